Context: an optimization exercise on an open-source flow, tuned for small area and a short achievable clock period. The choices shown serve that exercise and are no tape-out recipe. At most, simulation tests tie the RTL to the original design; equivalence was not proved. The runs stand in the order in which they began. Some may have run side by side, so a run need not build on the results above it, and the first need not be the original design. The series may have gaps, and a smaller design here may also do less where the tests do not look. For runs 2 to 9, 12, 13, 15, 17, 21 and 27, only the layout was checked, not whether the RTL still works. No activity file was given, so power comes from the tool's default toggle rates.

**flow/design.v**
```verilog
module multiplier #(parameter width_p="inv")
  ( input      [width_p-1:0] a_i
  , input      [width_p-1:0] b_i
  , output [(2*width_p)-1:0] c_o
  );
  assign c_o = a_i * b_i;
endmodule
module chip_top
  ( input          clk_i
  , input          reset_i
  , input          v_i
  , input  [31:0]  a_i
  , input  [31:0]  b_i
  , output         v_o
  , output [63:0]  c_o
  );
  reg        v_r, v_o_r;
  reg [31:0] a_r, b_r;
  reg [63:0] c_r;
  wire [63:0] c_n;
  multiplier #(.width_p(32)) MULT
    (.a_i(a_r)
    ,.b_i(b_r)
    ,.c_o(c_n)
    );
  always @(posedge clk_i) begin
    if (reset_i) begin
      v_r   <= 1'b0;
      v_o_r <= 1'b0;
    end else begin
      v_r   <= v_i;
      v_o_r <= v_r;
    end
    a_r <= a_i;
    b_r <= b_i;
    c_r <= c_n;
  end
  assign v_o = v_o_r;
  assign c_o = c_r;
endmodule
```
**flow/run.sh**
```bash
#!/bin/bash
# synth_recipe.tcl (not shown) runs the flow's synth.tcl, then flattens the netlist and writes it again
# the make line also repeats each setting of config.mk as NAME=value (left out here)
make -C /OpenROAD-flow-scripts/flow DESIGN_CONFIG=/design/flow/config.mk WORK_HOME=/design/flow/orfs CLKGATE_MAP_FILE= SYNTH_SCRIPT=/design/flow/synth_recipe.tcl finish
```
**flow/config.mk**
```make
export PLATFORM = sky130hd
export DESIGN_NAME = chip_top
export DESIGN_NICKNAME = chip_top
export VERILOG_FILES = /design/flow/design.v
export SDC_FILE = /design/flow/constraint.sdc
export NUM_CORES = 4
export LEC_CHECK = 0
export CAP_MARGIN = 20
export CORE_MARGIN = 2
export CORE_UTILIZATION = 40
export SLEW_MARGIN = 20
```
**flow/constraint.sdc**
```tcl
create_clock -name core_clock -period 7.5 [get_ports {clk_i}]
set_input_delay 1.5000 -clock core_clock [delete_from_list [all_inputs] [get_ports {clk_i}]]
set_output_delay 1.5000 -clock core_clock [all_outputs]
set_load 0.01 [all_outputs]
```
==> run notes, run 1 <==
HP Class reg -> reg; Starting Density 40.5%; vias in the first global route 28257; Post-synth EDFFs 0; syn_area_per_cell 9.38 um^2; antenna diode count 0; dpl cells 5238; cell area after synthesis 35900 um^2; slowest cell delay on critical path 620 ps; clock latency (worst-skew pair) 530 ps; ys async rst share 0%; Mapped Cells 3824; pre-CTS setup slack -302 ps; number of nets in the layout 5325; final worst slack 195 ps; CTS clock-pin slew for the worst setup and hold paths 80 ps; CP delay by family, top adder cells; Yosys reg bits 130; fmax 137 MHz; clk sinks 130; Total Routing Usage GR 22.7%; area grow syn2layout 17.4%; mean routed wirelength per cell 18.6 um; final hold slack 453 ps; Final Max Tran Viols 0; Hold Vio Cnt, Final 0; Detailed Route Iter0 Violations 1294; Core Rows 109; Post-route DRC 0; Post-Route Setup TNS 0 ps; core area 88600 um^2; Main synth FF type dfxtp_1; skew final 37.2 ps; Setup crit end kind register; DRT antenna net count 0; DP HPWL 85100 um; Synth Warn # 1; DRT Wirelength 97900 um; total iterations of the first detailed-routing run 5; I/O Buffers 131; startpoint types register; Die W 303 um; CP Buf/Inv Count 6; RSZ-0062 raised after global routing yes; share of layout cells above drive strength 1 11.1%; total grt overflow 0; maximum fanout along the worst path 13; final setup vio count 0; die area 92100 um^2; Top Ports 132; Slew HR 45.0%; minimum clock period 7300 ps; CP dominant cell by count fa_1; slowest CP cell fa_1; root buffer cell clkbuf_16; Non-Filler Instances 5277; Worst Tran Pin Value 825 ps; CTS Buf Count 17; period utilization 97.4%; Synth cell types 50; outcome timing/DRC/antenna clean; initial antenna violation count 1; syn nets 5050; RePlAce Congestion 0.877; Seq/Total Area, Yosys 7.26%; Hold-fix buffers, CTS 0; Worst Path Required 7970 ps; worst-path cell chain buf_12 -> buf_6 -> and2_1 -> fa_1 -> fa_1 -> inv_1 -> fa_1 -> fa_1 -> inv_1 -> fa_1 -> fa_1 -> fa_1 -> fa_1 -> ha_4 -> buf_4 -> buf_4 -> nand2_1 -> or4_1 -> o41ai_4 -> nand2_4 -> o41ai_4 -> xor2_1; CTS tree done; worst setup path class reg -> reg; die height 303 um; htree depth 4; first-pass GRT wire length 160000 um; clk buf depth 2; DR vias 25740; Max-cap violations 0; FF-to-FF setup slack 200 ps; routed vias/inst 4.88; largest net degree at the start of global routing 33; CP Data Arrival Time 7770 ps
## routing by layer
metal | GRT usage (%) | routed length, um
met1 | 32.2 | 44800
met2 | 36.4 | 45700
met3 | 3.52 | 4990
met4 | 6.38 | 2450
met5 | 0 | 0
## final timing paths
path,startpoint,end,depth (start not counted)
worst max-delay path,b_r[8]$_DFF_P_,c_r[52]$_DFF_P_,22
worst min-delay path,v_r$_SDFF_PP0_,v_o_r$_SDFF_PP0_,1
worst max register to register,b_r[8]$_DFF_P_,c_r[52]$_DFF_P_,22
worst min register to register,v_r$_SDFF_PP0_,v_o_r$_SDFF_PP0_,1
## placed cells by master, fill, tap and decap left out, types with 9 or more instances in the layout
master and n:
buf_4 289, and2_1 598, inv_1 873, clkdlybuf4s50_1 131, buf_12 49, xnor2_1 41
clkbuf_16 17, xor2_1 21, nand4_1 22, nand2_1 469, nor2_1 31, fa_1 890
nand3_1 11, o21ai_0 30, a21o_1 29, o21bai_1 13, ha_4 13, a21oi_1 59
dfxtp_2 16, dfxtp_1 111, ha_1 247, o21a_1 9
## final cells by class
| class | count | area, um^2 |
|---|---|---|
| Fill cell | 8504 | 46500 |
| Timing Repair Buffer | 474 | 4520 |
| Clock buffer | 17 | 425 |
| Clock inverter | 15 | 158 |
| Tap cell | 1165 | 1460 |
| Inverter | 873 | 3280 |
| Sequential cell | 130 | 2630 |
| Multi-Input combinational cell | 2603 | 29600 |
## synth_stat cells, types with 2 or more instances
library cell	count	area, um^2
a211oi_1	4	30.0
a21boi_0	3	22.5
a21o_1	29	218
a21oi_1	67	335
a221oi_1	2	17.5
a22oi_1	2	15.0
a31o_2	2	17.5
a31oi_1	10	62.6
and2_1	599	3750
and3_1	6	37.5
and4_1	2	17.5
clkbuf_1	218	818
dfxtp_1	130	2600
fa_1	896	17900
ha_1	263	3290
inv_1	873	3280
nand2_1	471	1770
nand3_1	12	60.1
nand4_1	22	138
nor2_1	32	120
nor2b_1	4	25.0
nor3_1	10	50.1
nor3b_1	2	15.0
nor4_1	2	12.5
o2111ai_1	2	17.5
o211a_1	3	30.0
o211ai_1	5	37.5
o21a_1	10	75.1
o21ai_0	37	185
o21ai_1	3	15.0
o21bai_1	13	97.6
o221a_2	2	22.5
o221ai_1	2	17.5
o31ai_1	3	22.5
o41ai_1	4	35.0
or3_1	4	25.0
or4_1	2	15.0
xnor2_1	41	359
xor2_1	21	184
## kinds of logic after synthesis
kind of cell	share of synthesized area, %
adders and majority gates	59.2
and+or+nand+nor	16.8
DFF	7.26
xor gates and xnor gates	1.51
buffers and inverters	11.4
AOI/OAI and AO/OA	3.79
## registers in the layout (all words and copies together) (netlist names)
signal and flops:
c_r 64, a_r 32, b_r 32, v_o_r 1, v_r 1
## metrics by stage
step / util (%) / area (um^2)
floorplan: - / 35900
global placement: 46.2 / 40900
detailed placement: 46.2 / 40900
CTS: 46.9 / 41600
global route: 47.5 / 42100
finish: 47.5 / 42100
## worst register-to-register path, stage by stage (launching register included)
cell and delay, ps:
dfxtp_1 330, buf_12 150, buf_6 150, and2_1 150, fa_1 510, fa_1 540
inv_1 50, fa_1 490, fa_1 520, inv_1 60, fa_1 620, fa_1 460
fa_1 530, fa_1 450, ha_4 310, buf_4 110, buf_4 120, nand2_1 100
or4_1 570, o41ai_4 350, nand2_4 150, o41ai_4 370, xor2_1 170
## what timing repair did
action,in CTS,in global routing
resized for setup,22,89
setup buffers,1,7
pin swaps,4,23
setup endpoints to repair,20,28
Power of run 1 is not shown: default switching activity piles up to over one toggle a cycle in this logic, so the estimate is an artifact.
## Run 2: large edit since run 1, in outline
flow/design.v: 40 -> 5796 lines; modules unchanged: 0
  chip_top: edited, 33 -> 5796 lines, shown in part
  removed: multiplier
==> module chip_top, changes in run 2, first 120 of 5806 lines <==
@@ -8,26 +8,5789 @@
   , output [63:0]  c_o
   );
-  reg        v_r, v_o_r;
   reg [31:0] a_r, b_r;
+  reg [2:0] v_r;
   reg [63:0] c_r;
-  wire [63:0] c_n;
-  multiplier #(.width_p(32)) MULT
-    (.a_i(a_r)
-    ,.b_i(b_r)
-    ,.c_o(c_n)
-    );
+  reg [63:0] fx_r, fy_r;
+  wire p1;
+  wire p2;
+  wire p3;
+  wire p4;
+  wire p5;
+  wire p6;
+  wire p7;
+  wire p8;
+  wire p9;
+  wire p10;
+  wire p11;
+  wire p12;
+  wire p13;
+  wire p14;
+  wire p15;
+  wire p16;
+  wire p17;
+  wire p18;
+  wire p19;
+  wire p20;
+  wire p21;
+  wire p22;
+  wire p23;
+  wire p24;
+  wire p25;
+  wire p26;
+  wire p27;
+  wire p28;
+  wire p29;
+  wire p30;
+  wire p31;
+  wire p32;
+  wire p33;
+  wire p34;
+  wire p35;
+  wire p36;
+  wire p37;
+  wire p38;
+  wire p39;
+  wire p40;
+  wire p41;
+  wire p42;
+  wire p43;
+  wire p44;
+  wire p45;
+  wire p46;
+  wire p47;
+  wire p48;
+  wire p49;
+  wire p50;
+  wire p51;
+  wire p52;
+  wire p53;
+  wire p54;
+  wire p55;
+  wire p56;
+  wire p57;
+  wire p58;
+  wire p59;
+  wire p60;
+  wire p61;
+  wire p62;
+  wire p63;
+  wire p64;
+  wire p65;
+  wire p66;
+  wire p67;
+  wire p68;
+  wire p69;
+  wire p70;
+  wire p71;
+  wire p72;
+  wire p73;
+  wire p74;
+  wire p75;
+  wire p76;
+  wire p77;
+  wire p78;
+  wire p79;
+  wire p80;
+  wire p81;
+  wire p82;
+  wire p83;
+  wire p84;
+  wire p85;
+  wire p86;
+  wire p87;
+  wire p88;
+  wire p89;
+  wire p90;
+  wire p91;
+  wire p92;
+  wire p93;
+  wire p94;
+  wire p95;
+  wire p96;
+  wire p97;
+  wire p98;
+  wire p99;
+  wire p100;
+  wire p101;
+  wire p102;
+  wire p103;
+  wire p104;
+  wire p105;
+  wire p106;
==> run notes, run 2 <==
worst setup path class reg -> reg; Worst Tran Pin Value 1250 ps; htree depth 2; CP Data Arrival Time 6070 ps; Reg2Reg Capture Point fy_r[32]$_DFF_P_; Slew HR 16.6%; DRT Wirelength 110000 um; CTS clock-pin slew for the worst setup and hold paths 60 ps; period utilization 75.0%; area grow syn2layout 9.92%; CP dominant cell by count fa_1; first-pass GRT wire length 168000 um; Setup crit end kind register; DR vias 23587; Total Routing Usage GR 25.2%; initial antenna violation count 10; Post-synth EDFFs 0; skew final 26.2 ps; CP Depth 11; ys async rst share 0%; Largest register FFs 64; total grt overflow 0; Die W 302 um; fmax 178 MHz; share of layout cells above drive strength 1 4.88%; slowest cell delay on critical path 1140 ps; total iterations of the first detailed-routing run 5; Finished Cell Area 39000 um^2; Synth cell types 53; outcome timing/DRC/antenna clean; gr busiest metal met2; Top Ports 132; syn nets 4382; Starting Density 40.3%; Max-cap violations 0; Mapped Cells 3322; Synth Warn # 1; Final Max Tran Viols 0; Hold Vio Cnt, Final 0; maximum fanout along the worst path 19; dpl cell area 37800 um^2; commonest non-fill, non-tap cell in the layout and2_1; core area 88100 um^2; I/O Buffers 131; Synth top cells by count and2_1 (937), fa_1 (900), inv_1 (428), dfxtp_1 (256), clkbuf_1 (209); Post-Route Setup TNS 0 ps; DRT antenna net count 0; syn_area_per_cell 10.7 um^2; FF-to-FF path depth 11; die area 91100 um^2; cells taking the most area after synthesis fa_1 (51%), and2_1 (17%), dfxtp_1 (14%), inv_1 (4.5%), ha_1 (3.3%); cell area after synthesis 35500 um^2; routed vias/inst 5.23; Main synth FF type dfxtp_1; Hold-fix buffers, CTS 0; crit path launch a_r[14]$_DFF_P_; clk buf depth 3; most frequent cells in the layout and2_1 (937), fa_1 (900), inv_1 (428); Worst R2R Start a_r[14]$_DFF_P_; startpoint types register; end of the critical path fy_r[32]$_DFF_P_; largest net degree at the start of global routing 33; CP Buf/Inv Count 2; CTS tree done; number of nets in the layout 4374; HP Class reg -> reg; CP delay by family, top adder cells; final setup vio count 0; DP HPWL 76700 um; die height 302 um; root buffer cell clkbuf_16; slowest CP cell dfxtp_1; RSZ-0062 raised after global routing no; RePlAce Congestion 0.909; Yosys top cell area share 50.8%; clock latency (worst-skew pair) 590 ps; post_cts resized 0; mean routed wirelength per cell 24.4 um; minimum clock period 5620 ps; routing usage on met3 7.29%; cell accounting for the most synthesized area fa_1; Core Rows 109; Largest Register c_r; most numerous cell in the Yosys netlist and2_1; Worst Path Required 7950 ps; Top Registers c_r (64), fx_r (63), fy_r (62); Seq/Total Area, Yosys 14.4%; FF-to-FF setup slack 1880 ps; worst-path cell chain and2_1 -> fa_1 -> fa_1 -> fa_1 -> fa_1 -> fa_1 -> fa_1 -> inv_1 -> fa_1 -> inv_1 -> fa_1; clk sinks 256; CTS Buf Count 34; Post-route DRC 0; Detailed Route Iter0 Violations 1929; post-CTS setup buffers 0; met1 GRT Util 35.1%; grt met2 use 38.6%; Yosys reg bits 256; vias in the first global route 26401
==> run 2: cell types whose count changed after synthesis, moves of 6 or more <==
cell / change
nor3_1: -6
o21ai_0: -15
dfxtp_1: +126
inv_1: -445
ha_1: -170
nand2_1: -339
nand4_1: -7
xnor2_1: -7
and2_1: +338
clkbuf_1: -9
a21o_1: +24
nand3_1: +6
==> run 2: worst min-delay path by stage <==
stage | startpoint | to | slack [ps] | depth (start not counted)
floorplan | fx_r[0]$_DFF_P_ | c_r[0]$_DFF_P_ | 310 | 0
global placement | fx_r[0]$_DFF_P_ | c_r[0]$_DFF_P_ | 310 | 0
detailed placement | fx_r[0]$_DFF_P_ | c_r[0]$_DFF_P_ | 320 | 0
CTS | fx_r[0]$_DFF_P_ | c_r[0]$_DFF_P_ | 330 | 0
global route | fx_r[0]$_DFF_P_ | c_r[0]$_DFF_P_ | 340 | 0
finish | fx_r[0]$_DFF_P_ | c_r[0]$_DFF_P_ | 330 | 0
==> run 2: logic make-up (layout without fill, tap and decap cells) <==
logic type / count (synthesis) / in the layout / share of synthesized area (%)
compound gates: 203 / 203 / 3.80
simple gates: 1168 / 1168 / 19.4
other cells: 0 / 1 / 0
xor+xnor: 60 / 60 / 1.48
fa+ha+maj: 993 / 993 / 54.1
flops: 256 / 256 / 14.4
buf+inv: 642 / 660 / 6.81
==> run 2: layout make-up <==
| type | instances | area, um^2 |
|---|---|---|
| diodes | 1 | 2.50 |
| clock buffers | 45 | 983 |
| clock inverters | 17 | 213 |
| fillers | 8411 | 49100 |
| inverters | 428 | 1610 |
| multi-input cells | 2424 | 27900 |
| flip-flops and latches | 256 | 5190 |
| well taps | 1165 | 1460 |
| repair buffers | 170 | 1600 |
==> run 2: routing by layer <==
layer / routed length, um / share of wire, %
met1: 46100 / 42
met2: 48700 / 44
met3: 12400 / 11
met4: 2980 / 2.7
met5: 51 / 0.046
==> run 2: stage by stage <==
| stage | worst slack (ps) | util [%] | hold slack, ps | cells |
|---|---|---|---|---|
| 2_1_floorplan | 2750 | - | 310 | 3322 |
| 3_3_place_gp | 1870 | 42.9 | 312 | 4443 |
| 3_5_place_dp | 1970 | 42.9 | 318 | 4443 |
| 4_1_cts | 1950 | 44.2 | 332 | 4505 |
| 5_1_grt | 1790 | 44.2 | 342 | 4505 |
| 6_report | 1880 | 44.3 | 330 | 4506 |
Power of run 2 is not shown: the default activity estimate is doubtful for this run.
==> run 3: too many edits to list; what changed since run 2 <==
flow/design.v: 5796 -> 6388 lines; modules unchanged: 0
  chip_top: edited, 5796 -> 6388 lines, shown in part
==> module chip_top, changes in run 3, first 108 of 1924 lines <==
@@ -9,5 +9,5 @@
   );
   reg [31:0] a_r, b_r;
-  reg [2:0] v_r;
+  reg [3:0] v_r;
   reg [63:0] c_r;
   reg [63:0] fx_r, fy_r;
@@ -2548,302 +2548,302 @@
   wire s2535;
   wire c2536;
-  wire h2537;
-  wire k2538;
-  wire s2539;
-  wire c2540;
-  wire s2541;
-  wire c2542;
-  wire s2543;
-  wire c2544;
-  wire s2545;
-  wire c2546;
-  wire s2547;
-  wire c2548;
-  wire s2549;
-  wire c2550;
-  wire s2551;
-  wire c2552;
-  wire s2553;
-  wire c2554;
-  wire s2555;
-  wire c2556;
-  wire s2557;
-  wire c2558;
-  wire s2559;
-  wire c2560;
-  wire s2561;
-  wire c2562;
-  wire s2563;
-  wire c2564;
-  wire s2565;
-  wire c2566;
-  wire s2567;
-  wire c2568;
-  wire s2569;
-  wire c2570;
-  wire s2571;
-  wire c2572;
-  wire s2573;
-  wire c2574;
-  wire s2575;
-  wire c2576;
-  wire s2577;
-  wire c2578;
-  wire s2579;
-  wire c2580;
-  wire s2581;
-  wire c2582;
-  wire s2583;
-  wire c2584;
-  wire s2585;
-  wire c2586;
-  wire s2587;
-  wire c2588;
-  wire s2589;
-  wire c2590;
-  wire s2591;
-  wire c2592;
-  wire s2593;
-  wire c2594;
-  wire s2595;
-  wire c2596;
-  wire s2597;
-  wire c2598;
-  wire s2599;
-  wire c2600;
-  wire s2601;
-  wire c2602;
-  wire s2603;
-  wire c2604;
-  wire s2605;
-  wire c2606;
-  wire s2607;
-  wire c2608;
-  wire s2609;
-  wire c2610;
-  wire s2611;
-  wire c2612;
-  wire s2613;
-  wire c2614;
-  wire s2615;
-  wire c2616;
-  wire s2617;
-  wire c2618;
-  wire s2619;
-  wire c2620;
-  wire s2621;
-  wire c2622;
-  wire s2623;
-  wire c2624;
-  wire s2625;
-  wire c2626;
-  wire s2627;
-  wire c2628;
-  wire s2629;
-  wire c2630;
-  wire s2631;
-  wire c2632;
-  wire s2633;
-  wire c2634;
==> run notes, run 3 <==
largest net degree at the start of global routing 33; clk sinks 553; Synth cell types 69; RSZ-0062 raised after global routing no; post-synthesis simple-gate area fraction 15.6%; mean routed wirelength per cell 21.7 um; Pwr Density 402 nW/um^2; Total Routing Usage GR 22.8%; Starting Density 40.5%; RePlAce Congestion 0.838; Top Ports 132; pre-CTS setup slack 3330 ps; fmax 238 MHz; Max-cap violations 0; largest family of logic cells by synthesized area adder cells; cell accounting for the most synthesized area fa_1; CTS Buf Count 67; Final Max Tran Viols 0; Synth Warn # 1; post-CTS setup buffers 0; maximum vdd ir drop 0.000226 V; Largest register FFs 64; Die W 331 um; Hold Vio Cnt, Final 0; Synth top cells by count fa_1 (900), and2_1 (812), inv_1 (752), dfxtp_1 (553), nand2_1 (265); minimum clock period 4210 ps; Post-route DRC 0; most numerous cell in the Yosys netlist fa_1; Adder-Cell Fraction of Synth Area 44.9%; root buffer cell clkbuf_16; filler cell count 9931; vias in the first global route 30021; routed vias/inst 4.95; CP Data Arrival Time 4740 ps; die area 109000 um^2; Top Registers c_r (64), fx_r (63), fy_r (62); Hold-fix buffers, CTS 0; number of nets in the layout 5073; complex-gate fraction of the synthesized area 3.77%; clock latency (worst-skew pair) 660 ps; Slew HR 25.4%; Core Rows 119; Yosys reg bits 553; Worst Path Required 8030 ps; Main synth FF type dfxtp_1; DR vias 27034; Largest Register c_r; Pleak 21.3 nW; CTS tree done; Yosys top cell area share 42.2%; commonest non-fill, non-tap cell in the layout fa_1; worst setup path class reg -> reg; outcome timing/DRC/antenna clean; syn nets 5044; Post-synth EDFFs 0; syn_area_per_cell 10.7 um^2; final setup vio count 0; maximum fanout along the worst path 19; startpoint types register; DRT Wirelength 119000 um; Worst Tran Pin Value 1120 ps; Post-Synth XOR/XNOR Area 1.17%; initial antenna violation count 7; DP HPWL 82700 um; total iterations of the first detailed-routing run 8; final worst slack 3290 ps; Detailed Route Iter0 Violations 1933; Setup crit end kind register; total grt overflow 0; mux share of post-synthesis cell area 0%; period utilization 56.1%; most frequent cells in the layout fa_1 (900), and2_1 (812), inv_1 (752); area grow syn2layout 11.2%; clk buf depth 3; cell area after synthesis 42700 um^2; first-pass GRT wire length 184000 um; HP Class reg -> reg; ys async rst share 0%; die height 331 um; core area 106000 um^2; Seq/Total Area, Yosys 25.9%; I/O Buffers 131; share of layout cells above drive strength 1 5.32%; CTS clock-pin slew for the worst setup and hold paths 60 ps; Post-Route Setup TNS 0 ps; post_cts resized 0; cells taking the most area after synthesis fa_1 (42%), dfxtp_1 (26%), and2_1 (12%), inv_1 (6.6%), ha_1 (2.7%); Mapped Cells 3984; DRT antenna net count 0; skew final 34.6 ps; htree depth 3
==> run 3: cell count changes after synthesis, moves of 5 or more <==
cell and delta:
a31oi_1 -6, a21o_1 -17, inv_1 +324, o21ai_0 +7, o21a_1 -7, a21oi_1 +12
nand3_1 -6, nand4_1 +5, and2_1 -125, nand2_1 +133, dfxtp_1 +297, buf_2 +7
==> run 3: per-layer routing <==
metal / share of wire [%] / global-route usage (%)
met2: 46 / 36.2
met4: 2.7 / 6.49
met5: 0.011 / 0
met1: 43 / 31.2
met3: 8.6 / 5.27
==> run 3: cell type report <==
| class | count | area [um^2] | area share [%] |
|---|---|---|---|
| timing repair buffer | 180 | 1680 | 3.54 |
| sequential | 553 | 11100 | 23.4 |
| inverter | 752 | 2820 | 5.94 |
| multi-input combinational | 2459 | 28000 | 58.9 |
| clock buffer | 89 | 1890 | 3.98 |
| antenna | 3 | 7.51 | 0.0158 |
| clock inverter | 29 | 294 | 0.619 |
| tap | 1391 | 1740 | 3.67 |
==> run 3: final timing paths <==
kind	startpoint	endpoint	slack, ps	depth (start not counted)
hold reg to reg	fx_r[0]$_DFF_P_	c_r[0]$_DFF_P_	330	0
hold / removal	fx_r[0]$_DFF_P_	c_r[0]$_DFF_P_	330	0
setup / recovery	b_r[18]$_DFF_P_	r1_2720$_DFF_P_	3290	10
setup reg to reg	b_r[18]$_DFF_P_	r1_2720$_DFF_P_	3290	10
==> run 3: power by group <==
part	switching (mW)	leakage [nW]	internal, mW
clock	1.36	1.09	1.87
sequential	0.551	4.65	4.20
combinational	6.53	15.6	4.56
total	8.44	21.3	10.6
==> run 3: logic make-up after synthesis <==
group                      after synthesis
xor gates and xnor gates                57
buffers and inverters                  972
and+or+nand+nor                       1187
adders and majority gates              993
DFF                                    553
AOI/OAI and AO/OA                      222
==> run 3: critical path, cell delays in order, from the launching register on <==
cell,delay (ps)
dfxtp_1,940
buf_4,380
and2_1,180
fa_1,440
fa_1,450
fa_1,540
inv_1,60
fa_1,520
inv_1,50
fa_1,480
inv_1,40
==> run 3: stage by stage <==
stage | hold WS, ps | utilization (%) | cell area (um^2) | std cells | total power [mW]
6_report | 328 | 45.0 | 47500 | 5456 | 19.1
5_1_grt | 334 | 45.0 | 47500 | 5453 | 20.8
4_1_cts | 326 | 45.0 | 47500 | 5453 | 19.2
3_5_place_dp | 313 | 42.9 | 45300 | 5335 | 15.9
3_3_place_gp | 313 | 42.9 | 45300 | 5335 | 15.7
2_1_floorplan | 310 | - | 42700 | 3984 | 11.6
==> run 4, diff against run 3 <==
--- a/flow/config.mk
+++ b/flow/config.mk
@@ -9,3 +9,4 @@
 export CORE_MARGIN = 2
 export CORE_UTILIZATION = 40
+export SETUP_SLACK_MARGIN = 4.0
 export SLEW_MARGIN = 20
==> run notes, run 4 <==
Synth top cells by count fa_1 (900), and2_1 (812), inv_1 (752), dfxtp_1 (553), nand2_1 (265); commonest non-fill, non-tap cell in the layout fa_1; Top Ports 132; Starting Density 40.5%; slowest cell delay on critical path 590 ps; clock share of power 16.7%; total grt overflow 0; Seq/Total Area, Yosys 25.9%; Worst Min Path Start fx_r[0]$_DFF_P_; htree depth 3; die height 331 um; I/O Buffers 131; Post-Route Setup TNS 0 ps; worst hold path depth 0; worst-path cell chain buf_12 -> and2_4 -> fa_1 -> fa_1 -> fa_1 -> inv_1 -> fa_1 -> inv_1 -> fa_1 -> inv_1; mean routed wirelength per cell 24.0 um; skew final 42.9 ps; ys async rst share 0%; dpl cells 5335; maximum fanout along the worst path 16; Yosys reg bits 553; CTS Buf Count 67; outcome timing/DRC/antenna clean; CTS clock-pin slew for the worst setup and hold paths 60 ps; Detailed Route Iter0 Violations 2214; CP Buf/Inv Count 4; die area 109000 um^2; DRT antenna net count 0; area grow syn2layout 18.0%; first-pass GRT wire length 199000 um; Yosys top cell area share 42.2%; DP HPWL 82700 um; Post-route DRC 0; Flop pwr share 24.3%; DR vias 28046; Pleak 22.7 nW; Hold-fix buffers, CTS 0; fmax 284 MHz; Reg2Reg Capture Point r1_2735$_DFF_P_; clock latency (worst-skew pair) 670 ps; most numerous cell in the Yosys netlist fa_1; Pwr Density 385 nW/um^2; syn_area_per_cell 10.7 um^2; slowest CP cell fa_1; Top Registers c_r (64), fx_r (63), fy_r (62); cells taking the most area after synthesis fa_1 (42%), dfxtp_1 (26%), and2_1 (12%), inv_1 (6.6%), ha_1 (2.7%); number of nets in the layout 5195; cell area after synthesis 42700 um^2; Logic pwr share 59.0%; CP dominant cell by count fa_1; routed vias/inst 5.02; Largest register FFs 64; Power Internal 10.8 mW; maximum vdd ir drop 0.000269 V; Core Rows 119; switching share of power 44.4%; period utilization 47.0%; root buffer cell clkbuf_16; Total Routing Usage GR 25.2%; Mapped Cells 3984; core area 106000 um^2; Non-Filler Instances 5586; Synth Warn # 1; final setup vio count 0; CP Data Arrival Time 4050 ps; initial antenna violation count 15; Max-cap violations 0; Main synth FF type dfxtp_1; Worst Tran Pin Value 979 ps; Die W 331 um; Worst R2R Start b_r[31]$_DFF_P_; RePlAce Congestion 0.838; DRT Wirelength 134000 um; Hold Vio Cnt, Final 0; worst setup path class reg -> reg; FF-to-FF setup slack 3970 ps; clk sinks 553; share of layout cells above drive strength 1 10.8%; clk buf depth 3; Synth cell types 69; syn nets 5044; HP Class reg -> reg; CTS tree done; Final Max Tran Viols 0; minimum clock period 3530 ps; startpoint types register; largest net degree at the start of global routing 33; RSZ-0062 raised after global routing yes; total iterations of the first detailed-routing run 6; FF-to-FF path depth 10; Hold Path End c_r[0]$_DFF_P_; most frequent cells in the layout fa_1 (862), and2_1 (778), inv_1 (746); Worst Path Required 8020 ps; Net Sw Power 8.62 mW; Setup crit end kind register; Post-synth EDFFs 0; vias in the first global route 30753; Slew HR 34.7%; Largest Register c_r; cell accounting for the most synthesized area fa_1; CP delay by family, top adder cells
[run 4: cell counts after synthesis]
Identical to the previous run, type by type.
[run 4: final cells by class]
cell class,instances,area [um^2]
fill,9578,55100
multi-input combinational,2459,28100
sequential,553,11300
timing repair buffer,302,4250
inverter,752,2820
clock buffer,89,1890
tap,1391,1740
clock inverter,29,294
antenna,11,27.5
[run 4: kinds of logic (layout without fill, tap and decap cells)]
| family | Yosys count | in the layout | share of synthesized area [%] |
|---|---|---|---|
| AND/OR/NAND/NOR | 1187 | 1187 | 15.6 |
| adder cells (fa/ha/maj) | 993 | 993 | 44.9 |
| buffers and inverters | 972 | 1172 | 8.63 |
| flip-flops | 553 | 553 | 25.9 |
| AO/OA/AOI/OAI | 222 | 222 | 3.77 |
| XOR/XNOR | 57 | 57 | 1.17 |
| other | 0 | 11 | 0 |
[run 4: how the worst max path moves through the flow]
stage / startpoint / end / depth (start not counted)
4_1_cts: b_r[29]$_DFF_P_ / r1_2720$_DFF_P_ / 10
6_report: b_r[31]$_DFF_P_ / r1_2735$_DFF_P_ / 10
5_1_grt: a_r[5]$_DFF_P_ / r1_2710$_DFF_P_ / 10
3_3_place_gp: a_r[15]$_DFF_P_ / r1_2725$_DFF_P_ / 10
3_5_place_dp: b_r[17]$_DFF_P_ / r1_2660$_DFF_P_ / 10
2_1_floorplan: b_r[17]$_DFF_P_ / r1_2660$_DFF_P_ / 10
[run 4: power groups by stage]
stage	clock, mW	sequential, mW	combinational, mW
CTS	3.31	4.74	11.3
global route	3.42	4.83	12.8
finish	3.24	4.73	11.5
global placement	0	4.81	10.9
floorplan	0	4.72	6.89
detailed placement	0	4.83	11.0
[run 4: per-layer routing]
metal	vias to the layer above	wire length [um]	track usage [%]
met2	1222	60200	39.3
met4	10	5030	9.05
li1	11912	-	-
met1	14619	55500	33.8
met5	-	63	0
met3	283	13000	6.56
[run 4: what timing repair did]
action,4_1_cts,5_1_grt
buffers inserted,69,15
setup endpoints to repair,81,24
gates cloned,32,6
gates resized for setup,230,56
pin swaps,60,65
[run 4: through the flow]
| stage | setup WS (ps) | instance area, um^2 | hold slack [ps] | power (mW) | util, % |
|---|---|---|---|---|---|
| after global placement | 3420 | 45300 | 313 | 15.7 | 42.9 |
| after floorplan | 4030 | 42700 | 310 | 11.6 | - |
| after CTS | 3930 | 50000 | 326 | 19.4 | 47.4 |
| after detailed placement | 3330 | 45300 | 313 | 15.9 | 42.9 |
| after global routing | 3880 | 50400 | 334 | 21.1 | 47.7 |
| final | 3970 | 50400 | 327 | 19.4 | 47.8 |
[run 4: worst reg2reg max path, delay by kind of cell, from the launching register on]
kind                     cells  cell delay [ps]
flip-flops                   1              350
adder cells (fa/ha/maj)      5             2550
AND/OR/NAND/NOR              1              200
buffers and inverters        4              300
--- run 5: outline of the changes from run 4 ---
flow/design.v: 6388 -> 4085 lines; modules unchanged: 0
  chip_top: edited, 6388 -> 4085 lines, shown in part
==> module chip_top, changes in run 5, first 103 of 9449 lines <==
@@ -8,1044 +8,1093 @@
   , output [63:0]  c_o
   );
-  reg [31:0] a_r, b_r;
+  reg [31:0] a_r;
+  reg one0;
+  reg two0;
+  reg neg0;
+  reg one1;
+  reg two1;
+  reg neg1;
+  reg one2;
+  reg two2;
+  reg neg2;
+  reg one3;
+  reg two3;
+  reg neg3;
+  reg one4;
+  reg two4;
+  reg neg4;
+  reg one5;
+  reg two5;
+  reg neg5;
+  reg one6;
+  reg two6;
+  reg neg6;
+  reg one7;
+  reg two7;
+  reg neg7;
+  reg one8;
+  reg two8;
+  reg neg8;
+  reg one9;
+  reg two9;
+  reg neg9;
+  reg one10;
+  reg two10;
+  reg neg10;
+  reg one11;
+  reg two11;
+  reg neg11;
+  reg one12;
+  reg two12;
+  reg neg12;
+  reg one13;
+  reg two13;
+  reg neg13;
+  reg one14;
+  reg two14;
+  reg neg14;
+  reg one15;
+  reg two15;
+  reg neg15;
+  reg b31;
   reg [3:0] v_r;
   reg [63:0] c_r;
   reg [63:0] fx_r, fy_r;
-  wire p1;
-  wire p2;
-  wire p3;
-  wire p4;
-  wire p5;
-  wire p6;
-  wire p7;
-  wire p8;
-  wire p9;
-  wire p10;
-  wire p11;
-  wire p12;
-  wire p13;
-  wire p14;
-  wire p15;
-  wire p16;
-  wire p17;
-  wire p18;
-  wire p19;
-  wire p20;
-  wire p21;
-  wire p22;
-  wire p23;
-  wire p24;
-  wire p25;
-  wire p26;
-  wire p27;
-  wire p28;
-  wire p29;
-  wire p30;
-  wire p31;
-  wire p32;
-  wire p33;
-  wire p34;
-  wire p35;
-  wire p36;
-  wire p37;
-  wire p38;
-  wire p39;
-  wire p40;
-  wire p41;
-  wire p42;
-  wire p43;
-  wire p44;
-  wire p45;
-  wire p46;
--- a/flow/config.mk
+++ b/flow/config.mk
@@ -6,7 +6,7 @@
 export NUM_CORES = 4
 export LEC_CHECK = 0
+export ABC_AREA = 1
 export CAP_MARGIN = 20
 export CORE_MARGIN = 2
 export CORE_UTILIZATION = 40
-export SETUP_SLACK_MARGIN = 4.0
 export SLEW_MARGIN = 20
==> run notes, run 5 <==
first-pass GRT wire length 196000 um; CTS clock-pin slew for the worst setup and hold paths 60 ps; syn_area_per_cell 9.20 um^2; mean routed wirelength per cell 23.7 um; Worst Min Path Start r1_1166$_DFF_P_; Detail Route met3 WL 16300 um; Worst R2R Start neg6$_DFF_P_; Yosys top cell area share 31.7%; Main synth FF type dfxtp_1; DRT Wirelength 133000 um; maximum fanout along the worst path 23; filler cell count 9187; minimum clock period 3790 ps; clk sinks 619; DRT antenna net count 0; Core Rows 114; most frequent cells in the layout inv_1 (727), nand2_1 (675), dfxtp_1 (618); DP HPWL 93200 um; DR vias 29802; Top Registers c_r (64), fx_r (64), fy_r (63); largest net degree at the start of global routing 33; syn nets 4886; I/O Buffers 131; Top Metal Used met5; antenna diode count 0; die area 100000 um^2; final setup vio count 0; worst hold path depth 0; total grt overflow 0; pre-CTS setup slack 3800 ps; clk buf depth 3; root buffer cell clkbuf_16; HP Class reg -> reg; Max-cap violations 0; Post-synth EDFFs 0; CTS tree done; Starting Density 40.4%; CP Data Arrival Time 4310 ps; Top Ports 132; FF-to-FF setup slack 3710 ps; number of nets in the layout 4924; post-layout util 45.5%; Finished Cell Area 44100 um^2; Seq/Total Area, Yosys 31.7%; Final Max Tran Viols 0; fmax 264 MHz; period utilization 50.5%; FF-to-FF path depth 9; outcome timing/DRC/antenna clean; area grow syn2layout 12.6%; dpl cell area 41700 um^2; RSZ-0062 raised after global routing no; htree depth 3; final worst slack 3710 ps; Worst Tran Pin Value 1070 ps; dpl cells 5492; initial antenna violation count 3; Worst Path Required 8020 ps; skew final 34.2 ps; commonest non-fill, non-tap cell in the layout inv_1; Synth top cells by count inv_1 (742), nand2_1 (675), dfxtp_1 (619), xor2_1 (560), o22ai_1 (496); Synth Warn # 1; post_cts resized 0; Hold Path End fy_r[0]$_DFF_P_; cells taking the most area after synthesis dfxtp_1 (32%), fa_1 (24%), xor2_1 (13%), o22ai_1 (7.9%), inv_1 (7.1%); Detailed Route Iter0 Violations 3196; crit path launch neg6$_DFF_P_; met2 WL 56200 um; Slew HR 28.8%; clock latency (worst-skew pair) 640 ps; CTS Buf Count 72; cell accounting for the most synthesized area dfxtp_1; vias in the first global route 30136; Yosys reg bits 619; final hold slack 329 ps; Mapped Cells 4252; Setup crit end kind register; RePlAce Congestion 0.975; die height 317 um; Post-route DRC 0; Die W 317 um; Hold Vio Cnt, Final 0; met1 wire length 53300 um; most numerous cell in the Yosys netlist inv_1; total iterations of the first detailed-routing run 7; Power Total 20.9 mW; core area 96900 um^2; post-CTS setup buffers 0; share of layout cells above drive strength 1 6.19%; Post-Route Setup TNS 0 ps; Pleak 20.9 nW; Non-Filler Instances 5621; maximum vdd ir drop 0.000230 V; ys async rst share 0%; Synth cell types 32; Total Routing Usage GR 26.6%; Hold-fix buffers, CTS 0; Reg2Reg Capture Point r1_1311$_DFF_P_; cell area after synthesis 39100 um^2; startpoint types register; worst setup path class reg -> reg; Pwr Density 473 nW/um^2; routed vias/inst 5.30
run 5: cell types whose count changed in the layout (fill, tap and decap cells not counted), sizes merged, moves of 55 or more:
| cell | before | now |
|---|---|---|
| and2 | 812 | 1 |
| buf | 137 | 82 |
| dfxtp | 553 | 619 |
| fa | 900 | 474 |
| nand2 | 265 | 691 |
| nor2 | 38 | 150 |
| o22ai | 0 | 496 |
| xor2 | 26 | 560 |
run 5: how the worst max path moves through the flow:
stage	endpoint	slack (ps)	cells after the start
after CTS	r1_1311$_DFF_P_	3770	9
after detailed placement	r1_1311$_DFF_P_	3800	9
after floorplan	r1_1311$_DFF_P_	4620	10
final	r1_1311$_DFF_P_	3710	9
after global placement	r1_1311$_DFF_P_	3830	9
after global routing	r1_1311$_DFF_P_	3720	9
run 5: kinds of logic (layout without fill, tap and decap cells):
kind of cell,after synthesis,after routing,synth area share [%]
mux,13,13,0.374
compound gates,549,549,8.63
simple gates,936,936,9.71
fa+ha+maj,567,567,27.2
buf+inv,1005,1098,9.80
flops,619,619,31.7
xor+xnor,563,563,12.6
run 5: worst max-delay path, stage by stage (launching register included):
cell and delay [ps]:
dfxtp_1 300, buf_4 380, clkinv_1 820, xor2_1 410, fa_1 500, inv_1 50, fa_1 530, inv_1 60
fa_1 540, inv_1 50
run 5: area by class of cell:
class                           instances  area (um^2)  area share, %
Sequential cell                       619        12400           28.1
Clock buffer                           99         2090           4.74
Inverter                              756         2840           6.44
Timing Repair Buffer                  213         1930           4.37
Clock inverter                         30          319          0.724
Multi-Input combinational cell       2628        22900           52.0
Tap cell                             1276         1600           3.62
run 5: where the power goes:
| part | internal (mW) | switching (mW) |
|---|---|---|
| combinational | 4.51 | 7.43 |
| sequential | 4.73 | 0.600 |
| clock | 2.13 | 1.47 |
run 5: metal layers:
metal | global-route usage, % | up-vias
met5 | 0.616 | -
met4 | 13.5 | 4
met3 | 9.11 | 396
met2 | 39.3 | 1775
met1 | 34.6 | 14401
li1 | - | 13226
--- run 6: outline of the changes from run 5 ---
flow/design.v: 4085 -> 6388 lines; modules unchanged: 0
  chip_top: edited, 4085 -> 6388 lines, shown in part
==> module chip_top as of run 6, first 42 of 6388 lines <==
module chip_top
  ( input          clk_i
  , input          reset_i
  , input          v_i
  , input  [31:0]  a_i
  , input  [31:0]  b_i
  , output         v_o
  , output [63:0]  c_o
  );
  reg [31:0] a_r, b_r;
  reg [3:0] v_r;
  reg [63:0] c_r;
  reg [63:0] fx_r, fy_r;
  wire p1;
  wire p2;
  wire p3;
  wire p4;
  wire p5;
  wire p6;
  wire p7;
  wire p8;
  wire p9;
  wire p10;
  wire p11;
  wire p12;
  wire p13;
  wire p14;
  wire p15;
  wire p16;
  wire p17;
  wire p18;
  wire p19;
  wire p20;
  wire p21;
  wire p22;
  wire p23;
  wire p24;
  wire p25;
  wire p26;
  wire p27;
  wire p28;
  wire p29;
new, not shown: flow/flow/polfix.py
removed: flow/run.sh
==> flow/flow/run.sh (new file) <==
#!/bin/bash
# Standard ORFS flow with one extra step after synthesis: flow/polfix.py
# removes inverters between full adders (and other self-dual cells) by
# choosing each cell's polarity; registers are not touched.
set -e
cp standard.sh standard.sh.txt 2>/dev/null || true
bash standard.sh synth > 1_synth_std.log 2>&1
R=orfs/results/${FLOW_PLATFORM}/chip_top/base
cp $R/1_2_yosys.v $R/1_2_yosys_std.v
python3 flow/polfix.py $R/1_2_yosys_std.v $R/1_2_yosys.v > polfix.log 2>&1
rm -f $R/1_synth.odb $R/1_synth.sdc
bash standard.sh finish > 2_finish_std.log 2>&1
==> flow/standard.sh (new file) <==
#!/bin/bash
# synth_recipe.tcl (not shown) runs the flow's synth.tcl, then flattens the netlist and writes it again
# the make line also repeats each setting of config.mk as NAME=value (left out here)
make -C /OpenROAD-flow-scripts/flow DESIGN_CONFIG=/design/flow/config.mk WORK_HOME=/design/flow/orfs CLKGATE_MAP_FILE= SYNTH_SCRIPT=/design/flow/synth_recipe.tcl "${@:-finish}"
--- a/flow/config.mk
+++ b/flow/config.mk
@@ -6,7 +6,7 @@
 export NUM_CORES = 4
 export LEC_CHECK = 0
-export ABC_AREA = 1
 export CAP_MARGIN = 20
 export CORE_MARGIN = 2
 export CORE_UTILIZATION = 40
+export SETUP_SLACK_MARGIN = 4.0
 export SLEW_MARGIN = 20
==> run notes, run 6 <==
DRT antenna net count 0; Slew HR 40.8%; mean routed wirelength per cell 25.6 um; antenna diode count 0; Max-cap violations 0; Total Routing Usage GR 24.4%; Detailed Route Iter0 Violations 2580; Setup crit end kind register; largest net degree at the start of global routing 33; CP dominant cell by count fa_1; routed vias/inst 5.35; share of layout cells above drive strength 1 11.1%; most frequent cells in the layout fa_1 (895), nand2_1 (662), dfxtp_1 (492); area grow syn2layout 19.9%; period utilization 46.2%; final worst slack 4040 ps; RePlAce Congestion 0.845; clk sinks 553; CP Buf/Inv Count 2; slowest cell delay on critical path 600 ps; clock latency (worst-skew pair) 680 ps; total iterations of the first detailed-routing run 7; end of the critical path r1_2665$_DFF_P_; Core Rows 115; Pleak 19.7 nW; CTS tree done; clk buf depth 3; core area 98100 um^2; Reg2Reg Capture Point r1_2665$_DFF_P_; cell area after synthesis 39500 um^2; Die W 318 um; Post-route DRC 0; number of nets in the layout 4697; DRT Wirelength 127000 um; fmax 289 MHz; Post-Route Setup TNS 0 ps; total grt overflow 0; FF-to-FF path depth 8; Largest register FFs 64; filler cell count 8762; Top Ports 132; root buffer cell clkbuf_16; Worst Tran Pin Value 888 ps; skew final 42.5 ps; Worst Path Required 8060 ps; DR vias 26616; crit path launch a_r[8]$_DFF_P_; Hold Vio Cnt, Final 0; initial antenna violation count 5; syn nets 4502; slowest CP cell fa_1; commonest non-fill, non-tap cell in the layout fa_1; Synth Warn # 1; CTS clock-pin slew for the worst setup and hold paths 60 ps; pre-CTS setup slack 3490 ps; worst setup path class reg -> reg; minimum clock period 3460 ps; vias in the first global route 29046; Worst R2R Start a_r[8]$_DFF_P_; maximum fanout along the worst path 16; Largest Register c_r; outcome timing/DRC/antenna clean; CP delay by family, top adder cells; startpoint types register; CP Depth 8; Final Max Tran Viols 0; htree depth 2; DP HPWL 78500 um; HP Class reg -> reg; worst-path cell chain buf_12 -> nand2_1 -> fa_1 -> fa_1 -> fa_1 -> fa_1 -> fa_1 -> inv_1; syn_area_per_cell 11.5 um^2; I/O Buffers 131; maximum vdd ir drop 0.000212 V; FF-to-FF setup slack 4040 ps; RSZ-0062 raised after global routing yes; Hold-fix buffers, CTS 0; Mapped Cells 3442; die height 318 um; Top Registers c_r (64), fx_r (63), fy_r (62); Starting Density 40.2%; CTS Buf Count 61; Pwr Density 374 nW/um^2; die area 101000 um^2; first-pass GRT wire length 183000 um; final setup vio count 0; CP Data Arrival Time 4020 ps
## run 6: cell types whose count changed in the layout (fill, tap and decap cells not counted), moves of 19 or more
cell / previous run / this run
fa_1: 474 / 895
o22ai_1: 496 / 3
buf_12: 0 / 56
dfxtp_1: 618 / 492
a21o_1: 0 / 32
inv_1: 727 / 257
nand3_1: 55 / 7
and2_1: 0 / 413
xor2_1: 560 / 20
o21ai_0: 6 / 25
dfxtp_4: 0 / 52
nor2_1: 136 / 25
xnor2_1: 3 / 35
## run 6: worst min path at each step
stage	start	end	slack [ps]	cells past startpoint
after detailed placement	fx_r[0]$_DFF_P_	c_r[0]$_DFF_P_	310	0
after global routing	r1_2538$_DFF_P_	fx_r[1]$_DFF_P_	320	0
after CTS	r1_2538$_DFF_P_	fx_r[1]$_DFF_P_	310	0
final	r1_2538$_DFF_P_	fx_r[1]$_DFF_P_	310	0
after global placement	fx_r[0]$_DFF_P_	c_r[0]$_DFF_P_	310	0
after floorplan	fx_r[0]$_DFF_P_	c_r[0]$_DFF_P_	310	0
## run 6: routing by layer
layer / global-route usage, % / share of wire, %
met5: 0 / 0.013
met4: 10.5 / 5.5
met3: 6.50 / 12
met2: 39.0 / 45
met1: 31.5 / 38
## run 6: area by class of cell
class / count / area (um^2) / area share [%]
clock buffers: 80 / 1660 / 3.51
clock inverters: 33 / 437 / 0.923
inverters: 260 / 978 / 2.07
multi-input cells: 2415 / 26700 / 56.5
flip-flops and latches: 553 / 11300 / 23.8
well taps: 1287 / 1610 / 3.41
repair buffers: 346 / 4610 / 9.75
## run 6: metrics by stage
step           instances  instance area [um^2]  hold slack (ps)  util (%)  power [mW]
2_1_floorplan       3442                 39500              310         -        10.7
3_3_place_gp        4702                 42000              310      42.8        14.1
3_5_place_dp        4702                 42000              315      42.8        14.3
4_1_cts             4872                 45700              313      46.6        17.6
5_1_grt             4974                 47300              322      48.2        19.2
6_report            4974                 47300              312      48.2        17.7
## run 6: report_power, final
part | internal [mW] | switching, mW | total (mW)
sequential | 4.20 | 0.539 | 4.73
clock | 1.79 | 1.32 | 3.10
combinational | 4.33 | 5.51 | 9.84
## run 6: what timing repair did
item / 4_1_cts / 5_1_grt
endpoints found under the setup margin: 133 / 59
hold endpoints to repair: 0 / 0
cloned: 17 / 24
gates resized for setup: 165 / 75
pin swaps: 2 / 53
setup buffers: 40 / 78
==> run 7, diff against run 6 <==
==> flow/design.v: back to that of run 5 <==
--- a/flow/config.mk
+++ b/flow/config.mk
@@ -6,7 +6,8 @@
 export NUM_CORES = 4
 export LEC_CHECK = 0
+export ABC_AREA = 1
 export CAP_MARGIN = 20
 export CORE_MARGIN = 2
 export CORE_UTILIZATION = 40
-export SETUP_SLACK_MARGIN = 4.0
+export SETUP_SLACK_MARGIN = 4.5
 export SLEW_MARGIN = 20
==> run notes, run 7 <==
DRT Wirelength 130000 um; largest net degree at the start of global routing 55; DP HPWL 89200 um; vias in the first global route 30181; final worst slack 4520 ps; final setup vio count 0; syn_area_per_cell 9.54 um^2; clk sinks 619; fmax 335 MHz; DRT antenna net count 0; Post-Route Setup TNS 0 ps; Die W 314 um; clock latency (worst-skew pair) 650 ps; FF-to-FF setup slack 4520 ps; mean routed wirelength per cell 23.9 um; Reg2Reg Capture Point r1_1371$_DFF_P_; clk buf depth 3; CP Data Arrival Time 3530 ps; DR vias 29139; most frequent cells in the layout nand2_1 (642), dfxtp_1 (614), xor2_1 (541); Pwr Density 480 nW/um^2; Setup crit end kind register; Max-cap violations 0; root buffer cell clkbuf_16; total grt overflow 0; startpoint types register; Top Ports 132; first-pass GRT wire length 191000 um; Starting Density 40.4%; period utilization 39.8%; commonest non-fill, non-tap cell in the layout nand2_1; initial antenna violation count 5; Pleak 20.0 nW; final hold slack 326 ps; pre-CTS setup slack 3860 ps; RSZ-0062 raised after global routing yes; Total Routing Usage GR 26.3%; Multi-input gate area 23000 um^2; I/O Buffers 131; Hold-fix buffers, CTS 0; core area 95000 um^2; filler cell count 8992; minimum clock period 2980 ps; Worst Path Required 8050 ps; die area 98300 um^2; end of the critical path r1_1371$_DFF_P_; Detailed Route Iter0 Violations 3000; Worst Tran Pin Value 821 ps; Power Total 21.1 mW; routed vias/inst 5.37; Final Max Tran Viols 0; cell area after synthesis 38300 um^2; CTS clock-pin slew for the worst setup and hold paths 60 ps; maximum fanout along the worst path 32; skew final 43.1 ps; die height 314 um; RePlAce Congestion 0.963; Mapped Cells 4019; Top Registers c_r (64), fx_r (64), fy_r (63); Post-route DRC 0; FF-to-FF path depth 9; Hold Vio Cnt, Final 0; HP Class reg -> reg; syn nets 4653; area grow syn2layout 14.6%; share of layout cells above drive strength 1 8.32%; total iterations of the first detailed-routing run 6; crit path launch a_r[28]$_DFF_P_; sequential cell area 12400 um^2; Slew HR 45.3%; htree depth 3; Worst R2R Start a_r[28]$_DFF_P_; maximum vdd ir drop 0.000408 V; number of nets in the layout 4736; CTS Buf Count 72; outcome timing/DRC/antenna clean; post-layout util 46.2%; worst setup path class reg -> reg; Core Rows 113; Synth Warn # 1; CTS tree done
==> run 7: cell types whose count changed in the layout (fill, tap and decap cells not counted), sizes merged, moves of 42 or more <==
cell / previous run / this run
xor2: 20 / 543
fa: 900 / 474
inv: 265 / 503
and2: 415 / 34
buf: 174 / 125
dfxtp: 553 / 619
nor2: 26 / 145
nand3: 7 / 59
clkdlybuf4s50: 131 / 89
o22ai: 3 / 496
==> run 7: how the worst min path moves through the flow <==
stage                     from               to  slack (ps)  cells past startpoint
2_1_floorplan  r1_1165$_DFF_P_  fx_r[0]$_DFF_P_         310                      0
3_3_place_gp   r1_1166$_DFF_P_  fy_r[0]$_DFF_P_         310                      0
3_5_place_dp   r1_1165$_DFF_P_  fx_r[0]$_DFF_P_         310                      0
4_1_cts        r1_1165$_DFF_P_  fx_r[0]$_DFF_P_         330                      0
5_1_grt        r1_1165$_DFF_P_  fx_r[0]$_DFF_P_         330                      0
6_report       r1_1166$_DFF_P_  fy_r[0]$_DFF_P_         330                      0
==> run 7: cell type report <==
cell class / count / share of cell area [%]
antenna: 3 / 0.0171
clock buffer: 99 / 4.75
clock inverter: 30 / 0.757
inverter: 523 / 4.67
multi-input combinational: 2628 / 52.4
sequential: 619 / 28.2
tap: 1265 / 3.60
timing repair buffer: 258 / 5.57
==> run 7: per-stage QoR <==
step | std cells | instance area (um^2)
detailed placement | 5246 | 40800
floorplan | 4019 | 38300
global placement | 5246 | 40800
finish | 5425 | 43900
global route | 5422 | 43900
CTS | 5407 | 43600
==> run 7: routing by layer <==
metal | GRT usage, % | vias up | wire [um]
met5 | 0 | - | 42
met4 | 15.1 | 4 | 8410
met3 | 8.83 | 468 | 15300
met2 | 39.8 | 1776 | 55900
met1 | 32.7 | 13997 | 50100
li1 | - | 12894 | -
==> run 7: timing repair <==
action                     4_1_cts  5_1_grt
gates resized for setup         76       60
pin swaps                        1        4
buffers inserted                32       14
cloned                           0        1
setup endpoints to repair      122       45
==> run 7: critical path, stage by stage (launching register included) <==
cell and delay [ps]:
dfxtp_1 310, inv_1 50, buf_4 420, o22ai_1 160
xor2_1 190, fa_1 560, inv_1 100, fa_1 490
fa_1 540, inv_1 40
==> run 7: where the power goes <==
part	internal [mW]	switching (mW)	total (mW)	leakage, nW
clock network	2.13	1.44	3.57	1.18
registers	4.73	0.563	5.30	5.22
logic	4.63	7.59	12.2	13.6
total	11.5	9.60	21.1	20.0
==> run 8: too many edits to list; what changed since run 7 <==
flow/design.v: 4085 -> 3849 lines; modules unchanged: 0
  chip_top: edited, 4085 -> 3849 lines, shown in part
==> module chip_top, changes in run 8, first 115 of 3593 lines <==
@@ -653,28 +653,28 @@
   wire f591;
   wire f592;
-  wire h593;
-  wire k594;
-  wire h595;
-  wire k596;
+  wire s593;
+  wire c594;
+  wire s595;
+  wire c596;
   wire s597;
   wire c598;
-  wire h599;
-  wire k600;
+  wire s599;
+  wire c600;
   wire s601;
   wire c602;
-  wire h603;
-  wire k604;
+  wire s603;
+  wire c604;
   wire s605;
   wire c606;
   wire s607;
   wire c608;
-  wire h609;
-  wire k610;
+  wire s609;
+  wire c610;
   wire s611;
   wire c612;
   wire s613;
   wire c614;
-  wire h615;
-  wire k616;
+  wire s615;
+  wire c616;
   wire s617;
   wire c618;
@@ -683,6 +683,6 @@
   wire s621;
   wire c622;
-  wire h623;
-  wire k624;
+  wire s623;
+  wire c624;
   wire s625;
   wire c626;
@@ -691,6 +691,6 @@
   wire s629;
   wire c630;
-  wire h631;
-  wire k632;
+  wire s631;
+  wire c632;
   wire s633;
   wire c634;
@@ -701,6 +701,6 @@
   wire s639;
   wire c640;
-  wire h641;
-  wire k642;
+  wire s641;
+  wire c642;
   wire s643;
   wire c644;
@@ -711,6 +711,6 @@
   wire s649;
   wire c650;
-  wire h651;
-  wire k652;
+  wire s651;
+  wire c652;
   wire s653;
   wire c654;
@@ -793,28 +793,28 @@
   wire s731;
   wire c732;
-  wire h733;
-  wire k734;
-  wire h735;
-  wire k736;
+  wire s733;
+  wire c734;
+  wire s735;
+  wire c736;
   wire s737;
   wire c738;
-  wire h739;
-  wire k740;
+  wire s739;
+  wire c740;
   wire s741;
   wire c742;
-  wire h743;
-  wire k744;
+  wire s743;
+  wire c744;
   wire s745;
   wire c746;
   wire s747;
   wire c748;
-  wire h749;
-  wire k750;
+  wire s749;
+  wire c750;
   wire s751;
   wire c752;
   wire s753;
   wire c754;
-  wire h755;
-  wire k756;
+  wire s755;
changed, not shown: flow/flow/polfix.py
==> run notes, run 8 <==
total grt overflow 0; Synth Warn # 1; die height 303 um; Finished Cell Area 40800 um^2; final setup vio count 0; Core Rows 109; htree depth 2; fmax 334 MHz; largest net degree at the start of global routing 46; Logic pwr share 59.8%; I/O Buffers 131; DRT Wirelength 120000 um; Worst Tran Pin Value 607 ps; worst hold path depth 0; minimum clock period 3000 ps; maximum fanout along the worst path 32; Post-Route Setup TNS 0 ps; DP HPWL 86000 um; startpoint types register; Hold Vio Cnt, Final 0; routed vias/inst 5.45; commonest non-fill, non-tap cell in the layout nand2_1; Slew HR 59.3%; clock latency (worst-skew pair) 650 ps; filler cell count 8421; Net Sw Power 8.56 mW; share of layout cells above drive strength 1 8.55%; number of nets in the layout 4521; Pwr Density 454 nW/um^2; RePlAce Congestion 0.958; CP Data Arrival Time 3500 ps; die area 91700 um^2; DR vias 27806; HP Class reg -> reg; cell area after synthesis 35700 um^2; maximum vdd ir drop 0.000258 V; root buffer cell clkbuf_16; Mapped Cells 3822; RSZ-0062 raised after global routing yes; total iterations of the first detailed-routing run 6; Top Registers c_r (64), fx_r (64), fy_r (60); final hold slack 323 ps; Top Ports 132; dpl cell area 38100 um^2; Setup crit end kind register; worst setup path class reg -> reg; core area 88400 um^2; period utilization 39.9%; clk buf depth 3; DRT antenna net count 0; area grow syn2layout 14.3%; most frequent cells in the layout nand2_1 (600), o22ai_1 (494), dfxtp_1 (482); Non-Filler Instances 5106; Pleak 17.3 nW; Worst Path Required 8010 ps; CTS Buf Count 57; first-pass GRT wire length 180000 um; syn_area_per_cell 9.34 um^2; CTS clock-pin slew for the worst setup and hold paths 60 ps; FF-to-FF path depth 8; dpl cells 4949; Power Internal 9.99 mW; Post-route DRC 0; Flop pwr share 24.5%; outcome timing/DRC/antenna clean; Total Routing Usage GR 26.4%; clock share of power 15.7%; Final Max Tran Viols 0; Starting Density 40.4%; initial antenna violation count 8; clk sinks 498; mean routed wirelength per cell 23.6 um; vias in the first global route 28184; Max-cap violations 0; Detailed Route Iter0 Violations 2759; CTS tree done; syn nets 4450; switching share of power 46.1%; Die W 303 um; skew final 31.1 ps
==> run 8: cell types whose count changed in the layout (fill, tap and decap cells not counted), moves of 7 or more <==
cell,change
nand2_1,-42
dlygate4sd2_1,+20
inv_1,-37
nor2_1,-10
and2_1,+19
clkbuf_16,-18
nand3_1,-7
buf_6,+16
xor2_1,-447
buf_4,-20
dfxtp_1,-132
clkdlybuf4s50_1,-17
xnor2_1,+448
==> run 8: timing repair <==
item	in CTS	in global routing
pin swaps	0	1
gates resized for setup	101	65
buffers inserted	33	14
hold endpoints to repair	0	0
setup endpoints to repair	212	94
cloned	3	0
hold buffers	0	0
==> run 8: final timing paths <==
path,start,to,slack [ps]
max,a_r[27]$_DFF_P_,r1_1471$_DFF_P_,4500
min,r1_1357$_DFF_P_,fx_r[1]$_DFF_P_,320
max reg2reg,a_r[27]$_DFF_P_,r1_1471$_DFF_P_,4500
min reg2reg,r1_1357$_DFF_P_,fx_r[1]$_DFF_P_,320
==> run 8: area by class of cell <==
| cell class | instances | area [um^2] | share of cell area, % |
|---|---|---|---|
| clock buffers | 74 | 1590 | 3.90 |
| flip-flops and latches | 498 | 10000 | 24.5 |
| diodes | 1 | 2.50 | 0.00613 |
| multi-input cells | 2596 | 23000 | 56.3 |
| repair inverters | 3 | 22.5 | 0.0552 |
| well taps | 1165 | 1460 | 3.57 |
| repair buffers | 257 | 2510 | 6.14 |
| inverters | 480 | 1880 | 4.61 |
| clock inverters | 32 | 379 | 0.929 |
==> run 8: critical path: stages (launching register included) <==
cell and delay (ps):
dfxtp_1 320, inv_1 50, buf_4 420, o22ai_1 150, xnor2_1 230, fa_1 540
fa_1 560, inv_1 60, fa_1 500
==> run 8: metal layers <==
metal / vias up / track usage [%] / share of wire, %
met4: 4 / 12.4 / 5.5
li1: 12288 / - / -
met5: - / 0 / 0.018
met1: 13426 / 34.3 / 39
met2: 1701 / 40.0 / 43
met3: 387 / 8.10 / 12
==> run 8: power groups by stage <==
stage	registers, mW	logic (mW)	clock network (mW)
floorplan	4.50	6.67	0
global placement	4.60	10.7	0
detailed placement	4.61	11.0	0
CTS	4.55	11.0	2.96
global route	4.64	12.4	3.07
finish	4.54	11.1	2.90
==> run 8: stage by stage <==
step / total power [mW] / utilization [%] / setup slack, ps
4_1_cts: 18.5 / 45.8 / 4500
3_5_place_dp: 15.6 / 43.1 / 3920
2_1_floorplan: 11.2 / - / 4740
3_3_place_gp: 15.3 / 43.1 / 3950
6_report: 18.5 / 46.2 / 4500
5_1_grt: 20.1 / 46.2 / 4470
==> run 9, diff against run 8 <==
==> flow/flow/run.sh (replaced) <==
#!/bin/bash
# Layout flow: the standard ORFS flow, with a cleaner synthesis netlist.
#  2. the same synthesis again with one change: Yosys's pre-mapping 'abc -fast'
#     (in synth's fine step) is skipped (-noabc), so extract_fa maps the
#     RTL's full adders without the inverters abc's restructuring leaves
#     between them.  Everything else (ORFS synth.tcl, synth_recipe.tcl,
#     -nofsm -noshare, flatten, renames, final abc mapping) is unchanged.
#  3. flow/polfix.py removes inverters left between self-dual cells.
#  4. the netlist is used only if its registers (names and cell types) are
#     exactly the standard synthesis's; otherwise the standard one is used.
#  5. bash standard.sh finish for the rest of the layout.
# Each tool's output goes to a log file of its own in this folder.
set -u
R=orfs/results/${FLOW_PLATFORM}/chip_top/base
bash standard.sh synth > 1_synth_standard.log 2>&1 || exit 1
cp $R/1_2_yosys.v $R/1_2_yosys_standard.v

# step 2: same make command as standard.sh, own WORK_HOME and synthesis script
sed '1s/yosys synth -nofsm -noshare /yosys synth -nofsm -noshare -noabc /' synth_recipe.tcl > synth_recipe_noabc.tcl
MK=$(grep -m1 '^make ' standard.sh | sed -e "s#SYNTH_SCRIPT=[^ ]*#SYNTH_SCRIPT=$PWD/synth_recipe_noabc.tcl#" -e "s#WORK_HOME=[^ ]*#WORK_HOME=$PWD/orfs_noabc#" -e 's#"${@:-finish}"#synth#')
echo "$MK" > 1_synth_noabc.cmd
ok=0
if bash -c "$MK" > 1_synth_noabc.log 2>&1; then
  N=orfs_noabc/results/${FLOW_PLATFORM}/chip_top/base/1_2_yosys.v
  if python3 flow/polfix.py $N $R/1_2_yosys_fixed.v > polfix.log 2>&1; then
    python3 - $R/1_2_yosys_standard.v $R/1_2_yosys_fixed.v > regcheck.log 2>&1 <<'PY' && ok=1
import re, sys
def regs(f):
    t = open(f).read()
    return sorted(re.findall(r'\n  (sky130_fd_sc_hd__(?:dfxtp|dfrtp|dfstp|dfbbp|dfrbp|dfxbp|edfxtp|sdf\w*|dl\w*)_\d+)\s+(\S+)', t))
a, b = regs(sys.argv[1]), regs(sys.argv[2])
print('registers: standard %d, new %d' % (len(a), len(b)))
sys.exit(0 if a == b and a else 1)
PY
  fi
fi
if [ $ok = 1 ]; then
  echo "using the -noabc netlist" >> regcheck.log
  cp $R/1_2_yosys_fixed.v $R/1_2_yosys.v
  rm -f $R/1_synth.odb $R/1_synth.sdc
else
  echo "using the standard netlist" >> regcheck.log
fi
bash standard.sh finish > 2_finish.log 2>&1
--- a/flow/flow/polfix.py
+++ b/flow/flow/polfix.py
@@ -33,5 +33,6 @@
 AREA, OUTS = lib_info()
 P = 'sky130_fd_sc_hd__'
-SELFDUAL = re.compile(P + r'(fa|maj3|xor3|xnor3|buf|clkbuf)_\d+$')
+SELFDUAL = re.compile(P + r'(fa|maj3|buf|clkbuf)_\d+$')
+XORC = re.compile(P + r'(xor2|xnor2|xor3|xnor3)_\d+$')
 INV = re.compile(P + r'(inv|clkinv)_\d+$')
 COMP = [('and2', 'nand2'), ('or2', 'nor2'), ('and3', 'nand3'), ('or3', 'nor3'), ('and4', 'nand4'),
@@ -39,5 +40,5 @@
         ('o22a', 'o22ai'), ('a211o', 'a211oi'), ('o211a', 'o211ai'), ('a31o', 'a31oi'), ('o31a', 'o31ai'),
         ('a32o', 'a32oi'), ('o32a', 'o32ai'), ('a221o', 'a221oi'), ('o221a', 'o221ai'), ('a2111o', 'a2111oi'),
-        ('o2111a', 'o2111ai'), ('a311o', 'a311oi'), ('o311a', 'o311ai'), ('a41o', 'a41oi'), ('o41a', 'o41ai'),
+        ('o2111a', 'o2111ai'), ('xor3', 'xnor3'), ('a311o', 'a311oi'), ('o311a', 'o311ai'), ('a41o', 'a41oi'), ('o41a', 'o41ai'),
         ('a21bo', 'a21boi'), ('o21ba', 'o21bai'), ('mux2', 'mux2i'), ('nor2b', 'or2b'), ('and2b', 'nand2b')]
 def comp_of(typ):
@@ -109,5 +110,7 @@
     if any(key(n) in ports for p, n in pins if p in OUTS[typ]):
         continue   # drives a port: frozen
-    if SELFDUAL.match(typ):
+    if XORC.match(typ):
+        kind[idx] = 'xor'
+    elif SELFDUAL.match(typ):
         kind[idx] = 'sd'
     elif comp_of(typ):
@@ -141,4 +144,6 @@
 def mism(k, ld):
     idx, pi, par = ld
+    if kind.get(idx) == 'xor':
+        return 0
     r = x.get(idx, 0) if kind.get(idx) == 'sd' else 0
     return par ^ r ^ xd(k)
@@ -146,4 +151,6 @@
 def comp_delta(idx):
     typ = insts[idx][0]
+    if kind.get(idx) == 'xor':
+        return 0.0
     return AREA[comp_of(typ)] - AREA[typ]
 
@@ -151,5 +158,5 @@
     changes = {}
     for k in cell_out.get(idx, []):
-        changes[k] = len(loads[k]) - mm[k]
+        changes[k] = sum(1 for ld in loads[k] if kind.get(ld[0]) != 'xor') - mm[k]
     if kind[idx] == 'sd':
         for k, li in cell_in.get(idx, []):
@@ -271,4 +278,22 @@
     for pi, (p, n) in enumerate(pins):
         pl.append((p, newpins.get((idx, pi), n)))
+    if kind.get(idx) == 'xor':
+        flip = x[idx]
+        for k, li in cell_in.get(idx, []):
+            flip ^= loads[k][li][2] ^ xd(k)
+        pl = []
+        for pi, (p, n) in enumerate(pins):
+            if (idx, pi) in newpins:
+                ks = key(resolve(n)[0])
+                n = srcname[ks]
+            pl.append((p, n))
+        if flip:
+            nt = comp_of(typ)
+            o_old = list(OUTS[typ])[0]; o_new = list(OUTS[nt])[0]
+            pl = [((o_new if p == o_old else p), n) for p, n in pl]
+            typ = nt
+            ncomp += 1
+        out_insts.append((typ, name, pl))
+        continue
     if kind.get(idx) == 'comp' and x[idx]:
         nt = comp_of(typ)
--- a/flow/config.mk
+++ b/flow/config.mk
@@ -6,5 +6,4 @@
 export NUM_CORES = 4
 export LEC_CHECK = 0
-export ABC_AREA = 1
 export CAP_MARGIN = 20
 export CORE_MARGIN = 2
==> run notes, run 9 <==
DP HPWL 65700 um; FF-to-FF path depth 5; root buffer cell clkbuf_16; Max-cap violations 0; die area 87500 um^2; CTS tree done; total grt overflow 0; worst hold path depth 0; period utilization 39.7%; Hold Vio Cnt, Final 0; die height 296 um; syn nets 3708; Post-route DRC 0; initial antenna violation count 4; Core Rows 107; Synth Warn # 1; post-layout util 44.9%; RSZ-0062 raised after global routing yes; Slew HR 41.6%; Total Routing Usage GR 24.9%; number of nets in the layout 3611; Worst Path Required 7950 ps; Post-Route Setup TNS 0 ps; syn_area_per_cell 11.1 um^2; outcome timing/DRC/antenna clean; Worst Tran Pin Value 876 ps; DR vias 24331; DRT antenna net count 0; share of layout cells above drive strength 1 8.38%; RePlAce Congestion 0.870; DRT Wirelength 110000 um; fmax 336 MHz; Detailed Route Iter0 Violations 2847; Starting Density 40.2%; routed vias/inst 5.84; area grow syn2layout 11.7%; first-pass GRT wire length 163000 um; Die W 296 um; Top Registers c_r (64), fx_r (64), fy_r (60); Pleak 14.3 nW; final setup vio count 0; maximum fanout along the worst path 35; clk sinks 498; Non-Filler Instances 4166; mean routed wirelength per cell 26.3 um; commonest non-fill, non-tap cell in the layout xnor2_1; htree depth 2; minimum clock period 2980 ps; clk buf depth 3; dpl cells 4061; startpoint types register; CTS Buf Count 53; Top Ports 132; largest net degree at the start of global routing 67; CP Data Arrival Time 3430 ps; Final Max Tran Viols 0; skew final 30.8 ps; I/O Buffers 131; Setup crit end kind register; most frequent cells in the layout xnor2_1 (532), a22oi_1 (496), fa_1 (482); maximum vdd ir drop 0.000237 V; clock latency (worst-skew pair) 630 ps; Pwr Density 464 nW/um^2; Mapped Cells 3072; total iterations of the first detailed-routing run 6; vias in the first global route 25790; cell area after synthesis 34100 um^2; core area 84700 um^2; worst setup path class reg -> reg; HP Class reg -> reg; CTS clock-pin slew for the worst setup and hold paths 70 ps
run 9: area by class of cell:
class / count / area [um^2]
flip-flops and latches: 498 / 10200
well taps: 1144 / 1430
clock buffers: 68 / 1490
clock inverters: 32 / 372
repair buffers: 166 / 1560
fillers: 7813 / 46700
multi-input cells: 2197 / 22800
diodes: 2 / 5.00
inverters: 59 / 226
run 9: through the flow:
step | hold WS, ps | total power, mW | instance area (um^2) | worst slack (ps)
finish | 326 | 17.7 | 38100 | 4520
global route | 321 | 19.1 | 38100 | 4440
CTS | 321 | 17.5 | 37900 | 4500
detailed placement | 312 | 14.7 | 35900 | 4130
global placement | 311 | 14.6 | 35900 | 4180
floorplan | 310 | 11.0 | 34100 | 4500
run 9: power breakdown:
group	leakage [nW]	switching, mW	internal, mW
Combinational	9.16	5.68	4.42
Clock	0.899	1.16	1.60
Sequential	4.22	0.788	4.03
run 9: layer usage:
metal | track usage, % | share of wire, %
met1 | 33.7 | 41
met2 | 36.9 | 43
met3 | 8.22 | 12
met4 | 9.79 | 3.9
met5 | 0.554 | 0.068
run 9: path summary, 6_finish.rpt:
check,startpoint,to,slack [ps]
setup / recovery,neg12$_DFF_P_,r1_1456$_DFF_P_,4520
hold reg to reg,r1_1573$_DFF_P_,fx_r[60]$_DFF_P_,330
setup reg to reg,neg12$_DFF_P_,r1_1456$_DFF_P_,4520
hold / removal,r1_1573$_DFF_P_,fx_r[60]$_DFF_P_,330
run 9: worst max-delay path: stages, from the launching register on:
cell and delay, ps:
dfxtp_2 310, buf_4 640, xnor2_1 240, fa_1 580, fa_1 460, fa_1 530
run 9: repair_timing:
item                       in CTS  in global routing
buffers inserted                1                  2
hold buffers                    0                  0
cloned                          0                  0
pin swaps                       5                  3
setup endpoints to repair     177                 70
resized for setup             101                 36
## Run 10: large edit since run 9, in outline
flow/design.v: 3849 -> 4007 lines; modules unchanged: 0
  chip_top: edited, 3849 -> 4007 lines, shown in part
==> module chip_top, changes in run 10, first 56 of 2456 lines <==
@@ -1257,162 +1257,162 @@
   wire s1195;
   wire c1196;
-  wire s1197;
-  wire c1198;
-  wire s1199;
-  wire c1200;
-  wire s1201;
-  wire c1202;
-  wire s1203;
-  wire c1204;
-  wire s1205;
-  wire c1206;
-  wire s1207;
-  wire c1208;
-  wire s1209;
-  wire c1210;
-  wire s1211;
-  wire c1212;
-  wire s1213;
-  wire c1214;
-  wire s1215;
-  wire c1216;
-  wire s1217;
-  wire c1218;
-  wire s1219;
-  wire c1220;
-  wire s1221;
-  wire c1222;
-  wire s1223;
-  wire c1224;
-  wire s1225;
-  wire c1226;
-  wire s1227;
-  wire c1228;
-  wire s1229;
-  wire c1230;
-  wire s1231;
-  wire c1232;
-  wire s1233;
-  wire c1234;
-  wire s1235;
-  wire c1236;
-  wire s1237;
-  wire c1238;
-  wire s1239;
-  wire c1240;
-  wire s1241;
-  wire c1242;
-  wire s1243;
-  wire c1244;
-  wire s1245;
-  wire c1246;
-  wire s1247;
-  wire c1248;
-  wire s1249;
==> flow/flow/run.sh (replaced) <==
#!/bin/bash
# Standard ORFS flow with one extra step after synthesis: flow/polfix.py
# removes inverters between full adders (and other self-dual cells) by
# choosing each cell's polarity; registers are not touched.
set -e
cp standard.sh standard.sh.txt 2>/dev/null || true
bash standard.sh synth > 1_synth_std.log 2>&1
R=orfs/results/${FLOW_PLATFORM}/chip_top/base
cp $R/1_2_yosys.v $R/1_2_yosys_std.v
python3 flow/polfix.py $R/1_2_yosys_std.v $R/1_2_yosys.v > polfix.log 2>&1
rm -f $R/1_synth.odb $R/1_synth.sdc
bash standard.sh finish > 2_finish_std.log 2>&1
==> flow/flow/polfix.py: back to that of run 8 <==
--- a/flow/config.mk
+++ b/flow/config.mk
@@ -6,7 +6,8 @@
 export NUM_CORES = 4
 export LEC_CHECK = 0
+export ABC_AREA = 1
 export CAP_MARGIN = 20
 export CORE_MARGIN = 2
 export CORE_UTILIZATION = 40
-export SETUP_SLACK_MARGIN = 4.5
+export SETUP_SLACK_MARGIN = 4.8
 export SLEW_MARGIN = 20
==> run notes, run 10 <==
FF-to-FF setup slack 4850 ps; first-pass GRT wire length 189000 um; DRT Wirelength 127000 um; Worst Path Required 6000 ps; share of layout cells above drive strength 1 9.42%; Synth Warn # 1; cell area after synthesis 37500 um^2; CP Buf/Inv Count 1; maximum fanout along the worst path 1; number of nets in the layout 4635; initial antenna violation count 4; Starting Density 40.3%; die area 96200 um^2; Top Registers c_r (64), fx_r (64), fy_r (61); met1 wire length 50100 um; die height 310 um; Core Rows 112; DP HPWL 88400 um; Hold-fix buffers, CTS 0; pre-CTS setup slack 4510 ps; Post-Route Setup TNS 0 ps; Worst Tran Pin Value 995 ps; Total Routing Usage GR 26.7%; Max-cap violations 0; antenna diode count 0; Setup crit end kind output pin; Non-Filler Instances 5308; total iterations of the first detailed-routing run 6; Detail Route met3 WL 14700 um; CP Data Arrival Time 1160 ps; dpl cells 5157; met2 WL 55800 um; slowest cell delay on critical path 310 ps; clock latency (worst-skew pair) 630 ps; sequential cell area 11600 um^2; Detailed Route Iter0 Violations 3029; area grow syn2layout 13.6%; Multi-input gate area 22900 um^2; largest net degree at the start of global routing 51; final setup vio count 0; syn_area_per_cell 9.49 um^2; syn nets 4581; CTS tree done; root buffer cell clkbuf_16; worst-path cell chain clkdlybuf4s15_1; mean routed wirelength per cell 24.0 um; core area 93000 um^2; filler cell count 8872; commonest non-fill, non-tap cell in the layout nand2_1; slowest CP cell dfxtp_1; DR vias 28326; fmax 376 MHz; RSZ-0062 raised after global routing no; minimum clock period 2660 ps; vias in the first global route 29452; Mapped Cells 3951; skew final 26.5 ps; post-layout util 45.8%; routed vias/inst 5.34; htree depth 3; Post-route DRC 0; Top Metal Used met5; Slew HR 33.6%; Hold Vio Cnt, Final 0; period utilization 35.4%; CTS clock-pin slew for the worst setup and hold paths 60 ps; clk buf depth 3; RePlAce Congestion 0.948; CTS Buf Count 68; clk sinks 578; Top Ports 132; HP Class reg -> reg; Final Max Tran Viols 0; Die W 310 um; most frequent cells in the layout nand2_1 (606), dfxtp_1 (577), xor2_1 (537); final worst slack 4840 ps; DRT antenna net count 0; startpoint types register; CP delay by family, top flip-flops; total grt overflow 0; I/O Buffers 131; outcome timing/DRC/antenna clean; worst setup path class reg -> out
-- run 10: path summary, 6_finish.rpt --
| kind | start | end | cells past startpoint |
|---|---|---|---|
| setup / recovery | c_r[6]$_DFF_P_ | c_o[6] | 1 |
| setup reg to reg | neg2$_DFF_P_ | r1_1237$_DFF_P_ | 6 |
| hold reg to reg | r1_1198$_DFF_P_ | fy_r[0]$_DFF_P_ | 0 |
| hold / removal | r1_1198$_DFF_P_ | fy_r[0]$_DFF_P_ | 0 |
-- run 10: timing repair --
action	4_1_cts	5_1_grt
endpoints found under the setup margin	213	77
hold endpoints to repair	0	0
resized for setup	193	52
buffers inserted	26	6
-- run 10: routing by layer --
layer  vias to the layer above  global-route usage, %
met5                         -                      0
met4                         4                   13.6
met3                       396                   8.00
met2                      1703                   41.0
met1                     13628                   34.2
li1                      12595                      -
-- run 10: area by class of cell --
type | instances | share of cell area [%]
Timing Repair Buffer | 231 | 4.80
Multi-Input combinational cell | 2591 | 53.8
Clock buffer | 88 | 4.58
Tap cell | 1254 | 3.69
Sequential cell | 578 | 27.2
Inverter | 535 | 4.93
Clock inverter | 31 | 1.00
-- run 10: per-stage QoR --
step | hold WS, ps | area [um^2]
CTS | 326 | 42600
finish | 325 | 42600
global placement | 310 | 39900
floorplan | 310 | 37500
global route | 331 | 42600
detailed placement | 312 | 39900
Power of run 10 is not shown: the default activity estimate is doubtful for this run.
==> run 11, diff against run 10 <==
==> flow/flow/run.sh (replaced) <==
#!/bin/bash
# Layout flow: the standard ORFS flow, with a cleaner synthesis netlist.
#  2. the same synthesis again with one change: Yosys's pre-mapping 'abc -fast'
#     (in synth's fine step) is skipped (-noabc), so extract_fa maps the
#     RTL's full adders without the inverters abc's restructuring leaves
#     between them.  Everything else (ORFS synth.tcl, synth_recipe.tcl,
#     -nofsm -noshare, flatten, renames, final abc mapping) is unchanged.
#  3. flow/polfix.py removes inverters left between self-dual cells.
#  4. the netlist is used only if its registers (names and cell types) are
#     exactly the standard synthesis's; otherwise the standard one is used.
#  5. bash standard.sh finish for the rest of the layout.
# Each tool's output goes to a log file of its own in this folder.
set -u
R=orfs/results/${FLOW_PLATFORM}/chip_top/base
bash standard.sh synth > 1_synth_standard.log 2>&1 || exit 1
cp $R/1_2_yosys.v $R/1_2_yosys_standard.v

# step 2: same make command as standard.sh, own WORK_HOME and synthesis script
sed '1s/yosys synth -nofsm -noshare /yosys synth -nofsm -noshare -noabc /' synth_recipe.tcl > synth_recipe_noabc.tcl
MK=$(grep -m1 '^make ' standard.sh | sed -e "s#SYNTH_SCRIPT=[^ ]*#SYNTH_SCRIPT=$PWD/synth_recipe_noabc.tcl#" -e "s#WORK_HOME=[^ ]*#WORK_HOME=$PWD/orfs_noabc#" -e 's#"${@:-finish}"#synth#')
echo "$MK" > 1_synth_noabc.cmd
ok=0
if bash -c "$MK" > 1_synth_noabc.log 2>&1; then
  N=orfs_noabc/results/${FLOW_PLATFORM}/chip_top/base/1_2_yosys.v
  if python3 flow/polfix.py $N $R/1_2_yosys_fixed.v > polfix.log 2>&1; then
    python3 - $R/1_2_yosys_standard.v $R/1_2_yosys_fixed.v > regcheck.log 2>&1 <<'PY' && ok=1
import re, sys
def regs(f):
    t = open(f).read()
    return sorted(re.findall(r'\n  (sky130_fd_sc_hd__(?:dfxtp|dfrtp|dfstp|dfbbp|dfrbp|dfxbp|edfxtp|sdf\w*|dl\w*)_\d+)\s+(\S+)', t))
a, b = regs(sys.argv[1]), regs(sys.argv[2])
print('registers: standard %d, new %d' % (len(a), len(b)))
sys.exit(0 if a == b and a else 1)
PY
  fi
fi
if [ $ok = 1 ]; then
  echo "using the -noabc netlist" >> regcheck.log
  cp $R/1_2_yosys_fixed.v $R/1_2_yosys.v
  rm -f $R/1_synth.odb $R/1_synth.sdc
else
  echo "using the standard netlist" >> regcheck.log
fi
bash standard.sh finish > 2_finish.log 2>&1
==> flow/flow/polfix.py: back to that of run 9 <==
--- a/flow/config.mk
+++ b/flow/config.mk
@@ -6,5 +6,4 @@
 export NUM_CORES = 4
 export LEC_CHECK = 0
-export ABC_AREA = 1
 export CAP_MARGIN = 20
 export CORE_MARGIN = 2
==> run notes, run 11 <==
CTS tree done; HP Class reg -> reg; Setup crit end kind register; antenna diode count 0; grt met2 use 35.9%; filler cell count 8063; cell area after synthesis 35600 um^2; vias in the first global route 26004; Total Routing Usage GR 25.8%; clk buf depth 3; syn nets 3777; Die W 302 um; largest net degree at the start of global routing 67; mean routed wirelength per cell 27.4 um; Post-Route Setup TNS 0 ps; CTS Buf Count 72; met1 GRT Util 37.0%; Hold Vio Cnt, Final 0; Worst Tran Pin Value 1050 ps; CP Data Arrival Time 3400 ps; CTS clock-pin slew for the worst setup and hold paths 60 ps; I/O Buffers 131; routing usage on met3 7.99%; end of the critical path c_r[60]$_DFF_P_; dpl cells 4145; RePlAce Congestion 0.869; clk sinks 578; Max-cap violations 0; syn_area_per_cell 11.3 um^2; DRT Wirelength 118000 um; Hold-fix buffers, CTS 0; clock latency (worst-skew pair) 640 ps; final worst slack 4610 ps; final setup vio count 0; Non-Filler Instances 4289; pre-CTS setup slack 4360 ps; gr busiest metal met1; FF-to-FF setup slack 4610 ps; dpl cell area 37400 um^2; htree depth 3; routed vias/inst 5.82; total iterations of the first detailed-routing run 6; Reg2Reg Capture Point c_r[60]$_DFF_P_; DR vias 24973; core area 88200 um^2; Pwr Density 532 nW/um^2; initial antenna violation count 7; FF-to-FF path depth 11; Slew HR 29.7%; Mapped Cells 3140; skew final 20.0 ps; Worst Path Required 8010 ps; DP HPWL 71200 um; Pleak 15.1 nW; total grt overflow 0; startpoint types register; RSZ-0062 raised after global routing yes; period utilization 38.5%; Final Max Tran Viols 0; final hold slack 327 ps; most frequent cells in the layout xnor2_1 (536), a22oi_1 (498), dfxtp_1 (484); Finished Cell Area 40200 um^2; crit path launch fy_r[5]$_DFF_P_; die height 302 um; maximum vdd ir drop 0.000346 V; outcome timing/DRC/antenna clean; minimum clock period 2890 ps; root buffer cell clkbuf_16; first-pass GRT wire length 173000 um; Post-route DRC 0; commonest non-fill, non-tap cell in the layout xnor2_1; Starting Density 40.3%; maximum fanout along the worst path 3; Core Rows 109; number of nets in the layout 3702; share of layout cells above drive strength 1 12.1%; DRT antenna net count 0; fmax 347 MHz; Top Ports 132; Top Registers c_r (64), fx_r (64), fy_r (61); Worst R2R Start fy_r[5]$_DFF_P_; worst setup path class reg -> reg; die area 91300 um^2; area grow syn2layout 13.1%; Detailed Route Iter0 Violations 2961; Synth Warn # 1
==> run 11: power breakdown <==
group / switching (mW) / internal [mW] / total, mW / leakage [nW]
clock network: 1.45 / 2.25 / 3.70 / 1.24
registers: 0.983 / 4.65 / 5.63 / 4.89
logic: 6.86 / 5.19 / 12.1 / 9.01
==> run 11: routing by layer <==
metal	vias up	share of wire, %	wire, um
li1	10489	-	-
met1	12482	43	51000
met2	1672	41	48200
met3	328	12	14400
met4	2	3.4	4050
met5	-	0.011	13
==> run 11: critical path, stage by stage (launching register included) <==
cell and delay [ps]:
dfxtp_2 340, ha_4 240, a211o_1 280, a311o_2 330, inv_2 80, o21a_4 150, o21ai_4 90, a2111o_4 570
clkinv_4 80, o31ai_4 60, a311o_2 410, xor2_1 140
==> run 11: per-stage QoR <==
step                      total power [mW]  util (%)
after floorplan                       12.3         -
after global placement                17.2      42.4
after detailed placement              17.2      42.4
after CTS                             21.1      45.3
after global routing                  22.9      45.6
final                                 21.4      45.6
==> run 11: how the worst min path moves through the flow <==
stage,cells after the start,slack (ps),startpoint,endpoint
floorplan,0,310,r1_1197$_DFF_P_,fx_r[0]$_DFF_P_
global placement,0,310,r1_1501$_DFF_P_,fy_r[63]$_DFF_P_
detailed placement,0,310,r1_1500$_DFF_P_,fx_r[63]$_DFF_P_
finish,0,330,r1_1500$_DFF_P_,fx_r[63]$_DFF_P_
CTS,0,330,r1_1500$_DFF_P_,fx_r[63]$_DFF_P_
global route,0,330,r1_1198$_DFF_P_,fy_r[0]$_DFF_P_
==> run 11: cell type report <==
type / count / area [um^2] / area share, %
Multi-Input combinational cell: 2189 / 22900 / 57.0
Clock inverter: 39 / 514 / 1.28
Sequential cell: 578 / 11800 / 29.4
Timing Repair Buffer: 162 / 1260 / 3.14
Clock buffer: 94 / 2000 / 4.98
Inverter: 62 / 238 / 0.591
Tap cell: 1165 / 1460 / 3.62
==> run 11: repair_timing <==
action	CTS	global route
setup endpoints to repair	115	93
cloned	0	0
pin swaps	14	15
gates resized for setup	326	71
endpoints found under the hold margin	0	0
buffers inserted	7	4
==> run 12, diff against run 11 <==
--- a/flow/design.v
+++ b/flow/design.v
@@ -3640,5 +3640,581 @@
   wire [63:0] fa_x = {r1_1500, r1_1498, c1917, c1915, c1913, c1911, c1909, c1907, c1905, c1903, c1901, c1899, c1897, c1895, c1893, c1891, c1889, c1887, c1885, c1883, c1881, c1879, c1877, c1875, c1873, c1871, c1869, c1867, c1865, c1863, c1861, c1859, c1857, c1855, c1853, c1851, c1849, c1847, c1845, c1843, c1841, c1839, c1837, c1835, c1833, c1831, c1829, c1827, c1825, c1823, c1821, c1819, c1817, c1815, k1813, k1811, k1809, k1807, k1805, h1804, r1_1201, r1_1200, r1_1199, r1_1197};
   wire [63:0] fa_y = {r1_1501, r1_1499, r1_1497, s1916, s1914, s1912, s1910, s1908, s1906, s1904, s1902, s1900, s1898, s1896, s1894, s1892, s1890, s1888, s1886, s1884, s1882, s1880, s1878, s1876, s1874, s1872, s1870, s1868, s1866, s1864, s1862, s1860, s1858, s1856, s1854, s1852, s1850, s1848, s1846, s1844, s1842, s1840, s1838, s1836, s1834, s1832, s1830, s1828, s1826, s1824, s1822, s1820, s1818, s1816, s1814, h1812, h1810, h1808, h1806, r1_1204, 1'b0, 1'b0, 1'b0, r1_1198};
-  wire [63:0] prod_n = fx_r + fy_r;
+  wire ad_g0_0 = fx_r[0] & fy_r[0];
+  wire ad_p0_0 = fx_r[0] ^ fy_r[0];
+  wire ad_g0_1 = fx_r[1] & fy_r[1];
+  wire ad_p0_1 = fx_r[1] ^ fy_r[1];
+  wire ad_g0_2 = fx_r[2] & fy_r[2];
+  wire ad_p0_2 = fx_r[2] ^ fy_r[2];
+  wire ad_g0_3 = fx_r[3] & fy_r[3];
+  wire ad_p0_3 = fx_r[3] ^ fy_r[3];
+  wire ad_g0_4 = fx_r[4] & fy_r[4];
+  wire ad_p0_4 = fx_r[4] ^ fy_r[4];
+  wire ad_g0_5 = fx_r[5] & fy_r[5];
+  wire ad_p0_5 = fx_r[5] ^ fy_r[5];
+  wire ad_g0_6 = fx_r[6] & fy_r[6];
+  wire ad_p0_6 = fx_r[6] ^ fy_r[6];
+  wire ad_g0_7 = fx_r[7] & fy_r[7];
+  wire ad_p0_7 = fx_r[7] ^ fy_r[7];
+  wire ad_g0_8 = fx_r[8] & fy_r[8];
+  wire ad_p0_8 = fx_r[8] ^ fy_r[8];
+  wire ad_g0_9 = fx_r[9] & fy_r[9];
+  wire ad_p0_9 = fx_r[9] ^ fy_r[9];
+  wire ad_g0_10 = fx_r[10] & fy_r[10];
+  wire ad_p0_10 = fx_r[10] ^ fy_r[10];
+  wire ad_g0_11 = fx_r[11] & fy_r[11];
+  wire ad_p0_11 = fx_r[11] ^ fy_r[11];
+  wire ad_g0_12 = fx_r[12] & fy_r[12];
+  wire ad_p0_12 = fx_r[12] ^ fy_r[12];
+  wire ad_g0_13 = fx_r[13] & fy_r[13];
+  wire ad_p0_13 = fx_r[13] ^ fy_r[13];
+  wire ad_g0_14 = fx_r[14] & fy_r[14];
+  wire ad_p0_14 = fx_r[14] ^ fy_r[14];
+  wire ad_g0_15 = fx_r[15] & fy_r[15];
+  wire ad_p0_15 = fx_r[15] ^ fy_r[15];
+  wire ad_g0_16 = fx_r[16] & fy_r[16];
+  wire ad_p0_16 = fx_r[16] ^ fy_r[16];
+  wire ad_g0_17 = fx_r[17] & fy_r[17];
+  wire ad_p0_17 = fx_r[17] ^ fy_r[17];
+  wire ad_g0_18 = fx_r[18] & fy_r[18];
+  wire ad_p0_18 = fx_r[18] ^ fy_r[18];
+  wire ad_g0_19 = fx_r[19] & fy_r[19];
+  wire ad_p0_19 = fx_r[19] ^ fy_r[19];
+  wire ad_g0_20 = fx_r[20] & fy_r[20];
+  wire ad_p0_20 = fx_r[20] ^ fy_r[20];
+  wire ad_g0_21 = fx_r[21] & fy_r[21];
+  wire ad_p0_21 = fx_r[21] ^ fy_r[21];
+  wire ad_g0_22 = fx_r[22] & fy_r[22];
+  wire ad_p0_22 = fx_r[22] ^ fy_r[22];
+  wire ad_g0_23 = fx_r[23] & fy_r[23];
+  wire ad_p0_23 = fx_r[23] ^ fy_r[23];
+  wire ad_g0_24 = fx_r[24] & fy_r[24];
+  wire ad_p0_24 = fx_r[24] ^ fy_r[24];
+  wire ad_g0_25 = fx_r[25] & fy_r[25];
+  wire ad_p0_25 = fx_r[25] ^ fy_r[25];
+  wire ad_g0_26 = fx_r[26] & fy_r[26];
+  wire ad_p0_26 = fx_r[26] ^ fy_r[26];
+  wire ad_g0_27 = fx_r[27] & fy_r[27];
+  wire ad_p0_27 = fx_r[27] ^ fy_r[27];
+  wire ad_g0_28 = fx_r[28] & fy_r[28];
+  wire ad_p0_28 = fx_r[28] ^ fy_r[28];
+  wire ad_g0_29 = fx_r[29] & fy_r[29];
+  wire ad_p0_29 = fx_r[29] ^ fy_r[29];
+  wire ad_g0_30 = fx_r[30] & fy_r[30];
+  wire ad_p0_30 = fx_r[30] ^ fy_r[30];
+  wire ad_g0_31 = fx_r[31] & fy_r[31];
+  wire ad_p0_31 = fx_r[31] ^ fy_r[31];
+  wire ad_g0_32 = fx_r[32] & fy_r[32];
+  wire ad_p0_32 = fx_r[32] ^ fy_r[32];
+  wire ad_g0_33 = fx_r[33] & fy_r[33];
+  wire ad_p0_33 = fx_r[33] ^ fy_r[33];
+  wire ad_g0_34 = fx_r[34] & fy_r[34];
+  wire ad_p0_34 = fx_r[34] ^ fy_r[34];
+  wire ad_g0_35 = fx_r[35] & fy_r[35];
+  wire ad_p0_35 = fx_r[35] ^ fy_r[35];
+  wire ad_g0_36 = fx_r[36] & fy_r[36];
+  wire ad_p0_36 = fx_r[36] ^ fy_r[36];
+  wire ad_g0_37 = fx_r[37] & fy_r[37];
+  wire ad_p0_37 = fx_r[37] ^ fy_r[37];
+  wire ad_g0_38 = fx_r[38] & fy_r[38];
+  wire ad_p0_38 = fx_r[38] ^ fy_r[38];
+  wire ad_g0_39 = fx_r[39] & fy_r[39];
+  wire ad_p0_39 = fx_r[39] ^ fy_r[39];
+  wire ad_g0_40 = fx_r[40] & fy_r[40];
+  wire ad_p0_40 = fx_r[40] ^ fy_r[40];
+  wire ad_g0_41 = fx_r[41] & fy_r[41];
+  wire ad_p0_41 = fx_r[41] ^ fy_r[41];
+  wire ad_g0_42 = fx_r[42] & fy_r[42];
+  wire ad_p0_42 = fx_r[42] ^ fy_r[42];
+  wire ad_g0_43 = fx_r[43] & fy_r[43];
+  wire ad_p0_43 = fx_r[43] ^ fy_r[43];
+  wire ad_g0_44 = fx_r[44] & fy_r[44];
+  wire ad_p0_44 = fx_r[44] ^ fy_r[44];
+  wire ad_g0_45 = fx_r[45] & fy_r[45];
+  wire ad_p0_45 = fx_r[45] ^ fy_r[45];
+  wire ad_g0_46 = fx_r[46] & fy_r[46];
+  wire ad_p0_46 = fx_r[46] ^ fy_r[46];
+  wire ad_g0_47 = fx_r[47] & fy_r[47];
+  wire ad_p0_47 = fx_r[47] ^ fy_r[47];
+  wire ad_g0_48 = fx_r[48] & fy_r[48];
+  wire ad_p0_48 = fx_r[48] ^ fy_r[48];
+  wire ad_g0_49 = fx_r[49] & fy_r[49];
+  wire ad_p0_49 = fx_r[49] ^ fy_r[49];
+  wire ad_g0_50 = fx_r[50] & fy_r[50];
+  wire ad_p0_50 = fx_r[50] ^ fy_r[50];
+  wire ad_g0_51 = fx_r[51] & fy_r[51];
+  wire ad_p0_51 = fx_r[51] ^ fy_r[51];
+  wire ad_g0_52 = fx_r[52] & fy_r[52];
+  wire ad_p0_52 = fx_r[52] ^ fy_r[52];
+  wire ad_g0_53 = fx_r[53] & fy_r[53];
+  wire ad_p0_53 = fx_r[53] ^ fy_r[53];
+  wire ad_g0_54 = fx_r[54] & fy_r[54];
+  wire ad_p0_54 = fx_r[54] ^ fy_r[54];
+  wire ad_g0_55 = fx_r[55] & fy_r[55];
+  wire ad_p0_55 = fx_r[55] ^ fy_r[55];
+  wire ad_g0_56 = fx_r[56] & fy_r[56];
+  wire ad_p0_56 = fx_r[56] ^ fy_r[56];
+  wire ad_g0_57 = fx_r[57] & fy_r[57];
+  wire ad_p0_57 = fx_r[57] ^ fy_r[57];
+  wire ad_g0_58 = fx_r[58] & fy_r[58];
+  wire ad_p0_58 = fx_r[58] ^ fy_r[58];
+  wire ad_g0_59 = fx_r[59] & fy_r[59];
+  wire ad_p0_59 = fx_r[59] ^ fy_r[59];
+  wire ad_g0_60 = fx_r[60] & fy_r[60];
+  wire ad_p0_60 = fx_r[60] ^ fy_r[60];
+  wire ad_g0_61 = fx_r[61] & fy_r[61];
+  wire ad_p0_61 = fx_r[61] ^ fy_r[61];
+  wire ad_g0_62 = fx_r[62] & fy_r[62];
+  wire ad_p0_62 = fx_r[62] ^ fy_r[62];
+  wire ad_g0_63 = fx_r[63] & fy_r[63];
+  wire ad_p0_63 = fx_r[63] ^ fy_r[63];
+  wire ad_g1_1 = ad_g0_1 | (ad_p0_1 & ad_g0_0);
+  wire ad_p1_1 = ad_p0_1 & ad_p0_0;
+  wire ad_g1_3 = ad_g0_3 | (ad_p0_3 & ad_g0_2);
+  wire ad_p1_3 = ad_p0_3 & ad_p0_2;
+  wire ad_g1_5 = ad_g0_5 | (ad_p0_5 & ad_g0_4);
+  wire ad_p1_5 = ad_p0_5 & ad_p0_4;
+  wire ad_g1_7 = ad_g0_7 | (ad_p0_7 & ad_g0_6);
+  wire ad_p1_7 = ad_p0_7 & ad_p0_6;
+  wire ad_g1_9 = ad_g0_9 | (ad_p0_9 & ad_g0_8);
+  wire ad_p1_9 = ad_p0_9 & ad_p0_8;
+  wire ad_g1_11 = ad_g0_11 | (ad_p0_11 & ad_g0_10);
+  wire ad_p1_11 = ad_p0_11 & ad_p0_10;
+  wire ad_g1_13 = ad_g0_13 | (ad_p0_13 & ad_g0_12);
+  wire ad_p1_13 = ad_p0_13 & ad_p0_12;
+  wire ad_g1_15 = ad_g0_15 | (ad_p0_15 & ad_g0_14);
+  wire ad_p1_15 = ad_p0_15 & ad_p0_14;
+  wire ad_g1_17 = ad_g0_17 | (ad_p0_17 & ad_g0_16);
+  wire ad_p1_17 = ad_p0_17 & ad_p0_16;
+  wire ad_g1_19 = ad_g0_19 | (ad_p0_19 & ad_g0_18);
+  wire ad_p1_19 = ad_p0_19 & ad_p0_18;
+  wire ad_g1_21 = ad_g0_21 | (ad_p0_21 & ad_g0_20);
+  wire ad_p1_21 = ad_p0_21 & ad_p0_20;
+  wire ad_g1_23 = ad_g0_23 | (ad_p0_23 & ad_g0_22);
+  wire ad_p1_23 = ad_p0_23 & ad_p0_22;
+  wire ad_g1_25 = ad_g0_25 | (ad_p0_25 & ad_g0_24);
+  wire ad_p1_25 = ad_p0_25 & ad_p0_24;
+  wire ad_g1_27 = ad_g0_27 | (ad_p0_27 & ad_g0_26);
+  wire ad_p1_27 = ad_p0_27 & ad_p0_26;
+  wire ad_g1_29 = ad_g0_29 | (ad_p0_29 & ad_g0_28);
+  wire ad_p1_29 = ad_p0_29 & ad_p0_28;
+  wire ad_g1_31 = ad_g0_31 | (ad_p0_31 & ad_g0_30);
+  wire ad_p1_31 = ad_p0_31 & ad_p0_30;
+  wire ad_g1_33 = ad_g0_33 | (ad_p0_33 & ad_g0_32);
+  wire ad_p1_33 = ad_p0_33 & ad_p0_32;
+  wire ad_g1_35 = ad_g0_35 | (ad_p0_35 & ad_g0_34);
+  wire ad_p1_35 = ad_p0_35 & ad_p0_34;
+  wire ad_g1_37 = ad_g0_37 | (ad_p0_37 & ad_g0_36);
+  wire ad_p1_37 = ad_p0_37 & ad_p0_36;
+  wire ad_g1_39 = ad_g0_39 | (ad_p0_39 & ad_g0_38);
+  wire ad_p1_39 = ad_p0_39 & ad_p0_38;
+  wire ad_g1_41 = ad_g0_41 | (ad_p0_41 & ad_g0_40);
+  wire ad_p1_41 = ad_p0_41 & ad_p0_40;
+  wire ad_g1_43 = ad_g0_43 | (ad_p0_43 & ad_g0_42);
+  wire ad_p1_43 = ad_p0_43 & ad_p0_42;
+  wire ad_g1_45 = ad_g0_45 | (ad_p0_45 & ad_g0_44);
+  wire ad_p1_45 = ad_p0_45 & ad_p0_44;
+  wire ad_g1_47 = ad_g0_47 | (ad_p0_47 & ad_g0_46);
+  wire ad_p1_47 = ad_p0_47 & ad_p0_46;
+  wire ad_g1_49 = ad_g0_49 | (ad_p0_49 & ad_g0_48);
+  wire ad_p1_49 = ad_p0_49 & ad_p0_48;
+  wire ad_g1_51 = ad_g0_51 | (ad_p0_51 & ad_g0_50);
+  wire ad_p1_51 = ad_p0_51 & ad_p0_50;
+  wire ad_g1_53 = ad_g0_53 | (ad_p0_53 & ad_g0_52);
+  wire ad_p1_53 = ad_p0_53 & ad_p0_52;
+  wire ad_g1_55 = ad_g0_55 | (ad_p0_55 & ad_g0_54);
+  wire ad_p1_55 = ad_p0_55 & ad_p0_54;
+  wire ad_g1_57 = ad_g0_57 | (ad_p0_57 & ad_g0_56);
+  wire ad_p1_57 = ad_p0_57 & ad_p0_56;
+  wire ad_g1_59 = ad_g0_59 | (ad_p0_59 & ad_g0_58);
+  wire ad_p1_59 = ad_p0_59 & ad_p0_58;
+  wire ad_g1_61 = ad_g0_61 | (ad_p0_61 & ad_g0_60);
+  wire ad_p1_61 = ad_p0_61 & ad_p0_60;
+  wire ad_g1_63 = ad_g0_63 | (ad_p0_63 & ad_g0_62);
+  wire ad_p1_63 = ad_p0_63 & ad_p0_62;
+  wire ad_g2_3 = ad_g1_3 | (ad_p1_3 & ad_g1_1);
+  wire ad_p2_3 = ad_p1_3 & ad_p1_1;
+  wire ad_g2_5 = ad_g1_5 | (ad_p1_5 & ad_g1_3);
+  wire ad_p2_5 = ad_p1_5 & ad_p1_3;
+  wire ad_g2_7 = ad_g1_7 | (ad_p1_7 & ad_g1_5);
+  wire ad_p2_7 = ad_p1_7 & ad_p1_5;
+  wire ad_g2_9 = ad_g1_9 | (ad_p1_9 & ad_g1_7);
+  wire ad_p2_9 = ad_p1_9 & ad_p1_7;
+  wire ad_g2_11 = ad_g1_11 | (ad_p1_11 & ad_g1_9);
+  wire ad_p2_11 = ad_p1_11 & ad_p1_9;
+  wire ad_g2_13 = ad_g1_13 | (ad_p1_13 & ad_g1_11);
+  wire ad_p2_13 = ad_p1_13 & ad_p1_11;
+  wire ad_g2_15 = ad_g1_15 | (ad_p1_15 & ad_g1_13);
+  wire ad_p2_15 = ad_p1_15 & ad_p1_13;
+  wire ad_g2_17 = ad_g1_17 | (ad_p1_17 & ad_g1_15);
+  wire ad_p2_17 = ad_p1_17 & ad_p1_15;
+  wire ad_g2_19 = ad_g1_19 | (ad_p1_19 & ad_g1_17);
+  wire ad_p2_19 = ad_p1_19 & ad_p1_17;
+  wire ad_g2_21 = ad_g1_21 | (ad_p1_21 & ad_g1_19);
+  wire ad_p2_21 = ad_p1_21 & ad_p1_19;
+  wire ad_g2_23 = ad_g1_23 | (ad_p1_23 & ad_g1_21);
+  wire ad_p2_23 = ad_p1_23 & ad_p1_21;
+  wire ad_g2_25 = ad_g1_25 | (ad_p1_25 & ad_g1_23);
+  wire ad_p2_25 = ad_p1_25 & ad_p1_23;
+  wire ad_g2_27 = ad_g1_27 | (ad_p1_27 & ad_g1_25);
+  wire ad_p2_27 = ad_p1_27 & ad_p1_25;
+  wire ad_g2_29 = ad_g1_29 | (ad_p1_29 & ad_g1_27);
+  wire ad_p2_29 = ad_p1_29 & ad_p1_27;
+  wire ad_g2_31 = ad_g1_31 | (ad_p1_31 & ad_g1_29);
+  wire ad_p2_31 = ad_p1_31 & ad_p1_29;
+  wire ad_g2_33 = ad_g1_33 | (ad_p1_33 & ad_g1_31);
+  wire ad_p2_33 = ad_p1_33 & ad_p1_31;
+  wire ad_g2_35 = ad_g1_35 | (ad_p1_35 & ad_g1_33);
+  wire ad_p2_35 = ad_p1_35 & ad_p1_33;
+  wire ad_g2_37 = ad_g1_37 | (ad_p1_37 & ad_g1_35);
+  wire ad_p2_37 = ad_p1_37 & ad_p1_35;
+  wire ad_g2_39 = ad_g1_39 | (ad_p1_39 & ad_g1_37);
+  wire ad_p2_39 = ad_p1_39 & ad_p1_37;
+  wire ad_g2_41 = ad_g1_41 | (ad_p1_41 & ad_g1_39);
+  wire ad_p2_41 = ad_p1_41 & ad_p1_39;
+  wire ad_g2_43 = ad_g1_43 | (ad_p1_43 & ad_g1_41);
+  wire ad_p2_43 = ad_p1_43 & ad_p1_41;
+  wire ad_g2_45 = ad_g1_45 | (ad_p1_45 & ad_g1_43);
+  wire ad_p2_45 = ad_p1_45 & ad_p1_43;
+  wire ad_g2_47 = ad_g1_47 | (ad_p1_47 & ad_g1_45);
+  wire ad_p2_47 = ad_p1_47 & ad_p1_45;
+  wire ad_g2_49 = ad_g1_49 | (ad_p1_49 & ad_g1_47);
+  wire ad_p2_49 = ad_p1_49 & ad_p1_47;
+  wire ad_g2_51 = ad_g1_51 | (ad_p1_51 & ad_g1_49);
+  wire ad_p2_51 = ad_p1_51 & ad_p1_49;
+  wire ad_g2_53 = ad_g1_53 | (ad_p1_53 & ad_g1_51);
+  wire ad_p2_53 = ad_p1_53 & ad_p1_51;
+  wire ad_g2_55 = ad_g1_55 | (ad_p1_55 & ad_g1_53);
+  wire ad_p2_55 = ad_p1_55 & ad_p1_53;
+  wire ad_g2_57 = ad_g1_57 | (ad_p1_57 & ad_g1_55);
+  wire ad_p2_57 = ad_p1_57 & ad_p1_55;
+  wire ad_g2_59 = ad_g1_59 | (ad_p1_59 & ad_g1_57);
+  wire ad_p2_59 = ad_p1_59 & ad_p1_57;
+  wire ad_g2_61 = ad_g1_61 | (ad_p1_61 & ad_g1_59);
+  wire ad_p2_61 = ad_p1_61 & ad_p1_59;
+  wire ad_g2_63 = ad_g1_63 | (ad_p1_63 & ad_g1_61);
+  wire ad_p2_63 = ad_p1_63 & ad_p1_61;
+  wire ad_g3_5 = ad_g2_5 | (ad_p2_5 & ad_g1_1);
+  wire ad_p3_5 = ad_p2_5 & ad_p1_1;
+  wire ad_g3_7 = ad_g2_7 | (ad_p2_7 & ad_g2_3);
+  wire ad_p3_7 = ad_p2_7 & ad_p2_3;
+  wire ad_g3_9 = ad_g2_9 | (ad_p2_9 & ad_g2_5);
+  wire ad_p3_9 = ad_p2_9 & ad_p2_5;
+  wire ad_g3_11 = ad_g2_11 | (ad_p2_11 & ad_g2_7);
+  wire ad_p3_11 = ad_p2_11 & ad_p2_7;
+  wire ad_g3_13 = ad_g2_13 | (ad_p2_13 & ad_g2_9);
+  wire ad_p3_13 = ad_p2_13 & ad_p2_9;
+  wire ad_g3_15 = ad_g2_15 | (ad_p2_15 & ad_g2_11);
+  wire ad_p3_15 = ad_p2_15 & ad_p2_11;
+  wire ad_g3_17 = ad_g2_17 | (ad_p2_17 & ad_g2_13);
+  wire ad_p3_17 = ad_p2_17 & ad_p2_13;
+  wire ad_g3_19 = ad_g2_19 | (ad_p2_19 & ad_g2_15);
+  wire ad_p3_19 = ad_p2_19 & ad_p2_15;
+  wire ad_g3_21 = ad_g2_21 | (ad_p2_21 & ad_g2_17);
+  wire ad_p3_21 = ad_p2_21 & ad_p2_17;
+  wire ad_g3_23 = ad_g2_23 | (ad_p2_23 & ad_g2_19);
+  wire ad_p3_23 = ad_p2_23 & ad_p2_19;
+  wire ad_g3_25 = ad_g2_25 | (ad_p2_25 & ad_g2_21);
+  wire ad_p3_25 = ad_p2_25 & ad_p2_21;
+  wire ad_g3_27 = ad_g2_27 | (ad_p2_27 & ad_g2_23);
+  wire ad_p3_27 = ad_p2_27 & ad_p2_23;
+  wire ad_g3_29 = ad_g2_29 | (ad_p2_29 & ad_g2_25);
+  wire ad_p3_29 = ad_p2_29 & ad_p2_25;
+  wire ad_g3_31 = ad_g2_31 | (ad_p2_31 & ad_g2_27);
+  wire ad_p3_31 = ad_p2_31 & ad_p2_27;
+  wire ad_g3_33 = ad_g2_33 | (ad_p2_33 & ad_g2_29);
+  wire ad_p3_33 = ad_p2_33 & ad_p2_29;
+  wire ad_g3_35 = ad_g2_35 | (ad_p2_35 & ad_g2_31);
+  wire ad_p3_35 = ad_p2_35 & ad_p2_31;
+  wire ad_g3_37 = ad_g2_37 | (ad_p2_37 & ad_g2_33);
+  wire ad_p3_37 = ad_p2_37 & ad_p2_33;
+  wire ad_g3_39 = ad_g2_39 | (ad_p2_39 & ad_g2_35);
+  wire ad_p3_39 = ad_p2_39 & ad_p2_35;
+  wire ad_g3_41 = ad_g2_41 | (ad_p2_41 & ad_g2_37);
+  wire ad_p3_41 = ad_p2_41 & ad_p2_37;
+  wire ad_g3_43 = ad_g2_43 | (ad_p2_43 & ad_g2_39);
+  wire ad_p3_43 = ad_p2_43 & ad_p2_39;
+  wire ad_g3_45 = ad_g2_45 | (ad_p2_45 & ad_g2_41);
+  wire ad_p3_45 = ad_p2_45 & ad_p2_41;
+  wire ad_g3_47 = ad_g2_47 | (ad_p2_47 & ad_g2_43);
+  wire ad_p3_47 = ad_p2_47 & ad_p2_43;
+  wire ad_g3_49 = ad_g2_49 | (ad_p2_49 & ad_g2_45);
+  wire ad_p3_49 = ad_p2_49 & ad_p2_45;
+  wire ad_g3_51 = ad_g2_51 | (ad_p2_51 & ad_g2_47);
+  wire ad_p3_51 = ad_p2_51 & ad_p2_47;
+  wire ad_g3_53 = ad_g2_53 | (ad_p2_53 & ad_g2_49);
+  wire ad_p3_53 = ad_p2_53 & ad_p2_49;
+  wire ad_g3_55 = ad_g2_55 | (ad_p2_55 & ad_g2_51);
+  wire ad_p3_55 = ad_p2_55 & ad_p2_51;
+  wire ad_g3_57 = ad_g2_57 | (ad_p2_57 & ad_g2_53);
+  wire ad_p3_57 = ad_p2_57 & ad_p2_53;
+  wire ad_g3_59 = ad_g2_59 | (ad_p2_59 & ad_g2_55);
+  wire ad_p3_59 = ad_p2_59 & ad_p2_55;
+  wire ad_g3_61 = ad_g2_61 | (ad_p2_61 & ad_g2_57);
+  wire ad_p3_61 = ad_p2_61 & ad_p2_57;
+  wire ad_g3_63 = ad_g2_63 | (ad_p2_63 & ad_g2_59);
+  wire ad_p3_63 = ad_p2_63 & ad_p2_59;
+  wire ad_g4_9 = ad_g3_9 | (ad_p3_9 & ad_g1_1);
+  wire ad_p4_9 = ad_p3_9 & ad_p1_1;
+  wire ad_g4_11 = ad_g3_11 | (ad_p3_11 & ad_g2_3);
+  wire ad_p4_11 = ad_p3_11 & ad_p2_3;
+  wire ad_g4_13 = ad_g3_13 | (ad_p3_13 & ad_g3_5);
+  wire ad_p4_13 = ad_p3_13 & ad_p3_5;
+  wire ad_g4_15 = ad_g3_15 | (ad_p3_15 & ad_g3_7);
+  wire ad_p4_15 = ad_p3_15 & ad_p3_7;
+  wire ad_g4_17 = ad_g3_17 | (ad_p3_17 & ad_g3_9);
+  wire ad_p4_17 = ad_p3_17 & ad_p3_9;
+  wire ad_g4_19 = ad_g3_19 | (ad_p3_19 & ad_g3_11);
+  wire ad_p4_19 = ad_p3_19 & ad_p3_11;
+  wire ad_g4_21 = ad_g3_21 | (ad_p3_21 & ad_g3_13);
+  wire ad_p4_21 = ad_p3_21 & ad_p3_13;
+  wire ad_g4_23 = ad_g3_23 | (ad_p3_23 & ad_g3_15);
+  wire ad_p4_23 = ad_p3_23 & ad_p3_15;
+  wire ad_g4_25 = ad_g3_25 | (ad_p3_25 & ad_g3_17);
+  wire ad_p4_25 = ad_p3_25 & ad_p3_17;
+  wire ad_g4_27 = ad_g3_27 | (ad_p3_27 & ad_g3_19);
+  wire ad_p4_27 = ad_p3_27 & ad_p3_19;
+  wire ad_g4_29 = ad_g3_29 | (ad_p3_29 & ad_g3_21);
+  wire ad_p4_29 = ad_p3_29 & ad_p3_21;
+  wire ad_g4_31 = ad_g3_31 | (ad_p3_31 & ad_g3_23);
+  wire ad_p4_31 = ad_p3_31 & ad_p3_23;
+  wire ad_g4_33 = ad_g3_33 | (ad_p3_33 & ad_g3_25);
+  wire ad_p4_33 = ad_p3_33 & ad_p3_25;
+  wire ad_g4_35 = ad_g3_35 | (ad_p3_35 & ad_g3_27);
+  wire ad_p4_35 = ad_p3_35 & ad_p3_27;
+  wire ad_g4_37 = ad_g3_37 | (ad_p3_37 & ad_g3_29);
+  wire ad_p4_37 = ad_p3_37 & ad_p3_29;
+  wire ad_g4_39 = ad_g3_39 | (ad_p3_39 & ad_g3_31);
+  wire ad_p4_39 = ad_p3_39 & ad_p3_31;
+  wire ad_g4_41 = ad_g3_41 | (ad_p3_41 & ad_g3_33);
+  wire ad_p4_41 = ad_p3_41 & ad_p3_33;
+  wire ad_g4_43 = ad_g3_43 | (ad_p3_43 & ad_g3_35);
+  wire ad_p4_43 = ad_p3_43 & ad_p3_35;
+  wire ad_g4_45 = ad_g3_45 | (ad_p3_45 & ad_g3_37);
+  wire ad_p4_45 = ad_p3_45 & ad_p3_37;
+  wire ad_g4_47 = ad_g3_47 | (ad_p3_47 & ad_g3_39);
+  wire ad_p4_47 = ad_p3_47 & ad_p3_39;
+  wire ad_g4_49 = ad_g3_49 | (ad_p3_49 & ad_g3_41);
+  wire ad_p4_49 = ad_p3_49 & ad_p3_41;
+  wire ad_g4_51 = ad_g3_51 | (ad_p3_51 & ad_g3_43);
+  wire ad_p4_51 = ad_p3_51 & ad_p3_43;
+  wire ad_g4_53 = ad_g3_53 | (ad_p3_53 & ad_g3_45);
+  wire ad_p4_53 = ad_p3_53 & ad_p3_45;
+  wire ad_g4_55 = ad_g3_55 | (ad_p3_55 & ad_g3_47);
+  wire ad_p4_55 = ad_p3_55 & ad_p3_47;
+  wire ad_g4_57 = ad_g3_57 | (ad_p3_57 & ad_g3_49);
+  wire ad_p4_57 = ad_p3_57 & ad_p3_49;
+  wire ad_g4_59 = ad_g3_59 | (ad_p3_59 & ad_g3_51);
+  wire ad_p4_59 = ad_p3_59 & ad_p3_51;
+  wire ad_g4_61 = ad_g3_61 | (ad_p3_61 & ad_g3_53);
+  wire ad_p4_61 = ad_p3_61 & ad_p3_53;
+  wire ad_g4_63 = ad_g3_63 | (ad_p3_63 & ad_g3_55);
+  wire ad_p4_63 = ad_p3_63 & ad_p3_55;
+  wire ad_g5_17 = ad_g4_17 | (ad_p4_17 & ad_g1_1);
+  wire ad_p5_17 = ad_p4_17 & ad_p1_1;
+  wire ad_g5_19 = ad_g4_19 | (ad_p4_19 & ad_g2_3);
+  wire ad_p5_19 = ad_p4_19 & ad_p2_3;
+  wire ad_g5_21 = ad_g4_21 | (ad_p4_21 & ad_g3_5);
+  wire ad_p5_21 = ad_p4_21 & ad_p3_5;
+  wire ad_g5_23 = ad_g4_23 | (ad_p4_23 & ad_g3_7);
+  wire ad_p5_23 = ad_p4_23 & ad_p3_7;
+  wire ad_g5_25 = ad_g4_25 | (ad_p4_25 & ad_g4_9);
+  wire ad_p5_25 = ad_p4_25 & ad_p4_9;
+  wire ad_g5_27 = ad_g4_27 | (ad_p4_27 & ad_g4_11);
+  wire ad_p5_27 = ad_p4_27 & ad_p4_11;
+  wire ad_g5_29 = ad_g4_29 | (ad_p4_29 & ad_g4_13);
+  wire ad_p5_29 = ad_p4_29 & ad_p4_13;
+  wire ad_g5_31 = ad_g4_31 | (ad_p4_31 & ad_g4_15);
+  wire ad_p5_31 = ad_p4_31 & ad_p4_15;
+  wire ad_g5_33 = ad_g4_33 | (ad_p4_33 & ad_g4_17);
+  wire ad_p5_33 = ad_p4_33 & ad_p4_17;
+  wire ad_g5_35 = ad_g4_35 | (ad_p4_35 & ad_g4_19);
+  wire ad_p5_35 = ad_p4_35 & ad_p4_19;
+  wire ad_g5_37 = ad_g4_37 | (ad_p4_37 & ad_g4_21);
+  wire ad_p5_37 = ad_p4_37 & ad_p4_21;
+  wire ad_g5_39 = ad_g4_39 | (ad_p4_39 & ad_g4_23);
+  wire ad_p5_39 = ad_p4_39 & ad_p4_23;
+  wire ad_g5_41 = ad_g4_41 | (ad_p4_41 & ad_g4_25);
+  wire ad_p5_41 = ad_p4_41 & ad_p4_25;
+  wire ad_g5_43 = ad_g4_43 | (ad_p4_43 & ad_g4_27);
+  wire ad_p5_43 = ad_p4_43 & ad_p4_27;
+  wire ad_g5_45 = ad_g4_45 | (ad_p4_45 & ad_g4_29);
+  wire ad_p5_45 = ad_p4_45 & ad_p4_29;
+  wire ad_g5_47 = ad_g4_47 | (ad_p4_47 & ad_g4_31);
+  wire ad_p5_47 = ad_p4_47 & ad_p4_31;
+  wire ad_g5_49 = ad_g4_49 | (ad_p4_49 & ad_g4_33);
+  wire ad_p5_49 = ad_p4_49 & ad_p4_33;
+  wire ad_g5_51 = ad_g4_51 | (ad_p4_51 & ad_g4_35);
+  wire ad_p5_51 = ad_p4_51 & ad_p4_35;
+  wire ad_g5_53 = ad_g4_53 | (ad_p4_53 & ad_g4_37);
+  wire ad_p5_53 = ad_p4_53 & ad_p4_37;
+  wire ad_g5_55 = ad_g4_55 | (ad_p4_55 & ad_g4_39);
+  wire ad_p5_55 = ad_p4_55 & ad_p4_39;
+  wire ad_g5_57 = ad_g4_57 | (ad_p4_57 & ad_g4_41);
+  wire ad_p5_57 = ad_p4_57 & ad_p4_41;
+  wire ad_g5_59 = ad_g4_59 | (ad_p4_59 & ad_g4_43);
+  wire ad_p5_59 = ad_p4_59 & ad_p4_43;
+  wire ad_g5_61 = ad_g4_61 | (ad_p4_61 & ad_g4_45);
+  wire ad_p5_61 = ad_p4_61 & ad_p4_45;
+  wire ad_g5_63 = ad_g4_63 | (ad_p4_63 & ad_g4_47);
+  wire ad_p5_63 = ad_p4_63 & ad_p4_47;
+  wire ad_g6_33 = ad_g5_33 | (ad_p5_33 & ad_g1_1);
+  wire ad_p6_33 = ad_p5_33 & ad_p1_1;
+  wire ad_g6_35 = ad_g5_35 | (ad_p5_35 & ad_g2_3);
+  wire ad_p6_35 = ad_p5_35 & ad_p2_3;
+  wire ad_g6_37 = ad_g5_37 | (ad_p5_37 & ad_g3_5);
+  wire ad_p6_37 = ad_p5_37 & ad_p3_5;
+  wire ad_g6_39 = ad_g5_39 | (ad_p5_39 & ad_g3_7);
+  wire ad_p6_39 = ad_p5_39 & ad_p3_7;
+  wire ad_g6_41 = ad_g5_41 | (ad_p5_41 & ad_g4_9);
+  wire ad_p6_41 = ad_p5_41 & ad_p4_9;
+  wire ad_g6_43 = ad_g5_43 | (ad_p5_43 & ad_g4_11);
+  wire ad_p6_43 = ad_p5_43 & ad_p4_11;
+  wire ad_g6_45 = ad_g5_45 | (ad_p5_45 & ad_g4_13);
+  wire ad_p6_45 = ad_p5_45 & ad_p4_13;
+  wire ad_g6_47 = ad_g5_47 | (ad_p5_47 & ad_g4_15);
+  wire ad_p6_47 = ad_p5_47 & ad_p4_15;
+  wire ad_g6_49 = ad_g5_49 | (ad_p5_49 & ad_g5_17);
+  wire ad_p6_49 = ad_p5_49 & ad_p5_17;
+  wire ad_g6_51 = ad_g5_51 | (ad_p5_51 & ad_g5_19);
+  wire ad_p6_51 = ad_p5_51 & ad_p5_19;
+  wire ad_g6_53 = ad_g5_53 | (ad_p5_53 & ad_g5_21);
+  wire ad_p6_53 = ad_p5_53 & ad_p5_21;
+  wire ad_g6_55 = ad_g5_55 | (ad_p5_55 & ad_g5_23);
+  wire ad_p6_55 = ad_p5_55 & ad_p5_23;
+  wire ad_g6_57 = ad_g5_57 | (ad_p5_57 & ad_g5_25);
+  wire ad_p6_57 = ad_p5_57 & ad_p5_25;
+  wire ad_g6_59 = ad_g5_59 | (ad_p5_59 & ad_g5_27);
+  wire ad_p6_59 = ad_p5_59 & ad_p5_27;
+  wire ad_g6_61 = ad_g5_61 | (ad_p5_61 & ad_g5_29);
+  wire ad_p6_61 = ad_p5_61 & ad_p5_29;
+  wire ad_g6_63 = ad_g5_63 | (ad_p5_63 & ad_g5_31);
+  wire ad_p6_63 = ad_p5_63 & ad_p5_31;
+  wire ad_g7_2 = ad_g0_2 | (ad_p0_2 & ad_g1_1);
+  wire ad_p7_2 = ad_p0_2 & ad_p1_1;
+  wire ad_g7_4 = ad_g0_4 | (ad_p0_4 & ad_g2_3);
+  wire ad_p7_4 = ad_p0_4 & ad_p2_3;
+  wire ad_g7_6 = ad_g0_6 | (ad_p0_6 & ad_g3_5);
+  wire ad_p7_6 = ad_p0_6 & ad_p3_5;
+  wire ad_g7_8 = ad_g0_8 | (ad_p0_8 & ad_g3_7);
+  wire ad_p7_8 = ad_p0_8 & ad_p3_7;
+  wire ad_g7_10 = ad_g0_10 | (ad_p0_10 & ad_g4_9);
+  wire ad_p7_10 = ad_p0_10 & ad_p4_9;
+  wire ad_g7_12 = ad_g0_12 | (ad_p0_12 & ad_g4_11);
+  wire ad_p7_12 = ad_p0_12 & ad_p4_11;
+  wire ad_g7_14 = ad_g0_14 | (ad_p0_14 & ad_g4_13);
+  wire ad_p7_14 = ad_p0_14 & ad_p4_13;
+  wire ad_g7_16 = ad_g0_16 | (ad_p0_16 & ad_g4_15);
+  wire ad_p7_16 = ad_p0_16 & ad_p4_15;
+  wire ad_g7_18 = ad_g0_18 | (ad_p0_18 & ad_g5_17);
+  wire ad_p7_18 = ad_p0_18 & ad_p5_17;
+  wire ad_g7_20 = ad_g0_20 | (ad_p0_20 & ad_g5_19);
+  wire ad_p7_20 = ad_p0_20 & ad_p5_19;
+  wire ad_g7_22 = ad_g0_22 | (ad_p0_22 & ad_g5_21);
+  wire ad_p7_22 = ad_p0_22 & ad_p5_21;
+  wire ad_g7_24 = ad_g0_24 | (ad_p0_24 & ad_g5_23);
+  wire ad_p7_24 = ad_p0_24 & ad_p5_23;
+  wire ad_g7_26 = ad_g0_26 | (ad_p0_26 & ad_g5_25);
+  wire ad_p7_26 = ad_p0_26 & ad_p5_25;
+  wire ad_g7_28 = ad_g0_28 | (ad_p0_28 & ad_g5_27);
+  wire ad_p7_28 = ad_p0_28 & ad_p5_27;
+  wire ad_g7_30 = ad_g0_30 | (ad_p0_30 & ad_g5_29);
+  wire ad_p7_30 = ad_p0_30 & ad_p5_29;
+  wire ad_g7_32 = ad_g0_32 | (ad_p0_32 & ad_g5_31);
+  wire ad_p7_32 = ad_p0_32 & ad_p5_31;
+  wire ad_g7_34 = ad_g0_34 | (ad_p0_34 & ad_g6_33);
+  wire ad_p7_34 = ad_p0_34 & ad_p6_33;
+  wire ad_g7_36 = ad_g0_36 | (ad_p0_36 & ad_g6_35);
+  wire ad_p7_36 = ad_p0_36 & ad_p6_35;
+  wire ad_g7_38 = ad_g0_38 | (ad_p0_38 & ad_g6_37);
+  wire ad_p7_38 = ad_p0_38 & ad_p6_37;
+  wire ad_g7_40 = ad_g0_40 | (ad_p0_40 & ad_g6_39);
+  wire ad_p7_40 = ad_p0_40 & ad_p6_39;
+  wire ad_g7_42 = ad_g0_42 | (ad_p0_42 & ad_g6_41);
+  wire ad_p7_42 = ad_p0_42 & ad_p6_41;
+  wire ad_g7_44 = ad_g0_44 | (ad_p0_44 & ad_g6_43);
+  wire ad_p7_44 = ad_p0_44 & ad_p6_43;
+  wire ad_g7_46 = ad_g0_46 | (ad_p0_46 & ad_g6_45);
+  wire ad_p7_46 = ad_p0_46 & ad_p6_45;
+  wire ad_g7_48 = ad_g0_48 | (ad_p0_48 & ad_g6_47);
+  wire ad_p7_48 = ad_p0_48 & ad_p6_47;
+  wire ad_g7_50 = ad_g0_50 | (ad_p0_50 & ad_g6_49);
+  wire ad_p7_50 = ad_p0_50 & ad_p6_49;
+  wire ad_g7_52 = ad_g0_52 | (ad_p0_52 & ad_g6_51);
+  wire ad_p7_52 = ad_p0_52 & ad_p6_51;
+  wire ad_g7_54 = ad_g0_54 | (ad_p0_54 & ad_g6_53);
+  wire ad_p7_54 = ad_p0_54 & ad_p6_53;
+  wire ad_g7_56 = ad_g0_56 | (ad_p0_56 & ad_g6_55);
+  wire ad_p7_56 = ad_p0_56 & ad_p6_55;
+  wire ad_g7_58 = ad_g0_58 | (ad_p0_58 & ad_g6_57);
+  wire ad_p7_58 = ad_p0_58 & ad_p6_57;
+  wire ad_g7_60 = ad_g0_60 | (ad_p0_60 & ad_g6_59);
+  wire ad_p7_60 = ad_p0_60 & ad_p6_59;
+  wire ad_g7_62 = ad_g0_62 | (ad_p0_62 & ad_g6_61);
+  wire ad_p7_62 = ad_p0_62 & ad_p6_61;
+  wire ad_s0 = ad_p0_0;
+  wire ad_s1 = ad_p0_1 ^ ad_g0_0;
+  wire ad_s2 = ad_p0_2 ^ ad_g1_1;
+  wire ad_s3 = ad_p0_3 ^ ad_g7_2;
+  wire ad_s4 = ad_p0_4 ^ ad_g2_3;
+  wire ad_s5 = ad_p0_5 ^ ad_g7_4;
+  wire ad_s6 = ad_p0_6 ^ ad_g3_5;
+  wire ad_s7 = ad_p0_7 ^ ad_g7_6;
+  wire ad_s8 = ad_p0_8 ^ ad_g3_7;
+  wire ad_s9 = ad_p0_9 ^ ad_g7_8;
+  wire ad_s10 = ad_p0_10 ^ ad_g4_9;
+  wire ad_s11 = ad_p0_11 ^ ad_g7_10;
+  wire ad_s12 = ad_p0_12 ^ ad_g4_11;
+  wire ad_s13 = ad_p0_13 ^ ad_g7_12;
+  wire ad_s14 = ad_p0_14 ^ ad_g4_13;
+  wire ad_s15 = ad_p0_15 ^ ad_g7_14;
+  wire ad_s16 = ad_p0_16 ^ ad_g4_15;
+  wire ad_s17 = ad_p0_17 ^ ad_g7_16;
+  wire ad_s18 = ad_p0_18 ^ ad_g5_17;
+  wire ad_s19 = ad_p0_19 ^ ad_g7_18;
+  wire ad_s20 = ad_p0_20 ^ ad_g5_19;
+  wire ad_s21 = ad_p0_21 ^ ad_g7_20;
+  wire ad_s22 = ad_p0_22 ^ ad_g5_21;
+  wire ad_s23 = ad_p0_23 ^ ad_g7_22;
+  wire ad_s24 = ad_p0_24 ^ ad_g5_23;
+  wire ad_s25 = ad_p0_25 ^ ad_g7_24;
+  wire ad_s26 = ad_p0_26 ^ ad_g5_25;
+  wire ad_s27 = ad_p0_27 ^ ad_g7_26;
+  wire ad_s28 = ad_p0_28 ^ ad_g5_27;
+  wire ad_s29 = ad_p0_29 ^ ad_g7_28;
+  wire ad_s30 = ad_p0_30 ^ ad_g5_29;
+  wire ad_s31 = ad_p0_31 ^ ad_g7_30;
+  wire ad_s32 = ad_p0_32 ^ ad_g5_31;
+  wire ad_s33 = ad_p0_33 ^ ad_g7_32;
+  wire ad_s34 = ad_p0_34 ^ ad_g6_33;
+  wire ad_s35 = ad_p0_35 ^ ad_g7_34;
+  wire ad_s36 = ad_p0_36 ^ ad_g6_35;
+  wire ad_s37 = ad_p0_37 ^ ad_g7_36;
+  wire ad_s38 = ad_p0_38 ^ ad_g6_37;
+  wire ad_s39 = ad_p0_39 ^ ad_g7_38;
+  wire ad_s40 = ad_p0_40 ^ ad_g6_39;
+  wire ad_s41 = ad_p0_41 ^ ad_g7_40;
+  wire ad_s42 = ad_p0_42 ^ ad_g6_41;
+  wire ad_s43 = ad_p0_43 ^ ad_g7_42;
+  wire ad_s44 = ad_p0_44 ^ ad_g6_43;
+  wire ad_s45 = ad_p0_45 ^ ad_g7_44;
+  wire ad_s46 = ad_p0_46 ^ ad_g6_45;
+  wire ad_s47 = ad_p0_47 ^ ad_g7_46;
+  wire ad_s48 = ad_p0_48 ^ ad_g6_47;
+  wire ad_s49 = ad_p0_49 ^ ad_g7_48;
+  wire ad_s50 = ad_p0_50 ^ ad_g6_49;
+  wire ad_s51 = ad_p0_51 ^ ad_g7_50;
+  wire ad_s52 = ad_p0_52 ^ ad_g6_51;
+  wire ad_s53 = ad_p0_53 ^ ad_g7_52;
+  wire ad_s54 = ad_p0_54 ^ ad_g6_53;
+  wire ad_s55 = ad_p0_55 ^ ad_g7_54;
+  wire ad_s56 = ad_p0_56 ^ ad_g6_55;
+  wire ad_s57 = ad_p0_57 ^ ad_g7_56;
+  wire ad_s58 = ad_p0_58 ^ ad_g6_57;
+  wire ad_s59 = ad_p0_59 ^ ad_g7_58;
+  wire ad_s60 = ad_p0_60 ^ ad_g6_59;
+  wire ad_s61 = ad_p0_61 ^ ad_g7_60;
+  wire ad_s62 = ad_p0_62 ^ ad_g6_61;
+  wire ad_s63 = ad_p0_63 ^ ad_g7_62;
+  wire [63:0] prod_n = {ad_s63, ad_s62, ad_s61, ad_s60, ad_s59, ad_s58, ad_s57, ad_s56, ad_s55, ad_s54, ad_s53, ad_s52, ad_s51, ad_s50, ad_s49, ad_s48, ad_s47, ad_s46, ad_s45, ad_s44, ad_s43, ad_s42, ad_s41, ad_s40, ad_s39, ad_s38, ad_s37, ad_s36, ad_s35, ad_s34, ad_s33, ad_s32, ad_s31, ad_s30, ad_s29, ad_s28, ad_s27, ad_s26, ad_s25, ad_s24, ad_s23, ad_s22, ad_s21, ad_s20, ad_s19, ad_s18, ad_s17, ad_s16, ad_s15, ad_s14, ad_s13, ad_s12, ad_s11, ad_s10, ad_s9, ad_s8, ad_s7, ad_s6, ad_s5, ad_s4, ad_s3, ad_s2, ad_s1, ad_s0};
   always @(posedge clk_i) begin
     if (reset_i) v_r <= 4'b0;
==> run notes, run 12 <==
outcome timing/DRC/antenna clean; CP Data Arrival Time 3420 ps; period utilization 38.4%; mean routed wirelength per cell 28.9 um; CP Depth 13; largest net degree at the start of global routing 67; Worst Tran Pin Value 1090 ps; maximum vdd ir drop 0.000252 V; DRT Wirelength 119000 um; RePlAce Congestion 0.872; first-pass GRT wire length 175000 um; skew final 25.5 ps; CTS clock-pin slew for the worst setup and hold paths 60 ps; I/O Buffers 131; vias in the first global route 27187; Slew HR 27.3%; clock latency (worst-skew pair) 640 ps; minimum clock period 2880 ps; clk sinks 578; sequential cell area 11800 um^2; Reg2Reg Capture Point c_r[63]$_DFF_P_; end of the critical path c_r[63]$_DFF_P_; Hold-fix buffers, CTS 0; worst-path cell chain ha_4 -> a21oi_4 -> o221a_4 -> inv_6 -> o2111ai_4 -> a21oi_4 -> buf_12 -> a311oi_4 -> buf_6 -> o211ai_1 -> fa_2 -> xnor2_2 -> xnor2_1; Detailed Route Iter0 Violations 2691; cell area after synthesis 34800 um^2; CP dominant cell by count a21oi_4; die area 89400 um^2; FF-to-FF path depth 13; Multi-input gate area 22500 um^2; FF-to-FF setup slack 4620 ps; number of nets in the layout 3577; final hold slack 327 ps; slowest CP cell fa_2; maximum fanout along the worst path 4; clk buf depth 3; Final Max Tran Viols 0; area grow syn2layout 14.4%; syn_area_per_cell 11.8 um^2; final setup vio count 0; Hold Vio Cnt, Final 0; Starting Density 40.2%; Mapped Cells 2946; root buffer cell clkbuf_16; CP delay by family, top compound AO/OA/AOI/OAI gates; dpl cells 3961; Post-route DRC 0; total iterations of the first detailed-routing run 7; Max-cap violations 0; fmax 347 MHz; RSZ-0062 raised after global routing yes; Non-Filler Instances 4122; commonest non-fill, non-tap cell in the layout fa_1; DR vias 24561; die height 299 um; most frequent cells in the layout fa_1 (502), xnor2_1 (501), a22oi_1 (496); htree depth 3; Die W 299 um; Top Ports 132; Core Rows 108; CTS tree done; total grt overflow 0; DP HPWL 70800 um; slowest cell delay on critical path 400 ps; Worst R2R Start fx_r[5]$_DFF_P_; Setup crit end kind register; Synth Warn # 1; CP Buf/Inv Count 3; syn nets 3613; Pleak 15.0 nW; Top Registers c_r (64), fx_r (64), fy_r (61); Pwr Density 502 nW/um^2; initial antenna violation count 3; routed vias/inst 5.96; Total Routing Usage GR 26.4%; filler cell count 7786; worst setup path class reg -> reg; Worst Path Required 8050 ps; startpoint types register; Post-Route Setup TNS 0 ps; HP Class reg -> reg; DRT antenna net count 0; CTS Buf Count 70; share of layout cells above drive strength 1 14.7%; core area 86500 um^2; crit path launch fx_r[5]$_DFF_P_
==> run 12: cell count changes in the layout (fill, tap and decap cells not counted), moves of 9 or more <==
| cell | previous run | this run |
|---|---|---|
| a21o_1 | 19 | 7 |
| a21oi_1 | 61 | 16 |
| a21oi_2 | 3 | 20 |
| buf_4 | 32 | 49 |
| dfxtp_2 | 40 | 51 |
| fa_1 | 481 | 502 |
| fa_2 | 0 | 9 |
| nand2_1 | 130 | 104 |
| nand3_1 | 18 | 8 |
| nor2_1 | 66 | 26 |
| nor3_1 | 14 | 4 |
| o21ai_0 | 42 | 25 |
| xnor2_1 | 536 | 501 |
==> run 12: layout make-up <==
class | instances | area share [%]
repair buffers | 183 | 3.74
clock buffers | 83 | 4.70
diodes | 1 | 0.00628
well taps | 1155 | 3.63
flip-flops and latches | 578 | 29.7
inverters | 61 | 0.594
multi-input cells | 2016 | 56.5
clock inverters | 45 | 1.19
==> run 12: worst min path at each step <==
| stage | to | from | depth (start not counted) |
|---|---|---|---|
| after global placement | fy_r[0]$_DFF_P_ | r1_1198$_DFF_P_ | 0 |
| final | fy_r[61]$_DFF_P_ | r1_1497$_DFF_P_ | 0 |
| after detailed placement | fx_r[62]$_DFF_P_ | r1_1498$_DFF_P_ | 0 |
| after global routing | fy_r[61]$_DFF_P_ | r1_1497$_DFF_P_ | 0 |
| after CTS | fx_r[62]$_DFF_P_ | r1_1498$_DFF_P_ | 0 |
| after floorplan | fx_r[0]$_DFF_P_ | r1_1197$_DFF_P_ | 0 |
==> run 12: metrics by stage <==
step	total power, mW	cell area [um^2]	setup slack, ps	util (%)
after global placement	15.5	36700	3930	42.4
final	20.0	39800	4620	46.1
after floorplan	11.3	34800	4860	-
after global routing	21.4	39800	4550	46.0
after CTS	19.6	39400	4600	45.5
after detailed placement	15.8	36700	3890	42.4
==> run 12: what timing repair did <==
action | in CTS | in global routing
endpoints found under the hold margin | 0 | 0
setup endpoints to repair | 150 | 128
pin swaps | 21 | 32
buffers inserted | 12 | 20
resized for setup | 370 | 89
==> run 12: power breakdown <==
part           total (mW)  internal (mW)  switching (mW)
clock network        3.47           2.02            1.45
logic                10.8           4.80            5.99
registers            5.75           4.65            1.10
==> run 12: worst reg2reg max path, cell delays in order (launching register included) <==
cell and delay [ps]:
dfxtp_2 330, ha_4 250, a21oi_4 140, o221a_4 240, inv_6 50, o2111ai_4 260
a21oi_4 100, buf_12 150, a311oi_4 220, buf_6 160, o211ai_1 120, fa_2 400
xnor2_2 150, xnor2_1 210
==> run 12: metal layers <==
| layer | global-route usage, % | vias to the layer above | share of wire (%) |
|---|---|---|---|
| li1 | - | 9828 | - |
| met1 | 33.1 | 12438 | 38 |
| met2 | 40.6 | 1804 | 44 |
| met3 | 9.00 | 489 | 12 |
| met4 | 13.6 | 2 | 5.2 |
| met5 | 0 | - | 0.044 |
==> run 13, diff against run 12 <==
--- a/flow/config.mk
+++ b/flow/config.mk
@@ -9,4 +9,4 @@
 export CORE_MARGIN = 2
 export CORE_UTILIZATION = 40
-export SETUP_SLACK_MARGIN = 4.8
+export SETUP_SLACK_MARGIN = 5.0
 export SLEW_MARGIN = 20
==> run notes, run 13 <==
Starting Density 40.2%; antenna diode count 0; CP dominant cell by count a21oi_4; routed vias/inst 6.05; clk sinks 578; syn nets 3613; most frequent cells in the layout xnor2_1 (502), a22oi_1 (496), fa_1 (480); pre-CTS setup slack 4050 ps; Core Rows 108; core area 86500 um^2; routing usage on met3 8.24%; die area 89400 um^2; Mapped Cells 2946; Logic pwr share 54.7%; CP Buf/Inv Count 4; switching share of power 41.9%; commonest non-fill, non-tap cell in the layout xnor2_1; Pwr Density 502 nW/um^2; crit path launch fy_r[5]$_DFF_P_; mean routed wirelength per cell 30.6 um; dpl cells 3965; RSZ-0062 raised after global routing yes; Reg2Reg Capture Point c_r[45]$_DFF_P_; clock share of power 17.3%; area grow syn2layout 17.6%; total iterations of the first detailed-routing run 7; Die W 299 um; worst-path cell chain ha_4 -> a21oi_4 -> o221a_4 -> inv_6 -> buf_6 -> o221ai_4 -> nand3_4 -> buf_12 -> a21oi_4 -> buf_4 -> nand2_2 -> fa_2 -> xor2_1; share of layout cells above drive strength 1 17.4%; DR vias 25073; Top Ports 132; htree depth 3; Non-Filler Instances 4143; cell area after synthesis 34800 um^2; period utilization 39.0%; FF-to-FF setup slack 4580 ps; CTS Buf Count 69; Worst R2R Start fy_r[5]$_DFF_P_; DRT Wirelength 127000 um; vias in the first global route 27293; Synth Warn # 1; Worst Min Path Start r1_1499$_DFF_P_; maximum fanout along the worst path 4; worst hold path depth 0; filler cell count 7693; DP HPWL 71600 um; fmax 342 MHz; final worst slack 4580 ps; CTS clock-pin slew for the worst setup and hold paths 60 ps; Hold-fix buffers, CTS 0; number of nets in the layout 3602; outcome timing/DRC/antenna clean; Worst Tran Pin Value 934 ps; I/O Buffers 131; Flop pwr share 28.1%; Final Max Tran Viols 0; Post-Route Setup TNS 0 ps; clock latency (worst-skew pair) 620 ps; Pleak 15.4 nW; skew final 29.8 ps; CP Data Arrival Time 3400 ps; FF-to-FF path depth 13; syn_area_per_cell 11.8 um^2; met1 GRT Util 33.7%; DRT antenna net count 0; root buffer cell clkbuf_16; end of the critical path c_r[45]$_DFF_P_; Hold Vio Cnt, Final 0; Setup crit end kind register; maximum vdd ir drop 0.000258 V; HP Class reg -> reg; Detailed Route Iter0 Violations 3154; sequential cell area 11900 um^2; clk buf depth 3; grt met2 use 40.8%; worst setup path class reg -> reg; initial antenna violation count 6; Slew HR 37.7%; total grt overflow 0; CP delay by family, top compound AO/OA/AOI/OAI gates; Power Internal 11.9 mW; startpoint types register; Net Sw Power 8.60 mW; slowest cell delay on critical path 340 ps; first-pass GRT wire length 177000 um; CP Depth 13; Worst Path Required 7980 ps; die height 299 um; Total Routing Usage GR 26.6%; slowest CP cell fa_2; gr busiest metal met2; RePlAce Congestion 0.908; Max-cap violations 0; Multi-input gate area 22600 um^2; largest net degree at the start of global routing 67; CTS tree done; final setup vio count 0; minimum clock period 2920 ps; Post-route DRC 0; Top Registers c_r (64), fx_r (64), fy_r (61)
==> run 13: final cells by class <==
cell class              count  area share (%)
clock inverters            29           0.881
clock buffers              95            4.96
repair buffers            209            5.67
multi-input cells        2016            55.3
well taps                1155            3.53
inverters                  61           0.603
flip-flops and latches    578            29.1
==> run 13: worst min-delay path by stage <==
stage | endpoint | slack (ps)
2_1_floorplan | fx_r[0]$_DFF_P_ | 310
3_3_place_gp | fy_r[0]$_DFF_P_ | 310
3_5_place_dp | fy_r[62]$_DFF_P_ | 310
4_1_cts | fy_r[62]$_DFF_P_ | 330
5_1_grt | fx_r[3]$_DFF_P_ | 330
6_report | fy_r[62]$_DFF_P_ | 330
==> run 13: power by group through the flow <==
stage	logic [mW]	registers (mW)	clock network, mW
final	11.2	5.76	3.54
after global routing	12.4	5.88	3.71
after CTS	10.6	5.74	3.59
after detailed placement	10.1	5.75	0
after global placement	9.98	5.70	0
after floorplan	6.08	5.30	0
==> run 13: worst reg2reg max path: cells and delay by family (launching register included) <==
| kind | cells | cell delay [ps] |
|---|---|---|
| compound gates | 4 | 960 |
| xor+xnor | 1 | 160 |
| fa+ha+maj | 2 | 590 |
| buf+inv | 4 | 530 |
| flops | 1 | 320 |
| simple gates | 2 | 230 |
==> run 13: layer usage <==
metal | vias up | wire (um)
met5 | - | 29
met4 | 4 | 7740
met3 | 553 | 16700
met2 | 2088 | 55400
met1 | 12555 | 46800
li1 | 9873 | -
==> run 13: timing repair <==
item / 4_1_cts / 5_1_grt
hold endpoints to repair: 0 / 0
buffers inserted: 16 / 38
cloned: 0 / 0
setup endpoints to repair: 352 / 166
gates resized for setup: 514 / 104
pin swaps: 30 / 36
==> run 13: stage by stage <==
stage               power, mW  hold WS, ps  utilization (%)  area (um^2)
floorplan                11.4          310                -        34900
global placement         15.7          310             42.5        36800
detailed placement       15.9          313             42.5        36800
CTS                      19.9          327             46.1        39900
global route             22.0          332             47.3        40900
finish                   20.5          327             47.3        40900
==> run 14, diff against run 13 <==
==> flow/design.v: back to that of run 10 <==
==> flow/flow/run.sh (replaced) <==
#!/bin/bash
# Standard ORFS flow with one extra step after synthesis: flow/polfix.py
# removes inverters between full adders (and other self-dual cells) by
# choosing each cell's polarity; registers are not touched.
set -e
cp standard.sh standard.sh.txt 2>/dev/null || true
bash standard.sh synth > 1_synth_std.log 2>&1
R=orfs/results/${FLOW_PLATFORM}/chip_top/base
cp $R/1_2_yosys.v $R/1_2_yosys_std.v
python3 flow/polfix.py $R/1_2_yosys_std.v $R/1_2_yosys.v > polfix.log 2>&1
rm -f $R/1_synth.odb $R/1_synth.sdc
bash standard.sh finish > 2_finish_std.log 2>&1
--- a/flow/config.mk
+++ b/flow/config.mk
@@ -9,4 +9,4 @@
 export CORE_MARGIN = 2
 export CORE_UTILIZATION = 40
-export SETUP_SLACK_MARGIN = 5.0
+export SETUP_SLACK_MARGIN = 4.8
 export SLEW_MARGIN = 20
==> run notes, run 14 <==
most frequent cells in the layout a22oi_1 (496), dfxtp_1 (486), fa_1 (474); Total Routing Usage GR 26.4%; mean routed wirelength per cell 27.5 um; Top Registers c_r (64), fx_r (64), fy_r (61); CTS Buf Count 67; Hold Vio Cnt, Final 0; Detailed Route Iter0 Violations 2794; clk buf depth 3; Power Total 20.9 mW; Post-Route Setup TNS 0 ps; RSZ-0062 raised after global routing yes; period utilization 38.1%; DR vias 25486; clock latency (worst-skew pair) 640 ps; number of nets in the layout 3801; maximum vdd ir drop 0.000216 V; Hold Path End fx_r[63]$_DFF_P_; Post-route DRC 0; gr busiest metal met1; Synth Warn # 1; CTS tree done; FF-to-FF path depth 10; total iterations of the first detailed-routing run 23; DRT Wirelength 121000 um; grt met2 use 36.9%; startpoint types register; Slew HR 33.5%; fmax 350 MHz; RePlAce Congestion 0.895; Worst Min Path Start r1_1500$_DFF_P_; core area 88500 um^2; syn_area_per_cell 11.1 um^2; Starting Density 40.4%; htree depth 3; Worst Path Required 8000 ps; met1 GRT Util 37.0%; filler cell count 7955; Top Ports 132; skew final 39.5 ps; Mapped Cells 3207; Worst Tran Pin Value 997 ps; CTS clock-pin slew for the worst setup and hold paths 60 ps; clock share of power 16.8%; Net Sw Power 9.02 mW; Die W 303 um; initial antenna violation count 4; total grt overflow 0; Pleak 16.0 nW; Setup crit end kind register; maximum fanout along the worst path 3; vias in the first global route 26303; Flop pwr share 27.1%; Pwr Density 511 nW/um^2; minimum clock period 2850 ps; DP HPWL 74100 um; CP Data Arrival Time 3360 ps; Reg2Reg Capture Point c_r[62]$_DFF_P_; routed vias/inst 5.80; largest net degree at the start of global routing 66; final setup vio count 0; routing usage on met3 9.20%; I/O Buffers 131; first-pass GRT wire length 178000 um; Core Rows 109; die height 303 um; DRT antenna net count 0; HP Class reg -> reg; Max-cap violations 0; root buffer cell clkbuf_16; worst hold path depth 0; dpl cell area 37600 um^2; commonest non-fill, non-tap cell in the layout a22oi_1; area grow syn2layout 14.8%; die area 91800 um^2; clk sinks 578; Worst R2R Start fy_r[11]$_DFF_P_; Final Max Tran Viols 0; FF-to-FF setup slack 4650 ps; worst setup path class reg -> reg; Power Internal 11.9 mW; share of layout cells above drive strength 1 13.8%; cell area after synthesis 35700 um^2; outcome timing/DRC/antenna clean; Logic pwr share 56.1%; syn nets 3837; switching share of power 43.0%; Finished Cell Area 41000 um^2; Hold-fix buffers, CTS 0
==> run 14: through the flow <==
| stage | setup slack [ps] | cells | hold WS [ps] | util, % |
|---|---|---|---|---|
| after floorplan | 4800 | 3207 | 310 | - |
| after global placement | 3960 | 4221 | 310 | 42.5 |
| after detailed placement | 3990 | 4221 | 312 | 42.5 |
| after CTS | 4660 | 4379 | 324 | 45.9 |
| after global routing | 4580 | 4388 | 329 | 46.3 |
| final | 4650 | 4393 | 323 | 46.4 |
==> run 14: worst max-delay path by stage <==
stage	cells past startpoint	from	slack [ps]	end
5_1_grt	10	fy_r[11]$_DFF_P_	4580	c_r[48]$_DFF_P_
6_report	10	fy_r[11]$_DFF_P_	4650	c_r[62]$_DFF_P_
4_1_cts	10	fy_r[9]$_DFF_P_	4660	c_r[62]$_DFF_P_
2_1_floorplan	11	fx_r[32]$_DFF_P_	4800	c_r[62]$_DFF_P_
3_5_place_dp	10	fx_r[11]$_DFF_P_	3990	c_r[59]$_DFF_P_
3_3_place_gp	10	fx_r[11]$_DFF_P_	3960	c_r[59]$_DFF_P_
==> run 14: routing by layer <==
metal  up-vias  wire length, um  part of all wire (%)
met5         -               26                 0.022
met4         4             4990                   4.1
met3       346            15700                    13
met2      1768            49500                    41
met1     12692            50600                    42
li1      10676                -                     -
==> run 14: timing repair <==
action / CTS / global route
setup buffers: 37 / 9
pin swaps: 37 / 26
resized for setup: 370 / 93
endpoints found under the hold margin: 0 / 0
setup endpoints to repair: 234 / 89
==> run 14: cell type report <==
| type | count | area, um^2 | area share (%) |
|---|---|---|---|
| antenna | 5 | 12.5 | 0.0305 |
| clock buffer | 82 | 1870 | 4.55 |
| clock inverter | 39 | 499 | 1.22 |
| inverter | 172 | 664 | 1.62 |
| multi-input combinational | 2152 | 23000 | 56.1 |
| sequential | 578 | 11800 | 28.9 |
| tap | 1165 | 1460 | 3.55 |
| timing repair buffer | 200 | 1670 | 4.06 |
==> run 14: worst max-delay path: stages (launching register included) <==
cell	delay, ps
dfxtp_2	330
ha_4	280
nand2_2	50
or3_4	370
buf_6	130
or4_4	580
nand4_1	150
a211o_1	170
nand2b_1	90
o41a_2	450
xnor2_1	130
==> run 14: power by group through the flow <==
| stage | registers [mW] | clock network, mW | logic [mW] |
|---|---|---|---|
| floorplan | 5.21 | 0 | 7.03 |
| global placement | 5.64 | 0 | 10.9 |
| detailed placement | 5.66 | 0 | 11.0 |
| CTS | 5.67 | 3.57 | 11.3 |
| global route | 5.79 | 3.70 | 13.2 |
| finish | 5.69 | 3.51 | 11.7 |
==> run 15, diff against run 14 <==
--- a/flow/design.v
+++ b/flow/design.v
@@ -3640,5 +3640,839 @@
   wire [63:0] fa_x = {r1_1500, r1_1498, c1917, c1915, c1913, c1911, c1909, c1907, c1905, c1903, c1901, c1899, c1897, c1895, c1893, c1891, c1889, c1887, c1885, c1883, c1881, c1879, c1877, c1875, c1873, c1871, c1869, c1867, c1865, c1863, c1861, c1859, c1857, c1855, c1853, c1851, c1849, c1847, c1845, c1843, c1841, c1839, c1837, c1835, c1833, c1831, c1829, c1827, c1825, c1823, c1821, c1819, c1817, c1815, k1813, k1811, k1809, k1807, k1805, h1804, r1_1201, r1_1200, r1_1199, r1_1197};
   wire [63:0] fa_y = {r1_1501, r1_1499, r1_1497, s1916, s1914, s1912, s1910, s1908, s1906, s1904, s1902, s1900, s1898, s1896, s1894, s1892, s1890, s1888, s1886, s1884, s1882, s1880, s1878, s1876, s1874, s1872, s1870, s1868, s1866, s1864, s1862, s1860, s1858, s1856, s1854, s1852, s1850, s1848, s1846, s1844, s1842, s1840, s1838, s1836, s1834, s1832, s1830, s1828, s1826, s1824, s1822, s1820, s1818, s1816, s1814, h1812, h1810, h1808, h1806, r1_1204, 1'b0, 1'b0, 1'b0, r1_1198};
-  wire [63:0] prod_n = fx_r + fy_r;
+  wire ad_g0_0 = fx_r[0] & fy_r[0];
+  wire ad_p0_0 = fx_r[0] ^ fy_r[0];
+  wire ad_g0_1 = fx_r[1] & fy_r[1];
+  wire ad_p0_1 = fx_r[1] ^ fy_r[1];
+  wire ad_g0_2 = fx_r[2] & fy_r[2];
+  wire ad_p0_2 = fx_r[2] ^ fy_r[2];
+  wire ad_g0_3 = fx_r[3] & fy_r[3];
+  wire ad_p0_3 = fx_r[3] ^ fy_r[3];
+  wire ad_g0_4 = fx_r[4] & fy_r[4];
+  wire ad_p0_4 = fx_r[4] ^ fy_r[4];
+  wire ad_g0_5 = fx_r[5] & fy_r[5];
+  wire ad_p0_5 = fx_r[5] ^ fy_r[5];
+  wire ad_g0_6 = fx_r[6] & fy_r[6];
+  wire ad_p0_6 = fx_r[6] ^ fy_r[6];
+  wire ad_g0_7 = fx_r[7] & fy_r[7];
+  wire ad_p0_7 = fx_r[7] ^ fy_r[7];
+  wire ad_g0_8 = fx_r[8] & fy_r[8];
+  wire ad_p0_8 = fx_r[8] ^ fy_r[8];
+  wire ad_g0_9 = fx_r[9] & fy_r[9];
+  wire ad_p0_9 = fx_r[9] ^ fy_r[9];
+  wire ad_g0_10 = fx_r[10] & fy_r[10];
+  wire ad_p0_10 = fx_r[10] ^ fy_r[10];
+  wire ad_g0_11 = fx_r[11] & fy_r[11];
+  wire ad_p0_11 = fx_r[11] ^ fy_r[11];
+  wire ad_g0_12 = fx_r[12] & fy_r[12];
+  wire ad_p0_12 = fx_r[12] ^ fy_r[12];
+  wire ad_g0_13 = fx_r[13] & fy_r[13];
+  wire ad_p0_13 = fx_r[13] ^ fy_r[13];
+  wire ad_g0_14 = fx_r[14] & fy_r[14];
+  wire ad_p0_14 = fx_r[14] ^ fy_r[14];
+  wire ad_g0_15 = fx_r[15] & fy_r[15];
+  wire ad_p0_15 = fx_r[15] ^ fy_r[15];
+  wire ad_g0_16 = fx_r[16] & fy_r[16];
+  wire ad_p0_16 = fx_r[16] ^ fy_r[16];
+  wire ad_g0_17 = fx_r[17] & fy_r[17];
+  wire ad_p0_17 = fx_r[17] ^ fy_r[17];
+  wire ad_g0_18 = fx_r[18] & fy_r[18];
+  wire ad_p0_18 = fx_r[18] ^ fy_r[18];
+  wire ad_g0_19 = fx_r[19] & fy_r[19];
+  wire ad_p0_19 = fx_r[19] ^ fy_r[19];
+  wire ad_g0_20 = fx_r[20] & fy_r[20];
+  wire ad_p0_20 = fx_r[20] ^ fy_r[20];
+  wire ad_g0_21 = fx_r[21] & fy_r[21];
+  wire ad_p0_21 = fx_r[21] ^ fy_r[21];
+  wire ad_g0_22 = fx_r[22] & fy_r[22];
+  wire ad_p0_22 = fx_r[22] ^ fy_r[22];
+  wire ad_g0_23 = fx_r[23] & fy_r[23];
+  wire ad_p0_23 = fx_r[23] ^ fy_r[23];
+  wire ad_g0_24 = fx_r[24] & fy_r[24];
+  wire ad_p0_24 = fx_r[24] ^ fy_r[24];
+  wire ad_g0_25 = fx_r[25] & fy_r[25];
+  wire ad_p0_25 = fx_r[25] ^ fy_r[25];
+  wire ad_g0_26 = fx_r[26] & fy_r[26];
+  wire ad_p0_26 = fx_r[26] ^ fy_r[26];
+  wire ad_g0_27 = fx_r[27] & fy_r[27];
+  wire ad_p0_27 = fx_r[27] ^ fy_r[27];
+  wire ad_g0_28 = fx_r[28] & fy_r[28];
+  wire ad_p0_28 = fx_r[28] ^ fy_r[28];
+  wire ad_g0_29 = fx_r[29] & fy_r[29];
+  wire ad_p0_29 = fx_r[29] ^ fy_r[29];
+  wire ad_g0_30 = fx_r[30] & fy_r[30];
+  wire ad_p0_30 = fx_r[30] ^ fy_r[30];
+  wire ad_g0_31 = fx_r[31] & fy_r[31];
+  wire ad_p0_31 = fx_r[31] ^ fy_r[31];
+  wire ad_g0_32 = fx_r[32] & fy_r[32];
+  wire ad_p0_32 = fx_r[32] ^ fy_r[32];
+  wire ad_g0_33 = fx_r[33] & fy_r[33];
+  wire ad_p0_33 = fx_r[33] ^ fy_r[33];
+  wire ad_g0_34 = fx_r[34] & fy_r[34];
+  wire ad_p0_34 = fx_r[34] ^ fy_r[34];
+  wire ad_g0_35 = fx_r[35] & fy_r[35];
+  wire ad_p0_35 = fx_r[35] ^ fy_r[35];
+  wire ad_g0_36 = fx_r[36] & fy_r[36];
+  wire ad_p0_36 = fx_r[36] ^ fy_r[36];
+  wire ad_g0_37 = fx_r[37] & fy_r[37];
+  wire ad_p0_37 = fx_r[37] ^ fy_r[37];
+  wire ad_g0_38 = fx_r[38] & fy_r[38];
+  wire ad_p0_38 = fx_r[38] ^ fy_r[38];
+  wire ad_g0_39 = fx_r[39] & fy_r[39];
+  wire ad_p0_39 = fx_r[39] ^ fy_r[39];
+  wire ad_g0_40 = fx_r[40] & fy_r[40];
+  wire ad_p0_40 = fx_r[40] ^ fy_r[40];
+  wire ad_g0_41 = fx_r[41] & fy_r[41];
+  wire ad_p0_41 = fx_r[41] ^ fy_r[41];
+  wire ad_g0_42 = fx_r[42] & fy_r[42];
+  wire ad_p0_42 = fx_r[42] ^ fy_r[42];
+  wire ad_g0_43 = fx_r[43] & fy_r[43];
+  wire ad_p0_43 = fx_r[43] ^ fy_r[43];
+  wire ad_g0_44 = fx_r[44] & fy_r[44];
+  wire ad_p0_44 = fx_r[44] ^ fy_r[44];
+  wire ad_g0_45 = fx_r[45] & fy_r[45];
+  wire ad_p0_45 = fx_r[45] ^ fy_r[45];
+  wire ad_g0_46 = fx_r[46] & fy_r[46];
+  wire ad_p0_46 = fx_r[46] ^ fy_r[46];
+  wire ad_g0_47 = fx_r[47] & fy_r[47];
+  wire ad_p0_47 = fx_r[47] ^ fy_r[47];
+  wire ad_g0_48 = fx_r[48] & fy_r[48];
+  wire ad_p0_48 = fx_r[48] ^ fy_r[48];
+  wire ad_g0_49 = fx_r[49] & fy_r[49];
+  wire ad_p0_49 = fx_r[49] ^ fy_r[49];
+  wire ad_g0_50 = fx_r[50] & fy_r[50];
+  wire ad_p0_50 = fx_r[50] ^ fy_r[50];
+  wire ad_g0_51 = fx_r[51] & fy_r[51];
+  wire ad_p0_51 = fx_r[51] ^ fy_r[51];
+  wire ad_g0_52 = fx_r[52] & fy_r[52];
+  wire ad_p0_52 = fx_r[52] ^ fy_r[52];
+  wire ad_g0_53 = fx_r[53] & fy_r[53];
+  wire ad_p0_53 = fx_r[53] ^ fy_r[53];
+  wire ad_g0_54 = fx_r[54] & fy_r[54];
+  wire ad_p0_54 = fx_r[54] ^ fy_r[54];
+  wire ad_g0_55 = fx_r[55] & fy_r[55];
+  wire ad_p0_55 = fx_r[55] ^ fy_r[55];
+  wire ad_g0_56 = fx_r[56] & fy_r[56];
+  wire ad_p0_56 = fx_r[56] ^ fy_r[56];
+  wire ad_g0_57 = fx_r[57] & fy_r[57];
+  wire ad_p0_57 = fx_r[57] ^ fy_r[57];
+  wire ad_g0_58 = fx_r[58] & fy_r[58];
+  wire ad_p0_58 = fx_r[58] ^ fy_r[58];
+  wire ad_g0_59 = fx_r[59] & fy_r[59];
+  wire ad_p0_59 = fx_r[59] ^ fy_r[59];
+  wire ad_g0_60 = fx_r[60] & fy_r[60];
+  wire ad_p0_60 = fx_r[60] ^ fy_r[60];
+  wire ad_g0_61 = fx_r[61] & fy_r[61];
+  wire ad_p0_61 = fx_r[61] ^ fy_r[61];
+  wire ad_g0_62 = fx_r[62] & fy_r[62];
+  wire ad_p0_62 = fx_r[62] ^ fy_r[62];
+  wire ad_g0_63 = fx_r[63] & fy_r[63];
+  wire ad_p0_63 = fx_r[63] ^ fy_r[63];
+  wire ad_g1_1 = ad_g0_1 | (ad_p0_1 & ad_g0_0);
+  wire ad_p1_1 = ad_p0_1 & ad_p0_0;
+  wire ad_g1_2 = ad_g0_2 | (ad_p0_2 & ad_g0_1);
+  wire ad_p1_2 = ad_p0_2 & ad_p0_1;
+  wire ad_g1_3 = ad_g0_3 | (ad_p0_3 & ad_g0_2);
+  wire ad_p1_3 = ad_p0_3 & ad_p0_2;
+  wire ad_g1_4 = ad_g0_4 | (ad_p0_4 & ad_g0_3);
+  wire ad_p1_4 = ad_p0_4 & ad_p0_3;
+  wire ad_g1_5 = ad_g0_5 | (ad_p0_5 & ad_g0_4);
+  wire ad_p1_5 = ad_p0_5 & ad_p0_4;
+  wire ad_g1_6 = ad_g0_6 | (ad_p0_6 & ad_g0_5);
+  wire ad_p1_6 = ad_p0_6 & ad_p0_5;
+  wire ad_g1_7 = ad_g0_7 | (ad_p0_7 & ad_g0_6);
+  wire ad_p1_7 = ad_p0_7 & ad_p0_6;
+  wire ad_g1_8 = ad_g0_8 | (ad_p0_8 & ad_g0_7);
+  wire ad_p1_8 = ad_p0_8 & ad_p0_7;
+  wire ad_g1_9 = ad_g0_9 | (ad_p0_9 & ad_g0_8);
+  wire ad_p1_9 = ad_p0_9 & ad_p0_8;
+  wire ad_g1_10 = ad_g0_10 | (ad_p0_10 & ad_g0_9);
+  wire ad_p1_10 = ad_p0_10 & ad_p0_9;
+  wire ad_g1_11 = ad_g0_11 | (ad_p0_11 & ad_g0_10);
+  wire ad_p1_11 = ad_p0_11 & ad_p0_10;
+  wire ad_g1_12 = ad_g0_12 | (ad_p0_12 & ad_g0_11);
+  wire ad_p1_12 = ad_p0_12 & ad_p0_11;
+  wire ad_g1_13 = ad_g0_13 | (ad_p0_13 & ad_g0_12);
+  wire ad_p1_13 = ad_p0_13 & ad_p0_12;
+  wire ad_g1_14 = ad_g0_14 | (ad_p0_14 & ad_g0_13);
+  wire ad_p1_14 = ad_p0_14 & ad_p0_13;
+  wire ad_g1_15 = ad_g0_15 | (ad_p0_15 & ad_g0_14);
+  wire ad_p1_15 = ad_p0_15 & ad_p0_14;
+  wire ad_g1_16 = ad_g0_16 | (ad_p0_16 & ad_g0_15);
+  wire ad_p1_16 = ad_p0_16 & ad_p0_15;
+  wire ad_g1_17 = ad_g0_17 | (ad_p0_17 & ad_g0_16);
+  wire ad_p1_17 = ad_p0_17 & ad_p0_16;
+  wire ad_g1_18 = ad_g0_18 | (ad_p0_18 & ad_g0_17);
+  wire ad_p1_18 = ad_p0_18 & ad_p0_17;
+  wire ad_g1_19 = ad_g0_19 | (ad_p0_19 & ad_g0_18);
+  wire ad_p1_19 = ad_p0_19 & ad_p0_18;
+  wire ad_g1_20 = ad_g0_20 | (ad_p0_20 & ad_g0_19);
+  wire ad_p1_20 = ad_p0_20 & ad_p0_19;
+  wire ad_g1_21 = ad_g0_21 | (ad_p0_21 & ad_g0_20);
+  wire ad_p1_21 = ad_p0_21 & ad_p0_20;
+  wire ad_g1_22 = ad_g0_22 | (ad_p0_22 & ad_g0_21);
+  wire ad_p1_22 = ad_p0_22 & ad_p0_21;
+  wire ad_g1_23 = ad_g0_23 | (ad_p0_23 & ad_g0_22);
+  wire ad_p1_23 = ad_p0_23 & ad_p0_22;
+  wire ad_g1_24 = ad_g0_24 | (ad_p0_24 & ad_g0_23);
+  wire ad_p1_24 = ad_p0_24 & ad_p0_23;
+  wire ad_g1_25 = ad_g0_25 | (ad_p0_25 & ad_g0_24);
+  wire ad_p1_25 = ad_p0_25 & ad_p0_24;
+  wire ad_g1_26 = ad_g0_26 | (ad_p0_26 & ad_g0_25);
+  wire ad_p1_26 = ad_p0_26 & ad_p0_25;
+  wire ad_g1_27 = ad_g0_27 | (ad_p0_27 & ad_g0_26);
+  wire ad_p1_27 = ad_p0_27 & ad_p0_26;
+  wire ad_g1_28 = ad_g0_28 | (ad_p0_28 & ad_g0_27);
+  wire ad_p1_28 = ad_p0_28 & ad_p0_27;
+  wire ad_g1_29 = ad_g0_29 | (ad_p0_29 & ad_g0_28);
+  wire ad_p1_29 = ad_p0_29 & ad_p0_28;
+  wire ad_g1_30 = ad_g0_30 | (ad_p0_30 & ad_g0_29);
+  wire ad_p1_30 = ad_p0_30 & ad_p0_29;
+  wire ad_g1_31 = ad_g0_31 | (ad_p0_31 & ad_g0_30);
+  wire ad_p1_31 = ad_p0_31 & ad_p0_30;
+  wire ad_g1_32 = ad_g0_32 | (ad_p0_32 & ad_g0_31);
+  wire ad_p1_32 = ad_p0_32 & ad_p0_31;
+  wire ad_g1_33 = ad_g0_33 | (ad_p0_33 & ad_g0_32);
+  wire ad_p1_33 = ad_p0_33 & ad_p0_32;
+  wire ad_g1_34 = ad_g0_34 | (ad_p0_34 & ad_g0_33);
+  wire ad_p1_34 = ad_p0_34 & ad_p0_33;
+  wire ad_g1_35 = ad_g0_35 | (ad_p0_35 & ad_g0_34);
+  wire ad_p1_35 = ad_p0_35 & ad_p0_34;
+  wire ad_g1_36 = ad_g0_36 | (ad_p0_36 & ad_g0_35);
+  wire ad_p1_36 = ad_p0_36 & ad_p0_35;
+  wire ad_g1_37 = ad_g0_37 | (ad_p0_37 & ad_g0_36);
+  wire ad_p1_37 = ad_p0_37 & ad_p0_36;
+  wire ad_g1_38 = ad_g0_38 | (ad_p0_38 & ad_g0_37);
+  wire ad_p1_38 = ad_p0_38 & ad_p0_37;
+  wire ad_g1_39 = ad_g0_39 | (ad_p0_39 & ad_g0_38);
+  wire ad_p1_39 = ad_p0_39 & ad_p0_38;
+  wire ad_g1_40 = ad_g0_40 | (ad_p0_40 & ad_g0_39);
+  wire ad_p1_40 = ad_p0_40 & ad_p0_39;
+  wire ad_g1_41 = ad_g0_41 | (ad_p0_41 & ad_g0_40);
+  wire ad_p1_41 = ad_p0_41 & ad_p0_40;
+  wire ad_g1_42 = ad_g0_42 | (ad_p0_42 & ad_g0_41);
+  wire ad_p1_42 = ad_p0_42 & ad_p0_41;
+  wire ad_g1_43 = ad_g0_43 | (ad_p0_43 & ad_g0_42);
+  wire ad_p1_43 = ad_p0_43 & ad_p0_42;
+  wire ad_g1_44 = ad_g0_44 | (ad_p0_44 & ad_g0_43);
+  wire ad_p1_44 = ad_p0_44 & ad_p0_43;
+  wire ad_g1_45 = ad_g0_45 | (ad_p0_45 & ad_g0_44);
+  wire ad_p1_45 = ad_p0_45 & ad_p0_44;
+  wire ad_g1_46 = ad_g0_46 | (ad_p0_46 & ad_g0_45);
+  wire ad_p1_46 = ad_p0_46 & ad_p0_45;
+  wire ad_g1_47 = ad_g0_47 | (ad_p0_47 & ad_g0_46);
+  wire ad_p1_47 = ad_p0_47 & ad_p0_46;
+  wire ad_g1_48 = ad_g0_48 | (ad_p0_48 & ad_g0_47);
+  wire ad_p1_48 = ad_p0_48 & ad_p0_47;
+  wire ad_g1_49 = ad_g0_49 | (ad_p0_49 & ad_g0_48);
+  wire ad_p1_49 = ad_p0_49 & ad_p0_48;
+  wire ad_g1_50 = ad_g0_50 | (ad_p0_50 & ad_g0_49);
+  wire ad_p1_50 = ad_p0_50 & ad_p0_49;
+  wire ad_g1_51 = ad_g0_51 | (ad_p0_51 & ad_g0_50);
+  wire ad_p1_51 = ad_p0_51 & ad_p0_50;
+  wire ad_g1_52 = ad_g0_52 | (ad_p0_52 & ad_g0_51);
+  wire ad_p1_52 = ad_p0_52 & ad_p0_51;
+  wire ad_g1_53 = ad_g0_53 | (ad_p0_53 & ad_g0_52);
+  wire ad_p1_53 = ad_p0_53 & ad_p0_52;
+  wire ad_g1_54 = ad_g0_54 | (ad_p0_54 & ad_g0_53);
+  wire ad_p1_54 = ad_p0_54 & ad_p0_53;
+  wire ad_g1_55 = ad_g0_55 | (ad_p0_55 & ad_g0_54);
+  wire ad_p1_55 = ad_p0_55 & ad_p0_54;
+  wire ad_g1_56 = ad_g0_56 | (ad_p0_56 & ad_g0_55);
+  wire ad_p1_56 = ad_p0_56 & ad_p0_55;
+  wire ad_g1_57 = ad_g0_57 | (ad_p0_57 & ad_g0_56);
+  wire ad_p1_57 = ad_p0_57 & ad_p0_56;
+  wire ad_g1_58 = ad_g0_58 | (ad_p0_58 & ad_g0_57);
+  wire ad_p1_58 = ad_p0_58 & ad_p0_57;
+  wire ad_g1_59 = ad_g0_59 | (ad_p0_59 & ad_g0_58);
+  wire ad_p1_59 = ad_p0_59 & ad_p0_58;
+  wire ad_g1_60 = ad_g0_60 | (ad_p0_60 & ad_g0_59);
+  wire ad_p1_60 = ad_p0_60 & ad_p0_59;
+  wire ad_g1_61 = ad_g0_61 | (ad_p0_61 & ad_g0_60);
+  wire ad_p1_61 = ad_p0_61 & ad_p0_60;
+  wire ad_g1_62 = ad_g0_62 | (ad_p0_62 & ad_g0_61);
+  wire ad_p1_62 = ad_p0_62 & ad_p0_61;
+  wire ad_g1_63 = ad_g0_63 | (ad_p0_63 & ad_g0_62);
+  wire ad_p1_63 = ad_p0_63 & ad_p0_62;
+  wire ad_g2_2 = ad_g1_2 | (ad_p1_2 & ad_g0_0);
+  wire ad_p2_2 = ad_p1_2 & ad_p0_0;
+  wire ad_g2_3 = ad_g1_3 | (ad_p1_3 & ad_g1_1);
+  wire ad_p2_3 = ad_p1_3 & ad_p1_1;
+  wire ad_g2_4 = ad_g1_4 | (ad_p1_4 & ad_g1_2);
+  wire ad_p2_4 = ad_p1_4 & ad_p1_2;
+  wire ad_g2_5 = ad_g1_5 | (ad_p1_5 & ad_g1_3);
+  wire ad_p2_5 = ad_p1_5 & ad_p1_3;
+  wire ad_g2_6 = ad_g1_6 | (ad_p1_6 & ad_g1_4);
+  wire ad_p2_6 = ad_p1_6 & ad_p1_4;
+  wire ad_g2_7 = ad_g1_7 | (ad_p1_7 & ad_g1_5);
+  wire ad_p2_7 = ad_p1_7 & ad_p1_5;
+  wire ad_g2_8 = ad_g1_8 | (ad_p1_8 & ad_g1_6);
+  wire ad_p2_8 = ad_p1_8 & ad_p1_6;
+  wire ad_g2_9 = ad_g1_9 | (ad_p1_9 & ad_g1_7);
+  wire ad_p2_9 = ad_p1_9 & ad_p1_7;
+  wire ad_g2_10 = ad_g1_10 | (ad_p1_10 & ad_g1_8);
+  wire ad_p2_10 = ad_p1_10 & ad_p1_8;
+  wire ad_g2_11 = ad_g1_11 | (ad_p1_11 & ad_g1_9);
+  wire ad_p2_11 = ad_p1_11 & ad_p1_9;
+  wire ad_g2_12 = ad_g1_12 | (ad_p1_12 & ad_g1_10);
+  wire ad_p2_12 = ad_p1_12 & ad_p1_10;
+  wire ad_g2_13 = ad_g1_13 | (ad_p1_13 & ad_g1_11);
+  wire ad_p2_13 = ad_p1_13 & ad_p1_11;
+  wire ad_g2_14 = ad_g1_14 | (ad_p1_14 & ad_g1_12);
+  wire ad_p2_14 = ad_p1_14 & ad_p1_12;
+  wire ad_g2_15 = ad_g1_15 | (ad_p1_15 & ad_g1_13);
+  wire ad_p2_15 = ad_p1_15 & ad_p1_13;
+  wire ad_g2_16 = ad_g1_16 | (ad_p1_16 & ad_g1_14);
+  wire ad_p2_16 = ad_p1_16 & ad_p1_14;
+  wire ad_g2_17 = ad_g1_17 | (ad_p1_17 & ad_g1_15);
+  wire ad_p2_17 = ad_p1_17 & ad_p1_15;
+  wire ad_g2_18 = ad_g1_18 | (ad_p1_18 & ad_g1_16);
+  wire ad_p2_18 = ad_p1_18 & ad_p1_16;
+  wire ad_g2_19 = ad_g1_19 | (ad_p1_19 & ad_g1_17);
+  wire ad_p2_19 = ad_p1_19 & ad_p1_17;
+  wire ad_g2_20 = ad_g1_20 | (ad_p1_20 & ad_g1_18);
+  wire ad_p2_20 = ad_p1_20 & ad_p1_18;
+  wire ad_g2_21 = ad_g1_21 | (ad_p1_21 & ad_g1_19);
+  wire ad_p2_21 = ad_p1_21 & ad_p1_19;
+  wire ad_g2_22 = ad_g1_22 | (ad_p1_22 & ad_g1_20);
+  wire ad_p2_22 = ad_p1_22 & ad_p1_20;
+  wire ad_g2_23 = ad_g1_23 | (ad_p1_23 & ad_g1_21);
+  wire ad_p2_23 = ad_p1_23 & ad_p1_21;
+  wire ad_g2_24 = ad_g1_24 | (ad_p1_24 & ad_g1_22);
+  wire ad_p2_24 = ad_p1_24 & ad_p1_22;
+  wire ad_g2_25 = ad_g1_25 | (ad_p1_25 & ad_g1_23);
+  wire ad_p2_25 = ad_p1_25 & ad_p1_23;
+  wire ad_g2_26 = ad_g1_26 | (ad_p1_26 & ad_g1_24);
+  wire ad_p2_26 = ad_p1_26 & ad_p1_24;
+  wire ad_g2_27 = ad_g1_27 | (ad_p1_27 & ad_g1_25);
+  wire ad_p2_27 = ad_p1_27 & ad_p1_25;
+  wire ad_g2_28 = ad_g1_28 | (ad_p1_28 & ad_g1_26);
+  wire ad_p2_28 = ad_p1_28 & ad_p1_26;
+  wire ad_g2_29 = ad_g1_29 | (ad_p1_29 & ad_g1_27);
+  wire ad_p2_29 = ad_p1_29 & ad_p1_27;
+  wire ad_g2_30 = ad_g1_30 | (ad_p1_30 & ad_g1_28);
+  wire ad_p2_30 = ad_p1_30 & ad_p1_28;
+  wire ad_g2_31 = ad_g1_31 | (ad_p1_31 & ad_g1_29);
+  wire ad_p2_31 = ad_p1_31 & ad_p1_29;
+  wire ad_g2_32 = ad_g1_32 | (ad_p1_32 & ad_g1_30);
+  wire ad_p2_32 = ad_p1_32 & ad_p1_30;
+  wire ad_g2_33 = ad_g1_33 | (ad_p1_33 & ad_g1_31);
+  wire ad_p2_33 = ad_p1_33 & ad_p1_31;
+  wire ad_g2_34 = ad_g1_34 | (ad_p1_34 & ad_g1_32);
+  wire ad_p2_34 = ad_p1_34 & ad_p1_32;
+  wire ad_g2_35 = ad_g1_35 | (ad_p1_35 & ad_g1_33);
+  wire ad_p2_35 = ad_p1_35 & ad_p1_33;
+  wire ad_g2_36 = ad_g1_36 | (ad_p1_36 & ad_g1_34);
+  wire ad_p2_36 = ad_p1_36 & ad_p1_34;
+  wire ad_g2_37 = ad_g1_37 | (ad_p1_37 & ad_g1_35);
+  wire ad_p2_37 = ad_p1_37 & ad_p1_35;
+  wire ad_g2_38 = ad_g1_38 | (ad_p1_38 & ad_g1_36);
+  wire ad_p2_38 = ad_p1_38 & ad_p1_36;
+  wire ad_g2_39 = ad_g1_39 | (ad_p1_39 & ad_g1_37);
+  wire ad_p2_39 = ad_p1_39 & ad_p1_37;
+  wire ad_g2_40 = ad_g1_40 | (ad_p1_40 & ad_g1_38);
+  wire ad_p2_40 = ad_p1_40 & ad_p1_38;
+  wire ad_g2_41 = ad_g1_41 | (ad_p1_41 & ad_g1_39);
+  wire ad_p2_41 = ad_p1_41 & ad_p1_39;
+  wire ad_g2_42 = ad_g1_42 | (ad_p1_42 & ad_g1_40);
+  wire ad_p2_42 = ad_p1_42 & ad_p1_40;
+  wire ad_g2_43 = ad_g1_43 | (ad_p1_43 & ad_g1_41);
+  wire ad_p2_43 = ad_p1_43 & ad_p1_41;
+  wire ad_g2_44 = ad_g1_44 | (ad_p1_44 & ad_g1_42);
+  wire ad_p2_44 = ad_p1_44 & ad_p1_42;
+  wire ad_g2_45 = ad_g1_45 | (ad_p1_45 & ad_g1_43);
+  wire ad_p2_45 = ad_p1_45 & ad_p1_43;
+  wire ad_g2_46 = ad_g1_46 | (ad_p1_46 & ad_g1_44);
+  wire ad_p2_46 = ad_p1_46 & ad_p1_44;
+  wire ad_g2_47 = ad_g1_47 | (ad_p1_47 & ad_g1_45);
+  wire ad_p2_47 = ad_p1_47 & ad_p1_45;
+  wire ad_g2_48 = ad_g1_48 | (ad_p1_48 & ad_g1_46);
+  wire ad_p2_48 = ad_p1_48 & ad_p1_46;
+  wire ad_g2_49 = ad_g1_49 | (ad_p1_49 & ad_g1_47);
+  wire ad_p2_49 = ad_p1_49 & ad_p1_47;
+  wire ad_g2_50 = ad_g1_50 | (ad_p1_50 & ad_g1_48);
+  wire ad_p2_50 = ad_p1_50 & ad_p1_48;
+  wire ad_g2_51 = ad_g1_51 | (ad_p1_51 & ad_g1_49);
+  wire ad_p2_51 = ad_p1_51 & ad_p1_49;
+  wire ad_g2_52 = ad_g1_52 | (ad_p1_52 & ad_g1_50);
+  wire ad_p2_52 = ad_p1_52 & ad_p1_50;
+  wire ad_g2_53 = ad_g1_53 | (ad_p1_53 & ad_g1_51);
+  wire ad_p2_53 = ad_p1_53 & ad_p1_51;
+  wire ad_g2_54 = ad_g1_54 | (ad_p1_54 & ad_g1_52);
+  wire ad_p2_54 = ad_p1_54 & ad_p1_52;
+  wire ad_g2_55 = ad_g1_55 | (ad_p1_55 & ad_g1_53);
+  wire ad_p2_55 = ad_p1_55 & ad_p1_53;
+  wire ad_g2_56 = ad_g1_56 | (ad_p1_56 & ad_g1_54);
+  wire ad_p2_56 = ad_p1_56 & ad_p1_54;
+  wire ad_g2_57 = ad_g1_57 | (ad_p1_57 & ad_g1_55);
+  wire ad_p2_57 = ad_p1_57 & ad_p1_55;
+  wire ad_g2_58 = ad_g1_58 | (ad_p1_58 & ad_g1_56);
+  wire ad_p2_58 = ad_p1_58 & ad_p1_56;
+  wire ad_g2_59 = ad_g1_59 | (ad_p1_59 & ad_g1_57);
+  wire ad_p2_59 = ad_p1_59 & ad_p1_57;
+  wire ad_g2_60 = ad_g1_60 | (ad_p1_60 & ad_g1_58);
+  wire ad_p2_60 = ad_p1_60 & ad_p1_58;
+  wire ad_g2_61 = ad_g1_61 | (ad_p1_61 & ad_g1_59);
+  wire ad_p2_61 = ad_p1_61 & ad_p1_59;
+  wire ad_g2_62 = ad_g1_62 | (ad_p1_62 & ad_g1_60);
+  wire ad_p2_62 = ad_p1_62 & ad_p1_60;
+  wire ad_g2_63 = ad_g1_63 | (ad_p1_63 & ad_g1_61);
+  wire ad_p2_63 = ad_p1_63 & ad_p1_61;
+  wire ad_g3_4 = ad_g2_4 | (ad_p2_4 & ad_g0_0);
+  wire ad_p3_4 = ad_p2_4 & ad_p0_0;
+  wire ad_g3_5 = ad_g2_5 | (ad_p2_5 & ad_g1_1);
+  wire ad_p3_5 = ad_p2_5 & ad_p1_1;
+  wire ad_g3_6 = ad_g2_6 | (ad_p2_6 & ad_g2_2);
+  wire ad_p3_6 = ad_p2_6 & ad_p2_2;
+  wire ad_g3_7 = ad_g2_7 | (ad_p2_7 & ad_g2_3);
+  wire ad_p3_7 = ad_p2_7 & ad_p2_3;
+  wire ad_g3_8 = ad_g2_8 | (ad_p2_8 & ad_g2_4);
+  wire ad_p3_8 = ad_p2_8 & ad_p2_4;
+  wire ad_g3_9 = ad_g2_9 | (ad_p2_9 & ad_g2_5);
+  wire ad_p3_9 = ad_p2_9 & ad_p2_5;
+  wire ad_g3_10 = ad_g2_10 | (ad_p2_10 & ad_g2_6);
+  wire ad_p3_10 = ad_p2_10 & ad_p2_6;
+  wire ad_g3_11 = ad_g2_11 | (ad_p2_11 & ad_g2_7);
+  wire ad_p3_11 = ad_p2_11 & ad_p2_7;
+  wire ad_g3_12 = ad_g2_12 | (ad_p2_12 & ad_g2_8);
+  wire ad_p3_12 = ad_p2_12 & ad_p2_8;
+  wire ad_g3_13 = ad_g2_13 | (ad_p2_13 & ad_g2_9);
+  wire ad_p3_13 = ad_p2_13 & ad_p2_9;
+  wire ad_g3_14 = ad_g2_14 | (ad_p2_14 & ad_g2_10);
+  wire ad_p3_14 = ad_p2_14 & ad_p2_10;
+  wire ad_g3_15 = ad_g2_15 | (ad_p2_15 & ad_g2_11);
+  wire ad_p3_15 = ad_p2_15 & ad_p2_11;
+  wire ad_g3_16 = ad_g2_16 | (ad_p2_16 & ad_g2_12);
+  wire ad_p3_16 = ad_p2_16 & ad_p2_12;
+  wire ad_g3_17 = ad_g2_17 | (ad_p2_17 & ad_g2_13);
+  wire ad_p3_17 = ad_p2_17 & ad_p2_13;
+  wire ad_g3_18 = ad_g2_18 | (ad_p2_18 & ad_g2_14);
+  wire ad_p3_18 = ad_p2_18 & ad_p2_14;
+  wire ad_g3_19 = ad_g2_19 | (ad_p2_19 & ad_g2_15);
+  wire ad_p3_19 = ad_p2_19 & ad_p2_15;
+  wire ad_g3_20 = ad_g2_20 | (ad_p2_20 & ad_g2_16);
+  wire ad_p3_20 = ad_p2_20 & ad_p2_16;
+  wire ad_g3_21 = ad_g2_21 | (ad_p2_21 & ad_g2_17);
+  wire ad_p3_21 = ad_p2_21 & ad_p2_17;
+  wire ad_g3_22 = ad_g2_22 | (ad_p2_22 & ad_g2_18);
+  wire ad_p3_22 = ad_p2_22 & ad_p2_18;
+  wire ad_g3_23 = ad_g2_23 | (ad_p2_23 & ad_g2_19);
+  wire ad_p3_23 = ad_p2_23 & ad_p2_19;
+  wire ad_g3_24 = ad_g2_24 | (ad_p2_24 & ad_g2_20);
+  wire ad_p3_24 = ad_p2_24 & ad_p2_20;
+  wire ad_g3_25 = ad_g2_25 | (ad_p2_25 & ad_g2_21);
+  wire ad_p3_25 = ad_p2_25 & ad_p2_21;
+  wire ad_g3_26 = ad_g2_26 | (ad_p2_26 & ad_g2_22);
+  wire ad_p3_26 = ad_p2_26 & ad_p2_22;
+  wire ad_g3_27 = ad_g2_27 | (ad_p2_27 & ad_g2_23);
+  wire ad_p3_27 = ad_p2_27 & ad_p2_23;
+  wire ad_g3_28 = ad_g2_28 | (ad_p2_28 & ad_g2_24);
+  wire ad_p3_28 = ad_p2_28 & ad_p2_24;
+  wire ad_g3_29 = ad_g2_29 | (ad_p2_29 & ad_g2_25);
+  wire ad_p3_29 = ad_p2_29 & ad_p2_25;
+  wire ad_g3_30 = ad_g2_30 | (ad_p2_30 & ad_g2_26);
+  wire ad_p3_30 = ad_p2_30 & ad_p2_26;
+  wire ad_g3_31 = ad_g2_31 | (ad_p2_31 & ad_g2_27);
+  wire ad_p3_31 = ad_p2_31 & ad_p2_27;
+  wire ad_g3_32 = ad_g2_32 | (ad_p2_32 & ad_g2_28);
+  wire ad_p3_32 = ad_p2_32 & ad_p2_28;
+  wire ad_g3_33 = ad_g2_33 | (ad_p2_33 & ad_g2_29);
+  wire ad_p3_33 = ad_p2_33 & ad_p2_29;
+  wire ad_g3_34 = ad_g2_34 | (ad_p2_34 & ad_g2_30);
+  wire ad_p3_34 = ad_p2_34 & ad_p2_30;
+  wire ad_g3_35 = ad_g2_35 | (ad_p2_35 & ad_g2_31);
+  wire ad_p3_35 = ad_p2_35 & ad_p2_31;
+  wire ad_g3_36 = ad_g2_36 | (ad_p2_36 & ad_g2_32);
+  wire ad_p3_36 = ad_p2_36 & ad_p2_32;
+  wire ad_g3_37 = ad_g2_37 | (ad_p2_37 & ad_g2_33);
+  wire ad_p3_37 = ad_p2_37 & ad_p2_33;
+  wire ad_g3_38 = ad_g2_38 | (ad_p2_38 & ad_g2_34);
+  wire ad_p3_38 = ad_p2_38 & ad_p2_34;
+  wire ad_g3_39 = ad_g2_39 | (ad_p2_39 & ad_g2_35);
+  wire ad_p3_39 = ad_p2_39 & ad_p2_35;
+  wire ad_g3_40 = ad_g2_40 | (ad_p2_40 & ad_g2_36);
+  wire ad_p3_40 = ad_p2_40 & ad_p2_36;
+  wire ad_g3_41 = ad_g2_41 | (ad_p2_41 & ad_g2_37);
+  wire ad_p3_41 = ad_p2_41 & ad_p2_37;
+  wire ad_g3_42 = ad_g2_42 | (ad_p2_42 & ad_g2_38);
+  wire ad_p3_42 = ad_p2_42 & ad_p2_38;
+  wire ad_g3_43 = ad_g2_43 | (ad_p2_43 & ad_g2_39);
+  wire ad_p3_43 = ad_p2_43 & ad_p2_39;
+  wire ad_g3_44 = ad_g2_44 | (ad_p2_44 & ad_g2_40);
+  wire ad_p3_44 = ad_p2_44 & ad_p2_40;
+  wire ad_g3_45 = ad_g2_45 | (ad_p2_45 & ad_g2_41);
+  wire ad_p3_45 = ad_p2_45 & ad_p2_41;
+  wire ad_g3_46 = ad_g2_46 | (ad_p2_46 & ad_g2_42);
+  wire ad_p3_46 = ad_p2_46 & ad_p2_42;
+  wire ad_g3_47 = ad_g2_47 | (ad_p2_47 & ad_g2_43);
+  wire ad_p3_47 = ad_p2_47 & ad_p2_43;
+  wire ad_g3_48 = ad_g2_48 | (ad_p2_48 & ad_g2_44);
+  wire ad_p3_48 = ad_p2_48 & ad_p2_44;
+  wire ad_g3_49 = ad_g2_49 | (ad_p2_49 & ad_g2_45);
+  wire ad_p3_49 = ad_p2_49 & ad_p2_45;
+  wire ad_g3_50 = ad_g2_50 | (ad_p2_50 & ad_g2_46);
+  wire ad_p3_50 = ad_p2_50 & ad_p2_46;
+  wire ad_g3_51 = ad_g2_51 | (ad_p2_51 & ad_g2_47);
+  wire ad_p3_51 = ad_p2_51 & ad_p2_47;
+  wire ad_g3_52 = ad_g2_52 | (ad_p2_52 & ad_g2_48);
+  wire ad_p3_52 = ad_p2_52 & ad_p2_48;
+  wire ad_g3_53 = ad_g2_53 | (ad_p2_53 & ad_g2_49);
+  wire ad_p3_53 = ad_p2_53 & ad_p2_49;
+  wire ad_g3_54 = ad_g2_54 | (ad_p2_54 & ad_g2_50);
+  wire ad_p3_54 = ad_p2_54 & ad_p2_50;
+  wire ad_g3_55 = ad_g2_55 | (ad_p2_55 & ad_g2_51);
+  wire ad_p3_55 = ad_p2_55 & ad_p2_51;
+  wire ad_g3_56 = ad_g2_56 | (ad_p2_56 & ad_g2_52);
+  wire ad_p3_56 = ad_p2_56 & ad_p2_52;
+  wire ad_g3_57 = ad_g2_57 | (ad_p2_57 & ad_g2_53);
+  wire ad_p3_57 = ad_p2_57 & ad_p2_53;
+  wire ad_g3_58 = ad_g2_58 | (ad_p2_58 & ad_g2_54);
+  wire ad_p3_58 = ad_p2_58 & ad_p2_54;
+  wire ad_g3_59 = ad_g2_59 | (ad_p2_59 & ad_g2_55);
+  wire ad_p3_59 = ad_p2_59 & ad_p2_55;
+  wire ad_g3_60 = ad_g2_60 | (ad_p2_60 & ad_g2_56);
+  wire ad_p3_60 = ad_p2_60 & ad_p2_56;
+  wire ad_g3_61 = ad_g2_61 | (ad_p2_61 & ad_g2_57);
+  wire ad_p3_61 = ad_p2_61 & ad_p2_57;
+  wire ad_g3_62 = ad_g2_62 | (ad_p2_62 & ad_g2_58);
+  wire ad_p3_62 = ad_p2_62 & ad_p2_58;
+  wire ad_g3_63 = ad_g2_63 | (ad_p2_63 & ad_g2_59);
+  wire ad_p3_63 = ad_p2_63 & ad_p2_59;
+  wire ad_g4_8 = ad_g3_8 | (ad_p3_8 & ad_g0_0);
+  wire ad_p4_8 = ad_p3_8 & ad_p0_0;
+  wire ad_g4_9 = ad_g3_9 | (ad_p3_9 & ad_g1_1);
+  wire ad_p4_9 = ad_p3_9 & ad_p1_1;
+  wire ad_g4_10 = ad_g3_10 | (ad_p3_10 & ad_g2_2);
+  wire ad_p4_10 = ad_p3_10 & ad_p2_2;
+  wire ad_g4_11 = ad_g3_11 | (ad_p3_11 & ad_g2_3);
+  wire ad_p4_11 = ad_p3_11 & ad_p2_3;
+  wire ad_g4_12 = ad_g3_12 | (ad_p3_12 & ad_g3_4);
+  wire ad_p4_12 = ad_p3_12 & ad_p3_4;
+  wire ad_g4_13 = ad_g3_13 | (ad_p3_13 & ad_g3_5);
+  wire ad_p4_13 = ad_p3_13 & ad_p3_5;
+  wire ad_g4_14 = ad_g3_14 | (ad_p3_14 & ad_g3_6);
+  wire ad_p4_14 = ad_p3_14 & ad_p3_6;
+  wire ad_g4_15 = ad_g3_15 | (ad_p3_15 & ad_g3_7);
+  wire ad_p4_15 = ad_p3_15 & ad_p3_7;
+  wire ad_g4_16 = ad_g3_16 | (ad_p3_16 & ad_g3_8);
+  wire ad_p4_16 = ad_p3_16 & ad_p3_8;
+  wire ad_g4_17 = ad_g3_17 | (ad_p3_17 & ad_g3_9);
+  wire ad_p4_17 = ad_p3_17 & ad_p3_9;
+  wire ad_g4_18 = ad_g3_18 | (ad_p3_18 & ad_g3_10);
+  wire ad_p4_18 = ad_p3_18 & ad_p3_10;
+  wire ad_g4_19 = ad_g3_19 | (ad_p3_19 & ad_g3_11);
+  wire ad_p4_19 = ad_p3_19 & ad_p3_11;
+  wire ad_g4_20 = ad_g3_20 | (ad_p3_20 & ad_g3_12);
+  wire ad_p4_20 = ad_p3_20 & ad_p3_12;
+  wire ad_g4_21 = ad_g3_21 | (ad_p3_21 & ad_g3_13);
+  wire ad_p4_21 = ad_p3_21 & ad_p3_13;
+  wire ad_g4_22 = ad_g3_22 | (ad_p3_22 & ad_g3_14);
+  wire ad_p4_22 = ad_p3_22 & ad_p3_14;
+  wire ad_g4_23 = ad_g3_23 | (ad_p3_23 & ad_g3_15);
+  wire ad_p4_23 = ad_p3_23 & ad_p3_15;
+  wire ad_g4_24 = ad_g3_24 | (ad_p3_24 & ad_g3_16);
+  wire ad_p4_24 = ad_p3_24 & ad_p3_16;
+  wire ad_g4_25 = ad_g3_25 | (ad_p3_25 & ad_g3_17);
+  wire ad_p4_25 = ad_p3_25 & ad_p3_17;
+  wire ad_g4_26 = ad_g3_26 | (ad_p3_26 & ad_g3_18);
+  wire ad_p4_26 = ad_p3_26 & ad_p3_18;
+  wire ad_g4_27 = ad_g3_27 | (ad_p3_27 & ad_g3_19);
+  wire ad_p4_27 = ad_p3_27 & ad_p3_19;
+  wire ad_g4_28 = ad_g3_28 | (ad_p3_28 & ad_g3_20);
+  wire ad_p4_28 = ad_p3_28 & ad_p3_20;
+  wire ad_g4_29 = ad_g3_29 | (ad_p3_29 & ad_g3_21);
+  wire ad_p4_29 = ad_p3_29 & ad_p3_21;
+  wire ad_g4_30 = ad_g3_30 | (ad_p3_30 & ad_g3_22);
+  wire ad_p4_30 = ad_p3_30 & ad_p3_22;
+  wire ad_g4_31 = ad_g3_31 | (ad_p3_31 & ad_g3_23);
+  wire ad_p4_31 = ad_p3_31 & ad_p3_23;
+  wire ad_g4_32 = ad_g3_32 | (ad_p3_32 & ad_g3_24);
+  wire ad_p4_32 = ad_p3_32 & ad_p3_24;
+  wire ad_g4_33 = ad_g3_33 | (ad_p3_33 & ad_g3_25);
+  wire ad_p4_33 = ad_p3_33 & ad_p3_25;
+  wire ad_g4_34 = ad_g3_34 | (ad_p3_34 & ad_g3_26);
+  wire ad_p4_34 = ad_p3_34 & ad_p3_26;
+  wire ad_g4_35 = ad_g3_35 | (ad_p3_35 & ad_g3_27);
+  wire ad_p4_35 = ad_p3_35 & ad_p3_27;
+  wire ad_g4_36 = ad_g3_36 | (ad_p3_36 & ad_g3_28);
+  wire ad_p4_36 = ad_p3_36 & ad_p3_28;
+  wire ad_g4_37 = ad_g3_37 | (ad_p3_37 & ad_g3_29);
+  wire ad_p4_37 = ad_p3_37 & ad_p3_29;
+  wire ad_g4_38 = ad_g3_38 | (ad_p3_38 & ad_g3_30);
+  wire ad_p4_38 = ad_p3_38 & ad_p3_30;
+  wire ad_g4_39 = ad_g3_39 | (ad_p3_39 & ad_g3_31);
+  wire ad_p4_39 = ad_p3_39 & ad_p3_31;
+  wire ad_g4_40 = ad_g3_40 | (ad_p3_40 & ad_g3_32);
+  wire ad_p4_40 = ad_p3_40 & ad_p3_32;
+  wire ad_g4_41 = ad_g3_41 | (ad_p3_41 & ad_g3_33);
+  wire ad_p4_41 = ad_p3_41 & ad_p3_33;
+  wire ad_g4_42 = ad_g3_42 | (ad_p3_42 & ad_g3_34);
+  wire ad_p4_42 = ad_p3_42 & ad_p3_34;
+  wire ad_g4_43 = ad_g3_43 | (ad_p3_43 & ad_g3_35);
+  wire ad_p4_43 = ad_p3_43 & ad_p3_35;
+  wire ad_g4_44 = ad_g3_44 | (ad_p3_44 & ad_g3_36);
+  wire ad_p4_44 = ad_p3_44 & ad_p3_36;
+  wire ad_g4_45 = ad_g3_45 | (ad_p3_45 & ad_g3_37);
+  wire ad_p4_45 = ad_p3_45 & ad_p3_37;
+  wire ad_g4_46 = ad_g3_46 | (ad_p3_46 & ad_g3_38);
+  wire ad_p4_46 = ad_p3_46 & ad_p3_38;
+  wire ad_g4_47 = ad_g3_47 | (ad_p3_47 & ad_g3_39);
+  wire ad_p4_47 = ad_p3_47 & ad_p3_39;
+  wire ad_g4_48 = ad_g3_48 | (ad_p3_48 & ad_g3_40);
+  wire ad_p4_48 = ad_p3_48 & ad_p3_40;
+  wire ad_g4_49 = ad_g3_49 | (ad_p3_49 & ad_g3_41);
+  wire ad_p4_49 = ad_p3_49 & ad_p3_41;
+  wire ad_g4_50 = ad_g3_50 | (ad_p3_50 & ad_g3_42);
+  wire ad_p4_50 = ad_p3_50 & ad_p3_42;
+  wire ad_g4_51 = ad_g3_51 | (ad_p3_51 & ad_g3_43);
+  wire ad_p4_51 = ad_p3_51 & ad_p3_43;
+  wire ad_g4_52 = ad_g3_52 | (ad_p3_52 & ad_g3_44);
+  wire ad_p4_52 = ad_p3_52 & ad_p3_44;
+  wire ad_g4_53 = ad_g3_53 | (ad_p3_53 & ad_g3_45);
+  wire ad_p4_53 = ad_p3_53 & ad_p3_45;
+  wire ad_g4_54 = ad_g3_54 | (ad_p3_54 & ad_g3_46);
+  wire ad_p4_54 = ad_p3_54 & ad_p3_46;
+  wire ad_g4_55 = ad_g3_55 | (ad_p3_55 & ad_g3_47);
+  wire ad_p4_55 = ad_p3_55 & ad_p3_47;
+  wire ad_g4_56 = ad_g3_56 | (ad_p3_56 & ad_g3_48);
+  wire ad_p4_56 = ad_p3_56 & ad_p3_48;
+  wire ad_g4_57 = ad_g3_57 | (ad_p3_57 & ad_g3_49);
+  wire ad_p4_57 = ad_p3_57 & ad_p3_49;
+  wire ad_g4_58 = ad_g3_58 | (ad_p3_58 & ad_g3_50);
+  wire ad_p4_58 = ad_p3_58 & ad_p3_50;
+  wire ad_g4_59 = ad_g3_59 | (ad_p3_59 & ad_g3_51);
+  wire ad_p4_59 = ad_p3_59 & ad_p3_51;
+  wire ad_g4_60 = ad_g3_60 | (ad_p3_60 & ad_g3_52);
+  wire ad_p4_60 = ad_p3_60 & ad_p3_52;
+  wire ad_g4_61 = ad_g3_61 | (ad_p3_61 & ad_g3_53);
+  wire ad_p4_61 = ad_p3_61 & ad_p3_53;
+  wire ad_g4_62 = ad_g3_62 | (ad_p3_62 & ad_g3_54);
+  wire ad_p4_62 = ad_p3_62 & ad_p3_54;
+  wire ad_g4_63 = ad_g3_63 | (ad_p3_63 & ad_g3_55);
+  wire ad_p4_63 = ad_p3_63 & ad_p3_55;
+  wire ad_g5_16 = ad_g4_16 | (ad_p4_16 & ad_g0_0);
+  wire ad_p5_16 = ad_p4_16 & ad_p0_0;
+  wire ad_g5_17 = ad_g4_17 | (ad_p4_17 & ad_g1_1);
+  wire ad_p5_17 = ad_p4_17 & ad_p1_1;
+  wire ad_g5_18 = ad_g4_18 | (ad_p4_18 & ad_g2_2);
+  wire ad_p5_18 = ad_p4_18 & ad_p2_2;
+  wire ad_g5_19 = ad_g4_19 | (ad_p4_19 & ad_g2_3);
+  wire ad_p5_19 = ad_p4_19 & ad_p2_3;
+  wire ad_g5_20 = ad_g4_20 | (ad_p4_20 & ad_g3_4);
+  wire ad_p5_20 = ad_p4_20 & ad_p3_4;
+  wire ad_g5_21 = ad_g4_21 | (ad_p4_21 & ad_g3_5);
+  wire ad_p5_21 = ad_p4_21 & ad_p3_5;
+  wire ad_g5_22 = ad_g4_22 | (ad_p4_22 & ad_g3_6);
+  wire ad_p5_22 = ad_p4_22 & ad_p3_6;
+  wire ad_g5_23 = ad_g4_23 | (ad_p4_23 & ad_g3_7);
+  wire ad_p5_23 = ad_p4_23 & ad_p3_7;
+  wire ad_g5_24 = ad_g4_24 | (ad_p4_24 & ad_g4_8);
+  wire ad_p5_24 = ad_p4_24 & ad_p4_8;
+  wire ad_g5_25 = ad_g4_25 | (ad_p4_25 & ad_g4_9);
+  wire ad_p5_25 = ad_p4_25 & ad_p4_9;
+  wire ad_g5_26 = ad_g4_26 | (ad_p4_26 & ad_g4_10);
+  wire ad_p5_26 = ad_p4_26 & ad_p4_10;
+  wire ad_g5_27 = ad_g4_27 | (ad_p4_27 & ad_g4_11);
+  wire ad_p5_27 = ad_p4_27 & ad_p4_11;
+  wire ad_g5_28 = ad_g4_28 | (ad_p4_28 & ad_g4_12);
+  wire ad_p5_28 = ad_p4_28 & ad_p4_12;
+  wire ad_g5_29 = ad_g4_29 | (ad_p4_29 & ad_g4_13);
+  wire ad_p5_29 = ad_p4_29 & ad_p4_13;
+  wire ad_g5_30 = ad_g4_30 | (ad_p4_30 & ad_g4_14);
+  wire ad_p5_30 = ad_p4_30 & ad_p4_14;
+  wire ad_g5_31 = ad_g4_31 | (ad_p4_31 & ad_g4_15);
+  wire ad_p5_31 = ad_p4_31 & ad_p4_15;
+  wire ad_g5_32 = ad_g4_32 | (ad_p4_32 & ad_g4_16);
+  wire ad_p5_32 = ad_p4_32 & ad_p4_16;
+  wire ad_g5_33 = ad_g4_33 | (ad_p4_33 & ad_g4_17);
+  wire ad_p5_33 = ad_p4_33 & ad_p4_17;
+  wire ad_g5_34 = ad_g4_34 | (ad_p4_34 & ad_g4_18);
+  wire ad_p5_34 = ad_p4_34 & ad_p4_18;
+  wire ad_g5_35 = ad_g4_35 | (ad_p4_35 & ad_g4_19);
+  wire ad_p5_35 = ad_p4_35 & ad_p4_19;
+  wire ad_g5_36 = ad_g4_36 | (ad_p4_36 & ad_g4_20);
+  wire ad_p5_36 = ad_p4_36 & ad_p4_20;
+  wire ad_g5_37 = ad_g4_37 | (ad_p4_37 & ad_g4_21);
+  wire ad_p5_37 = ad_p4_37 & ad_p4_21;
+  wire ad_g5_38 = ad_g4_38 | (ad_p4_38 & ad_g4_22);
+  wire ad_p5_38 = ad_p4_38 & ad_p4_22;
+  wire ad_g5_39 = ad_g4_39 | (ad_p4_39 & ad_g4_23);
+  wire ad_p5_39 = ad_p4_39 & ad_p4_23;
+  wire ad_g5_40 = ad_g4_40 | (ad_p4_40 & ad_g4_24);
+  wire ad_p5_40 = ad_p4_40 & ad_p4_24;
+  wire ad_g5_41 = ad_g4_41 | (ad_p4_41 & ad_g4_25);
+  wire ad_p5_41 = ad_p4_41 & ad_p4_25;
+  wire ad_g5_42 = ad_g4_42 | (ad_p4_42 & ad_g4_26);
+  wire ad_p5_42 = ad_p4_42 & ad_p4_26;
+  wire ad_g5_43 = ad_g4_43 | (ad_p4_43 & ad_g4_27);
+  wire ad_p5_43 = ad_p4_43 & ad_p4_27;
+  wire ad_g5_44 = ad_g4_44 | (ad_p4_44 & ad_g4_28);
+  wire ad_p5_44 = ad_p4_44 & ad_p4_28;
+  wire ad_g5_45 = ad_g4_45 | (ad_p4_45 & ad_g4_29);
+  wire ad_p5_45 = ad_p4_45 & ad_p4_29;
+  wire ad_g5_46 = ad_g4_46 | (ad_p4_46 & ad_g4_30);
+  wire ad_p5_46 = ad_p4_46 & ad_p4_30;
+  wire ad_g5_47 = ad_g4_47 | (ad_p4_47 & ad_g4_31);
+  wire ad_p5_47 = ad_p4_47 & ad_p4_31;
+  wire ad_g5_48 = ad_g4_48 | (ad_p4_48 & ad_g4_32);
+  wire ad_p5_48 = ad_p4_48 & ad_p4_32;
+  wire ad_g5_49 = ad_g4_49 | (ad_p4_49 & ad_g4_33);
+  wire ad_p5_49 = ad_p4_49 & ad_p4_33;
+  wire ad_g5_50 = ad_g4_50 | (ad_p4_50 & ad_g4_34);
+  wire ad_p5_50 = ad_p4_50 & ad_p4_34;
+  wire ad_g5_51 = ad_g4_51 | (ad_p4_51 & ad_g4_35);
+  wire ad_p5_51 = ad_p4_51 & ad_p4_35;
+  wire ad_g5_52 = ad_g4_52 | (ad_p4_52 & ad_g4_36);
+  wire ad_p5_52 = ad_p4_52 & ad_p4_36;
+  wire ad_g5_53 = ad_g4_53 | (ad_p4_53 & ad_g4_37);
+  wire ad_p5_53 = ad_p4_53 & ad_p4_37;
+  wire ad_g5_54 = ad_g4_54 | (ad_p4_54 & ad_g4_38);
+  wire ad_p5_54 = ad_p4_54 & ad_p4_38;
+  wire ad_g5_55 = ad_g4_55 | (ad_p4_55 & ad_g4_39);
+  wire ad_p5_55 = ad_p4_55 & ad_p4_39;
+  wire ad_g5_56 = ad_g4_56 | (ad_p4_56 & ad_g4_40);
+  wire ad_p5_56 = ad_p4_56 & ad_p4_40;
+  wire ad_g5_57 = ad_g4_57 | (ad_p4_57 & ad_g4_41);
+  wire ad_p5_57 = ad_p4_57 & ad_p4_41;
+  wire ad_g5_58 = ad_g4_58 | (ad_p4_58 & ad_g4_42);
+  wire ad_p5_58 = ad_p4_58 & ad_p4_42;
+  wire ad_g5_59 = ad_g4_59 | (ad_p4_59 & ad_g4_43);
+  wire ad_p5_59 = ad_p4_59 & ad_p4_43;
+  wire ad_g5_60 = ad_g4_60 | (ad_p4_60 & ad_g4_44);
+  wire ad_p5_60 = ad_p4_60 & ad_p4_44;
+  wire ad_g5_61 = ad_g4_61 | (ad_p4_61 & ad_g4_45);
+  wire ad_p5_61 = ad_p4_61 & ad_p4_45;
+  wire ad_g5_62 = ad_g4_62 | (ad_p4_62 & ad_g4_46);
+  wire ad_p5_62 = ad_p4_62 & ad_p4_46;
+  wire ad_g5_63 = ad_g4_63 | (ad_p4_63 & ad_g4_47);
+  wire ad_p5_63 = ad_p4_63 & ad_p4_47;
+  wire ad_g6_32 = ad_g5_32 | (ad_p5_32 & ad_g0_0);
+  wire ad_p6_32 = ad_p5_32 & ad_p0_0;
+  wire ad_g6_33 = ad_g5_33 | (ad_p5_33 & ad_g1_1);
+  wire ad_p6_33 = ad_p5_33 & ad_p1_1;
+  wire ad_g6_34 = ad_g5_34 | (ad_p5_34 & ad_g2_2);
+  wire ad_p6_34 = ad_p5_34 & ad_p2_2;
+  wire ad_g6_35 = ad_g5_35 | (ad_p5_35 & ad_g2_3);
+  wire ad_p6_35 = ad_p5_35 & ad_p2_3;
+  wire ad_g6_36 = ad_g5_36 | (ad_p5_36 & ad_g3_4);
+  wire ad_p6_36 = ad_p5_36 & ad_p3_4;
+  wire ad_g6_37 = ad_g5_37 | (ad_p5_37 & ad_g3_5);
+  wire ad_p6_37 = ad_p5_37 & ad_p3_5;
+  wire ad_g6_38 = ad_g5_38 | (ad_p5_38 & ad_g3_6);
+  wire ad_p6_38 = ad_p5_38 & ad_p3_6;
+  wire ad_g6_39 = ad_g5_39 | (ad_p5_39 & ad_g3_7);
+  wire ad_p6_39 = ad_p5_39 & ad_p3_7;
+  wire ad_g6_40 = ad_g5_40 | (ad_p5_40 & ad_g4_8);
+  wire ad_p6_40 = ad_p5_40 & ad_p4_8;
+  wire ad_g6_41 = ad_g5_41 | (ad_p5_41 & ad_g4_9);
+  wire ad_p6_41 = ad_p5_41 & ad_p4_9;
+  wire ad_g6_42 = ad_g5_42 | (ad_p5_42 & ad_g4_10);
+  wire ad_p6_42 = ad_p5_42 & ad_p4_10;
+  wire ad_g6_43 = ad_g5_43 | (ad_p5_43 & ad_g4_11);
+  wire ad_p6_43 = ad_p5_43 & ad_p4_11;
+  wire ad_g6_44 = ad_g5_44 | (ad_p5_44 & ad_g4_12);
+  wire ad_p6_44 = ad_p5_44 & ad_p4_12;
+  wire ad_g6_45 = ad_g5_45 | (ad_p5_45 & ad_g4_13);
+  wire ad_p6_45 = ad_p5_45 & ad_p4_13;
+  wire ad_g6_46 = ad_g5_46 | (ad_p5_46 & ad_g4_14);
+  wire ad_p6_46 = ad_p5_46 & ad_p4_14;
+  wire ad_g6_47 = ad_g5_47 | (ad_p5_47 & ad_g4_15);
+  wire ad_p6_47 = ad_p5_47 & ad_p4_15;
+  wire ad_g6_48 = ad_g5_48 | (ad_p5_48 & ad_g5_16);
+  wire ad_p6_48 = ad_p5_48 & ad_p5_16;
+  wire ad_g6_49 = ad_g5_49 | (ad_p5_49 & ad_g5_17);
+  wire ad_p6_49 = ad_p5_49 & ad_p5_17;
+  wire ad_g6_50 = ad_g5_50 | (ad_p5_50 & ad_g5_18);
+  wire ad_p6_50 = ad_p5_50 & ad_p5_18;
+  wire ad_g6_51 = ad_g5_51 | (ad_p5_51 & ad_g5_19);
+  wire ad_p6_51 = ad_p5_51 & ad_p5_19;
+  wire ad_g6_52 = ad_g5_52 | (ad_p5_52 & ad_g5_20);
+  wire ad_p6_52 = ad_p5_52 & ad_p5_20;
+  wire ad_g6_53 = ad_g5_53 | (ad_p5_53 & ad_g5_21);
+  wire ad_p6_53 = ad_p5_53 & ad_p5_21;
+  wire ad_g6_54 = ad_g5_54 | (ad_p5_54 & ad_g5_22);
+  wire ad_p6_54 = ad_p5_54 & ad_p5_22;
+  wire ad_g6_55 = ad_g5_55 | (ad_p5_55 & ad_g5_23);
+  wire ad_p6_55 = ad_p5_55 & ad_p5_23;
+  wire ad_g6_56 = ad_g5_56 | (ad_p5_56 & ad_g5_24);
+  wire ad_p6_56 = ad_p5_56 & ad_p5_24;
+  wire ad_g6_57 = ad_g5_57 | (ad_p5_57 & ad_g5_25);
+  wire ad_p6_57 = ad_p5_57 & ad_p5_25;
+  wire ad_g6_58 = ad_g5_58 | (ad_p5_58 & ad_g5_26);
+  wire ad_p6_58 = ad_p5_58 & ad_p5_26;
+  wire ad_g6_59 = ad_g5_59 | (ad_p5_59 & ad_g5_27);
+  wire ad_p6_59 = ad_p5_59 & ad_p5_27;
+  wire ad_g6_60 = ad_g5_60 | (ad_p5_60 & ad_g5_28);
+  wire ad_p6_60 = ad_p5_60 & ad_p5_28;
+  wire ad_g6_61 = ad_g5_61 | (ad_p5_61 & ad_g5_29);
+  wire ad_p6_61 = ad_p5_61 & ad_p5_29;
+  wire ad_g6_62 = ad_g5_62 | (ad_p5_62 & ad_g5_30);
+  wire ad_p6_62 = ad_p5_62 & ad_p5_30;
+  wire ad_g6_63 = ad_g5_63 | (ad_p5_63 & ad_g5_31);
+  wire ad_p6_63 = ad_p5_63 & ad_p5_31;
+  wire ad_s0 = ad_p0_0;
+  wire ad_s1 = ad_p0_1 ^ ad_g0_0;
+  wire ad_s2 = ad_p0_2 ^ ad_g1_1;
+  wire ad_s3 = ad_p0_3 ^ ad_g2_2;
+  wire ad_s4 = ad_p0_4 ^ ad_g2_3;
+  wire ad_s5 = ad_p0_5 ^ ad_g3_4;
+  wire ad_s6 = ad_p0_6 ^ ad_g3_5;
+  wire ad_s7 = ad_p0_7 ^ ad_g3_6;
+  wire ad_s8 = ad_p0_8 ^ ad_g3_7;
+  wire ad_s9 = ad_p0_9 ^ ad_g4_8;
+  wire ad_s10 = ad_p0_10 ^ ad_g4_9;
+  wire ad_s11 = ad_p0_11 ^ ad_g4_10;
+  wire ad_s12 = ad_p0_12 ^ ad_g4_11;
+  wire ad_s13 = ad_p0_13 ^ ad_g4_12;
+  wire ad_s14 = ad_p0_14 ^ ad_g4_13;
+  wire ad_s15 = ad_p0_15 ^ ad_g4_14;
+  wire ad_s16 = ad_p0_16 ^ ad_g4_15;
+  wire ad_s17 = ad_p0_17 ^ ad_g5_16;
+  wire ad_s18 = ad_p0_18 ^ ad_g5_17;
+  wire ad_s19 = ad_p0_19 ^ ad_g5_18;
+  wire ad_s20 = ad_p0_20 ^ ad_g5_19;
+  wire ad_s21 = ad_p0_21 ^ ad_g5_20;
+  wire ad_s22 = ad_p0_22 ^ ad_g5_21;
+  wire ad_s23 = ad_p0_23 ^ ad_g5_22;
+  wire ad_s24 = ad_p0_24 ^ ad_g5_23;
+  wire ad_s25 = ad_p0_25 ^ ad_g5_24;
+  wire ad_s26 = ad_p0_26 ^ ad_g5_25;
+  wire ad_s27 = ad_p0_27 ^ ad_g5_26;
+  wire ad_s28 = ad_p0_28 ^ ad_g5_27;
+  wire ad_s29 = ad_p0_29 ^ ad_g5_28;
+  wire ad_s30 = ad_p0_30 ^ ad_g5_29;
+  wire ad_s31 = ad_p0_31 ^ ad_g5_30;
+  wire ad_s32 = ad_p0_32 ^ ad_g5_31;
+  wire ad_s33 = ad_p0_33 ^ ad_g6_32;
+  wire ad_s34 = ad_p0_34 ^ ad_g6_33;
+  wire ad_s35 = ad_p0_35 ^ ad_g6_34;
+  wire ad_s36 = ad_p0_36 ^ ad_g6_35;
+  wire ad_s37 = ad_p0_37 ^ ad_g6_36;
+  wire ad_s38 = ad_p0_38 ^ ad_g6_37;
+  wire ad_s39 = ad_p0_39 ^ ad_g6_38;
+  wire ad_s40 = ad_p0_40 ^ ad_g6_39;
+  wire ad_s41 = ad_p0_41 ^ ad_g6_40;
+  wire ad_s42 = ad_p0_42 ^ ad_g6_41;
+  wire ad_s43 = ad_p0_43 ^ ad_g6_42;
+  wire ad_s44 = ad_p0_44 ^ ad_g6_43;
+  wire ad_s45 = ad_p0_45 ^ ad_g6_44;
+  wire ad_s46 = ad_p0_46 ^ ad_g6_45;
+  wire ad_s47 = ad_p0_47 ^ ad_g6_46;
+  wire ad_s48 = ad_p0_48 ^ ad_g6_47;
+  wire ad_s49 = ad_p0_49 ^ ad_g6_48;
+  wire ad_s50 = ad_p0_50 ^ ad_g6_49;
+  wire ad_s51 = ad_p0_51 ^ ad_g6_50;
+  wire ad_s52 = ad_p0_52 ^ ad_g6_51;
+  wire ad_s53 = ad_p0_53 ^ ad_g6_52;
+  wire ad_s54 = ad_p0_54 ^ ad_g6_53;
+  wire ad_s55 = ad_p0_55 ^ ad_g6_54;
+  wire ad_s56 = ad_p0_56 ^ ad_g6_55;
+  wire ad_s57 = ad_p0_57 ^ ad_g6_56;
+  wire ad_s58 = ad_p0_58 ^ ad_g6_57;
+  wire ad_s59 = ad_p0_59 ^ ad_g6_58;
+  wire ad_s60 = ad_p0_60 ^ ad_g6_59;
+  wire ad_s61 = ad_p0_61 ^ ad_g6_60;
+  wire ad_s62 = ad_p0_62 ^ ad_g6_61;
+  wire ad_s63 = ad_p0_63 ^ ad_g6_62;
+  wire [63:0] prod_n = {ad_s63, ad_s62, ad_s61, ad_s60, ad_s59, ad_s58, ad_s57, ad_s56, ad_s55, ad_s54, ad_s53, ad_s52, ad_s51, ad_s50, ad_s49, ad_s48, ad_s47, ad_s46, ad_s45, ad_s44, ad_s43, ad_s42, ad_s41, ad_s40, ad_s39, ad_s38, ad_s37, ad_s36, ad_s35, ad_s34, ad_s33, ad_s32, ad_s31, ad_s30, ad_s29, ad_s28, ad_s27, ad_s26, ad_s25, ad_s24, ad_s23, ad_s22, ad_s21, ad_s20, ad_s19, ad_s18, ad_s17, ad_s16, ad_s15, ad_s14, ad_s13, ad_s12, ad_s11, ad_s10, ad_s9, ad_s8, ad_s7, ad_s6, ad_s5, ad_s4, ad_s3, ad_s2, ad_s1, ad_s0};
   always @(posedge clk_i) begin
     if (reset_i) v_r <= 4'b0;
==> flow/flow/run.sh (replaced) <==
#!/bin/bash
# Layout flow: the standard ORFS flow, with a cleaner synthesis netlist.
#  2. the same synthesis again with one change: Yosys's pre-mapping 'abc -fast'
#     (in synth's fine step) is skipped (-noabc), so extract_fa maps the
#     RTL's full adders without the inverters abc's restructuring leaves
#     between them.  Everything else (ORFS synth.tcl, synth_recipe.tcl,
#     -nofsm -noshare, flatten, renames, final abc mapping) is unchanged.
#  3. flow/polfix.py removes inverters left between self-dual cells.
#  4. the netlist is used only if its registers (names and cell types) are
#     exactly the standard synthesis's; otherwise the standard one is used.
#  5. bash standard.sh finish for the rest of the layout.
# Each tool's output goes to a log file of its own in this folder.
set -u
R=orfs/results/${FLOW_PLATFORM}/chip_top/base
bash standard.sh synth > 1_synth_standard.log 2>&1 || exit 1
cp $R/1_2_yosys.v $R/1_2_yosys_standard.v

# step 2: same make command as standard.sh, own WORK_HOME and synthesis script
sed '1s/yosys synth -nofsm -noshare /yosys synth -nofsm -noshare -noabc /' synth_recipe.tcl > synth_recipe_noabc.tcl
MK=$(grep -m1 '^make ' standard.sh | sed -e "s#SYNTH_SCRIPT=[^ ]*#SYNTH_SCRIPT=$PWD/synth_recipe_noabc.tcl#" -e "s#WORK_HOME=[^ ]*#WORK_HOME=$PWD/orfs_noabc#" -e 's#"${@:-finish}"#synth#')
echo "$MK" > 1_synth_noabc.cmd
ok=0
if bash -c "$MK" > 1_synth_noabc.log 2>&1; then
  N=orfs_noabc/results/${FLOW_PLATFORM}/chip_top/base/1_2_yosys.v
  if python3 flow/polfix.py $N $R/1_2_yosys_fixed.v > polfix.log 2>&1; then
    python3 - $R/1_2_yosys_standard.v $R/1_2_yosys_fixed.v > regcheck.log 2>&1 <<'PY' && ok=1
import re, sys
def regs(f):
    t = open(f).read()
    return sorted(re.findall(r'\n  (sky130_fd_sc_hd__(?:dfxtp|dfrtp|dfstp|dfbbp|dfrbp|dfxbp|edfxtp|sdf\w*|dl\w*)_\d+)\s+(\S+)', t))
a, b = regs(sys.argv[1]), regs(sys.argv[2])
print('registers: standard %d, new %d' % (len(a), len(b)))
sys.exit(0 if a == b and a else 1)
PY
  fi
fi
if [ $ok = 1 ]; then
  echo "using the -noabc netlist" >> regcheck.log
  cp $R/1_2_yosys_fixed.v $R/1_2_yosys.v
  rm -f $R/1_synth.odb $R/1_synth.sdc
else
  echo "using the standard netlist" >> regcheck.log
fi
bash standard.sh finish > 2_finish.log 2>&1
==> run notes, run 15 <==
outcome timing/DRC/antenna clean; CP delay by family, top flip-flops; Hold-fix buffers, CTS 0; HP Class reg -> reg; CTS Buf Count 67; Detailed Route Iter0 Violations 2759; core area 88400 um^2; Synth Warn # 1; Post-Route Setup TNS 0 ps; period utilization 36.3%; Total Routing Usage GR 25.5%; Die W 303 um; Slew HR 32.5%; routed vias/inst 5.78; minimum clock period 2720 ps; worst setup path class reg -> out; die area 91600 um^2; Hold Vio Cnt, Final 0; vias in the first global route 25772; Pwr Density 519 nW/um^2; CTS tree done; total iterations of the first detailed-routing run 7; Setup crit end kind output pin; Mapped Cells 3138; Pleak 15.3 nW; share of layout cells above drive strength 1 14.0%; maximum vdd ir drop 0.000234 V; syn_area_per_cell 11.4 um^2; Starting Density 40.4%; clk sinks 578; DR vias 24862; cell area after synthesis 35700 um^2; CTS clock-pin slew for the worst setup and hold paths 60 ps; Non-Filler Instances 4299; root buffer cell clkbuf_16; slowest cell delay on critical path 360 ps; CP Buf/Inv Count 1; pre-CTS setup slack 4230 ps; die height 303 um; htree depth 3; maximum fanout along the worst path 1; DRT antenna net count 0; Worst Path Required 6000 ps; clk buf depth 3; RePlAce Congestion 0.877; I/O Buffers 131; Top Ports 132; Max-cap violations 0; skew final 44.0 ps; number of nets in the layout 3719; Post-route DRC 0; Top Registers c_r (64), fx_r (64), fy_r (61); DP HPWL 72100 um; dpl cells 4141; final worst slack 4780 ps; Worst Tran Pin Value 1010 ps; largest net degree at the start of global routing 67; syn nets 3775; startpoint types register; total grt overflow 0; RSZ-0062 raised after global routing yes; area grow syn2layout 13.8%; most frequent cells in the layout xnor2_1 (536), a22oi_1 (497), fa_1 (481); slowest CP cell dfxtp_1; Final Max Tran Viols 0; CP Data Arrival Time 1220 ps; initial antenna violation count 9; final setup vio count 0; worst-path cell chain clkdlybuf4s15_2; fmax 368 MHz; filler cell count 8026; Power Total 21.1 mW; DRT Wirelength 117000 um; Core Rows 109; commonest non-fill, non-tap cell in the layout xnor2_1; clock latency (worst-skew pair) 640 ps; first-pass GRT wire length 173000 um; mean routed wirelength per cell 27.3 um
==> run 15: through the flow <==
step / util (%) / hold slack (ps) / cell area (um^2)
after floorplan: - / 310 / 35700
after CTS: 45.7 / 326 / 40400
final: 45.9 / 327 / 40600
after global routing: 45.9 / 329 / 40600
after global placement: 42.4 / 311 / 37500
after detailed placement: 42.4 / 312 / 37500
==> run 15: worst paths after layout <==
check	depth (start not counted)	slack (ps)	start	end
hold / removal	0	330	r1_1200$_DFF_P_	fx_r[2]$_DFF_P_
setup reg to reg	12	4780	fy_r[11]$_DFF_P_	c_r[46]$_DFF_P_
setup / recovery	1	4780	c_r[46]$_DFF_P_	c_o[46]
hold reg to reg	0	330	r1_1200$_DFF_P_	fx_r[2]$_DFF_P_
==> run 15: cell type report <==
cell class,count,area (um^2),area share [%]
multi-input combinational,2178,23100,57.0
clock inverter,36,548,1.35
timing repair buffer,189,1520,3.75
clock buffer,84,1830,4.51
sequential,578,11800,29.2
tap,1165,1460,3.59
inverter,68,273,0.672
antenna,1,2.50,0.00616
==> run 15: power by group <==
| part | total (mW) | switching [mW] | leakage [nW] | internal, mW |
|---|---|---|---|---|
| Sequential | 5.64 | 0.988 | 4.89 | 4.65 |
| Combinational | 11.9 | 6.61 | 9.20 | 5.25 |
| Clock | 3.56 | 1.40 | 1.16 | 2.16 |
==> run 15: layer usage <==
| metal | up-vias | track usage (%) | part of all wire, % |
|---|---|---|---|
| met2 | 1636 | 36.4 | 41 |
| met4 | 6 | 8.61 | 3.1 |
| met1 | 12435 | 35.7 | 42 |
| met3 | 285 | 9.30 | 13 |
| met5 | - | 0 | 0.033 |
| li1 | 10500 | - | - |
==> run 15: repair_timing <==
| item | in CTS | in global routing |
|---|---|---|
| setup endpoints to repair | 117 | 90 |
| pin swaps | 38 | 23 |
| resized for setup | 367 | 73 |
| buffers inserted | 30 | 7 |
==> run 16, diff against run 15 <==
==> flow/design.v: back to that of run 10 <==
--- a/flow/flow/run.sh
+++ b/flow/flow/run.sh
@@ -2,8 +2,9 @@
 # Layout flow: the standard ORFS flow, with a cleaner synthesis netlist.
 #  2. the same synthesis again with one change: Yosys's pre-mapping 'abc -fast'
-#     (in synth's fine step) is skipped (-noabc), so extract_fa maps the
-#     RTL's full adders without the inverters abc's restructuring leaves
-#     between them.  Everything else (ORFS synth.tcl, synth_recipe.tcl,
-#     -nofsm -noshare, flatten, renames, final abc mapping) is unchanged.
+#     (in synth's fine step) is skipped (-noabc) except on the final adder,
+#     so extract_fa maps the RTL's full adders without the inverters abc's
+#     restructuring leaves between them.  Everything else (ORFS synth.tcl,
+#     synth_recipe.tcl, -nofsm -noshare, flatten, renames, final abc
+#     mapping) is unchanged.
 #  3. flow/polfix.py removes inverters left between self-dual cells.
 #  4. the netlist is used only if its registers (names and cell types) are
@@ -17,5 +18,9 @@
 
 # step 2: same make command as standard.sh, own WORK_HOME and synthesis script
-sed '1s/yosys synth -nofsm -noshare /yosys synth -nofsm -noshare -noabc /' synth_recipe.tcl > synth_recipe_noabc.tcl
+# own synthesis script: synth_recipe.tcl with its first line (the synth
+# wrapper) replaced; flow/synth_wrap.tcl adds -noabc to synth's fine step
+# and runs 'abc -fast' only on the final adder (the logic between the
+# carry-save registers fx_r/fy_r and prod_n), which maps better that way.
+{ cat flow/synth_wrap.tcl; tail -n +2 synth_recipe.tcl; } > synth_recipe_noabc.tcl
 MK=$(grep -m1 '^make ' standard.sh | sed -e "s#SYNTH_SCRIPT=[^ ]*#SYNTH_SCRIPT=$PWD/synth_recipe_noabc.tcl#" -e "s#WORK_HOME=[^ ]*#WORK_HOME=$PWD/orfs_noabc#" -e 's#"${@:-finish}"#synth#')
 echo "$MK" > 1_synth_noabc.cmd
==> flow/flow/synth_wrap.tcl (new file) <==
proc synth {args} {
  if {[lsearch -exact $args "fine:"] >= 0} {
    yosys synth -nofsm -noshare -noabc {*}$args
    yosys select -set adder w:fx_r w:fy_r %co* w:prod_n %ci* %i
    yosys abc -fast @adder
    yosys opt -fast
  } else {
    yosys synth -nofsm -noshare {*}$args
  }
}
--- a/flow/config.mk
+++ b/flow/config.mk
@@ -6,4 +6,5 @@
 export NUM_CORES = 4
 export LEC_CHECK = 0
+export ABC_AREA = 1
 export CAP_MARGIN = 20
 export CORE_MARGIN = 2
==> run notes, run 16 <==
Hold Path End fy_r[0]$_DFF_P_; CTS tree done; minimum clock period 2730 ps; Synth Warn # 1; total iterations of the first detailed-routing run 6; commonest non-fill, non-tap cell in the layout nand2_1; RSZ-0062 raised after global routing yes; share of layout cells above drive strength 1 8.87%; clk buf depth 3; Worst Min Path Start r1_1198$_DFF_P_; worst hold path depth 0; FF-to-FF path depth 5; CP Data Arrival Time 3230 ps; period utilization 36.4%; Hold-fix buffers, CTS 0; DP HPWL 82600 um; initial antenna violation count 6; outcome timing/DRC/antenna clean; Detailed Route Iter0 Violations 2828; fmax 366 MHz; DRT Wirelength 127000 um; skew final 27.6 ps; total grt overflow 0; RePlAce Congestion 0.899; DR vias 28147; Core Rows 111; number of nets in the layout 4485; Post-Route Setup TNS 0 ps; vias in the first global route 29516; Worst R2R Start a_r[17]$_DFF_P_; Worst Path Required 8000 ps; root buffer cell clkbuf_16; CTS clock-pin slew for the worst setup and hold paths 60 ps; core area 91900 um^2; CTS Buf Count 68; syn_area_per_cell 9.68 um^2; Slew HR 31.9%; Setup crit end kind register; crit path launch a_r[17]$_DFF_P_; clk sinks 578; filler cell count 8770; Max-cap violations 0; Worst Tran Pin Value 1020 ps; DRT antenna net count 0; Mapped Cells 3842; Reg2Reg Capture Point r1_1319$_DFF_P_; startpoint types register; htree depth 3; Starting Density 40.4%; first-pass GRT wire length 188000 um; cell area after synthesis 37200 um^2; routed vias/inst 5.47; I/O Buffers 131; clock latency (worst-skew pair) 620 ps; Top Registers c_r (64), fx_r (64), fy_r (61); antenna diode count 0; final setup vio count 0; Total Routing Usage GR 26.7%; HP Class reg -> reg; maximum fanout along the worst path 32; mean routed wirelength per cell 24.8 um; die area 95400 um^2; syn nets 4479; Hold Vio Cnt, Final 0; most frequent cells in the layout nand2_1 (597), dfxtp_1 (560), o22ai_1 (496); largest net degree at the start of global routing 47; FF-to-FF setup slack 4770 ps; Final Max Tran Viols 0; final hold slack 326 ps; die height 309 um; Top Ports 132; area grow syn2layout 12.4%; Post-route DRC 0; Die W 309 um; worst setup path class reg -> reg
-- run 16: how the worst max path moves through the flow --
stage                     depth (start not counted)          endpoint  slack [ps]
final                                             5   r1_1319$_DFF_P_        4770
after global routing                              5   r1_1250$_DFF_P_        4780
after CTS                                         1           c_o[45]        4730
after detailed placement                          6   r1_1423$_DFF_P_        4510
after global placement                            6   r1_1397$_DFF_P_        4540
after floorplan                                   4  fy_r[27]$_DFF_P_        5200
-- run 16: layout make-up --
cell class	instances	area, um^2	share of cell area, %
Tap cell	1243	1560	3.72
Clock buffer	94	1920	4.60
Multi-Input combinational cell	2587	23000	55.0
Inverter	418	1630	3.90
Timing Repair Buffer	195	1760	4.20
Sequential cell	578	11600	27.7
Clock inverter	30	339	0.811
-- run 16: what timing repair did --
item | CTS | global route
resized for setup | 176 | 47
setup buffers | 4 | 0
setup endpoints to repair | 170 | 70
-- run 16: through the flow --
stage / instances / utilization (%) / worst slack [ps] / instance area (um^2)
4_1_cts: 5145 / 45.5 / 4730 / 41800
2_1_floorplan: 3842 / - / 5200 / 37200
6_report: 5145 / 45.5 / 4770 / 41800
5_1_grt: 5145 / 45.5 / 4780 / 41800
3_5_place_dp: 5017 / 42.9 / 4510 / 39500
3_3_place_gp: 5017 / 42.9 / 4540 / 39500
-- run 16: critical path: stages (launching register included) --
cell and delay (ps):
dfxtp_1 320, inv_2 730, o22ai_1 240, xor2_1 220
fa_1 640, fa_1 420
-- run 16: metal layers --
metal / track usage [%] / vias up / wire (um)
met5: 0 / - / 44
met4: 14.3 / 6 / 6710
met3: 8.11 / 455 / 15000
met2: 41.0 / 1846 / 55300
met1: 33.9 / 13588 / 50400
li1: - / 12252 / -
Power of run 16 is not shown: the default activity estimate is doubtful for this run.
==> run 17, diff against run 16 <==
==> flow/design.v: back to that of run 15 <==
--- a/flow/flow/run.sh
+++ b/flow/flow/run.sh
@@ -2,9 +2,8 @@
 # Layout flow: the standard ORFS flow, with a cleaner synthesis netlist.
 #  2. the same synthesis again with one change: Yosys's pre-mapping 'abc -fast'
-#     (in synth's fine step) is skipped (-noabc) except on the final adder,
-#     so extract_fa maps the RTL's full adders without the inverters abc's
-#     restructuring leaves between them.  Everything else (ORFS synth.tcl,
-#     synth_recipe.tcl, -nofsm -noshare, flatten, renames, final abc
-#     mapping) is unchanged.
+#     (in synth's fine step) is skipped (-noabc), so extract_fa maps the
+#     RTL's full adders without the inverters abc's restructuring leaves
+#     between them.  Everything else (ORFS synth.tcl, synth_recipe.tcl,
+#     -nofsm -noshare, flatten, renames, final abc mapping) is unchanged.
 #  3. flow/polfix.py removes inverters left between self-dual cells.
 #  4. the netlist is used only if its registers (names and cell types) are
@@ -18,9 +17,5 @@
 
 # step 2: same make command as standard.sh, own WORK_HOME and synthesis script
-# own synthesis script: synth_recipe.tcl with its first line (the synth
-# wrapper) replaced; flow/synth_wrap.tcl adds -noabc to synth's fine step
-# and runs 'abc -fast' only on the final adder (the logic between the
-# carry-save registers fx_r/fy_r and prod_n), which maps better that way.
-{ cat flow/synth_wrap.tcl; tail -n +2 synth_recipe.tcl; } > synth_recipe_noabc.tcl
+sed '1s/yosys synth -nofsm -noshare /yosys synth -nofsm -noshare -noabc /' synth_recipe.tcl > synth_recipe_noabc.tcl
 MK=$(grep -m1 '^make ' standard.sh | sed -e "s#SYNTH_SCRIPT=[^ ]*#SYNTH_SCRIPT=$PWD/synth_recipe_noabc.tcl#" -e "s#WORK_HOME=[^ ]*#WORK_HOME=$PWD/orfs_noabc#" -e 's#"${@:-finish}"#synth#')
 echo "$MK" > 1_synth_noabc.cmd
removed: flow/flow/synth_wrap.tcl
==> run notes, run 17 <==
DRT Wirelength 126000 um; Starting Density 40.4%; Mapped Cells 3851; core area 91800 um^2; outcome timing/DRC/antenna clean; CTS clock-pin slew for the worst setup and hold paths 60 ps; clock latency (worst-skew pair) 620 ps; Reg2Reg Capture Point r1_1250$_DFF_P_; slowest cell delay on critical path 460 ps; routed vias/inst 5.44; CP Depth 6; largest net degree at the start of global routing 56; die area 95200 um^2; syn nets 4488; vias in the first global route 29250; Top Registers c_r (64), fx_r (64), fy_r (61); skew final 27.9 ps; Max-cap violations 0; htree depth 3; FF-to-FF path depth 6; Slew HR 36.6%; I/O Buffers 131; root buffer cell clkbuf_16; most frequent cells in the layout nand2_1 (625), dfxtp_1 (561), o22ai_1 (496); final setup vio count 0; clk sinks 578; cell area after synthesis 37100 um^2; share of layout cells above drive strength 1 7.57%; crit path launch a_r[4]$_DFF_P_; Hold Vio Cnt, Final 0; initial antenna violation count 10; number of nets in the layout 4498; DRT antenna net count 0; Finished Cell Area 41700 um^2; mean routed wirelength per cell 24.4 um; minimum clock period 2670 ps; filler cell count 8716; RSZ-0062 raised after global routing no; Top Ports 132; DR vias 28012; RePlAce Congestion 0.952; Worst Tran Pin Value 949 ps; CP Data Arrival Time 3140 ps; Setup crit end kind register; Die W 309 um; die height 309 um; fmax 375 MHz; maximum fanout along the worst path 19; HP Class reg -> reg; startpoint types register; dpl cell area 39400 um^2; first-pass GRT wire length 185000 um; total iterations of the first detailed-routing run 6; Post-Route Setup TNS 0 ps; FF-to-FF setup slack 4830 ps; CTS Buf Count 71; Synth Warn # 1; Detailed Route Iter0 Violations 2702; end of the critical path r1_1250$_DFF_P_; DP HPWL 83000 um; slowest CP cell fa_1; Worst Path Required 7970 ps; period utilization 35.6%; CP dominant cell by count fa_1; worst setup path class reg -> reg; Total Routing Usage GR 26.5%; area grow syn2layout 12.5%; Post-route DRC 0; CTS tree done; CP Buf/Inv Count 2; commonest non-fill, non-tap cell in the layout nand2_1; Final Max Tran Viols 0; total grt overflow 0; Worst R2R Start a_r[4]$_DFF_P_; Core Rows 111; worst-path cell chain clkinvlp_4 -> buf_4 -> o22ai_1 -> xor2_1 -> fa_1 -> fa_1; syn_area_per_cell 9.63 um^2; clk buf depth 3; CP delay by family, top adder cells
[run 17: what timing repair did]
action,in CTS,in global routing
hold buffers,0,0
cloned,0,0
pin swaps,0,0
buffers inserted,2,0
gates resized for setup,150,46
endpoints found under the setup margin,118,74
[run 17: through the flow]
stage / hold slack, ps / utilization, % / worst slack [ps] / cells
2_1_floorplan: 310 / - / 5200 / 3851
5_1_grt: 330 / 45.5 / 4800 / 5152
4_1_cts: 326 / 45.5 / 4700 / 5152
3_3_place_gp: 311 / 42.9 / 4570 / 5029
3_5_place_dp: 312 / 42.9 / 4530 / 5029
6_report: 326 / 45.5 / 4830 / 5154
[run 17: per-layer routing]
metal	routed length, um	track usage, %	vias up
met5	90	0.152	-
met4	6880	14.5	12
met3	13500	6.92	445
met2	56200	41.5	1679
met1	49000	33.4	13600
li1	-	-	12276
[run 17: how the worst min path moves through the flow]
stage,startpoint,slack (ps),endpoint,cells past startpoint
2_1_floorplan,r1_1197$_DFF_P_,310,fx_r[0]$_DFF_P_,0
3_3_place_gp,r1_1198$_DFF_P_,310,fy_r[0]$_DFF_P_,0
3_5_place_dp,r1_1201$_DFF_P_,310,fx_r[3]$_DFF_P_,0
4_1_cts,r1_1201$_DFF_P_,330,fx_r[3]$_DFF_P_,0
5_1_grt,r1_1198$_DFF_P_,330,fy_r[0]$_DFF_P_,0
6_report,r1_1497$_DFF_P_,330,fy_r[61]$_DFF_P_,0
[run 17: area by class of cell]
| cell class | instances | area [um^2] | area share [%] |
|---|---|---|---|
| antenna | 2 | 5.00 | 0.0120 |
| clock buffer | 98 | 2060 | 4.94 |
| clock inverter | 23 | 235 | 0.563 |
| inverter | 427 | 1660 | 3.97 |
| multi-input combinational | 2587 | 22900 | 54.8 |
| sequential | 578 | 11600 | 27.8 |
| tap | 1243 | 1560 | 3.73 |
| timing repair buffer | 196 | 1750 | 4.19 |
Power of run 17 is not shown: the default activity estimate is doubtful for this run.
==> run 18, diff against run 17 <==
--- a/flow/design.v
+++ b/flow/design.v
@@ -8,54 +8,54 @@
   , output [63:0]  c_o
   );
-  reg [31:0] a_r;
-  reg one0;
-  reg two0;
+  reg [31:0] an_r;
+  reg onen0;
+  reg twon0;
   reg neg0;
-  reg one1;
-  reg two1;
+  reg onen1;
+  reg twon1;
   reg neg1;
-  reg one2;
-  reg two2;
+  reg onen2;
+  reg twon2;
   reg neg2;
-  reg one3;
-  reg two3;
+  reg onen3;
+  reg twon3;
   reg neg3;
-  reg one4;
-  reg two4;
+  reg onen4;
+  reg twon4;
   reg neg4;
-  reg one5;
-  reg two5;
+  reg onen5;
+  reg twon5;
   reg neg5;
-  reg one6;
-  reg two6;
+  reg onen6;
+  reg twon6;
   reg neg6;
-  reg one7;
-  reg two7;
+  reg onen7;
+  reg twon7;
   reg neg7;
-  reg one8;
-  reg two8;
+  reg onen8;
+  reg twon8;
   reg neg8;
-  reg one9;
-  reg two9;
+  reg onen9;
+  reg twon9;
   reg neg9;
-  reg one10;
-  reg two10;
+  reg onen10;
+  reg twon10;
   reg neg10;
-  reg one11;
-  reg two11;
+  reg onen11;
+  reg twon11;
   reg neg11;
-  reg one12;
-  reg two12;
+  reg onen12;
+  reg twon12;
   reg neg12;
-  reg one13;
-  reg two13;
+  reg onen13;
+  reg twon13;
   reg neg13;
-  reg one14;
-  reg two14;
+  reg onen14;
+  reg twon14;
   reg neg14;
-  reg one15;
-  reg two15;
+  reg onen15;
+  reg twon15;
   reg neg15;
-  reg b31;
+  reg b31n;
   reg [3:0] v_r;
   reg [63:0] c_r;
@@ -1978,52 +1978,86 @@
   wire s1916;
   wire c1917;
-  wire one_n0 = b_i[0] ^ 1'b0;
-  wire two_n0 = (b_i[1] & ~b_i[0] & ~1'b0) | (~b_i[1] & b_i[0] & 1'b0);
+  wire onen_n0 = ~(b_i[0] ^ 1'b0);
+  wire twon_n0 = ~((b_i[1] & ~b_i[0] & ~1'b0) | (~b_i[1] & b_i[0] & 1'b0));
   wire neg_n0 = b_i[1];
-  wire one_n1 = b_i[2] ^ b_i[1];
-  wire two_n1 = (b_i[3] & ~b_i[2] & ~b_i[1]) | (~b_i[3] & b_i[2] & b_i[1]);
+  wire one0 = ~onen0;
+  wire two0 = ~twon0;
+  wire onen_n1 = ~(b_i[2] ^ b_i[1]);
+  wire twon_n1 = ~((b_i[3] & ~b_i[2] & ~b_i[1]) | (~b_i[3] & b_i[2] & b_i[1]));
   wire neg_n1 = b_i[3];
-  wire one_n2 = b_i[4] ^ b_i[3];
-  wire two_n2 = (b_i[5] & ~b_i[4] & ~b_i[3]) | (~b_i[5] & b_i[4] & b_i[3]);
+  wire one1 = ~onen1;
+  wire two1 = ~twon1;
+  wire onen_n2 = ~(b_i[4] ^ b_i[3]);
+  wire twon_n2 = ~((b_i[5] & ~b_i[4] & ~b_i[3]) | (~b_i[5] & b_i[4] & b_i[3]));
   wire neg_n2 = b_i[5];
-  wire one_n3 = b_i[6] ^ b_i[5];
-  wire two_n3 = (b_i[7] & ~b_i[6] & ~b_i[5]) | (~b_i[7] & b_i[6] & b_i[5]);
+  wire one2 = ~onen2;
+  wire two2 = ~twon2;
+  wire onen_n3 = ~(b_i[6] ^ b_i[5]);
+  wire twon_n3 = ~((b_i[7] & ~b_i[6] & ~b_i[5]) | (~b_i[7] & b_i[6] & b_i[5]));
   wire neg_n3 = b_i[7];
-  wire one_n4 = b_i[8] ^ b_i[7];
-  wire two_n4 = (b_i[9] & ~b_i[8] & ~b_i[7]) | (~b_i[9] & b_i[8] & b_i[7]);
+  wire one3 = ~onen3;
+  wire two3 = ~twon3;
+  wire onen_n4 = ~(b_i[8] ^ b_i[7]);
+  wire twon_n4 = ~((b_i[9] & ~b_i[8] & ~b_i[7]) | (~b_i[9] & b_i[8] & b_i[7]));
   wire neg_n4 = b_i[9];
-  wire one_n5 = b_i[10] ^ b_i[9];
-  wire two_n5 = (b_i[11] & ~b_i[10] & ~b_i[9]) | (~b_i[11] & b_i[10] & b_i[9]);
+  wire one4 = ~onen4;
+  wire two4 = ~twon4;
+  wire onen_n5 = ~(b_i[10] ^ b_i[9]);
+  wire twon_n5 = ~((b_i[11] & ~b_i[10] & ~b_i[9]) | (~b_i[11] & b_i[10] & b_i[9]));
   wire neg_n5 = b_i[11];
-  wire one_n6 = b_i[12] ^ b_i[11];
-  wire two_n6 = (b_i[13] & ~b_i[12] & ~b_i[11]) | (~b_i[13] & b_i[12] & b_i[11]);
+  wire one5 = ~onen5;
+  wire two5 = ~twon5;
+  wire onen_n6 = ~(b_i[12] ^ b_i[11]);
+  wire twon_n6 = ~((b_i[13] & ~b_i[12] & ~b_i[11]) | (~b_i[13] & b_i[12] & b_i[11]));
   wire neg_n6 = b_i[13];
-  wire one_n7 = b_i[14] ^ b_i[13];
-  wire two_n7 = (b_i[15] & ~b_i[14] & ~b_i[13]) | (~b_i[15] & b_i[14] & b_i[13]);
+  wire one6 = ~onen6;
+  wire two6 = ~twon6;
+  wire onen_n7 = ~(b_i[14] ^ b_i[13]);
+  wire twon_n7 = ~((b_i[15] & ~b_i[14] & ~b_i[13]) | (~b_i[15] & b_i[14] & b_i[13]));
   wire neg_n7 = b_i[15];
-  wire one_n8 = b_i[16] ^ b_i[15];
-  wire two_n8 = (b_i[17] & ~b_i[16] & ~b_i[15]) | (~b_i[17] & b_i[16] & b_i[15]);
+  wire one7 = ~onen7;
+  wire two7 = ~twon7;
+  wire onen_n8 = ~(b_i[16] ^ b_i[15]);
+  wire twon_n8 = ~((b_i[17] & ~b_i[16] & ~b_i[15]) | (~b_i[17] & b_i[16] & b_i[15]));
   wire neg_n8 = b_i[17];
-  wire one_n9 = b_i[18] ^ b_i[17];
-  wire two_n9 = (b_i[19] & ~b_i[18] & ~b_i[17]) | (~b_i[19] & b_i[18] & b_i[17]);
+  wire one8 = ~onen8;
+  wire two8 = ~twon8;
+  wire onen_n9 = ~(b_i[18] ^ b_i[17]);
+  wire twon_n9 = ~((b_i[19] & ~b_i[18] & ~b_i[17]) | (~b_i[19] & b_i[18] & b_i[17]));
   wire neg_n9 = b_i[19];
-  wire one_n10 = b_i[20] ^ b_i[19];
-  wire two_n10 = (b_i[21] & ~b_i[20] & ~b_i[19]) | (~b_i[21] & b_i[20] & b_i[19]);
+  wire one9 = ~onen9;
+  wire two9 = ~twon9;
+  wire onen_n10 = ~(b_i[20] ^ b_i[19]);
+  wire twon_n10 = ~((b_i[21] & ~b_i[20] & ~b_i[19]) | (~b_i[21] & b_i[20] & b_i[19]));
   wire neg_n10 = b_i[21];
-  wire one_n11 = b_i[22] ^ b_i[21];
-  wire two_n11 = (b_i[23] & ~b_i[22] & ~b_i[21]) | (~b_i[23] & b_i[22] & b_i[21]);
+  wire one10 = ~onen10;
+  wire two10 = ~twon10;
+  wire onen_n11 = ~(b_i[22] ^ b_i[21]);
+  wire twon_n11 = ~((b_i[23] & ~b_i[22] & ~b_i[21]) | (~b_i[23] & b_i[22] & b_i[21]));
   wire neg_n11 = b_i[23];
-  wire one_n12 = b_i[24] ^ b_i[23];
-  wire two_n12 = (b_i[25] & ~b_i[24] & ~b_i[23]) | (~b_i[25] & b_i[24] & b_i[23]);
+  wire one11 = ~onen11;
+  wire two11 = ~twon11;
+  wire onen_n12 = ~(b_i[24] ^ b_i[23]);
+  wire twon_n12 = ~((b_i[25] & ~b_i[24] & ~b_i[23]) | (~b_i[25] & b_i[24] & b_i[23]));
   wire neg_n12 = b_i[25];
-  wire one_n13 = b_i[26] ^ b_i[25];
-  wire two_n13 = (b_i[27] & ~b_i[26] & ~b_i[25]) | (~b_i[27] & b_i[26] & b_i[25]);
+  wire one12 = ~onen12;
+  wire two12 = ~twon12;
+  wire onen_n13 = ~(b_i[26] ^ b_i[25]);
+  wire twon_n13 = ~((b_i[27] & ~b_i[26] & ~b_i[25]) | (~b_i[27] & b_i[26] & b_i[25]));
   wire neg_n13 = b_i[27];
-  wire one_n14 = b_i[28] ^ b_i[27];
-  wire two_n14 = (b_i[29] & ~b_i[28] & ~b_i[27]) | (~b_i[29] & b_i[28] & b_i[27]);
+  wire one13 = ~onen13;
+  wire two13 = ~twon13;
+  wire onen_n14 = ~(b_i[28] ^ b_i[27]);
+  wire twon_n14 = ~((b_i[29] & ~b_i[28] & ~b_i[27]) | (~b_i[29] & b_i[28] & b_i[27]));
   wire neg_n14 = b_i[29];
-  wire one_n15 = b_i[30] ^ b_i[29];
-  wire two_n15 = (b_i[31] & ~b_i[30] & ~b_i[29]) | (~b_i[31] & b_i[30] & b_i[29]);
+  wire one14 = ~onen14;
+  wire two14 = ~twon14;
+  wire onen_n15 = ~(b_i[30] ^ b_i[29]);
+  wire twon_n15 = ~((b_i[31] & ~b_i[30] & ~b_i[29]) | (~b_i[31] & b_i[30] & b_i[29]));
   wire neg_n15 = b_i[31];
+  wire one15 = ~onen15;
+  wire two15 = ~twon15;
+  wire b31 = ~b31n;
+  wire [31:0] a_r = ~an_r;
   assign x1 = ((one0 & a_r[0])) ^ neg0;
   assign x2 = ((one0 & a_r[1]) | (two0 & a_r[0])) ^ neg0;
@@ -4478,54 +4512,54 @@
     if (reset_i) v_r <= 4'b0;
     else v_r <= {v_r[2:0], v_i};
-    a_r <= a_i;
-    one0 <= one_n0;
-    two0 <= two_n0;
+    an_r <= ~a_i;
+    onen0 <= onen_n0;
+    twon0 <= twon_n0;
     neg0 <= neg_n0;
-    one1 <= one_n1;
-    two1 <= two_n1;
+    onen1 <= onen_n1;
+    twon1 <= twon_n1;
     neg1 <= neg_n1;
-    one2 <= one_n2;
-    two2 <= two_n2;
+    onen2 <= onen_n2;
+    twon2 <= twon_n2;
     neg2 <= neg_n2;
-    one3 <= one_n3;
-    two3 <= two_n3;
+    onen3 <= onen_n3;
+    twon3 <= twon_n3;
     neg3 <= neg_n3;
-    one4 <= one_n4;
-    two4 <= two_n4;
+    onen4 <= onen_n4;
+    twon4 <= twon_n4;
     neg4 <= neg_n4;
-    one5 <= one_n5;
-    two5 <= two_n5;
+    onen5 <= onen_n5;
+    twon5 <= twon_n5;
     neg5 <= neg_n5;
-    one6 <= one_n6;
-    two6 <= two_n6;
+    onen6 <= onen_n6;
+    twon6 <= twon_n6;
     neg6 <= neg_n6;
-    one7 <= one_n7;
-    two7 <= two_n7;
+    onen7 <= onen_n7;
+    twon7 <= twon_n7;
     neg7 <= neg_n7;
-    one8 <= one_n8;
-    two8 <= two_n8;
+    onen8 <= onen_n8;
+    twon8 <= twon_n8;
     neg8 <= neg_n8;
-    one9 <= one_n9;
-    two9 <= two_n9;
+    onen9 <= onen_n9;
+    twon9 <= twon_n9;
     neg9 <= neg_n9;
-    one10 <= one_n10;
-    two10 <= two_n10;
+    onen10 <= onen_n10;
+    twon10 <= twon_n10;
     neg10 <= neg_n10;
-    one11 <= one_n11;
-    two11 <= two_n11;
+    onen11 <= onen_n11;
+    twon11 <= twon_n11;
     neg11 <= neg_n11;
-    one12 <= one_n12;
-    two12 <= two_n12;
+    onen12 <= onen_n12;
+    twon12 <= twon_n12;
     neg12 <= neg_n12;
-    one13 <= one_n13;
-    two13 <= two_n13;
+    onen13 <= onen_n13;
+    twon13 <= twon_n13;
     neg13 <= neg_n13;
-    one14 <= one_n14;
-    two14 <= two_n14;
+    onen14 <= onen_n14;
+    twon14 <= twon_n14;
     neg14 <= neg_n14;
-    one15 <= one_n15;
-    two15 <= two_n15;
+    onen15 <= onen_n15;
+    twon15 <= twon_n15;
     neg15 <= neg_n15;
-    b31 <= b_i[31];
+    b31n <= ~b_i[31];
     r1_1197 <= x1;
     r1_1198 <= neg0;
--- a/flow/flow/run.sh
+++ b/flow/flow/run.sh
@@ -2,8 +2,9 @@
 # Layout flow: the standard ORFS flow, with a cleaner synthesis netlist.
 #  2. the same synthesis again with one change: Yosys's pre-mapping 'abc -fast'
-#     (in synth's fine step) is skipped (-noabc), so extract_fa maps the
-#     RTL's full adders without the inverters abc's restructuring leaves
-#     between them.  Everything else (ORFS synth.tcl, synth_recipe.tcl,
-#     -nofsm -noshare, flatten, renames, final abc mapping) is unchanged.
+#     (in synth's fine step) is skipped (-noabc) except on the final adder,
+#     so extract_fa maps the RTL's full adders without the inverters abc's
+#     restructuring leaves between them.  Everything else (ORFS synth.tcl,
+#     synth_recipe.tcl, -nofsm -noshare, flatten, renames, final abc
+#     mapping) is unchanged.
 #  3. flow/polfix.py removes inverters left between self-dual cells.
 #  4. the netlist is used only if its registers (names and cell types) are
@@ -17,5 +18,9 @@
 
 # step 2: same make command as standard.sh, own WORK_HOME and synthesis script
-sed '1s/yosys synth -nofsm -noshare /yosys synth -nofsm -noshare -noabc /' synth_recipe.tcl > synth_recipe_noabc.tcl
+# own synthesis script: synth_recipe.tcl with its first line (the synth
+# wrapper) replaced; flow/synth_wrap.tcl adds -noabc to synth's fine step
+# and runs 'abc -fast' only on the final adder (the logic between the
+# carry-save registers fx_r/fy_r and prod_n), which maps better that way.
+{ cat flow/synth_wrap.tcl; tail -n +2 synth_recipe.tcl; } > synth_recipe_noabc.tcl
 MK=$(grep -m1 '^make ' standard.sh | sed -e "s#SYNTH_SCRIPT=[^ ]*#SYNTH_SCRIPT=$PWD/synth_recipe_noabc.tcl#" -e "s#WORK_HOME=[^ ]*#WORK_HOME=$PWD/orfs_noabc#" -e 's#"${@:-finish}"#synth#')
 echo "$MK" > 1_synth_noabc.cmd
==> flow/flow/synth_wrap.tcl (new file) <==
proc synth {args} {
  if {[lsearch -exact $args "fine:"] >= 0} {
    yosys synth -nofsm -noshare -noabc {*}$args
    yosys select -set adder w:fx_r w:fy_r %co* w:prod_n %ci* %i
    yosys abc -fast @adder
    yosys opt -fast
  } else {
    yosys synth -nofsm -noshare {*}$args
  }
}
--- a/flow/config.mk
+++ b/flow/config.mk
@@ -6,5 +6,4 @@
 export NUM_CORES = 4
 export LEC_CHECK = 0
-export ABC_AREA = 1
 export CAP_MARGIN = 20
 export CORE_MARGIN = 2
==> run notes, run 18 <==
RSZ-0062 raised after global routing yes; final hold slack 309 ps; core area 86900 um^2; Hold-fix buffers, CTS 0; root buffer cell clkbuf_16; share of layout cells above drive strength 1 12.2%; Pleak 16.0 nW; Worst Tran Pin Value 1110 ps; Max-cap violations 0; outcome timing/DRC/antenna clean; filler cell count 7916; syn nets 3800; DP HPWL 69500 um; syn_area_per_cell 11.1 um^2; Detailed Route Iter0 Violations 2962; die area 90300 um^2; Post-Route Setup TNS 0 ps; cell area after synthesis 35200 um^2; DRT antenna net count 0; largest net degree at the start of global routing 36; first-pass GRT wire length 173000 um; htree depth 3; RePlAce Congestion 0.871; CP Data Arrival Time 3190 ps; startpoint types register; fmax 365 MHz; commonest non-fill, non-tap cell in the layout xor2_1; CTS Buf Count 68; skew final 33.6 ps; Hold Vio Cnt, Final 0; CTS clock-pin slew for the worst setup and hold paths 60 ps; initial antenna violation count 6; Finished Cell Area 39700 um^2; Final Max Tran Viols 0; vias in the first global route 26871; pre-CTS setup slack 4320 ps; final worst slack 4760 ps; Slew HR 26.1%; total grt overflow 0; number of nets in the layout 3725; Setup crit end kind register; period utilization 36.5%; DRT Wirelength 116000 um; minimum clock period 2740 ps; Total Routing Usage GR 25.7%; maximum vdd ir drop 0.000317 V; final setup vio count 0; antenna diode count 0; routed vias/inst 5.91; Top Registers c_r (64), fx_r (64), fy_r (61); most frequent cells in the layout xor2_1 (522), o22ai_1 (496), dfxtp_1 (492); Worst Path Required 7950 ps; DR vias 25390; total iterations of the first detailed-routing run 6; I/O Buffers 131; worst setup path class reg -> reg; Top Ports 132; clk sinks 579; Starting Density 40.5%; Post-route DRC 0; Core Rows 108; Synth Warn # 1; Mapped Cells 3163; CTS tree done; maximum fanout along the worst path 32; die height 300 um; dpl cell area 37000 um^2; Pwr Density 533 nW/um^2; mean routed wirelength per cell 27.1 um; HP Class reg -> reg; Die W 300 um; area grow syn2layout 13.0%; clk buf depth 3; clock latency (worst-skew pair) 630 ps
## run 18: metal layers
layer / GRT usage (%) / vias to the layer above / part of all wire (%)
met2: 36.5 / 1786 / 41
met4: 10.8 / 0 / 4.5
met1: 36.3 / 12593 / 42
li1: - / 10555 / -
met5: 0 / - / 0
met3: 7.56 / 456 / 12
## run 18: worst max-delay path, stage by stage (launching register included)
cell,delay [ps]
dfxtp_2,1040
o22ai_1,200
xor2_1,210
fa_1,580
fa_1,530
## run 18: layout make-up
cell class	count	area, um^2	area share [%]
sequential	579	11800	29.7
multi-input combinational	2170	22400	56.4
tap	1155	1450	3.64
inverter	95	357	0.898
clock buffer	83	1870	4.71
timing repair buffer	174	1410	3.56
clock inverter	38	459	1.16
## run 18: stage by stage
| stage | total power, mW | std cells | utilization [%] |
|---|---|---|---|
| 2_1_floorplan | 12.3 | 3163 | - |
| 3_3_place_gp | 17.1 | 4155 | 42.6 |
| 3_5_place_dp | 17.3 | 4155 | 42.6 |
| 4_1_cts | 20.9 | 4282 | 45.5 |
| 5_1_grt | 22.8 | 4294 | 45.7 |
| 6_report | 21.2 | 4294 | 45.7 |
## run 18: path summary, 6_finish.rpt
kind | startpoint | end | slack, ps | depth (start not counted)
worst max-delay path | onen10$_DFF_P_ | r1_1334$_DFF_P_ | 4760 | 4
worst min-delay path | r1_1197$_DFF_P_ | fx_r[0]$_DFF_P_ | 310 | 0
worst max register to register | onen10$_DFF_P_ | r1_1334$_DFF_P_ | 4760 | 4
worst min register to register | r1_1197$_DFF_P_ | fx_r[0]$_DFF_P_ | 310 | 0
## run 18: report_power, final
| group | internal, mW | leakage, nW | switching, mW | total [mW] |
|---|---|---|---|---|
| combinational | 5.18 | 9.95 | 6.91 | 12.1 |
| clock | 2.04 | 1.12 | 1.43 | 3.47 |
| sequential | 4.65 | 4.89 | 0.974 | 5.62 |
| total | 11.9 | 16.0 | 9.31 | 21.2 |
## run 18: timing repair
action,CTS,global route
setup buffers,6,12
pin swaps,16,17
setup endpoints to repair,99,94
resized for setup,267,79
gates cloned,0,0
==> run 19, diff against run 18 <==
--- a/flow/config.mk
+++ b/flow/config.mk
@@ -9,4 +9,4 @@
 export CORE_MARGIN = 2
 export CORE_UTILIZATION = 40
-export SETUP_SLACK_MARGIN = 4.8
+export SETUP_SLACK_MARGIN = 5.0
 export SLEW_MARGIN = 20
==> run notes, run 19 <==
CP Depth 10; Worst R2R Start fy_r[6]$_DFF_P_; Setup crit end kind register; Worst Tran Pin Value 923 ps; Detail Route met3 WL 14800 um; met2 WL 48600 um; final hold slack 322 ps; FF-to-FF path depth 10; CP Data Arrival Time 3140 ps; Max-cap violations 0; worst hold path depth 0; worst setup path class reg -> reg; slowest CP cell a211o_1; first-pass GRT wire length 172000 um; startpoint types register; Top Ports 132; FF-to-FF setup slack 4850 ps; worst-path cell chain ha_4 -> and4_4 -> a32o_2 -> o2bb2ai_4 -> o21ai_4 -> a211o_1 -> a211oi_2 -> nor4_2 -> o31a_2 -> xor2_1; number of nets in the layout 3741; CTS tree done; Top Metal Used met4; share of layout cells above drive strength 1 16.0%; largest net degree at the start of global routing 36; slowest cell delay on critical path 390 ps; core area 86900 um^2; maximum fanout along the worst path 3; RSZ-0062 raised after global routing yes; outcome timing/DRC/antenna clean; CTS Buf Count 70; vias in the first global route 27113; Final Max Tran Viols 0; Slew HR 38.5%; Worst Path Required 7980 ps; area grow syn2layout 15.4%; Detailed Route Iter0 Violations 2781; Non-Filler Instances 4312; DRT antenna net count 0; DP HPWL 70200 um; die height 300 um; clk sinks 579; crit path launch fy_r[6]$_DFF_P_; CP Buf/Inv Count 0; cell area after synthesis 35200 um^2; CTS clock-pin slew for the worst setup and hold paths 60 ps; Post-route DRC 0; htree depth 3; root buffer cell clkbuf_16; RePlAce Congestion 0.870; most frequent cells in the layout xor2_1 (522), o22ai_1 (496), fa_1 (476); Synth Warn # 1; skew final 35.4 ps; antenna diode count 0; minimum clock period 2650 ps; syn_area_per_cell 11.1 um^2; DRT Wirelength 116000 um; Post-Route Setup TNS 0 ps; clock latency (worst-skew pair) 620 ps; DR vias 25466; clk buf depth 3; routed vias/inst 5.91; met1 wire length 48100 um; Total Routing Usage GR 25.5%; syn nets 3800; I/O Buffers 131; period utilization 35.3%; Starting Density 40.5%; Die W 300 um; Top Registers c_r (64), fx_r (64), fy_r (61); mean routed wirelength per cell 26.9 um; total grt overflow 0; Mapped Cells 3163; commonest non-fill, non-tap cell in the layout xor2_1; CP delay by family, top compound AO/OA/AOI/OAI gates; Core Rows 108; fmax 377 MHz; Hold-fix buffers, CTS 0; Hold Vio Cnt, Final 0; HP Class reg -> reg; final setup vio count 0; Worst Min Path Start r1_1500$_DFF_P_; die area 90300 um^2; initial antenna violation count 3; dpl cells 4153; total iterations of the first detailed-routing run 8
## run 19: path summary, 6_finish.rpt
kind,endpoint
worst max register to register,c_r[48]$_DFF_P_
worst max-delay path,c_r[48]$_DFF_P_
worst min register to register,fx_r[63]$_DFF_P_
worst min-delay path,fx_r[63]$_DFF_P_
## run 19: per-stage QoR
stage	area [um^2]	util, %	setup WS (ps)
after detailed placement	37000	42.6	4380
after CTS	40000	46.0	4850
after floorplan	35200	-	5010
final	40600	46.7	4850
after global placement	37000	42.6	4350
after global routing	40600	46.7	4810
## run 19: per-layer routing
layer / track usage, % / vias to the layer above
met4: 10.6 / 0
li1: - / 10608
met5: 0 / -
met1: 34.8 / 12642
met2: 36.8 / 1827
met3: 8.87 / 389
## run 19: final cells by class
cell class / instances / area, um^2
Inverter: 95 / 359
Clock inverter: 31 / 425
Clock buffer: 94 / 2020
Fill cell: 7813 / 46300
Sequential cell: 579 / 11900
Tap cell: 1155 / 1450
Multi-Input combinational cell: 2170 / 22700
Timing Repair Buffer: 188 / 1700
## run 19: repair_timing
item | 4_1_cts | 5_1_grt
endpoints found under the setup margin | 276 | 143
pin swaps | 39 | 28
setup buffers | 16 | 18
gates cloned | 0 | 0
resized for setup | 471 | 108
Power of run 19 is not shown: the default activity estimate is doubtful for this run.
==> run 20, diff against run 19 <==
--- a/flow/config.mk
+++ b/flow/config.mk
@@ -9,4 +9,6 @@
 export CORE_MARGIN = 2
 export CORE_UTILIZATION = 40
+export CTS_CLUSTER_DIAMETER = 60
+export CTS_CLUSTER_SIZE = 24
 export SETUP_SLACK_MARGIN = 5.0
 export SLEW_MARGIN = 20
==> run notes, run 20 <==
outcome timing/DRC/antenna clean; area grow syn2layout 14.6%; syn_area_per_cell 11.1 um^2; FF-to-FF setup slack 4820 ps; Detail Route met3 WL 14100 um; Hold Path End fy_r[62]$_DFF_P_; RePlAce Congestion 0.870; first-pass GRT wire length 171000 um; startpoint types register; total grt overflow 0; worst setup path class reg -> reg; mean routed wirelength per cell 26.9 um; Detailed Route Iter0 Violations 2547; syn nets 3800; initial antenna violation count 3; Top Ports 132; CTS clock-pin slew for the worst setup and hold paths 90 ps; final setup vio count 0; Worst R2R Start fx_r[5]$_DFF_P_; worst hold path depth 0; Final Max Tran Viols 0; vias in the first global route 26833; Post-Route Setup TNS 0 ps; Synth Warn # 1; share of layout cells above drive strength 1 15.5%; Die W 300 um; maximum fanout along the worst path 3; number of nets in the layout 3726; clk buf depth 3; Non-Filler Instances 4292; clk sinks 579; DP HPWL 70200 um; met2 WL 48400 um; root buffer cell clkbuf_16; Worst Path Required 8020 ps; pre-CTS setup slack 4380 ps; Top Metal Used met4; DRT antenna net count 0; Max-cap violations 0; total iterations of the first detailed-routing run 7; Reg2Reg Capture Point c_r[48]$_DFF_P_; Slew HR 42.5%; final hold slack 333 ps; CTS Buf Count 56; filler cell count 7862; minimum clock period 2680 ps; die area 90300 um^2; DR vias 25360; HP Class reg -> reg; die height 300 um; Top Registers c_r (64), fx_r (64), fy_r (61); Starting Density 40.5%; clock latency (worst-skew pair) 670 ps; final worst slack 4820 ps; skew final 27.1 ps; most frequent cells in the layout xor2_1 (522), o22ai_1 (496), fa_1 (475); Mapped Cells 3163; fmax 374 MHz; routed vias/inst 5.91; cell area after synthesis 35200 um^2; core area 86900 um^2; largest net degree at the start of global routing 36; RSZ-0062 raised after global routing yes; Core Rows 108; dpl cells 4153; Hold Vio Cnt, Final 0; commonest non-fill, non-tap cell in the layout xor2_1; DRT Wirelength 115000 um; period utilization 35.7%; FF-to-FF path depth 10; Worst Tran Pin Value 862 ps; met1 wire length 47600 um; Setup crit end kind register; I/O Buffers 131; Worst Min Path Start r1_1499$_DFF_P_; CTS tree done; CP Data Arrival Time 3200 ps; Total Routing Usage GR 25.3%; htree depth 2; Post-route DRC 0
==> run 20: cell types whose count changed in the layout (fill, tap and decap cells not counted), moves of 7 or more <==
cell       delta
inv_16        +8
clkbuf_16    -15
inv_12        +8
bufinv_16     -7
clkinv_8      +8
clkbuf_8     -13
==> run 20: layout make-up <==
cell class	count	area [um^2]	share of cell area (%)
multi-input cells	2170	22700	56.3
clock inverters	44	718	1.78
inverters	95	359	0.892
diodes	1	2.50	0.00621
flip-flops and latches	579	11900	29.6
clock buffers	61	1450	3.60
repair buffers	187	1710	4.25
well taps	1155	1450	3.59
==> run 20: stage by stage <==
stage / cell area [um^2] / util, %
CTS: 39700 / 45.7
global route: 40300 / 46.3
finish: 40300 / 46.4
detailed placement: 37000 / 42.6
floorplan: 35200 / -
global placement: 37000 / 42.6
==> run 20: critical path: stages (launching register included) <==
cell and delay, ps:
dfxtp_2 340, ha_4 240, and4_4 190, a32o_2 280
o2bb2ai_4 200, o21ai_4 90, a211o_1 350, a211oi_2 280
nor4_2 80, o31a_2 340, xor2_1 140
==> run 20: metal layers <==
metal / up-vias / GRT usage, %
met3: 393 / 8.83
met4: 0 / 10.6
li1: 10584 / -
met1: 12642 / 34.2
met2: 1741 / 36.8
met5: - / 0
==> run 20: timing repair <==
item / CTS / global route
setup endpoints to repair: 287 / 118
resized for setup: 476 / 105
pin swaps: 38 / 33
hold buffers: 0 / 0
setup buffers: 16 / 17
==> run 20: worst max-delay path by stage <==
stage                          start              end  cells after the start
floorplan           fx_r[11]$_DFF_P_  c_r[48]$_DFF_P_                     11
global placement    fx_r[11]$_DFF_P_  c_r[57]$_DFF_P_                     10
detailed placement  fx_r[11]$_DFF_P_  c_r[57]$_DFF_P_                     10
CTS                  fy_r[6]$_DFF_P_  c_r[48]$_DFF_P_                     10
global route        fy_r[18]$_DFF_P_  c_r[51]$_DFF_P_                     10
finish               fx_r[5]$_DFF_P_  c_r[48]$_DFF_P_                     10
Power of run 20 is not shown: the default activity estimate is doubtful for this run.
==> run 21, diff against run 20 <==
--- a/flow/design.v
+++ b/flow/design.v
@@ -3804,642 +3804,384 @@
   wire ad_g1_1 = ad_g0_1 | (ad_p0_1 & ad_g0_0);
   wire ad_p1_1 = ad_p0_1 & ad_p0_0;
-  wire ad_g1_2 = ad_g0_2 | (ad_p0_2 & ad_g0_1);
-  wire ad_p1_2 = ad_p0_2 & ad_p0_1;
   wire ad_g1_3 = ad_g0_3 | (ad_p0_3 & ad_g0_2);
   wire ad_p1_3 = ad_p0_3 & ad_p0_2;
-  wire ad_g1_4 = ad_g0_4 | (ad_p0_4 & ad_g0_3);
-  wire ad_p1_4 = ad_p0_4 & ad_p0_3;
   wire ad_g1_5 = ad_g0_5 | (ad_p0_5 & ad_g0_4);
   wire ad_p1_5 = ad_p0_5 & ad_p0_4;
-  wire ad_g1_6 = ad_g0_6 | (ad_p0_6 & ad_g0_5);
-  wire ad_p1_6 = ad_p0_6 & ad_p0_5;
   wire ad_g1_7 = ad_g0_7 | (ad_p0_7 & ad_g0_6);
   wire ad_p1_7 = ad_p0_7 & ad_p0_6;
-  wire ad_g1_8 = ad_g0_8 | (ad_p0_8 & ad_g0_7);
-  wire ad_p1_8 = ad_p0_8 & ad_p0_7;
   wire ad_g1_9 = ad_g0_9 | (ad_p0_9 & ad_g0_8);
   wire ad_p1_9 = ad_p0_9 & ad_p0_8;
-  wire ad_g1_10 = ad_g0_10 | (ad_p0_10 & ad_g0_9);
-  wire ad_p1_10 = ad_p0_10 & ad_p0_9;
   wire ad_g1_11 = ad_g0_11 | (ad_p0_11 & ad_g0_10);
   wire ad_p1_11 = ad_p0_11 & ad_p0_10;
-  wire ad_g1_12 = ad_g0_12 | (ad_p0_12 & ad_g0_11);
-  wire ad_p1_12 = ad_p0_12 & ad_p0_11;
   wire ad_g1_13 = ad_g0_13 | (ad_p0_13 & ad_g0_12);
   wire ad_p1_13 = ad_p0_13 & ad_p0_12;
-  wire ad_g1_14 = ad_g0_14 | (ad_p0_14 & ad_g0_13);
-  wire ad_p1_14 = ad_p0_14 & ad_p0_13;
   wire ad_g1_15 = ad_g0_15 | (ad_p0_15 & ad_g0_14);
   wire ad_p1_15 = ad_p0_15 & ad_p0_14;
-  wire ad_g1_16 = ad_g0_16 | (ad_p0_16 & ad_g0_15);
-  wire ad_p1_16 = ad_p0_16 & ad_p0_15;
   wire ad_g1_17 = ad_g0_17 | (ad_p0_17 & ad_g0_16);
   wire ad_p1_17 = ad_p0_17 & ad_p0_16;
-  wire ad_g1_18 = ad_g0_18 | (ad_p0_18 & ad_g0_17);
-  wire ad_p1_18 = ad_p0_18 & ad_p0_17;
   wire ad_g1_19 = ad_g0_19 | (ad_p0_19 & ad_g0_18);
   wire ad_p1_19 = ad_p0_19 & ad_p0_18;
-  wire ad_g1_20 = ad_g0_20 | (ad_p0_20 & ad_g0_19);
-  wire ad_p1_20 = ad_p0_20 & ad_p0_19;
   wire ad_g1_21 = ad_g0_21 | (ad_p0_21 & ad_g0_20);
   wire ad_p1_21 = ad_p0_21 & ad_p0_20;
-  wire ad_g1_22 = ad_g0_22 | (ad_p0_22 & ad_g0_21);
-  wire ad_p1_22 = ad_p0_22 & ad_p0_21;
   wire ad_g1_23 = ad_g0_23 | (ad_p0_23 & ad_g0_22);
   wire ad_p1_23 = ad_p0_23 & ad_p0_22;
-  wire ad_g1_24 = ad_g0_24 | (ad_p0_24 & ad_g0_23);
-  wire ad_p1_24 = ad_p0_24 & ad_p0_23;
   wire ad_g1_25 = ad_g0_25 | (ad_p0_25 & ad_g0_24);
   wire ad_p1_25 = ad_p0_25 & ad_p0_24;
-  wire ad_g1_26 = ad_g0_26 | (ad_p0_26 & ad_g0_25);
-  wire ad_p1_26 = ad_p0_26 & ad_p0_25;
   wire ad_g1_27 = ad_g0_27 | (ad_p0_27 & ad_g0_26);
   wire ad_p1_27 = ad_p0_27 & ad_p0_26;
-  wire ad_g1_28 = ad_g0_28 | (ad_p0_28 & ad_g0_27);
-  wire ad_p1_28 = ad_p0_28 & ad_p0_27;
   wire ad_g1_29 = ad_g0_29 | (ad_p0_29 & ad_g0_28);
   wire ad_p1_29 = ad_p0_29 & ad_p0_28;
-  wire ad_g1_30 = ad_g0_30 | (ad_p0_30 & ad_g0_29);
-  wire ad_p1_30 = ad_p0_30 & ad_p0_29;
   wire ad_g1_31 = ad_g0_31 | (ad_p0_31 & ad_g0_30);
   wire ad_p1_31 = ad_p0_31 & ad_p0_30;
-  wire ad_g1_32 = ad_g0_32 | (ad_p0_32 & ad_g0_31);
-  wire ad_p1_32 = ad_p0_32 & ad_p0_31;
   wire ad_g1_33 = ad_g0_33 | (ad_p0_33 & ad_g0_32);
   wire ad_p1_33 = ad_p0_33 & ad_p0_32;
-  wire ad_g1_34 = ad_g0_34 | (ad_p0_34 & ad_g0_33);
-  wire ad_p1_34 = ad_p0_34 & ad_p0_33;
   wire ad_g1_35 = ad_g0_35 | (ad_p0_35 & ad_g0_34);
   wire ad_p1_35 = ad_p0_35 & ad_p0_34;
-  wire ad_g1_36 = ad_g0_36 | (ad_p0_36 & ad_g0_35);
-  wire ad_p1_36 = ad_p0_36 & ad_p0_35;
   wire ad_g1_37 = ad_g0_37 | (ad_p0_37 & ad_g0_36);
   wire ad_p1_37 = ad_p0_37 & ad_p0_36;
-  wire ad_g1_38 = ad_g0_38 | (ad_p0_38 & ad_g0_37);
-  wire ad_p1_38 = ad_p0_38 & ad_p0_37;
   wire ad_g1_39 = ad_g0_39 | (ad_p0_39 & ad_g0_38);
   wire ad_p1_39 = ad_p0_39 & ad_p0_38;
-  wire ad_g1_40 = ad_g0_40 | (ad_p0_40 & ad_g0_39);
-  wire ad_p1_40 = ad_p0_40 & ad_p0_39;
   wire ad_g1_41 = ad_g0_41 | (ad_p0_41 & ad_g0_40);
   wire ad_p1_41 = ad_p0_41 & ad_p0_40;
-  wire ad_g1_42 = ad_g0_42 | (ad_p0_42 & ad_g0_41);
-  wire ad_p1_42 = ad_p0_42 & ad_p0_41;
   wire ad_g1_43 = ad_g0_43 | (ad_p0_43 & ad_g0_42);
   wire ad_p1_43 = ad_p0_43 & ad_p0_42;
-  wire ad_g1_44 = ad_g0_44 | (ad_p0_44 & ad_g0_43);
-  wire ad_p1_44 = ad_p0_44 & ad_p0_43;
   wire ad_g1_45 = ad_g0_45 | (ad_p0_45 & ad_g0_44);
   wire ad_p1_45 = ad_p0_45 & ad_p0_44;
-  wire ad_g1_46 = ad_g0_46 | (ad_p0_46 & ad_g0_45);
-  wire ad_p1_46 = ad_p0_46 & ad_p0_45;
   wire ad_g1_47 = ad_g0_47 | (ad_p0_47 & ad_g0_46);
   wire ad_p1_47 = ad_p0_47 & ad_p0_46;
-  wire ad_g1_48 = ad_g0_48 | (ad_p0_48 & ad_g0_47);
-  wire ad_p1_48 = ad_p0_48 & ad_p0_47;
   wire ad_g1_49 = ad_g0_49 | (ad_p0_49 & ad_g0_48);
   wire ad_p1_49 = ad_p0_49 & ad_p0_48;
-  wire ad_g1_50 = ad_g0_50 | (ad_p0_50 & ad_g0_49);
-  wire ad_p1_50 = ad_p0_50 & ad_p0_49;
   wire ad_g1_51 = ad_g0_51 | (ad_p0_51 & ad_g0_50);
   wire ad_p1_51 = ad_p0_51 & ad_p0_50;
-  wire ad_g1_52 = ad_g0_52 | (ad_p0_52 & ad_g0_51);
-  wire ad_p1_52 = ad_p0_52 & ad_p0_51;
   wire ad_g1_53 = ad_g0_53 | (ad_p0_53 & ad_g0_52);
   wire ad_p1_53 = ad_p0_53 & ad_p0_52;
-  wire ad_g1_54 = ad_g0_54 | (ad_p0_54 & ad_g0_53);
-  wire ad_p1_54 = ad_p0_54 & ad_p0_53;
   wire ad_g1_55 = ad_g0_55 | (ad_p0_55 & ad_g0_54);
   wire ad_p1_55 = ad_p0_55 & ad_p0_54;
-  wire ad_g1_56 = ad_g0_56 | (ad_p0_56 & ad_g0_55);
-  wire ad_p1_56 = ad_p0_56 & ad_p0_55;
   wire ad_g1_57 = ad_g0_57 | (ad_p0_57 & ad_g0_56);
   wire ad_p1_57 = ad_p0_57 & ad_p0_56;
-  wire ad_g1_58 = ad_g0_58 | (ad_p0_58 & ad_g0_57);
-  wire ad_p1_58 = ad_p0_58 & ad_p0_57;
   wire ad_g1_59 = ad_g0_59 | (ad_p0_59 & ad_g0_58);
   wire ad_p1_59 = ad_p0_59 & ad_p0_58;
-  wire ad_g1_60 = ad_g0_60 | (ad_p0_60 & ad_g0_59);
-  wire ad_p1_60 = ad_p0_60 & ad_p0_59;
   wire ad_g1_61 = ad_g0_61 | (ad_p0_61 & ad_g0_60);
   wire ad_p1_61 = ad_p0_61 & ad_p0_60;
-  wire ad_g1_62 = ad_g0_62 | (ad_p0_62 & ad_g0_61);
-  wire ad_p1_62 = ad_p0_62 & ad_p0_61;
   wire ad_g1_63 = ad_g0_63 | (ad_p0_63 & ad_g0_62);
   wire ad_p1_63 = ad_p0_63 & ad_p0_62;
-  wire ad_g2_2 = ad_g1_2 | (ad_p1_2 & ad_g0_0);
-  wire ad_p2_2 = ad_p1_2 & ad_p0_0;
+  wire ad_g2_2 = ad_g0_2 | (ad_p0_2 & ad_g1_1);
+  wire ad_p2_2 = ad_p0_2 & ad_p1_1;
   wire ad_g2_3 = ad_g1_3 | (ad_p1_3 & ad_g1_1);
   wire ad_p2_3 = ad_p1_3 & ad_p1_1;
-  wire ad_g2_4 = ad_g1_4 | (ad_p1_4 & ad_g1_2);
-  wire ad_p2_4 = ad_p1_4 & ad_p1_2;
-  wire ad_g2_5 = ad_g1_5 | (ad_p1_5 & ad_g1_3);
-  wire ad_p2_5 = ad_p1_5 & ad_p1_3;
-  wire ad_g2_6 = ad_g1_6 | (ad_p1_6 & ad_g1_4);
-  wire ad_p2_6 = ad_p1_6 & ad_p1_4;
+  wire ad_g2_6 = ad_g0_6 | (ad_p0_6 & ad_g1_5);
+  wire ad_p2_6 = ad_p0_6 & ad_p1_5;
   wire ad_g2_7 = ad_g1_7 | (ad_p1_7 & ad_g1_5);
   wire ad_p2_7 = ad_p1_7 & ad_p1_5;
-  wire ad_g2_8 = ad_g1_8 | (ad_p1_8 & ad_g1_6);
-  wire ad_p2_8 = ad_p1_8 & ad_p1_6;
-  wire ad_g2_9 = ad_g1_9 | (ad_p1_9 & ad_g1_7);
-  wire ad_p2_9 = ad_p1_9 & ad_p1_7;
-  wire ad_g2_10 = ad_g1_10 | (ad_p1_10 & ad_g1_8);
-  wire ad_p2_10 = ad_p1_10 & ad_p1_8;
+  wire ad_g2_10 = ad_g0_10 | (ad_p0_10 & ad_g1_9);
+  wire ad_p2_10 = ad_p0_10 & ad_p1_9;
   wire ad_g2_11 = ad_g1_11 | (ad_p1_11 & ad_g1_9);
   wire ad_p2_11 = ad_p1_11 & ad_p1_9;
-  wire ad_g2_12 = ad_g1_12 | (ad_p1_12 & ad_g1_10);
-  wire ad_p2_12 = ad_p1_12 & ad_p1_10;
-  wire ad_g2_13 = ad_g1_13 | (ad_p1_13 & ad_g1_11);
-  wire ad_p2_13 = ad_p1_13 & ad_p1_11;
-  wire ad_g2_14 = ad_g1_14 | (ad_p1_14 & ad_g1_12);
-  wire ad_p2_14 = ad_p1_14 & ad_p1_12;
+  wire ad_g2_14 = ad_g0_14 | (ad_p0_14 & ad_g1_13);
+  wire ad_p2_14 = ad_p0_14 & ad_p1_13;
   wire ad_g2_15 = ad_g1_15 | (ad_p1_15 & ad_g1_13);
   wire ad_p2_15 = ad_p1_15 & ad_p1_13;
-  wire ad_g2_16 = ad_g1_16 | (ad_p1_16 & ad_g1_14);
-  wire ad_p2_16 = ad_p1_16 & ad_p1_14;
-  wire ad_g2_17 = ad_g1_17 | (ad_p1_17 & ad_g1_15);
-  wire ad_p2_17 = ad_p1_17 & ad_p1_15;
-  wire ad_g2_18 = ad_g1_18 | (ad_p1_18 & ad_g1_16);
-  wire ad_p2_18 = ad_p1_18 & ad_p1_16;
+  wire ad_g2_18 = ad_g0_18 | (ad_p0_18 & ad_g1_17);
+  wire ad_p2_18 = ad_p0_18 & ad_p1_17;
   wire ad_g2_19 = ad_g1_19 | (ad_p1_19 & ad_g1_17);
   wire ad_p2_19 = ad_p1_19 & ad_p1_17;
-  wire ad_g2_20 = ad_g1_20 | (ad_p1_20 & ad_g1_18);
-  wire ad_p2_20 = ad_p1_20 & ad_p1_18;
-  wire ad_g2_21 = ad_g1_21 | (ad_p1_21 & ad_g1_19);
-  wire ad_p2_21 = ad_p1_21 & ad_p1_19;
-  wire ad_g2_22 = ad_g1_22 | (ad_p1_22 & ad_g1_20);
-  wire ad_p2_22 = ad_p1_22 & ad_p1_20;
+  wire ad_g2_22 = ad_g0_22 | (ad_p0_22 & ad_g1_21);
+  wire ad_p2_22 = ad_p0_22 & ad_p1_21;
   wire ad_g2_23 = ad_g1_23 | (ad_p1_23 & ad_g1_21);
   wire ad_p2_23 = ad_p1_23 & ad_p1_21;
-  wire ad_g2_24 = ad_g1_24 | (ad_p1_24 & ad_g1_22);
-  wire ad_p2_24 = ad_p1_24 & ad_p1_22;
-  wire ad_g2_25 = ad_g1_25 | (ad_p1_25 & ad_g1_23);
-  wire ad_p2_25 = ad_p1_25 & ad_p1_23;
-  wire ad_g2_26 = ad_g1_26 | (ad_p1_26 & ad_g1_24);
-  wire ad_p2_26 = ad_p1_26 & ad_p1_24;
+  wire ad_g2_26 = ad_g0_26 | (ad_p0_26 & ad_g1_25);
+  wire ad_p2_26 = ad_p0_26 & ad_p1_25;
   wire ad_g2_27 = ad_g1_27 | (ad_p1_27 & ad_g1_25);
   wire ad_p2_27 = ad_p1_27 & ad_p1_25;
-  wire ad_g2_28 = ad_g1_28 | (ad_p1_28 & ad_g1_26);
-  wire ad_p2_28 = ad_p1_28 & ad_p1_26;
-  wire ad_g2_29 = ad_g1_29 | (ad_p1_29 & ad_g1_27);
-  wire ad_p2_29 = ad_p1_29 & ad_p1_27;
-  wire ad_g2_30 = ad_g1_30 | (ad_p1_30 & ad_g1_28);
-  wire ad_p2_30 = ad_p1_30 & ad_p1_28;
+  wire ad_g2_30 = ad_g0_30 | (ad_p0_30 & ad_g1_29);
+  wire ad_p2_30 = ad_p0_30 & ad_p1_29;
   wire ad_g2_31 = ad_g1_31 | (ad_p1_31 & ad_g1_29);
   wire ad_p2_31 = ad_p1_31 & ad_p1_29;
-  wire ad_g2_32 = ad_g1_32 | (ad_p1_32 & ad_g1_30);
-  wire ad_p2_32 = ad_p1_32 & ad_p1_30;
-  wire ad_g2_33 = ad_g1_33 | (ad_p1_33 & ad_g1_31);
-  wire ad_p2_33 = ad_p1_33 & ad_p1_31;
-  wire ad_g2_34 = ad_g1_34 | (ad_p1_34 & ad_g1_32);
-  wire ad_p2_34 = ad_p1_34 & ad_p1_32;
+  wire ad_g2_34 = ad_g0_34 | (ad_p0_34 & ad_g1_33);
+  wire ad_p2_34 = ad_p0_34 & ad_p1_33;
   wire ad_g2_35 = ad_g1_35 | (ad_p1_35 & ad_g1_33);
   wire ad_p2_35 = ad_p1_35 & ad_p1_33;
-  wire ad_g2_36 = ad_g1_36 | (ad_p1_36 & ad_g1_34);
-  wire ad_p2_36 = ad_p1_36 & ad_p1_34;
-  wire ad_g2_37 = ad_g1_37 | (ad_p1_37 & ad_g1_35);
-  wire ad_p2_37 = ad_p1_37 & ad_p1_35;
-  wire ad_g2_38 = ad_g1_38 | (ad_p1_38 & ad_g1_36);
-  wire ad_p2_38 = ad_p1_38 & ad_p1_36;
+  wire ad_g2_38 = ad_g0_38 | (ad_p0_38 & ad_g1_37);
+  wire ad_p2_38 = ad_p0_38 & ad_p1_37;
   wire ad_g2_39 = ad_g1_39 | (ad_p1_39 & ad_g1_37);
   wire ad_p2_39 = ad_p1_39 & ad_p1_37;
-  wire ad_g2_40 = ad_g1_40 | (ad_p1_40 & ad_g1_38);
-  wire ad_p2_40 = ad_p1_40 & ad_p1_38;
-  wire ad_g2_41 = ad_g1_41 | (ad_p1_41 & ad_g1_39);
-  wire ad_p2_41 = ad_p1_41 & ad_p1_39;
-  wire ad_g2_42 = ad_g1_42 | (ad_p1_42 & ad_g1_40);
-  wire ad_p2_42 = ad_p1_42 & ad_p1_40;
+  wire ad_g2_42 = ad_g0_42 | (ad_p0_42 & ad_g1_41);
+  wire ad_p2_42 = ad_p0_42 & ad_p1_41;
   wire ad_g2_43 = ad_g1_43 | (ad_p1_43 & ad_g1_41);
   wire ad_p2_43 = ad_p1_43 & ad_p1_41;
-  wire ad_g2_44 = ad_g1_44 | (ad_p1_44 & ad_g1_42);
-  wire ad_p2_44 = ad_p1_44 & ad_p1_42;
-  wire ad_g2_45 = ad_g1_45 | (ad_p1_45 & ad_g1_43);
-  wire ad_p2_45 = ad_p1_45 & ad_p1_43;
-  wire ad_g2_46 = ad_g1_46 | (ad_p1_46 & ad_g1_44);
-  wire ad_p2_46 = ad_p1_46 & ad_p1_44;
+  wire ad_g2_46 = ad_g0_46 | (ad_p0_46 & ad_g1_45);
+  wire ad_p2_46 = ad_p0_46 & ad_p1_45;
   wire ad_g2_47 = ad_g1_47 | (ad_p1_47 & ad_g1_45);
   wire ad_p2_47 = ad_p1_47 & ad_p1_45;
-  wire ad_g2_48 = ad_g1_48 | (ad_p1_48 & ad_g1_46);
-  wire ad_p2_48 = ad_p1_48 & ad_p1_46;
-  wire ad_g2_49 = ad_g1_49 | (ad_p1_49 & ad_g1_47);
-  wire ad_p2_49 = ad_p1_49 & ad_p1_47;
-  wire ad_g2_50 = ad_g1_50 | (ad_p1_50 & ad_g1_48);
-  wire ad_p2_50 = ad_p1_50 & ad_p1_48;
+  wire ad_g2_50 = ad_g0_50 | (ad_p0_50 & ad_g1_49);
+  wire ad_p2_50 = ad_p0_50 & ad_p1_49;
   wire ad_g2_51 = ad_g1_51 | (ad_p1_51 & ad_g1_49);
   wire ad_p2_51 = ad_p1_51 & ad_p1_49;
-  wire ad_g2_52 = ad_g1_52 | (ad_p1_52 & ad_g1_50);
-  wire ad_p2_52 = ad_p1_52 & ad_p1_50;
-  wire ad_g2_53 = ad_g1_53 | (ad_p1_53 & ad_g1_51);
-  wire ad_p2_53 = ad_p1_53 & ad_p1_51;
-  wire ad_g2_54 = ad_g1_54 | (ad_p1_54 & ad_g1_52);
-  wire ad_p2_54 = ad_p1_54 & ad_p1_52;
+  wire ad_g2_54 = ad_g0_54 | (ad_p0_54 & ad_g1_53);
+  wire ad_p2_54 = ad_p0_54 & ad_p1_53;
   wire ad_g2_55 = ad_g1_55 | (ad_p1_55 & ad_g1_53);
   wire ad_p2_55 = ad_p1_55 & ad_p1_53;
-  wire ad_g2_56 = ad_g1_56 | (ad_p1_56 & ad_g1_54);
-  wire ad_p2_56 = ad_p1_56 & ad_p1_54;
-  wire ad_g2_57 = ad_g1_57 | (ad_p1_57 & ad_g1_55);
-  wire ad_p2_57 = ad_p1_57 & ad_p1_55;
-  wire ad_g2_58 = ad_g1_58 | (ad_p1_58 & ad_g1_56);
-  wire ad_p2_58 = ad_p1_58 & ad_p1_56;
+  wire ad_g2_58 = ad_g0_58 | (ad_p0_58 & ad_g1_57);
+  wire ad_p2_58 = ad_p0_58 & ad_p1_57;
   wire ad_g2_59 = ad_g1_59 | (ad_p1_59 & ad_g1_57);
   wire ad_p2_59 = ad_p1_59 & ad_p1_57;
-  wire ad_g2_60 = ad_g1_60 | (ad_p1_60 & ad_g1_58);
-  wire ad_p2_60 = ad_p1_60 & ad_p1_58;
-  wire ad_g2_61 = ad_g1_61 | (ad_p1_61 & ad_g1_59);
-  wire ad_p2_61 = ad_p1_61 & ad_p1_59;
-  wire ad_g2_62 = ad_g1_62 | (ad_p1_62 & ad_g1_60);
-  wire ad_p2_62 = ad_p1_62 & ad_p1_60;
+  wire ad_g2_62 = ad_g0_62 | (ad_p0_62 & ad_g1_61);
+  wire ad_p2_62 = ad_p0_62 & ad_p1_61;
   wire ad_g2_63 = ad_g1_63 | (ad_p1_63 & ad_g1_61);
   wire ad_p2_63 = ad_p1_63 & ad_p1_61;
-  wire ad_g3_4 = ad_g2_4 | (ad_p2_4 & ad_g0_0);
-  wire ad_p3_4 = ad_p2_4 & ad_p0_0;
-  wire ad_g3_5 = ad_g2_5 | (ad_p2_5 & ad_g1_1);
-  wire ad_p3_5 = ad_p2_5 & ad_p1_1;
-  wire ad_g3_6 = ad_g2_6 | (ad_p2_6 & ad_g2_2);
-  wire ad_p3_6 = ad_p2_6 & ad_p2_2;
+  wire ad_g3_4 = ad_g0_4 | (ad_p0_4 & ad_g2_3);
+  wire ad_p3_4 = ad_p0_4 & ad_p2_3;
+  wire ad_g3_5 = ad_g1_5 | (ad_p1_5 & ad_g2_3);
+  wire ad_p3_5 = ad_p1_5 & ad_p2_3;
+  wire ad_g3_6 = ad_g2_6 | (ad_p2_6 & ad_g2_3);
+  wire ad_p3_6 = ad_p2_6 & ad_p2_3;
   wire ad_g3_7 = ad_g2_7 | (ad_p2_7 & ad_g2_3);
   wire ad_p3_7 = ad_p2_7 & ad_p2_3;
-  wire ad_g3_8 = ad_g2_8 | (ad_p2_8 & ad_g2_4);
-  wire ad_p3_8 = ad_p2_8 & ad_p2_4;
-  wire ad_g3_9 = ad_g2_9 | (ad_p2_9 & ad_g2_5);
-  wire ad_p3_9 = ad_p2_9 & ad_p2_5;
-  wire ad_g3_10 = ad_g2_10 | (ad_p2_10 & ad_g2_6);
-  wire ad_p3_10 = ad_p2_10 & ad_p2_6;
-  wire ad_g3_11 = ad_g2_11 | (ad_p2_11 & ad_g2_7);
-  wire ad_p3_11 = ad_p2_11 & ad_p2_7;
-  wire ad_g3_12 = ad_g2_12 | (ad_p2_12 & ad_g2_8);
-  wire ad_p3_12 = ad_p2_12 & ad_p2_8;
-  wire ad_g3_13 = ad_g2_13 | (ad_p2_13 & ad_g2_9);
-  wire ad_p3_13 = ad_p2_13 & ad_p2_9;
-  wire ad_g3_14 = ad_g2_14 | (ad_p2_14 & ad_g2_10);
-  wire ad_p3_14 = ad_p2_14 & ad_p2_10;
+  wire ad_g3_12 = ad_g0_12 | (ad_p0_12 & ad_g2_11);
+  wire ad_p3_12 = ad_p0_12 & ad_p2_11;
+  wire ad_g3_13 = ad_g1_13 | (ad_p1_13 & ad_g2_11);
+  wire ad_p3_13 = ad_p1_13 & ad_p2_11;
+  wire ad_g3_14 = ad_g2_14 | (ad_p2_14 & ad_g2_11);
+  wire ad_p3_14 = ad_p2_14 & ad_p2_11;
   wire ad_g3_15 = ad_g2_15 | (ad_p2_15 & ad_g2_11);
   wire ad_p3_15 = ad_p2_15 & ad_p2_11;
-  wire ad_g3_16 = ad_g2_16 | (ad_p2_16 & ad_g2_12);
-  wire ad_p3_16 = ad_p2_16 & ad_p2_12;
-  wire ad_g3_17 = ad_g2_17 | (ad_p2_17 & ad_g2_13);
-  wire ad_p3_17 = ad_p2_17 & ad_p2_13;
-  wire ad_g3_18 = ad_g2_18 | (ad_p2_18 & ad_g2_14);
-  wire ad_p3_18 = ad_p2_18 & ad_p2_14;
-  wire ad_g3_19 = ad_g2_19 | (ad_p2_19 & ad_g2_15);
-  wire ad_p3_19 = ad_p2_19 & ad_p2_15;
-  wire ad_g3_20 = ad_g2_20 | (ad_p2_20 & ad_g2_16);
-  wire ad_p3_20 = ad_p2_20 & ad_p2_16;
-  wire ad_g3_21 = ad_g2_21 | (ad_p2_21 & ad_g2_17);
-  wire ad_p3_21 = ad_p2_21 & ad_p2_17;
-  wire ad_g3_22 = ad_g2_22 | (ad_p2_22 & ad_g2_18);
-  wire ad_p3_22 = ad_p2_22 & ad_p2_18;
+  wire ad_g3_20 = ad_g0_20 | (ad_p0_20 & ad_g2_19);
+  wire ad_p3_20 = ad_p0_20 & ad_p2_19;
+  wire ad_g3_21 = ad_g1_21 | (ad_p1_21 & ad_g2_19);
+  wire ad_p3_21 = ad_p1_21 & ad_p2_19;
+  wire ad_g3_22 = ad_g2_22 | (ad_p2_22 & ad_g2_19);
+  wire ad_p3_22 = ad_p2_22 & ad_p2_19;
   wire ad_g3_23 = ad_g2_23 | (ad_p2_23 & ad_g2_19);
   wire ad_p3_23 = ad_p2_23 & ad_p2_19;
-  wire ad_g3_24 = ad_g2_24 | (ad_p2_24 & ad_g2_20);
-  wire ad_p3_24 = ad_p2_24 & ad_p2_20;
-  wire ad_g3_25 = ad_g2_25 | (ad_p2_25 & ad_g2_21);
-  wire ad_p3_25 = ad_p2_25 & ad_p2_21;
-  wire ad_g3_26 = ad_g2_26 | (ad_p2_26 & ad_g2_22);
-  wire ad_p3_26 = ad_p2_26 & ad_p2_22;
-  wire ad_g3_27 = ad_g2_27 | (ad_p2_27 & ad_g2_23);
-  wire ad_p3_27 = ad_p2_27 & ad_p2_23;
-  wire ad_g3_28 = ad_g2_28 | (ad_p2_28 & ad_g2_24);
-  wire ad_p3_28 = ad_p2_28 & ad_p2_24;
-  wire ad_g3_29 = ad_g2_29 | (ad_p2_29 & ad_g2_25);
-  wire ad_p3_29 = ad_p2_29 & ad_p2_25;
-  wire ad_g3_30 = ad_g2_30 | (ad_p2_30 & ad_g2_26);
-  wire ad_p3_30 = ad_p2_30 & ad_p2_26;
+  wire ad_g3_28 = ad_g0_28 | (ad_p0_28 & ad_g2_27);
+  wire ad_p3_28 = ad_p0_28 & ad_p2_27;
+  wire ad_g3_29 = ad_g1_29 | (ad_p1_29 & ad_g2_27);
+  wire ad_p3_29 = ad_p1_29 & ad_p2_27;
+  wire ad_g3_30 = ad_g2_30 | (ad_p2_30 & ad_g2_27);
+  wire ad_p3_30 = ad_p2_30 & ad_p2_27;
   wire ad_g3_31 = ad_g2_31 | (ad_p2_31 & ad_g2_27);
   wire ad_p3_31 = ad_p2_31 & ad_p2_27;
-  wire ad_g3_32 = ad_g2_32 | (ad_p2_32 & ad_g2_28);
-  wire ad_p3_32 = ad_p2_32 & ad_p2_28;
-  wire ad_g3_33 = ad_g2_33 | (ad_p2_33 & ad_g2_29);
-  wire ad_p3_33 = ad_p2_33 & ad_p2_29;
-  wire ad_g3_34 = ad_g2_34 | (ad_p2_34 & ad_g2_30);
-  wire ad_p3_34 = ad_p2_34 & ad_p2_30;
-  wire ad_g3_35 = ad_g2_35 | (ad_p2_35 & ad_g2_31);
-  wire ad_p3_35 = ad_p2_35 & ad_p2_31;
-  wire ad_g3_36 = ad_g2_36 | (ad_p2_36 & ad_g2_32);
-  wire ad_p3_36 = ad_p2_36 & ad_p2_32;
-  wire ad_g3_37 = ad_g2_37 | (ad_p2_37 & ad_g2_33);
-  wire ad_p3_37 = ad_p2_37 & ad_p2_33;
-  wire ad_g3_38 = ad_g2_38 | (ad_p2_38 & ad_g2_34);
-  wire ad_p3_38 = ad_p2_38 & ad_p2_34;
+  wire ad_g3_36 = ad_g0_36 | (ad_p0_36 & ad_g2_35);
+  wire ad_p3_36 = ad_p0_36 & ad_p2_35;
+  wire ad_g3_37 = ad_g1_37 | (ad_p1_37 & ad_g2_35);
+  wire ad_p3_37 = ad_p1_37 & ad_p2_35;
+  wire ad_g3_38 = ad_g2_38 | (ad_p2_38 & ad_g2_35);
+  wire ad_p3_38 = ad_p2_38 & ad_p2_35;
   wire ad_g3_39 = ad_g2_39 | (ad_p2_39 & ad_g2_35);
   wire ad_p3_39 = ad_p2_39 & ad_p2_35;
-  wire ad_g3_40 = ad_g2_40 | (ad_p2_40 & ad_g2_36);
-  wire ad_p3_40 = ad_p2_40 & ad_p2_36;
-  wire ad_g3_41 = ad_g2_41 | (ad_p2_41 & ad_g2_37);
-  wire ad_p3_41 = ad_p2_41 & ad_p2_37;
-  wire ad_g3_42 = ad_g2_42 | (ad_p2_42 & ad_g2_38);
-  wire ad_p3_42 = ad_p2_42 & ad_p2_38;
-  wire ad_g3_43 = ad_g2_43 | (ad_p2_43 & ad_g2_39);
-  wire ad_p3_43 = ad_p2_43 & ad_p2_39;
-  wire ad_g3_44 = ad_g2_44 | (ad_p2_44 & ad_g2_40);
-  wire ad_p3_44 = ad_p2_44 & ad_p2_40;
-  wire ad_g3_45 = ad_g2_45 | (ad_p2_45 & ad_g2_41);
-  wire ad_p3_45 = ad_p2_45 & ad_p2_41;
-  wire ad_g3_46 = ad_g2_46 | (ad_p2_46 & ad_g2_42);
-  wire ad_p3_46 = ad_p2_46 & ad_p2_42;
+  wire ad_g3_44 = ad_g0_44 | (ad_p0_44 & ad_g2_43);
+  wire ad_p3_44 = ad_p0_44 & ad_p2_43;
+  wire ad_g3_45 = ad_g1_45 | (ad_p1_45 & ad_g2_43);
+  wire ad_p3_45 = ad_p1_45 & ad_p2_43;
+  wire ad_g3_46 = ad_g2_46 | (ad_p2_46 & ad_g2_43);
+  wire ad_p3_46 = ad_p2_46 & ad_p2_43;
   wire ad_g3_47 = ad_g2_47 | (ad_p2_47 & ad_g2_43);
   wire ad_p3_47 = ad_p2_47 & ad_p2_43;
-  wire ad_g3_48 = ad_g2_48 | (ad_p2_48 & ad_g2_44);
-  wire ad_p3_48 = ad_p2_48 & ad_p2_44;
-  wire ad_g3_49 = ad_g2_49 | (ad_p2_49 & ad_g2_45);
-  wire ad_p3_49 = ad_p2_49 & ad_p2_45;
-  wire ad_g3_50 = ad_g2_50 | (ad_p2_50 & ad_g2_46);
-  wire ad_p3_50 = ad_p2_50 & ad_p2_46;
-  wire ad_g3_51 = ad_g2_51 | (ad_p2_51 & ad_g2_47);
-  wire ad_p3_51 = ad_p2_51 & ad_p2_47;
-  wire ad_g3_52 = ad_g2_52 | (ad_p2_52 & ad_g2_48);
-  wire ad_p3_52 = ad_p2_52 & ad_p2_48;
-  wire ad_g3_53 = ad_g2_53 | (ad_p2_53 & ad_g2_49);
-  wire ad_p3_53 = ad_p2_53 & ad_p2_49;
-  wire ad_g3_54 = ad_g2_54 | (ad_p2_54 & ad_g2_50);
-  wire ad_p3_54 = ad_p2_54 & ad_p2_50;
+  wire ad_g3_52 = ad_g0_52 | (ad_p0_52 & ad_g2_51);
+  wire ad_p3_52 = ad_p0_52 & ad_p2_51;
+  wire ad_g3_53 = ad_g1_53 | (ad_p1_53 & ad_g2_51);
+  wire ad_p3_53 = ad_p1_53 & ad_p2_51;
+  wire ad_g3_54 = ad_g2_54 | (ad_p2_54 & ad_g2_51);
+  wire ad_p3_54 = ad_p2_54 & ad_p2_51;
   wire ad_g3_55 = ad_g2_55 | (ad_p2_55 & ad_g2_51);
   wire ad_p3_55 = ad_p2_55 & ad_p2_51;
-  wire ad_g3_56 = ad_g2_56 | (ad_p2_56 & ad_g2_52);
-  wire ad_p3_56 = ad_p2_56 & ad_p2_52;
-  wire ad_g3_57 = ad_g2_57 | (ad_p2_57 & ad_g2_53);
-  wire ad_p3_57 = ad_p2_57 & ad_p2_53;
-  wire ad_g3_58 = ad_g2_58 | (ad_p2_58 & ad_g2_54);
-  wire ad_p3_58 = ad_p2_58 & ad_p2_54;
-  wire ad_g3_59 = ad_g2_59 | (ad_p2_59 & ad_g2_55);
-  wire ad_p3_59 = ad_p2_59 & ad_p2_55;
-  wire ad_g3_60 = ad_g2_60 | (ad_p2_60 & ad_g2_56);
-  wire ad_p3_60 = ad_p2_60 & ad_p2_56;
-  wire ad_g3_61 = ad_g2_61 | (ad_p2_61 & ad_g2_57);
-  wire ad_p3_61 = ad_p2_61 & ad_p2_57;
-  wire ad_g3_62 = ad_g2_62 | (ad_p2_62 & ad_g2_58);
-  wire ad_p3_62 = ad_p2_62 & ad_p2_58;
+  wire ad_g3_60 = ad_g0_60 | (ad_p0_60 & ad_g2_59);
+  wire ad_p3_60 = ad_p0_60 & ad_p2_59;
+  wire ad_g3_61 = ad_g1_61 | (ad_p1_61 & ad_g2_59);
+  wire ad_p3_61 = ad_p1_61 & ad_p2_59;
+  wire ad_g3_62 = ad_g2_62 | (ad_p2_62 & ad_g2_59);
+  wire ad_p3_62 = ad_p2_62 & ad_p2_59;
   wire ad_g3_63 = ad_g2_63 | (ad_p2_63 & ad_g2_59);
   wire ad_p3_63 = ad_p2_63 & ad_p2_59;
-  wire ad_g4_8 = ad_g3_8 | (ad_p3_8 & ad_g0_0);
-  wire ad_p4_8 = ad_p3_8 & ad_p0_0;
-  wire ad_g4_9 = ad_g3_9 | (ad_p3_9 & ad_g1_1);
-  wire ad_p4_9 = ad_p3_9 & ad_p1_1;
-  wire ad_g4_10 = ad_g3_10 | (ad_p3_10 & ad_g2_2);
-  wire ad_p4_10 = ad_p3_10 & ad_p2_2;
-  wire ad_g4_11 = ad_g3_11 | (ad_p3_11 & ad_g2_3);
-  wire ad_p4_11 = ad_p3_11 & ad_p2_3;
-  wire ad_g4_12 = ad_g3_12 | (ad_p3_12 & ad_g3_4);
-  wire ad_p4_12 = ad_p3_12 & ad_p3_4;
-  wire ad_g4_13 = ad_g3_13 | (ad_p3_13 & ad_g3_5);
-  wire ad_p4_13 = ad_p3_13 & ad_p3_5;
-  wire ad_g4_14 = ad_g3_14 | (ad_p3_14 & ad_g3_6);
-  wire ad_p4_14 = ad_p3_14 & ad_p3_6;
+  wire ad_g4_8 = ad_g0_8 | (ad_p0_8 & ad_g3_7);
+  wire ad_p4_8 = ad_p0_8 & ad_p3_7;
+  wire ad_g4_9 = ad_g1_9 | (ad_p1_9 & ad_g3_7);
+  wire ad_p4_9 = ad_p1_9 & ad_p3_7;
+  wire ad_g4_10 = ad_g2_10 | (ad_p2_10 & ad_g3_7);
+  wire ad_p4_10 = ad_p2_10 & ad_p3_7;
+  wire ad_g4_11 = ad_g2_11 | (ad_p2_11 & ad_g3_7);
+  wire ad_p4_11 = ad_p2_11 & ad_p3_7;
+  wire ad_g4_12 = ad_g3_12 | (ad_p3_12 & ad_g3_7);
+  wire ad_p4_12 = ad_p3_12 & ad_p3_7;
+  wire ad_g4_13 = ad_g3_13 | (ad_p3_13 & ad_g3_7);
+  wire ad_p4_13 = ad_p3_13 & ad_p3_7;
+  wire ad_g4_14 = ad_g3_14 | (ad_p3_14 & ad_g3_7);
+  wire ad_p4_14 = ad_p3_14 & ad_p3_7;
   wire ad_g4_15 = ad_g3_15 | (ad_p3_15 & ad_g3_7);
   wire ad_p4_15 = ad_p3_15 & ad_p3_7;
-  wire ad_g4_16 = ad_g3_16 | (ad_p3_16 & ad_g3_8);
-  wire ad_p4_16 = ad_p3_16 & ad_p3_8;
-  wire ad_g4_17 = ad_g3_17 | (ad_p3_17 & ad_g3_9);
-  wire ad_p4_17 = ad_p3_17 & ad_p3_9;
-  wire ad_g4_18 = ad_g3_18 | (ad_p3_18 & ad_g3_10);
-  wire ad_p4_18 = ad_p3_18 & ad_p3_10;
-  wire ad_g4_19 = ad_g3_19 | (ad_p3_19 & ad_g3_11);
-  wire ad_p4_19 = ad_p3_19 & ad_p3_11;
-  wire ad_g4_20 = ad_g3_20 | (ad_p3_20 & ad_g3_12);
-  wire ad_p4_20 = ad_p3_20 & ad_p3_12;
-  wire ad_g4_21 = ad_g3_21 | (ad_p3_21 & ad_g3_13);
-  wire ad_p4_21 = ad_p3_21 & ad_p3_13;
-  wire ad_g4_22 = ad_g3_22 | (ad_p3_22 & ad_g3_14);
-  wire ad_p4_22 = ad_p3_22 & ad_p3_14;
-  wire ad_g4_23 = ad_g3_23 | (ad_p3_23 & ad_g3_15);
-  wire ad_p4_23 = ad_p3_23 & ad_p3_15;
-  wire ad_g4_24 = ad_g3_24 | (ad_p3_24 & ad_g3_16);
-  wire ad_p4_24 = ad_p3_24 & ad_p3_16;
-  wire ad_g4_25 = ad_g3_25 | (ad_p3_25 & ad_g3_17);
-  wire ad_p4_25 = ad_p3_25 & ad_p3_17;
-  wire ad_g4_26 = ad_g3_26 | (ad_p3_26 & ad_g3_18);
-  wire ad_p4_26 = ad_p3_26 & ad_p3_18;
-  wire ad_g4_27 = ad_g3_27 | (ad_p3_27 & ad_g3_19);
-  wire ad_p4_27 = ad_p3_27 & ad_p3_19;
-  wire ad_g4_28 = ad_g3_28 | (ad_p3_28 & ad_g3_20);
-  wire ad_p4_28 = ad_p3_28 & ad_p3_20;
-  wire ad_g4_29 = ad_g3_29 | (ad_p3_29 & ad_g3_21);
-  wire ad_p4_29 = ad_p3_29 & ad_p3_21;
-  wire ad_g4_30 = ad_g3_30 | (ad_p3_30 & ad_g3_22);
-  wire ad_p4_30 = ad_p3_30 & ad_p3_22;
+  wire ad_g4_24 = ad_g0_24 | (ad_p0_24 & ad_g3_23);
+  wire ad_p4_24 = ad_p0_24 & ad_p3_23;
+  wire ad_g4_25 = ad_g1_25 | (ad_p1_25 & ad_g3_23);
+  wire ad_p4_25 = ad_p1_25 & ad_p3_23;
+  wire ad_g4_26 = ad_g2_26 | (ad_p2_26 & ad_g3_23);
+  wire ad_p4_26 = ad_p2_26 & ad_p3_23;
+  wire ad_g4_27 = ad_g2_27 | (ad_p2_27 & ad_g3_23);
+  wire ad_p4_27 = ad_p2_27 & ad_p3_23;
+  wire ad_g4_28 = ad_g3_28 | (ad_p3_28 & ad_g3_23);
+  wire ad_p4_28 = ad_p3_28 & ad_p3_23;
+  wire ad_g4_29 = ad_g3_29 | (ad_p3_29 & ad_g3_23);
+  wire ad_p4_29 = ad_p3_29 & ad_p3_23;
+  wire ad_g4_30 = ad_g3_30 | (ad_p3_30 & ad_g3_23);
+  wire ad_p4_30 = ad_p3_30 & ad_p3_23;
   wire ad_g4_31 = ad_g3_31 | (ad_p3_31 & ad_g3_23);
   wire ad_p4_31 = ad_p3_31 & ad_p3_23;
-  wire ad_g4_32 = ad_g3_32 | (ad_p3_32 & ad_g3_24);
-  wire ad_p4_32 = ad_p3_32 & ad_p3_24;
-  wire ad_g4_33 = ad_g3_33 | (ad_p3_33 & ad_g3_25);
-  wire ad_p4_33 = ad_p3_33 & ad_p3_25;
-  wire ad_g4_34 = ad_g3_34 | (ad_p3_34 & ad_g3_26);
-  wire ad_p4_34 = ad_p3_34 & ad_p3_26;
-  wire ad_g4_35 = ad_g3_35 | (ad_p3_35 & ad_g3_27);
-  wire ad_p4_35 = ad_p3_35 & ad_p3_27;
-  wire ad_g4_36 = ad_g3_36 | (ad_p3_36 & ad_g3_28);
-  wire ad_p4_36 = ad_p3_36 & ad_p3_28;
-  wire ad_g4_37 = ad_g3_37 | (ad_p3_37 & ad_g3_29);
-  wire ad_p4_37 = ad_p3_37 & ad_p3_29;
-  wire ad_g4_38 = ad_g3_38 | (ad_p3_38 & ad_g3_30);
-  wire ad_p4_38 = ad_p3_38 & ad_p3_30;
-  wire ad_g4_39 = ad_g3_39 | (ad_p3_39 & ad_g3_31);
-  wire ad_p4_39 = ad_p3_39 & ad_p3_31;
-  wire ad_g4_40 = ad_g3_40 | (ad_p3_40 & ad_g3_32);
-  wire ad_p4_40 = ad_p3_40 & ad_p3_32;
-  wire ad_g4_41 = ad_g3_41 | (ad_p3_41 & ad_g3_33);
-  wire ad_p4_41 = ad_p3_41 & ad_p3_33;
-  wire ad_g4_42 = ad_g3_42 | (ad_p3_42 & ad_g3_34);
-  wire ad_p4_42 = ad_p3_42 & ad_p3_34;
-  wire ad_g4_43 = ad_g3_43 | (ad_p3_43 & ad_g3_35);
-  wire ad_p4_43 = ad_p3_43 & ad_p3_35;
-  wire ad_g4_44 = ad_g3_44 | (ad_p3_44 & ad_g3_36);
-  wire ad_p4_44 = ad_p3_44 & ad_p3_36;
-  wire ad_g4_45 = ad_g3_45 | (ad_p3_45 & ad_g3_37);
-  wire ad_p4_45 = ad_p3_45 & ad_p3_37;
-  wire ad_g4_46 = ad_g3_46 | (ad_p3_46 & ad_g3_38);
-  wire ad_p4_46 = ad_p3_46 & ad_p3_38;
+  wire ad_g4_40 = ad_g0_40 | (ad_p0_40 & ad_g3_39);
+  wire ad_p4_40 = ad_p0_40 & ad_p3_39;
+  wire ad_g4_41 = ad_g1_41 | (ad_p1_41 & ad_g3_39);
+  wire ad_p4_41 = ad_p1_41 & ad_p3_39;
+  wire ad_g4_42 = ad_g2_42 | (ad_p2_42 & ad_g3_39);
+  wire ad_p4_42 = ad_p2_42 & ad_p3_39;
+  wire ad_g4_43 = ad_g2_43 | (ad_p2_43 & ad_g3_39);
+  wire ad_p4_43 = ad_p2_43 & ad_p3_39;
+  wire ad_g4_44 = ad_g3_44 | (ad_p3_44 & ad_g3_39);
+  wire ad_p4_44 = ad_p3_44 & ad_p3_39;
+  wire ad_g4_45 = ad_g3_45 | (ad_p3_45 & ad_g3_39);
+  wire ad_p4_45 = ad_p3_45 & ad_p3_39;
+  wire ad_g4_46 = ad_g3_46 | (ad_p3_46 & ad_g3_39);
+  wire ad_p4_46 = ad_p3_46 & ad_p3_39;
   wire ad_g4_47 = ad_g3_47 | (ad_p3_47 & ad_g3_39);
   wire ad_p4_47 = ad_p3_47 & ad_p3_39;
-  wire ad_g4_48 = ad_g3_48 | (ad_p3_48 & ad_g3_40);
-  wire ad_p4_48 = ad_p3_48 & ad_p3_40;
-  wire ad_g4_49 = ad_g3_49 | (ad_p3_49 & ad_g3_41);
-  wire ad_p4_49 = ad_p3_49 & ad_p3_41;
-  wire ad_g4_50 = ad_g3_50 | (ad_p3_50 & ad_g3_42);
-  wire ad_p4_50 = ad_p3_50 & ad_p3_42;
-  wire ad_g4_51 = ad_g3_51 | (ad_p3_51 & ad_g3_43);
-  wire ad_p4_51 = ad_p3_51 & ad_p3_43;
-  wire ad_g4_52 = ad_g3_52 | (ad_p3_52 & ad_g3_44);
-  wire ad_p4_52 = ad_p3_52 & ad_p3_44;
-  wire ad_g4_53 = ad_g3_53 | (ad_p3_53 & ad_g3_45);
-  wire ad_p4_53 = ad_p3_53 & ad_p3_45;
-  wire ad_g4_54 = ad_g3_54 | (ad_p3_54 & ad_g3_46);
-  wire ad_p4_54 = ad_p3_54 & ad_p3_46;
-  wire ad_g4_55 = ad_g3_55 | (ad_p3_55 & ad_g3_47);
-  wire ad_p4_55 = ad_p3_55 & ad_p3_47;
-  wire ad_g4_56 = ad_g3_56 | (ad_p3_56 & ad_g3_48);
-  wire ad_p4_56 = ad_p3_56 & ad_p3_48;
-  wire ad_g4_57 = ad_g3_57 | (ad_p3_57 & ad_g3_49);
-  wire ad_p4_57 = ad_p3_57 & ad_p3_49;
-  wire ad_g4_58 = ad_g3_58 | (ad_p3_58 & ad_g3_50);
-  wire ad_p4_58 = ad_p3_58 & ad_p3_50;
-  wire ad_g4_59 = ad_g3_59 | (ad_p3_59 & ad_g3_51);
-  wire ad_p4_59 = ad_p3_59 & ad_p3_51;
-  wire ad_g4_60 = ad_g3_60 | (ad_p3_60 & ad_g3_52);
-  wire ad_p4_60 = ad_p3_60 & ad_p3_52;
-  wire ad_g4_61 = ad_g3_61 | (ad_p3_61 & ad_g3_53);
-  wire ad_p4_61 = ad_p3_61 & ad_p3_53;
-  wire ad_g4_62 = ad_g3_62 | (ad_p3_62 & ad_g3_54);
-  wire ad_p4_62 = ad_p3_62 & ad_p3_54;
+  wire ad_g4_56 = ad_g0_56 | (ad_p0_56 & ad_g3_55);
+  wire ad_p4_56 = ad_p0_56 & ad_p3_55;
+  wire ad_g4_57 = ad_g1_57 | (ad_p1_57 & ad_g3_55);
+  wire ad_p4_57 = ad_p1_57 & ad_p3_55;
+  wire ad_g4_58 = ad_g2_58 | (ad_p2_58 & ad_g3_55);
+  wire ad_p4_58 = ad_p2_58 & ad_p3_55;
+  wire ad_g4_59 = ad_g2_59 | (ad_p2_59 & ad_g3_55);
+  wire ad_p4_59 = ad_p2_59 & ad_p3_55;
+  wire ad_g4_60 = ad_g3_60 | (ad_p3_60 & ad_g3_55);
+  wire ad_p4_60 = ad_p3_60 & ad_p3_55;
+  wire ad_g4_61 = ad_g3_61 | (ad_p3_61 & ad_g3_55);
+  wire ad_p4_61 = ad_p3_61 & ad_p3_55;
+  wire ad_g4_62 = ad_g3_62 | (ad_p3_62 & ad_g3_55);
+  wire ad_p4_62 = ad_p3_62 & ad_p3_55;
   wire ad_g4_63 = ad_g3_63 | (ad_p3_63 & ad_g3_55);
   wire ad_p4_63 = ad_p3_63 & ad_p3_55;
-  wire ad_g5_16 = ad_g4_16 | (ad_p4_16 & ad_g0_0);
-  wire ad_p5_16 = ad_p4_16 & ad_p0_0;
-  wire ad_g5_17 = ad_g4_17 | (ad_p4_17 & ad_g1_1);
-  wire ad_p5_17 = ad_p4_17 & ad_p1_1;
-  wire ad_g5_18 = ad_g4_18 | (ad_p4_18 & ad_g2_2);
-  wire ad_p5_18 = ad_p4_18 & ad_p2_2;
-  wire ad_g5_19 = ad_g4_19 | (ad_p4_19 & ad_g2_3);
-  wire ad_p5_19 = ad_p4_19 & ad_p2_3;
-  wire ad_g5_20 = ad_g4_20 | (ad_p4_20 & ad_g3_4);
-  wire ad_p5_20 = ad_p4_20 & ad_p3_4;
-  wire ad_g5_21 = ad_g4_21 | (ad_p4_21 & ad_g3_5);
-  wire ad_p5_21 = ad_p4_21 & ad_p3_5;
-  wire ad_g5_22 = ad_g4_22 | (ad_p4_22 & ad_g3_6);
-  wire ad_p5_22 = ad_p4_22 & ad_p3_6;
-  wire ad_g5_23 = ad_g4_23 | (ad_p4_23 & ad_g3_7);
-  wire ad_p5_23 = ad_p4_23 & ad_p3_7;
-  wire ad_g5_24 = ad_g4_24 | (ad_p4_24 & ad_g4_8);
-  wire ad_p5_24 = ad_p4_24 & ad_p4_8;
-  wire ad_g5_25 = ad_g4_25 | (ad_p4_25 & ad_g4_9);
-  wire ad_p5_25 = ad_p4_25 & ad_p4_9;
-  wire ad_g5_26 = ad_g4_26 | (ad_p4_26 & ad_g4_10);
-  wire ad_p5_26 = ad_p4_26 & ad_p4_10;
-  wire ad_g5_27 = ad_g4_27 | (ad_p4_27 & ad_g4_11);
-  wire ad_p5_27 = ad_p4_27 & ad_p4_11;
-  wire ad_g5_28 = ad_g4_28 | (ad_p4_28 & ad_g4_12);
-  wire ad_p5_28 = ad_p4_28 & ad_p4_12;
-  wire ad_g5_29 = ad_g4_29 | (ad_p4_29 & ad_g4_13);
-  wire ad_p5_29 = ad_p4_29 & ad_p4_13;
-  wire ad_g5_30 = ad_g4_30 | (ad_p4_30 & ad_g4_14);
-  wire ad_p5_30 = ad_p4_30 & ad_p4_14;
+  wire ad_g5_16 = ad_g0_16 | (ad_p0_16 & ad_g4_15);
+  wire ad_p5_16 = ad_p0_16 & ad_p4_15;
+  wire ad_g5_17 = ad_g1_17 | (ad_p1_17 & ad_g4_15);
+  wire ad_p5_17 = ad_p1_17 & ad_p4_15;
+  wire ad_g5_18 = ad_g2_18 | (ad_p2_18 & ad_g4_15);
+  wire ad_p5_18 = ad_p2_18 & ad_p4_15;
+  wire ad_g5_19 = ad_g2_19 | (ad_p2_19 & ad_g4_15);
+  wire ad_p5_19 = ad_p2_19 & ad_p4_15;
+  wire ad_g5_20 = ad_g3_20 | (ad_p3_20 & ad_g4_15);
+  wire ad_p5_20 = ad_p3_20 & ad_p4_15;
+  wire ad_g5_21 = ad_g3_21 | (ad_p3_21 & ad_g4_15);
+  wire ad_p5_21 = ad_p3_21 & ad_p4_15;
+  wire ad_g5_22 = ad_g3_22 | (ad_p3_22 & ad_g4_15);
+  wire ad_p5_22 = ad_p3_22 & ad_p4_15;
+  wire ad_g5_23 = ad_g3_23 | (ad_p3_23 & ad_g4_15);
+  wire ad_p5_23 = ad_p3_23 & ad_p4_15;
+  wire ad_g5_24 = ad_g4_24 | (ad_p4_24 & ad_g4_15);
+  wire ad_p5_24 = ad_p4_24 & ad_p4_15;
+  wire ad_g5_25 = ad_g4_25 | (ad_p4_25 & ad_g4_15);
+  wire ad_p5_25 = ad_p4_25 & ad_p4_15;
+  wire ad_g5_26 = ad_g4_26 | (ad_p4_26 & ad_g4_15);
+  wire ad_p5_26 = ad_p4_26 & ad_p4_15;
+  wire ad_g5_27 = ad_g4_27 | (ad_p4_27 & ad_g4_15);
+  wire ad_p5_27 = ad_p4_27 & ad_p4_15;
+  wire ad_g5_28 = ad_g4_28 | (ad_p4_28 & ad_g4_15);
+  wire ad_p5_28 = ad_p4_28 & ad_p4_15;
+  wire ad_g5_29 = ad_g4_29 | (ad_p4_29 & ad_g4_15);
+  wire ad_p5_29 = ad_p4_29 & ad_p4_15;
+  wire ad_g5_30 = ad_g4_30 | (ad_p4_30 & ad_g4_15);
+  wire ad_p5_30 = ad_p4_30 & ad_p4_15;
   wire ad_g5_31 = ad_g4_31 | (ad_p4_31 & ad_g4_15);
   wire ad_p5_31 = ad_p4_31 & ad_p4_15;
-  wire ad_g5_32 = ad_g4_32 | (ad_p4_32 & ad_g4_16);
-  wire ad_p5_32 = ad_p4_32 & ad_p4_16;
-  wire ad_g5_33 = ad_g4_33 | (ad_p4_33 & ad_g4_17);
-  wire ad_p5_33 = ad_p4_33 & ad_p4_17;
-  wire ad_g5_34 = ad_g4_34 | (ad_p4_34 & ad_g4_18);
-  wire ad_p5_34 = ad_p4_34 & ad_p4_18;
-  wire ad_g5_35 = ad_g4_35 | (ad_p4_35 & ad_g4_19);
-  wire ad_p5_35 = ad_p4_35 & ad_p4_19;
-  wire ad_g5_36 = ad_g4_36 | (ad_p4_36 & ad_g4_20);
-  wire ad_p5_36 = ad_p4_36 & ad_p4_20;
-  wire ad_g5_37 = ad_g4_37 | (ad_p4_37 & ad_g4_21);
-  wire ad_p5_37 = ad_p4_37 & ad_p4_21;
-  wire ad_g5_38 = ad_g4_38 | (ad_p4_38 & ad_g4_22);
-  wire ad_p5_38 = ad_p4_38 & ad_p4_22;
-  wire ad_g5_39 = ad_g4_39 | (ad_p4_39 & ad_g4_23);
-  wire ad_p5_39 = ad_p4_39 & ad_p4_23;
-  wire ad_g5_40 = ad_g4_40 | (ad_p4_40 & ad_g4_24);
-  wire ad_p5_40 = ad_p4_40 & ad_p4_24;
-  wire ad_g5_41 = ad_g4_41 | (ad_p4_41 & ad_g4_25);
-  wire ad_p5_41 = ad_p4_41 & ad_p4_25;
-  wire ad_g5_42 = ad_g4_42 | (ad_p4_42 & ad_g4_26);
-  wire ad_p5_42 = ad_p4_42 & ad_p4_26;
-  wire ad_g5_43 = ad_g4_43 | (ad_p4_43 & ad_g4_27);
-  wire ad_p5_43 = ad_p4_43 & ad_p4_27;
-  wire ad_g5_44 = ad_g4_44 | (ad_p4_44 & ad_g4_28);
-  wire ad_p5_44 = ad_p4_44 & ad_p4_28;
-  wire ad_g5_45 = ad_g4_45 | (ad_p4_45 & ad_g4_29);
-  wire ad_p5_45 = ad_p4_45 & ad_p4_29;
-  wire ad_g5_46 = ad_g4_46 | (ad_p4_46 & ad_g4_30);
-  wire ad_p5_46 = ad_p4_46 & ad_p4_30;
-  wire ad_g5_47 = ad_g4_47 | (ad_p4_47 & ad_g4_31);
-  wire ad_p5_47 = ad_p4_47 & ad_p4_31;
-  wire ad_g5_48 = ad_g4_48 | (ad_p4_48 & ad_g4_32);
-  wire ad_p5_48 = ad_p4_48 & ad_p4_32;
-  wire ad_g5_49 = ad_g4_49 | (ad_p4_49 & ad_g4_33);
-  wire ad_p5_49 = ad_p4_49 & ad_p4_33;
-  wire ad_g5_50 = ad_g4_50 | (ad_p4_50 & ad_g4_34);
-  wire ad_p5_50 = ad_p4_50 & ad_p4_34;
-  wire ad_g5_51 = ad_g4_51 | (ad_p4_51 & ad_g4_35);
-  wire ad_p5_51 = ad_p4_51 & ad_p4_35;
-  wire ad_g5_52 = ad_g4_52 | (ad_p4_52 & ad_g4_36);
-  wire ad_p5_52 = ad_p4_52 & ad_p4_36;
-  wire ad_g5_53 = ad_g4_53 | (ad_p4_53 & ad_g4_37);
-  wire ad_p5_53 = ad_p4_53 & ad_p4_37;
-  wire ad_g5_54 = ad_g4_54 | (ad_p4_54 & ad_g4_38);
-  wire ad_p5_54 = ad_p4_54 & ad_p4_38;
-  wire ad_g5_55 = ad_g4_55 | (ad_p4_55 & ad_g4_39);
-  wire ad_p5_55 = ad_p4_55 & ad_p4_39;
-  wire ad_g5_56 = ad_g4_56 | (ad_p4_56 & ad_g4_40);
-  wire ad_p5_56 = ad_p4_56 & ad_p4_40;
-  wire ad_g5_57 = ad_g4_57 | (ad_p4_57 & ad_g4_41);
-  wire ad_p5_57 = ad_p4_57 & ad_p4_41;
-  wire ad_g5_58 = ad_g4_58 | (ad_p4_58 & ad_g4_42);
-  wire ad_p5_58 = ad_p4_58 & ad_p4_42;
-  wire ad_g5_59 = ad_g4_59 | (ad_p4_59 & ad_g4_43);
-  wire ad_p5_59 = ad_p4_59 & ad_p4_43;
-  wire ad_g5_60 = ad_g4_60 | (ad_p4_60 & ad_g4_44);
-  wire ad_p5_60 = ad_p4_60 & ad_p4_44;
-  wire ad_g5_61 = ad_g4_61 | (ad_p4_61 & ad_g4_45);
-  wire ad_p5_61 = ad_p4_61 & ad_p4_45;
-  wire ad_g5_62 = ad_g4_62 | (ad_p4_62 & ad_g4_46);
-  wire ad_p5_62 = ad_p4_62 & ad_p4_46;
+  wire ad_g5_48 = ad_g0_48 | (ad_p0_48 & ad_g4_47);
+  wire ad_p5_48 = ad_p0_48 & ad_p4_47;
+  wire ad_g5_49 = ad_g1_49 | (ad_p1_49 & ad_g4_47);
+  wire ad_p5_49 = ad_p1_49 & ad_p4_47;
+  wire ad_g5_50 = ad_g2_50 | (ad_p2_50 & ad_g4_47);
+  wire ad_p5_50 = ad_p2_50 & ad_p4_47;
+  wire ad_g5_51 = ad_g2_51 | (ad_p2_51 & ad_g4_47);
+  wire ad_p5_51 = ad_p2_51 & ad_p4_47;
+  wire ad_g5_52 = ad_g3_52 | (ad_p3_52 & ad_g4_47);
+  wire ad_p5_52 = ad_p3_52 & ad_p4_47;
+  wire ad_g5_53 = ad_g3_53 | (ad_p3_53 & ad_g4_47);
+  wire ad_p5_53 = ad_p3_53 & ad_p4_47;
+  wire ad_g5_54 = ad_g3_54 | (ad_p3_54 & ad_g4_47);
+  wire ad_p5_54 = ad_p3_54 & ad_p4_47;
+  wire ad_g5_55 = ad_g3_55 | (ad_p3_55 & ad_g4_47);
+  wire ad_p5_55 = ad_p3_55 & ad_p4_47;
+  wire ad_g5_56 = ad_g4_56 | (ad_p4_56 & ad_g4_47);
+  wire ad_p5_56 = ad_p4_56 & ad_p4_47;
+  wire ad_g5_57 = ad_g4_57 | (ad_p4_57 & ad_g4_47);
+  wire ad_p5_57 = ad_p4_57 & ad_p4_47;
+  wire ad_g5_58 = ad_g4_58 | (ad_p4_58 & ad_g4_47);
+  wire ad_p5_58 = ad_p4_58 & ad_p4_47;
+  wire ad_g5_59 = ad_g4_59 | (ad_p4_59 & ad_g4_47);
+  wire ad_p5_59 = ad_p4_59 & ad_p4_47;
+  wire ad_g5_60 = ad_g4_60 | (ad_p4_60 & ad_g4_47);
+  wire ad_p5_60 = ad_p4_60 & ad_p4_47;
+  wire ad_g5_61 = ad_g4_61 | (ad_p4_61 & ad_g4_47);
+  wire ad_p5_61 = ad_p4_61 & ad_p4_47;
+  wire ad_g5_62 = ad_g4_62 | (ad_p4_62 & ad_g4_47);
+  wire ad_p5_62 = ad_p4_62 & ad_p4_47;
   wire ad_g5_63 = ad_g4_63 | (ad_p4_63 & ad_g4_47);
   wire ad_p5_63 = ad_p4_63 & ad_p4_47;
-  wire ad_g6_32 = ad_g5_32 | (ad_p5_32 & ad_g0_0);
-  wire ad_p6_32 = ad_p5_32 & ad_p0_0;
-  wire ad_g6_33 = ad_g5_33 | (ad_p5_33 & ad_g1_1);
-  wire ad_p6_33 = ad_p5_33 & ad_p1_1;
-  wire ad_g6_34 = ad_g5_34 | (ad_p5_34 & ad_g2_2);
-  wire ad_p6_34 = ad_p5_34 & ad_p2_2;
-  wire ad_g6_35 = ad_g5_35 | (ad_p5_35 & ad_g2_3);
-  wire ad_p6_35 = ad_p5_35 & ad_p2_3;
-  wire ad_g6_36 = ad_g5_36 | (ad_p5_36 & ad_g3_4);
-  wire ad_p6_36 = ad_p5_36 & ad_p3_4;
-  wire ad_g6_37 = ad_g5_37 | (ad_p5_37 & ad_g3_5);
-  wire ad_p6_37 = ad_p5_37 & ad_p3_5;
-  wire ad_g6_38 = ad_g5_38 | (ad_p5_38 & ad_g3_6);
-  wire ad_p6_38 = ad_p5_38 & ad_p3_6;
-  wire ad_g6_39 = ad_g5_39 | (ad_p5_39 & ad_g3_7);
-  wire ad_p6_39 = ad_p5_39 & ad_p3_7;
-  wire ad_g6_40 = ad_g5_40 | (ad_p5_40 & ad_g4_8);
-  wire ad_p6_40 = ad_p5_40 & ad_p4_8;
-  wire ad_g6_41 = ad_g5_41 | (ad_p5_41 & ad_g4_9);
-  wire ad_p6_41 = ad_p5_41 & ad_p4_9;
-  wire ad_g6_42 = ad_g5_42 | (ad_p5_42 & ad_g4_10);
-  wire ad_p6_42 = ad_p5_42 & ad_p4_10;
-  wire ad_g6_43 = ad_g5_43 | (ad_p5_43 & ad_g4_11);
-  wire ad_p6_43 = ad_p5_43 & ad_p4_11;
-  wire ad_g6_44 = ad_g5_44 | (ad_p5_44 & ad_g4_12);
-  wire ad_p6_44 = ad_p5_44 & ad_p4_12;
-  wire ad_g6_45 = ad_g5_45 | (ad_p5_45 & ad_g4_13);
-  wire ad_p6_45 = ad_p5_45 & ad_p4_13;
-  wire ad_g6_46 = ad_g5_46 | (ad_p5_46 & ad_g4_14);
-  wire ad_p6_46 = ad_p5_46 & ad_p4_14;
-  wire ad_g6_47 = ad_g5_47 | (ad_p5_47 & ad_g4_15);
-  wire ad_p6_47 = ad_p5_47 & ad_p4_15;
-  wire ad_g6_48 = ad_g5_48 | (ad_p5_48 & ad_g5_16);
-  wire ad_p6_48 = ad_p5_48 & ad_p5_16;
-  wire ad_g6_49 = ad_g5_49 | (ad_p5_49 & ad_g5_17);
-  wire ad_p6_49 = ad_p5_49 & ad_p5_17;
-  wire ad_g6_50 = ad_g5_50 | (ad_p5_50 & ad_g5_18);
-  wire ad_p6_50 = ad_p5_50 & ad_p5_18;
-  wire ad_g6_51 = ad_g5_51 | (ad_p5_51 & ad_g5_19);
-  wire ad_p6_51 = ad_p5_51 & ad_p5_19;
-  wire ad_g6_52 = ad_g5_52 | (ad_p5_52 & ad_g5_20);
-  wire ad_p6_52 = ad_p5_52 & ad_p5_20;
-  wire ad_g6_53 = ad_g5_53 | (ad_p5_53 & ad_g5_21);
-  wire ad_p6_53 = ad_p5_53 & ad_p5_21;
-  wire ad_g6_54 = ad_g5_54 | (ad_p5_54 & ad_g5_22);
-  wire ad_p6_54 = ad_p5_54 & ad_p5_22;
-  wire ad_g6_55 = ad_g5_55 | (ad_p5_55 & ad_g5_23);
-  wire ad_p6_55 = ad_p5_55 & ad_p5_23;
-  wire ad_g6_56 = ad_g5_56 | (ad_p5_56 & ad_g5_24);
-  wire ad_p6_56 = ad_p5_56 & ad_p5_24;
-  wire ad_g6_57 = ad_g5_57 | (ad_p5_57 & ad_g5_25);
-  wire ad_p6_57 = ad_p5_57 & ad_p5_25;
-  wire ad_g6_58 = ad_g5_58 | (ad_p5_58 & ad_g5_26);
-  wire ad_p6_58 = ad_p5_58 & ad_p5_26;
-  wire ad_g6_59 = ad_g5_59 | (ad_p5_59 & ad_g5_27);
-  wire ad_p6_59 = ad_p5_59 & ad_p5_27;
-  wire ad_g6_60 = ad_g5_60 | (ad_p5_60 & ad_g5_28);
-  wire ad_p6_60 = ad_p5_60 & ad_p5_28;
-  wire ad_g6_61 = ad_g5_61 | (ad_p5_61 & ad_g5_29);
-  wire ad_p6_61 = ad_p5_61 & ad_p5_29;
-  wire ad_g6_62 = ad_g5_62 | (ad_p5_62 & ad_g5_30);
-  wire ad_p6_62 = ad_p5_62 & ad_p5_30;
+  wire ad_g6_32 = ad_g0_32 | (ad_p0_32 & ad_g5_31);
+  wire ad_p6_32 = ad_p0_32 & ad_p5_31;
+  wire ad_g6_33 = ad_g1_33 | (ad_p1_33 & ad_g5_31);
+  wire ad_p6_33 = ad_p1_33 & ad_p5_31;
+  wire ad_g6_34 = ad_g2_34 | (ad_p2_34 & ad_g5_31);
+  wire ad_p6_34 = ad_p2_34 & ad_p5_31;
+  wire ad_g6_35 = ad_g2_35 | (ad_p2_35 & ad_g5_31);
+  wire ad_p6_35 = ad_p2_35 & ad_p5_31;
+  wire ad_g6_36 = ad_g3_36 | (ad_p3_36 & ad_g5_31);
+  wire ad_p6_36 = ad_p3_36 & ad_p5_31;
+  wire ad_g6_37 = ad_g3_37 | (ad_p3_37 & ad_g5_31);
+  wire ad_p6_37 = ad_p3_37 & ad_p5_31;
+  wire ad_g6_38 = ad_g3_38 | (ad_p3_38 & ad_g5_31);
+  wire ad_p6_38 = ad_p3_38 & ad_p5_31;
+  wire ad_g6_39 = ad_g3_39 | (ad_p3_39 & ad_g5_31);
+  wire ad_p6_39 = ad_p3_39 & ad_p5_31;
+  wire ad_g6_40 = ad_g4_40 | (ad_p4_40 & ad_g5_31);
+  wire ad_p6_40 = ad_p4_40 & ad_p5_31;
+  wire ad_g6_41 = ad_g4_41 | (ad_p4_41 & ad_g5_31);
+  wire ad_p6_41 = ad_p4_41 & ad_p5_31;
+  wire ad_g6_42 = ad_g4_42 | (ad_p4_42 & ad_g5_31);
+  wire ad_p6_42 = ad_p4_42 & ad_p5_31;
+  wire ad_g6_43 = ad_g4_43 | (ad_p4_43 & ad_g5_31);
+  wire ad_p6_43 = ad_p4_43 & ad_p5_31;
+  wire ad_g6_44 = ad_g4_44 | (ad_p4_44 & ad_g5_31);
+  wire ad_p6_44 = ad_p4_44 & ad_p5_31;
+  wire ad_g6_45 = ad_g4_45 | (ad_p4_45 & ad_g5_31);
+  wire ad_p6_45 = ad_p4_45 & ad_p5_31;
+  wire ad_g6_46 = ad_g4_46 | (ad_p4_46 & ad_g5_31);
+  wire ad_p6_46 = ad_p4_46 & ad_p5_31;
+  wire ad_g6_47 = ad_g4_47 | (ad_p4_47 & ad_g5_31);
+  wire ad_p6_47 = ad_p4_47 & ad_p5_31;
+  wire ad_g6_48 = ad_g5_48 | (ad_p5_48 & ad_g5_31);
+  wire ad_p6_48 = ad_p5_48 & ad_p5_31;
+  wire ad_g6_49 = ad_g5_49 | (ad_p5_49 & ad_g5_31);
+  wire ad_p6_49 = ad_p5_49 & ad_p5_31;
+  wire ad_g6_50 = ad_g5_50 | (ad_p5_50 & ad_g5_31);
+  wire ad_p6_50 = ad_p5_50 & ad_p5_31;
+  wire ad_g6_51 = ad_g5_51 | (ad_p5_51 & ad_g5_31);
+  wire ad_p6_51 = ad_p5_51 & ad_p5_31;
+  wire ad_g6_52 = ad_g5_52 | (ad_p5_52 & ad_g5_31);
+  wire ad_p6_52 = ad_p5_52 & ad_p5_31;
+  wire ad_g6_53 = ad_g5_53 | (ad_p5_53 & ad_g5_31);
+  wire ad_p6_53 = ad_p5_53 & ad_p5_31;
+  wire ad_g6_54 = ad_g5_54 | (ad_p5_54 & ad_g5_31);
+  wire ad_p6_54 = ad_p5_54 & ad_p5_31;
+  wire ad_g6_55 = ad_g5_55 | (ad_p5_55 & ad_g5_31);
+  wire ad_p6_55 = ad_p5_55 & ad_p5_31;
+  wire ad_g6_56 = ad_g5_56 | (ad_p5_56 & ad_g5_31);
+  wire ad_p6_56 = ad_p5_56 & ad_p5_31;
+  wire ad_g6_57 = ad_g5_57 | (ad_p5_57 & ad_g5_31);
+  wire ad_p6_57 = ad_p5_57 & ad_p5_31;
+  wire ad_g6_58 = ad_g5_58 | (ad_p5_58 & ad_g5_31);
+  wire ad_p6_58 = ad_p5_58 & ad_p5_31;
+  wire ad_g6_59 = ad_g5_59 | (ad_p5_59 & ad_g5_31);
+  wire ad_p6_59 = ad_p5_59 & ad_p5_31;
+  wire ad_g6_60 = ad_g5_60 | (ad_p5_60 & ad_g5_31);
+  wire ad_p6_60 = ad_p5_60 & ad_p5_31;
+  wire ad_g6_61 = ad_g5_61 | (ad_p5_61 & ad_g5_31);
+  wire ad_p6_61 = ad_p5_61 & ad_p5_31;
+  wire ad_g6_62 = ad_g5_62 | (ad_p5_62 & ad_g5_31);
+  wire ad_p6_62 = ad_p5_62 & ad_p5_31;
   wire ad_g6_63 = ad_g5_63 | (ad_p5_63 & ad_g5_31);
   wire ad_p6_63 = ad_p5_63 & ad_p5_31;
--- a/flow/config.mk
+++ b/flow/config.mk
@@ -9,6 +9,4 @@
 export CORE_MARGIN = 2
 export CORE_UTILIZATION = 40
-export CTS_CLUSTER_DIAMETER = 60
-export CTS_CLUSTER_SIZE = 24
 export SETUP_SLACK_MARGIN = 5.0
 export SLEW_MARGIN = 20
==> run notes, run 21 <==
outcome timing/DRC/antenna clean; total iterations of the first detailed-routing run 8; RePlAce Congestion 0.833; core area 83700 um^2; routed vias/inst 5.83; syn nets 3561; switching share of power 40.4%; maximum fanout along the worst path 3; RSZ-0062 raised after global routing yes; Flop pwr share 29.3%; area grow syn2layout 15.1%; DRT Wirelength 107000 um; number of nets in the layout 3523; Total Routing Usage GR 24.8%; Power Total 19.3 mW; Starting Density 40.4%; clock share of power 16.9%; startpoint types register; die area 86900 um^2; minimum clock period 2900 ps; clock latency (worst-skew pair) 630 ps; DRT antenna net count 0; post-layout util 46.5%; Slew HR 29.9%; DP HPWL 64500 um; commonest non-fill, non-tap cell in the layout xor2_1; Worst Path Required 8000 ps; Top Registers c_r (64), fx_r (64), fy_r (61); syn_area_per_cell 11.6 um^2; Mapped Cells 2919; Post-route DRC 0; maximum vdd ir drop 0.000348 V; Pleak 15.7 nW; Power Internal 11.5 mW; worst setup path class reg -> reg; Worst R2R Start fy_r[49]$_DFF_P_; clk buf depth 3; total grt overflow 0; Pwr Density 496 nW/um^2; CTS clock-pin slew for the worst setup and hold paths 60 ps; crit path launch fy_r[49]$_DFF_P_; cell area after synthesis 33800 um^2; first-pass GRT wire length 161000 um; mean routed wirelength per cell 26.4 um; root buffer cell clkbuf_16; dpl cell area 35800 um^2; Core Rows 106; skew final 39.8 ps; Worst Min Path Start r1_1198$_DFF_P_; CTS tree done; share of layout cells above drive strength 1 15.0%; Post-Route Setup TNS 0 ps; largest net degree at the start of global routing 36; Logic pwr share 53.7%; Die W 295 um; Hold Vio Cnt, Final 0; die height 295 um; final setup vio count 0; Finished Cell Area 38900 um^2; Detailed Route Iter0 Violations 2376; Synth Warn # 1; CP Data Arrival Time 3400 ps; Net Sw Power 7.80 mW; Setup crit end kind register; Worst Tran Pin Value 1050 ps; I/O Buffers 131; DR vias 23714; fmax 344 MHz; period utilization 38.7%; most frequent cells in the layout xor2_1 (526), o22ai_1 (496), fa_1 (480); HP Class reg -> reg; FF-to-FF setup slack 4600 ps; htree depth 3; Final Max Tran Viols 0; initial antenna violation count 8; Max-cap violations 0; final hold slack 324 ps; CTS Buf Count 67; Top Ports 132; vias in the first global route 26138; clk sinks 579
==> run 21: metrics by stage <==
stage	std cells	worst slack, ps
6_report	4067	4600
5_1_grt	4066	4520
4_1_cts	4058	4700
3_5_place_dp	3920	3860
3_3_place_gp	3920	3880
2_1_floorplan	2919	4960
==> run 21: power groups by stage <==
stage          Combinational (mW)  Clock, mW  Sequential (mW)
3_3_place_gp                 9.63          0             5.57
4_1_cts                      10.2       3.33             5.62
5_1_grt                      11.7       3.46             5.78
6_report                     10.4       3.27             5.67
2_1_floorplan                6.04          0             5.23
3_5_place_dp                 9.74          0             5.61
==> run 21: worst max-delay path, stage by stage, from the launching register on <==
cell and delay, ps:
dfxtp_2 330, ha_4 230, a21o_1 160, a21o_1 180, a21o_1 180, a221o_1 370
a221o_1 450, a41o_1 230, a311o_1 300, a21o_2 200, xor2_1 130
==> run 21: worst paths after layout <==
path                endpoint  cells after the start
min          fy_r[0]$_DFF_P_                      0
min reg2reg  fy_r[0]$_DFF_P_                      0
max reg2reg  c_r[63]$_DFF_P_                     10
max          c_r[63]$_DFF_P_                     10
==> run 21: layer usage <==
metal	share of wire, %	routed length, um	vias to the layer above	GRT usage [%]
met5	0.023	25	-	0
met4	5.0	5370	4	13.0
met3	10	10700	422	5.92
met2	47	49900	1598	39.7
met1	38	41300	11974	31.2
li1	-	-	9716	-
==> run 21: area by class of cell <==
cell class	count	area [um^2]
clock buffers	98	1960
diodes	1	2.50
flip-flops and latches	579	11900
well taps	1134	1420
inverters	84	315
clock inverters	22	236
repair buffers	184	1700
fillers	7453	44800
multi-input cells	1965	21400
==> run 21: timing repair <==
| action | CTS | global route |
|---|---|---|
| endpoints found under the hold margin | 0 | 0 |
| buffers inserted | 18 | 8 |
| pin swaps | 30 | 19 |
| setup endpoints to repair | 319 | 242 |
| hold buffers | 0 | 0 |
| gates resized for setup | 429 | 89 |
==> run 22, diff against run 21 <==
==> flow/design.v: back to that of run 18 <==
--- a/flow/config.mk
+++ b/flow/config.mk
@@ -8,5 +8,6 @@
 export CAP_MARGIN = 20
 export CORE_MARGIN = 2
-export CORE_UTILIZATION = 40
+export CORE_UTILIZATION = 70
+export PLACE_DENSITY = 0.78
 export SETUP_SLACK_MARGIN = 5.0
 export SLEW_MARGIN = 20
==> run notes, run 22 <==
outcome timing/DRC/antenna clean; skew final 17.3 ps; Worst Path Required 8060 ps; DR vias 27312; fmax 384 MHz; syn nets 3800; most frequent cells in the layout xor2_1 (522), o22ai_1 (496), fa_1 (470); total grt overflow 0; clk sinks 579; clock latency (worst-skew pair) 650 ps; vias in the first global route 29074; core area 49900 um^2; share of layout cells above drive strength 1 14.6%; Starting Density 70.5%; slowest CP cell o41a_4; FF-to-FF setup slack 4900 ps; Final Max Tran Viols 0; filler cell count 3117; I/O Buffers 131; Mapped Cells 3163; Max-cap violations 0; RSZ-0062 raised after global routing yes; Finished Cell Area 39300 um^2; Synth Warn # 1; largest net degree at the start of global routing 36; Hold Vio Cnt, Final 0; period utilization 34.7%; post-layout util 78.9%; die height 228 um; Post-route DRC 0; CTS tree done; worst setup path class reg -> reg; CP Buf/Inv Count 0; cell area after synthesis 35200 um^2; Setup crit end kind register; CTS Buf Count 60; Worst Tran Pin Value 883 ps; die area 52000 um^2; Detailed Route Iter0 Violations 4647; total iterations of the first detailed-routing run 11; Core Rows 82; root buffer cell clkbuf_16; htree depth 2; maximum fanout along the worst path 4; FF-to-FF path depth 10; initial antenna violation count 7; dpl cell area 36400 um^2; Top Ports 132; worst hold path depth 0; DP HPWL 66600 um; commonest non-fill, non-tap cell in the layout xor2_1; clk buf depth 3; Total Routing Usage GR 44.1%; CTS clock-pin slew for the worst setup and hold paths 60 ps; sequential cell area 11900 um^2; CP Depth 10; slowest cell delay on critical path 420 ps; Die W 228 um; minimum clock period 2600 ps; Slew HR 41.1%; Post-Route Setup TNS 0 ps; first-pass GRT wire length 173000 um; area grow syn2layout 11.9%; number of nets in the layout 3714; pre-CTS setup slack 4590 ps; CP Data Arrival Time 3160 ps; RePlAce Congestion 0.904; Multi-input gate area 22600 um^2; final setup vio count 0; DRT antenna net count 0; CP delay by family, top compound AO/OA/AOI/OAI gates; routed vias/inst 7.19; mean routed wirelength per cell 30.4 um; HP Class reg -> reg; Hold-fix buffers, CTS 0; syn_area_per_cell 11.1 um^2; worst-path cell chain ha_4 -> and4_4 -> a32oi_4 -> a211oi_4 -> o41a_4 -> a31o_4 -> a31oi_4 -> o21ai_4 -> a31oi_2 -> xnor2_1; DRT Wirelength 116000 um; final worst slack 4900 ps; Top Registers c_r (64), fx_r (64), fy_r (61); startpoint types register
==> run 22: changes by cell type in the layout (fill, tap and decap cells not counted), sizes merged, moves of 15 or more <==
cell / delta
a21oi: +47
clkbuf: -27
o21ai: +29
nand4: +15
nor2: +23
nand2: +38
==> run 22: what timing repair did <==
action,in CTS,in global routing
pin swaps,32,19
buffers inserted,13,8
gates resized for setup,436,97
endpoints found under the setup margin,259,187
==> run 22: metal layers <==
metal	global-route usage [%]	routed length (um)	vias up
met2	65.8	49200	2742
li1	-	-	10540
met5	0.368	97	-
met4	22.5	8000	8
met1	54.6	39500	13116
met3	19.5	18800	906
==> run 22: worst paths after layout <==
| kind | startpoint | endpoint |
|---|---|---|
| min reg2reg | r1_1498$_DFF_P_ | fx_r[62]$_DFF_P_ |
| max reg2reg | fy_r[6]$_DFF_P_ | c_r[62]$_DFF_P_ |
| max | fy_r[6]$_DFF_P_ | c_r[62]$_DFF_P_ |
| min | r1_1498$_DFF_P_ | fx_r[62]$_DFF_P_ |
==> run 22: final cells by class <==
type | instances | area share, %
Multi-Input combinational cell | 2170 | 57.5
Sequential cell | 579 | 30.3
Clock buffer | 71 | 4.02
Timing Repair Buffer | 171 | 3.91
Tap cell | 672 | 2.14
Clock inverter | 39 | 1.30
Inverter | 95 | 0.907
Antenna cell | 1 | 0.00636
==> run 22: through the flow <==
step | instances | hold slack, ps
final | 3798 | 327
after global routing | 3797 | 334
after CTS | 3789 | 327
after detailed placement | 3666 | 312
after global placement | 3666 | 312
after floorplan | 3163 | 310
Power of run 22 is not shown: the default activity estimate is doubtful for this run.
==> run 23, diff against run 22 <==
--- a/flow/config.mk
+++ b/flow/config.mk
@@ -6,8 +6,7 @@
 export NUM_CORES = 4
 export LEC_CHECK = 0
-export CAP_MARGIN = 20
+export CAP_MARGIN = 0
 export CORE_MARGIN = 2
-export CORE_UTILIZATION = 70
-export PLACE_DENSITY = 0.78
+export CORE_UTILIZATION = 60
 export SETUP_SLACK_MARGIN = 5.0
-export SLEW_MARGIN = 20
+export SLEW_MARGIN = 0
==> run notes, run 23 <==
outcome timing/DRC/antenna clean; Total Routing Usage GR 39.2%; RePlAce Congestion 0.887; number of nets in the layout 3730; HP Class reg -> reg; I/O Buffers 131; clk sinks 579; Post-route DRC 0; share of layout cells above drive strength 1 14.9%; Starting Density 60.8%; syn_area_per_cell 11.1 um^2; CP Buf/Inv Count 1; Die W 246 um; clock latency (worst-skew pair) 640 ps; worst setup path class reg -> out; die height 246 um; clk buf depth 3; mean routed wirelength per cell 30.1 um; Top Ports 132; most frequent cells in the layout xor2_1 (522), o22ai_1 (496), fa_1 (467); final setup vio count 0; total iterations of the first detailed-routing run 8; total grt overflow 0; syn nets 3800; maximum fanout along the worst path 1; area grow syn2layout 13.0%; htree depth 3; root buffer cell clkbuf_16; RSZ-0062 raised after global routing yes; CP delay by family, top flip-flops; CTS clock-pin slew for the worst setup and hold paths 60 ps; Hold Vio Cnt, Final 0; Final Max Tran Viols 0; DP HPWL 68200 um; DR vias 26387; Max-cap violations 0; startpoint types register; Mapped Cells 3163; DRT antenna net count 0; commonest non-fill, non-tap cell in the layout xor2_1; die area 60500 um^2; minimum clock period 2550 ps; skew final 26.4 ps; core area 57800 um^2; fmax 392 MHz; CP Data Arrival Time 1050 ps; cell area after synthesis 35200 um^2; CTS tree done; CTS Buf Count 66; first-pass GRT wire length 175000 um; slowest cell delay on critical path 330 ps; Setup crit end kind output pin; largest net degree at the start of global routing 36; Top Registers c_r (64), fx_r (64), fy_r (61); Worst Tran Pin Value 889 ps; vias in the first global route 28636; sequential cell area 11900 um^2; filler cell count 4348; DRT Wirelength 118000 um; Slew HR 40.7%; period utilization 34.0%; Core Rows 88; Detailed Route Iter0 Violations 3118; initial antenna violation count 7; routed vias/inst 6.75; Multi-input gate area 22700 um^2; slowest CP cell dfxtp_2; Worst Path Required 6000 ps; Synth Warn # 1; worst-path cell chain buf_6; Post-Route Setup TNS 0 ps
## run 23: worst paths after layout
| path | startpoint | end | slack (ps) | depth (start not counted) |
|---|---|---|---|---|
| max | c_r[53]$_DFF_P_ | c_o[53] | 4950 | 1 |
| min | r1_1501$_DFF_P_ | fy_r[63]$_DFF_P_ | 330 | 0 |
| max reg2reg | r1_1314$_DFF_P_ | fy_r[29]$_DFF_P_ | 4950 | 4 |
| min reg2reg | r1_1501$_DFF_P_ | fy_r[63]$_DFF_P_ | 330 | 0 |
## run 23: worst reg2reg max path, cell delays in order, from the launching register on
cell and delay, ps:
dfxtp_1 320, fa_2 570, fa_2 470, fa_2 610, fa_1 440
## run 23: timing repair
action,in CTS,in global routing
gates resized for setup,430,104
setup buffers,18,11
pin swaps,37,24
hold buffers,0,0
endpoints found under the setup margin,288,163
## run 23: area by class of cell
class,instances,area share (%)
Multi-Input combinational cell,2170,57.1
Sequential cell,579,29.9
Clock buffer,88,4.70
Timing Repair Buffer,181,3.95
Tap cell,765,2.41
Clock inverter,28,1.06
Inverter,95,0.904
Antenna cell,1,0.00630
## run 23: per-layer routing
metal | vias to the layer above | part of all wire [%] | GRT usage [%]
li1 | 10571 | - | -
met1 | 12990 | 37 | 50.3
met2 | 2238 | 43 | 58.0
met3 | 584 | 14 | 16.0
met4 | 4 | 5.2 | 18.3
met5 | - | 0.020 | 0
## run 23: through the flow
| stage | cells | hold WS [ps] | area (um^2) | util (%) | worst slack, ps |
|---|---|---|---|---|---|
| finish | 3907 | 325 | 39700 | 68.7 | 4950 |
| global route | 3906 | 336 | 39700 | 68.7 | 4890 |
| global placement | 3761 | 313 | 36500 | 63.1 | 4670 |
| CTS | 3895 | 329 | 39200 | 67.9 | 4910 |
| floorplan | 3163 | 310 | 35200 | - | 5010 |
| detailed placement | 3761 | 312 | 36500 | 63.1 | 4600 |
Power of run 23 is not shown: the default activity estimate is doubtful for this run.
==> run 24, diff against run 23 <==
--- a/flow/config.mk
+++ b/flow/config.mk
@@ -6,7 +6,7 @@
 export NUM_CORES = 4
 export LEC_CHECK = 0
-export CAP_MARGIN = 0
+export CAP_MARGIN = 20
 export CORE_MARGIN = 2
 export CORE_UTILIZATION = 60
 export SETUP_SLACK_MARGIN = 5.0
-export SLEW_MARGIN = 0
+export SLEW_MARGIN = 20
==> run notes, run 24 <==
outcome timing/DRC/antenna clean; clock latency (worst-skew pair) 640 ps; slowest cell delay on critical path 330 ps; skew final 26.4 ps; startpoint types register; Synth Warn # 1; RePlAce Congestion 0.887; Slew HR 40.7%; worst setup path class reg -> out; RSZ-0062 raised after global routing yes; die area 60500 um^2; Setup crit end kind output pin; CP Data Arrival Time 1050 ps; Reg2Reg Capture Point fy_r[29]$_DFF_P_; crit path launch c_r[53]$_DFF_P_; clk sinks 579; DR vias 26387; routing usage on met3 16.0%; routed vias/inst 6.75; commonest non-fill, non-tap cell in the layout xor2_1; Post-Route Setup TNS 0 ps; grt met2 use 58.0%; Worst Min Path Start r1_1501$_DFF_P_; CTS clock-pin slew for the worst setup and hold paths 60 ps; total iterations of the first detailed-routing run 8; number of nets in the layout 3730; Detailed Route Iter0 Violations 3118; CP delay by family, top flip-flops; syn_area_per_cell 11.1 um^2; final setup vio count 0; Mapped Cells 3163; Final Max Tran Viols 0; Worst Path Required 6000 ps; largest net degree at the start of global routing 36; DRT antenna net count 0; FF-to-FF path depth 4; DRT Wirelength 118000 um; htree depth 3; gr busiest metal met2; Top Registers c_r (64), fx_r (64), fy_r (61); Worst Tran Pin Value 889 ps; filler cell count 4348; Top Ports 132; initial antenna violation count 7; Post-route DRC 0; FF-to-FF setup slack 4950 ps; dpl cells 3761; mean routed wirelength per cell 30.1 um; die height 246 um; CTS tree done; syn nets 3800; share of layout cells above drive strength 1 14.9%; met1 GRT Util 50.3%; Die W 246 um; dpl cell area 36500 um^2; HP Class reg -> reg; worst hold path depth 0; CTS Buf Count 66; clk buf depth 3; Hold Path End fy_r[63]$_DFF_P_; minimum clock period 2550 ps; cell area after synthesis 35200 um^2; first-pass GRT wire length 175000 um; maximum fanout along the worst path 1; area grow syn2layout 13.0%; DP HPWL 68200 um; fmax 392 MHz; Total Routing Usage GR 39.2%; Starting Density 60.8%; most frequent cells in the layout xor2_1 (522), o22ai_1 (496), fa_1 (467); Max-cap violations 0; total grt overflow 0; I/O Buffers 131; Core Rows 88; worst-path cell chain buf_6; core area 57800 um^2; vias in the first global route 28636; Worst R2R Start r1_1314$_DFF_P_; period utilization 34.0%; CP Buf/Inv Count 1; Non-Filler Instances 3907; root buffer cell clkbuf_16; Finished Cell Area 39700 um^2; slowest CP cell dfxtp_2; Hold Vio Cnt, Final 0
run 24: layout make-up:
type,instances,area [um^2],area share (%)
inverters,95,359,0.904
repair buffers,181,1570,3.95
flip-flops and latches,579,11900,29.9
well taps,765,957,2.41
diodes,1,2.50,0.00630
multi-input cells,2170,22700,57.1
clock buffers,88,1870,4.70
clock inverters,28,423,1.06
run 24: worst max path at each step:
stage                       to  cells after the start
6_report               c_o[53]                      1
5_1_grt        c_r[55]$_DFF_P_                     11
4_1_cts        c_r[48]$_DFF_P_                     10
3_5_place_dp   c_r[45]$_DFF_P_                     11
3_3_place_gp   c_r[45]$_DFF_P_                     11
2_1_floorplan  c_r[48]$_DFF_P_                     11
run 24: through the flow:
stage | hold slack, ps | setup WS [ps] | util [%]
6_report | 325 | 4950 | 68.7
5_1_grt | 336 | 4890 | 68.7
4_1_cts | 329 | 4910 | 67.9
3_5_place_dp | 312 | 4600 | 63.1
3_3_place_gp | 313 | 4670 | 63.1
2_1_floorplan | 310 | 5010 | -
run 24: what timing repair did:
item,in CTS,in global routing
pin swaps,37,24
hold buffers,0,0
gates resized for setup,430,104
setup buffers,18,11
endpoints found under the setup margin,288,163
run 24: per-layer routing:
metal	wire (um)	share of wire, %
met1	44000	37
met5	23	0.020
met3	17000	14
met2	50600	43
met4	6110	5.2
Power of run 24 is not shown: the default activity estimate is doubtful for this run.
==> run 25, diff against run 24 <==
--- a/flow/config.mk
+++ b/flow/config.mk
@@ -11,2 +11,3 @@
 export SETUP_SLACK_MARGIN = 5.0
 export SLEW_MARGIN = 20
+export TNS_END_PERCENT = 10
==> run notes, run 25 <==
DP HPWL 68200 um; Detailed Route Iter0 Violations 3159; DR vias 26340; syn_area_per_cell 11.1 um^2; filler cell count 4373; RSZ-0062 raised after global routing yes; startpoint types register; initial antenna violation count 7; area grow syn2layout 12.2%; root buffer cell clkbuf_16; Worst Path Required 7990 ps; maximum fanout along the worst path 8; minimum clock period 2610 ps; share of layout cells above drive strength 1 13.7%; HP Class reg -> reg; largest net degree at the start of global routing 36; final setup vio count 0; CTS tree done; DRT Wirelength 117000 um; most frequent cells in the layout xor2_1 (522), o22ai_1 (496), fa_1 (481); Top Ports 132; Mapped Cells 3163; total iterations of the first detailed-routing run 7; commonest non-fill, non-tap cell in the layout xor2_1; RePlAce Congestion 0.887; routed vias/inst 6.76; Starting Density 60.8%; vias in the first global route 28561; Final Max Tran Viols 0; clock latency (worst-skew pair) 630 ps; CTS Buf Count 66; Worst R2R Start fy_r[47]$_DFF_P_; skew final 32.6 ps; core area 57800 um^2; Hold Vio Cnt, Final 0; CP Data Arrival Time 3100 ps; Non-Filler Instances 3899; total grt overflow 0; Top Registers c_r (64), fx_r (64), fy_r (61); first-pass GRT wire length 175000 um; Slew HR 40.9%; DRT antenna net count 0; outcome timing/DRC/antenna clean; dpl cells 3761; crit path launch fy_r[47]$_DFF_P_; syn nets 3800; clk buf depth 3; CTS clock-pin slew for the worst setup and hold paths 60 ps; Worst Tran Pin Value 887 ps; Worst Min Path Start r1_1501$_DFF_P_; Core Rows 88; number of nets in the layout 3722; Setup crit end kind register; Synth Warn # 1; Die W 246 um; die area 60500 um^2; Max-cap violations 0; htree depth 3; cell area after synthesis 35200 um^2; mean routed wirelength per cell 30.1 um; Post-Route Setup TNS 0 ps; Post-route DRC 0; worst setup path class reg -> reg; Total Routing Usage GR 39.1%; fmax 382 MHz; clk sinks 579; I/O Buffers 131; period utilization 34.9%; die height 246 um
-- run 25: final timing paths --
path                 endpoint  slack (ps)  depth (start not counted)
min reg2reg  fy_r[63]$_DFF_P_         330                          0
max           c_r[60]$_DFF_P_        4890                          8
min          fy_r[63]$_DFF_P_         330                          0
max reg2reg   c_r[60]$_DFF_P_        4890                          8
-- run 25: routing by layer --
metal	global-route usage, %	part of all wire [%]	vias to the layer above	wire length, um
li1	-	-	10546	-
met1	50.0	37	12990	43400
met2	57.9	43	2193	50400
met3	16.1	15	599	17100
met4	17.5	5.4	12	6280
met5	1.23	0.21	-	242
-- run 25: worst max-delay path, cell delays in order, from the launching register on --
cell,delay (ps)
dfxtp_1,380
ha_1,520
nand4_1,270
nor2_1,340
nand2_1,150
a2bb2oi_4,200
o41ai_1,370
a21oi_1,130
xnor2_1,130
-- run 25: what timing repair did --
item / in CTS / in global routing
resized for setup: 387 / 90
setup buffers: 13 / 8
pin swaps: 25 / 20
cloned: 0 / 0
hold buffers: 0 / 0
setup endpoints to repair: 288 / 325
-- run 25: cell type report --
cell class / instances / area [um^2] / area share (%)
Inverter: 95 / 359 / 0.910
Clock inverter: 28 / 423 / 1.07
Antenna cell: 1 / 2.50 / 0.00634
Sequential cell: 579 / 11900 / 30.1
Tap cell: 765 / 957 / 2.43
Clock buffer: 88 / 1870 / 4.73
Timing Repair Buffer: 173 / 1420 / 3.61
Multi-Input combinational cell: 2170 / 22600 / 57.2
-- run 25: per-stage QoR --
step                util (%)  cell area [um^2]  setup WS, ps  hold WS [ps]
finish                  68.3             39500          4890           326
global route            68.2             39500          4840           335
CTS                     67.5             39000          4910           329
detailed placement      63.1             36500          4600           312
global placement        63.1             36500          4670           313
floorplan                  -             35200          5010           310
Power of run 25 is not shown: the default activity estimate is doubtful for this run.
==> run 26, diff against run 25 <==
--- a/flow/config.mk
+++ b/flow/config.mk
@@ -9,5 +9,6 @@
 export CORE_MARGIN = 2
 export CORE_UTILIZATION = 60
+export CTS_CLUSTER_DIAMETER = 50
+export CTS_CLUSTER_SIZE = 40
 export SETUP_SLACK_MARGIN = 5.0
 export SLEW_MARGIN = 20
-export TNS_END_PERCENT = 10
==> run notes, run 26 <==
outcome timing/DRC/antenna clean; share of layout cells above drive strength 1 15.2%; worst setup path class reg -> out; Reg2Reg Capture Point fy_r[29]$_DFF_P_; Setup crit end kind output pin; Post-Route Setup TNS 0 ps; CTS Buf Count 60; Multi-input gate area 22700 um^2; syn_area_per_cell 11.1 um^2; Core Rows 88; RSZ-0062 raised after global routing yes; CTS tree done; dpl cells 3761; Die W 246 um; commonest non-fill, non-tap cell in the layout xor2_1; root buffer cell clkbuf_16; Final Max Tran Viols 0; largest net degree at the start of global routing 36; CP Buf/Inv Count 1; routed vias/inst 6.77; mean routed wirelength per cell 30.0 um; syn nets 3800; HP Class reg -> reg; die area 60500 um^2; vias in the first global route 28688; CP delay by family, top flip-flops; Finished Cell Area 39600 um^2; CP Data Arrival Time 1100 ps; initial antenna violation count 9; total grt overflow 0; Total Routing Usage GR 38.9%; Worst R2R Start r1_1314$_DFF_P_; FF-to-FF setup slack 4950 ps; Worst Path Required 6000 ps; post-layout util 68.5%; DRT antenna net count 0; DP HPWL 68200 um; Synth Warn # 1; Post-route DRC 0; period utilization 34.6%; worst hold path depth 0; Worst Min Path Start r1_1199$_DFF_P_; total iterations of the first detailed-routing run 6; worst-path cell chain buf_6; Mapped Cells 3163; skew final 30.4 ps; clk sinks 579; minimum clock period 2600 ps; Hold Path End fx_r[1]$_DFF_P_; Detailed Route Iter0 Violations 3202; FF-to-FF path depth 4; Non-Filler Instances 3901; I/O Buffers 131; Top Ports 132; slowest CP cell dfxtp_2; startpoint types register; most frequent cells in the layout xor2_1 (522), o22ai_1 (496), fa_1 (467); first-pass GRT wire length 175000 um; final setup vio count 0; slowest cell delay on critical path 340 ps; Worst Tran Pin Value 927 ps; core area 57800 um^2; area grow syn2layout 12.7%; clock latency (worst-skew pair) 650 ps; Slew HR 38.2%; maximum fanout along the worst path 1; fmax 385 MHz; RePlAce Congestion 0.887; number of nets in the layout 3720; Hold-fix buffers, CTS 0; Max-cap violations 0; dpl cell area 36500 um^2; Starting Density 60.8%; clk buf depth 3; htree depth 2; CTS clock-pin slew for the worst setup and hold paths 80 ps; die height 246 um; cell area after synthesis 35200 um^2; Hold Vio Cnt, Final 0; DRT Wirelength 117000 um; filler cell count 4369; DR vias 26425; sequential cell area 11900 um^2; Top Registers c_r (64), fx_r (64), fy_r (61)
==> run 26: timing repair <==
item,CTS,global route
setup endpoints to repair,284,181
pin swaps,38,29
endpoints found under the hold margin,0,0
resized for setup,438,97
buffers inserted,18,7
==> run 26: how the worst max path moves through the flow <==
stage	slack, ps	cells after the start	start	end
4_1_cts	4870	1	c_r[53]$_DFF_P_	c_o[53]
3_3_place_gp	4670	11	fx_r[5]$_DFF_P_	c_r[45]$_DFF_P_
6_report	4900	1	c_r[53]$_DFF_P_	c_o[53]
3_5_place_dp	4600	11	fx_r[5]$_DFF_P_	c_r[45]$_DFF_P_
5_1_grt	4860	10	fx_r[10]$_DFF_P_	c_r[55]$_DFF_P_
2_1_floorplan	5010	11	fx_r[11]$_DFF_P_	c_r[48]$_DFF_P_
==> run 26: metrics by stage <==
step | worst slack (ps) | hold slack, ps
3_5_place_dp | 4600 | 312
2_1_floorplan | 5010 | 310
3_3_place_gp | 4670 | 313
4_1_cts | 4870 | 333
6_report | 4900 | 332
5_1_grt | 4860 | 341
==> run 26: layout make-up <==
cell class	count	area share, %
multi-input cells	2170	57.2
flip-flops and latches	579	30.0
clock buffers	64	3.93
repair buffers	177	3.85
well taps	765	2.42
clock inverters	48	1.65
inverters	95	0.906
diodes	3	0.0190
==> run 26: metal layers <==
layer	track usage (%)	up-vias	part of all wire (%)	wire, um
li1	-	10542	-	-
met3	16.4	614	15	17600
met2	57.9	2261	43	50400
met1	49.8	12998	37	43300
met5	0	-	0.084	98
met4	16.7	10	4.9	5690
Power of run 26 is not shown: the default activity estimate is doubtful for this run.
==> run 27, diff against run 26 <==
--- a/flow/design.v
+++ b/flow/design.v
@@ -60,5 +60,5 @@
   reg [3:0] v_r;
   reg [63:0] c_r;
-  reg [63:0] fx_r, fy_r;
+  reg [16:0] lo_r; reg [47:0] hx_r, hy_r;
   wire x1;
   wire x2;
@@ -3674,133 +3674,103 @@
   wire [63:0] fa_x = {r1_1500, r1_1498, c1917, c1915, c1913, c1911, c1909, c1907, c1905, c1903, c1901, c1899, c1897, c1895, c1893, c1891, c1889, c1887, c1885, c1883, c1881, c1879, c1877, c1875, c1873, c1871, c1869, c1867, c1865, c1863, c1861, c1859, c1857, c1855, c1853, c1851, c1849, c1847, c1845, c1843, c1841, c1839, c1837, c1835, c1833, c1831, c1829, c1827, c1825, c1823, c1821, c1819, c1817, c1815, k1813, k1811, k1809, k1807, k1805, h1804, r1_1201, r1_1200, r1_1199, r1_1197};
   wire [63:0] fa_y = {r1_1501, r1_1499, r1_1497, s1916, s1914, s1912, s1910, s1908, s1906, s1904, s1902, s1900, s1898, s1896, s1894, s1892, s1890, s1888, s1886, s1884, s1882, s1880, s1878, s1876, s1874, s1872, s1870, s1868, s1866, s1864, s1862, s1860, s1858, s1856, s1854, s1852, s1850, s1848, s1846, s1844, s1842, s1840, s1838, s1836, s1834, s1832, s1830, s1828, s1826, s1824, s1822, s1820, s1818, s1816, s1814, h1812, h1810, h1808, h1806, r1_1204, 1'b0, 1'b0, 1'b0, r1_1198};
-  wire ad_g0_0 = fx_r[0] & fy_r[0];
-  wire ad_p0_0 = fx_r[0] ^ fy_r[0];
-  wire ad_g0_1 = fx_r[1] & fy_r[1];
-  wire ad_p0_1 = fx_r[1] ^ fy_r[1];
-  wire ad_g0_2 = fx_r[2] & fy_r[2];
-  wire ad_p0_2 = fx_r[2] ^ fy_r[2];
-  wire ad_g0_3 = fx_r[3] & fy_r[3];
-  wire ad_p0_3 = fx_r[3] ^ fy_r[3];
-  wire ad_g0_4 = fx_r[4] & fy_r[4];
-  wire ad_p0_4 = fx_r[4] ^ fy_r[4];
-  wire ad_g0_5 = fx_r[5] & fy_r[5];
-  wire ad_p0_5 = fx_r[5] ^ fy_r[5];
-  wire ad_g0_6 = fx_r[6] & fy_r[6];
-  wire ad_p0_6 = fx_r[6] ^ fy_r[6];
-  wire ad_g0_7 = fx_r[7] & fy_r[7];
-  wire ad_p0_7 = fx_r[7] ^ fy_r[7];
-  wire ad_g0_8 = fx_r[8] & fy_r[8];
-  wire ad_p0_8 = fx_r[8] ^ fy_r[8];
-  wire ad_g0_9 = fx_r[9] & fy_r[9];
-  wire ad_p0_9 = fx_r[9] ^ fy_r[9];
-  wire ad_g0_10 = fx_r[10] & fy_r[10];
-  wire ad_p0_10 = fx_r[10] ^ fy_r[10];
-  wire ad_g0_11 = fx_r[11] & fy_r[11];
-  wire ad_p0_11 = fx_r[11] ^ fy_r[11];
-  wire ad_g0_12 = fx_r[12] & fy_r[12];
-  wire ad_p0_12 = fx_r[12] ^ fy_r[12];
-  wire ad_g0_13 = fx_r[13] & fy_r[13];
-  wire ad_p0_13 = fx_r[13] ^ fy_r[13];
-  wire ad_g0_14 = fx_r[14] & fy_r[14];
-  wire ad_p0_14 = fx_r[14] ^ fy_r[14];
-  wire ad_g0_15 = fx_r[15] & fy_r[15];
-  wire ad_p0_15 = fx_r[15] ^ fy_r[15];
-  wire ad_g0_16 = fx_r[16] & fy_r[16];
-  wire ad_p0_16 = fx_r[16] ^ fy_r[16];
-  wire ad_g0_17 = fx_r[17] & fy_r[17];
-  wire ad_p0_17 = fx_r[17] ^ fy_r[17];
-  wire ad_g0_18 = fx_r[18] & fy_r[18];
-  wire ad_p0_18 = fx_r[18] ^ fy_r[18];
-  wire ad_g0_19 = fx_r[19] & fy_r[19];
-  wire ad_p0_19 = fx_r[19] ^ fy_r[19];
-  wire ad_g0_20 = fx_r[20] & fy_r[20];
-  wire ad_p0_20 = fx_r[20] ^ fy_r[20];
-  wire ad_g0_21 = fx_r[21] & fy_r[21];
-  wire ad_p0_21 = fx_r[21] ^ fy_r[21];
-  wire ad_g0_22 = fx_r[22] & fy_r[22];
-  wire ad_p0_22 = fx_r[22] ^ fy_r[22];
-  wire ad_g0_23 = fx_r[23] & fy_r[23];
-  wire ad_p0_23 = fx_r[23] ^ fy_r[23];
-  wire ad_g0_24 = fx_r[24] & fy_r[24];
-  wire ad_p0_24 = fx_r[24] ^ fy_r[24];
-  wire ad_g0_25 = fx_r[25] & fy_r[25];
-  wire ad_p0_25 = fx_r[25] ^ fy_r[25];
-  wire ad_g0_26 = fx_r[26] & fy_r[26];
-  wire ad_p0_26 = fx_r[26] ^ fy_r[26];
-  wire ad_g0_27 = fx_r[27] & fy_r[27];
-  wire ad_p0_27 = fx_r[27] ^ fy_r[27];
-  wire ad_g0_28 = fx_r[28] & fy_r[28];
-  wire ad_p0_28 = fx_r[28] ^ fy_r[28];
-  wire ad_g0_29 = fx_r[29] & fy_r[29];
-  wire ad_p0_29 = fx_r[29] ^ fy_r[29];
-  wire ad_g0_30 = fx_r[30] & fy_r[30];
-  wire ad_p0_30 = fx_r[30] ^ fy_r[30];
-  wire ad_g0_31 = fx_r[31] & fy_r[31];
-  wire ad_p0_31 = fx_r[31] ^ fy_r[31];
-  wire ad_g0_32 = fx_r[32] & fy_r[32];
-  wire ad_p0_32 = fx_r[32] ^ fy_r[32];
-  wire ad_g0_33 = fx_r[33] & fy_r[33];
-  wire ad_p0_33 = fx_r[33] ^ fy_r[33];
-  wire ad_g0_34 = fx_r[34] & fy_r[34];
-  wire ad_p0_34 = fx_r[34] ^ fy_r[34];
-  wire ad_g0_35 = fx_r[35] & fy_r[35];
-  wire ad_p0_35 = fx_r[35] ^ fy_r[35];
-  wire ad_g0_36 = fx_r[36] & fy_r[36];
-  wire ad_p0_36 = fx_r[36] ^ fy_r[36];
-  wire ad_g0_37 = fx_r[37] & fy_r[37];
-  wire ad_p0_37 = fx_r[37] ^ fy_r[37];
-  wire ad_g0_38 = fx_r[38] & fy_r[38];
-  wire ad_p0_38 = fx_r[38] ^ fy_r[38];
-  wire ad_g0_39 = fx_r[39] & fy_r[39];
-  wire ad_p0_39 = fx_r[39] ^ fy_r[39];
-  wire ad_g0_40 = fx_r[40] & fy_r[40];
-  wire ad_p0_40 = fx_r[40] ^ fy_r[40];
-  wire ad_g0_41 = fx_r[41] & fy_r[41];
-  wire ad_p0_41 = fx_r[41] ^ fy_r[41];
-  wire ad_g0_42 = fx_r[42] & fy_r[42];
-  wire ad_p0_42 = fx_r[42] ^ fy_r[42];
-  wire ad_g0_43 = fx_r[43] & fy_r[43];
-  wire ad_p0_43 = fx_r[43] ^ fy_r[43];
-  wire ad_g0_44 = fx_r[44] & fy_r[44];
-  wire ad_p0_44 = fx_r[44] ^ fy_r[44];
-  wire ad_g0_45 = fx_r[45] & fy_r[45];
-  wire ad_p0_45 = fx_r[45] ^ fy_r[45];
-  wire ad_g0_46 = fx_r[46] & fy_r[46];
-  wire ad_p0_46 = fx_r[46] ^ fy_r[46];
-  wire ad_g0_47 = fx_r[47] & fy_r[47];
-  wire ad_p0_47 = fx_r[47] ^ fy_r[47];
-  wire ad_g0_48 = fx_r[48] & fy_r[48];
-  wire ad_p0_48 = fx_r[48] ^ fy_r[48];
-  wire ad_g0_49 = fx_r[49] & fy_r[49];
-  wire ad_p0_49 = fx_r[49] ^ fy_r[49];
-  wire ad_g0_50 = fx_r[50] & fy_r[50];
-  wire ad_p0_50 = fx_r[50] ^ fy_r[50];
-  wire ad_g0_51 = fx_r[51] & fy_r[51];
-  wire ad_p0_51 = fx_r[51] ^ fy_r[51];
-  wire ad_g0_52 = fx_r[52] & fy_r[52];
-  wire ad_p0_52 = fx_r[52] ^ fy_r[52];
-  wire ad_g0_53 = fx_r[53] & fy_r[53];
-  wire ad_p0_53 = fx_r[53] ^ fy_r[53];
-  wire ad_g0_54 = fx_r[54] & fy_r[54];
-  wire ad_p0_54 = fx_r[54] ^ fy_r[54];
-  wire ad_g0_55 = fx_r[55] & fy_r[55];
-  wire ad_p0_55 = fx_r[55] ^ fy_r[55];
-  wire ad_g0_56 = fx_r[56] & fy_r[56];
-  wire ad_p0_56 = fx_r[56] ^ fy_r[56];
-  wire ad_g0_57 = fx_r[57] & fy_r[57];
-  wire ad_p0_57 = fx_r[57] ^ fy_r[57];
-  wire ad_g0_58 = fx_r[58] & fy_r[58];
-  wire ad_p0_58 = fx_r[58] ^ fy_r[58];
-  wire ad_g0_59 = fx_r[59] & fy_r[59];
-  wire ad_p0_59 = fx_r[59] ^ fy_r[59];
-  wire ad_g0_60 = fx_r[60] & fy_r[60];
-  wire ad_p0_60 = fx_r[60] ^ fy_r[60];
-  wire ad_g0_61 = fx_r[61] & fy_r[61];
-  wire ad_p0_61 = fx_r[61] ^ fy_r[61];
-  wire ad_g0_62 = fx_r[62] & fy_r[62];
-  wire ad_p0_62 = fx_r[62] ^ fy_r[62];
-  wire ad_g0_63 = fx_r[63] & fy_r[63];
-  wire ad_p0_63 = fx_r[63] ^ fy_r[63];
-  wire ad_g1_1 = ad_g0_1 | (ad_p0_1 & ad_g0_0);
+  wire [16:0] lo_n = {1'b0, fa_x[15:0]} + {1'b0, fa_y[15:0]};
+  wire ad_g0_0 = hx_r[0] & hy_r[0];
+  wire ad_p0_0 = hx_r[0] ^ hy_r[0];
+  wire ad_g0_1 = hx_r[1] & hy_r[1];
+  wire ad_p0_1 = hx_r[1] ^ hy_r[1];
+  wire ad_g0_2 = hx_r[2] & hy_r[2];
+  wire ad_p0_2 = hx_r[2] ^ hy_r[2];
+  wire ad_g0_3 = hx_r[3] & hy_r[3];
+  wire ad_p0_3 = hx_r[3] ^ hy_r[3];
+  wire ad_g0_4 = hx_r[4] & hy_r[4];
+  wire ad_p0_4 = hx_r[4] ^ hy_r[4];
+  wire ad_g0_5 = hx_r[5] & hy_r[5];
+  wire ad_p0_5 = hx_r[5] ^ hy_r[5];
+  wire ad_g0_6 = hx_r[6] & hy_r[6];
+  wire ad_p0_6 = hx_r[6] ^ hy_r[6];
+  wire ad_g0_7 = hx_r[7] & hy_r[7];
+  wire ad_p0_7 = hx_r[7] ^ hy_r[7];
+  wire ad_g0_8 = hx_r[8] & hy_r[8];
+  wire ad_p0_8 = hx_r[8] ^ hy_r[8];
+  wire ad_g0_9 = hx_r[9] & hy_r[9];
+  wire ad_p0_9 = hx_r[9] ^ hy_r[9];
+  wire ad_g0_10 = hx_r[10] & hy_r[10];
+  wire ad_p0_10 = hx_r[10] ^ hy_r[10];
+  wire ad_g0_11 = hx_r[11] & hy_r[11];
+  wire ad_p0_11 = hx_r[11] ^ hy_r[11];
+  wire ad_g0_12 = hx_r[12] & hy_r[12];
+  wire ad_p0_12 = hx_r[12] ^ hy_r[12];
+  wire ad_g0_13 = hx_r[13] & hy_r[13];
+  wire ad_p0_13 = hx_r[13] ^ hy_r[13];
+  wire ad_g0_14 = hx_r[14] & hy_r[14];
+  wire ad_p0_14 = hx_r[14] ^ hy_r[14];
+  wire ad_g0_15 = hx_r[15] & hy_r[15];
+  wire ad_p0_15 = hx_r[15] ^ hy_r[15];
+  wire ad_g0_16 = hx_r[16] & hy_r[16];
+  wire ad_p0_16 = hx_r[16] ^ hy_r[16];
+  wire ad_g0_17 = hx_r[17] & hy_r[17];
+  wire ad_p0_17 = hx_r[17] ^ hy_r[17];
+  wire ad_g0_18 = hx_r[18] & hy_r[18];
+  wire ad_p0_18 = hx_r[18] ^ hy_r[18];
+  wire ad_g0_19 = hx_r[19] & hy_r[19];
+  wire ad_p0_19 = hx_r[19] ^ hy_r[19];
+  wire ad_g0_20 = hx_r[20] & hy_r[20];
+  wire ad_p0_20 = hx_r[20] ^ hy_r[20];
+  wire ad_g0_21 = hx_r[21] & hy_r[21];
+  wire ad_p0_21 = hx_r[21] ^ hy_r[21];
+  wire ad_g0_22 = hx_r[22] & hy_r[22];
+  wire ad_p0_22 = hx_r[22] ^ hy_r[22];
+  wire ad_g0_23 = hx_r[23] & hy_r[23];
+  wire ad_p0_23 = hx_r[23] ^ hy_r[23];
+  wire ad_g0_24 = hx_r[24] & hy_r[24];
+  wire ad_p0_24 = hx_r[24] ^ hy_r[24];
+  wire ad_g0_25 = hx_r[25] & hy_r[25];
+  wire ad_p0_25 = hx_r[25] ^ hy_r[25];
+  wire ad_g0_26 = hx_r[26] & hy_r[26];
+  wire ad_p0_26 = hx_r[26] ^ hy_r[26];
+  wire ad_g0_27 = hx_r[27] & hy_r[27];
+  wire ad_p0_27 = hx_r[27] ^ hy_r[27];
+  wire ad_g0_28 = hx_r[28] & hy_r[28];
+  wire ad_p0_28 = hx_r[28] ^ hy_r[28];
+  wire ad_g0_29 = hx_r[29] & hy_r[29];
+  wire ad_p0_29 = hx_r[29] ^ hy_r[29];
+  wire ad_g0_30 = hx_r[30] & hy_r[30];
+  wire ad_p0_30 = hx_r[30] ^ hy_r[30];
+  wire ad_g0_31 = hx_r[31] & hy_r[31];
+  wire ad_p0_31 = hx_r[31] ^ hy_r[31];
+  wire ad_g0_32 = hx_r[32] & hy_r[32];
+  wire ad_p0_32 = hx_r[32] ^ hy_r[32];
+  wire ad_g0_33 = hx_r[33] & hy_r[33];
+  wire ad_p0_33 = hx_r[33] ^ hy_r[33];
+  wire ad_g0_34 = hx_r[34] & hy_r[34];
+  wire ad_p0_34 = hx_r[34] ^ hy_r[34];
+  wire ad_g0_35 = hx_r[35] & hy_r[35];
+  wire ad_p0_35 = hx_r[35] ^ hy_r[35];
+  wire ad_g0_36 = hx_r[36] & hy_r[36];
+  wire ad_p0_36 = hx_r[36] ^ hy_r[36];
+  wire ad_g0_37 = hx_r[37] & hy_r[37];
+  wire ad_p0_37 = hx_r[37] ^ hy_r[37];
+  wire ad_g0_38 = hx_r[38] & hy_r[38];
+  wire ad_p0_38 = hx_r[38] ^ hy_r[38];
+  wire ad_g0_39 = hx_r[39] & hy_r[39];
+  wire ad_p0_39 = hx_r[39] ^ hy_r[39];
+  wire ad_g0_40 = hx_r[40] & hy_r[40];
+  wire ad_p0_40 = hx_r[40] ^ hy_r[40];
+  wire ad_g0_41 = hx_r[41] & hy_r[41];
+  wire ad_p0_41 = hx_r[41] ^ hy_r[41];
+  wire ad_g0_42 = hx_r[42] & hy_r[42];
+  wire ad_p0_42 = hx_r[42] ^ hy_r[42];
+  wire ad_g0_43 = hx_r[43] & hy_r[43];
+  wire ad_p0_43 = hx_r[43] ^ hy_r[43];
+  wire ad_g0_44 = hx_r[44] & hy_r[44];
+  wire ad_p0_44 = hx_r[44] ^ hy_r[44];
+  wire ad_g0_45 = hx_r[45] & hy_r[45];
+  wire ad_p0_45 = hx_r[45] ^ hy_r[45];
+  wire ad_g0_46 = hx_r[46] & hy_r[46];
+  wire ad_p0_46 = hx_r[46] ^ hy_r[46];
+  wire ad_g0_47 = hx_r[47] & hy_r[47];
+  wire ad_p0_47 = hx_r[47] ^ hy_r[47];
+  wire ad_gc = ad_g0_0 | (ad_p0_0 & lo_r[16]);
+  wire ad_g1_1 = ad_g0_1 | (ad_p0_1 & ad_gc);
   wire ad_p1_1 = ad_p0_1 & ad_p0_0;
   wire ad_g1_2 = ad_g0_2 | (ad_p0_2 & ad_g0_1);
@@ -3896,37 +3866,5 @@
   wire ad_g1_47 = ad_g0_47 | (ad_p0_47 & ad_g0_46);
   wire ad_p1_47 = ad_p0_47 & ad_p0_46;
-  wire ad_g1_48 = ad_g0_48 | (ad_p0_48 & ad_g0_47);
-  wire ad_p1_48 = ad_p0_48 & ad_p0_47;
-  wire ad_g1_49 = ad_g0_49 | (ad_p0_49 & ad_g0_48);
-  wire ad_p1_49 = ad_p0_49 & ad_p0_48;
-  wire ad_g1_50 = ad_g0_50 | (ad_p0_50 & ad_g0_49);
-  wire ad_p1_50 = ad_p0_50 & ad_p0_49;
-  wire ad_g1_51 = ad_g0_51 | (ad_p0_51 & ad_g0_50);
-  wire ad_p1_51 = ad_p0_51 & ad_p0_50;
-  wire ad_g1_52 = ad_g0_52 | (ad_p0_52 & ad_g0_51);
-  wire ad_p1_52 = ad_p0_52 & ad_p0_51;
-  wire ad_g1_53 = ad_g0_53 | (ad_p0_53 & ad_g0_52);
-  wire ad_p1_53 = ad_p0_53 & ad_p0_52;
-  wire ad_g1_54 = ad_g0_54 | (ad_p0_54 & ad_g0_53);
-  wire ad_p1_54 = ad_p0_54 & ad_p0_53;
-  wire ad_g1_55 = ad_g0_55 | (ad_p0_55 & ad_g0_54);
-  wire ad_p1_55 = ad_p0_55 & ad_p0_54;
-  wire ad_g1_56 = ad_g0_56 | (ad_p0_56 & ad_g0_55);
-  wire ad_p1_56 = ad_p0_56 & ad_p0_55;
-  wire ad_g1_57 = ad_g0_57 | (ad_p0_57 & ad_g0_56);
-  wire ad_p1_57 = ad_p0_57 & ad_p0_56;
-  wire ad_g1_58 = ad_g0_58 | (ad_p0_58 & ad_g0_57);
-  wire ad_p1_58 = ad_p0_58 & ad_p0_57;
-  wire ad_g1_59 = ad_g0_59 | (ad_p0_59 & ad_g0_58);
-  wire ad_p1_59 = ad_p0_59 & ad_p0_58;
-  wire ad_g1_60 = ad_g0_60 | (ad_p0_60 & ad_g0_59);
-  wire ad_p1_60 = ad_p0_60 & ad_p0_59;
-  wire ad_g1_61 = ad_g0_61 | (ad_p0_61 & ad_g0_60);
-  wire ad_p1_61 = ad_p0_61 & ad_p0_60;
-  wire ad_g1_62 = ad_g0_62 | (ad_p0_62 & ad_g0_61);
-  wire ad_p1_62 = ad_p0_62 & ad_p0_61;
-  wire ad_g1_63 = ad_g0_63 | (ad_p0_63 & ad_g0_62);
-  wire ad_p1_63 = ad_p0_63 & ad_p0_62;
-  wire ad_g2_2 = ad_g1_2 | (ad_p1_2 & ad_g0_0);
+  wire ad_g2_2 = ad_g1_2 | (ad_p1_2 & ad_gc);
   wire ad_p2_2 = ad_p1_2 & ad_p0_0;
   wire ad_g2_3 = ad_g1_3 | (ad_p1_3 & ad_g1_1);
@@ -4020,37 +3958,5 @@
   wire ad_g2_47 = ad_g1_47 | (ad_p1_47 & ad_g1_45);
   wire ad_p2_47 = ad_p1_47 & ad_p1_45;
-  wire ad_g2_48 = ad_g1_48 | (ad_p1_48 & ad_g1_46);
-  wire ad_p2_48 = ad_p1_48 & ad_p1_46;
-  wire ad_g2_49 = ad_g1_49 | (ad_p1_49 & ad_g1_47);
-  wire ad_p2_49 = ad_p1_49 & ad_p1_47;
-  wire ad_g2_50 = ad_g1_50 | (ad_p1_50 & ad_g1_48);
-  wire ad_p2_50 = ad_p1_50 & ad_p1_48;
-  wire ad_g2_51 = ad_g1_51 | (ad_p1_51 & ad_g1_49);
-  wire ad_p2_51 = ad_p1_51 & ad_p1_49;
-  wire ad_g2_52 = ad_g1_52 | (ad_p1_52 & ad_g1_50);
-  wire ad_p2_52 = ad_p1_52 & ad_p1_50;
-  wire ad_g2_53 = ad_g1_53 | (ad_p1_53 & ad_g1_51);
-  wire ad_p2_53 = ad_p1_53 & ad_p1_51;
-  wire ad_g2_54 = ad_g1_54 | (ad_p1_54 & ad_g1_52);
-  wire ad_p2_54 = ad_p1_54 & ad_p1_52;
-  wire ad_g2_55 = ad_g1_55 | (ad_p1_55 & ad_g1_53);
-  wire ad_p2_55 = ad_p1_55 & ad_p1_53;
-  wire ad_g2_56 = ad_g1_56 | (ad_p1_56 & ad_g1_54);
-  wire ad_p2_56 = ad_p1_56 & ad_p1_54;
-  wire ad_g2_57 = ad_g1_57 | (ad_p1_57 & ad_g1_55);
-  wire ad_p2_57 = ad_p1_57 & ad_p1_55;
-  wire ad_g2_58 = ad_g1_58 | (ad_p1_58 & ad_g1_56);
-  wire ad_p2_58 = ad_p1_58 & ad_p1_56;
-  wire ad_g2_59 = ad_g1_59 | (ad_p1_59 & ad_g1_57);
-  wire ad_p2_59 = ad_p1_59 & ad_p1_57;
-  wire ad_g2_60 = ad_g1_60 | (ad_p1_60 & ad_g1_58);
-  wire ad_p2_60 = ad_p1_60 & ad_p1_58;
-  wire ad_g2_61 = ad_g1_61 | (ad_p1_61 & ad_g1_59);
-  wire ad_p2_61 = ad_p1_61 & ad_p1_59;
-  wire ad_g2_62 = ad_g1_62 | (ad_p1_62 & ad_g1_60);
-  wire ad_p2_62 = ad_p1_62 & ad_p1_60;
-  wire ad_g2_63 = ad_g1_63 | (ad_p1_63 & ad_g1_61);
-  wire ad_p2_63 = ad_p1_63 & ad_p1_61;
-  wire ad_g3_4 = ad_g2_4 | (ad_p2_4 & ad_g0_0);
+  wire ad_g3_4 = ad_g2_4 | (ad_p2_4 & ad_gc);
   wire ad_p3_4 = ad_p2_4 & ad_p0_0;
   wire ad_g3_5 = ad_g2_5 | (ad_p2_5 & ad_g1_1);
@@ -4140,37 +4046,5 @@
   wire ad_g3_47 = ad_g2_47 | (ad_p2_47 & ad_g2_43);
   wire ad_p3_47 = ad_p2_47 & ad_p2_43;
-  wire ad_g3_48 = ad_g2_48 | (ad_p2_48 & ad_g2_44);
-  wire ad_p3_48 = ad_p2_48 & ad_p2_44;
-  wire ad_g3_49 = ad_g2_49 | (ad_p2_49 & ad_g2_45);
-  wire ad_p3_49 = ad_p2_49 & ad_p2_45;
-  wire ad_g3_50 = ad_g2_50 | (ad_p2_50 & ad_g2_46);
-  wire ad_p3_50 = ad_p2_50 & ad_p2_46;
-  wire ad_g3_51 = ad_g2_51 | (ad_p2_51 & ad_g2_47);
-  wire ad_p3_51 = ad_p2_51 & ad_p2_47;
-  wire ad_g3_52 = ad_g2_52 | (ad_p2_52 & ad_g2_48);
-  wire ad_p3_52 = ad_p2_52 & ad_p2_48;
-  wire ad_g3_53 = ad_g2_53 | (ad_p2_53 & ad_g2_49);
-  wire ad_p3_53 = ad_p2_53 & ad_p2_49;
-  wire ad_g3_54 = ad_g2_54 | (ad_p2_54 & ad_g2_50);
-  wire ad_p3_54 = ad_p2_54 & ad_p2_50;
-  wire ad_g3_55 = ad_g2_55 | (ad_p2_55 & ad_g2_51);
-  wire ad_p3_55 = ad_p2_55 & ad_p2_51;
-  wire ad_g3_56 = ad_g2_56 | (ad_p2_56 & ad_g2_52);
-  wire ad_p3_56 = ad_p2_56 & ad_p2_52;
-  wire ad_g3_57 = ad_g2_57 | (ad_p2_57 & ad_g2_53);
-  wire ad_p3_57 = ad_p2_57 & ad_p2_53;
-  wire ad_g3_58 = ad_g2_58 | (ad_p2_58 & ad_g2_54);
-  wire ad_p3_58 = ad_p2_58 & ad_p2_54;
-  wire ad_g3_59 = ad_g2_59 | (ad_p2_59 & ad_g2_55);
-  wire ad_p3_59 = ad_p2_59 & ad_p2_55;
-  wire ad_g3_60 = ad_g2_60 | (ad_p2_60 & ad_g2_56);
-  wire ad_p3_60 = ad_p2_60 & ad_p2_56;
-  wire ad_g3_61 = ad_g2_61 | (ad_p2_61 & ad_g2_57);
-  wire ad_p3_61 = ad_p2_61 & ad_p2_57;
-  wire ad_g3_62 = ad_g2_62 | (ad_p2_62 & ad_g2_58);
-  wire ad_p3_62 = ad_p2_62 & ad_p2_58;
-  wire ad_g3_63 = ad_g2_63 | (ad_p2_63 & ad_g2_59);
-  wire ad_p3_63 = ad_p2_63 & ad_p2_59;
-  wire ad_g4_8 = ad_g3_8 | (ad_p3_8 & ad_g0_0);
+  wire ad_g4_8 = ad_g3_8 | (ad_p3_8 & ad_gc);
   wire ad_p4_8 = ad_p3_8 & ad_p0_0;
   wire ad_g4_9 = ad_g3_9 | (ad_p3_9 & ad_g1_1);
@@ -4252,37 +4126,5 @@
   wire ad_g4_47 = ad_g3_47 | (ad_p3_47 & ad_g3_39);
   wire ad_p4_47 = ad_p3_47 & ad_p3_39;
-  wire ad_g4_48 = ad_g3_48 | (ad_p3_48 & ad_g3_40);
-  wire ad_p4_48 = ad_p3_48 & ad_p3_40;
-  wire ad_g4_49 = ad_g3_49 | (ad_p3_49 & ad_g3_41);
-  wire ad_p4_49 = ad_p3_49 & ad_p3_41;
-  wire ad_g4_50 = ad_g3_50 | (ad_p3_50 & ad_g3_42);
-  wire ad_p4_50 = ad_p3_50 & ad_p3_42;
-  wire ad_g4_51 = ad_g3_51 | (ad_p3_51 & ad_g3_43);
-  wire ad_p4_51 = ad_p3_51 & ad_p3_43;
-  wire ad_g4_52 = ad_g3_52 | (ad_p3_52 & ad_g3_44);
-  wire ad_p4_52 = ad_p3_52 & ad_p3_44;
-  wire ad_g4_53 = ad_g3_53 | (ad_p3_53 & ad_g3_45);
-  wire ad_p4_53 = ad_p3_53 & ad_p3_45;
-  wire ad_g4_54 = ad_g3_54 | (ad_p3_54 & ad_g3_46);
-  wire ad_p4_54 = ad_p3_54 & ad_p3_46;
-  wire ad_g4_55 = ad_g3_55 | (ad_p3_55 & ad_g3_47);
-  wire ad_p4_55 = ad_p3_55 & ad_p3_47;
-  wire ad_g4_56 = ad_g3_56 | (ad_p3_56 & ad_g3_48);
-  wire ad_p4_56 = ad_p3_56 & ad_p3_48;
-  wire ad_g4_57 = ad_g3_57 | (ad_p3_57 & ad_g3_49);
-  wire ad_p4_57 = ad_p3_57 & ad_p3_49;
-  wire ad_g4_58 = ad_g3_58 | (ad_p3_58 & ad_g3_50);
-  wire ad_p4_58 = ad_p3_58 & ad_p3_50;
-  wire ad_g4_59 = ad_g3_59 | (ad_p3_59 & ad_g3_51);
-  wire ad_p4_59 = ad_p3_59 & ad_p3_51;
-  wire ad_g4_60 = ad_g3_60 | (ad_p3_60 & ad_g3_52);
-  wire ad_p4_60 = ad_p3_60 & ad_p3_52;
-  wire ad_g4_61 = ad_g3_61 | (ad_p3_61 & ad_g3_53);
-  wire ad_p4_61 = ad_p3_61 & ad_p3_53;
-  wire ad_g4_62 = ad_g3_62 | (ad_p3_62 & ad_g3_54);
-  wire ad_p4_62 = ad_p3_62 & ad_p3_54;
-  wire ad_g4_63 = ad_g3_63 | (ad_p3_63 & ad_g3_55);
-  wire ad_p4_63 = ad_p3_63 & ad_p3_55;
-  wire ad_g5_16 = ad_g4_16 | (ad_p4_16 & ad_g0_0);
+  wire ad_g5_16 = ad_g4_16 | (ad_p4_16 & ad_gc);
   wire ad_p5_16 = ad_p4_16 & ad_p0_0;
   wire ad_g5_17 = ad_g4_17 | (ad_p4_17 & ad_g1_1);
@@ -4348,37 +4190,5 @@
   wire ad_g5_47 = ad_g4_47 | (ad_p4_47 & ad_g4_31);
   wire ad_p5_47 = ad_p4_47 & ad_p4_31;
-  wire ad_g5_48 = ad_g4_48 | (ad_p4_48 & ad_g4_32);
-  wire ad_p5_48 = ad_p4_48 & ad_p4_32;
-  wire ad_g5_49 = ad_g4_49 | (ad_p4_49 & ad_g4_33);
-  wire ad_p5_49 = ad_p4_49 & ad_p4_33;
-  wire ad_g5_50 = ad_g4_50 | (ad_p4_50 & ad_g4_34);
-  wire ad_p5_50 = ad_p4_50 & ad_p4_34;
-  wire ad_g5_51 = ad_g4_51 | (ad_p4_51 & ad_g4_35);
-  wire ad_p5_51 = ad_p4_51 & ad_p4_35;
-  wire ad_g5_52 = ad_g4_52 | (ad_p4_52 & ad_g4_36);
-  wire ad_p5_52 = ad_p4_52 & ad_p4_36;
-  wire ad_g5_53 = ad_g4_53 | (ad_p4_53 & ad_g4_37);
-  wire ad_p5_53 = ad_p4_53 & ad_p4_37;
-  wire ad_g5_54 = ad_g4_54 | (ad_p4_54 & ad_g4_38);
-  wire ad_p5_54 = ad_p4_54 & ad_p4_38;
-  wire ad_g5_55 = ad_g4_55 | (ad_p4_55 & ad_g4_39);
-  wire ad_p5_55 = ad_p4_55 & ad_p4_39;
-  wire ad_g5_56 = ad_g4_56 | (ad_p4_56 & ad_g4_40);
-  wire ad_p5_56 = ad_p4_56 & ad_p4_40;
-  wire ad_g5_57 = ad_g4_57 | (ad_p4_57 & ad_g4_41);
-  wire ad_p5_57 = ad_p4_57 & ad_p4_41;
-  wire ad_g5_58 = ad_g4_58 | (ad_p4_58 & ad_g4_42);
-  wire ad_p5_58 = ad_p4_58 & ad_p4_42;
-  wire ad_g5_59 = ad_g4_59 | (ad_p4_59 & ad_g4_43);
-  wire ad_p5_59 = ad_p4_59 & ad_p4_43;
-  wire ad_g5_60 = ad_g4_60 | (ad_p4_60 & ad_g4_44);
-  wire ad_p5_60 = ad_p4_60 & ad_p4_44;
-  wire ad_g5_61 = ad_g4_61 | (ad_p4_61 & ad_g4_45);
-  wire ad_p5_61 = ad_p4_61 & ad_p4_45;
-  wire ad_g5_62 = ad_g4_62 | (ad_p4_62 & ad_g4_46);
-  wire ad_p5_62 = ad_p4_62 & ad_p4_46;
-  wire ad_g5_63 = ad_g4_63 | (ad_p4_63 & ad_g4_47);
-  wire ad_p5_63 = ad_p4_63 & ad_p4_47;
-  wire ad_g6_32 = ad_g5_32 | (ad_p5_32 & ad_g0_0);
+  wire ad_g6_32 = ad_g5_32 | (ad_p5_32 & ad_gc);
   wire ad_p6_32 = ad_p5_32 & ad_p0_0;
   wire ad_g6_33 = ad_g5_33 | (ad_p5_33 & ad_g1_1);
@@ -4412,38 +4222,6 @@
   wire ad_g6_47 = ad_g5_47 | (ad_p5_47 & ad_g4_15);
   wire ad_p6_47 = ad_p5_47 & ad_p4_15;
-  wire ad_g6_48 = ad_g5_48 | (ad_p5_48 & ad_g5_16);
-  wire ad_p6_48 = ad_p5_48 & ad_p5_16;
-  wire ad_g6_49 = ad_g5_49 | (ad_p5_49 & ad_g5_17);
-  wire ad_p6_49 = ad_p5_49 & ad_p5_17;
-  wire ad_g6_50 = ad_g5_50 | (ad_p5_50 & ad_g5_18);
-  wire ad_p6_50 = ad_p5_50 & ad_p5_18;
-  wire ad_g6_51 = ad_g5_51 | (ad_p5_51 & ad_g5_19);
-  wire ad_p6_51 = ad_p5_51 & ad_p5_19;
-  wire ad_g6_52 = ad_g5_52 | (ad_p5_52 & ad_g5_20);
-  wire ad_p6_52 = ad_p5_52 & ad_p5_20;
-  wire ad_g6_53 = ad_g5_53 | (ad_p5_53 & ad_g5_21);
-  wire ad_p6_53 = ad_p5_53 & ad_p5_21;
-  wire ad_g6_54 = ad_g5_54 | (ad_p5_54 & ad_g5_22);
-  wire ad_p6_54 = ad_p5_54 & ad_p5_22;
-  wire ad_g6_55 = ad_g5_55 | (ad_p5_55 & ad_g5_23);
-  wire ad_p6_55 = ad_p5_55 & ad_p5_23;
-  wire ad_g6_56 = ad_g5_56 | (ad_p5_56 & ad_g5_24);
-  wire ad_p6_56 = ad_p5_56 & ad_p5_24;
-  wire ad_g6_57 = ad_g5_57 | (ad_p5_57 & ad_g5_25);
-  wire ad_p6_57 = ad_p5_57 & ad_p5_25;
-  wire ad_g6_58 = ad_g5_58 | (ad_p5_58 & ad_g5_26);
-  wire ad_p6_58 = ad_p5_58 & ad_p5_26;
-  wire ad_g6_59 = ad_g5_59 | (ad_p5_59 & ad_g5_27);
-  wire ad_p6_59 = ad_p5_59 & ad_p5_27;
-  wire ad_g6_60 = ad_g5_60 | (ad_p5_60 & ad_g5_28);
-  wire ad_p6_60 = ad_p5_60 & ad_p5_28;
-  wire ad_g6_61 = ad_g5_61 | (ad_p5_61 & ad_g5_29);
-  wire ad_p6_61 = ad_p5_61 & ad_p5_29;
-  wire ad_g6_62 = ad_g5_62 | (ad_p5_62 & ad_g5_30);
-  wire ad_p6_62 = ad_p5_62 & ad_p5_30;
-  wire ad_g6_63 = ad_g5_63 | (ad_p5_63 & ad_g5_31);
-  wire ad_p6_63 = ad_p5_63 & ad_p5_31;
-  wire ad_s0 = ad_p0_0;
-  wire ad_s1 = ad_p0_1 ^ ad_g0_0;
+  wire ad_s0 = ad_p0_0 ^ lo_r[16];
+  wire ad_s1 = ad_p0_1 ^ ad_gc;
   wire ad_s2 = ad_p0_2 ^ ad_g1_1;
   wire ad_s3 = ad_p0_3 ^ ad_g2_2;
@@ -4492,21 +4270,5 @@
   wire ad_s46 = ad_p0_46 ^ ad_g6_45;
   wire ad_s47 = ad_p0_47 ^ ad_g6_46;
-  wire ad_s48 = ad_p0_48 ^ ad_g6_47;
-  wire ad_s49 = ad_p0_49 ^ ad_g6_48;
-  wire ad_s50 = ad_p0_50 ^ ad_g6_49;
-  wire ad_s51 = ad_p0_51 ^ ad_g6_50;
-  wire ad_s52 = ad_p0_52 ^ ad_g6_51;
-  wire ad_s53 = ad_p0_53 ^ ad_g6_52;
-  wire ad_s54 = ad_p0_54 ^ ad_g6_53;
-  wire ad_s55 = ad_p0_55 ^ ad_g6_54;
-  wire ad_s56 = ad_p0_56 ^ ad_g6_55;
-  wire ad_s57 = ad_p0_57 ^ ad_g6_56;
-  wire ad_s58 = ad_p0_58 ^ ad_g6_57;
-  wire ad_s59 = ad_p0_59 ^ ad_g6_58;
-  wire ad_s60 = ad_p0_60 ^ ad_g6_59;
-  wire ad_s61 = ad_p0_61 ^ ad_g6_60;
-  wire ad_s62 = ad_p0_62 ^ ad_g6_61;
-  wire ad_s63 = ad_p0_63 ^ ad_g6_62;
-  wire [63:0] prod_n = {ad_s63, ad_s62, ad_s61, ad_s60, ad_s59, ad_s58, ad_s57, ad_s56, ad_s55, ad_s54, ad_s53, ad_s52, ad_s51, ad_s50, ad_s49, ad_s48, ad_s47, ad_s46, ad_s45, ad_s44, ad_s43, ad_s42, ad_s41, ad_s40, ad_s39, ad_s38, ad_s37, ad_s36, ad_s35, ad_s34, ad_s33, ad_s32, ad_s31, ad_s30, ad_s29, ad_s28, ad_s27, ad_s26, ad_s25, ad_s24, ad_s23, ad_s22, ad_s21, ad_s20, ad_s19, ad_s18, ad_s17, ad_s16, ad_s15, ad_s14, ad_s13, ad_s12, ad_s11, ad_s10, ad_s9, ad_s8, ad_s7, ad_s6, ad_s5, ad_s4, ad_s3, ad_s2, ad_s1, ad_s0};
+  wire [63:0] prod_n = {ad_s47, ad_s46, ad_s45, ad_s44, ad_s43, ad_s42, ad_s41, ad_s40, ad_s39, ad_s38, ad_s37, ad_s36, ad_s35, ad_s34, ad_s33, ad_s32, ad_s31, ad_s30, ad_s29, ad_s28, ad_s27, ad_s26, ad_s25, ad_s24, ad_s23, ad_s22, ad_s21, ad_s20, ad_s19, ad_s18, ad_s17, ad_s16, ad_s15, ad_s14, ad_s13, ad_s12, ad_s11, ad_s10, ad_s9, ad_s8, ad_s7, ad_s6, ad_s5, ad_s4, ad_s3, ad_s2, ad_s1, ad_s0, lo_r[15:0]};
   always @(posedge clk_i) begin
     if (reset_i) v_r <= 4'b0;
@@ -4867,6 +4629,7 @@
     r1_1500 <= c1196;
     r1_1501 <= s951;
-    fx_r <= fa_x;
-    fy_r <= fa_y;
+    lo_r <= lo_n;
+    hx_r <= fa_x[63:16];
+    hy_r <= fa_y[63:16];
     c_r <= prod_n;
   end
==> flow/flow/synth_wrap.tcl (replaced) <==
proc synth {args} {
  if {[lsearch -exact $args "fine:"] >= 0} {
    yosys synth -nofsm -noshare -noabc {*}$args
    yosys select -set adder w:fx_r w:fy_r w:hx_r w:hy_r %co* w:prod_n %ci* %i
    yosys abc -fast @adder
    yosys opt -fast
  } else {
    yosys synth -nofsm -noshare {*}$args
  }
}
--- a/flow/config.mk
+++ b/flow/config.mk
@@ -9,6 +9,4 @@
 export CORE_MARGIN = 2
 export CORE_UTILIZATION = 60
-export CTS_CLUSTER_DIAMETER = 50
-export CTS_CLUSTER_SIZE = 40
 export SETUP_SLACK_MARGIN = 5.0
 export SLEW_MARGIN = 20
==> run notes, run 27 <==
outcome timing/DRC/antenna clean; I/O Buffers 131; period utilization 40.7%; cell area after synthesis 34300 um^2; total iterations of the first detailed-routing run 5; CTS Buf Count 60; Slew HR 29.0%; filler cell count 4138; syn_area_per_cell 11.2 um^2; Logic pwr share 58.1%; first-pass GRT wire length 161000 um; clock latency (worst-skew pair) 640 ps; Setup crit end kind register; Reg2Reg Capture Point c_r[63]$_DFF_P_; die height 243 um; Mapped Cells 3065; switching share of power 41.4%; Die W 243 um; Worst Path Required 8020 ps; Post-route DRC 0; DRT Wirelength 106000 um; Power Total 21.1 mW; number of nets in the layout 3650; Top Registers c_r (64), hx_r (48), hy_r (48); crit path launch hy_r[0]$_DFF_P_; commonest non-fill, non-tap cell in the layout xor2_1; Core Rows 87; vias in the first global route 26998; minimum clock period 3050 ps; Final Max Tran Viols 0; Pleak 15.9 nW; Max-cap violations 0; root buffer cell clkbuf_16; clock share of power 15.6%; Post-Route Setup TNS 0 ps; mean routed wirelength per cell 27.8 um; FF-to-FF setup slack 4450 ps; Synth Warn # 1; Worst Tran Pin Value 1060 ps; Flop pwr share 26.3%; Multi-input gate area 22200 um^2; HP Class reg -> reg; core area 56500 um^2; Pwr Density 541 nW/um^2; RSZ-0062 raised after global routing yes; CTS tree done; Total Routing Usage GR 36.0%; Hold-fix buffers, CTS 0; DRT antenna net count 0; die area 59100 um^2; Detailed Route Iter0 Violations 2513; final setup vio count 0; FF-to-FF path depth 13; end of the critical path c_r[63]$_DFF_P_; total grt overflow 0; fmax 328 MHz; DP HPWL 63300 um; initial antenna violation count 1; Hold Vio Cnt, Final 0; htree depth 2; sequential cell area 11600 um^2; Power Internal 12.4 mW; routed vias/inst 6.52; Net Sw Power 8.75 mW; most frequent cells in the layout xor2_1 (521), o22ai_1 (496), fa_1 (474); maximum vdd ir drop 0.000482 V; area grow syn2layout 13.8%; Worst R2R Start hy_r[0]$_DFF_P_; syn nets 3703; Largest Register c_r; RePlAce Congestion 0.859; DR vias 24885; Largest register FFs 64; startpoint types register; largest net degree at the start of global routing 36; clk buf depth 3; clk sinks 567; share of layout cells above drive strength 1 15.0%; skew final 13.9 ps; worst setup path class reg -> reg; CP Data Arrival Time 3570 ps; Starting Density 60.8%; CTS clock-pin slew for the worst setup and hold paths 60 ps; maximum fanout along the worst path 2; Top Ports 132
==> run 27: power groups by stage <==
stage | clock network, mW | registers [mW] | logic, mW
floorplan | 0 | 5.14 | 7.14
global placement | 0 | 5.46 | 10.6
detailed placement | 0 | 5.50 | 10.8
finish | 3.30 | 5.55 | 12.3
global route | 3.46 | 5.65 | 13.6
CTS | 3.34 | 5.49 | 11.7
==> run 27: worst min path at each step <==
stage                     start          endpoint  slack (ps)  cells past startpoint
2_1_floorplan   lo_r[0]$_DFF_P_    c_r[0]$_DFF_P_         310                      0
3_3_place_gp    r1_1501$_DFF_P_  hy_r[47]$_DFF_P_         310                      0
3_5_place_dp    r1_1497$_DFF_P_  hy_r[45]$_DFF_P_         320                      0
4_1_cts         r1_1499$_DFF_P_  hy_r[46]$_DFF_P_         330                      0
5_1_grt        lo_r[11]$_DFF_P_   c_r[11]$_DFF_P_         330                      0
6_report        r1_1499$_DFF_P_  hy_r[46]$_DFF_P_         330                      0
==> run 27: repair_timing <==
| action | CTS | global route |
|---|---|---|
| hold endpoints to repair | 0 | 0 |
| setup endpoints to repair | 272 | 263 |
| gates cloned | 0 | 0 |
| buffers inserted | 23 | 14 |
| resized for setup | 457 | 64 |
| pin swaps | 40 | 37 |
==> run 27: per-layer routing <==
layer	track usage, %	up-vias	wire (um)	part of all wire [%]
li1	-	10214	-	-
met4	15.6	0	5010	4.7
met5	0	-	0	0
met2	55.4	1732	46800	44
met1	47.1	12508	41400	39
met3	11.4	431	12800	12
==> run 27: area by class of cell <==
cell class                 instances  share of cell area, %
multi-input combinational       2104                   56.9
sequential                       567                   29.8
timing repair buffer             190                   4.36
clock buffer                      77                   4.29
tap                              756                   2.42
clock inverter                    31                   1.38
inverter                          89                  0.862
antenna                            1                0.00641
==> run 27: critical path, cell delays in order, from the launching register on <==
cell and delay [ps]:
dfxtp_2 320, fa_2 410, buf_4 150, buf_6 110
a211oi_4 220, o21a_1 210, o211a_4 220, nor4_4 70
o31ai_2 170, buf_4 160, a21oi_4 100, a21o_1 250
a221o_2 400, xnor2_1 130
==> run 27: metrics by stage <==
stage	cells	utilization [%]	hold WS, ps	worst slack, ps	area, um^2
5_1_grt	3814	69.1	330	4350	39000
6_report	3815	69.1	326	4450	39000
3_3_place_gp	3669	63.3	312	3930	35800
4_1_cts	3800	68.4	327	4470	38600
2_1_floorplan	3065	-	310	4810	34400
3_5_place_dp	3669	63.3	315	3910	35800
==> run 28, diff against run 27 <==
==> flow/design.v: back to that of run 18 <==
==> flow/flow/synth_wrap.tcl (replaced) <==
proc synth {args} {
  if {[lsearch -exact $args "fine:"] >= 0} {
    yosys synth -nofsm -noshare -noabc {*}$args
    yosys select -set adder w:fx_r w:fy_r %co* w:prod_n %ci* %i
    yosys abc -fast @adder
    yosys opt -fast
  } else {
    yosys synth -nofsm -noshare {*}$args
  }
}
--- a/flow/config.mk
+++ b/flow/config.mk
@@ -8,5 +8,6 @@
 export CAP_MARGIN = 20
 export CORE_MARGIN = 2
-export CORE_UTILIZATION = 60
+export CORE_UTILIZATION = 65
+export PLACE_DENSITY = 0.7
 export SETUP_SLACK_MARGIN = 5.0
 export SLEW_MARGIN = 20
==> run notes, run 28 <==
CTS Buf Count 60; Reg2Reg Capture Point c_r[41]$_DFF_P_; FF-to-FF setup slack 4900 ps; core area 53600 um^2; vias in the first global route 28228; Top Registers c_r (64), fx_r (64), fy_r (61); Finished Cell Area 39200 um^2; mean routed wirelength per cell 30.2 um; skew final 26.4 ps; worst setup path class reg -> reg; area grow syn2layout 11.6%; number of nets in the layout 3720; Top Metal Used met5; CTS tree done; I/O Buffers 131; Max-cap violations 0; most frequent cells in the layout xor2_1 (522), o22ai_1 (496), fa_1 (468); DP HPWL 66200 um; Slew HR 38.0%; final setup vio count 0; Total Routing Usage GR 40.9%; Core Rows 85; Worst Min Path Start r1_1501$_DFF_P_; Synth Warn # 1; period utilization 34.7%; maximum fanout along the worst path 3; share of layout cells above drive strength 1 14.5%; Post-Route Setup TNS 0 ps; root buffer cell clkbuf_16; routed vias/inst 7.00; commonest non-fill, non-tap cell in the layout xor2_1; first-pass GRT wire length 171000 um; CP Data Arrival Time 3130 ps; largest net degree at the start of global routing 36; fmax 384 MHz; Starting Density 65.6%; HP Class reg -> reg; Hold Path End fy_r[63]$_DFF_P_; initial antenna violation count 5; dpl cell area 36400 um^2; clk buf depth 3; clock latency (worst-skew pair) 650 ps; RePlAce Congestion 0.940; syn_area_per_cell 11.1 um^2; Detailed Route Iter0 Violations 3587; total grt overflow 0; Mapped Cells 3163; cell area after synthesis 35200 um^2; met1 wire length 41400 um; Hold Vio Cnt, Final 0; post-layout util 73.2%; dpl cells 3690; crit path launch fx_r[5]$_DFF_P_; CTS clock-pin slew for the worst setup and hold paths 60 ps; Die W 237 um; total iterations of the first detailed-routing run 8; worst hold path depth 0; DRT Wirelength 116000 um; Non-Filler Instances 3828; filler cell count 3710; startpoint types register; syn nets 3800; Detail Route met3 WL 18700 um; Worst Path Required 8020 ps; Setup crit end kind register; Worst R2R Start fx_r[5]$_DFF_P_; met2 WL 48200 um; RSZ-0062 raised after global routing yes; DR vias 26806; die area 56000 um^2; Final Max Tran Viols 0; DRT antenna net count 0; FF-to-FF path depth 12; Worst Tran Pin Value 930 ps; Top Ports 132; htree depth 2; clk sinks 579; die height 237 um; minimum clock period 2600 ps; Post-route DRC 0; outcome timing/DRC/antenna clean
[run 28: stage by stage]
step	hold slack, ps	setup slack [ps]
floorplan	310	5010
global placement	311	4600
detailed placement	318	4520
CTS	329	4880
global route	335	4820
finish	327	4900
[run 28: repair_timing]
item                                    in CTS  in global routing
endpoints found under the setup margin     293                168
hold endpoints to repair                     0                  0
setup buffers                               15                 12
resized for setup                          439                 89
pin swaps                                   29                 30
hold buffers                                 0                  0
[run 28: area by class of cell]
cell class | count | area [um^2] | area share [%]
tap | 696 | 871 | 2.22
timing repair buffer | 177 | 1540 | 3.93
sequential | 579 | 11900 | 30.3
inverter | 95 | 359 | 0.915
clock buffer | 73 | 1600 | 4.08
antenna | 2 | 5.00 | 0.0128
multi-input combinational | 2170 | 22600 | 57.6
clock inverter | 36 | 383 | 0.976
[run 28: worst max-delay path by stage]
| stage | to | cells past startpoint |
|---|---|---|
| after floorplan | c_r[48]$_DFF_P_ | 11 |
| after global routing | c_r[41]$_DFF_P_ | 12 |
| after CTS | c_o[53] | 1 |
| final | c_r[41]$_DFF_P_ | 12 |
| after global placement | c_r[45]$_DFF_P_ | 11 |
| after detailed placement | c_r[45]$_DFF_P_ | 11 |
[run 28: routing by layer]
metal | GRT usage, % | up-vias
met2 | 59.2 | 2536
met5 | 0.260 | -
met4 | 20.1 | 4
met1 | 52.4 | 13005
li1 | - | 10551
met3 | 18.4 | 710
[run 28: critical path, stage by stage (launching register included)]
cell,delay (ps)
dfxtp_2,330
ha_4,240
a21o_1,210
a221o_2,440
inv_4,90
o21bai_4,70
a31oi_4,270
o21a_1,250
o21ai_4,90
a21oi_4,200
buf_4,160
buf_6,90
xnor2_2,50
Power of run 28 is not shown: the default activity estimate is doubtful for this run.
==> run 29, diff against run 28 <==
--- a/flow/config.mk
+++ b/flow/config.mk
@@ -8,6 +8,6 @@
 export CAP_MARGIN = 20
 export CORE_MARGIN = 2
-export CORE_UTILIZATION = 65
-export PLACE_DENSITY = 0.7
+export CORE_UTILIZATION = 60
+export CTS_BUF_LIST = sky130_fd_sc_hd__clkbuf_8
 export SETUP_SLACK_MARGIN = 5.0
 export SLEW_MARGIN = 20
==> run notes, run 29 <==
first-pass GRT wire length 174000 um; root buffer cell clkbuf_8; syn nets 3800; total grt overflow 0; Worst Tran Pin Value 911 ps; DR vias 26525; worst setup path class reg -> out; Post-route DRC 0; vias in the first global route 28754; Slew HR 39.3%; Worst Path Required 6000 ps; CTS clock-pin slew for the worst setup and hold paths 60 ps; cell area after synthesis 35200 um^2; CTS tree done; Synth Warn # 1; most frequent cells in the layout xor2_1 (522), o22ai_1 (496), fa_1 (467); DP HPWL 68200 um; Hold-fix buffers, CTS 0; outcome timing/DRC/antenna clean; Reg2Reg Capture Point c_r[48]$_DFF_P_; FF-to-FF path depth 10; routed vias/inst 6.69; FF-to-FF setup slack 4910 ps; number of nets in the layout 3754; clk buf depth 3; largest net degree at the start of global routing 36; skew final 32.8 ps; Setup crit end kind output pin; CP delay by family, top flip-flops; CP Buf/Inv Count 1; Hold Path End fx_r[0]$_DFF_P_; Worst Min Path Start r1_1197$_DFF_P_; syn_area_per_cell 11.1 um^2; commonest non-fill, non-tap cell in the layout xor2_1; Max-cap violations 0; Worst R2R Start fy_r[5]$_DFF_P_; DRT Wirelength 117000 um; RePlAce Congestion 0.887; Final Max Tran Viols 0; HP Class reg -> reg; Hold Vio Cnt, Final 0; Die W 246 um; worst-path cell chain buf_6; Detailed Route Iter0 Violations 3350; Core Rows 88; minimum clock period 2670 ps; I/O Buffers 131; Mapped Cells 3163; slowest cell delay on critical path 320 ps; period utilization 35.6%; filler cell count 4400; core area 57800 um^2; startpoint types register; fmax 375 MHz; Top Registers c_r (64), fx_r (64), fy_r (61); clk sinks 579; die area 60500 um^2; Total Routing Usage GR 38.9%; Top Ports 132; die height 246 um; htree depth 3; worst hold path depth 0; RSZ-0062 raised after global routing yes; DRT antenna net count 0; Starting Density 60.8%; final setup vio count 0; area grow syn2layout 12.4%; share of layout cells above drive strength 1 15.9%; clock latency (worst-skew pair) 740 ps; CP Data Arrival Time 1170 ps; maximum fanout along the worst path 1; total iterations of the first detailed-routing run 6; Post-Route Setup TNS 0 ps; mean routed wirelength per cell 29.5 um; slowest CP cell dfxtp_2; initial antenna violation count 11; CTS Buf Count 98
## run 29: what timing repair did
item                       in CTS  in global routing
gates resized for setup       428                 96
setup endpoints to repair     285                156
hold endpoints to repair        0                  0
setup buffers                  14                  7
pin swaps                      33                 28
## run 29: worst max path at each step
stage | depth (start not counted) | slack (ps) | end | startpoint
2_1_floorplan | 11 | 5010 | c_r[48]$_DFF_P_ | fx_r[11]$_DFF_P_
3_3_place_gp | 11 | 4670 | c_r[45]$_DFF_P_ | fx_r[5]$_DFF_P_
3_5_place_dp | 11 | 4600 | c_r[45]$_DFF_P_ | fx_r[5]$_DFF_P_
4_1_cts | 1 | 4780 | c_o[53] | c_r[53]$_DFF_P_
5_1_grt | 1 | 4770 | c_o[53] | c_r[53]$_DFF_P_
6_report | 1 | 4830 | c_o[12] | c_r[12]$_DFF_P_
## run 29: layer usage
layer  vias up  part of all wire (%)  GRT usage (%)
met5         -                 0.043              0
met4         8                   5.0           18.1
met3       596                    15           16.1
met2      2249                    43           57.6
met1     13028                    37           49.8
li1      10644                     -              -
## run 29: through the flow
step | hold WS, ps | std cells | worst slack (ps) | utilization (%) | area (um^2)
after floorplan | 310 | 3163 | 5010 | - | 35200
after CTS | 319 | 3955 | 4780 | 67.6 | 39100
after global placement | 313 | 3761 | 4670 | 63.1 | 36500
after detailed placement | 312 | 3761 | 4600 | 63.1 | 36500
final | 307 | 3965 | 4830 | 68.3 | 39500
after global routing | 328 | 3963 | 4770 | 68.3 | 39500
## run 29: cell type report
| cell class | count | area, um^2 | share of cell area, % |
|---|---|---|---|
| multi-input combinational | 2170 | 22600 | 57.2 |
| clock inverter | 54 | 477 | 1.21 |
| timing repair buffer | 173 | 1490 | 3.78 |
| antenna | 3 | 7.51 | 0.0190 |
| clock buffer | 126 | 1730 | 4.39 |
| inverter | 95 | 359 | 0.909 |
| tap | 765 | 957 | 2.42 |
| sequential | 579 | 11900 | 30.1 |
Power of run 29 is not shown: the default activity estimate is doubtful for this run.

## re-timing with driven ports
In the flow no input, the clock included, has a driving cell. The finished layouts below were timed again as built, in two steps.
Step 1 (the two cells are an assumption about what drives the block):
set clk [get_ports {clk_i}]
set_driving_cell -lib_cell sky130_fd_sc_hd__clkbuf_16 $clk
set_driving_cell -lib_cell sky130_fd_sc_hd__buf_2 [delete_from_list [all_inputs] $clk]
Step 2 also shifts input and output timing later by t, the mid clock arrival at the registers, as if the neighbouring blocks saw the same clock.
Slacks: no drivers / after step 1 / after step 2; pairs: no drivers / after step 1.
run | t (ns) | setup slack, ns | clock arrival spread, ns | worst slew at a driven data input, ns
run 1 | 0.587 | 0.195 / 0.195 / 0.195 | 0.045 / 0.045 | 0.05
run 2 | 0.637 | 1.878 / 1.878 / 1.878 | 0.026 / 0.026 | 0.05
run 3 | 0.715 | 3.290 / 3.290 / 3.290 | 0.038 / 0.038 | 0.04
run 4 | 0.718 | 3.973 / 3.973 / 3.973 | 0.044 / 0.045 | 0.04
run 5 | 0.696 | 3.711 / 3.711 / 3.711 | 0.037 / 0.037 | 0.05
run 6 | 0.732 | 4.037 / 4.037 / 4.037 | 0.043 / 0.043 | 0.06
run 7 | 0.693 | 4.517 / 4.483 / 4.517 | 0.047 / 0.047 | 0.08
run 8 | 0.698 | 4.505 / 4.481 / 4.505 | 0.037 / 0.037 | 0.05
run 9 | 0.676 | 4.521 / 4.474 / 4.521 | 0.031 / 0.031 | 0.05
run 10 | 0.685 | 4.843 / 4.779 / 4.721 | 0.027 / 0.026 | 0.05
run 11 | 0.698 | 4.615 / 4.615 / 4.615 | 0.021 / 0.021 | 0.04
run 12 | 0.702 | 4.620 / 4.620 / 4.620 | 0.027 / 0.026 | 0.05
run 13 | 0.672 | 4.577 / 4.577 / 4.577 | 0.031 / 0.031 | 0.05
run 14 | 0.689 | 4.646 / 4.646 / 4.646 | 0.039 / 0.039 | 0.04
run 15 | 0.685 | 4.780 / 4.714 / 4.785 | 0.044 / 0.044 | 0.04
run 16 | 0.680 | 4.770 / 4.770 / 4.729 | 0.028 / 0.029 | 0.08
run 17 | 0.675 | 4.830 / 4.778 / 4.779 | 0.027 / 0.028 | 0.05
run 18 | 0.677 | 4.761 / 4.761 / 4.761 | 0.035 / 0.036 | 0.05
run 19 | 0.667 | 4.849 / 4.849 / 4.849 | 0.037 / 0.037 | 0.05
run 20 | 0.717 | 4.823 / 4.801 / 4.823 | 0.030 / 0.030 | 0.05
run 21 | 0.680 | 4.596 / 4.596 / 4.596 | 0.048 / 0.048 | 0.07
run 22 | 0.705 | 4.898 / 4.840 / 4.898 | 0.019 / 0.020 | 0.04
run 23 | 0.686 | 4.947 / 4.882 / 4.882 | 0.028 / 0.027 | 0.10
run 24 | 0.686 | 4.947 / 4.882 / 4.882 | 0.028 / 0.027 | 0.10
run 25 | 0.682 | 4.885 / 4.885 / 4.869 | 0.032 / 0.032 | 0.10
run 26 | 0.699 | 4.905 / 4.840 / 4.852 | 0.032 / 0.033 | 0.10
run 27 | 0.702 | 4.447 / 4.447 / 4.447 | 0.014 / 0.014 | 0.07
run 28 | 0.702 | 4.895 / 4.846 / 4.853 | 0.027 / 0.026 | 0.06
run 29 | 0.783 | 4.831 / 4.768 / 4.890 | 0.034 / 0.034 | 0.10
After both steps every run listed still meets setup and hold. For run 10, which loses most, drivers alone change the setup slack by -0.064 ns; drivers and shift together by -0.122 ns.
